Source: an optimization exercise on an open RTL-to-GDS flow (aim: small area, a short achievable clock period and few clock cycles). Production flows keep margins and buffers that such runs may drop. Where RTL was checked, it was by simulation tests only, not by an equivalence proof against the original. Order is by start time. A run may have started before the one above it ended, and the first run may already hold edits. Some runs may be left out. An edit can pass the tests and still lose a function that they never use. For runs 5 to 17, 20 to 25 and 27 to 30, only the layout was checked, not whether the RTL still works. Power figures rest on the tool's default switching activity, not on a simulated workload.

==> design/flow/design.v <==
module Sbox5 (
    input [5 : 0] in,
    output reg [3 : 0] out
);
reg [1 : 0] row;
reg [3 : 0] column;
    always @(*) begin
        row = {in[5], in[0]};
        column = in[4 : 1];
        case (column)
            4'b0000 : case (row)
                        2'b00 :  out = 4'b0010; 
                        2'b01 :  out = 4'b1110;
                        2'b10 :  out = 4'b0100;
                        2'b11 :  out = 4'b1011;
                    endcase
            4'b0001 : case (row)
                        2'b00 :  out = 4'b1100; 
                        2'b01 :  out = 4'b1011;
                        2'b10 :  out = 4'b0010;
                        2'b11 :  out = 4'b1000;
                    endcase
            4'b0010 : case (row)
                        2'b00 :  out = 4'b0100; 
                        2'b01 :  out = 4'b0010;
                        2'b10 :  out = 4'b0001;
                        2'b11 :  out = 4'b1100;
                    endcase
            4'b0011 : case (row)
                        2'b00 :  out = 4'b0001; 
                        2'b01 :  out = 4'b1100;
                        2'b10 :  out = 4'b1011;
                        2'b11 :  out = 4'b0111;
                    endcase
            4'b0100 : case (row)
                        2'b00 :  out = 4'b0111;
                        2'b01 :  out = 4'b0100;
                        2'b10 :  out = 4'b1100;
                        2'b11 :  out = 4'b0001;
                    endcase
            4'b0101 : case (row)
                        2'b00 :  out = 4'b1010; 
                        2'b01 :  out = 4'b0111;
                        2'b10 :  out = 4'b1101;
                        2'b11 :  out = 4'b1110;
                    endcase
            4'b0110 : case (row)
                        2'b00 :  out = 4'b1011;
                        2'b01 :  out = 4'b1101;
                        2'b10 :  out = 4'b0111;
                        2'b11 :  out = 4'b0010;
                    endcase
            4'b0111 : case (row)
                        2'b00 :  out = 4'b0110;
                        2'b01 :  out = 4'b0001;
                        2'b10 :  out = 4'b1000;
                        2'b11 :  out = 4'b1101;
                    endcase
            4'b1000 : case (row)
                        2'b00 :  out = 4'b1000; 
                        2'b01 :  out = 4'b0101;
                        2'b10 :  out = 4'b1111;
                        2'b11 :  out = 4'b0110;
                    endcase
            4'b1001 : case (row)
                        2'b00 :  out = 4'b0101;
                        2'b01 :  out = 4'b0000;
                        2'b10 :  out = 4'b1001;
                        2'b11 :  out = 4'b1111;
                    endcase
            4'b1010 : case (row)
                        2'b00 :  out = 4'b0011;
                        2'b01 :  out = 4'b1111;
                        2'b10 :  out = 4'b1100;
                        2'b11 :  out = 4'b0000;
                    endcase
            4'b1011 : case (row)
                        2'b00 :  out = 4'b1111; 
                        2'b01 :  out = 4'b1100;
                        2'b10 :  out = 4'b0101;
                        2'b11 :  out = 4'b1001;
                    endcase
            4'b1100 :  case (row)
                        2'b00 :  out = 4'b1101;
                        2'b01 :  out = 4'b0011;
                        2'b10 :  out = 4'b0110;
                        2'b11 :  out = 4'b1100;
                    endcase
            4'b1101 :  case (row)
                        2'b00 :  out = 4'b0000; 
                        2'b01 :  out = 4'b1001;
                        2'b10 :  out = 4'b0011;
                        2'b11 :  out = 4'b0100;
                    endcase
            4'b1110 : case (row)
                        2'b00 :  out = 4'b1110; 
                        2'b01 :  out = 4'b1000;
                        2'b10 :  out = 4'b0000;
                        2'b11 :  out = 4'b0101;
                    endcase
            4'b1111 : case (row)
                        2'b00 :  out = 4'b1001;
                        2'b01 :  out = 4'b0110;
                        2'b10 :  out = 4'b1110;
                        2'b11 :  out = 4'b0011;
                    endcase 
        endcase
    end
endmodule
module Round (
    input [3 : 0] s_box_out, 
    input [7 : 0] [3 : 0] h_in, 
    output reg [7 : 0] [3 : 0]  h_out 
);
reg [3 : 0] temp; 
    always @(*) begin
        temp = h_in[2] ^ s_box_out;
        h_out[0] = temp;
        temp = h_in[3] ^ s_box_out;
        h_out[1] = temp;
        temp = h_in[4] ^ s_box_out;
        h_out[2] = (temp << 1) | (temp >> 3);
        temp = h_in[5] ^ s_box_out;
        h_out[3] = (temp << 1) | (temp >> 3);
        temp = h_in[6] ^ s_box_out;
        h_out[4] = (temp << 2) | (temp >> 2);
        temp = h_in[7] ^ s_box_out;
        h_out[5] = (temp << 2) | (temp >> 2);
        temp = h_in[0] ^ s_box_out;
        h_out[6] = (temp << 3) | (temp >> 1);
        temp = h_in[1] ^ s_box_out;
        h_out[7] = (temp << 3) | (temp >> 1);
    end
endmodule
module HashIteration (
    input [7 : 0] M,
    input [7 : 0] [3 : 0] h,
    output [7 : 0] [3 : 0] h_out
);
reg [3 : 0] s_box_out;
wire [5 : 0] M6;
assign M6 = {M[5], M[7]^M[2], M[3], M[0], M[4]^M[1], M[6]};
Sbox5 sbox(
    .in (M6),
    .out (s_box_out)
);
wire [7 : 0] [3 : 0] h1_out;
wire [7 : 0] [3 : 0] h2_out;
wire [7 : 0] [3 : 0] h3_out;
Round round1 (
    .s_box_out(s_box_out),
    .h_in(h),
    .h_out(h1_out)
);
Round round2 (
    .s_box_out(s_box_out),
    .h_in(h1_out),
    .h_out(h2_out)
);
Round round3 (
    .s_box_out(s_box_out),
    .h_in(h2_out),
    .h_out(h3_out)
);
Round round4 (
    .s_box_out(s_box_out),
    .h_in(h3_out),
    .h_out(h_out)
);
endmodule
 module lightHashDES(
        input clk, 
        input M_valid,
        input rst_n,
        input [7 : 0] M,
        input [63 : 0] input_lenght,
        output reg hash_ready, 
        output reg [31 : 0] digest
    );
localparam Iv_h0 = 4'hF;
localparam Iv_h1 = 4'h3;
localparam Iv_h2 = 4'hC;
localparam Iv_h3 = 4'h2;
localparam Iv_h4 = 4'h9;
localparam Iv_h5 = 4'hD;
localparam Iv_h6 = 4'h4;
localparam Iv_h7 = 4'hB;    
reg busy;
reg [63:0] counter;
reg [7 : 0] M_t;
reg M_valid_t;
reg [7 : 0] [3 : 0]  H;
wire [7 : 0] [3 : 0] H_fb;
wire init_state;
wire compute_state;
wire final_state;
assign init_state = busy == 0 && M_valid; 
assign compute_state = busy == 1 && counter > 0;
assign final_state = busy == 1 && counter == 0;  
HashIteration main(
    .M(M_t), 
    .h(H),
    .h_out(H_fb)
);
always @(posedge clk or negedge rst_n) begin
        if (!rst_n) begin 
            hash_ready <= 0;
            busy <= 0;
        end else if(init_state) begin 
            counter <= input_lenght;
            busy <= 1;
            hash_ready <= 0;
            M_t <= M;
            M_valid_t <= M_valid;
            H[0] <= Iv_h0;
            H[1] <= Iv_h1;
            H[2] <= Iv_h2;
            H[3] <= Iv_h3;
            H[4] <= Iv_h4;
            H[5] <= Iv_h5;
            H[6] <= Iv_h6;
            H[7] <= Iv_h7;
        end else if(compute_state) begin 
            if(M_valid_t == 1)begin 
                counter <= (counter - 1);
                H <= H_fb;
            end
                M_t <= M;
                M_valid_t <= M_valid;
        end else if(final_state) begin 
            hash_ready <= 1; 
            busy <= 0;
            digest <= H;
        end else begin 
        end
    end
 endmodule
==> design/flow/run.sh <==
#!/bin/bash
# synth_recipe.tcl (not shown) runs the flow's synth.tcl, then flattens the netlist and writes it again
# the make line also repeats each setting of config.mk as NAME=value (left out here)
make -C /OpenROAD-flow-scripts/flow DESIGN_CONFIG=/design/flow/config.mk WORK_HOME=/design/flow/orfs CLKGATE_MAP_FILE= SYNTH_SCRIPT=/design/flow/synth_recipe.tcl finish
==> design/flow/config.mk <==
export PLATFORM = sky130hd
export DESIGN_NAME = lightHashDES
export DESIGN_NICKNAME = lightHashDES
export VERILOG_FILES = /design/flow/design.v
export SDC_FILE = /design/flow/constraint.sdc
export NUM_CORES = 4
export LEC_CHECK = 0
export CAP_MARGIN = 20
export CORE_MARGIN = 2
export CORE_UTILIZATION = 40
export PLACE_DENSITY = 0.6
export SLEW_MARGIN = 20
==> design/flow/constraint.sdc <==
create_clock -name core_clock -period 4.5 [get_ports {clk}]
set_input_delay 0.9000 -clock core_clock [delete_from_list [all_inputs] [get_ports {clk}]]
set_output_delay 0.9000 -clock core_clock [all_outputs]
set_load 0.01 [all_outputs]
==> results.txt, run 1 <==
The run finished with no timing, DRC or antenna violations. The met2 routing resource usage after global routing is 0.243. The count of buffers from port buffering is 107. The synthesized design contains 139 register bits. The CTS clock-pin slew for the worst setup and hold paths is 0.07 ns.

The number of instances in the synthesized netlist is 659. After synthesis the cells add up to between 0.007 and 0.008 mm^2. The count of buffers added by post-CTS timing repair for setup is 0. The final period demand of the worst path came out at 3.41 ns.

The number of hold buffers added after CTS came out at 0. The number of remaining DRC errors came out at 0. The initial core utilization came out at 0.408.

The die is about 140 um wide. After the first detailed-routing iteration, the DRC count stood at 303. The remaining global-route overflow came out at 0. TritonCTS built the clock tree.

The register cell area after layout came out at 0.00416 mm^2. The power density over the cells came out at 376 mW/mm^2. The count of nets left with antenna violations once routing finished came out at 0.

The net count of the finished layout is 840. The count of yosys warnings during synthesis is 3. The maximum number of pins on one net before global-route repair is 124. The first global-routing pass estimated 25.1 mm of wire. The detailed placement HPWL came out at 10.3 mm. The total core area came out at 0.0180 mm^2.

In this run the deepest clock path goes through 2 buffers. For the worst setup path, the data required time is around 4.8 ns. The share of async-settable or async-resettable flops after synthesis is 0.0144. For the pin with the worst max-slew slack, the measured transition is ~1.1 ns.

After floorplanning, the core was divided into 49 placement rows. The setup TNS is 0 ns. The later pin in the worst-skew pair is clocked with a latency of around 0.42 ns. The global-route total usage across every layer came out at 0.160. The die area came out at 0.0194 mm^2. The count of final setup violators came out at 0. The critical path arrival came out at around 3.7 ns. The number of filler cells placed in the layout came out at 1582. The number of antenna violations at the first check in global routing is 0.

The number of detailed-routing iterations run before antenna repair is 4. The peak clock frequency supported by timing is 293 MHz. The routability-driven placement congestion ratio is approximately 0.83.

Setup repair after global routing left no endpoint under its margin. During I/O placement, the number of pins put on the boundary was 108. The tool flagged a number of max-cap violations equal to 0. The worst setup skew after layout is 0.0108 ns. The worst setup path is captured at a flip-flop. The most common cell after layout, fill and taps aside is sky130_fd_sc_hd__edfxtp_1. The max-slew headroom at the worst pin is 0.281. The library cell used as clock root buffer is sky130_fd_sc_hd__clkbuf_16. The synthesized design contains 137 enable-type register cells. The analysis attributes to cell leakage a power of 2.93 nW. The final standard cell utilization of the core is 0.511.

From bottom edge to top edge, the die measures around 140 um. The fraction of final layout cells with drive strength greater than 1 is 0.0703. After routing the design area is 0.00918 mm^2.

The number of buffers created by CTS came out at 17. The worst setup path is launched from a flip-flop. The worst vdd rail ir drop is about 0.29 mV. After clock tree synthesis, the repair step resized 0 gates. The register-to-register path setup slack came out at between 1 and 1.5 ns. The number of global-route vias before repair came out at 4960.

The routed via count divided by cell count came out at between 5 and 6. The top cell types in the final layout, fill and taps aside, are sky130_fd_sc_hd__edfxtp_1 (137), sky130_fd_sc_hd__clkdlybuf4s50_1 (107), sky130_fd_sc_hd__nand2_1 (86). The number of pins with negative max-slew slack in the final report came out at 0.

The startpoint-to-endpoint class of the critical path is reg -> reg. Along the worst path, the maximum fanout reaches 24. The routing usage on met1 is 0.226.

The post-detailed-route wirelength per cell is 15.4 um. The final worst-path cycle share came out at 0.759. In the global route stage, met3 resource usage came out at 0.0365. The repair_antennas step left the layout with diodes totalling 0.

The tree built by TritonCTS fans out to 139 sinks. The routed via count came out at 5199. The multi-input combinational cell area is 0.00302 mm^2. The path class of the lowest-slack min-delay path is reg -> reg.

For this block, the routed nets add up to 15.3 mm of wire. The portion of the post-synthesis area used by sequential elements came out at 0.568. Compared with the post-synthesis result, the final layout area differs by 25.1%. The leading register cell type out of synthesis is sky130_fd_sc_hd__edfxtp_1. The H-tree depth came out at 4. The number of distinct library cells after synthesis is 63. The synthesized area per cell is 11.1 um^2.

The count of endpoints failing hold in the final timing report is 0. The standard cell area after detailed placement came out at 0.00861 mm^2. The highest-utilization routing layer at the global route stage is met2.
[report_power, final]
part / total (mW) / switching [mW] / internal, mW / leakage, nW
Combinational: 0.503 / 0.247 / 0.256 / 1.36
Clock: 1.34 / 0.569 / 0.769 / 0.271
Sequential: 1.61 / 0.0644 / 1.55 / 1.30
Total: 3.45 / 0.880 / 2.57 / 2.93
[cells by family after synthesis]
logic type / synth area share
buf+inv: 0.0258
mux: 0.0164
compound gates: 0.0960
xor+xnor: 0.109
simple gates: 0.170
fa+ha+maj: 0.0154
flops: 0.568
[layer usage]
layer	up-vias	wire length, um
met5	-	0
met4	0	252
met3	25	727
met2	150	7080
met1	2450	7250
li1	2574	-
[Yosys cell counts (all sizes together), types with 2 or more instances]
cell type	n	share of area
a2111oi	2	0.0024
a211oi	5	0.0051
a21oi	12	0.0082
a31oi	4	0.0034
a32oi	2	0.0024
and2	12	0.010
and3	2	0.0017
buf	11	0.0094
clkbuf	23	0.012
dfrtp	2	0.0068
edfxtp	137	0.56
ha	9	0.015
inv	9	0.0046
mux2i	12	0.016
nand2	86	0.044
nand2b	11	0.0094
nand3	8	0.0055
nand3b	2	0.0020
nand4	5	0.0043
nor2	65	0.034
nor2b	4	0.0034
nor3	25	0.017
nor3b	3	0.0031
nor4	16	0.017
o21ai	70	0.048
o2bb2ai	2	0.0024
o311ai	3	0.0060
o41ai	2	0.0024
or2	2	0.0017
or3	11	0.0094
or4	3	0.0031
xnor2	56	0.069
xor2	27	0.039
[final timing paths]
check | start | end | depth (start not counted)
worst max register to register | M_t[2]$_DFFE_PP_ | H[1]$_SDFFCE_PP1P_ | 7
worst min register to register | H[19]$_SDFFCE_PP1P_ | digest[19]$_DFFE_PP_ | 0
min in group asynchronous | rst_n | hash_ready$_DFFE_PN0P_ | 1
max in group asynchronous | rst_n | busy$_DFFE_PN0P_ | 1
worst min-delay path | H[19]$_SDFFCE_PP1P_ | digest[19]$_DFFE_PP_ | 0
worst max-delay path | M_t[2]$_DFFE_PP_ | H[1]$_SDFFCE_PP1P_ | 7
[critical path, cell delays in order, from the launching register on]
cell                        delay (ns)
sky130_fd_sc_hd__edfxtp_1         0.44
sky130_fd_sc_hd__xor2_2           0.80
sky130_fd_sc_hd__o21ai_1          0.19
sky130_fd_sc_hd__a2111oi_0        0.66
sky130_fd_sc_hd__o21ai_2          0.20
sky130_fd_sc_hd__xor2_4           0.46
sky130_fd_sc_hd__xnor2_4          0.26
sky130_fd_sc_hd__mux2i_1          0.26
[metrics by stage]
stage / std cells / hold slack [ns] / worst slack, ns / total power [mW]
after floorplan: 659 / 0.417 / -0.0331 / 1.99
after detailed placement: 966 / 0.431 / 1.18 / 2.14
final: 997 / 0.449 / 1.09 / 3.45
after global placement: 966 / 0.430 / 1.32 / 2.11
after CTS: 997 / 0.450 / 1.09 / 3.48
after global routing: 997 / 0.461 / 0.848 / 3.60
[flip-flops by register name (all words and copies together), names as in the netlist]
register	cells
M_t	8
digest	32
busy	1
M_valid_t	1
counter	64
H	32
hash_ready	1
[area by class of cell]
type	count	area share
flip-flops and latches	139	0.454
multi-input cells	477	0.329
repair buffers	112	0.121
clock buffers	17	0.0463
well taps	229	0.0312
clock inverters	14	0.0147
inverters	9	0.00368
Testbench counts, summed over its fixed seeds: cycles 31,577.
==> run 2: changes to the inputs <==
--- a/design/flow/design.v
+++ b/design/flow/design.v
@@ -110,33 +110,28 @@
 module Round (
-    input [3 : 0] s_box_out, 
-    input [7 : 0] [3 : 0] h_in, 
-    output reg [7 : 0] [3 : 0]  h_out 
-);
-reg [3 : 0] temp; 
-    always @(*) begin
-        temp = h_in[2] ^ s_box_out;
-        h_out[0] = temp;
-        temp = h_in[3] ^ s_box_out;
-        h_out[1] = temp;
-        temp = h_in[4] ^ s_box_out;
-        h_out[2] = (temp << 1) | (temp >> 3);
-        temp = h_in[5] ^ s_box_out;
-        h_out[3] = (temp << 1) | (temp >> 3);
-        temp = h_in[6] ^ s_box_out;
-        h_out[4] = (temp << 2) | (temp >> 2);
-        temp = h_in[7] ^ s_box_out;
-        h_out[5] = (temp << 2) | (temp >> 2);
-        temp = h_in[0] ^ s_box_out;
-        h_out[6] = (temp << 3) | (temp >> 1);
-        temp = h_in[1] ^ s_box_out;
-        h_out[7] = (temp << 3) | (temp >> 1);
-    end
+    input              odd,     
+    input              A,
+    input              B,
+    output [7 : 0] [3 : 0] h_out
+);
+localparam [31:0] IV = 32'hB4D92C3F;
+genvar i;
+generate
+    for (i = 0; i < 8; i = i + 1) begin : nib
+        wire [3:0] iv  = IV[i*4 +: 4];
+        wire [3:0] ivr = {iv[1:0], iv[3:2]};
+        wire [3:0] g   = (i < 2) ? {4{A ^ B}} :
+                         (i < 4) ? {B, A, B, A} :
+                         (i < 6) ? 4'b0000 :
+                                   {A, B, A, B};
+        assign h_out[i] = (odd ? ivr : iv) ^ g;
+    end
+endgenerate
 endmodule
 module HashIteration (
-    input [7 : 0] M,
-    input [7 : 0] [3 : 0] h,
-    output [7 : 0] [3 : 0] h_out
-);
-reg [3 : 0] s_box_out;
+    input  [7 : 0] M,
+    output         a,
+    output         b
+);
 wire [5 : 0] M6;
+wire [3 : 0] s_box_out;
 assign M6 = {M[5], M[7]^M[2], M[3], M[0], M[4]^M[1], M[6]};
@@ -146,28 +141,7 @@
 );
-wire [7 : 0] [3 : 0] h1_out;
-wire [7 : 0] [3 : 0] h2_out;
-wire [7 : 0] [3 : 0] h3_out;
-Round round1 (
-    .s_box_out(s_box_out),
-    .h_in(h),
-    .h_out(h1_out)
-);
-Round round2 (
-    .s_box_out(s_box_out),
-    .h_in(h1_out),
-    .h_out(h2_out)
-);
-Round round3 (
-    .s_box_out(s_box_out),
-    .h_in(h2_out),
-    .h_out(h3_out)
-);
-Round round4 (
-    .s_box_out(s_box_out),
-    .h_in(h3_out),
-    .h_out(h_out)
-);
-endmodule
- module lightHashDES(
-        input clk, 
+assign a = s_box_out[1] ^ s_box_out[3];
+assign b = s_box_out[0] ^ s_box_out[2];
+endmodule
+module lightHashDES(
+        input clk,
         input M_valid,
@@ -176,62 +150,53 @@
         input [63 : 0] input_lenght,
-        output reg hash_ready, 
-        output reg [31 : 0] digest
+        output reg hash_ready,
+        output [31 : 0] digest
     );
-localparam Iv_h0 = 4'hF;
-localparam Iv_h1 = 4'h3;
-localparam Iv_h2 = 4'hC;
-localparam Iv_h3 = 4'h2;
-localparam Iv_h4 = 4'h9;
-localparam Iv_h5 = 4'hD;
-localparam Iv_h6 = 4'h4;
-localparam Iv_h7 = 4'hB;    
 reg busy;
 reg [63:0] counter;
-reg [7 : 0] M_t;
-reg M_valid_t;
-reg [7 : 0] [3 : 0]  H;
-wire [7 : 0] [3 : 0] H_fb;
-wire init_state;
-wire compute_state;
-wire final_state;
-assign init_state = busy == 0 && M_valid; 
-assign compute_state = busy == 1 && counter > 0;
-assign final_state = busy == 1 && counter == 0;  
+reg odd, A, B;
+wire a, b;
 HashIteration main(
-    .M(M_t), 
-    .h(H),
-    .h_out(H_fb)
-);
+    .M(M),
+    .a(a),
+    .b(b)
+);
+Round expand(
+    .odd(odd),
+    .A(A),
+    .B(B),
+    .h_out(digest)
+);
+wire start    = !busy && M_valid;
+wire len_le1  = input_lenght[63:1] == 63'd0;
+wire len_zero = len_le1 && !input_lenght[0];
+wire last     = busy && M_valid && counter == 64'd2;
 always @(posedge clk or negedge rst_n) begin
-        if (!rst_n) begin 
-            hash_ready <= 0;
-            busy <= 0;
-        end else if(init_state) begin 
-            counter <= input_lenght;
-            busy <= 1;
-            hash_ready <= 0;
-            M_t <= M;
-            M_valid_t <= M_valid;
-            H[0] <= Iv_h0;
-            H[1] <= Iv_h1;
-            H[2] <= Iv_h2;
-            H[3] <= Iv_h3;
-            H[4] <= Iv_h4;
-            H[5] <= Iv_h5;
-            H[6] <= Iv_h6;
-            H[7] <= Iv_h7;
-        end else if(compute_state) begin 
-            if(M_valid_t == 1)begin 
-                counter <= (counter - 1);
-                H <= H_fb;
-            end
-                M_t <= M;
-                M_valid_t <= M_valid;
-        end else if(final_state) begin 
-            hash_ready <= 1; 
-            busy <= 0;
-            digest <= H;
-        end else begin 
-        end
-    end
- endmodule
+    if (!rst_n) begin
+        hash_ready <= 1'b0;
+        busy <= 1'b0;
+    end else if (start) begin
+        hash_ready <= len_le1;
+        busy <= !len_le1;
+    end else if (last) begin
+        hash_ready <= 1'b1;
+        busy <= 1'b0;
+    end
+end
+always @(posedge clk) begin
+    if (!busy)
+        counter <= input_lenght;
+    else if (M_valid)
+        counter <= counter - 64'd1;
+end
+always @(posedge clk) begin
+    if (start) begin
+        odd <= !len_zero;
+        A <= a && !len_zero;
+        B <= b && !len_zero;
+    end else if (busy && M_valid) begin
+        odd <= !odd;
+        A <= A ^ a;
+        B <= B ^ b;
+    end
+end
+endmodule
==> results.txt, run 2 <==
Setup violations remaining at the end of the flow were counted as 0. The number of antenna violations at the first check in global routing is 0. The most numerous cell type found on the critical path is sky130_fd_sc_hd__mux2i_1. The total core area is 0.0127 mm^2.

The final period demand of the worst path came out at 3.74 ns. The power density over the cells is 364 mW/mm^2. The top cell type's share of synthesized area is 0.386. Counting every instance in the synthesized netlist gives 584. The number of pins with negative max-slew slack in the final report was 0. The number of global-route vias before repair is approximately 4500.

Entering global routing, the biggest net connects 74 pins. The peak clock frequency supported by timing is 268 MHz. The required time at the endpoint of the critical path is 4.58 ns. The post-synthesis sequential element count came out at 69. The total number of clock tree sinks came out at just under 70. The number of antenna diodes in the final layout is 0. The global-route total usage across every layer is 0.202. The clock latency of the later-clocked register in the worst-skew pair came out at roughly 0.34 ns. The setup TNS is 0 ns. The critical path goes through clkdlybuf4s50_1 -> inv_1 -> ha_1 -> nor2_1 -> nor3_1 -> a311o_1 -> a2111oi_0 -> buf_4 -> a21oi_1 -> mux2i_1 -> mux2i_1 -> nand3_1.

The flip-flop count of the largest register, all copies and words added came out at 64. Setup repair after global routing left no endpoint under its margin. The delay of the slowest cell on the worst path came out at about 0.56 ns. The number of hold buffers added after CTS came out at 0.

From synthesis to final layout, the design area changed by 26.7%. In the synthesized netlist the dominant register cell turns out to be sky130_fd_sc_hd__edfxtp_1. The number of detailed-routing iterations run before antenna repair is 4. In the final design database the tool counted 747 nets. The netlist uses between 60 and 70 different library cells. The synthesized design spends more area on one cell type than any other, namely sky130_fd_sc_hd__edfxtp_1. The final antenna-violating net count is 0. The measured slew at the worst slew-check pin came out at 0.666 ns. The number of buffers created by CTS came out at 9.

The number of filler cells placed in the layout came out at between 1000 and 1500. The largest fanout on the critical path is 6. The number of cells on the worst hold path came out at 2. The setup check on the worst reg-to-reg path leaves a slack of 1.61 ns. The count of cells in the finished layout, fillers not included, comes to 840. The path class of the lowest-slack min-delay path is reg -> reg. The clock tree synthesis step divided the H-tree into 3 levels. STA classifies the critical path endpoint as a flip-flop. The critical-path cell with the highest stage delay is sky130_fd_sc_hd__clkdlybuf4s50_1. Together, buffers and inverters on the worst path number 3. The worst setup skew after layout came out at 0.0121 ns.

In this run the most critical hold path is launched from hash_ready$_DFFE_PN0P_. The synthesized design contains 67 enable-type register cells. Leaving out fill and tap cells, the most frequent cells in the layout are sky130_fd_sc_hd__clkdlybuf4s50_1 (105), sky130_fd_sc_hd__nor2_1 (103), sky130_fd_sc_hd__edfxtp_1 (67). The worst setup path is launched from an input pin. The fraction of final layout cells with drive strength greater than 1 is 0.0778. In the final routed layout, each cell accounts on average for ~16 um. The setup path with the least slack is of type in -> reg.

The final worst-path cycle share came out at 0.831. The wire-length estimate of the detail-placed layout is between 10 and 15 mm. The library cell used as clock root buffer is sky130_fd_sc_hd__clkbuf_16.

By instance count, the leading cell after synthesis is sky130_fd_sc_hd__nor2_1. The synthesized netlist occupies a cell area of 0.00521 mm^2. The routed via count came out at 4552.

The final wirelength is 13.6 mm. The flow ran to the end and the layout has no timing, DRC or antenna violations. The max-cap violation count is 0.

The die covers 0.0140 mm^2. The wire length of the first global-routing pass came out at between 20 and 25 mm. Yosys printed 2 warnings. Input and output buffers added on the ports amount to about 110.

The count of buffers added by post-CTS timing repair for setup came out at 0. The worst hold path terminates at hash_ready$_DFFE_PN0P_. For this design the static power due to leakage is about 2.2 nW.

By area the synthesized netlist is led by sky130_fd_sc_hd__edfxtp_1 (39%), sky130_fd_sc_hd__nor2_1 (7.4%), sky130_fd_sc_hd__xnor2_1 (6.9%). The number of remaining DRC errors came out at 0. The height of the chip is 118 um. The worst vdd rail ir drop is 0.214 mV. The CTS clock-pin slew for the worst setup and hold paths is 0.07 ns.

Routability-driven placement finished with a final weighted congestion of 0.803. The length in cells of the worst reg-to-reg path is 7. The count of standard-cell rows is 41. More flip-flops sit in one register than any other, and that register is counter.

In this run the tightest slew margin relative to its limit is 0.556. The synthesized area per cell came out at around 8.9 um^2. The routed via count divided by cell count came out at 5.42.

The most common cell after layout, fill and taps aside is sky130_fd_sc_hd__clkdlybuf4s50_1. In this run the critical register-to-register path is launched from counter[5]$_DFFE_PP_. The post-cts resize count came out at 0. The category of cells accounting for the largest share of critical-path delay is compound AO/OA/AOI/OAI gates.

Counting flops with an async set or reset pin after synthesis yields a share of 0.0290. The worst register-to-register path ends at counter[44]$_DFFE_PP_. The maximum root-to-sink buffer count is 2. The count of endpoints failing hold in the final timing report is 0. In this run the horizontal extent of the chip is 118 um.

The number of placed I/O pins came out at roughly 110. The commonest cells after synthesis are sky130_fd_sc_hd__nor2_1 (103), sky130_fd_sc_hd__edfxtp_1 (67), sky130_fd_sc_hd__a21oi_1 (65), sky130_fd_sc_hd__xnor2_1 (41), sky130_fd_sc_hd__nand2_1 (33). Summed over all layers, the global routing overflow is 0. The violation count after the first detailed-routing iteration is 198. The initial core utilization is 0.411. The portion of the post-synthesis area used by sequential elements is 0.396. The total instance count after detailed placement is ~820. The critical path arrival is 3.82 ns.

TritonCTS built the clock tree.
run 2: cell families (layout without fill, tap and decap cells):
group                    after synthesis  after routing  share of synthesized area
other                                  1              2                   0.000720
AO/OA/AOI/OAI                        118            118                      0.137
adder cells (fa/ha/maj)                9              9                     0.0216
XOR/XNOR                              65             65                      0.109
AND/OR/NAND/NOR                      249            249                      0.253
multiplexers                           8              8                     0.0180
flip-flops                            69             69                      0.396
buffers and inverters                 65            148                     0.0641
run 2: cell type report:
cell class | count | area [um^2] | share of cell area
clock inverters | 5 | 58.8 | 0.00890
clock buffers | 11 | 243 | 0.0367
well taps | 172 | 215 | 0.0326
inverters | 14 | 52.6 | 0.00796
multi-input cells | 451 | 2820 | 0.427
flip-flops and latches | 69 | 2070 | 0.313
repair buffers | 118 | 1150 | 0.174
run 2: worst max path at each step:
stage	startpoint	to	slack (ns)	cells after the start
after floorplan	M[6]	A$_DFFE_PP_	1.38	10
after global placement	M[6]	A$_DFFE_PP_	0.56	12
after global routing	M[6]	A$_DFFE_PP_	0.46	12
after detailed placement	M[6]	A$_DFFE_PP_	0.42	12
after CTS	M[6]	A$_DFFE_PP_	0.78	12
final	M[6]	A$_DFFE_PP_	0.76	12
run 2: metal layers:
layer	track usage	vias to the layer above	share of wire
li1	-	2277	-
met1	0.271	2154	0.47
met2	0.327	109	0.48
met3	0.0357	12	0.045
met4	0.0715	0	0.013
met5	0	-	0
run 2: worst reg2reg max path, stage by stage (launching register included):
cell,delay [ns]
sky130_fd_sc_hd__edfxtp_1,0.41
sky130_fd_sc_hd__nor4_1,0.51
sky130_fd_sc_hd__nand2_1,0.31
sky130_fd_sc_hd__or3_1,0.50
sky130_fd_sc_hd__nor3_1,0.49
sky130_fd_sc_hd__nand3b_1,0.16
sky130_fd_sc_hd__xor2_1,0.15
sky130_fd_sc_hd__a21oi_1,0.08
run 2: metrics by stage:
stage | total power, mW | setup slack (ns) | hold WS [ns] | util | instance area [um^2]
global placement | 1.68 | 0.563 | 0.521 | 0.497 | 6300
global route | 2.53 | 0.457 | 0.613 | 0.521 | 6610
floorplan | 1.42 | 1.38 | 0.571 | - | 5220
CTS | 2.42 | 0.784 | 0.549 | 0.521 | 6610
detailed placement | 1.69 | 0.423 | 0.535 | 0.497 | 6300
finish | 2.40 | 0.762 | 0.549 | 0.521 | 6610
run 2: power by group:
group          total, mW  leakage [nW]  switching, mW  internal, mW
registers          0.974         0.674          0.116         0.858
logic              0.699          1.33          0.319         0.380
clock network      0.731         0.142          0.285         0.446
Testbench counts for the RTL of run 2, summed over its fixed seeds: cycles 29,177.
==> run 3: changes to the inputs <==
--- a/design/flow/design.v
+++ b/design/flow/design.v
@@ -185,6 +185,3 @@
 always @(posedge clk) begin
-    if (!busy)
-        counter <= input_lenght;
-    else if (M_valid)
-        counter <= counter - 64'd1;
+    counter <= busy ? counter - {63'd0, M_valid} : input_lenght;
 end
==> results.txt, run 3 <==
The number of instances in the synthesized netlist is 587. The area added between synthesis and finish came out at 28.1%. The largest individual stage delay along the critical path comes from the cell sky130_fd_sc_hd__clkdlybuf4s50_1. The critical path goes through clkdlybuf4s50_1 -> ha_1 -> nor4b_1 -> nand3_1 -> nor3_1 -> nand4bb_1 -> nor3b_1 -> xnor2_1 -> a21oi_1. The number of buffer and inverter instances along the worst setup path is 1. The number of flops mapped to enable cells by yosys came out at 3. The count of endpoints failing hold in the final timing report came to 0. The measured slew at the worst slew-check pin is 0.843 ns.

The tightest min-delay check is of the reg -> reg type. The peak clock frequency supported by timing is 271 MHz. The routed via count divided by cell count came out at roughly 5.3. Setup violations remaining at the end of the flow were counted as 0. Setup repair after global routing left no endpoint under its margin.

The run finished with no timing, DRC or antenna violations. The number of remaining DRC errors came out at 0. The number of buffers created by CTS came out at 9. The register with the most flip-flops in the layout has between 60 and 70 of them. The total number of clock tree sinks is 69. The worst setup skew after layout came out at 0.00711 ns. Subtracting the final worst setup slack from the clock period gives 3.69 ns. The number of global-route vias before repair came out at about 4000. The largest single stage delay on the critical path is 0.64 ns.

Along the worst path, the maximum fanout reaches 7. The count of buffers from port buffering came out at 105. Dividing the detail-routed wire length by the instance count gives 14.6 um.

The routed layout has ~4300 vias. The first global-routing pass estimated between 15 and 20 mm of wire. Across the run, the number of max-cap violations was 0. The total core area came out at ~0.011 mm^2. The portion of the post-synthesis area used by sequential elements is 0.315. The worst setup path is launched from an input pin.

The die covers 0.0121 mm^2. The floorplan step set the die width to 110 um. The initial utilization of the core area, before any placement, comes to 0.412.

Summed over all cells, the static leakage comes to just under 2 nW. The filler cells instantiated in the layout total 1070. The max-slew headroom at the worst pin came out at 0.438.

The top cell types in the final layout, fill and taps aside, are sky130_fd_sc_hd__clkdlybuf4s50_1 (105), sky130_fd_sc_hd__nor2_1 (93), sky130_fd_sc_hd__a21oi_1 (67). The maximum number of pins on one net before global-route repair is 129. After clock tree synthesis, the flow added hold-fix buffers numbering 0. The synthesized cell area came out at 0.00451 mm^2. sky130_fd_sc_hd__nor2_1 is the most common cell in the netlist. Before antenna repair, the detailed router went through 5 iterations. The synthesized design spends more area on one cell type than any other, namely sky130_fd_sc_hd__dfxtp_1.

Of the post-synthesis cell area, the dominant cell type holds 0.284. The maximum root-to-sink buffer count is 2. In this run the count of I/O pins placed on the die edge is 108.

By startpoint and endpoint, the worst setup path is classified as in -> reg. The final wirelength came out at 11.7 mm. In the final layout, the share of cells above drive strength 1 is 0.0499. IR analysis of the VDD net gives a maximum drop of 0.257 mV. The synthesized netlist contains 58 unique library cells. The count of buffers added by post-CTS timing repair for setup is 0. The leading register cell type out of synthesis is sky130_fd_sc_hd__dfxtp_1. The critical path arrival came out at roughly 3.9 ns. The share of async-settable or async-resettable flops after synthesis is 0.0290. At the end of routability-driven placement, the weighted congestion stood at 0.852. The commonest cells after synthesis are sky130_fd_sc_hd__nor2_1 (93), sky130_fd_sc_hd__a21oi_1 (67), sky130_fd_sc_hd__dfxtp_1 (64), sky130_fd_sc_hd__xnor2_1 (46), sky130_fd_sc_hd__nor4_1 (32). The H-tree depth is 3. The register name with the most flops is counter. The clock latency of the later-clocked register in the worst-skew pair is 0.32 ns. The number of pins with negative max-slew slack in the final report came to 0. In this run, synthesis produced a sequential element count of 69.

The count of standard-cell rows is 38. The final antenna-violating net count came out at 0. In this run, the number of DRC markers left after iteration 0 of detailed routing was 253. The setup TNS came out at 0 ns. Clock-pin slew was measured on the worst setup and hold paths at roughly 0.060 ns.

The final standard cell utilization of the core is 0.528. The count of yosys warnings during synthesis came out at 2. The height of the chip came out at 110 um.

The remaining global-route overflow came out at 0. STA classifies the critical path endpoint as a flip-flop. Dividing total power by cell area gives a power density of 439 mW/mm^2. The CTS tree is built. Across every metal layer, demand over resource in global routing totals 0.197. The detailed placement HPWL is 8.75 mm. Leaving out fill and tap cells, the most frequent cell in the layout is sky130_fd_sc_hd__clkdlybuf4s50_1. A synthesized cell averages 7.68 um^2. The final worst-path cycle share is 0.819. The number of antenna violations at the first check in global routing is 0. The number of nets in the finished design is 740.

The post-cts resize count is 0. The library cell used as clock root buffer is sky130_fd_sc_hd__clkbuf_16. Data on the critical path is required at its endpoint by 4.67 ns. The number of antenna diodes in the final layout is 0. Grouping stages by cell kind, the critical path spends the most delay in simple AND/OR/NAND/NOR gates. In the post-synthesis netlist, the biggest area contributors are sky130_fd_sc_hd__dfxtp_1 (28%), sky130_fd_sc_hd__xnor2_1 (8.9%), sky130_fd_sc_hd__nor2_1 (7.7%).
[run 3: changes by cell type after synthesis, moves of 5 or more]
cell                       delta
sky130_fd_sc_hd__dfxtp_1     +64
sky130_fd_sc_hd__nand2_1     -14
sky130_fd_sc_hd__edfxtp_1    -64
sky130_fd_sc_hd__nor4_1       +6
sky130_fd_sc_hd__nor2b_1      +6
sky130_fd_sc_hd__o21ai_0      +9
sky130_fd_sc_hd__nor2_1      -10
sky130_fd_sc_hd__xnor2_1      +5
sky130_fd_sc_hd__or3_1        +7
sky130_fd_sc_hd__nor3_1       +7
[run 3: path summary, 6_finish.rpt]
| kind | from | to | slack, ns | cells past startpoint |
|---|---|---|---|---|
| max reg2reg | counter[37]$_DFF_P_ | counter[60]$_DFF_P_ | 1.42 | 7 |
| max | M_valid | counter[63]$_DFF_P_ | 0.81 | 9 |
| min | counter[7]$_DFF_P_ | counter[7]$_DFF_P_ | 0.49 | 2 |
| min in group asynchronous | rst_n | busy$_DFFE_PN0P_ | 0.74 | 1 |
| max in group asynchronous | rst_n | busy$_DFFE_PN0P_ | 3.62 | 1 |
| min reg2reg | counter[7]$_DFF_P_ | counter[7]$_DFF_P_ | 0.49 | 2 |
[run 3: layer usage]
metal | track usage | wire length, um
met5 | 0 | 0
met4 | 0.0402 | 97
met3 | 0.0447 | 565
met2 | 0.326 | 5620
met1 | 0.263 | 5410
[run 3: report_power, final]
group | internal (mW) | switching (mW)
sequential | 0.845 | 0.199
combinational | 0.474 | 0.359
clock | 0.402 | 0.255
total | 1.72 | 0.814
[run 3: area by class of cell]
cell class	instances	area [um^2]	share of cell area
clock inverters	5	33.8	0.00585
multi-input cells	451	2740	0.474
repair buffers	111	1100	0.190
well taps	140	175	0.0303
clock buffers	11	253	0.0437
flip-flops and latches	69	1430	0.247
inverters	14	52.6	0.00909
[run 3: logic make-up after synthesis]
family	share of synthesized area
fa+ha+maj	0.0250
flops	0.315
mux	0.00916
other cells	0.000832
simple gates	0.282
compound gates	0.153
buf+inv	0.0777
xor+xnor	0.137
[run 3: metrics by stage]
stage / setup WS, ns / cell area, um^2 / hold WS [ns] / instances / total power, mW
final: 0.814 / 5780 / 0.487 / 801 / 2.53
after global routing: 0.401 / 5780 / 0.524 / 801 / 2.70
after CTS: 0.869 / 5770 / 0.492 / 801 / 2.56
after detailed placement: 0.545 / 5490 / 0.484 / 785 / 1.88
after global placement: 0.580 / 5480 / 0.479 / 784 / 1.86
after floorplan: 1.56 / 4510 / 0.457 / 588 / 1.60
[run 3: worst register-to-register path, cell delays in order (launching register included)]
cell and delay [ns]:
sky130_fd_sc_hd__dfxtp_1 0.34, sky130_fd_sc_hd__or3_1 0.46, sky130_fd_sc_hd__nor4_1 0.44, sky130_fd_sc_hd__or4b_2 0.71, sky130_fd_sc_hd__nor3_2 0.54, sky130_fd_sc_hd__nand3b_1 0.16, sky130_fd_sc_hd__xor2_1 0.19, sky130_fd_sc_hd__a21oi_1 0.08
Testbench counts for the RTL of run 3, summed over its fixed seeds: cycles 29,177.
==> run 4: changes to the inputs <==
==> design/flow/flow/run.sh (new file) <==
#!/bin/bash
set -euo pipefail
bash standard.sh "BUFFER_PORTS_ARGS=-buffer_cell sky130_fd_sc_hd__buf_1" finish > flow.log 2>&1
==> design/flow/standard.sh (new file) <==
#!/bin/bash
# synth_recipe.tcl (not shown) runs the flow's synth.tcl, then flattens the netlist and writes it again
# the make line also repeats each setting of config.mk as NAME=value (left out here)
make -C /OpenROAD-flow-scripts/flow DESIGN_CONFIG=/design/flow/config.mk WORK_HOME=/design/flow/orfs CLKGATE_MAP_FILE= SYNTH_SCRIPT=/design/flow/synth_recipe.tcl "${@:-finish}"
removed: design/flow/run.sh
==> results.txt, run 4 <==
The number of antenna violations at the first check in global routing is 0. The share of the Yosys chip area taken by registers is 0.315. The Yosys step of the flow raised 2 warnings.

The maximum root-to-sink buffer count came out at 2. The setup TNS is 0 ns. The measured slew at the worst slew-check pin came out at 1.05 ns. In the layout the commonest cells are sky130_fd_sc_hd__buf_1 (105), sky130_fd_sc_hd__nor2_1 (93), sky130_fd_sc_hd__a21oi_1 (67). The path class of the lowest-slack min-delay path is in -> async.

The number of setup buffers added after CTS is 0. The count of standard-cell rows is 38. Counting tap cells, the placed design contains a total of 784 instances.

Averaged over all synthesized cells, the footprint is around 7.7 um^2. The worst-case IR drop observed on VDD is 0.215 mV. The power density over the cells came out at ~470 mW/mm^2. The number of remaining DRC errors came out at 0. Setup violations remaining at the end of the flow were counted as 0. In this run the cell area measured after placement is 0.00483 mm^2. The final wirelength came out at about 11 mm.

The area added between synthesis and finish came out at 12.9%. At the worst endpoint, the required time is 4.69 ns. The tightest hold path in the finished design has a slack of 0.364 ns.

Setup repair after global routing left no endpoint under its margin. The die area came out at 0.0121 mm^2. By instance count, the leading cell after synthesis is sky130_fd_sc_hd__nor2_1.

The number of buffers created by CTS came out at 9. Of the post-synthesis cell area, the part taken by muxes is 0.00916. The number of gates resized after CTS was 0. The routability-driven placement congestion ratio came out at 0.853. Summing all non-filler instances in the final layout gives an area of 0.00509 mm^2. The first global-routing pass estimated 17.5 mm of wire.

The number of inserted diodes came out at 0. The max-cap violation count came out at 0. The share of synthesized cell area in and, or, nand and nor gates is 0.282. Across the whole layout, storage elements account for 0.00143 mm^2. The final standard cell count with taps included and fillers excluded is 798.

After synthesis, the share of flip-flops with an asynchronous set or reset is 0.0290. The worst setup path is captured at a flip-flop. In this run, synthesis produced a sequential element count of 69.

The top cell type's share of synthesized area came out at 0.284. The number of placed I/O pins is 108. The length in cells of the worst reg-to-reg path came out at 7. In the synthesized netlist the dominant register cell turns out to be sky130_fd_sc_hd__dfxtp_1. The worst register-to-register path begins at counter[37]$_DFF_P_. The number of detailed-routing iterations run before antenna repair is 4. The peak clock frequency supported by timing came out at 311 MHz. The endpoint identified for the worst register-to-register timing path is counter[58]$_DFF_P_. The final worst-path cycle share came out at 0.715. The number of hold buffers added after CTS came out at 0. In this run, the number of DRC markers left after iteration 0 of detailed routing was 240. The routed via count divided by cell count is roughly 5.3.

Counting distinct cell types in the post-synthesis netlist gives 58. Of the cells placed in the final design, the portion with a size suffix greater than 1 is 0.0441. The library cell used as clock root buffer is sky130_fd_sc_hd__clkbuf_16. The flow ran to the end and the layout has no timing, DRC or antenna violations.

The worst register-to-register path has a setup slack of 1.44 ns. The tree built by TritonCTS fans out to 69 sinks. The worst setup skew after layout came out at about 0.0060 ns. In this run the tightest slew margin relative to its limit is 0.303. The final antenna-violating net count came out at 0. The count of endpoints failing hold in the final timing report was 0. The die is 110 um tall. The clock latency of the later-clocked register in the worst-skew pair is 0.33 ns. The detailed router placed 4205 vias in this run. The maximum number of pins on one net before global-route repair is 70. The post-detailed-route wirelength per cell is 14.2 um. Leaving out fill and tap cells, the most frequent cell in the layout is sky130_fd_sc_hd__buf_1. The number of global-route vias before repair came out at 3764.

The number of nets in the finished design is around 740. Setup slack on the critical path of the routed design comes to 1.28 ns. The register name with the most flops is counter. The region available for standard cell placement spans 0.0109 mm^2. The number of instances in the synthesized netlist is a little under 600. The worst setup slack before clock tree synthesis is 0.945 ns. The global-route total usage across every layer came out at 0.184. The critical path arrival came out at 3.40 ns. The fraction of the mapped netlist area in adder cells is 0.0250.

The largest fanout on the critical path is 8. After synthesis, the most frequently instantiated cells are sky130_fd_sc_hd__nor2_1 (93), sky130_fd_sc_hd__a21oi_1 (67), sky130_fd_sc_hd__dfxtp_1 (64), sky130_fd_sc_hd__xnor2_1 (46), sky130_fd_sc_hd__nor4_1 (32). TritonCTS built the clock tree. The H-tree depth came out at 3. The detailed placement HPWL came out at 8.47 mm. The floorplan step set the die width to between 100 and 150 um. The number of pins with negative max-slew slack in the final report is 0. The element type at the critical path start is an input pin. The startpoint-to-endpoint class of the critical path is in -> reg. The final period demand of the worst path came out at 3.22 ns. The share of the synthesized area in compound gates (AO/OA/AOI/OAI) is 0.153.

The largest family of logic cells by synthesized area is simple AND/OR/NAND/NOR gates. The count of buffers from port buffering is 105. The layout has 1128 filler cells.

The CTS clock-pin slew for the worst setup and hold paths is 0.05 ns. The remaining global-route overflow is 0. Ranked by total cell area, the synthesized netlist is headed by sky130_fd_sc_hd__dfxtp_1 (28%), sky130_fd_sc_hd__xnor2_1 (8.9%), sky130_fd_sc_hd__nor2_1 (7.7%). After synthesis the cells add up to 0.00451 mm^2. The initial utilization of the core area, before any placement, comes to 0.412. The number of flops mapped to enable cells by yosys came out at 3.

The flip-flop count of the largest register, all copies and words added came out at 64. In the final layout, the multi-input gates occupy roughly 0.0027 mm^2. sky130_fd_sc_hd__dfxtp_1 takes more of the synthesized area than any other cell. Of the total synthesized cell area, the portion taken by XOR and XNOR cells is 0.137.

In this run the static leakage power is 1.68 nW.
-- run 4: cells by family (layout without fill, tap and decap cells) --
group                    after synthesis  in the layout
multiplexers                           4              4
other                                  1              2
XOR/XNOR                              69             69
adder cells (fa/ha/maj)                9              9
buffers and inverters                 68            138
flip-flops                            69             69
AND/OR/NAND/NOR                      248            248
AO/OA/AOI/OAI                        119            119
-- run 4: cell type report --
type                            count  share of cell area
Clock buffer                       12              0.0504
Inverter                           14              0.0103
Sequential cell                    69               0.280
Clock inverter                      2             0.00197
Tap cell                          140              0.0344
Timing Repair Buffer              110              0.0848
Multi-Input combinational cell    451               0.538
-- run 4: stage by stage --
stage,util,total power [mW]
floorplan,-,1.60
global placement,0.441,1.71
detailed placement,0.441,1.74
CTS,0.466,2.38
global route,0.466,2.52
finish,0.466,2.37
-- run 4: worst max-delay path, cell delays in order --
cell                      delay [ns]
sky130_fd_sc_hd__buf_1          0.27
sky130_fd_sc_hd__ha_1           0.28
sky130_fd_sc_hd__ha_1           0.24
sky130_fd_sc_hd__nand4_1        0.13
sky130_fd_sc_hd__or3_1          0.57
sky130_fd_sc_hd__or2_4          0.34
sky130_fd_sc_hd__or4_4          0.42
sky130_fd_sc_hd__xor2_1         0.17
sky130_fd_sc_hd__a21oi_1        0.08
-- run 4: metal layers --
metal  part of all wire  vias up  GRT usage
met1               0.47     1904      0.251
met5                  0        -          0
met3              0.061       12     0.0353
li1                   -     2184          -
met4              0.018        0     0.0589
met2               0.45      105      0.294
-- run 4: how the worst max path moves through the flow --
stage / start / end / slack [ns] / depth (start not counted)
after floorplan: M[5] / A$_DFFE_PP_ / 1.56 / 10
final: M_valid / counter[42]$_DFF_P_ / 1.28 / 9
after global placement: M_valid / counter[42]$_DFF_P_ / 1.02 / 9
after global routing: M_valid / counter[62]$_DFF_P_ / 1.04 / 9
after CTS: M_valid / counter[42]$_DFF_P_ / 1.28 / 9
after detailed placement: M_valid / counter[42]$_DFF_P_ / 0.94 / 9
-- run 4: where the power goes --
part	internal [mW]	switching [mW]	total, mW
combinational	0.324	0.345	0.669
clock	0.395	0.247	0.642
sequential	0.845	0.216	1.06
total	1.56	0.808	2.37
==> run 5: changes to the inputs <==
--- a/design/flow/design.v
+++ b/design/flow/design.v
@@ -154,2 +154,3 @@
 reg busy;
+reg pend;
 reg [63:0] counter;
@@ -171,3 +172,5 @@
 wire len_zero = len_le1 && !input_lenght[0];
-wire last     = busy && M_valid && counter == 64'd2;
+wire at_two   = pend ? counter == 64'd3 : counter == 64'd2;
+wire last     = busy && M_valid && at_two;
+wire take     = M_valid && (busy || !len_zero);
 always @(posedge clk or negedge rst_n) begin
@@ -185,14 +188,9 @@
 always @(posedge clk) begin
-    counter <= busy ? counter - {63'd0, M_valid} : input_lenght;
+    pend <= busy && M_valid;
+    counter <= busy ? counter - {63'd0, pend} : input_lenght;
 end
 always @(posedge clk) begin
-    if (start) begin
-        odd <= !len_zero;
-        A <= a && !len_zero;
-        B <= b && !len_zero;
-    end else if (busy && M_valid) begin
-        odd <= !odd;
-        A <= A ^ a;
-        B <= B ^ b;
-    end
+    odd <= (odd && !start) ^ take;
+    A   <= (A   && !start) ^ (a && take);
+    B   <= (B   && !start) ^ (b && take);
 end
==> results.txt, run 5 <==
The setup path with the least slack is of type in -> reg. sky130_fd_sc_hd__nor2_1 is the most common cell in the netlist. The met2 routed wirelength is ~5.4 mm.

After synthesis, the cell types taking the most area are sky130_fd_sc_hd__dfxtp_1 (30%), sky130_fd_sc_hd__xnor2_1 (8.8%), sky130_fd_sc_hd__nor2_1 (7.8%). The flip-flop count of the largest register, all copies and words added came out at 64. The number of antenna violations at the first check in global routing is 0.

The leakage power of the design came out at 1.78 nW. The area added between synthesis and finish came out at 14.1%. The maximum root-to-sink buffer count came out at 2. Synthesis inferred 70 register bits. The clock latency of the later-clocked register in the worst-skew pair is 0.34 ns.

The die covers 0.0123 mm^2. In the layout the commonest cells are sky130_fd_sc_hd__buf_1 (105), sky130_fd_sc_hd__nor2_1 (95), sky130_fd_sc_hd__dfxtp_1 (68), sky130_fd_sc_hd__a21oi_1 (68), sky130_fd_sc_hd__xnor2_1 (46). Buffers added to address setup during post-CTS repair amount to 0. The maximum number of pins on one net before global-route repair is 108. 0 antenna diodes ended up in the layout. The design area is between 0.005 and 0.006 mm^2. The number of hold buffers added after CTS came out at 0. For the final routed database, the setup TNS stands at 0 ns. After detailed routing, the number of vias per cell comes to 5.41.

The die outline width is 111 um. The number of distinct library cells after synthesis is 62. In this run the critical register-to-register path is captured at counter[59]$_DFF_P_. Setup violations remaining at the end of the flow were counted as 0. The peak clock frequency supported by timing came out at around 310 MHz. The clock drives 70 sinks. The wire length of the first global-routing pass is 19.5 mm. The share of async-settable or async-resettable flops after synthesis came out at 0.0286. The routability-driven placement congestion ratio came out at 0.824. The critical path arrival came out at 3.44 ns. The final antenna-violating net count is 0. Summing all multi-input logic gate instances after layout gives 0.00285 mm^2.

At the pin with the least slew margin, the transition time is 1.00 ns. The final worst-path cycle share is 0.718. The launching element of the worst setup path is M[5]. By count the netlist is led by sky130_fd_sc_hd__nor2_1 (95), sky130_fd_sc_hd__a21oi_1 (68), sky130_fd_sc_hd__dfxtp_1 (68), sky130_fd_sc_hd__xnor2_1 (46). The register cell area after layout is 0.00142 mm^2. The count of endpoints failing hold in the final timing report was 0. The count of standard-cell rows is 39. The worst setup path is launched from an input pin. The number of global-route vias before repair came out at 4076. After detailed routing, the wire length on met1 is 5.42 mm.

The power density over the cells came out at 410 mW/mm^2. The number of nets in the finished design came out at 747. Setup repair after global routing left no endpoint under its margin. The length in cells of the worst reg-to-reg path came out at 8. The worst setup skew after layout is 0.0114 ns. At the worst endpoint, the required time is 4.71 ns. During synthesis, Yosys emitted a total of 2 warnings.

The met3 routed wirelength is about 640 um. The routed via count is 4386. The number of detailed-routing iterations run before antenna repair is 5. The number of pins with negative max-slew slack in the final report is 0.

Following the worst setup path forward leads to its endpoint at A$_DFF_P_. The synthesized cell area is 0.00458 mm^2. The post-cts resize count came out at 0.

The H-tree depth is 3. Setup slack on the critical path of the routed design comes to approximately 1.3 ns. The worst setup path is captured at a flip-flop. The global-route total usage across every layer is 0.191. The standard cell area after detailed placement came out at slightly below 0.005 mm^2. In this run, synthesis inferred 0 flip-flops with an integrated enable. The number of filler cells placed in the layout came out at 1177. The synthesized area per cell came out at 7.77 um^2.

The count of buffers from port buffering came out at 105. The number of placed I/O pins is 108. The max-cap violation count is 0. The run finished with no timing, DRC or antenna violations. For this run, the register share of the synthesized area comes to 0.308.

The worst pin sits at a relative slew slack of 0.331. In this run the register-to-register setup slack is around 1.6 ns. The CTS clock-pin slew for the worst setup and hold paths is 0.06 ns.

Once detailed placement completed, the half-perimeter wirelength came to around 8.4 mm. TritonCTS built the clock tree. The height of the chip is about 110 um. Total power for the finished layout comes to 2.14 mW. The number of remaining DRC errors is 0.

Measured on the finished design, the core utilization comes to 0.462. The tree is rooted in a sky130_fd_sc_hd__clkbuf_16. The initial utilization of the core area, before any placement, comes to 0.405.

The final wirelength is between 10 and 15 mm. Buffers inserted during clock tree synthesis total 9. Summed over all instances, the cell type with the most area after synthesis is sky130_fd_sc_hd__dfxtp_1. In this run the worst hold path is classified as in -> async. OpenSTA, run right after detailed placement, puts the worst setup slack at 0.968 ns. The library cell used most frequently in the layout, excluding fill and tap cells, is sky130_fd_sc_hd__buf_1.

The worst vdd rail ir drop came out at 0.341 mV. The fraction of final layout cells with drive strength greater than 1 is 0.0599. More flip-flops sit in one register than any other, and that register is counter. The most used flip-flop cell after synthesis is sky130_fd_sc_hd__dfxtp_1. For this block, the initial DRC count from the detailed router was 224.

In this run the top signal layer used is met4. The post-detailed-route wirelength per cell is 14.3 um. The reg-to-reg critical path startpoint is counter[21]$_DFF_P_. The largest fanout on the critical path is 14. The number of instances in the synthesized netlist is a little under 600. The final period demand of the worst path came out at 3.23 ns. The share of synthesized area in the top cell type comes to 0.297.

The total core area came out at 0.0113 mm^2. The remaining global-route overflow came out at 0.
==> run 5: power by group <==
| part | internal (mW) | total, mW | switching [mW] |
|---|---|---|---|
| Combinational | 0.256 | 0.615 | 0.359 |
| Clock | 0.430 | 0.712 | 0.283 |
| Sequential | 0.709 | 0.817 | 0.108 |
| Total | 1.39 | 2.14 | 0.749 |
==> run 5: layout make-up <==
type,count,share of cell area
flip-flops and latches,70,0.271
clock buffers,9,0.0431
inverters,14,0.0100
well taps,143,0.0342
clock inverters,7,0.0139
multi-input cells,457,0.544
repair buffers,111,0.0840
==> run 5: per-layer routing <==
layer,GRT usage,vias to the layer above
li1,-,2213
met1,0.258,2034
met2,0.307,126
met3,0.0344,13
met4,0.0724,0
met5,0,-
==> run 5: cells by family after synthesis <==
family | synth area share
xor+xnor | 0.137
compound gates | 0.153
mux | 0.0134
simple gates | 0.291
other cells | 0.000818
buf+inv | 0.0715
flops | 0.308
fa+ha+maj | 0.0246
==> run 5: how the worst min path moves through the flow <==
stage / start / to / slack, ns / depth (start not counted)
final: rst_n / busy$_DFFE_PN0P_ / 0.34 / 1
after global routing: rst_n / busy$_DFFE_PN0P_ / 0.34 / 1
after CTS: rst_n / hash_ready$_DFFE_PN0P_ / 0.33 / 1
after detailed placement: counter[5]$_DFF_P_ / counter[5]$_DFF_P_ / 0.51 / 2
after global placement: counter[5]$_DFF_P_ / counter[5]$_DFF_P_ / 0.50 / 2
after floorplan: counter[5]$_DFF_P_ / counter[5]$_DFF_P_ / 0.48 / 2
==> run 5: critical path, stage by stage <==
cell and delay (ns):
sky130_fd_sc_hd__buf_1 0.13, sky130_fd_sc_hd__inv_1 0.13, sky130_fd_sc_hd__ha_1 0.48, sky130_fd_sc_hd__o21ba_2 0.24, sky130_fd_sc_hd__nand3_1 0.08, sky130_fd_sc_hd__o311ai_0 0.13, sky130_fd_sc_hd__and3_1 0.20, sky130_fd_sc_hd__or4_1 0.52
sky130_fd_sc_hd__and3_1 0.20, sky130_fd_sc_hd__o311ai_1 0.29, sky130_fd_sc_hd__o211ai_1 0.13
==> run 5: stage by stage <==
step / hold WS [ns] / cells
after global placement: 0.503 / 795
after detailed placement: 0.508 / 795
final: 0.342 / 811
after CTS: 0.334 / 811
after floorplan: 0.480 / 591
after global routing: 0.342 / 811
==> run 6: changes to the inputs <==
--- a/design/flow/config.mk
+++ b/design/flow/config.mk
@@ -7,2 +7,3 @@
 export LEC_CHECK = 0
+export ABC_AREA = 1
 export CAP_MARGIN = 20
@@ -11,2 +12,3 @@
 export PLACE_DENSITY = 0.6
+export SETUP_SLACK_MARGIN = 2.7
 export SLEW_MARGIN = 20
==> results.txt, run 6 <==
The flow ran to the end and the layout has no timing, DRC or antenna violations. Of the total power, the share spent switching nets is 0.362. At the worst endpoint, the required time is 3.60 ns. The worst setup slack before clock tree synthesis is 1.79 ns. The H-tree depth is 3. The clock latency of the later-clocked register in the worst-skew pair came out at 0.34 ns. The critical path arrival is 1.29 ns.

The peak clock frequency supported by timing came out at approximately 460 MHz. Across the VDD grid, the largest voltage drop is about 0.43 mV. The post-synthesis sequential element count came out at 70. The die covers 0.0149 mm^2. The number of hold buffers added after CTS came out at 0. The top cell type's share of synthesized area is 0.245. Final hold analysis gives a worst-case slack of roughly 0.35 ns. The net load switching power came out at 858 uW.

The number of remaining DRC errors is 0. The first routing iteration left between 300 and 400 violations. In this run, synthesis inferred 0 flip-flops with an integrated enable. Setup repair after global routing could not meet its margin everywhere. Yosys printed 2 warnings. In this run the standard cell core region covers 0.0137 mm^2. Of the total power, registers draw 0.323. The maximum number of pins on one net before global-route repair is 83. The element type at the critical path start is a flip-flop. For the pin with the worst max-slew slack, the measured transition is 0.560 ns. The wire length of the first global-routing pass came out at around 27 mm.

Headroom to the max-slew limit came out at 0.627. The tool flagged a number of max-cap violations equal to 0. The CTS clock-pin slew for the worst setup and hold paths came out at 0.05 ns. The die outline width came out at 122 um. The top cell types in the final layout, fill and taps aside, are sky130_fd_sc_hd__nand2_1 (252), sky130_fd_sc_hd__inv_1 (99), sky130_fd_sc_hd__nor2_1 (99). The number of distinct library cells after synthesis came out at 39. The final wirelength is roughly 18 mm. Leaving out fill and tap cells, the most frequent cell in the layout is sky130_fd_sc_hd__nand2_1.

After layout, the minimum clock period comes to 2.19 ns. By area the synthesized netlist is led by sky130_fd_sc_hd__dfxtp_1 (24%), sky130_fd_sc_hd__nand2_1 (19%), sky130_fd_sc_hd__nor2_1 (11%). In the final layout, the share of cells above drive strength 1 is 0.280. The kind of end point of the critical path is an output pin. The routed via count is roughly 6200. For this configuration, the core starts out at a cell density of 0.405. TritonCTS built the clock tree. The number of buffers created by CTS came out at 9. The area added between synthesis and finish came out at 40.1%.

The global-route total usage across every layer came out at 0.231. Each instance of the synthesized netlist takes up on average 5.95 um^2. The setup path with the least slack is of type reg -> out. Counting flops per register, the top entry is counter.

108 I/O pins were placed. For this design the static power due to leakage is 3.47 nW. The portion of the post-synthesis area used by sequential elements came out at 0.254. The count of standard-cell rows is 43. Dividing total power by cell area gives a power density of 304 mW/mm^2.

The number of detailed-routing iterations run before antenna repair came out at 5. After routing, the total negative slack on setup checks comes to 0 ns. The power share of the combinational group came out at 0.408. After synthesis, the share of flip-flops with an asynchronous set or reset is 0.0286. Of the total power, the clock network draws 0.269. The routed via count divided by cell count came out at 4.96. The count of buffers from port buffering is between 100 and 150.

The remaining global-route overflow came out at 0. The path class of the lowest-slack min-delay path is in -> async. The leading register cell type out of synthesis is sky130_fd_sc_hd__dfxtp_1. The flip-flop count of the largest register, all copies and words added is 64. CTS placed an instance of sky130_fd_sc_hd__clkbuf_16 at the clock tree root. The count of final setup violators came out at 0.

The final antenna-violating net count came out at 0. The synthesized netlist occupies a cell area of 0.00556 mm^2. The post-detailed-route wirelength per cell is 14.3 um. In the post-synthesis netlist, the cell with the most instances is sky130_fd_sc_hd__nand2_1.

For the final database, setup skew stands at between 0.006 and 0.007 ns. The number of pins with negative max-slew slack in the final report is 0. The wire-length estimate of the detail-placed layout is 12.9 mm. The dominant cell type by area after synthesis is sky130_fd_sc_hd__dfxtp_1. The worst setup slack after layout came out at 2.31 ns.

The number of filler cells placed in the layout is 1345. The final worst-path cycle share came out at 0.486. The maximum root-to-sink buffer count came out at 2. The register-to-register path setup slack is 2.56 ns. Synthesis produced ~940 cells. The total number of clock tree sinks came out at 70. The internal cell power came out at 1.51 mW. After synthesis, the most frequently instantiated cells are sky130_fd_sc_hd__nand2_1 (287), sky130_fd_sc_hd__nor2_1 (168), sky130_fd_sc_hd__inv_1 (119), sky130_fd_sc_hd__dfxtp_1 (68), sky130_fd_sc_hd__nand3_1 (40).

The number of inserted diodes is 0. The power consumption came out at around 2.4 mW. The count of endpoints failing hold in the final timing report came to 0. The number of antenna violations at the first check in global routing is 0.

Along the worst path, the maximum fanout reaches 3. The routability-driven placement congestion ratio came out at between 0.9 and 1. The net count of the finished layout is 1152. The number of global-route vias before repair came out at about 5600.

The height of the chip came out at 122 um.
## run 6: changes by cell type after synthesis, sizes merged, moves of 7 or more
cell    previous run  this run
inv               14       123
o21ai             12        51
or4                7         0
clkbuf            25        11
nand2             23       294
nor2              96       178
nand4              8        23
a21oi             68         5
nor3              29        11
nand3             15        40
xnor2             47        36
or3               11         0
nor4              30        18
## run 6: what timing repair did
action | in CTS | in global routing
pin swaps | 57 | 70
gates resized for setup | 153 | 153
setup buffers | 29 | 23
setup endpoints to repair | 66 | 75
## run 6: cell families (layout without fill, tap and decap cells)
logic type,Yosys count,after routing,synth area share
and+or+nand+nor,573,573,0.451
xor gates and xnor gates,59,59,0.0929
buffers and inverters,162,298,0.125
DFF,70,70,0.254
other,1,2,0.000674
AOI/OAI and AO/OA,61,61,0.0567
adders and majority gates,9,9,0.0202
## run 6: area by class of cell
type / count / area, um^2 / area share
clock inverters: 2 / 10.0 / 0.00128
clock buffers: 13 / 250 / 0.0321
inverters: 124 / 505 / 0.0649
multi-input cells: 704 / 4360 / 0.560
well taps: 180 / 225 / 0.0289
flip-flops and latches: 70 / 1430 / 0.184
repair buffers: 159 / 1000 / 0.129
## run 6: worst paths after layout
check,start,to,cells after the start
worst max register to register,counter[4]$_DFF_P_,counter[60]$_DFF_P_,13
worst max-delay path,B$_DFF_P_,digest[4],4
min in group core_clock,counter[63]$_DFF_P_,counter[63]$_DFF_P_,2
worst min-delay path,rst_n,hash_ready$_DFFE_PN0P_,1
worst min register to register,counter[63]$_DFF_P_,counter[63]$_DFF_P_,2
max in group asynchronous,rst_n,busy$_DFFE_PN0P_,1
## run 6: worst max-delay path, cell delays in order (launching register included)
cell and delay, ns:
sky130_fd_sc_hd__dfxtp_4 0.37, sky130_fd_sc_hd__xnor2_4 0.21, sky130_fd_sc_hd__xor2_2 0.20, sky130_fd_sc_hd__inv_2 0.05, sky130_fd_sc_hd__buf_1 0.13
## run 6: layer usage
metal,vias up,GRT usage,share of wire
li1,3145,-,-
met1,2825,0.292,0.43
met2,204,0.397,0.48
met3,40,0.0506,0.062
met4,0,0.0618,0.024
met5,-,0,0
## run 6: power groups by stage
| stage | Combinational [mW] | Sequential [mW] | Clock [mW] |
|---|---|---|---|
| after global routing | 1.05 | 0.772 | 0.684 |
| final | 0.966 | 0.765 | 0.637 |
| after floorplan | 0.669 | 0.746 | 0 |
| after detailed placement | 0.696 | 0.757 | 0 |
| after global placement | 0.701 | 0.758 | 0 |
| after CTS | 0.835 | 0.762 | 0.652 |
## run 6: stage by stage
step	utilization	instance area (um^2)	std cells
2_1_floorplan	-	5710	936
3_3_place_gp	0.445	6110	1185
3_5_place_dp	0.445	6110	1185
4_1_cts	0.518	7110	1229
5_1_grt	0.568	7790	1252
6_report	0.568	7790	1252
==> run 7: changes to the inputs <==
--- a/design/flow/config.mk
+++ b/design/flow/config.mk
@@ -7,3 +7,2 @@
 export LEC_CHECK = 0
-export ABC_AREA = 1
 export CAP_MARGIN = 20
==> results.txt, run 7 <==
After legalization and detailed placement, the total HPWL measured around 8.5 mm. The critical path is of the in -> reg type. In the layout the commonest cells are sky130_fd_sc_hd__nor2_1 (84), sky130_fd_sc_hd__buf_1 (67), sky130_fd_sc_hd__a21oi_1 (66).

The synthesized netlist contains a little over 60 unique library cells. TritonCTS built the clock tree. The leakage power of the design is 2.74 nW. The flip-flop count of the largest register, all copies and words added is 64. The later pin in the worst-skew pair is clocked with a latency of approximately 0.34 ns. The share of async-settable or async-resettable flops after synthesis is 0.0286.

The die area is 0.0123 mm^2. The total number of clock tree sinks is 70. The standard cell area after detailed placement came out at ~0.0053 mm^2. Setup repair after global routing could not meet its margin everywhere. For this run, global-route usage on met3 was measured as 0.0443. VDD sags by at most 0.304 mV.

The delay of the slowest cell on the worst path came out at approximately 0.52 ns. The layer flagged by global routing as most heavily used is met2. The count of nets left with antenna violations once routing finished came out at 0. The largest fanout on the critical path is 8.

The number of instances in the synthesized netlist came out at 590. Entering global routing, the biggest net connects roughly 130 pins. The run finished with no timing, DRC or antenna violations. The library cell used as clock root buffer is sky130_fd_sc_hd__clkbuf_16. The number of nets in the finished design is 829.

The maximum root-to-sink buffer count is 2. The number of placed I/O pins came out at about 110. The count of yosys warnings during synthesis is 2. The height of the chip is 111 um. For this design the ratio of total power to cell area is 367 mW/mm^2. The most numerous cell type found on the critical path is sky130_fd_sc_hd__o311ai_4. The number of pins with negative max-slew slack in the final report is 0. The kind of end point of the critical path is a flip-flop. The count of final setup violators is 0. In the post-synthesis netlist, the biggest area contributors are sky130_fd_sc_hd__dfxtp_1 (30%), sky130_fd_sc_hd__xnor2_1 (8.8%), sky130_fd_sc_hd__nor2_1 (7.8%).

Clock-pin slew was measured on the worst setup and hold paths at 0.06 ns. The setup TNS came out at 0 ns. The peak clock frequency supported by timing is 372 MHz. The number of global-route vias before repair came out at 4514. The number of inserted diodes came out at 0. The count of endpoints failing hold in the final timing report was 0. The count of standard-cell rows is 39. The minimum hold slack came out at between 0.3 and 0.4 ns. In this run the worst hold path is classified as in -> async. In the synthesized netlist, the cells that appear most often are sky130_fd_sc_hd__nor2_1 (95), sky130_fd_sc_hd__a21oi_1 (68), sky130_fd_sc_hd__dfxtp_1 (68), sky130_fd_sc_hd__xnor2_1 (46). The finished cells cover 0.00724 mm^2.

Across every metal layer, demand over resource in global routing totals 0.210. Leaving out fill and tap cells, the most frequent cell in the layout is sky130_fd_sc_hd__nor2_1. The area added between synthesis and finish is 57.9%.

The H-tree depth is 3. The final period demand of the worst path came out at 2.69 ns. The post-detailed-route wirelength per cell came out at 15.8 um. The synthesized area per cell came out at 7.77 um^2. The met2 routing resource usage after global routing came out at 0.348. The wire length of the first global-routing pass is 21.3 mm. The most used flip-flop cell after synthesis is sky130_fd_sc_hd__dfxtp_1. The count of buffers from port buffering came out at 105.

The total core area came out at 0.0113 mm^2. The fraction of final layout cells with drive strength greater than 1 is 0.368. The number of antenna violations at the first check in global routing is 0.

The element type at the critical path start is an input pin. The number of hold buffers added after CTS came out at 0. The share of synthesized area in the top cell type comes to 0.297. For this run, the register share of the synthesized area comes to 0.308. The measured slew at the worst slew-check pin is 0.845 ns. The first detailed-routing pass took 5 iterations.

The required time at the endpoint of the critical path is 4.72 ns. The post-synthesis sequential element count came out at 70. The initial core utilization is 0.405. The routed via count is 4855.

Among all cell types in the netlist, the one instantiated most often is sky130_fd_sc_hd__nor2_1. Measured along the x axis, the die boundary spans 111 um. The routability-driven placement congestion ratio came out at 0.836. The routing usage on met1 is 0.271. The dominant cell type by area after synthesis is sky130_fd_sc_hd__dfxtp_1.

Summed over all layers, the routed wires come to 14.1 mm. In the routed design, unresolved DRC markers number 0. The critical path arrival is 2.91 ns. The max-cap violation count is 0. The register with the most flip-flops in the final layout is counter. The remaining global-route overflow came out at 0. The routed via count divided by cell count is 5.44.

The number of flops mapped to enable cells by yosys came out at 0. The critical-path cell with the highest stage delay is sky130_fd_sc_hd__or4_4. The synthesized cell area came out at 0.00458 mm^2. The number of buffer and inverter instances along the worst setup path came out at 2. The signal on the critical path passes through buf_6 -> inv_6 -> ha_4 -> o21ba_4 -> nand3_2 -> o311ai_4 -> and3_1 -> or4_4 -> and3_4 -> o311ai_4 -> o211ai_1.

The number of clock buffers added by TritonCTS is 9. The worst setup skew after layout is just under 0.009 ns. The kind of cell with the highest combined delay along the critical path is simple AND/OR/NAND/NOR gates. Measured against its own limit, the worst slew margin works out to 0.437. The final worst-path cycle share is 0.598. After the first detailed-routing iteration, the DRC count stood at about 230.
## run 7: cell count changes in the layout (fill, tap and decap cells not counted), sizes merged, moves of 25 or more
cell	delta
inv	-109
a21oi	+63
nor2	-82
o21ai	-39
nand2	-271
nand3	-25
buf	+30
## run 7: worst paths after layout
kind	startpoint	end	slack (ns)	cells after the start
max	M[5]	A$_DFF_P_	1.81	11
min	rst_n	busy$_DFFE_PN0P_	0.34	1
min reg2reg	counter[17]$_DFF_P_	counter[17]$_DFF_P_	0.55	2
max reg2reg	counter[10]$_DFF_P_	counter[61]$_DFF_P_	1.89	9
max in group asynchronous	rst_n	busy$_DFFE_PN0P_	4.01	1
min in group core_clock	counter[17]$_DFF_P_	counter[17]$_DFF_P_	0.55	2
## run 7: layer usage
metal	routed length, um	up-vias
met4	252	0
met5	0	-
li1	-	2381
met1	5990	2301
met2	7060	149
met3	818	24
## run 7: metrics by stage
step	power, mW	setup WS (ns)	cells	util
2_1_floorplan	1.44	1.70	591	-
3_3_place_gp	1.48	1.14	791	0.464
3_5_place_dp	1.49	1.05	791	0.464
4_1_cts	2.41	1.72	845	0.557
5_1_grt	2.78	1.73	892	0.639
6_report	2.66	1.81	892	0.639
## run 7: worst reg2reg max path: stages (launching register included)
cell and delay, ns:
sky130_fd_sc_hd__dfxtp_2 0.32, sky130_fd_sc_hd__or4_4 0.57, sky130_fd_sc_hd__nor4_4 0.24, sky130_fd_sc_hd__nand4_4 0.14, sky130_fd_sc_hd__or4_4 0.46, sky130_fd_sc_hd__nor3_4 0.21, sky130_fd_sc_hd__buf_6 0.14, sky130_fd_sc_hd__nand3b_1 0.10
sky130_fd_sc_hd__xor2_1 0.19, sky130_fd_sc_hd__a21oi_1 0.09
## run 7: logic make-up after synthesis
kind of cell             after synthesis  share of synthesized area
XOR/XNOR                              71                      0.137
AND/OR/NAND/NOR                      251                      0.291
multiplexers                           6                     0.0134
adder cells (fa/ha/maj)                9                     0.0246
AO/OA/AOI/OAI                        118                      0.153
buffers and inverters                 64                     0.0715
other                                  1                   0.000818
flip-flops                            70                      0.308
## run 7: power breakdown
part	switching, mW	internal [mW]
Sequential	0.141	0.722
Combinational	0.499	0.616
Clock	0.263	0.415
Total	0.903	1.75
## run 7: cell type report
cell class | count | area (um^2)
Inverter | 14 | 70.1
Clock buffer | 14 | 274
Clock inverter | 1 | 5.00
Multi-Input combinational cell | 459 | 3860
Timing Repair Buffer | 191 | 1420
Tap cell | 143 | 179
Sequential cell | 70 | 1430
Fill cell | 948 | 4090
## run 7: what timing repair did
item / 4_1_cts / 5_1_grt
pin swaps: 44 / 79
cloned: 0 / 2
endpoints found under the setup margin: 90 / 92
resized for setup: 120 / 128
buffers inserted: 39 / 45
==> run 8: changes to the inputs <==
--- a/design/flow/design.v
+++ b/design/flow/design.v
@@ -110,20 +110,13 @@
 module Round (
-    input              odd,     
-    input              A,
-    input              B,
-    output [7 : 0] [3 : 0] h_out
-);
-localparam [31:0] IV = 32'hB4D92C3F;
-genvar i;
-generate
-    for (i = 0; i < 8; i = i + 1) begin : nib
-        wire [3:0] iv  = IV[i*4 +: 4];
-        wire [3:0] ivr = {iv[1:0], iv[3:2]};
-        wire [3:0] g   = (i < 2) ? {4{A ^ B}} :
-                         (i < 4) ? {B, A, B, A} :
-                         (i < 6) ? 4'b0000 :
-                                   {A, B, A, B};
-        assign h_out[i] = (odd ? ivr : iv) ^ g;
-    end
-endgenerate
+    input o, no, A, nA, nAB, oA, noA, oB, noB, oAB, noAB,
+    output [31 : 0] h_out
+);
+assign h_out[ 3: 0] = {nAB,  nAB,  nAB,  nAB };
+assign h_out[ 7: 4] = {oAB,  oAB,  noAB, noAB};
+assign h_out[11: 8] = {noB,  noA,  oB,   oA  };
+assign h_out[15:12] = {oB,   A,    noB,  A   };
+assign h_out[19:16] = {no,   o,    o,    no  };
+assign h_out[23:20] = {no,   1'b1, o,    1'b1};
+assign h_out[27:24] = {A,    noB,  A,    oB  };
+assign h_out[31:28] = {nA,   oB,   nA,   noB };
 endmodule
@@ -156,3 +149,3 @@
 reg [63:0] counter;
-reg odd, A, B;
+reg o, no, A, nA, nAB, oA, noA, oB, noB, oAB, noAB;
 wire a, b;
@@ -164,13 +157,35 @@
 Round expand(
-    .odd(odd),
-    .A(A),
-    .B(B),
+    .o(o), .no(no), .A(A), .nA(nA), .nAB(nAB), .oA(oA), .noA(noA),
+    .oB(oB), .noB(noB), .oAB(oAB), .noAB(noAB),
     .h_out(digest)
 );
+wire [7:0]  blk_zero;
+wire [7:0]  blk_pre;
+wire [63:0] low_zero;
+genvar i;
+generate
+    for (i = 0; i < 8; i = i + 1) begin : blk
+        assign blk_zero[i] = ~|counter[8*i +: 8];
+        if (i == 0) begin : first
+            assign blk_pre[i] = 1'b1;
+        end else begin : rest
+            assign blk_pre[i] = &blk_zero[i-1:0];
+        end
+    end
+    for (i = 0; i < 64; i = i + 1) begin : bit_
+        if (i % 8 == 0) begin : first
+            assign low_zero[i] = blk_pre[i/8];
+        end else begin : rest
+            assign low_zero[i] = blk_pre[i/8] & ~|counter[i-1 : 8*(i/8)];
+        end
+    end
+endgenerate
 wire start    = !busy && M_valid;
-wire len_le1  = input_lenght[63:1] == 63'd0;
+wire len_le1  = ~|input_lenght[63:1];
 wire len_zero = len_le1 && !input_lenght[0];
-wire at_two   = pend ? counter == 64'd3 : counter == 64'd2;
+wire at_two   = ~|counter[63:2] && counter[1] && (counter[0] == pend);
 wire last     = busy && M_valid && at_two;
 wire take     = M_valid && (busy || !len_zero);
+wire ta       = take && a;
+wire tb       = take && b;
 always @(posedge clk or negedge rst_n) begin
@@ -189,8 +204,16 @@
     pend <= busy && M_valid;
-    counter <= busy ? counter - {63'd0, pend} : input_lenght;
+    counter <= busy ? counter ^ ({64{pend}} & low_zero) : input_lenght;
 end
 always @(posedge clk) begin
-    odd <= (odd && !start) ^ take;
-    A   <= (A   && !start) ^ (a && take);
-    B   <= (B   && !start) ^ (b && take);
+    o    <= (start ? 1'b0 : o   ) ^ take;
+    no   <= (start ? 1'b1 : no  ) ^ take;
+    A    <= (start ? 1'b0 : A   ) ^ ta;
+    nA   <= (start ? 1'b1 : nA  ) ^ ta;
+    nAB  <= (start ? 1'b1 : nAB ) ^ ta ^ tb;
+    oA   <= (start ? 1'b0 : oA  ) ^ take ^ ta;
+    noA  <= (start ? 1'b1 : noA ) ^ take ^ ta;
+    oB   <= (start ? 1'b0 : oB  ) ^ take ^ tb;
+    noB  <= (start ? 1'b1 : noB ) ^ take ^ tb;
+    oAB  <= (start ? 1'b0 : oAB ) ^ take ^ ta ^ tb;
+    noAB <= (start ? 1'b1 : noAB) ^ take ^ ta ^ tb;
 end
--- a/design/flow/config.mk
+++ b/design/flow/config.mk
@@ -11,3 +11,2 @@
 export PLACE_DENSITY = 0.6
-export SETUP_SLACK_MARGIN = 2.7
 export SLEW_MARGIN = 20
==> results.txt, run 8 <==
The wire length of the first global-routing pass came out at 19.2 mm. The count of buffers from port buffering came out at approximately 110. Walking the worst path, the cells encountered are buf_1 -> inv_1 -> ha_1 -> mux2_2 -> nand3_1 -> o311ai_0 -> a221oi_1 -> nand4_1 -> o21ai_1 -> xnor2_1 -> o211a_1. The violation count after the first detailed-routing iteration is approximately 290. The register with the most flip-flops in the layout has 64 of them. At the worst endpoint, the arrival time is 3.65 ns.

For this configuration, the core starts out at a cell density of 0.409. The fraction of final layout cells with drive strength greater than 1 is 0.0701. The startpoint-to-endpoint class of the critical path is in -> reg. The required time at the endpoint of the critical path is 4.72 ns. The number of global-route vias before repair came out at 4111. In the layout the commonest cells are sky130_fd_sc_hd__buf_1 (105), sky130_fd_sc_hd__nor2_1 (102), sky130_fd_sc_hd__dfxtp_1 (76). The die outline width is 115 um. The synthesized-area fraction occupied by xor and xnor cells is 0.132.

The H-tree generated during clock tree synthesis spans 3 levels. Summed over all layers, the routed wires come to 11.7 mm. In the final layout, the multi-input gates occupy 0.00291 mm^2. Setup repair after global routing left no endpoint under its margin. The number of hold buffers added after CTS is 0. The multiplexer area fraction after synthesis is 0.0107. The remaining global-route overflow came out at 0. The count of final setup violators is 0.

The routability-driven placement congestion ratio came out at 0.845. The peak clock frequency supported by timing came out at 292 MHz. By area the synthesized netlist is led by sky130_fd_sc_hd__dfxtp_1 (31%), sky130_fd_sc_hd__xnor2_1 (8.0%), sky130_fd_sc_hd__nor2_1 (7.8%).

The number of instances in the synthesized netlist is 621. The post-detailed-route wirelength per cell is 14.0 um. TritonCTS built the clock tree.

Across the routed clock network, the largest skew measured is 0.00526 ns. The cell sitting at the root of the clock tree is a sky130_fd_sc_hd__clkbuf_16. The number of nets in the finished design came out at approximately 760. The share of the synthesized area in compound gates (AO/OA/AOI/OAI) is 0.162.

The length in cells of the worst reg-to-reg path is 8. The final route contains 4454 vias. The die covers 0.0131 mm^2. The critical-path cell with the highest stage delay is sky130_fd_sc_hd__a221oi_1. The share of async-settable or async-resettable flops after synthesis is 0.0256. Setup slack on the worst reg-to-reg path comes out at 1.72 ns. The number of inserted diodes came out at 0.

The maximum root-to-sink buffer count is 2. The detailed placement HPWL is 8.80 mm. The max-cap violation count is 0. The clock latency of the later-clocked register in the worst-skew pair came out at roughly 0.33 ns. The analysis attributes to cell leakage a power of between 1.5 and 2 nW. The CTS clock-pin slew for the worst setup and hold paths came out at 0.06 ns.

The measured slew at the worst slew-check pin came out at approximately 0.7 ns. The setup TNS is 0 ns. The filler cells instantiated in the layout total around 1200. The cell area that synthesis handed to floorplanning was roughly 0.0049 mm^2. The count of buffers added by post-CTS timing repair for setup came out at 0. The dominant cell type by area after synthesis is sky130_fd_sc_hd__dfxtp_1. The library cell used most frequently in the layout, excluding fill and tap cells, is sky130_fd_sc_hd__buf_1.

The worst pin sits at a relative slew slack of 0.533. The kind of end point of the critical path is a flip-flop. The global-route total usage across every layer is 0.182. The top cell type's share of synthesized area came out at 0.311. The number of pins with negative max-slew slack in the final report came out at 0.

The synthesized area per cell came out at 7.89 um^2. STA classifies the critical path startpoint as an input pin. The number of cells on the critical path came out at 11.

The fraction of the mapped netlist area in adder cells came out at 0.0230. Power spread over the standard cell area amounts to 522 mW/mm^2. The synthesized netlist contains 70 unique library cells. The maximum number of pins on one net before global-route repair came out at 70. The area added between synthesis and finish came out at 12.0%.

The routed via count divided by cell count came out at 5.35. The number of remaining DRC errors is 0. The category of cells accounting for the largest share of critical-path delay is compound AO/OA/AOI/OAI gates. The count of yosys warnings during synthesis came out at 2. For the finished layout, the period the worst path requires is between 3 and 4 ns. Before antenna repair, the detailed router went through 4 iterations. The worst vdd rail ir drop came out at 0.188 mV. Ranked by instance count, the synthesized netlist is headed by sky130_fd_sc_hd__nor2_1 (102), sky130_fd_sc_hd__dfxtp_1 (76), sky130_fd_sc_hd__a21oi_1 (68), sky130_fd_sc_hd__xnor2_1 (45), sky130_fd_sc_hd__buf_4 (32). The number of placed I/O pins came out at 108.

The number of gates resized after CTS was 0. The post-synthesis sequential element count is 78. The leading register cell type out of synthesis is sky130_fd_sc_hd__dfxtp_1.

At the end of the flow the core is filled with cells to 0.459. In the final layout, flip-flops and latches occupy 0.00158 mm^2. The final worst-path cycle share came out at 0.762. The total core area is roughly 0.012 mm^2. For this run, the register share of the synthesized area comes to 0.321. The flow ran to the end and the layout has no timing, DRC or antenna violations. The delay of the slowest cell on the worst path came out at about 0.49 ns.

The count of endpoints failing hold in the final timing report is 0. The share of synthesized cell area in and, or, nand and nor gates came out at 0.265. After synthesis, the largest family of logic cells by area is simple AND/OR/NAND/NOR gates. The largest fanout on the critical path came out at 9. The count of standard-cell rows came out at 40.

The total number of clock tree sinks came out at 78. The register with the most flip-flops in the final layout is counter. The tightest min-delay check is of the in -> async type. The number of buffers created by CTS came out at 9.

The cell with the most instances after synthesis is sky130_fd_sc_hd__nor2_1. The number of antenna violations at the first check in global routing came out at 0. The number of flops mapped to enable cells by yosys came out at 0.

The final antenna-violating net count came out at 0. The height of the chip came out at between 100 and 150 um. The number of buffer and inverter instances along the worst setup path came out at 2.
## run 8: final timing paths
check | endpoint | start
setup / recovery | noAB$_DFF_P_ | M[5]
hold / removal | busy$_DFFE_PN0P_ | rst_n
setup reg to reg | counter[53]$_DFF_P_ | counter[2]$_DFF_P_
hold reg to reg | oA$_DFF_P_ | oA$_DFF_P_
max in group asynchronous | busy$_DFFE_PN0P_ | rst_n
min in group core_clock | oA$_DFF_P_ | oA$_DFF_P_
## run 8: area by class of cell
type | count | share of cell area
repair buffers | 113 | 0.0828
well taps | 147 | 0.0335
clock inverters | 6 | 0.0171
flip-flops and latches | 78 | 0.287
clock buffers | 10 | 0.0417
multi-input cells | 468 | 0.531
inverters | 10 | 0.00684
## run 8: stage by stage
step	instances	instance area [um^2]	total power, mW	setup WS [ns]	hold WS, ns
2_1_floorplan	622	4900	2.01	1.33	0.452
3_3_place_gp	816	5160	2.06	0.867	0.471
3_5_place_dp	816	5160	2.10	0.740	0.476
4_1_cts	832	5490	2.89	1.07	0.334
5_1_grt	832	5490	3.06	0.771	0.334
6_report	832	5490	2.86	1.07	0.342
## run 8: metal layers
layer  wire (um)  share of wire  GRT usage
met3         673          0.058     0.0355
met5           0              0          0
met1        5440           0.47      0.247
met4         200          0.017     0.0683
met2        5350           0.46      0.286
## run 8: power breakdown
group	internal, mW	total (mW)	switching [mW]
clock network	0.490	0.779	0.289
logic	0.403	0.852	0.449
registers	0.966	1.23	0.267
## run 8: cells by family after synthesis
group	Yosys count
AO/OA/AOI/OAI	128
XOR/XNOR	74
adder cells (fa/ha/maj)	9
buffers and inverters	76
flip-flops	78
multiplexers	5
other	1
AND/OR/NAND/NOR	250
==> run 9: changes to the inputs <==
--- a/design/flow/config.mk
+++ b/design/flow/config.mk
@@ -7,2 +7,3 @@
 export LEC_CHECK = 0
+export ABC_AREA = 1
 export CAP_MARGIN = 20
==> results.txt, run 9 <==
The commonest cells after synthesis are sky130_fd_sc_hd__nand2_1 (201), sky130_fd_sc_hd__nor2_1 (150), sky130_fd_sc_hd__dfxtp_1 (76), sky130_fd_sc_hd__inv_1 (72), sky130_fd_sc_hd__nand3_1 (41). The number of nets in the finished design came out at 962. The first global-routing pass estimated 21.4 mm of wire. The share of synthesized area in the top cell type comes to 0.296. Counting flops with a built-in enable in the synthesized netlist gives 0.

The area added between synthesis and finish is 12.3%. The global-route total usage across every layer came out at 0.188. The worst vdd rail ir drop is 0.339 mV. The post-detailed-route wirelength per cell is 11.9 um. The path class of the lowest-slack min-delay path is in -> async. The library cell used as clock root buffer is sky130_fd_sc_hd__clkbuf_16. The maximum number of pins on one net before global-route repair came out at 69. The max-slew headroom at the worst pin came out at 0.576. At the end of the flow the core is filled with cells to 0.460.

The fraction of final layout cells with drive strength greater than 1 came out at 0.0725. Dividing total power by cell area gives a power density of slightly below 400 mW/mm^2. The final wirelength came out at 12.6 mm. The critical path arrival came out at 2.87 ns. The repair_antennas step left the layout with diodes totalling 0. The peak clock frequency supported by timing is 379 MHz. The count of standard-cell rows is 41.

The H-tree depth is 3. The setup path with the least slack is of type in -> reg. Adding up every negative setup slack in the final design gives 0 ns. The number of placed I/O pins came out at about 110. The number of buffer and inverter instances along the worst setup path came out at 2. The die area came out at 0.0138 mm^2.

The post-synthesis sequential element count is 78. For this run, asynchronously set or reset flops after synthesis account for 0.0256. The max-cap violation count came out at 0.

The worst setup path is launched from an input pin. TritonCTS built the clock tree. The leakage power of the design is approximately 2.5 nW. Yosys attributes the largest share of cell area to sky130_fd_sc_hd__dfxtp_1 (30%), sky130_fd_sc_hd__nand2_1 (15%), sky130_fd_sc_hd__nor2_1 (11%). In this run the standard cell core region covers 0.0126 mm^2. The flip-flop count of the largest register, all copies and words added came out at 64. The length in cells of the worst reg-to-reg path came out at 11. The count of yosys warnings during synthesis is 2. The remaining global-route overflow is 0. The final period demand of the worst path came out at ~2.6 ns. The final antenna-violating net count came out at 0. For this configuration, the core starts out at a cell density of 0.410. The required time at the endpoint of the critical path is between 4 and 5 ns. After filler insertion, the fill cell instance count of the layout stands at 1383.

The critical-path cell with the highest stage delay is sky130_fd_sc_hd__or2_2. The count of endpoints failing hold in the final timing report came out at 0. Synthesis produced around 810 cells. The number of pins with negative max-slew slack in the final report is 0. Clock latency on the worst-skew pair, taken at its later pin, is 0.33 ns. The critical path runs through a total of 16 cells. The delay of the slowest cell on the worst path came out at ~0.35 ns. A synthesized cell averages 6.39 um^2. The total number of clock tree sinks is 78.

The final worst-path cycle share came out at 0.586. In the routed design, unresolved DRC markers number 0. The routability-driven placement congestion ratio came out at around 0.91. The post-cts resize count is 0. For this run, the leading register cell type out of synthesis is sky130_fd_sc_hd__dfxtp_1. The category of cells accounting for the largest share of critical-path delay is simple AND/OR/NAND/NOR gates. The number of global-route vias before repair is about 4700. Across all layers, the routed design uses 5039 vias.

The routed via count divided by cell count came out at ~4.8. No sink is reached through more buffers than the 2 on the longest clock path. The detailed placement HPWL is 9.77 mm. The number of different library cells used by synthesis comes to 38. The run finished with no timing, DRC or antenna violations. The measured slew at the worst slew-check pin came out at 0.635 ns. The largest fanout on the critical path is 6. The cell area that synthesis handed to floorplanning was 0.00515 mm^2. After the first detailed-routing iteration, the DRC count stood at 295.

The number of hold buffers added after CTS came out at 0. The most numerous cell type found on the critical path is sky130_fd_sc_hd__nand2_1. The count of final setup violators is 0. The CTS clock-pin slew for the worst setup and hold paths came out at 0.06 ns. The most common cell after layout, fill and taps aside is sky130_fd_sc_hd__nand2_1. Measured along the x axis, the die boundary spans between 100 and 150 um.

The number of buffers created by CTS came out at 9. The library cells used most frequently in the layout, excluding fill and tap cells, are sky130_fd_sc_hd__nand2_1 (201), sky130_fd_sc_hd__nor2_1 (150), sky130_fd_sc_hd__buf_1 (105). The critical path goes through buf_1 -> inv_1 -> ha_1 -> or2_2 -> nand2_1 -> nand2_1 -> nor2_1 -> nand2_1 -> nor2_1 -> nand2_1 -> nand2_1 -> nand3_2 -> nand2_1 -> nand2_1 -> nand2_1 -> nand2_1. The count of buffers added by post-CTS timing repair for setup is 0. The worst setup path is captured at a flip-flop. The dominant cell type by area after synthesis is sky130_fd_sc_hd__dfxtp_1. The worst setup skew after layout is 0.00473 ns.

Setup repair after global routing left no endpoint under its margin. The count of buffers from port buffering is 105. The number of antenna violations at the first check in global routing is 0.

The height of the chip is 117 um. The register with the most flip-flops in the final layout is counter. The portion of the post-synthesis area used by sequential elements came out at 0.305. The first TritonRoute pass finished after 5 iterations. Among all cell types in the netlist, the one instantiated most often is sky130_fd_sc_hd__nand2_1.
## run 9: cell count changes after synthesis, moves of 10 or more
cell and change:
sky130_fd_sc_hd__a21oi_1 -56, sky130_fd_sc_hd__a31oi_1 +31, sky130_fd_sc_hd__clkbuf_1 -11, sky130_fd_sc_hd__inv_1 +63, sky130_fd_sc_hd__nand2_1 +171, sky130_fd_sc_hd__nand3_1 +31, sky130_fd_sc_hd__nor2_1 +48, sky130_fd_sc_hd__nor4_1 -17
sky130_fd_sc_hd__o21ai_1 +13, sky130_fd_sc_hd__or2_1 +10, sky130_fd_sc_hd__xnor2_1 -41
## run 9: final cells by class
class                      count  area [um^2]  area share
multi-input combinational    603         2980       0.516
sequential                    78         1570       0.272
timing repair buffer         107          409      0.0708
inverter                      79          298      0.0515
clock buffer                  12          256      0.0444
tap                          172          215      0.0372
clock inverter                 4         45.0     0.00779
## run 9: per-layer routing
layer	routed length [um]	vias to the layer above	GRT usage
met2	5920	118	0.322
met4	44	0	0.0361
li1	-	2683	-
met5	0	-	0
met3	669	2	0.0486
met1	5950	2236	0.241
## run 9: cell families after synthesis
kind of cell	count (synthesis)	synth area share
AND/OR/NAND/NOR	479	0.414
buffers and inverters	126	0.116
AO/OA/AOI/OAI	85	0.0950
flip-flops	78	0.305
XOR/XNOR	28	0.0476
adder cells (fa/ha/maj)	9	0.0219
other	1	0.000729
## run 9: path summary, 6_finish.rpt
path                                      from                      to  slack, ns
max                                       M[5]             nAB$_DFF_P_       1.86
min                                      rst_n  hash_ready$_DFFE_PN0P_       0.36
max reg2reg                       pend$_DFF_P_     counter[51]$_DFF_P_       2.33
min reg2reg                counter[10]$_DFF_P_     counter[10]$_DFF_P_       0.47
max in group asynchronous                rst_n        busy$_DFFE_PN0P_       3.98
min in group core_clock    counter[10]$_DFF_P_     counter[10]$_DFF_P_       0.47
## run 9: worst register-to-register path: cells and delay by family, from the launching register on
family / cells / cell delay, ns
compound gates: 2 / 0.22
simple gates: 9 / 1.17
flops: 1 / 0.64
## run 9: through the flow
stage | hold slack (ns) | cell area, um^2 | total power, mW | cells | setup WS (ns)
3_3_place_gp | 0.462 | 5480 | 1.50 | 1039 | 1.58
3_5_place_dp | 0.464 | 5480 | 1.50 | 1039 | 1.53
5_1_grt | 0.353 | 5780 | 2.36 | 1055 | 1.67
2_1_floorplan | 0.443 | 5150 | 1.49 | 807 | 1.99
6_report | 0.360 | 5780 | 2.22 | 1055 | 1.86
4_1_cts | 0.345 | 5780 | 2.25 | 1055 | 1.87
## run 9: power breakdown
group	leakage, nW	internal, mW	switching (mW)
registers	0.656	0.811	0.0984
clock network	0.152	0.457	0.277
logic	1.71	0.219	0.360
total	2.51	1.49	0.735
==> run 10: changes to the inputs <==
==> design/flow/flow/run.sh (replaced) <==
#!/bin/bash
set -euo pipefail
bash standard.sh "ADDER_MAP_FILE=" "BUFFER_PORTS_ARGS=-buffer_cell sky130_fd_sc_hd__buf_1" finish > flow.log 2>&1
--- a/design/flow/config.mk
+++ b/design/flow/config.mk
@@ -7,3 +7,2 @@
 export LEC_CHECK = 0
-export ABC_AREA = 1
 export CAP_MARGIN = 20
==> results.txt, run 10 <==
The die outline width came out at around 110 um. The number of nets in the finished design came out at ~670. The max-cap violation count came out at 0. The setup TNS came out at 0 ns.

The number of flops mapped to enable cells by yosys is 0. The critical-path cell with the highest stage delay is sky130_fd_sc_hd__a2111oi_0. The worst setup slack before clock tree synthesis is 1.27 ns. At the pin with the least slew margin, the transition time is 0.893 ns. The clock latency of the later-clocked register in the worst-skew pair came out at between 0.3 and 0.4 ns.

By count the netlist is led by sky130_fd_sc_hd__nor2_1 (98), sky130_fd_sc_hd__dfxtp_1 (76), sky130_fd_sc_hd__a21oi_1 (61), sky130_fd_sc_hd__xnor2_1 (42), sky130_fd_sc_hd__buf_4 (32). After detailed placement, the design holds a cell count of ~700. The number of detailed-routing iterations run before antenna repair is 4. Counting the buffers created by CTS gives 9.

The tightest min-delay check is of the in -> async type. After clock tree synthesis, the clock-pin slew on the worst setup and hold paths is roughly 0.07 ns. The H-tree depth is 3. The number of global-route vias before repair came out at 3399.

The most used flip-flop cell after synthesis is sky130_fd_sc_hd__dfxtp_1. The number of gates resized after CTS was 0. The delay of the slowest cell on the worst path is ~0.69 ns. In this run, the number of DRC markers left after iteration 0 of detailed routing was 195. The total number of clock tree sinks came out at 78. The routed via count came out at 3793. The routed design has between 9 and 10 mm of wire. The post-detailed-route wirelength per cell is 13.2 um. The library cell used most frequently in the layout, excluding fill and tap cells, is sky130_fd_sc_hd__buf_1. For this run, asynchronously set or reset flops after synthesis account for 0.0256. The synthesized cell area came out at 0.00428 mm^2. Along the worst path, the maximum fanout reaches 8.

The required time at the endpoint of the critical path came out at 4.72 ns. Detailed placement ended at an HPWL of 7.25 mm. The number of hold buffers added after CTS is 0. The fraction of final layout cells with drive strength greater than 1 is 0.0599.

The final period demand of the worst path came out at around 2.9 ns. The flow ran to the end and the layout has no timing, DRC or antenna violations. The region available for standard cell placement spans roughly 0.010 mm^2. The number of inserted diodes is 0. In this run the remaining antenna-violating nets after routing total 0. The number of antenna violations at the first check in global routing is 0.

TritonCTS built the clock tree. The design area came out at 0.00476 mm^2. The power consumption is 2.00 mW. Using the TritonRoute via totals, the vias-per-cell ratio works out to a little over 5. The worst setup path is launched from an input pin. During synthesis, Yosys emitted a total of 2 warnings. The leakage power of the design is around 1.6 nW.

The register with the most flip-flops in the layout has 64 of them. The number of pins with negative max-slew slack in the final report came out at 0. The remaining global-route overflow is 0. The number of buffers and inverters on the critical path is 1. The global-route total usage across every layer is 0.171. The top cell type's share of synthesized area is 0.355. The biggest area contributor in the post-synthesis netlist is sky130_fd_sc_hd__dfxtp_1. The peak clock frequency supported by timing came out at 349 MHz. The wire length of the first global-routing pass came out at 15.9 mm. Counting flops and latches in the post-synthesis netlist gives 78.

The maximum root-to-sink buffer count is 2. The count of buffers added by post-CTS timing repair for setup came out at 0. The cell with the most instances after synthesis is sky130_fd_sc_hd__nor2_1. Traced cell by cell, the critical path runs through buf_1 -> xnor2_1 -> or4_1 -> a31oi_1 -> a2111oi_0 -> a21boi_0 -> o21ai_0 -> xor2_1.

The die covers 0.0115 mm^2. The count of endpoints failing hold in the final timing report is 0. In this run the count of I/O pins placed on the die edge is ~110.

The synthesized area per cell came out at 8.06 um^2. The library cell used as clock root buffer is sky130_fd_sc_hd__clkbuf_8. Synthesis produced approximately 530 cells. The power density over the cells came out at 420 mW/mm^2.

The critical path arrival came out at 3.08 ns. Clock skew on the completed layout was measured at 0.0157 ns. The final worst-path cycle share came out at 0.637.

The area added between synthesis and finish came out at 11.2%. The startpoint-to-endpoint class of the critical path is in -> reg. Setup repair after global routing left no endpoint under its margin.

Setup violations remaining at the end of the flow were counted as 0. The max-slew headroom at the worst pin came out at 0.404. From bottom edge to top edge, the die measures 107 um. After detailed routing, the number of remaining DRC violations is 0. The cell family contributing the most delay on the critical path is compound AO/OA/AOI/OAI gates. In the post-synthesis netlist, the biggest area contributors are sky130_fd_sc_hd__dfxtp_1 (36%), sky130_fd_sc_hd__nor2_1 (8.6%), sky130_fd_sc_hd__xnor2_1 (8.6%). The count of standard-cell rows came out at 37. The standard cell area after detailed placement came out at approximately 0.0045 mm^2. The worst setup slack after layout came out at 1.63 ns.

Excluding fillers, the count of instances in the completed layout stands at 737. The number of filler cells placed in the layout is ~1100. The maximum number of pins on one net before global-route repair is 97. The worst vdd rail ir drop came out at roughly 0.29 mV.

In the layout the commonest cells are sky130_fd_sc_hd__buf_1 (105), sky130_fd_sc_hd__nor2_1 (98), sky130_fd_sc_hd__dfxtp_1 (76). The kind of end point of the critical path is a flip-flop. The register name with the most flops is counter. The portion of the post-synthesis area used by sequential elements came out at 0.367. The routability-driven placement congestion ratio is 0.767. The initial core utilization is 0.413. Input and output buffers added on the ports amount to 105. The number of different library cells used by synthesis comes to 53.
[run 10: cell count changes after synthesis, sizes merged, moves of 6 or more]
cell   previous run  this run
xnor2             4        42
a21oi            12        61
o21ai            35        10
nor2            158        99
nand2           208        19
nor4              6        28
ha                9         0
or4               0         8
or2              22         1
a31oi            37         9
inv              78         4
nand3            46        10
nor3             27        21
or3               0        16
[run 10: cells by family after synthesis]
family,after synthesis,share of synthesized area
compound gates,94,0.121
xor+xnor,70,0.143
buf+inv,57,0.0804
flops,78,0.367
other cells,1,0.000876
simple gates,231,0.287
[run 10: path summary, 6_finish.rpt]
check	cells after the start	slack, ns	from	end
min in group core_clock	2	0.49	counter[5]$_DFF_P_	counter[5]$_DFF_P_
setup / recovery	8	1.63	M[1]	noAB$_DFF_P_
max in group asynchronous	1	4.02	rst_n	busy$_DFFE_PN0P_
hold / removal	1	0.33	rst_n	hash_ready$_DFFE_PN0P_
hold reg to reg	2	0.49	counter[5]$_DFF_P_	counter[5]$_DFF_P_
setup reg to reg	7	1.84	counter[16]$_DFF_P_	counter[46]$_DFF_P_
[run 10: per-stage QoR]
stage	util	hold slack (ns)
after floorplan	-	0.452
after global placement	0.437	0.467
after detailed placement	0.437	0.475
after CTS	0.459	0.328
after global routing	0.459	0.322
final	0.459	0.334
[run 10: worst reg2reg max path: stages, from the launching register on]
cell	delay [ns]
sky130_fd_sc_hd__dfxtp_1	0.36
sky130_fd_sc_hd__or4_4	0.55
sky130_fd_sc_hd__nor4_4	0.41
sky130_fd_sc_hd__nand3_1	0.30
sky130_fd_sc_hd__or3_1	0.51
sky130_fd_sc_hd__nor3_4	0.17
sky130_fd_sc_hd__xnor2_1	0.13
sky130_fd_sc_hd__a21oi_1	0.08
[run 10: per-layer routing]
layer	track usage	up-vias	wire, um
li1	-	1951	-
met1	0.234	1739	4700
met4	0.0385	0	67
met5	0	-	0
met3	0.0412	10	515
met2	0.272	93	4440
[run 10: report_power, final]
part / internal [mW] / switching [mW] / total, mW / leakage [nW]
Sequential: 0.820 / 0.117 / 0.938 / 0.662
Clock: 0.332 / 0.275 / 0.607 / 0.117
Combinational: 0.201 / 0.252 / 0.453 / 0.780
[run 10: final cells by class]
type                            instances  area, um^2  share of cell area
Clock buffer                           10         138              0.0289
Clock inverter                          6        91.3              0.0192
Inverter                                4        15.0             0.00315
Multi-Input combinational cell        397        2370               0.498
Sequential cell                        78        1580               0.331
Tap cell                              136         170              0.0357
Timing Repair Buffer                  106         402              0.0844
==> run 11: changes to the inputs <==
--- a/design/flow/config.mk
+++ b/design/flow/config.mk
@@ -9,4 +9,5 @@
 export CORE_MARGIN = 2
-export CORE_UTILIZATION = 40
-export PLACE_DENSITY = 0.6
+export CORE_UTILIZATION = 60
+export CTS_BUF_LIST = sky130_fd_sc_hd__clkbuf_4 sky130_fd_sc_hd__clkbuf_8
+export PLACE_DENSITY = 0.7
 export SLEW_MARGIN = 20
==> results.txt, run 11 <==
The number of global-route vias before repair came to 3343. counter holds more flip-flops than any other register. The number of flops mapped to enable cells by yosys is 0. Headroom to the max-slew limit came out at 0.374.

Summed over all instances, the cell type with the most area after synthesis is sky130_fd_sc_hd__dfxtp_1. The initial core utilization is 0.627. The max-cap violation count is 0. The share of synthesized area in the top cell type comes to 0.355.

By area the synthesized netlist is led by sky130_fd_sc_hd__dfxtp_1 (36%), sky130_fd_sc_hd__nor2_1 (8.6%), sky130_fd_sc_hd__xnor2_1 (8.6%). The height of the chip is 88.5 um. Counting tap cells, the placed design contains a total of 681 instances.

The number of cells on the worst reg-to-reg path is 7. The power consumption came out at 2.10 mW. The critical-path cell with the highest stage delay is sky130_fd_sc_hd__a2111oi_0.

Along the worst path, the maximum fanout reaches 13. Leaving out fill and tap cells, the most frequent cells in the layout are sky130_fd_sc_hd__buf_1 (105), sky130_fd_sc_hd__nor2_1 (98), sky130_fd_sc_hd__dfxtp_1 (76). The required time at the endpoint of the critical path came out at 4.74 ns.

The end point of the critical path is oAB$_DFF_P_. The CTS tree is built. The count of endpoints failing hold in the final timing report is 0.

The count of buffers added by post-CTS timing repair for setup is 0. Summed over all layers, the global routing overflow is 0. The most critical setup path has its startpoint at M[0]. The first global-routing pass estimated 14.8 mm of wire. In this run the count of I/O pins placed on the die edge is between 100 and 150.

In this run the cell area measured after placement is 0.00448 mm^2. The critical path arrival came out at 3.24 ns. The synthesized design contains 78 register bits. The global-route total usage across every layer is 0.242.

Dividing the detail-routed wire length by the instance count gives 13.2 um. In this run, the number of DRC markers left after iteration 0 of detailed routing was 106. The final wirelength is roughly 9.2 mm.

The count of buffers from port buffering is 105. In this run, post-CTS repair resized a total of 0 instances. The total number of clock tree sinks came out at between 70 and 80. The met2 routed wirelength is about 4.4 mm.

After synthesis the cells add up to 0.00428 mm^2. The number of remaining DRC errors is 0. For this run, asynchronously set or reset flops after synthesis account for 0.0256. The clock latency of the later-clocked register in the worst-skew pair came out at 0.35 ns. The number of hold buffers added after CTS is 0. The register with the most flip-flops in the layout has between 60 and 70 of them. The run finished with no timing, DRC or antenna violations.

The delay of the slowest cell on the worst path came out at 0.79 ns. The tree is rooted in a sky130_fd_sc_hd__clkbuf_8. The synthesized area per cell is 8.06 um^2. The reg-to-reg critical path startpoint is counter[17]$_DFF_P_. The number of pins with negative max-slew slack in the final report is 0.

Yosys mapped the design onto 53 distinct sky130hd cell types. The number of nets in the finished design is 671. The worst setup skew after layout came out at 0.00992 ns. The met3 routed wirelength came out at 372 um. The number of filler cells placed in the layout came out at about 630. The minimum hold slack is around 0.33 ns. Adding up every negative setup slack in the final design gives 0 ns. Setup violations remaining at the end of the flow were counted as 0.

The register-to-register path setup slack came out at 1.79 ns. Walking the worst path, the cells encountered are buf_1 -> inv_1 -> o2111ai_1 -> a31oi_1 -> a2111oi_0 -> a21boi_0 -> o21ai_0 -> xor2_1. In this run the horizontal extent of the chip is around 90 um. The final antenna-violating net count came out at 0.

The most common cell after layout, fill and taps aside is sky130_fd_sc_hd__buf_1. For this block, wires on met1 add up to ~4.2 mm. For this run, the leading register cell type out of synthesis is sky130_fd_sc_hd__dfxtp_1. Setup repair after global routing left no endpoint under its margin.

IR analysis of the VDD net gives a maximum drop of 0.222 mV. The design area is 0.00475 mm^2. In the finished design, the share of the clock period the worst path needs comes to 0.666.

The final period demand of the worst path is 3.00 ns. The kind of end point of the critical path is a flip-flop. The congestion estimate from routability-driven global placement came to 0.843. Counting the buffers created by CTS gives 9. The measured slew at the worst slew-check pin came out at 0.938 ns. The routed via count is ~3800.

The die area is 0.00783 mm^2. The HPWL after detailed placement is 6.94 mm. In the final layout, the share of cells above drive strength 1 is 0.0599. In this run the static leakage power is 1.57 nW. Ranked by instance count, the synthesized netlist is headed by sky130_fd_sc_hd__nor2_1 (98), sky130_fd_sc_hd__dfxtp_1 (76), sky130_fd_sc_hd__a21oi_1 (61), sky130_fd_sc_hd__xnor2_1 (42), sky130_fd_sc_hd__buf_4 (32). Based on the critical path, the design can be clocked at up to 333 MHz.

The final standard cell count with taps included and fillers excluded is 697. The H-tree was split into 3 levels. The CTS clock-pin slew for the worst setup and hold paths came out at 0.09 ns. The highest metal layer carrying signal wires in the routed design is met4.

The portion of the post-synthesis area used by sequential elements is 0.367. The element type at the critical path start is an input pin. The number of detailed-routing iterations run before antenna repair came out at 4. The worst flop-to-flop path endpoint is counter[62]$_DFF_P_. The number of antenna violations at the first check in global routing came out at 0. 0 antenna diodes ended up in the layout. The count of yosys warnings during synthesis is 2. In the routed layout, each cell is associated on average with a via count of 5.44.

In the synthesized netlist, the number of instances is 531. The path class of the lowest-slack min-delay path is in -> async. The area added between synthesis and finish came out at 11.0%. The total core area is 0.00683 mm^2. The maximum number of pins on one net before global-route repair is 104. The critical path in this run is classified as in -> reg.

The count of standard-cell rows is 30. The clock passes through at most 2 buffers. The power density over the cells is about 440 mW/mm^2.

By instance count, the leading cell after synthesis is sky130_fd_sc_hd__nor2_1.
[run 11: cell counts after synthesis]
Identical to the previous run, type by type.
[run 11: kinds of logic after synthesis]
group / synth area share
AND/OR/NAND/NOR: 0.287
AO/OA/AOI/OAI: 0.121
flip-flops: 0.367
XOR/XNOR: 0.143
buffers and inverters: 0.0804
other: 0.000876
[run 11: how the worst min path moves through the flow]
stage / depth (start not counted) / from / slack [ns] / end
after global placement: 2 / oA$_DFF_P_ / 0.46 / oA$_DFF_P_
final: 1 / rst_n / 0.33 / busy$_DFFE_PN0P_
after floorplan: 2 / oA$_DFF_P_ / 0.45 / oA$_DFF_P_
after detailed placement: 2 / oA$_DFF_P_ / 0.47 / oA$_DFF_P_
after global routing: 1 / rst_n / 0.33 / busy$_DFFE_PN0P_
after CTS: 1 / rst_n / 0.32 / busy$_DFFE_PN0P_
[run 11: stage by stage]
step / util / setup WS, ns
4_1_cts: 0.695 / 1.53
3_5_place_dp: 0.656 / 1.14
3_3_place_gp: 0.656 / 1.29
5_1_grt: 0.695 / 1.23
6_report: 0.695 / 1.50
2_1_floorplan: - / 1.72
[run 11: worst max-delay path: cells and delay by family]
family | cells | cell delay (ns)
compound gates | 5 | 1.60
xor+xnor | 1 | 0.22
buf+inv | 2 | 0.51
[run 11: layer usage]
metal,vias up,global-route usage
met2,94,0.407
met3,17,0.0429
li1,1973,-
met5,-,0
met1,1707,0.310
met4,0,0.0950
[run 11: power breakdown]
part / leakage [nW] / total (mW) / internal [mW] / switching, mW
logic: 0.780 / 0.460 / 0.201 / 0.259
clock network: 0.130 / 0.698 / 0.427 / 0.271
registers: 0.662 / 0.939 / 0.820 / 0.119
[run 11: area by class of cell]
type | instances | area [um^2] | share of cell area
repair buffers | 106 | 402 | 0.0845
inverters | 4 | 15.0 | 0.00316
clock buffers | 9 | 124 | 0.0261
multi-input cells | 397 | 2370 | 0.499
well taps | 96 | 120 | 0.0253
flip-flops and latches | 78 | 1580 | 0.332
clock inverters | 7 | 145 | 0.0306
==> run 12: changes to the inputs <==
--- a/design/flow/config.mk
+++ b/design/flow/config.mk
@@ -9,5 +9,5 @@
 export CORE_MARGIN = 2
-export CORE_UTILIZATION = 60
-export CTS_BUF_LIST = sky130_fd_sc_hd__clkbuf_4 sky130_fd_sc_hd__clkbuf_8
-export PLACE_DENSITY = 0.7
+export CORE_UTILIZATION = 40
+export PLACE_DENSITY = 0.6
+export SETUP_SLACK_MARGIN = 2.6
 export SLEW_MARGIN = 20
==> results.txt, run 12 <==
The flow ran to the end and the layout has no timing, DRC or antenna violations. Of the synthesized area, sequential elements account for 0.367. The power consumption came out at 2.11 mW. Counting I/O delays and the setup requirement, the final critical path takes 2.38 ns.

The final wirelength came out at 11.3 mm. The worst setup slack after layout came out at 2.12 ns. In this run the static leakage power is 2.13 nW. Across all layers, the routed design uses between 4000 and 5000 vias. In the final layout, the share of cells above drive strength 1 is 0.292.

The register name with the most flops is counter. The number of remaining DRC errors is 0. The maximum number of pins on one net before global-route repair is 97. The required time at the endpoint of the critical path is roughly 4.7 ns. The detail route stage leaves a number of antenna-violating nets equal to 0.

The length in cells of the worst reg-to-reg path is 7. In the final design database the tool counted approximately 700 nets. Setup total negative slack on the finished layout was measured at 0 ns. The worst vdd rail ir drop is approximately 0.18 mV.

Of all nets on the critical path, the largest fanout is 3. At the worst endpoint, the arrival time is 2.61 ns. After detailed routing, the number of vias per cell comes to 5.13. Before CTS, the worst setup slack after placement is 1.59 ns. The share of synthesized area in the top cell type comes to 0.355. The post-synthesis sequential element count is 78. At the pin with the least slew margin, the transition time is 0.871 ns. The synthesized cell area is roughly 0.0043 mm^2.

The number of placed I/O pins is 108. The initial utilization of the core area, before any placement, comes to 0.413. The number of distinct library cells after synthesis is 53. The library cells used most frequently in the layout, excluding fill and tap cells, are sky130_fd_sc_hd__buf_1 (91), sky130_fd_sc_hd__nor2_1 (88), sky130_fd_sc_hd__dfxtp_1 (66). Clock tree synthesis inserted a total of 9 buffers.

The share of async-settable or async-resettable flops after synthesis came out at 0.0256. The max-cap violation count is 0. The register cell area after layout came out at 0.00160 mm^2. The later pin in the worst-skew pair is clocked with a latency of 0.37 ns. The total overflow left after global routing is 0. The clock net in this run drives a total of 78 sinks.

The die is 107 um tall. The worst pin sits at a relative slew slack of 0.419. The violation count after the first detailed-routing iteration is 181. The count of final setup violators is 0.

The routability-driven placement congestion ratio is 0.762. Sorting the synthesized cells by how often they occur yields sky130_fd_sc_hd__nor2_1 (98), sky130_fd_sc_hd__dfxtp_1 (76), sky130_fd_sc_hd__a21oi_1 (61), sky130_fd_sc_hd__xnor2_1 (42), sky130_fd_sc_hd__buf_4 (32). The global-route total usage across every layer came out at 0.194.

The CTS tree is built. The most common cell after layout, fill and taps aside is sky130_fd_sc_hd__buf_1. The post-detailed-route wirelength per cell came out at 14.3 um.

The leading register cell type out of synthesis is sky130_fd_sc_hd__dfxtp_1. Counting every instance in the synthesized netlist gives 531. The power density over the cells came out at approximately 350 mW/mm^2. The total core area came out at 0.0104 mm^2. The number of detailed-routing iterations run before antenna repair came out at 4. The number of antenna violations at the first check in global routing is 0. The signal on the critical path passes through or4_4 -> and4bb_4 -> nand3_4 -> or4b_4 -> nor2_4 -> xnor2_1 -> a21oi_1. The critical path is of the reg -> reg type. The number of filler cells placed in the layout is roughly 910.

The count of yosys warnings during synthesis is 2. The register-to-register path setup slack is 2.12 ns. STA classifies the critical path endpoint as a flip-flop. sky130_fd_sc_hd__dfxtp_1 takes more of the synthesized area than any other cell. The synthesized area per cell is 8.06 um^2. The number of global-route vias before repair is 3848.

The maximum root-to-sink buffer count came out at 2. The number of pins with negative max-slew slack in the final report is 0. The worst setup path is launched from a flip-flop.

Setup repair after global routing could not meet its margin everywhere. The number of inserted diodes came out at 0. The path class of the tightest hold or removal check is in -> async. The die area came out at roughly 0.012 mm^2. The most critical setup path has its startpoint at counter[11]$_DFF_P_. The most critical setup path has its endpoint at counter[31]$_DFF_P_.

In the post-synthesis netlist, the cell with the most instances is sky130_fd_sc_hd__nor2_1. The count of endpoints failing hold in the final timing report came to 0. After legalization and detailed placement, the total HPWL measured 7.50 mm. The first global-routing pass estimated 17.6 mm of wire. The count of buffers from port buffering came out at ~110. The number of flops mapped to enable cells by yosys is 0. The multi-input combinational cell area came out at ~0.0031 mm^2. The count of standard-cell rows came out at 37. The library cell used as clock root buffer is sky130_fd_sc_hd__clkbuf_8. The worst flop-to-flop path endpoint is counter[31]$_DFF_P_. In this run the critical register-to-register path is launched from counter[11]$_DFF_P_. The slowest stage of the critical path belongs to the cell sky130_fd_sc_hd__or4b_4. The H-tree depth is 3. Derived from the worst setup path, the maximum achievable clock frequency is around 420 MHz. Yosys attributes the largest share of cell area to sky130_fd_sc_hd__dfxtp_1 (36%), sky130_fd_sc_hd__nor2_1 (8.6%), sky130_fd_sc_hd__xnor2_1 (8.6%). The worst setup skew after layout is 0.0139 ns. The final worst-path cycle share came out at 0.528. The CTS clock-pin slew for the worst setup and hold paths came out at roughly 0.090 ns.

The flip-flop count of the largest register, all copies and words added is 64. The die outline width came out at 107 um. The area added between synthesis and finish came out at 41.6%. The delay of the slowest cell on the worst path is 0.59 ns.
==> run 12: cell counts after synthesis <==
Identical to the previous run, type by type.
==> run 12: worst min path at each step <==
stage / from / end / slack (ns)
floorplan: oA$_DFF_P_ / oA$_DFF_P_ / 0.45
global placement: oA$_DFF_P_ / oA$_DFF_P_ / 0.46
detailed placement: oA$_DFF_P_ / oA$_DFF_P_ / 0.48
CTS: rst_n / busy$_DFFE_PN0P_ / 0.29
global route: rst_n / busy$_DFFE_PN0P_ / 0.30
finish: rst_n / busy$_DFFE_PN0P_ / 0.30
==> run 12: metal layers <==
layer | wire length (um) | global-route usage | share of wire
met4 | 208 | 0.0806 | 0.018
met5 | 0 | 0 | 0
met3 | 442 | 0.0406 | 0.039
met1 | 4870 | 0.233 | 0.43
met2 | 5730 | 0.335 | 0.51
==> run 12: power by group <==
group / internal (mW) / total [mW] / switching (mW)
logic: 0.260 / 0.558 / 0.298
registers: 0.821 / 0.954 / 0.133
clock network: 0.314 / 0.595 / 0.281
==> run 12: timing repair <==
action                                  in CTS  in global routing
endpoints found under the setup margin      61                 63
setup buffers                               32                 18
pin swaps                                   44                 47
cloned                                       0                  0
resized for setup                           78                 65
hold buffers                                 0                  0
==> run 12: worst max-delay path, delay by kind of cell (launching register included) <==
family	cells	cell delay, ns
AOI/OAI and AO/OA	1	0.07
xor gates and xnor gates	1	0.11
DFF	1	0.33
and+or+nand+nor	5	1.72
==> run 12: logic make-up after synthesis <==
group	count (synthesis)	share of synthesized area
compound gates	94	0.121
xor+xnor	70	0.143
buf+inv	57	0.0804
flops	78	0.367
other cells	1	0.000876
simple gates	231	0.287
==> run 12: final cells by class <==
type                    count  share of cell area
clock inverters             7              0.0157
multi-input cells         397               0.513
repair buffers            156               0.157
inverters                   4             0.00248
well taps                 136              0.0281
clock buffers               9              0.0204
flip-flops and latches     78               0.263
==> run 12: metrics by stage <==
stage                     utilization  instances  hold slack (ns)  instance area (um^2)
after CTS                       0.542        769            0.289                  5620
after floorplan                     -        532            0.452                  4590
after detailed placement        0.466        721            0.476                  4830
after global routing            0.584        787            0.296                  6060
final                           0.584        787            0.300                  6060
after global placement          0.466        721            0.465                  4830
==> run 13: changes to the inputs <==
--- a/design/flow/design.v
+++ b/design/flow/design.v
@@ -161,21 +161,23 @@
 );
+reg  [7:1]  blk_borrow;
+wire [7:0]  borrow_in = {blk_borrow, pend};
 wire [7:0]  blk_zero;
-wire [7:0]  blk_pre;
-wire [63:0] low_zero;
+wire [63:0] low_zero;      
 genvar i;
 generate
+    for (i = 0; i < 64; i = i + 1) begin : bit_
+        if (i % 8 == 0) begin : first
+            assign low_zero[i] = 1'b1;
+        end else begin : rest
+            assign low_zero[i] = ~|counter[i-1 : 8*(i/8)];
+        end
+    end
     for (i = 0; i < 8; i = i + 1) begin : blk
         assign blk_zero[i] = ~|counter[8*i +: 8];
-        if (i == 0) begin : first
-            assign blk_pre[i] = 1'b1;
-        end else begin : rest
-            assign blk_pre[i] = &blk_zero[i-1:0];
-        end
-    end
-    for (i = 0; i < 64; i = i + 1) begin : bit_
-        if (i % 8 == 0) begin : first
-            assign low_zero[i] = blk_pre[i/8];
-        end else begin : rest
-            assign low_zero[i] = blk_pre[i/8] & ~|counter[i-1 : 8*(i/8)];
-        end
+    end
+endgenerate
+wire [63:0] toggle;
+generate
+    for (i = 0; i < 64; i = i + 1) begin : tog
+        assign toggle[i] = borrow_in[i/8] & low_zero[i];
     end
@@ -204,3 +206,4 @@
     pend <= busy && M_valid;
-    counter <= busy ? counter ^ ({64{pend}} & low_zero) : input_lenght;
+    blk_borrow <= {7{busy}} & borrow_in[6:0] & blk_zero[6:0];
+    counter <= busy ? counter ^ toggle : input_lenght;
 end
==> design/flow/flow/run.sh (replaced) <==
#!/bin/bash
set -euo pipefail
bash standard.sh "ADDER_MAP_FILE=" "BUFFER_PORTS_ARGS=-buffer_cell sky130_fd_sc_hd__buf_1" \
  "CTS_ARGS=-sink_clustering_enable -repair_clock_nets -dont_use_dummy_load" finish > flow.log 2>&1
--- a/design/flow/config.mk
+++ b/design/flow/config.mk
@@ -11,3 +11,3 @@
 export PLACE_DENSITY = 0.6
-export SETUP_SLACK_MARGIN = 2.6
+export SETUP_SLACK_MARGIN = 2.65
 export SLEW_MARGIN = 20
==> results.txt, run 13 <==
The number of global-route vias before repair is 3528. The most common cell after layout, fill and taps aside is sky130_fd_sc_hd__nor2_1. The worst setup slack after layout is 2.27 ns. The area added between synthesis and finish came out at 20.9%.

The detailed placement HPWL came out at 7.26 mm. In this run the remaining antenna-violating nets after routing total 0. The largest fanout on the critical path came out at 7. In this run the core area contains 37 standard-cell rows. CTS saw 85 sinks. The H-tree depth is 3. The later pin in the worst-skew pair is clocked with a latency of ~0.35 ns. The number of flops mapped to enable cells by yosys is 0. The worst flop-to-flop path endpoint is busy$_DFFE_PN0P_. The worst-case IR drop observed on VDD is 0.187 mV. The maximum number of pins on one net before global-route repair is 77. The number of inserted diodes is 0. Ranked by instance count, the synthesized netlist is headed by sky130_fd_sc_hd__nor2_1 (100), sky130_fd_sc_hd__dfxtp_1 (83), sky130_fd_sc_hd__a21oi_1 (52), sky130_fd_sc_hd__xnor2_1 (36), sky130_fd_sc_hd__buf_4 (33). The height of the chip is approximately 110 um.

The length in cells of the worst reg-to-reg path is 5. Summed over all instances, the cell type with the most area after synthesis is sky130_fd_sc_hd__dfxtp_1. Headroom to the max-slew limit came out at 0.544. The total instance count after detailed placement is 712.

In the final layout, the registers with the most flip-flops are counter (64), blk_borrow (7). The max-cap violation count is 0. The number of antenna violations at the first check in global routing was 0.

After global routing the overflow that remains totals 0. The count of final setup violators came out at 0. The worst path in the final design needs a cycle of about 2.2 ns, including I/O delays and setup. Buffers placed on the I/O ports in this run total 105. In this run the clock root is driven by a sky130_fd_sc_hd__clkbuf_8. The CTS tree is built. The top cell types in the final layout, fill and taps aside, are sky130_fd_sc_hd__nor2_1 (99), sky130_fd_sc_hd__buf_1 (89), sky130_fd_sc_hd__dfxtp_1 (82). The critical path arrival is 2.46 ns. The global-route total usage across every layer came out at 0.182. The register name with the most flops is counter.

For this run, the register share of the synthesized area comes to 0.408. The first routing iteration left between 200 and 250 violations. The worst register-to-register path begins at busy$_DFFE_PN0P_. The synthesized cell area came out at 0.00420 mm^2. The top cell type's share of synthesized area came out at 0.396. Dividing the detail-routed via count by the number of cells gives ~5.1. The leakage power of the design came out at 1.74 nW. The number of placed I/O pins is 108. For flop-to-flop paths, the worst setup slack is between 2 and 3 ns. The share of async-settable or async-resettable flops after synthesis is 0.0235.

The number of instances in the synthesized netlist came out at 520. The post-synthesis sequential element count is 85. The run finished with no timing, DRC or antenna violations. The critical path is of the in -> reg type. Clock tree synthesis inserted a total of 9 buffers. At the worst endpoint, the required time is between 4 and 5 ns. For the final routed database, the setup TNS stands at 0 ns. The launching element of the worst setup path is M[1]. Of the cells placed in the final design, the portion with a size suffix greater than 1 is 0.123. The number of pins with negative max-slew slack in the final report was 0.

In the final design database the tool counted between 600 and 700 nets. The die area is 0.0113 mm^2. The CTS clock-pin slew for the worst setup and hold paths is 0.06 ns. The power consumption is 2.44 mW.

By area the synthesized netlist is led by sky130_fd_sc_hd__dfxtp_1 (40%), sky130_fd_sc_hd__nor2_1 (8.9%), sky130_fd_sc_hd__xnor2_1 (7.5%). The final standard cell count with taps included and fillers excluded is 736. The initial utilization of the core area, before any placement, comes to 0.408. The die outline width came out at 106 um. The number of filler cells placed in the layout is between 1000 and 1500. The routability-driven placement congestion ratio came out at 0.849. The element type at the critical path start is an input pin. After detailed routing, the average wire length per cell comes to 13.8 um. The kind of end point of the critical path is a flip-flop. After floorplanning, the core was sized to cover 0.0103 mm^2.

The number of detailed-routing iterations run before antenna repair came out at 4. Setup repair after global routing could not meet its margin everywhere. The worst setup slack before clock tree synthesis came out at about 1.4 ns. The count of endpoints failing hold in the final timing report came out at 0. The wire length of the first global-routing pass came out at about 16 mm. The routed layout has 3777 vias. In this run the worst hold path is classified as in -> async.

During synthesis, Yosys emitted a total of 2 warnings. The synthesized area per cell came out at 8.07 um^2. The cell with the most instances after synthesis is sky130_fd_sc_hd__nor2_1. Among all flip-flop cells after synthesis, the most frequent one is sky130_fd_sc_hd__dfxtp_1. The power density over the cells is 481 mW/mm^2. The register with the most flip-flops in the layout has 64 of them. For the pin with the worst max-slew slack, the measured transition is 0.678 ns. The worst setup skew after layout is 0.0239 ns. The final worst-path cycle share is 0.496. The number of distinct library cells after synthesis is 41.

In this run the deepest clock path goes through 2 buffers. The final wirelength is between 10 and 15 mm. The number of remaining DRC errors is 0.

The peak clock frequency supported by timing came out at 448 MHz.
==> run 13: changes by cell type after synthesis, sizes merged, moves of 5 or more <==
cell,previous run,this run
or3,16,1
xnor2,42,37
or4,8,1
xor2,28,22
inv,4,10
nand3b,5,0
dfxtp,76,83
a21oi,61,52
a31oi,9,20
==> run 13: cell families after synthesis <==
family,synth area share
flip-flops,0.408
AO/OA/AOI/OAI,0.145
other,0.000893
buffers and inverters,0.0846
XOR/XNOR,0.127
AND/OR/NAND/NOR,0.235
==> run 13: critical path: stages <==
cell and delay [ns]:
sky130_fd_sc_hd__buf_4 0.15, sky130_fd_sc_hd__xnor2_4 0.28, sky130_fd_sc_hd__buf_4 0.17, sky130_fd_sc_hd__nor3_1 0.04, sky130_fd_sc_hd__o21ai_0 0.20, sky130_fd_sc_hd__o2111ai_2 0.16
sky130_fd_sc_hd__a21o_1 0.20, sky130_fd_sc_hd__a21bo_1 0.22, sky130_fd_sc_hd__xor2_1 0.14
==> run 13: worst max-delay path by stage <==
stage | endpoint | slack (ns) | depth (start not counted)
6_report | oAB$_DFF_P_ | 2.27 | 9
2_1_floorplan | noAB$_DFF_P_ | 2.24 | 8
4_1_cts | noAB$_DFF_P_ | 2.32 | 8
5_1_grt | noAB$_DFF_P_ | 2.20 | 8
3_3_place_gp | noAB$_DFF_P_ | 1.40 | 7
3_5_place_dp | oAB$_DFF_P_ | 1.42 | 7
==> run 13: through the flow <==
| step | area [um^2] | utilization | hold slack, ns |
|---|---|---|---|
| after floorplan | 4310 | - | 0.446 |
| after global placement | 4560 | 0.444 | 0.466 |
| after detailed placement | 4560 | 0.444 | 0.474 |
| after CTS | 4990 | 0.486 | 0.340 |
| after global routing | 5070 | 0.494 | 0.360 |
| final | 5070 | 0.494 | 0.354 |
==> run 13: power breakdown <==
part           switching [mW]  total, mW  leakage [nW]  internal, mW
clock network           0.241      0.421        0.0647         0.179
registers               0.241       1.27         0.717          1.03
logic                   0.388      0.752         0.955         0.364
total                   0.871       2.44          1.74          1.57
==> run 13: what timing repair did <==
item | in CTS | in global routing
pin swaps | 20 | 9
gates resized for setup | 45 | 19
setup buffers | 14 | 1
setup endpoints to repair | 15 | 18
hold buffers | 0 | 0
==> run 13: per-layer routing <==
metal / track usage / part of all wire / up-vias
met4: 0.0696 / 0.018 / 0
met3: 0.0288 / 0.055 / 17
met1: 0.251 / 0.47 / 1716
li1: - / - / 1945
met5: 0 / 0 / -
met2: 0.284 / 0.46 / 99
==> run 13: cell type report <==
cell class                      count  area [um^2]  share of cell area
Multi-Input combinational cell    375         2410               0.476
Timing Repair Buffer              121          613               0.121
Inverter                           10         37.5             0.00740
Clock buffer                        9          124              0.0244
Sequential cell                    85         1720               0.338
Tap cell                          136          170              0.0335
==> run 14: changes to the inputs <==
==> design/flow/flow/run.sh (replaced) <==
#!/bin/bash
set -euo pipefail
bash standard.sh "ADDER_MAP_FILE=" "BUFFER_PORTS_ARGS=-buffer_cell sky130_fd_sc_hd__buf_1" finish > flow.log 2>&1
==> results.txt, run 14 <==
From bottom edge to top edge, the die measures 106 um. The die outline width is 106 um. Of the total power, the share spent switching nets is 0.352. The sequential share of power came out at 0.492. The worst setup skew after layout came out at about 0.010 ns. In the final layout, the registers with the most flip-flops are counter (64), blk_borrow (7).

sky130_fd_sc_hd__nor2_1 is the most common cell in the netlist. The maximum root-to-sink buffer count is 2. The final layout contains routed wiring with a total length of ~10 mm. Counting instances in the post-synthesis netlist gives the leading cell types as sky130_fd_sc_hd__nor2_1 (100), sky130_fd_sc_hd__dfxtp_1 (83), sky130_fd_sc_hd__a21oi_1 (52), sky130_fd_sc_hd__xnor2_1 (36), sky130_fd_sc_hd__buf_4 (33). For this configuration, the core starts out at a cell density of 0.408. The category of cells accounting for the largest share of critical-path delay is simple AND/OR/NAND/NOR gates. The routed via count divided by cell count came out at 5.07. Of the cells placed in the final design, the portion with a size suffix greater than 1 is 0.138.

The total number of clock tree sinks came out at 85. The synthesized cell area came out at ~0.0042 mm^2. Clock tree synthesis inserted a total of 9 buffers. The delay of the slowest cell on the worst path came out at 0.30 ns. After clock tree synthesis, the clock-pin slew on the worst setup and hold paths is 0.08 ns. At the later pin of the worst-skew pair, clock insertion delay measures ~0.35 ns. The library cell used as clock root buffer is sky130_fd_sc_hd__clkbuf_8. The final standard cell utilization of the core came out at 0.501. The count of endpoints failing hold in the final timing report is 0.

The number of global-route vias before repair came out at 3527. Of all cell types, the one taking the most synthesized area is sky130_fd_sc_hd__dfxtp_1. The routed via count came out at 3765. The critical-path cell with the highest stage delay is sky130_fd_sc_hd__nor4_4. The measured slew at the worst slew-check pin came out at roughly 0.68 ns. The detailed router finished its first iteration with 234 violations. The internal cell power is 1.68 mW. Across the VDD grid, the largest voltage drop is 0.192 mV.

The leakage power of the design came out at 1.77 nW. The most critical setup path has its startpoint at input_lenght[35]. The number of detailed-routing iterations run before antenna repair came out at 4. The count of yosys warnings during synthesis is 2.

The remaining global-route overflow is 0. The number of pins with negative max-slew slack in the final report came out at 0. The area added between synthesis and finish came out at 22.7%. The share of async-settable or async-resettable flops after synthesis came out at 0.0235.

The critical path arrival is approximately 2.5 ns. Measured in cells, the most critical reg-to-reg path has a length of 5. The detailed placement HPWL came out at ~7.3 mm. The final period demand of the worst path came out at 2.21 ns. Synthesis handed over a netlist of 520 instances. The element type at the critical path start is an input pin. The final worst-path cycle share came out at 0.490. The path class of the lowest-slack min-delay path is in -> async.

The portion of the post-synthesis area used by sequential elements is 0.408. The cell repeated most along the worst path is sky130_fd_sc_hd__nor4_4. The max-cap violation count is 0. The post-detailed-route wirelength per cell is 13.7 um. The net load switching power is 912 uW.

For this run, design rule violations remaining after detail routing come to 0. Of the total power, the clock network draws 0.220. The critical path runs through a total of 8 cells. Together, buffers and inverters on the worst path number 2. Yosys attributes the largest share of cell area to sky130_fd_sc_hd__dfxtp_1 (40%), sky130_fd_sc_hd__nor2_1 (8.9%), sky130_fd_sc_hd__xnor2_1 (7.5%).

The final antenna-violating net count is 0. The number of antenna violations at the first check in global routing was 0. The share of total power dissipated in combinational logic is 0.288.

The max-slew headroom at the worst pin is 0.545. At the end of routability-driven placement, the weighted congestion stood at 0.849. The kind of end point of the critical path is a flip-flop.

The top cell type's share of synthesized area came out at 0.396. Among all flip-flop cells after synthesis, the most frequent one is sky130_fd_sc_hd__dfxtp_1. The critical path in this run is classified as in -> reg. The register with the most flip-flops in the layout has 64 of them.

Leaving out fill and tap cells, the most frequent cells in the layout are sky130_fd_sc_hd__nor2_1 (99), sky130_fd_sc_hd__buf_1 (89), sky130_fd_sc_hd__dfxtp_1 (79). Setup violations remaining at the end of the flow were counted as 0. The total core area is 0.0103 mm^2. The count of buffers from port buffering came out at 105. Setup repair after global routing could not meet its margin everywhere. The first global-routing pass estimated about 16 mm of wire. Across every metal layer, demand over resource in global routing totals 0.181. The worst register-to-register path begins at busy$_DFFE_PN0P_. Total power for the finished layout comes to 2.60 mW. Timing would allow up to ~450 MHz.

The number of nets in the finished design is approximately 680. The register name with the most flops is counter. The count of standard-cell rows came out at 37. The number of flops mapped to enable cells by yosys came out at 0. The number of hold buffers added after CTS is 0. Synthesis instantiated 41 different standard cells from the library. The H-tree depth came out at 3. The power density over the cells came out at 504 mW/mm^2.

The largest fanout on the critical path came out at 7. The setup TNS came out at 0 ns. TritonCTS built the clock tree. The die area is 0.0113 mm^2. The library cell used most frequently in the layout, excluding fill and tap cells, is sky130_fd_sc_hd__nor2_1. The synthesized area per cell came out at 8.07 um^2.

Walking the worst path, the cells encountered are clkbuf_2 -> nor4_4 -> nand4_1 -> nor4_4 -> buf_4 -> a21boi_4 -> a21bo_1 -> xor2_1. The number of antenna diodes in the final layout is 0. At the worst endpoint, the required time is 4.78 ns. The number of placed I/O pins is 108.

The run finished with no timing, DRC or antenna violations. Entering global routing, the biggest net connects 77 pins. Counting flops and latches in the post-synthesis netlist gives 85.
## run 14: final timing paths
path / end / slack (ns)
setup / recovery: oAB$_DFF_P_ / 2.29
hold / removal: busy$_DFFE_PN0P_ / 0.33
setup reg to reg: busy$_DFFE_PN0P_ / 2.65
hold reg to reg: oA$_DFF_P_ / 0.49
max in group asynchronous: busy$_DFFE_PN0P_ / 4.01
min in group core_clock: oA$_DFF_P_ / 0.49
## run 14: timing repair
action                                  4_1_cts  5_1_grt
pin swaps                                    19       10
resized for setup                            44       22
endpoints found under the setup margin       23       26
buffers inserted                             13        2
## run 14: final cells by class
type | count | area (um^2)
multi-input cells | 375 | 2400
repair buffers | 121 | 613
flip-flops and latches | 85 | 1720
clock inverters | 4 | 55.1
inverters | 10 | 37.5
clock buffers | 12 | 155
well taps | 136 | 170
fillers | 1052 | 5130
## run 14: power by group through the flow
| stage | sequential [mW] | clock, mW | combinational [mW] |
|---|---|---|---|
| floorplan | 1.22 | 0 | 0.706 |
| global placement | 1.27 | 0 | 0.683 |
| detailed placement | 1.29 | 0 | 0.699 |
| CTS | 1.27 | 0.588 | 0.747 |
| global route | 1.32 | 0.617 | 0.835 |
| finish | 1.28 | 0.571 | 0.748 |
## run 14: kinds of logic after synthesis
| family | after synthesis | synth area share |
|---|---|---|
| flops | 85 | 0.408 |
| buf+inv | 61 | 0.0846 |
| simple gates | 210 | 0.235 |
| compound gates | 104 | 0.145 |
| xor+xnor | 59 | 0.127 |
| other cells | 1 | 0.000893 |
## run 14: stage by stage
| stage | hold slack, ns | area, um^2 | instances | setup slack, ns |
|---|---|---|---|---|
| floorplan | 0.446 | 4310 | 521 | 2.24 |
| global placement | 0.466 | 4560 | 712 | 1.40 |
| detailed placement | 0.474 | 4560 | 712 | 1.42 |
| CTS | 0.315 | 5050 | 741 | 2.34 |
| global route | 0.337 | 5150 | 743 | 2.22 |
| finish | 0.334 | 5150 | 743 | 2.29 |
## run 14: routing by layer
metal	up-vias	wire, um	GRT usage	share of wire
li1	1949	-	-	-
met1	1731	4920	0.253	0.48
met2	75	4700	0.282	0.46
met3	10	416	0.0288	0.041
met4	0	118	0.0659	0.012
met5	-	0	0	0
==> run 15: changes to the inputs <==
==> design/flow/design.v (replaced) <==
module Sbox5 (
    input  [7 : 0] M,
    output a,
    output b,
    output p
);
localparam [15:0] A00 = 16'hd899, A01 = 16'hdb69, A10 = 16'h36b5, A11 = 16'h99e8;
localparam [15:0] B00 = 16'h3f66, B01 = 16'h24cf, B10 = 16'h3664, B11 = 16'hf9e8;
localparam [15:0] P00 = 16'he7ff, P01 = 16'hffa6, P10 = 16'h00d1, P11 = 16'h6000;
wire [3:0] e = {M[5], M[3], M[0], M[6]};
wire x = M[7] ^ M[2];
wire y = M[4] ^ M[1];
wire [3:0] av = {A11[e], A10[e], A01[e], A00[e]};
wire [3:0] bv = {B11[e], B10[e], B01[e], B00[e]};
wire [3:0] pv = {P11[e], P10[e], P01[e], P00[e]};
assign a = av[{x, y}];
assign b = bv[{x, y}];
assign p = pv[{x, y}];
endmodule
module Round (
    input o, no, A, nA, nAB, oA, noA, oB, noB, oAB, noAB,
    output [31 : 0] h_out
);
assign h_out[ 3: 0] = {nAB,  nAB,  nAB,  nAB };
assign h_out[ 7: 4] = {oAB,  oAB,  noAB, noAB};
assign h_out[11: 8] = {noB,  noA,  oB,   oA  };
assign h_out[15:12] = {oB,   A,    noB,  A   };
assign h_out[19:16] = {no,   o,    o,    no  };
assign h_out[23:20] = {no,   1'b1, o,    1'b1};
assign h_out[27:24] = {A,    noB,  A,    oB  };
assign h_out[31:28] = {nA,   oB,   nA,   noB };
endmodule
module HashIteration (
    input  [7 : 0] M,
    output         a,
    output         b,
    output         p
);
Sbox5 sbox(
    .M (M),
    .a (a),
    .b (b),
    .p (p)
);
endmodule
module lightHashDES(
        input clk,
        input M_valid,
        input rst_n,
        input [7 : 0] M,
        input [63 : 0] input_lenght,
        output reg hash_ready,
        output [31 : 0] digest
    );
reg busy;
reg pend;
reg [63:0] counter;
reg o, no, A, nA, nAB, oA, noA, oB, noB, oAB, noAB;
wire a, b, p;
HashIteration main(
    .M(M),
    .a(a),
    .b(b),
    .p(p)
);
Round expand(
    .o(o), .no(no), .A(A), .nA(nA), .nAB(nAB), .oA(oA), .noA(noA),
    .oB(oB), .noB(noB), .oAB(oAB), .noAB(noAB),
    .h_out(digest)
);
reg  [7:1]  blk_borrow;
wire [7:0]  borrow_in = {blk_borrow, pend};
wire [7:0]  blk_zero;
wire [63:0] low_zero;      
genvar i;
generate
    for (i = 0; i < 64; i = i + 1) begin : bit_
        if (i % 8 == 0) begin : first
            assign low_zero[i] = 1'b1;
        end else begin : rest
            assign low_zero[i] = ~|counter[i-1 : 8*(i/8)];
        end
    end
    for (i = 0; i < 8; i = i + 1) begin : blk
        assign blk_zero[i] = ~|counter[8*i +: 8];
    end
endgenerate
wire [63:0] toggle;
generate
    for (i = 0; i < 64; i = i + 1) begin : tog
        assign toggle[i] = borrow_in[i/8] & low_zero[i];
    end
endgenerate
wire start    = !busy && M_valid;
wire len_le1  = ~|input_lenght[63:1];
wire len_zero = len_le1 && !input_lenght[0];
wire at_two   = ~|counter[63:2] && counter[1] && (counter[0] == pend);
wire last     = busy && M_valid && at_two;
wire take     = M_valid && (busy || !len_zero);
always @(posedge clk or negedge rst_n) begin
    if (!rst_n) begin
        hash_ready <= 1'b0;
        busy <= 1'b0;
    end else if (start) begin
        hash_ready <= len_le1;
        busy <= !len_le1;
    end else if (last) begin
        hash_ready <= 1'b1;
        busy <= 1'b0;
    end
end
always @(posedge clk) begin
    pend <= busy && M_valid;
    blk_borrow <= {7{busy}} & borrow_in[6:0] & blk_zero[6:0];
    counter <= busy ? counter ^ toggle : input_lenght;
end
wire [10:0] k = start ? 11'b10101011010 : {noAB, oAB, noB, oB, noA, oA, nAB, nA, A, no, o};
wire [10:0] kt = k ^ {11{take}};
always @(posedge clk) begin
    o    <= kt[0];
    no   <= kt[1];
    A    <= a ? kt[2]  : k[2];
    nA   <= a ? kt[3]  : k[3];
    nAB  <= p ? kt[4]  : k[4];
    oA   <= a ? k[5]   : kt[5];
    noA  <= a ? k[6]   : kt[6];
    oB   <= b ? k[7]   : kt[7];
    noB  <= b ? k[8]   : kt[8];
    oAB  <= p ? k[9]   : kt[9];
    noAB <= p ? k[10]  : kt[10];
end
endmodule
==> design/flow/flow/run.sh (replaced) <==
#!/bin/bash
set -euo pipefail
bash standard.sh "ADDER_MAP_FILE=" "BUFFER_PORTS_ARGS=-buffer_cell sky130_fd_sc_hd__buf_1" \
  "SYNTH_KEEP_MODULES=Sbox5" "CTS_ARGS=-sink_clustering_enable -repair_clock_nets -dont_use_dummy_load" finish > flow.log 2>&1
==> results.txt, run 15 <==
The violation count after the first detailed-routing iteration is ~180. The count of standard-cell rows came out at 38. The leakage power of the design came out at approximately 1.8 nW. The fraction of final layout cells with drive strength greater than 1 came out at 0.138. Entering global routing, the biggest net connects 102 pins. The final antenna-violating net count came out at 0. The routed layout has 4019 vias. The critical path goes through buf_1 -> nor4_2 -> nand4_1 -> nor4_4 -> nand2_2 -> a32o_1. The number of remaining DRC errors came out at 0. In the synthesized netlist, the number of instances is 544. The critical path arrival is approximately 2.4 ns. The register-to-register path setup slack came out at approximately 2.5 ns. The clock latency of the later-clocked register in the worst-skew pair came out at roughly 0.35 ns. Of all nets on the critical path, the largest fanout is 6. In this run the power density over the cells is 460 mW/mm^2. The net load switching power is 869 uW. The leading register cell type out of synthesis is sky130_fd_sc_hd__dfxtp_1.

Static timing analysis puts the maximum clock frequency at 455 MHz. The post-detailed-route wirelength per cell is 14.9 um. The switching power as a share of total power is 0.362. The number of detailed-routing iterations run before antenna repair came out at 4. The final standard cell utilization of the core is 0.485.

The total number of clock tree sinks came out at between 80 and 90. The flow ran to the end and the layout has no timing, DRC or antenna violations. IR analysis of the VDD net gives a maximum drop of around 0.16 mV. Setup repair after global routing could not meet its margin everywhere. Counting cells, the worst reg-to-reg path comes to 5. The share of synthesized area in the top cell type comes to 0.381. The die covers between 0.01 and 0.015 mm^2. The number of antenna violations at the first check in global routing came out at 0.

The final standard cell count with taps included and fillers excluded is 757. Counting instances in the post-synthesis netlist gives the leading cell types as sky130_fd_sc_hd__nor2_1 (90), sky130_fd_sc_hd__dfxtp_1 (83), sky130_fd_sc_hd__a21oi_1 (56), sky130_fd_sc_hd__buf_4 (32), sky130_fd_sc_hd__nand2_1 (30). The cell with the most instances after synthesis is sky130_fd_sc_hd__nor2_1. In the layout the commonest cells are sky130_fd_sc_hd__nor2_1 (89), sky130_fd_sc_hd__buf_1 (88), sky130_fd_sc_hd__dfxtp_1 (76). After synthesis the cells add up to 0.00436 mm^2. TritonCTS built the clock tree. The register name with the most flops is counter.

The share of total power dissipated in the clock network is 0.175. The delay of the slowest cell on the worst path is 0.41 ns. STA classifies the critical path endpoint as a flip-flop. The internal cell power is 1.53 mW. The number of flops mapped to enable cells by yosys came out at 0. The remaining global-route overflow came out at 0. The number of global-route vias before repair came to approximately 3700. The most common cell after layout, fill and taps aside is sky130_fd_sc_hd__nor2_1. The final period demand of the worst path is 2.20 ns. The sequential share of power is 0.536.

Routability-driven placement finished with a final weighted congestion of 0.862. The portion of the post-synthesis area used by sequential elements came out at 0.393. The final wirelength is around 11 mm. The biggest area contributor in the post-synthesis netlist is sky130_fd_sc_hd__dfxtp_1.

The die outline width came out at 108 um. On the critical path, the stage with the largest delay is an instance of sky130_fd_sc_hd__nor4_4. The number of placed I/O pins came out at approximately 110.

A synthesized cell averages ~8.0 um^2. The global-route total usage across every layer is 0.189. The final worst-path cycle share is 0.488. The worst setup skew after layout is 0.0235 ns. The tool flagged a number of max-cap violations equal to 0.

The height of the chip came out at 108 um. The share of async-settable or async-resettable flops after synthesis came out at 0.0235. The maximum root-to-sink buffer count is 2. The count of endpoints failing hold in the final timing report is 0. The reg-to-reg critical path startpoint is counter[7]$_DFF_P_. The worst flop-to-flop path endpoint is busy$_DFFE_PN0P_. The number of distinct library cells after synthesis came out at just under 60. CTS placed an instance of sky130_fd_sc_hd__clkbuf_8 at the clock tree root. At the end of the flow, the number of nets in the layout was 694. The measured slew at the worst slew-check pin is 0.670 ns. The worst setup path is launched from an input pin. By area the synthesized netlist is led by sky130_fd_sc_hd__dfxtp_1 (38%), sky130_fd_sc_hd__nor2_1 (7.8%), sky130_fd_sc_hd__a21oi_1 (6.4%).

The number of inserted diodes is 0. The area added between synthesis and finish is 19.7%. The startpoint-to-endpoint class of the critical path is in -> reg. The number of buffers created by CTS came out at 9. The count of final setup violators came out at 0.

The count of buffers from port buffering is 105. The power share of the combinational group is 0.289. The flip-flop count of the largest register, all copies and words added came out at 64. The number of pins with negative max-slew slack in the final report is 0.

The H-tree depth came out at 3. The CTS clock-pin slew for the worst setup and hold paths is around 0.060 ns. In this run the tightest slew margin relative to its limit is 0.553. The detailed placement HPWL came out at around 8 mm. On the final layout, the worst hold slack is 0.339 ns. The total core area is 0.0107 mm^2. The routed via count divided by cell count came out at 5.31. The count of yosys warnings during synthesis came out at 1. The setup TNS is 0 ns.

The wire length of the first global-routing pass came out at roughly 17 mm. The post-synthesis sequential element count came out at 85. The largest registers in the layout are counter (64), blk_borrow (7).

The tightest min-delay check is of the in -> async type. Data on the critical path is required at its endpoint by 4.73 ns. The initial core utilization came out at 0.405.

The total instance count after detailed placement came out at 736. The number of filler cells placed in the layout came out at ~1100.
-- run 15: changes by cell type after synthesis, sizes merged, moves of 7 or more --
cell and change:
buf +12, clkbuf -7, nand2 +8, nor2 -9, nor3 -7, o21ai +12
xnor2 -8
-- run 15: power groups by stage --
stage / Combinational (mW) / Sequential (mW) / Clock [mW]
after CTS: 0.688 / 1.27 / 0.430
final: 0.694 / 1.29 / 0.420
after detailed placement: 0.650 / 1.28 / 0
after global routing: 0.775 / 1.32 / 0.457
after floorplan: 0.612 / 1.21 / 0
after global placement: 0.633 / 1.26 / 0
-- run 15: layout make-up --
| type | instances | area [um^2] | share of cell area |
|---|---|---|---|
| Inverter | 13 | 48.8 | 0.00936 |
| Multi-Input combinational cell | 392 | 2570 | 0.492 |
| Clock buffer | 9 | 124 | 0.0238 |
| Tap cell | 140 | 175 | 0.0336 |
| Sequential cell | 85 | 1730 | 0.331 |
| Timing Repair Buffer | 118 | 572 | 0.110 |
-- run 15: layer usage --
| layer | part of all wire | up-vias | track usage |
|---|---|---|---|
| met2 | 0.50 | 78 | 0.329 |
| li1 | - | 2033 | - |
| met1 | 0.44 | 1896 | 0.230 |
| met4 | 0.013 | 0 | 0.0549 |
| met3 | 0.043 | 12 | 0.0482 |
| met5 | 0 | - | 0 |
-- run 15: what timing repair did --
item                                    4_1_cts  5_1_grt
cloned                                        2        0
hold buffers                                  0        0
buffers inserted                              8        2
endpoints found under the setup margin       49       38
pin swaps                                    17       14
resized for setup                            46       25
-- run 15: worst max-delay path, delay by kind of cell --
family,cells,cell delay (ns)
and+or+nand+nor,4,1.16
AOI/OAI and AO/OA,1,0.27
buffers and inverters,1,0.09
-- run 15: Yosys stat by module, one instance, submodules excluded --
module / area, um^2 / flops+latches / copies in the design / cells inside
lightHashDES: 3990 / 85 / 1 / 490
Sbox5: 367 / 0 / 1 / 54
-- run 15: kinds of logic after synthesis --
logic type / count (synthesis) / synth area share
xor gates and xnor gates: 47 / 0.0997
AOI/OAI and AO/OA: 129 / 0.179
and+or+nand+nor: 211 / 0.235
muxes: 2 / 0.00460
other: 1 / 0.000861
DFF: 85 / 0.393
buffers and inverters: 69 / 0.0879
-- run 15: how the worst max path moves through the flow --
stage / start / to / cells after the start
after floorplan: input_lenght[18] / o$_DFF_P_ / 6
final: input_lenght[44] / oB$_DFF_P_ / 6
after detailed placement: input_lenght[5] / oAB$_DFF_P_ / 6
after CTS: input_lenght[62] / oB$_DFF_P_ / 6
after global placement: input_lenght[5] / o$_DFF_P_ / 6
after global routing: input_lenght[15] / oB$_DFF_P_ / 6
-- run 15: stage by stage --
stage          instance area (um^2)  setup WS (ns)  total power [mW]
3_3_place_gp                   4730           1.76              1.90
3_5_place_dp                   4730           1.67              1.93
4_1_cts                        5120           2.34              2.39
5_1_grt                        5210           2.27              2.55
6_report                       5210           2.30              2.40
2_1_floorplan                  4510           2.34              1.82
==> run 16: changes to the inputs <==
==> design/flow/flow/run.sh (replaced) <==
#!/bin/bash
set -euo pipefail
bash standard.sh "ADDER_MAP_FILE=" "BUFFER_PORTS_ARGS=-buffer_cell sky130_fd_sc_hd__buf_1" \
  "CTS_ARGS=-sink_clustering_enable -repair_clock_nets -dont_use_dummy_load" finish > flow.log 2>&1
==> results.txt, run 16 <==
The number of buffers created by CTS came out at 9. The minimum hold slack came out at between 0.3 and 0.4 ns. The violation count after the first detailed-routing iteration is 181. The total instance count after detailed placement came out at approximately 700. The maximum number of pins on one net before global-route repair is 77.

The worst register-to-register path ends at oB$_DFF_P_. The number of inserted diodes is 0. The synthesized cell area is 0.00429 mm^2. The clock latency of the later-clocked register in the worst-skew pair came out at around 0.35 ns. The element type at the critical path start is an input pin. The count of yosys warnings during synthesis came out at 1. The H-tree was split into 3 levels. The final wirelength came out at 10.3 mm. The setup TNS came out at 0 ns.

By area the synthesized netlist is led by sky130_fd_sc_hd__dfxtp_1 (39%), sky130_fd_sc_hd__nor2_1 (8.0%), sky130_fd_sc_hd__xnor2_1 (7.6%). The detailed router placed 3780 vias in this run. The number of cells on the worst reg-to-reg path is 4. The maximum root-to-sink buffer count is 2. The total core area came out at 0.0104 mm^2. The number of remaining DRC errors is 0. The CTS clock-pin slew for the worst setup and hold paths is roughly 0.07 ns. In this run the cell area measured after placement is 0.00463 mm^2.

In the layout the commonest cells are sky130_fd_sc_hd__buf_1 (94), sky130_fd_sc_hd__nor2_1 (91), sky130_fd_sc_hd__dfxtp_1 (83). The critical path arrival came out at approximately 2.5 ns. Ranked by flip-flop count, first place goes to counter. The share of async-settable or async-resettable flops after synthesis came out at 0.0235. The die is 108 um wide. The synthesized area per cell is 8.10 um^2. Of the available clock period, the critical path in the final layout requires 0.507.

sky130_fd_sc_hd__nor2_1 is the most common cell in the netlist. The number of detailed-routing iterations run before antenna repair is 5. The min-delay analysis places its worst path in the category in -> async. The number of nets in the finished design came out at between 600 and 700.

The worst setup slack after layout came out at 2.22 ns. The count of endpoints failing hold in the final timing report came to 0. Setup violations remaining at the end of the flow were counted as 0. The number of placed I/O pins came out at roughly 110.

The tool flagged a number of max-cap violations equal to 0. The internal cell power came out at 1.56 mW. The max-slew headroom at the worst pin is 0.562. The die is 108 um tall. Synthesis produced a netlist whose cell count is 530. The share of the Yosys chip area taken by registers is 0.399. The first global-routing pass estimated about 17 mm of wire.

Setup repair after global routing could not meet its margin everywhere. The sequential share of power came out at 0.521. The number of antenna violations at the first check in global routing is 0. The total number of clock tree sinks is 85. The count of standard-cell rows is 37.

Leaving out fill and tap cells, the most frequent cell in the layout is sky130_fd_sc_hd__buf_1. The count of nets left with antenna violations once routing finished came out at 0. The number of pins with negative max-slew slack in the final report is 0. The most used flip-flop cell after synthesis is sky130_fd_sc_hd__dfxtp_1. In the final layout, the share of cells above drive strength 1 is 0.0956. After detailed routing, the average wire length per cell comes to between 10 and 15 um.

The largest registers in the layout are counter (64), blk_borrow (7). The die area is 0.0116 mm^2. The power share of the combinational group is 0.307.

Global routing finished with a remaining overflow of 0. The count of buffers from port buffering is 105. The routed via count divided by cell count is roughly 5.2. In this run, synthesis inferred 0 flip-flops with an integrated enable. The routability-driven placement congestion ratio came out at 0.795. For the finished layout, the period the worst path requires is approximately 2.3 ns.

The power density over the cells is 485 mW/mm^2. TritonCTS built the clock tree. The final standard cell utilization of the core came out at 0.482. The area added between synthesis and finish is 16.4%. After layout, the design draws a total of 2.43 mW.

The initial core utilization is 0.414. The largest fanout on the critical path came out at 6. The startpoint-to-endpoint class of the critical path is in -> reg. The number of global-route vias before repair came out at ~3500. The design area is 0.00500 mm^2.

The run finished with no timing, DRC or antenna violations. The worst setup skew after layout came out at 0.0249 ns. Timing analysis after detailed placement gives a worst setup slack of 1.43 ns. The worst vdd rail ir drop is 0.170 mV.

The net load switching power is 864 uW. For this run, the top clock speed supported by timing is 438 MHz. The global-route total usage across every layer came out at 0.186. The flip-flop count of the largest register, all copies and words added is 64. The final standard cell count with taps included and fillers excluded came out at between 700 and 800. The switching power as a share of total power came out at 0.356.

Counting instances in the post-synthesis netlist gives the leading cell types as sky130_fd_sc_hd__nor2_1 (92), sky130_fd_sc_hd__dfxtp_1 (83), sky130_fd_sc_hd__a21oi_1 (50), sky130_fd_sc_hd__xnor2_1 (37), sky130_fd_sc_hd__buf_4 (33). The share of total power dissipated in the clock network is 0.172. The post-synthesis sequential element count came out at 85. The required time at the endpoint of the critical path came out at 4.71 ns. STA classifies the critical path endpoint as a flip-flop.

The measured slew at the worst slew-check pin is approximately 0.65 ns. The HPWL after detailed placement is ~7.7 mm. The library cell used as clock root buffer is sky130_fd_sc_hd__clkbuf_8. In this run the register-to-register setup slack is 2.53 ns. The top cell type's share of synthesized area came out at 0.387.

The number of distinct library cells after synthesis is 45. The dominant cell type by area after synthesis is sky130_fd_sc_hd__dfxtp_1. The startpoint identified for the worst register-to-register timing path is busy$_DFFE_PN0P_.

In this run the static leakage power is roughly 1.7 nW.
run 16: how the worst max path moves through the flow:
| stage | startpoint | cells after the start | end |
|---|---|---|---|
| final | input_lenght[4] | 7 | A$_DFF_P_ |
| after global routing | input_lenght[1] | 7 | A$_DFF_P_ |
| after CTS | input_lenght[1] | 7 | A$_DFF_P_ |
| after detailed placement | input_lenght[13] | 7 | nA$_DFF_P_ |
| after global placement | input_lenght[13] | 7 | nA$_DFF_P_ |
| after floorplan | M[1] | 7 | noA$_DFF_P_ |
run 16: cells by family after synthesis:
| group | after synthesis | share of synthesized area |
|---|---|---|
| other cells | 1 | 0.000874 |
| compound gates | 110 | 0.152 |
| buf+inv | 65 | 0.0875 |
| simple gates | 209 | 0.238 |
| xor+xnor | 60 | 0.122 |
| flops | 85 | 0.399 |
run 16: cell type report:
type | count | area [um^2]
Inverter | 9 | 33.8
Tap cell | 136 | 170
Timing Repair Buffer | 112 | 500
Fill cell | 1053 | 5370
Sequential cell | 85 | 1720
Multi-Input combinational cell | 381 | 2450
Clock buffer | 9 | 124
run 16: routing by layer:
layer / vias to the layer above / global-route usage / part of all wire
met3: 13 / 0.0393 / 0.053
met5: - / 0 / 0
met4: 0 / 0.0632 / 0.017
met1: 1734 / 0.273 / 0.48
met2: 86 / 0.270 / 0.45
li1: 1947 / - / -
run 16: what timing repair did:
item	in CTS	in global routing
pin swaps	8	3
buffers inserted	3	3
setup endpoints to repair	21	19
gates resized for setup	25	12
hold buffers	0	0
run 16: power by group through the flow:
stage | clock network [mW] | registers [mW] | logic, mW
5_1_grt | 0.463 | 1.31 | 0.843
4_1_cts | 0.428 | 1.26 | 0.741
2_1_floorplan | 0 | 1.22 | 0.713
6_report | 0.417 | 1.26 | 0.744
3_3_place_gp | 0 | 1.26 | 0.699
3_5_place_dp | 0 | 1.28 | 0.713
run 16: worst max-delay path, cell delays in order:
cell and delay [ns]:
sky130_fd_sc_hd__buf_1 0.13, sky130_fd_sc_hd__nor4_4 0.36, sky130_fd_sc_hd__nand4_1 0.20, sky130_fd_sc_hd__nor4_4 0.44, sky130_fd_sc_hd__a21boi_4 0.15, sky130_fd_sc_hd__nor4b_4 0.16, sky130_fd_sc_hd__xnor2_1 0.15
==> run 17: changes to the inputs <==
--- a/design/flow/design.v
+++ b/design/flow/design.v
@@ -56,3 +56,7 @@
 reg pend;
-reg [63:0] counter;
+reg [7:0] low;
+reg [55:0] up;
+reg [5:0]  phase;
+reg        req;    
+reg        bor;    
 reg o, no, A, nA, nAB, oA, noA, oB, noB, oAB, noAB;
@@ -70,25 +74,15 @@
 );
-reg  [7:1]  blk_borrow;
-wire [7:0]  borrow_in = {blk_borrow, pend};
-wire [7:0]  blk_zero;
-wire [63:0] low_zero;      
+wire [7:0] low_zero;       
 genvar i;
 generate
-    for (i = 0; i < 64; i = i + 1) begin : bit_
-        if (i % 8 == 0) begin : first
+    for (i = 0; i < 8; i = i + 1) begin : bit_
+        if (i == 0) begin : first
             assign low_zero[i] = 1'b1;
         end else begin : rest
-            assign low_zero[i] = ~|counter[i-1 : 8*(i/8)];
+            assign low_zero[i] = ~|low[i-1 : 0];
         end
     end
-    for (i = 0; i < 8; i = i + 1) begin : blk
-        assign blk_zero[i] = ~|counter[8*i +: 8];
-    end
 endgenerate
-wire [63:0] toggle;
-generate
-    for (i = 0; i < 64; i = i + 1) begin : tog
-        assign toggle[i] = borrow_in[i/8] & low_zero[i];
-    end
-endgenerate
+wire phase0  = phase == 6'd0;
+wire bor_eff = phase0 ? req : bor;
 wire start    = !busy && M_valid;
@@ -96,3 +90,3 @@
 wire len_zero = len_le1 && !input_lenght[0];
-wire at_two   = ~|counter[63:2] && counter[1] && (counter[0] == pend);
+wire at_two   = ~|up && ~|low[7:2] && low[1] && (low[0] == pend);
 wire last     = busy && M_valid && at_two;
@@ -113,4 +107,7 @@
     pend <= busy && M_valid;
-    blk_borrow <= {7{busy}} & borrow_in[6:0] & blk_zero[6:0];
-    counter <= busy ? counter ^ toggle : input_lenght;
+    low <= busy ? low ^ ({8{pend}} & low_zero) : input_lenght[7:0];
+    up <= busy ? {up[0] ^ bor_eff, up[55:1]} : input_lenght[63:8];
+    phase <= (busy && phase != 6'd55) ? phase + 6'd1 : 6'd0;
+    req <= busy && ((pend && low == 8'd0) || (req && !phase0));
+    bor <= busy && bor_eff && !up[0];
 end
==> results.txt, run 17 <==
Of the post-synthesis cell area, the dominant cell type holds 0.437. After synthesis, the share of cell area in mux cells is 0.169. Walking the worst path, the cells encountered are buf_4 -> xor2_4 -> buf_6 -> maj3_1 -> nor4_2 -> a31oi_2 -> a21boi_4 -> xnor2_1. Yosys attributes the largest share of cell area to sky130_fd_sc_hd__dfxtp_1 (44%), sky130_fd_sc_hd__mux2_2 (16%), sky130_fd_sc_hd__buf_4 (6.2%). Clock tree synthesis selected as its root buffer the cell sky130_fd_sc_hd__clkbuf_8.

Leaving out fill and tap cells, the most frequent cell in the layout is sky130_fd_sc_hd__dfxtp_1. The register-to-register path setup slack came out at 2.79 ns. Leaving out fill and tap cells, the most frequent cells in the layout are sky130_fd_sc_hd__dfxtp_1 (80), sky130_fd_sc_hd__buf_1 (78), sky130_fd_sc_hd__mux2_2 (56).

The total instance count after detailed placement is 566. The max-cap violation count came out at 0. In the post-route analysis, the smallest setup slack over all paths is roughly 2.4 ns. The relative contribution of the clock network to total power came out at 0.166. The routability-driven placement congestion ratio is 0.763. Of all flip-flops after synthesis, the portion carrying an async set or reset was 0.0233.

The largest fanout on the critical path is 3. The largest registers in the layout are up (56), low (8), phase (6). The number of inserted diodes came out at 0. The violation count after the first detailed-routing iteration came out at 100.

The number of buffers created by CTS is 9. The power consumption came out at 2.46 mW. The register name with the most flops is up. The delay of the slowest cell on the worst path came out at 0.37 ns. The post-synthesis sequential element count came out at between 80 and 90. The most used flip-flop cell after synthesis is sky130_fd_sc_hd__dfxtp_1. The floorplan step defined a die boundary enclosing 0.0104 mm^2.

Based on the critical path, the design can be clocked at up to 474 MHz. The initial core utilization came out at 0.414. The number of detailed-routing iterations run before antenna repair is 4. The internal cell power came out at 1.67 mW.

The critical path arrival is 2.39 ns. For this run, the number of standard cells in the final layout without fillers is 588. The maximum number of pins on one net before global-route repair is between 40 and 50. The startpoint-to-endpoint class of the critical path is in -> reg. The synthesized area per cell came out at 10.2 um^2. The total number of clock tree sinks came out at 86. The flow ran to the end and the layout has no timing, DRC or antenna violations. The leakage power of the design came out at 1.74 nW. TritonCTS built the clock tree. The number of buffer and inverter instances along the worst setup path came out at 2. The number of flops mapped to enable cells by yosys came out at 0. On the critical path, the stage with the largest delay is an instance of sky130_fd_sc_hd__maj3_1. The clock latency of the later-clocked register in the worst-skew pair came out at 0.35 ns. The reg-to-reg critical path startpoint is up[14]$_DFF_P_. Among all cell types in the netlist, the one instantiated most often is sky130_fd_sc_hd__dfxtp_1.

The setup TNS came out at 0 ns. The final wirelength is roughly 8.7 mm. The number of hold buffers added after CTS came out at 0. The flip-flop count of the largest register, all copies and words added came out at 56. The share of synthesized cell area in and, or, nand and nor gates came out at 0.168. The H-tree depth is 3. The fraction of final layout cells with drive strength greater than 1 came out at 0.314. The number of nets in the finished design is 536. The switching power as a share of total power is 0.321.

The number of global-route vias before repair came to roughly 2800. The number of pins with negative max-slew slack in the final report is 0. The worst register-to-register path ends at busy$_DFFE_PN0P_.

Clock skew on the completed layout was measured at 0.0176 ns. The area added between synthesis and finish came out at 24.2%. The worst register-to-register path has a depth of 5. The number of placed I/O pins is 108. The count of buffers from port buffering is 105. IR analysis of the VDD net gives a maximum drop of approximately 0.27 mV.

Setup repair after global routing could not meet its margin everywhere. The share of total power dissipated in combinational logic is 0.308. The biggest area contributor in the post-synthesis netlist is sky130_fd_sc_hd__dfxtp_1.

The final antenna-violating net count is 0. STA classifies the critical path endpoint as a flip-flop. The worst setup path is launched from an input pin. The post-detailed-route wirelength per cell is 14.8 um.

The synthesized cell area is ~0.0038 mm^2. The count of yosys warnings during synthesis came out at 1. Setup violations remaining at the end of the flow were counted as 0.

Clock-pin slew was measured on the worst setup and hold paths at 0.08 ns. On the critical path the largest part of the delay comes from adder cells. The number of distinct library cells after synthesis came out at 47. The count of endpoints failing hold in the final timing report is 0.

The die outline width is 102 um. The detailed placement HPWL is 6.39 mm. The portion of the post-synthesis area used by sequential elements is 0.450. By area, the combinational part of the netlist is dominated by multiplexers.

The required time at the endpoint of the critical path is 4.78 ns. The final period demand of the worst path is 2.11 ns. The worst setup slack before clock tree synthesis is ~1.6 ns. The count of standard-cell rows came out at 35. After technology mapping, the gate count stands at 378. The minimum hold slack came out at 0.338 ns. The core region is a little over 0.009 mm^2. The sequential share of power is 0.526. The final worst-path cycle share is 0.468. For this run, the total global-route usage over all layers was measured as 0.170. The synthesized-area fraction occupied by xor and xnor cells is 0.0635. The final standard cell utilization of the core is 0.514. The net load switching power is 790 uW. The die is 102 um tall. After routing the design area is roughly 0.0048 mm^2. The standard cell area after detailed placement came out at 0.00422 mm^2. The number of remaining DRC errors came out at 0. The share of the synthesized area in compound gates (AO/OA/AOI/OAI) came out at 0.0635.

Dividing total power by cell area gives a power density of 516 mW/mm^2. Across all layers, the routed design uses 3036 vias. The wire length of the first global-routing pass is roughly 14 mm. In this run the worst hold path is classified as in -> async. After synthesis, the most frequently instantiated cells are sky130_fd_sc_hd__dfxtp_1 (84), sky130_fd_sc_hd__mux2_2 (56), sky130_fd_sc_hd__buf_4 (32), sky130_fd_sc_hd__nor4_1 (32), sky130_fd_sc_hd__nor2_1 (21). The fraction of the mapped netlist area in adder cells is 0.00260. Counting along the longest clock path gives a buffer depth of 2. The routed via count divided by cell count is roughly 5.2. The remaining global-route overflow came out at 0. The number of antenna violations at the first check in global routing was 0.
-- run 17: cell types whose count changed after synthesis, moves of 13 or more --
cell,previous run,this run
sky130_fd_sc_hd__xnor2_1,37,18
sky130_fd_sc_hd__a21oi_1,50,8
sky130_fd_sc_hd__mux2_2,0,56
sky130_fd_sc_hd__nor3_1,18,5
sky130_fd_sc_hd__nor2_1,92,21
sky130_fd_sc_hd__xor2_1,23,8
-- run 17: cells by family (layout without fill, tap and decap cells) --
logic type               count (synthesis)  after routing
XOR/XNOR                                27             27
flip-flops                              86             86
adder cells (fa/ha/maj)                  1              1
multiplexers                            58             58
other                                    1              2
AND/OR/NAND/NOR                        117            117
AO/OA/AOI/OAI                           37             37
buffers and inverters                   51            131
-- run 17: worst register-to-register path, cell delays in order (launching register included) --
cell and delay (ns):
sky130_fd_sc_hd__dfxtp_1 0.32, sky130_fd_sc_hd__nor4_1 0.35, sky130_fd_sc_hd__nand4_1 0.18, sky130_fd_sc_hd__nor4_2 0.35
sky130_fd_sc_hd__nand4_1 0.16, sky130_fd_sc_hd__a21o_1 0.21
-- run 17: timing repair --
action / CTS / global route
pin swaps: 15 / 23
setup endpoints to repair: 42 / 62
resized for setup: 44 / 47
endpoints found under the hold margin: 0 / 0
buffers inserted: 8 / 5
-- run 17: final cells by class --
| class | count | area [um^2] |
|---|---|---|
| repair buffers | 119 | 623 |
| multi-input cells | 242 | 2120 |
| clock buffers | 9 | 124 |
| flip-flops and latches | 86 | 1740 |
| inverters | 3 | 11.3 |
| well taps | 129 | 161 |
| fillers | 899 | 4510 |
-- run 17: worst max-delay path by stage --
stage	start	endpoint	slack (ns)	depth (start not counted)
global placement	M[6]	A$_DFF_P_	1.66	7
CTS	input_lenght[2]	oB$_DFF_P_	2.39	7
detailed placement	M[6]	A$_DFF_P_	1.62	7
global route	M[2]	oB$_DFF_P_	2.32	8
finish	M[2]	oB$_DFF_P_	2.39	8
floorplan	M[1]	A$_DFF_P_	2.29	6
-- run 17: routing by layer --
metal	wire length (um)	GRT usage	vias to the layer above	part of all wire
met2	4230	0.276	94	0.48
met1	3800	0.217	1444	0.44
li1	-	-	1487	-
met4	112	0.0421	0	0.013
met3	580	0.0622	11	0.067
met5	0	0	-	0
-- run 17: power by group through the flow --
stage	combinational, mW	sequential (mW)	clock (mW)
global placement	0.686	1.30	0
finish	0.759	1.30	0.408
floorplan	0.708	1.24	0
global route	0.847	1.34	0.459
CTS	0.730	1.30	0.422
detailed placement	0.698	1.31	0
==> run 18: changes to the inputs <==
--- a/design/flow/design.v
+++ b/design/flow/design.v
@@ -31,2 +31,20 @@
 assign h_out[31:28] = {nA,   oB,   nA,   noB };
+endmodule
+module LenCheck (
+    input  [63 : 0] len,
+    output          le1,
+    output          zero
+);
+wire [31:0] n1 = ~(len[63:32] | len[31:0]);
+wire [15:0] n2 = n1[31:16] & n1[15:0];
+wire [7:0]  n3 = n2[15:8] & n2[7:0];
+wire [3:0]  n4 = n3[7:4] & n3[3:0];
+wire [1:0]  n5 = n4[3:2] & n4[1:0];
+wire [31:0] m1 = {n1[31:1], ~len[32]};
+wire [15:0] m2 = m1[31:16] & m1[15:0];
+wire [7:0]  m3 = m2[15:8] & m2[7:0];
+wire [3:0]  m4 = m3[7:4] & m3[3:0];
+wire [1:0]  m5 = m4[3:2] & m4[1:0];
+assign zero = n5[1] & n5[0];
+assign le1  = m5[1] & m5[0];
 endmodule
@@ -88,7 +106,10 @@
 wire start    = !busy && M_valid;
-wire len_le1  = ~|input_lenght[63:1];
-wire len_zero = len_le1 && !input_lenght[0];
+wire len_le1, len_zero;
+LenCheck len_check(
+    .len(input_lenght),
+    .le1(len_le1),
+    .zero(len_zero)
+);
 wire at_two   = ~|up && ~|low[7:2] && low[1] && (low[0] == pend);
 wire last     = busy && M_valid && at_two;
-wire take     = M_valid && (busy || !len_zero);
 always @(posedge clk or negedge rst_n) begin
@@ -113,16 +134,20 @@
 end
-wire [10:0] k = start ? 11'b10101011010 : {noAB, oAB, noB, oB, noA, oA, nAB, nA, A, no, o};
-wire [10:0] kt = k ^ {11{take}};
+wire [10:0] c  = 11'b10101011010;
+wire [10:0] k  = start ? c : {noAB, oAB, noB, oB, noA, oA, nAB, nA, A, no, o};
+wire [10:0] kt = k ^ {11{M_valid}};
+wire        zs = start && len_zero;
+wire [10:0] nx;
+assign nx[0]  = kt[0];
+assign nx[1]  = kt[1];
+assign nx[2]  = a ? kt[2]  : k[2];
+assign nx[3]  = a ? kt[3]  : k[3];
+assign nx[4]  = p ? kt[4]  : k[4];
+assign nx[5]  = a ? k[5]   : kt[5];
+assign nx[6]  = a ? k[6]   : kt[6];
+assign nx[7]  = b ? k[7]   : kt[7];
+assign nx[8]  = b ? k[8]   : kt[8];
+assign nx[9]  = p ? k[9]   : kt[9];
+assign nx[10] = p ? k[10]  : kt[10];
 always @(posedge clk) begin
-    o    <= kt[0];
-    no   <= kt[1];
-    A    <= a ? kt[2]  : k[2];
-    nA   <= a ? kt[3]  : k[3];
-    nAB  <= p ? kt[4]  : k[4];
-    oA   <= a ? k[5]   : kt[5];
-    noA  <= a ? k[6]   : kt[6];
-    oB   <= b ? k[7]   : kt[7];
-    noB  <= b ? k[8]   : kt[8];
-    oAB  <= p ? k[9]   : kt[9];
-    noAB <= p ? k[10]  : kt[10];
+    {noAB, oAB, noB, oB, noA, oA, nAB, nA, A, no, o} <= zs ? c : nx;
 end
==> design/flow/flow/run.sh (replaced) <==
#!/bin/bash
set -euo pipefail
bash standard.sh "ADDER_MAP_FILE=" "BUFFER_PORTS_ARGS=-buffer_cell sky130_fd_sc_hd__buf_1" \
  "SYNTH_KEEP_MODULES=Sbox5 LenCheck" "CTS_ARGS=-sink_clustering_enable -repair_clock_nets -dont_use_dummy_load" finish > flow.log 2>&1
==> results.txt, run 18 <==
The flow ran to the end and the layout has no timing, DRC or antenna violations. Of all nets on the critical path, the largest fanout is 6. The total number of clock tree sinks is 86.

The area added between synthesis and finish came out at 19.5%. The count of buffers from port buffering came out at 105. In this run the remaining antenna-violating nets after routing total 0. The met1 routed wirelength after detailed routing is 4.64 mm.

The worst setup slack after layout is around 2.1 ns. In the global route stage, overall resource usage came out at 0.182. The number of antenna violations at the first check in global routing was 0.

The count of cells in the finished layout, fillers not included, comes to roughly 600. The number of pins with negative max-slew slack in the final report came out at 0. After clock tree synthesis, the clock-pin slew on the worst setup and hold paths is 0.09 ns. Between clock sinks in the finished design, the worst skew comes to 0.0253 ns.

The setup TNS is 0 ns. Counting distinct cell types in the post-synthesis netlist gives 55. The register with the most flip-flops in the layout has 56 of them. The total core area is 0.00968 mm^2. The top cell type's share of synthesized area is 0.423. The first routing iteration left 117 violations. The number of global-route vias before repair is 3057. Setup repair after global routing could not meet its margin everywhere. The routed via count divided by cell count came out at 5.27. In this run the vertical extent of the chip is 104 um. The share of async-settable or async-resettable flops after synthesis came out at 0.0233. Summing all multi-input logic gate instances after layout gives 0.00213 mm^2. The worst setup slack before clock tree synthesis came out at around 1.6 ns.

Ranked by instance count, the synthesized netlist is headed by sky130_fd_sc_hd__dfxtp_1 (84), sky130_fd_sc_hd__mux2_2 (56), sky130_fd_sc_hd__buf_4 (32), sky130_fd_sc_hd__nor4_1 (26), sky130_fd_sc_hd__nor2_1 (24). After detailed routing, the met2 layer carries 4.67 mm of wire. The portion of the post-synthesis area used by sequential elements is 0.436. The count of standard-cell rows is 36. The synthesized design contains 86 register bits.

Of the cells placed in the final design, the portion with a size suffix greater than 1 is 0.277. The repair_antennas step left the layout with diodes totalling 0. The path class of the tightest hold or removal check is in -> async. The number of instances in the synthesized netlist came out at roughly 400. The cell with the most instances after synthesis is sky130_fd_sc_hd__dfxtp_1. Summed over all instances, the cell type with the most area after synthesis is sky130_fd_sc_hd__dfxtp_1.

The count of final setup violators came out at 0. For this run, the share of the core covered by cells in the final layout is 0.490. The measured slew at the worst slew-check pin came out at 0.514 ns. Entering global routing, the biggest net connects 43 pins. The library cell used most frequently in the layout, excluding fill and tap cells, is sky130_fd_sc_hd__buf_1. The met3 routed wirelength is ~460 um.

The library cell used as clock root buffer is sky130_fd_sc_hd__clkbuf_8. The H-tree generated during clock tree synthesis spans 3 levels. The worst vdd rail ir drop is roughly 0.17 mV. The detailed placement HPWL is ~7.3 mm.

The signal on the critical path passes through buf_1 -> nor4_2 -> nand4_1 -> nor4_4 -> nor2b_4 -> nor2_4 -> o21bai_1 -> a32o_1. The final period demand of the worst path came out at approximately 2.4 ns. The final wirelength is 9.89 mm. The number of buffers created by CTS came out at 9. In this run the power density over the cells is 393 mW/mm^2. The number of placed I/O pins came out at 108. The CTS tree is built. STA classifies the critical path endpoint as a flip-flop. The number of filler cells placed in the layout came out at 930.

The total instance count after detailed placement came out at roughly 600. The max-cap violation count came out at 0. The slowest stage of the critical path belongs to the cell sky130_fd_sc_hd__nor4_4. On the worst path, the slowest cell contributes a delay of approximately 0.37 ns. In the layout the commonest cells are sky130_fd_sc_hd__buf_1 (87), sky130_fd_sc_hd__dfxtp_1 (78), sky130_fd_sc_hd__mux2_2 (55).

The peak clock frequency supported by timing is 420 MHz. The clock latency of the later-clocked register in the worst-skew pair is 0.35 ns. The number of remaining DRC errors came out at 0. Counting flops with a built-in enable in the synthesized netlist gives 0. The post-detailed-route wirelength per cell is 16.4 um.

The most used flip-flop cell after synthesis is sky130_fd_sc_hd__dfxtp_1. The leakage power of the design is 1.76 nW. By startpoint and endpoint, the worst setup path is classified as in -> reg. By area the synthesized netlist is led by sky130_fd_sc_hd__dfxtp_1 (42%), sky130_fd_sc_hd__mux2_2 (16%), sky130_fd_sc_hd__buf_4 (6.0%). The first global-routing pass estimated 15.5 mm of wire. The critical path arrival came out at 2.64 ns. The register cell area after layout came out at 0.00174 mm^2.

The die area is 0.0107 mm^2. The synthesized area per cell came out at 10.0 um^2. The max-slew headroom at the worst pin is 0.654. The count of endpoints failing hold in the final timing report is 0.

The clock passes through at most 2 buffers. The die outline width is 104 um. Hold timing on the final database bottoms out at a slack of 0.320 ns.

More flip-flops sit in one register than any other, and that register is up. The initial core utilization is 0.410. The number of nets in the finished design is 547.

The synthesized cell area is ~0.0040 mm^2. The routed via count is 3176. In the final layout, the registers with the most flip-flops are up (56), low (8), phase (6). The number of detailed-routing iterations run before antenna repair is 4. The required time at the endpoint of the critical path came out at 4.76 ns.

The worst setup path is launched from an input pin. Of the available clock period, the critical path in the final layout requires 0.529. For this run, the number of Yosys warnings is 1. The routability-driven placement congestion ratio is 0.869. The top layer used by detailed routing is met4. The remaining global-route overflow came out at 0.
run 18: logic make-up (layout without fill, tap and decap cells):
group,Yosys count,count (layout),synth area share
other,1,2,0.000944
muxes,59,59,0.166
xor gates and xnor gates,13,13,0.0343
buffers and inverters,59,130,0.0888
AOI/OAI and AO/OA,68,68,0.117
DFF,86,86,0.436
and+or+nand+nor,111,112,0.157
run 18: layout make-up:
class | count | share of cell area
clock buffer | 9 | 0.0261
timing repair buffer | 114 | 0.118
multi-input combinational | 254 | 0.448
sequential | 86 | 0.367
inverter | 7 | 0.00554
tap | 133 | 0.0351
run 18: where the power goes:
part / internal, mW / switching (mW) / total [mW]
logic: 0.222 / 0.247 / 0.469
registers: 0.881 / 0.0996 / 0.980
clock network: 0.179 / 0.236 / 0.415
total: 1.28 / 0.582 / 1.86
run 18: through the flow:
step / power [mW] / area [um^2]
after floorplan: 1.40 / 4040
after global placement: 1.41 / 4280
after detailed placement: 1.43 / 4280
after CTS: 1.85 / 4580
after global routing: 1.97 / 4750
final: 1.86 / 4750
run 18: final timing paths:
check	from	to	slack [ns]	cells past startpoint
setup / recovery	input_lenght[10]	oAB$_SDFF_PP0_	2.12	8
setup reg to reg	busy$_DFFE_PN0P_	busy$_DFFE_PN0P_	2.49	4
hold / removal	rst_n	busy$_DFFE_PN0P_	0.32	1
min in group core_clock	o$_SDFF_PP0_	o$_SDFF_PP0_	0.48	2
hold reg to reg	o$_SDFF_PP0_	o$_SDFF_PP0_	0.48	2
max in group asynchronous	rst_n	busy$_DFFE_PN0P_	4.02	1
run 18: per-layer routing:
layer | vias to the layer above | track usage
met2 | 97 | 0.296
li1 | 1558 | -
met4 | 0 | 0.0463
met3 | 13 | 0.0422
met5 | - | 0
met1 | 1508 | 0.245
run 18: repair_timing:
item                       CTS  global route
hold buffers                 0             0
gates cloned                 1             0
setup endpoints to repair   56            27
resized for setup           30            48
setup buffers                5             2
pin swaps                    7            18
run 18: modules after synthesis (local to each module, per instance):
module	cell area (um^2)	copies in the design
LenCheck	149	1
lightHashDES	3460	1
Sbox5	367	1
run 18: critical path, delay by kind of cell:
family                 cells  cell delay, ns
AND/OR/NAND/NOR            5            1.19
buffers and inverters      1            0.11
AO/OA/AOI/OAI              2            0.44
Testbench counts for the RTL of run 18, summed over its fixed seeds: cycles 29,177.
==> run 19: changes to the inputs <==
==> design/flow/flow/run.sh (replaced) <==
#!/bin/bash
set -euo pipefail
bash standard.sh "ADDER_MAP_FILE=" "BUFFER_PORTS_ARGS=-buffer_cell sky130_fd_sc_hd__buf_1" \
  "CTS_ARGS=-sink_clustering_enable -repair_clock_nets -dont_use_dummy_load" finish > flow.log 2>&1
==> results.txt, run 19 <==
The flow ran to the end and the layout has no timing, DRC or antenna violations. The number of placed I/O pins came out at 108. The number of instances in the synthesized netlist came out at 402.

The number of antenna violations at the first check in global routing came out at 0. The element type at the critical path start is an input pin. Static timing analysis puts the maximum clock frequency at 474 MHz. The repair_antennas step left the layout with diodes totalling 0. The clock drives 86 sinks. The count of yosys warnings during synthesis came out at 1.

The tree is rooted in a sky130_fd_sc_hd__clkbuf_8. The max-cap violation count came out at 0. The routed via count divided by cell count is 5.10. The number of distinct library cells after synthesis is 49. The count of endpoints failing hold in the final timing report came out at 0. The worst register-to-register path begins at busy$_DFFE_PN0P_. The final worst-path cycle share came out at 0.469.

The number of detailed-routing iterations run before antenna repair is 4. Compared with the post-synthesis result, the final layout area differs by 20.3%. The violation count after the first detailed-routing iteration came out at 110.

Counting flops per register, the top entry is up. In the post-synthesis netlist, the biggest area contributors are sky130_fd_sc_hd__dfxtp_1 (43%), sky130_fd_sc_hd__mux2_2 (16%), sky130_fd_sc_hd__buf_4 (6.1%). The number of remaining DRC errors is 0.

The design area came out at 0.00472 mm^2. The die outline width is 103 um. The path class of the lowest-slack min-delay path is in -> async.

For this configuration, the core starts out at a cell density of 0.407. The number of filler cells placed in the layout is roughly 950. The required time at the endpoint of the critical path came out at ~4.8 ns. The category of cells accounting for the largest share of critical-path delay is simple AND/OR/NAND/NOR gates.

The final antenna-violating net count came out at 0. TritonCTS built the clock tree. Dividing the detail-routed wire length by the instance count gives roughly 14 um. The worst setup skew after layout is 0.0166 ns. The biggest area contributor in the post-synthesis netlist is sky130_fd_sc_hd__dfxtp_1.

Yosys instantiated no cell more often than sky130_fd_sc_hd__dfxtp_1. Of the post-synthesis cell area, the dominant cell type holds 0.428. Summed over all layers, the global routing overflow is 0.

The clock latency of the later-clocked register in the worst-skew pair came out at approximately 0.36 ns. After synthesis, the most frequently instantiated cells are sky130_fd_sc_hd__dfxtp_1 (84), sky130_fd_sc_hd__mux2_2 (56), sky130_fd_sc_hd__nor2_1 (33), sky130_fd_sc_hd__buf_4 (32), sky130_fd_sc_hd__nor4_1 (27). The power density over the cells is between 500 and 600 mW/mm^2. The routed via count came out at 3114. The H-tree depth came out at 3. The number of global-route vias before repair came out at 2939.

The measured slew at the worst slew-check pin is 0.850 ns. STA classifies the critical path endpoint as a flip-flop. The post-synthesis sequential element count is 86. Once detailed placement completed, the half-perimeter wirelength came to 6.52 mm. The placed instances occupy a cell area of 0.00426 mm^2. Measured against its own limit, the worst slew margin works out to 0.433. The core region is 0.00964 mm^2. The maximum number of pins on one net before global-route repair is 74. The setup TNS is 0 ns. The global-route total usage across every layer is 0.170. The startpoint-to-endpoint class of the critical path is in -> reg.

Among the stages of the critical path, the cell type that occurs most often is sky130_fd_sc_hd__nor4_4. The portion of the post-synthesis area used by sequential elements is 0.441. In this run the tool buffered the top-level ports with 105 buffer cells. The CTS clock-pin slew for the worst setup and hold paths came out at 0.08 ns. In the synthesized netlist the async set-or-reset flop fraction comes to 0.0233.

Leaving out fill and tap cells, the most frequent cell in the layout is sky130_fd_sc_hd__buf_1. The die covers 0.0106 mm^2. The number of buffer and inverter instances along the worst setup path is 2.

The leading register cell type out of synthesis is sky130_fd_sc_hd__dfxtp_1. In the final layout, the registers with the most flip-flops are up (56), low (8), phase (6). The count of standard-cell rows came out at 36. Setup repair after global routing could not meet its margin everywhere. The flip-flop count of the largest register, all copies and words added is 56. The synthesized netlist occupies a cell area of 0.00393 mm^2.

The average instance in the mapped netlist occupies 9.77 um^2. The wire length of the first global-routing pass is 13.9 mm. The delay of the slowest cell on the worst path came out at 0.36 ns.

The count of final setup violators is 0. The slowest stage of the critical path belongs to the cell sky130_fd_sc_hd__nor4_4. After the last flow step, the layout net total stands at 555. The worst register-to-register path ends at noB$_SDFF_PP1_.

The critical path arrival came out at around 2.4 ns. The routability-driven placement congestion ratio is 0.779. Summed over all layers, the routed wires come to roughly 8.8 mm.

For flop-to-flop paths, the worst setup slack is ~2.7 ns. The length in cells of the worst reg-to-reg path is 7. The worst-case IR drop observed on VDD is roughly 0.25 mV. Counting I/O delays and the setup requirement, the final critical path takes 2.11 ns. The number of buffers created by CTS came out at 9. Traced cell by cell, the critical path runs through buf_8 -> nor4_4 -> nand4_1 -> nor4_4 -> and2_4 -> buf_12 -> nor2_1 -> mux2i_1. The synthesized design contains 0 enable-type register cells. The number of pins with negative max-slew slack in the final report came out at 0. The fraction of final layout cells with drive strength greater than 1 came out at 0.291. The largest fanout on the critical path is 5. Measured along the y axis, the die boundary spans between 100 and 150 um. The maximum root-to-sink buffer count came out at 2. The analysis attributes to cell leakage a power of 1.75 nW.

The library cells used most frequently in the layout, excluding fill and tap cells, are sky130_fd_sc_hd__buf_1 (84), sky130_fd_sc_hd__dfxtp_1 (78), sky130_fd_sc_hd__mux2_2 (56).
==> run 19: cell count changes in the layout (fill, tap and decap cells not counted), sizes merged, moves of 3 or more <==
cell    change
a21o        -3
nor2b       +4
a211oi      +4
o21bai      -4
nand2       +7
nor2        +8
inv         -5
a32o        -4
a21oi       -3
mux2i       +6
nor3        +5
==> run 19: what timing repair did <==
action | CTS | global route
resized for setup | 51 | 22
buffers inserted | 7 | 1
cloned | 1 | 0
hold buffers | 0 | 0
endpoints found under the setup margin | 17 | 35
pin swaps | 20 | 10
==> run 19: logic make-up after synthesis <==
group / count (synthesis) / synth area share
XOR/XNOR: 14 / 0.0312
AO/OA/AOI/OAI: 49 / 0.0787
flip-flops: 86 / 0.441
other: 1 / 0.000955
buffers and inverters: 52 / 0.0838
AND/OR/NAND/NOR: 135 / 0.181
multiplexers: 65 / 0.183
==> run 19: power by group <==
| group | internal (mW) | switching [mW] | leakage, nW |
|---|---|---|---|
| Combinational | 0.376 | 0.346 | 0.960 |
| Clock | 0.179 | 0.240 | 0.0647 |
| Sequential | 1.07 | 0.203 | 0.728 |
| Total | 1.63 | 0.788 | 1.75 |
==> run 19: final cells by class <==
class | count | area, um^2 | area share
multi-input combinational | 266 | 2140 | 0.453
inverter | 3 | 11.3 | 0.00238
timing repair buffer | 114 | 542 | 0.115
clock buffer | 9 | 124 | 0.0262
sequential | 86 | 1740 | 0.368
tap | 133 | 166 | 0.0352
==> run 19: metal layers <==
metal / up-vias / global-route usage / wire length [um]
met5: - / 0 / 0
met4: 0 / 0.0577 / 108
met3: 9 / 0.0427 / 501
met2: 90 / 0.297 / 4380
met1: 1455 / 0.205 / 3820
li1: 1560 / - / -
==> run 19: how the worst max path moves through the flow <==
stage | end | cells past startpoint | slack, ns | start
global placement | nAB$_SDFF_PP1_ | 7 | 1.71 | input_lenght[23]
CTS | nAB$_SDFF_PP1_ | 7 | 2.38 | input_lenght[9]
global route | nA$_SDFF_PP1_ | 8 | 2.30 | input_lenght[25]
detailed placement | nAB$_SDFF_PP1_ | 7 | 1.67 | input_lenght[23]
floorplan | nAB$_SDFF_PP1_ | 7 | 2.34 | input_lenght[55]
finish | noB$_SDFF_PP1_ | 8 | 2.39 | input_lenght[25]
==> run 19: stage by stage <==
step	power, mW	util	hold WS (ns)	std cells	setup WS (ns)
2_1_floorplan	1.89	-	0.441	403	2.34
3_3_place_gp	1.94	0.442	0.459	593	1.71
3_5_place_dp	1.97	0.442	0.471	593	1.67
4_1_cts	2.42	0.485	0.304	610	2.38
5_1_grt	2.59	0.490	0.301	611	2.30
6_report	2.41	0.490	0.318	611	2.39
==> run 20: changes to the inputs <==
--- a/design/flow/design.v
+++ b/design/flow/design.v
@@ -1,6 +1,6 @@
 module Sbox5 (
-    input  [7 : 0] M,
-    output a,
-    output b,
-    output p
+    input  [3 : 0]  e,
+    output [3 : 0]  a,     
+    output [3 : 0]  b,
+    output [3 : 0]  p
 );
@@ -9,11 +9,5 @@
 localparam [15:0] P00 = 16'he7ff, P01 = 16'hffa6, P10 = 16'h00d1, P11 = 16'h6000;
-wire [3:0] e = {M[5], M[3], M[0], M[6]};
-wire x = M[7] ^ M[2];
-wire y = M[4] ^ M[1];
-wire [3:0] av = {A11[e], A10[e], A01[e], A00[e]};
-wire [3:0] bv = {B11[e], B10[e], B01[e], B00[e]};
-wire [3:0] pv = {P11[e], P10[e], P01[e], P00[e]};
-assign a = av[{x, y}];
-assign b = bv[{x, y}];
-assign p = pv[{x, y}];
+assign a = {A11[e], A10[e], A01[e], A00[e]};
+assign b = {B11[e], B10[e], B01[e], B00[e]};
+assign p = {P11[e], P10[e], P01[e], P00[e]};
 endmodule
@@ -34,17 +28,36 @@
     input  [63 : 0] len,
-    output          le1,
-    output          zero
-);
-wire [31:0] n1 = ~(len[63:32] | len[31:0]);
-wire [15:0] n2 = n1[31:16] & n1[15:0];
-wire [7:0]  n3 = n2[15:8] & n2[7:0];
-wire [3:0]  n4 = n3[7:4] & n3[3:0];
-wire [1:0]  n5 = n4[3:2] & n4[1:0];
-wire [31:0] m1 = {n1[31:1], ~len[32]};
-wire [15:0] m2 = m1[31:16] & m1[15:0];
-wire [7:0]  m3 = m2[15:8] & m2[7:0];
-wire [3:0]  m4 = m3[7:4] & m3[3:0];
-wire [1:0]  m5 = m4[3:2] & m4[1:0];
-assign zero = n5[1] & n5[0];
-assign le1  = m5[1] & m5[0];
+    output          nz,
+    output          nle1
+);
+wire [31:0] z1;    
+wire [15:0] n2;    
+wire [7:0]  z3;    
+wire [3:0]  n4;    
+wire [1:0]  z5;    
+wire z1x, n2x, z3x, n4x, z5x;    
+genvar i;
+generate
+    for (i = 0; i < 32; i = i + 1) begin : l1
+        ZNor2 g(.i0(len[2*i]), .i1(len[2*i+1]), .o(z1[i]));
+    end
+    for (i = 0; i < 16; i = i + 1) begin : l2
+        ZNand2 g(.i0(z1[2*i]), .i1(z1[2*i+1]), .o(n2[i]));
+    end
+    for (i = 0; i < 8; i = i + 1) begin : l3
+        ZNor2 g(.i0(n2[2*i]), .i1(n2[2*i+1]), .o(z3[i]));
+    end
+    for (i = 0; i < 4; i = i + 1) begin : l4
+        ZNand2 g(.i0(z3[2*i]), .i1(z3[2*i+1]), .o(n4[i]));
+    end
+    for (i = 0; i < 2; i = i + 1) begin : l5
+        ZNor2 g(.i0(n4[2*i]), .i1(n4[2*i+1]), .o(z5[i]));
+    end
+endgenerate
+ZNand2 l6(.i0(z5[0]), .i1(z5[1]), .o(nz));
+ZInv   x1(.i0(len[1]), .o(z1x));
+ZNand2 x2(.i0(z1x), .i1(z1[1]), .o(n2x));
+ZNor2  x3(.i0(n2x), .i1(n2[1]), .o(z3x));
+ZNand2 x4(.i0(z3x), .i1(z3[1]), .o(n4x));
+ZNor2  x5(.i0(n4x), .i1(n4[1]), .o(z5x));
+ZNand2 x6(.i0(z5x), .i1(z5[1]), .o(nle1));
 endmodule
@@ -56,8 +69,45 @@
 );
+wire [3:0] av, bv, pv;
 Sbox5 sbox(
-    .M (M),
-    .a (a),
-    .b (b),
-    .p (p)
-);
+    .e ({M[5], M[3], M[0], M[6]}),
+    .a (av),
+    .b (bv),
+    .p (pv)
+);
+wire x = M[7] ^ M[2];
+wire y = M[4] ^ M[1];
+wire [1:0] an, bn, pn;
+ZMux2i a0(.s(y), .i0(av[0]), .i1(av[1]), .o(an[0]));
+ZMux2i a1(.s(y), .i0(av[2]), .i1(av[3]), .o(an[1]));
+ZMux2i a2(.s(x), .i0(an[0]), .i1(an[1]), .o(a));
+ZMux2i b0(.s(y), .i0(bv[0]), .i1(bv[1]), .o(bn[0]));
+ZMux2i b1(.s(y), .i0(bv[2]), .i1(bv[3]), .o(bn[1]));
+ZMux2i b2(.s(x), .i0(bn[0]), .i1(bn[1]), .o(b));
+ZMux2i p0(.s(y), .i0(pv[0]), .i1(pv[1]), .o(pn[0]));
+ZMux2i p1(.s(y), .i0(pv[2]), .i1(pv[3]), .o(pn[1]));
+ZMux2i p2(.s(x), .i0(pn[0]), .i1(pn[1]), .o(p));
+endmodule
+module ZNor2 (input i0, input i1, output o);
+assign o = ~(i0 | i1);
+endmodule
+module ZNand2 (input i0, input i1, output o);
+assign o = ~(i0 & i1);
+endmodule
+module ZInv (input i0, output o);
+assign o = ~i0;
+endmodule
+module FlagZ0 (input nx, input nz, input q, output o);
+assign o = nx & (nz | q);
+endmodule
+module FlagZ1 (input nx, input nz, input q, output o);
+assign o = nx | ~(nz | q);
+endmodule
+module ZMux2i (input s, input i0, input i1, output o);
+assign o = ~(s ? i1 : i0);
+endmodule
+module FlagZ0n (input nx, input nz, input q, output o);
+assign o = ~(nx & (nz | q));
+endmodule
+module FlagZ1n (input nx, input nz, input q, output o);
+assign o = ~(nx | ~(nz | q));
 endmodule
@@ -106,7 +156,7 @@
 wire start    = !busy && M_valid;
-wire len_le1, len_zero;
+wire len_nz, len_gt1;
 LenCheck len_check(
     .len(input_lenght),
-    .le1(len_le1),
-    .zero(len_zero)
+    .nz(len_nz),
+    .nle1(len_gt1)
 );
@@ -119,4 +169,4 @@
     end else if (start) begin
-        hash_ready <= len_le1;
-        busy <= !len_le1;
+        hash_ready <= !len_gt1;
+        busy <= len_gt1;
     end else if (last) begin
@@ -134,20 +184,36 @@
 end
-wire [10:0] c  = 11'b10101011010;
+localparam [10:0] c = 11'b10101011010;
 wire [10:0] k  = start ? c : {noAB, oAB, noB, oB, noA, oA, nAB, nA, A, no, o};
 wire [10:0] kt = k ^ {11{M_valid}};
-wire        zs = start && len_zero;
-wire [10:0] nx;
-assign nx[0]  = kt[0];
-assign nx[1]  = kt[1];
-assign nx[2]  = a ? kt[2]  : k[2];
-assign nx[3]  = a ? kt[3]  : k[3];
-assign nx[4]  = p ? kt[4]  : k[4];
-assign nx[5]  = a ? k[5]   : kt[5];
-assign nx[6]  = a ? k[6]   : kt[6];
-assign nx[7]  = b ? k[7]   : kt[7];
-assign nx[8]  = b ? k[8]   : kt[8];
-assign nx[9]  = p ? k[9]   : kt[9];
-assign nx[10] = p ? k[10]  : kt[10];
+wire        q  = busy || !M_valid;    
+wire [10:0] f    = {p, p, b, b, a, a, p, a, a, 1'b1, 1'b1};
+localparam [10:0] flip = 11'b11111100000;
+wire [10:0] kn, ktn, d;
+genvar j;
+generate
+    for (j = 0; j < 11; j = j + 1) begin : flag
+        if (j < 2) begin : plain
+            if (c[j]) begin : one
+                FlagZ1 z(.nx(kt[j]), .nz(len_nz), .q(q), .o(d[j]));
+            end else begin : zero
+                FlagZ0 z(.nx(kt[j]), .nz(len_nz), .q(q), .o(d[j]));
+            end
+        end else begin : pick
+            if (c[j]) begin : one
+                FlagZ1n z0(.nx(k[j]),  .nz(len_nz), .q(q), .o(kn[j]));
+                FlagZ1n z1(.nx(kt[j]), .nz(len_nz), .q(q), .o(ktn[j]));
+            end else begin : zero
+                FlagZ0n z0(.nx(k[j]),  .nz(len_nz), .q(q), .o(kn[j]));
+                FlagZ0n z1(.nx(kt[j]), .nz(len_nz), .q(q), .o(ktn[j]));
+            end
+            if (flip[j]) begin : inv
+                ZMux2i m(.s(f[j]), .i0(ktn[j]), .i1(kn[j]), .o(d[j]));
+            end else begin : pos
+                ZMux2i m(.s(f[j]), .i0(kn[j]), .i1(ktn[j]), .o(d[j]));
+            end
+        end
+    end
+endgenerate
 always @(posedge clk) begin
-    {noAB, oAB, noB, oB, noA, oA, nAB, nA, A, no, o} <= zs ? c : nx;
+    {noAB, oAB, noB, oB, noA, oA, nAB, nA, A, no, o} <= d;
 end
==> design/flow/flow/run.sh (replaced) <==
#!/bin/bash
set -euo pipefail
bash standard.sh "ADDER_MAP_FILE=" "BUFFER_PORTS_ARGS=-buffer_cell sky130_fd_sc_hd__buf_1" \
  "SYNTH_KEEP_MODULES=Sbox5 ZNor2 ZNand2 ZInv ZMux2i FlagZ0 FlagZ1 FlagZ0n FlagZ1n" \
  "CTS_ARGS=-sink_clustering_enable -repair_clock_nets -dont_use_dummy_load" finish > flow.log 2>&1
==> results.txt, run 20 <==
The flow ran to the end and the layout has no timing, DRC or antenna violations. The total number of clock tree sinks came out at 86. The height of the chip came out at approximately 110 um. The H-tree depth is 3. The number of remaining DRC errors is 0. The peak clock frequency supported by timing is 530 MHz. Counting flops with a built-in enable in the synthesized netlist gives 0. Of all flip-flops after synthesis, the portion carrying an async set or reset was 0.0233.

The top cell type's share of synthesized area came out at 0.391. Among all cell types in the netlist, the one instantiated most often is sky130_fd_sc_hd__dfxtp_1. The final period demand of the worst path came out at 1.89 ns. The maximum number of pins on one net before global-route repair is 47. The setup path with the least slack is of type in -> reg. After floorplanning, the core was divided into 37 placement rows. The number of placed I/O pins is roughly 110. TritonCTS built the clock tree. The violation count after the first detailed-routing iteration came out at 97. Of all nets on the critical path, the largest fanout is 5. Once detailed placement completed, the half-perimeter wirelength came to 6.58 mm. The tree is rooted in a sky130_fd_sc_hd__clkbuf_8. The number of global-route vias before repair is 3227. After global routing the overflow that remains totals 0. Summed over all cells, the static leakage comes to 2.11 nW. The critical path arrival is 2.12 ns. The floorplan step defined a die boundary enclosing 0.0116 mm^2.

The count of final setup violators is 0. The final wirelength is 9.90 mm. The number of antenna violations at the first check in global routing is 0. Setup repair after global routing could not meet its margin everywhere. STA classifies the critical path endpoint as a flip-flop. The area added between synthesis and finish came out at 21.9%. The flip-flop count of the largest register, all copies and words added is between 50 and 60. Ranked by instance count, the synthesized netlist is headed by sky130_fd_sc_hd__dfxtp_1 (84), sky130_fd_sc_hd__nor2_1 (60), sky130_fd_sc_hd__mux2_2 (55), sky130_fd_sc_hd__nand2_1 (36), sky130_fd_sc_hd__buf_4 (34). The clock passes through at most 2 buffers. Across all hold checks on the routed design, the worst slack comes to 0.340 ns. The count of yosys warnings during synthesis came out at 1. The number of detailed-routing iterations run before antenna repair is 4. The worst setup slack after layout came out at roughly 2.6 ns.

For this design, the CTS-stage hold fixing added 0 buffers. A synthesized cell averages 9.24 um^2. In the final layout, the share of cells above drive strength 1 is 0.299. The setup TNS came out at 0 ns.

The initial core utilization came out at 0.414. The count of endpoints failing hold in the final timing report is 0. The routability-driven placement congestion ratio came out at 0.761.

Leaving out fill and tap cells, the most frequent cell in the layout is sky130_fd_sc_hd__buf_1. In the synthesized netlist the dominant register cell turns out to be sky130_fd_sc_hd__dfxtp_1. The mapped netlist covers 0.00430 mm^2.

The worst setup slack before clock tree synthesis came out at approximately 1.7 ns. The repair_antennas step left the layout with diodes totalling 0. Of all cell types, the one taking the most synthesized area is sky130_fd_sc_hd__dfxtp_1.

The total core area is 0.0104 mm^2. The number of pins with negative max-slew slack in the final report came out at 0. The routed via count came out at 3460. The die outline width came out at 108 um. The cell count after synthesis came out at 465. Synthesis inferred 86 register bits.

Leaving out fill and tap cells, the most frequent cells in the layout are sky130_fd_sc_hd__buf_1 (78), sky130_fd_sc_hd__dfxtp_1 (77), sky130_fd_sc_hd__mux2_2 (55). The portion of the post-synthesis area used by sequential elements is 0.403. The post-detailed-route wirelength per cell is roughly 14 um. The number of nets in the finished design is 628. The number of distinct library cells after synthesis came out at 53. Ranked by total cell area, the synthesized netlist is headed by sky130_fd_sc_hd__dfxtp_1 (39%), sky130_fd_sc_hd__mux2_2 (14%), sky130_fd_sc_hd__buf_4 (5.9%). The power density over the cells came out at 423 mW/mm^2. The routed via count divided by cell count is between 5 and 6.

The final antenna-violating net count is 0. The tool flagged a number of max-cap violations equal to 0. In the final layout, the registers with the most flip-flops are up (56), low (8), phase (6). The register name with the most flops is up.

Data on the critical path is required at its endpoint by 4.74 ns. The number of placed instances, taps included, is 658. The number of buffers created by CTS is 9.

STA classifies the critical path startpoint as an input pin. The count of buffers added on input and output ports is 105. The first global-routing pass estimated 15.1 mm of wire. The worst setup skew after layout is around 0.022 ns. The clock latency of the later-clocked register in the worst-skew pair is 0.35 ns. In the global route stage, overall resource usage came out at 0.168. The CTS clock-pin slew for the worst setup and hold paths came out at 0.08 ns. The final worst-path cycle share came out at 0.419. The final standard cell count with taps included and fillers excluded came out at 687. The tightest min-delay check is of the in -> async type. The worst vdd rail ir drop is 0.233 mV.
## run 20: cell types whose count changed in the layout (fill, tap and decap cells not counted), moves of 8 or more
cell,delta
sky130_fd_sc_hd__clkbuf_2,+8
sky130_fd_sc_hd__inv_1,+10
sky130_fd_sc_hd__mux2i_1,+9
sky130_fd_sc_hd__nand2_1,+10
sky130_fd_sc_hd__nor2_1,+15
sky130_fd_sc_hd__nor4_4,-8
sky130_fd_sc_hd__o21ai_1,+8
sky130_fd_sc_hd__o21ba_1,+11
## run 20: Yosys stat by module (local to each module, per instance), a selection
module	area, um^2	flip-flops and latches
FlagZ0	7.51	0
FlagZ0n	5.00	0
FlagZ1	7.51	0
FlagZ1n	10.0	0
Sbox5	290	0
ZInv	3.75	0
ZMux2i	10.0	0
ZNand2	3.75	0
lightHashDES	3410	86
## run 20: area by class of cell
| cell class | instances | area, um^2 |
|---|---|---|
| Inverter | 13 | 53.8 |
| Tap cell | 136 | 170 |
| Timing Repair Buffer | 123 | 743 |
| Sequential cell | 86 | 1740 |
| Multi-Input combinational cell | 320 | 2400 |
| Clock buffer | 9 | 124 |
| Fill cell | 995 | 5130 |
## run 20: cells by family after synthesis
group,Yosys count,synth area share
simple gates,161,0.183
buf+inv,62,0.0865
compound gates,65,0.102
flops,86,0.403
xor+xnor,12,0.0262
other cells,1,0.000873
mux,78,0.199
## run 20: per-layer routing
metal	track usage	wire, um	up-vias
li1	-	-	1749
met5	0	0	-
met2	0.290	4940	85
met1	0.202	4420	1617
met3	0.0496	441	9
met4	0.0476	99	0
## run 20: power breakdown
group	internal (mW)	switching, mW	leakage [nW]
Sequential	0.954	0.154	0.729
Clock	0.179	0.240	0.0647
Combinational	0.369	0.318	1.31
## run 20: worst max-delay path, stage by stage
cell and delay [ns]:
sky130_fd_sc_hd__buf_12 0.11, sky130_fd_sc_hd__nor3_4 0.25, sky130_fd_sc_hd__a21oi_2 0.05, sky130_fd_sc_hd__mux2_4 0.26, sky130_fd_sc_hd__mux2i_1 0.17, sky130_fd_sc_hd__mux2i_2 0.09, sky130_fd_sc_hd__buf_4 0.17, sky130_fd_sc_hd__mux2i_1 0.11
## run 20: stage by stage
stage                      util  total power [mW]  instance area (um^2)
after detailed placement  0.440              1.74                  4570
after global routing      0.505              2.37                  5240
final                     0.505              2.22                  5240
after CTS                 0.473              2.19                  4900
after floorplan               -              1.70                  4330
after global placement    0.440              1.72                  4570
## run 20: path summary, 6_finish.rpt
check                              endpoint             start  cells after the start  slack [ns]
setup / recovery                 oA$_DFF_P_              M[6]                      8        2.61
max in group asynchronous  busy$_DFFE_PN0P_             rst_n                      1        4.02
setup reg to reg           busy$_DFFE_PN0P_  busy$_DFFE_PN0P_                      4        2.70
hold / removal             busy$_DFFE_PN0P_             rst_n                      1        0.34
hold reg to reg               up[2]$_DFF_P_     up[3]$_DFF_P_                      1        0.48
min in group core_clock       up[2]$_DFF_P_     up[3]$_DFF_P_                      1        0.48
## run 20: repair_timing
| action | in CTS | in global routing |
|---|---|---|
| pin swaps | 1 | 29 |
| resized for setup | 34 | 78 |
| cloned | 1 | 3 |
| endpoints found under the setup margin | 25 | 32 |
| setup buffers | 6 | 10 |
==> run 21: changes to the inputs <==
--- a/design/flow/config.mk
+++ b/design/flow/config.mk
@@ -11,3 +11,3 @@
 export PLACE_DENSITY = 0.6
-export SETUP_SLACK_MARGIN = 2.65
+export SETUP_SLACK_MARGIN = 2.5
 export SLEW_MARGIN = 20
==> results.txt, run 21 <==
The flow ran to the end and the layout has no timing, DRC or antenna violations. The power consumption is 2.16 mW. The number of buffers created by CTS came out at 9. Setup repair after global routing could not meet its margin everywhere. In the post-route analysis, the smallest setup slack over all paths is 2.52 ns. The final worst-path cycle share came out at 0.439. The final standard cell count with taps included and fillers excluded came out at approximately 670. The net load switching power is 693 uW. In this run the cell area of the synthesized design comes to between 0.004 and 0.005 mm^2. Summing over every cut layer, the via total after detailed routing is 3338.

The count of endpoints failing hold in the final timing report is 0. The max-slew headroom at the worst pin is 0.624. A synthesized cell averages 9.24 um^2. The largest fanout on the critical path is 3. STA classifies the critical path startpoint as an input pin. The total instance count after detailed placement is 659. The maximum number of pins on one net before global-route repair came out at 47.

The final antenna-violating net count came out at 0. More flip-flops sit in one register than any other, and that register is up. The measured slew at the worst slew-check pin came out at 0.562 ns. Dividing total power by cell area gives a power density of between 400 and 500 mW/mm^2. The maximum root-to-sink buffer count came out at 2. The sequential share of power is 0.512. For the final routed database, the setup TNS stands at 0 ns. In this run, synthesis produced a sequential element count of between 80 and 90. The kind of end point of the critical path is a flip-flop. The number of nets in the finished design is 615. For the worst setup path, the data arrival time is 2.21 ns.

The number of flops mapped to enable cells by yosys came out at 0. The CTS clock-pin slew for the worst setup and hold paths came out at around 0.080 ns. The number of detailed-routing iterations run before antenna repair is 4.

The final wirelength came out at 9.42 mm. The portion of the post-synthesis area used by sequential elements is 0.403. IR analysis of the VDD net gives a maximum drop of 0.208 mV.

The startpoint-to-endpoint class of the critical path is in -> reg. The global-route total usage across every layer came out at 0.168. The count of final setup violators is 0. The max-cap violation count is 0. The leakage power of the design came out at about 1.9 nW. In the final layout, the share of cells above drive strength 1 is 0.182. From synthesis to final layout, the design area changed by 13.3%. In the synthesized netlist, the number of instances is 465. The number of placed I/O pins came out at 108. The largest total area in the synthesized netlist belongs to sky130_fd_sc_hd__dfxtp_1. The required time at the endpoint of the critical path is 4.73 ns. The routability-driven placement congestion ratio came out at between 0.8 and 0.9.

The wire length of the first global-routing pass came out at 15.3 mm. The H-tree depth came out at 3. The share of async-settable or async-resettable flops after synthesis is 0.0233. The total number of clock tree sinks came out at 86.

The violation count after the first detailed-routing iteration is 101. The final period demand of the worst path is 1.98 ns. The clock latency of the later-clocked register in the worst-skew pair is around 0.34 ns. Among all flip-flop cells after synthesis, the most frequent one is sky130_fd_sc_hd__dfxtp_1. In the final routed layout, each cell accounts on average for 14.0 um. The number of pins with negative max-slew slack in the final report came out at 0. In the routed layout, each cell is associated on average with a via count of approximately 5.0. Clock tree synthesis selected as its root buffer the cell sky130_fd_sc_hd__clkbuf_8.

The detailed placement HPWL came out at between 6 and 7 mm. Buffers placed on the I/O ports in this run total 105. The largest registers in the layout are up (56), low (8), phase (6). The peak clock frequency supported by timing is 506 MHz. The register with the most flip-flops in the layout has between 50 and 60 of them. For this run the aggregate overflow at the end of global routing stands at 0.

The floorplan step defined a die boundary enclosing 0.0116 mm^2. The minimum hold slack came out at 0.320 ns. In the layout the commonest cells are sky130_fd_sc_hd__buf_1 (100), sky130_fd_sc_hd__dfxtp_1 (84), sky130_fd_sc_hd__nor2_1 (58).

Prior to clock tree synthesis, the placed netlist has a worst setup slack of 1.80 ns. The number of antenna violations at the first check in global routing is 0. For this run, design rule violations remaining after detail routing come to 0.

The cell with the most instances after synthesis is sky130_fd_sc_hd__dfxtp_1. The number of global-route vias before repair was 3273. The power share of the combinational group is 0.296. TritonCTS built the clock tree. The commonest cells after synthesis are sky130_fd_sc_hd__dfxtp_1 (84), sky130_fd_sc_hd__nor2_1 (60), sky130_fd_sc_hd__mux2_2 (55), sky130_fd_sc_hd__nand2_1 (36), sky130_fd_sc_hd__buf_4 (34). By area the synthesized netlist is led by sky130_fd_sc_hd__dfxtp_1 (39%), sky130_fd_sc_hd__mux2_2 (14%), sky130_fd_sc_hd__buf_4 (5.9%).

The top cell type's share of synthesized area came out at 0.391. The count of standard-cell rows is 37. The count of yosys warnings during synthesis is 1. The switching power as a share of total power is 0.321. The number of distinct library cells after synthesis came out at 53. The height of the chip is roughly 110 um.

The internal cell power is 1.46 mW. The most common cell after layout, fill and taps aside is sky130_fd_sc_hd__buf_1. In this run the horizontal extent of the chip is 108 um. The relative contribution of the clock network to total power is 0.192. The tightest min-delay check is of the in -> async type. The initial core utilization is 0.414. 0 antenna diodes ended up in the layout. Across the routed clock network, the largest skew measured is 0.0150 ns. The total core area is 0.0104 mm^2.
-- run 21: cell counts after synthesis --
Identical to the previous run, type by type.
-- run 21: worst paths after layout --
kind	from	endpoint	slack, ns	cells after the start
worst min-delay path	rst_n	hash_ready$_DFFE_PN0P_	0.32	1
worst max-delay path	M_valid	busy$_DFFE_PN0P_	2.52	6
max in group asynchronous	rst_n	busy$_DFFE_PN0P_	4.04	1
worst max register to register	busy$_DFFE_PN0P_	busy$_DFFE_PN0P_	2.69	4
worst min register to register	up[15]$_DFF_P_	up[14]$_DFF_P_	0.48	1
min in group core_clock	up[15]$_DFF_P_	up[14]$_DFF_P_	0.48	1
-- run 21: modules after synthesis, one instance, submodules excluded --
module,area [um^2],flops+latches,times used,cells inside
FlagZ0,7.51,0,1,1
FlagZ0n,5.00,0,8,1
FlagZ1,7.51,0,1,1
FlagZ1n,10.0,0,10,1
Sbox5,290,0,1,42
ZInv,3.75,0,1,1
ZMux2i,10.0,0,18,1
ZNand2,3.75,0,24,1
ZNor2,3.75,0,44,1
lightHashDES,3410,86,1,316
-- run 21: logic make-up (layout without fill, tap and decap cells) --
family                    Yosys count  after routing  share of synthesized area
buffers and inverters              62            134                     0.0865
DFF                                86             86                      0.403
xor gates and xnor gates           12             12                     0.0262
muxes                              78             78                      0.199
and+or+nand+nor                   161            161                      0.183
AOI/OAI and AO/OA                  65             65                      0.102
other                               1              2                   0.000873
-- run 21: layout make-up --
| type | instances | area [um^2] |
|---|---|---|
| tap | 136 | 170 |
| fill | 1024 | 5500 |
| sequential | 86 | 1740 |
| timing repair buffer | 112 | 513 |
| inverter | 13 | 53.8 |
| multi-input combinational | 318 | 2270 |
| clock buffer | 9 | 124 |
-- run 21: per-layer routing --
metal  wire (um)  global-route usage  part of all wire  up-vias
li1            -                   -                 -     1719
met1        4190               0.204              0.45     1526
met2        4600               0.288              0.49       82
met3         484              0.0412             0.051       11
met4         135              0.0595             0.014        0
met5           0                   0                 0        -
-- run 21: repair_timing --
item | CTS | global route
gates cloned | 1 | 0
resized for setup | 12 | 18
hold buffers | 0 | 0
buffers inserted | 4 | 1
setup endpoints to repair | 12 | 11
pin swaps | 1 | 2
-- run 21: power groups by stage --
stage	combinational, mW	clock [mW]	sequential, mW
after floorplan	0.625	0	1.08
after global placement	0.609	0	1.11
after detailed placement	0.624	0	1.12
after CTS	0.634	0.435	1.10
after global routing	0.716	0.462	1.13
final	0.638	0.415	1.10
-- run 21: worst max-delay path, stage by stage --
cell                       delay (ns)
sky130_fd_sc_hd__buf_2           0.15
sky130_fd_sc_hd__buf_8           0.12
sky130_fd_sc_hd__nor4bb_4        0.26
sky130_fd_sc_hd__nand4_1         0.15
sky130_fd_sc_hd__or4_4           0.44
sky130_fd_sc_hd__o21ba_1         0.18
-- run 21: per-stage QoR --
| step | util | cell area [um^2] |
|---|---|---|
| global placement | 0.441 | 4570 |
| global route | 0.470 | 4870 |
| CTS | 0.463 | 4800 |
| floorplan | - | 4330 |
| detailed placement | 0.441 | 4570 |
| finish | 0.470 | 4870 |
==> run 22: changes to the inputs <==
--- a/design/flow/config.mk
+++ b/design/flow/config.mk
@@ -11,3 +11,3 @@
 export PLACE_DENSITY = 0.6
-export SETUP_SLACK_MARGIN = 2.5
+export SETUP_SLACK_MARGIN = 2.3
 export SLEW_MARGIN = 20
==> results.txt, run 22 <==
Yosys mapped the design onto between 50 and 60 distinct sky130hd cell types. Of the total power, the clock network draws 0.194. The number of placed I/O pins is 108. The count of final setup violators came out at 0. Among all cell types in the netlist, the one instantiated most often is sky130_fd_sc_hd__dfxtp_1.

The final standard cell count with taps included and fillers excluded is around 670. The clock arrives with 0.0360 ns of skew. The number of antenna violations at the first check in global routing came to 0.

The final antenna-violating net count came out at 0. The number of buffers created by CTS came out at 9. The startpoint-to-endpoint class of the critical path is in -> reg. The number of inserted diodes came out at 0. The final layout contains routed wiring with a total length of 9.05 mm. The signal on the critical path passes through buf_1 -> buf_6 -> nor4bb_2 -> nand4_1 -> or4_1 -> o21ba_1.

The number of remaining DRC errors is 0. In the final layout, the registers with the most flip-flops are up (56), low (8), phase (6). The largest individual stage delay along the critical path comes from the cell sky130_fd_sc_hd__or4_1. The library cell used as clock root buffer is sky130_fd_sc_hd__clkbuf_8. The number of hold buffers added after CTS is 0.

In this run, the number of DRC markers left after iteration 0 of detailed routing was around 110. The delay of the slowest cell on the worst path is 0.56 ns. The share of async-settable or async-resettable flops after synthesis came out at 0.0233. The sequential share of power is 0.515. The min-delay analysis places its worst path in the category in -> async. CTS saw 86 sinks. The die outline width is 108 um. The count of buffers from port buffering came out at 105. TritonCTS built the clock tree. A synthesized cell averages 9.24 um^2.

The number of flops mapped to enable cells by yosys came out at 0. The final worst-path cycle share is 0.464. The critical path arrival is 2.32 ns.

The element type at the critical path start is an input pin. The synthesized netlist occupies a cell area of 0.00430 mm^2. After routing, the total negative slack on setup checks comes to 0 ns. Across all hold checks on the routed design, the worst slack comes to 0.322 ns. In the synthesized netlist the dominant register cell turns out to be sky130_fd_sc_hd__dfxtp_1.

The count of yosys warnings during synthesis came out at 1. The routed via count divided by cell count came out at 4.96. The global-route total usage across every layer is 0.162.

The H-tree depth came out at 3. The dominant cell type by area after synthesis is sky130_fd_sc_hd__dfxtp_1. The routability-driven placement congestion ratio came out at 0.740. The die area is 0.0116 mm^2. The number of buffer and inverter instances along the worst setup path is 2.

The critical path runs through a total of 6 cells. The internal cell power came out at 1.45 mW. The register with the most flip-flops in the layout has 56 of them. The cell family contributing the most delay on the critical path is simple AND/OR/NAND/NOR gates.

Summed over all nets, the switching power comes to 688 uW. The flow ran to the end and the layout has no timing, DRC or antenna violations. Subtracting the final worst setup slack from the clock period gives approximately 2.1 ns. The total core area came out at 0.0104 mm^2. The fraction of final layout cells with drive strength greater than 1 is 0.159. The number of pins with negative max-slew slack in the final report came out at 0. The wire length of the first global-routing pass is 14.8 mm. The maximum number of pins on one net before global-route repair is 48. Measured along the y axis, the die boundary spans 108 um. The power density over the cells is 449 mW/mm^2.

Detailed placement ended at an HPWL of 6.57 mm. The measured slew at the worst slew-check pin came out at 0.543 ns. The initial utilization of the core area, before any placement, comes to 0.414. The remaining global-route overflow came out at 0. In the layout the commonest cells are sky130_fd_sc_hd__buf_1 (101), sky130_fd_sc_hd__dfxtp_1 (84), sky130_fd_sc_hd__nor2_1 (60).

The standard cell area after detailed placement came out at 0.00455 mm^2. Of all nets on the critical path, the largest fanout is 3. The worst vdd rail ir drop is 0.192 mV. For this design the static power due to leakage is 1.86 nW. The portion of the post-synthesis area used by sequential elements came out at 0.403. The power consumption is 2.14 mW. The number of nets in the finished design is 613. The switching power as a share of total power is 0.321. The clock latency of the later-clocked register in the worst-skew pair came out at between 0.3 and 0.4 ns. Max-cap violations in this run came to 0.

The count of endpoints failing hold in the final timing report is 0. The number of global-route vias before repair was between 3000 and 4000. By count the netlist is led by sky130_fd_sc_hd__dfxtp_1 (84), sky130_fd_sc_hd__nor2_1 (60), sky130_fd_sc_hd__mux2_2 (55), sky130_fd_sc_hd__nand2_1 (36), sky130_fd_sc_hd__buf_4 (34). The design area came out at roughly 0.0048 mm^2.

Setup repair after global routing left no endpoint under its margin. The post-synthesis sequential element count came out at 86. Leaving out fill and tap cells, the most frequent cell in the layout is sky130_fd_sc_hd__buf_1. The max-slew headroom at the worst pin is 0.637. The maximum root-to-sink buffer count is 2. The routed via count is 3334. The register name with the most flops is up. Including well taps, the total number of placed cells is about 660. In the final routed layout, each cell accounts on average for 13.5 um. The required time at the endpoint of the critical path is 4.74 ns. The length in cells of the worst reg-to-reg path came out at 4. The first TritonRoute pass finished after 4 iterations. The power share of the combinational group is 0.292. The share of synthesized area in the top cell type comes to 0.391. Based on the critical path, the design can be clocked at up to about 480 MHz. The number of instances in the synthesized netlist is 465. The CTS clock-pin slew for the worst setup and hold paths came out at 0.08 ns. By area the synthesized netlist is led by sky130_fd_sc_hd__dfxtp_1 (39%), sky130_fd_sc_hd__mux2_2 (14%), sky130_fd_sc_hd__buf_4 (5.9%).

The area added between synthesis and finish came out at 11.0%. In this run the core area contains 37 standard-cell rows. The worst setup path is captured at a flip-flop.
-- run 22: cell counts after synthesis --
No cell type changed its count.
-- run 22: area by class of cell --
| class | count | area [um^2] |
|---|---|---|
| fill | 1049 | 5600 |
| multi-input combinational | 318 | 2230 |
| sequential | 86 | 1740 |
| timing repair buffer | 110 | 463 |
| tap | 136 | 170 |
| clock buffer | 9 | 124 |
| inverter | 13 | 50.0 |
-- run 22: logic make-up after synthesis --
group | synth area share
and+or+nand+nor | 0.183
xor gates and xnor gates | 0.0262
AOI/OAI and AO/OA | 0.102
buffers and inverters | 0.0865
muxes | 0.199
DFF | 0.403
other | 0.000873
-- run 22: modules after synthesis (local to each module, per instance) --
module        cell area (um^2)  copies in the design
FlagZ0                    7.51                     1
ZInv                      3.75                     1
lightHashDES              3410                     1
ZMux2i                    10.0                    18
FlagZ0n                   5.00                     8
FlagZ1n                   10.0                    10
ZNor2                     3.75                    44
FlagZ1                    7.51                     1
Sbox5                      290                     1
ZNand2                    3.75                    24
-- run 22: power by group through the flow --
stage	clock, mW	sequential, mW	combinational (mW)
global placement	0	1.11	0.608
finish	0.415	1.10	0.625
global route	0.464	1.13	0.707
floorplan	0	1.08	0.622
CTS	0.430	1.10	0.628
detailed placement	0	1.12	0.620
-- run 22: stage by stage --
step	utilization	setup slack, ns
after floorplan	-	2.30
after global placement	0.439	1.79
after detailed placement	0.439	1.69
after CTS	0.454	2.31
after global routing	0.460	2.34
final	0.460	2.41
-- run 22: final timing paths --
kind | end | slack, ns | startpoint
setup / recovery | busy$_DFFE_PN0P_ | 2.41 | M_valid
hold / removal | busy$_DFFE_PN0P_ | 0.32 | rst_n
setup reg to reg | busy$_DFFE_PN0P_ | 2.57 | busy$_DFFE_PN0P_
hold reg to reg | up[50]$_DFF_P_ | 0.46 | up[51]$_DFF_P_
max in group asynchronous | busy$_DFFE_PN0P_ | 4.04 | rst_n
min in group core_clock | up[50]$_DFF_P_ | 0.46 | up[51]$_DFF_P_
-- run 22: per-layer routing --
metal,track usage,part of all wire
met2,0.280,0.49
met5,0,0
met3,0.0430,0.055
met4,0.0723,0.025
met1,0.188,0.43
-- run 22: repair_timing --
item                                    4_1_cts  5_1_grt
gates resized for setup                       5        6
endpoints found under the setup margin       12       12
setup buffers                                 1        2
cloned                                        0        1
==> run 23: changes to the inputs <==
--- a/design/flow/design.v
+++ b/design/flow/design.v
@@ -163,3 +163,9 @@
 wire at_two   = ~|up && ~|low[7:2] && low[1] && (low[0] == pend);
-wire last     = busy && M_valid && at_two;
+wire len_le1;
+ZInv le1_inv(.i0(len_gt1), .o(len_le1));
+wire busy_xn, hr_yn, busy_d, hr_d;
+ZMux2i busy_x(.s(busy), .i0(len_gt1), .i1(!at_two), .o(busy_xn));
+ZMux2i hr_y  (.s(busy), .i0(len_le1), .i1(at_two),  .o(hr_yn));
+ZMux2i busy_m(.s(M_valid), .i0(!busy),       .i1(busy_xn), .o(busy_d));
+ZMux2i hr_m  (.s(M_valid), .i0(!hash_ready), .i1(hr_yn),   .o(hr_d));
 always @(posedge clk or negedge rst_n) begin
@@ -168,8 +174,5 @@
         busy <= 1'b0;
-    end else if (start) begin
-        hash_ready <= !len_gt1;
-        busy <= len_gt1;
-    end else if (last) begin
-        hash_ready <= 1'b1;
-        busy <= 1'b0;
+    end else begin
+        hash_ready <= hr_d;
+        busy <= busy_d;
     end
--- a/design/flow/config.mk
+++ b/design/flow/config.mk
@@ -11,3 +11,3 @@
 export PLACE_DENSITY = 0.6
-export SETUP_SLACK_MARGIN = 2.3
+export SETUP_SLACK_MARGIN = 2.5
 export SLEW_MARGIN = 20
==> results.txt, run 23 <==
For this run, the number of Yosys warnings is 1. The slowest stage of the critical path belongs to the cell sky130_fd_sc_hd__mux2_4. The number of inserted diodes came out at 0.

The largest registers in the layout are up (56), low (8), phase (6). The detailed placement HPWL came out at roughly 6.5 mm. The number of pins with negative max-slew slack in the final report came out at 0. The layout has 1078 filler cells.

IR analysis of the VDD net gives a maximum drop of ~0.25 mV. The violation count after the first detailed-routing iteration is 116. The number of remaining DRC errors is 0.

The required time at the endpoint of the critical path came out at 4.70 ns. The die covers 0.0117 mm^2. Entering global routing, the biggest net connects 83 pins. The initial core utilization is 0.405.

The remaining global-route overflow came out at 0. The critical path starts at M[6]. The largest fanout on the critical path came out at 15. At the pin with the least slew margin, the transition time is 0.693 ns. The number of nets in the finished design came out at 614. The total number of clock tree sinks is 86. The number of buffers created by CTS is 9. The worst setup skew after layout is 0.0211 ns. TritonCTS built the clock tree. The share of async-settable or async-resettable flops after synthesis came out at 0.0233. STA classifies the critical path startpoint as an input pin.

The number of instances in the synthesized netlist came out at 468. Leaving out fill and tap cells, the most frequent cell in the layout is sky130_fd_sc_hd__buf_1. By count the netlist is led by sky130_fd_sc_hd__dfxtp_1 (84), sky130_fd_sc_hd__nor2_1 (64), sky130_fd_sc_hd__mux2_2 (55), sky130_fd_sc_hd__nand2_1 (39), sky130_fd_sc_hd__buf_4 (34). The CTS clock-pin slew for the worst setup and hold paths is 0.07 ns. The signal on the critical path passes through clkbuf_4 -> nand2b_4 -> a21boi_1 -> mux2_4 -> mux2i_2 -> mux2i_4 -> mux2i_1. Summed over all cells, the static leakage comes to 1.92 nW.

The number of cells on the critical path came out at 7. The register with the most flip-flops in the layout has between 50 and 60 of them. The power consumption came out at 1.93 mW. The routed layout has 3341 vias.

The maximum root-to-sink buffer count is 2. On the critical path the largest part of the delay comes from multiplexers. The routability-driven placement congestion ratio came out at ~0.74. The number of distinct library cells after synthesis came out at 52. By startpoint and endpoint, the worst setup path is classified as in -> reg. A synthesized cell averages 9.26 um^2. The root buffer cell chosen for the clock tree is sky130_fd_sc_hd__clkbuf_8. For this block, the routed nets add up to 8.88 mm of wire. The final antenna-violating net count came out at 0. The kind of end point of the critical path is a flip-flop. Before CTS, the worst setup slack after placement is ~1.8 ns. The number of flops mapped to enable cells by yosys came out at 0.

The register-to-register path setup slack came out at 2.72 ns. The H-tree depth is 3. The number of global-route vias before repair came to 3196. At the later pin of the worst-skew pair, clock insertion delay measures 0.35 ns. The worst path in the final design needs a cycle of a little under 2 ns, including I/O delays and setup.

The number of placed I/O pins came out at 108. The leading register cell type out of synthesis is sky130_fd_sc_hd__dfxtp_1. By area the synthesized netlist is led by sky130_fd_sc_hd__dfxtp_1 (39%), sky130_fd_sc_hd__mux2_2 (14%), sky130_fd_sc_hd__mux2i_1 (6.0%). Setup repair after global routing could not meet its margin everywhere. The setup TNS is 0 ns. The share of synthesized area in the top cell type comes to 0.388. The count of endpoints failing hold in the final timing report is 0. The wire length of the first global-routing pass is between 10 and 15 mm. The endpoint identified for the worst register-to-register timing path is hash_ready$_DFF_PN0_. The count of final setup violators came out at 0. The dominant cell type by area after synthesis is sky130_fd_sc_hd__dfxtp_1. The area growth from synthesis to layout is 11.3%. The max-cap violation count is 0. The number of buffer and inverter instances along the worst setup path came out at 1. The worst register-to-register path begins at up[25]$_DFF_P_. Setup slack on the critical path of the routed design comes to 2.52 ns.

In this run the power density over the cells is ~400 mW/mm^2. For the worst flop-to-flop path, the logic depth is 6. The height of the chip is about 110 um.

The run finished with no timing, DRC or antenna violations. The register name with the most flops is up. In the final layout, the share of cells above drive strength 1 is 0.173.

The total core area came out at 0.0107 mm^2. Headroom to the max-slew limit came out at 0.538. The floorplan has 38 rows. The global-route total usage across every layer came out at 0.157.

sky130_fd_sc_hd__dfxtp_1 is the most common cell in the netlist. The post-synthesis sequential element count is 86. The number of antenna violations at the first check in global routing is 0. The die outline width came out at 108 um.

The first detailed-routing pass ran for 6 iterations. The final worst-path cycle share came out at 0.440. Dividing the detail-routed wire length by the instance count gives 13.1 um. The peak clock frequency supported by timing is 505 MHz.

The synthesized cell area came out at 0.00433 mm^2. The portion of the post-synthesis area used by sequential elements is 0.400. The critical path arrival came out at 2.18 ns.

The delay of the slowest cell on the worst path is 0.27 ns. During placement, the flow inserted port buffers numbering 105. The end point of the critical path is oA$_DFF_P_. The tightest min-delay check is of the in -> async type.

In the layout the commonest cells are sky130_fd_sc_hd__buf_1 (101), sky130_fd_sc_hd__dfxtp_1 (84), sky130_fd_sc_hd__nor2_1 (62). The routed via count divided by cell count came out at 4.94.
-- run 23: changes by cell type after synthesis, moves of 3 or more --
cell,before,now
sky130_fd_sc_hd__nor2b_1,6,2
sky130_fd_sc_hd__nor2_1,60,64
sky130_fd_sc_hd__nand2_1,36,39
sky130_fd_sc_hd__mux2i_1,22,26
-- run 23: layout make-up --
type / instances / area, um^2 / area share
Clock buffer: 9 / 124 / 0.0257
Inverter: 13 / 48.8 / 0.0101
Multi-Input combinational cell: 321 / 2310 / 0.478
Sequential cell: 86 / 1730 / 0.359
Tap cell: 140 / 175 / 0.0363
Timing Repair Buffer: 108 / 437 / 0.0905
-- run 23: stage by stage --
stage | utilization | cells | hold WS (ns) | instance area, um^2
4_1_cts | 0.445 | 675 | 0.353 | 4760
2_1_floorplan | - | 469 | 0.444 | 4360
5_1_grt | 0.451 | 677 | 0.355 | 4820
3_5_place_dp | 0.430 | 666 | 0.470 | 4600
6_report | 0.451 | 677 | 0.356 | 4820
3_3_place_gp | 0.430 | 666 | 0.458 | 4600
-- run 23: cell families (layout without fill, tap and decap cells) --
family,Yosys count,in the layout,share of synthesized area
DFF,86,86,0.400
and+or+nand+nor,164,165,0.186
other,1,2,0.000865
xor gates and xnor gates,11,11,0.0240
AOI/OAI and AO/OA,61,61,0.0947
muxes,82,82,0.206
buffers and inverters,63,130,0.0886
-- run 23: metal layers --
metal	up-vias	share of wire	track usage
li1	1716	-	-
met2	79	0.46	0.254
met1	1536	0.47	0.203
met4	0	0.017	0.0440
met5	-	0	0
met3	10	0.052	0.0458
-- run 23: modules after synthesis (local to each module, per instance), excerpt --
| module | flops+latches | copies in the design |
|---|---|---|
| FlagZ0n | 0 | 8 |
| FlagZ1 | 0 | 1 |
| ZInv | 0 | 2 |
| ZMux2i | 0 | 22 |
| ZNand2 | 0 | 24 |
| ZNor2 | 0 | 44 |
| lightHashDES | 86 | 1 |
-- run 23: where the power goes --
part	switching [mW]	leakage, nW	internal [mW]	total [mW]
clock	0.231	0.0647	0.179	0.410
combinational	0.266	1.13	0.264	0.530
sequential	0.109	0.731	0.880	0.988
total	0.605	1.92	1.32	1.93
-- run 23: worst min path at each step --
stage | start | endpoint | slack [ns] | cells after the start
finish | rst_n | hash_ready$_DFF_PN0_ | 0.36 | 1
global route | rst_n | hash_ready$_DFF_PN0_ | 0.35 | 1
CTS | rst_n | hash_ready$_DFF_PN0_ | 0.35 | 1
detailed placement | up[2]$_DFF_P_ | up[1]$_DFF_P_ | 0.47 | 1
global placement | phase[0]$_SDFF_PN0_ | phase[0]$_SDFF_PN0_ | 0.46 | 1
floorplan | phase[0]$_SDFF_PN0_ | phase[0]$_SDFF_PN0_ | 0.44 | 1
-- run 23: what timing repair did --
item | in CTS | in global routing
setup endpoints to repair | 9 | 11
resized for setup | 10 | 14
setup buffers | 0 | 1
hold buffers | 0 | 0
pin swaps | 0 | 1
gates cloned | 0 | 1
==> run 24: changes to the inputs <==
--- a/design/flow/design.v
+++ b/design/flow/design.v
@@ -14,5 +14,11 @@
 module Round (
-    input o, no, A, nA, nAB, oA, noA, oB, noB, oAB, noAB,
+    input o, A, nAB, oA, oB, oAB,
     output [31 : 0] h_out
 );
+wire no, nA, noA, noB, noAB;
+ZInv i_no  (.i0(o),   .o(no));
+ZInv i_nA  (.i0(A),   .o(nA));
+ZInv i_noA (.i0(oA),  .o(noA));
+ZInv i_noB (.i0(oB),  .o(noB));
+ZInv i_noAB(.i0(oAB), .o(noAB));
 assign h_out[ 3: 0] = {nAB,  nAB,  nAB,  nAB };
@@ -129,3 +135,3 @@
 reg        bor;    
-reg o, no, A, nA, nAB, oA, noA, oB, noB, oAB, noAB;
+reg o, A, nAB, oA, oB, oAB;
 wire a, b, p;
@@ -138,4 +144,3 @@
 Round expand(
-    .o(o), .no(no), .A(A), .nA(nA), .nAB(nAB), .oA(oA), .noA(noA),
-    .oB(oB), .noB(noB), .oAB(oAB), .noAB(noAB),
+    .o(o), .A(A), .nAB(nAB), .oA(oA), .oB(oB), .oAB(oAB),
     .h_out(digest)
@@ -187,13 +192,13 @@
 end
-localparam [10:0] c = 11'b10101011010;
-wire [10:0] k  = start ? c : {noAB, oAB, noB, oB, noA, oA, nAB, nA, A, no, o};
-wire [10:0] kt = k ^ {11{M_valid}};
-wire        q  = busy || !M_valid;    
-wire [10:0] f    = {p, p, b, b, a, a, p, a, a, 1'b1, 1'b1};
-localparam [10:0] flip = 11'b11111100000;
-wire [10:0] kn, ktn, d;
+localparam [5:0] c = 6'b000100;
+wire [5:0] k  = start ? c : {oAB, oB, oA, nAB, A, o};
+wire [5:0] kt = k ^ {6{M_valid}};
+wire       q  = busy || !M_valid;    
+wire [5:0] f    = {p, b, a, p, a, 1'b1};
+localparam [5:0] flip = 6'b111000;
+wire [5:0] kn, ktn, d;
 genvar j;
 generate
-    for (j = 0; j < 11; j = j + 1) begin : flag
-        if (j < 2) begin : plain
+    for (j = 0; j < 6; j = j + 1) begin : flag
+        if (j < 1) begin : plain
             if (c[j]) begin : one
@@ -220,3 +225,3 @@
 always @(posedge clk) begin
-    {noAB, oAB, noB, oB, noA, oA, nAB, nA, A, no, o} <= d;
+    {oAB, oB, oA, nAB, A, o} <= d;
 end
==> results.txt, run 24 <==
The run stopped with a tool error. The flow stopped in 1_2_yosys. The tool reported: "ERROR: No such module: FlagZ1". The count of yosys warnings during synthesis came out at 1.
==> run 25: changes to the inputs <==
--- a/design/flow/config.mk
+++ b/design/flow/config.mk
@@ -11,3 +11,3 @@
 export PLACE_DENSITY = 0.6
-export SETUP_SLACK_MARGIN = 2.5
+export SETUP_SLACK_MARGIN = 2.6
 export SLEW_MARGIN = 20
==> results.txt, run 25 <==
The tool reported: "ERROR: No such module: FlagZ1". The flow stopped in 1_2_yosys. The count of yosys warnings during synthesis came out at 1.

The run stopped with a tool error.
==> run 26: changes to the inputs <==
--- a/design/flow/design.v
+++ b/design/flow/design.v
@@ -106,5 +106,2 @@
 assign o = nx & (nz | q);
-endmodule
-module FlagZ1 (input nx, input nz, input q, output o);
-assign o = nx | ~(nz | q);
 endmodule
@@ -170,7 +167,5 @@
 ZInv le1_inv(.i0(len_gt1), .o(len_le1));
-wire busy_xn, hr_yn, busy_d, hr_d;
-ZMux2i busy_x(.s(busy), .i0(len_gt1), .i1(!at_two), .o(busy_xn));
-ZMux2i hr_y  (.s(busy), .i0(len_le1), .i1(at_two),  .o(hr_yn));
-ZMux2i busy_m(.s(M_valid), .i0(!busy),       .i1(busy_xn), .o(busy_d));
-ZMux2i hr_m  (.s(M_valid), .i0(!hash_ready), .i1(hr_yn),   .o(hr_d));
+wire busy_x, hr_y;
+ZMux2i busy_m(.s(busy), .i0(len_le1), .i1(at_two),  .o(busy_x));
+ZMux2i hr_m  (.s(busy), .i0(len_gt1), .i1(!at_two), .o(hr_y));
 always @(posedge clk or negedge rst_n) begin
@@ -179,5 +174,5 @@
         busy <= 1'b0;
-    end else begin
-        hash_ready <= hr_d;
-        busy <= busy_d;
+    end else if (M_valid) begin
+        hash_ready <= hr_y;
+        busy <= busy_x;
     end
==> design/flow/flow/run.sh (replaced) <==
#!/bin/bash
set -euo pipefail
bash standard.sh "ADDER_MAP_FILE=" "BUFFER_PORTS_ARGS=-buffer_cell sky130_fd_sc_hd__buf_1" \
  "SYNTH_KEEP_MODULES=Sbox5 ZNor2 ZNand2 ZInv ZMux2i FlagZ0 FlagZ0n FlagZ1n" \
  "CTS_ARGS=-sink_clustering_enable -repair_clock_nets -dont_use_dummy_load" finish > flow.log 2>&1
==> results.txt, run 26 <==
The flow ran to the end and the layout has no timing, DRC or antenna violations. The routability-driven placement congestion ratio is 0.764. The register name with the most flops is up.

The number of inserted diodes is 0. The peak clock frequency supported by timing is 531 MHz. The signal on the critical path passes through clkbuf_4 -> and2b_2 -> nor3_2 -> a211o_1 -> mux2i_1 -> mux2i_1 -> mux2i_1. The clock latency of the later-clocked register in the worst-skew pair came out at roughly 0.34 ns. The number of global-route vias before repair came out at 2846. The synthesized design contains 0 enable-type register cells. The count of standard-cell rows is 36. The required time at the endpoint of the critical path is 4.74 ns. The number of antenna violations at the first check in global routing came out at 0. Of all flip-flops after synthesis, the portion carrying an async set or reset was 0.0247. The fraction of final layout cells with drive strength greater than 1 came out at 0.208. The number of placed I/O pins is 108. The worst setup path is launched from an input pin. Using the TritonRoute via totals, the vias-per-cell ratio works out to between 4 and 5.

The height of the chip is 104 um. The largest single stage delay on the critical path is about 0.26 ns. Setup repair after global routing could not meet its margin everywhere. The first detailed-routing pass ran for 4 iterations. For this run, design rule violations remaining after detail routing come to 0.

The number of clock buffers added by TritonCTS is 9. The count of final setup violators is 0. The worst vdd rail ir drop came out at 0.185 mV. The cell with the most instances after synthesis is sky130_fd_sc_hd__dfxtp_1. The number of pins with negative max-slew slack in the final report is 0. The worst flop-to-flop path endpoint is busy$_DFFE_PN0P_.

Measured along the x axis, the die boundary spans 104 um. The power consumption is 1.84 mW. Among the stages of the critical path, the cell type that occurs most often is sky130_fd_sc_hd__mux2i_1.

The final wirelength came out at 8.16 mm. The maximum root-to-sink buffer count came out at 2. The count of endpoints failing hold in the final timing report is 0.

The end point of the critical path is A$_DFF_P_. Summed over all instances, the cell type with the most area after synthesis is sky130_fd_sc_hd__dfxtp_1. On the critical path, the stage with the largest delay is an instance of sky130_fd_sc_hd__mux2i_1. The max-slew headroom at the worst pin is 0.561. Input and output buffers added on the ports amount to between 100 and 150. The die area is 0.0109 mm^2. The critical path starts at M[5]. The setup TNS is 0 ns. The leading register cell type out of synthesis is sky130_fd_sc_hd__dfxtp_1. The length in cells of the worst reg-to-reg path came out at 7. Across every metal layer, demand over resource in global routing totals 0.149.

In this run, the number of DRC markers left after iteration 0 of detailed routing was 73. The post-synthesis sequential element count came out at 81. The power density over the cells came out at 402 mW/mm^2. By startpoint and endpoint, the worst setup path is classified as in -> reg.

The CTS tree is built. The remaining global-route overflow came out at 0. The register with the most flip-flops in the layout has 56 of them. The final route contains 3120 vias. The number of buffer and inverter instances along the worst setup path came out at 1. Data on the critical path arrives at its endpoint at between 2 and 2.5 ns. The H-tree depth is 3. For flop-to-flop paths, the worst setup slack is roughly 2.8 ns. The total core area came out at 0.00977 mm^2. The worst setup skew after layout came out at 0.0212 ns. The largest fanout on the critical path is 13. From synthesis to final layout, the design area changed by 13.7%. The leakage power of the design came out at roughly 1.8 nW. In the final layout, the registers with the most flip-flops are up (56), low (8), phase (6). By area the synthesized netlist is led by sky130_fd_sc_hd__dfxtp_1 (39%), sky130_fd_sc_hd__mux2_2 (16%), sky130_fd_sc_hd__buf_4 (6.3%). The post-detailed-route wirelength per cell is 12.7 um.

The detailed placement HPWL came out at 6.07 mm. The minimum hold slack is around 0.35 ns. The top cell type's share of synthesized area is 0.393. Counting I/O delays and the setup requirement, the final critical path takes 1.88 ns. The count of yosys warnings during synthesis is 1. The final worst-path cycle share is 0.418.

The synthesized cell area came out at 0.00402 mm^2. The kind of end point of the critical path is a flip-flop. On the critical path the largest part of the delay comes from multiplexers. The wire length of the first global-routing pass came out at 13.0 mm. The total number of clock tree sinks came out at 81.

The portion of the post-synthesis area used by sequential elements came out at 0.405. The max-cap violation count is 0. The synthesized area per cell is 9.21 um^2. Counting buffers and inverters, the worst setup path is 7 cells deep. Leaving out fill and tap cells, the most frequent cell in the layout is sky130_fd_sc_hd__buf_1.

The number of distinct library cells after synthesis came out at 52. The final antenna-violating net count came out at 0. The reg-to-reg critical path startpoint is up[22]$_DFF_P_.

The CTS clock-pin slew for the worst setup and hold paths came out at 0.06 ns. By count the netlist is led by sky130_fd_sc_hd__dfxtp_1 (79), sky130_fd_sc_hd__nor2_1 (66), sky130_fd_sc_hd__mux2_2 (56), sky130_fd_sc_hd__nand2_1 (37), sky130_fd_sc_hd__buf_4 (34). In the layout the commonest cells are sky130_fd_sc_hd__buf_1 (100), sky130_fd_sc_hd__dfxtp_1 (74), sky130_fd_sc_hd__nor2_1 (64). For this run, the post-layout net count is 586. The number of instances in the synthesized netlist came out at between 400 and 500.

The measured slew at the worst slew-check pin is 0.658 ns. The tightest min-delay check is of the in -> async type. The library cell used as clock root buffer is sky130_fd_sc_hd__clkbuf_8. The initial core utilization is 0.412. The maximum number of pins on one net before global-route repair is ~80.
==> run 26: final cells by class <==
type / instances / area (um^2)
clock buffer: 9 / 124
fill: 988 / 5200
inverter: 13 / 48.8
multi-input combinational: 297 / 2150
sequential: 81 / 1640
tap: 133 / 166
timing repair buffer: 109 / 449
==> run 26: kinds of logic (layout without fill, tap and decap cells) <==
family / after synthesis / in the layout / share of synthesized area
AOI/OAI and AO/OA: 50 / 50 / 0.0765
xor gates and xnor gates: 11 / 11 / 0.0258
buffers and inverters: 61 / 131 / 0.0936
DFF: 81 / 81 / 0.405
muxes: 75 / 75 / 0.205
other: 1 / 2 / 0.000932
and+or+nand+nor: 158 / 159 / 0.192
==> run 26: modules after synthesis (local to each module, per instance) <==
module	cells inside	area, um^2	copies in the design
FlagZ0	1	7.51	1
FlagZ0n	1	5.00	8
FlagZ1n	1	10.0	2
Sbox5	42	290	1
ZInv	1	3.75	7
ZMux2i	1	10.0	16
ZNand2	1	3.75	24
ZNor2	1	3.75	44
lightHashDES	293	3220	1
==> run 26: how the worst min path moves through the flow <==
stage	slack (ns)	end	from	cells after the start
floorplan	0.44	phase[0]$_SDFF_PN0_	phase[0]$_SDFF_PN0_	1
global placement	0.46	phase[0]$_SDFF_PN0_	phase[0]$_SDFF_PN0_	1
detailed placement	0.47	up[33]$_DFF_P_	up[34]$_DFF_P_	1
CTS	0.33	hash_ready$_DFFE_PN0P_	rst_n	1
global route	0.34	hash_ready$_DFFE_PN0P_	rst_n	1
finish	0.35	hash_ready$_DFFE_PN0P_	rst_n	1
==> run 26: per-stage QoR <==
| stage | cell area [um^2] | std cells | worst slack, ns | utilization |
|---|---|---|---|---|
| after global routing | 4570 | 642 | 2.54 | 0.468 |
| final | 4570 | 642 | 2.62 | 0.468 |
| after CTS | 4430 | 638 | 2.60 | 0.453 |
| after detailed placement | 4280 | 629 | 1.89 | 0.438 |
| after floorplan | 4050 | 438 | 2.50 | - |
| after global placement | 4280 | 629 | 1.98 | 0.438 |
==> run 26: what timing repair did <==
item / in CTS / in global routing
cloned: 0 / 1
pin swaps: 0 / 6
hold buffers: 0 / 0
setup endpoints to repair: 13 / 11
resized for setup: 11 / 28
buffers inserted: 0 / 3
==> run 26: per-layer routing <==
metal	wire length (um)	global-route usage	vias to the layer above
met5	0	0	-
met4	119	0.0579	0
met3	375	0.0376	9
met2	3960	0.250	82
met1	3710	0.181	1425
li1	-	-	1604
==> run 26: power breakdown <==
| part | switching (mW) | total [mW] | internal (mW) |
|---|---|---|---|
| sequential | 0.105 | 0.956 | 0.850 |
| combinational | 0.250 | 0.483 | 0.233 |
| clock | 0.220 | 0.398 | 0.179 |
Testbench counts for the RTL of run 26, summed over its fixed seeds: cycles 29,177.
==> run 27: changes to the inputs <==
--- a/design/flow/design.v
+++ b/design/flow/design.v
@@ -126,3 +126,2 @@
 reg busy;
-reg pend;
 reg [7:0] low;
@@ -164,3 +163,3 @@
 );
-wire at_two   = ~|up && ~|low[7:2] && low[1] && (low[0] == pend);
+wire at_two   = ~|up && low == 8'd2;
 wire len_le1;
@@ -180,7 +179,6 @@
 always @(posedge clk) begin
-    pend <= busy && M_valid;
-    low <= busy ? low ^ ({8{pend}} & low_zero) : input_lenght[7:0];
+    low <= busy ? low ^ ({8{M_valid}} & low_zero) : input_lenght[7:0];
     up <= busy ? {up[0] ^ bor_eff, up[55:1]} : input_lenght[63:8];
     phase <= (busy && phase != 6'd55) ? phase + 6'd1 : 6'd0;
-    req <= busy && ((pend && low == 8'd0) || (req && !phase0));
+    req <= busy && ((M_valid && low == 8'd0) || (req && !phase0));
     bor <= busy && bor_eff && !up[0];
==> results.txt, run 27 <==
The worst setup path is of the reg -> reg kind. In this run the cell area of the synthesized design comes to 0.00402 mm^2. After synthesis, the share of cell area in mux cells is 0.206.

The required time at the endpoint of the critical path is 4.77 ns. The largest registers in the layout are up (56), low (8), phase (6). In this run the core area contains 36 standard-cell rows. The analysis attributes to cell leakage a power of around 1.8 nW. After detailed routing, the number of vias per cell comes to 4.91. In this run the critical register-to-register path is launched from low[5]$_DFF_P_. The synthesized-area fraction occupied by xor and xnor cells came out at 0.0193. The path class of the lowest-slack min-delay path is in -> async. The final standard cell utilization of the core came out at 0.472. STA classifies the critical path startpoint as a flip-flop. The share of async-settable or async-resettable flops after synthesis came out at 0.0250. The die area is between 0.01 and 0.015 mm^2.

Once detailed placement completed, the half-perimeter wirelength came to 6.48 mm. The number of global-route vias before repair came out at 3101. The count of endpoints failing hold in the final timing report is 0.

The clock latency of the later-clocked register in the worst-skew pair came out at 0.35 ns. At the worst endpoint, the arrival time is ~2.2 ns. Relative to the synthesized area, the layout overhead comes to 14.7%. The H-tree depth came out at 3. The largest fanout on the critical path came out at 2.

The power density over the cells came out at between 400 and 500 mW/mm^2. The top cell types in the final layout, fill and taps aside, are sky130_fd_sc_hd__buf_1 (96), sky130_fd_sc_hd__dfxtp_1 (71), sky130_fd_sc_hd__nor2_1 (61). The measured slew at the worst slew-check pin is 0.909 ns.

The minimum hold slack is roughly 0.35 ns. Detailed routing inserted a total of 3170 vias. The biggest area contributor in the post-synthesis netlist is sky130_fd_sc_hd__dfxtp_1. The net load switching power came out at 589 uW. The wire length of the first global-routing pass came out at 14.2 mm. The share of the synthesized area in compound gates (AO/OA/AOI/OAI) is 0.0855. Synthesis produced 434 cells. The register-to-register path setup slack is 2.57 ns.

The worst setup slack before clock tree synthesis is 1.89 ns. By area the synthesized netlist is led by sky130_fd_sc_hd__dfxtp_1 (39%), sky130_fd_sc_hd__mux2_2 (11%), sky130_fd_sc_hd__buf_4 (6.3%). The first routing iteration left 80 violations.

The switching power as a share of total power is 0.317. The worst setup path is captured at a flip-flop. The final period demand of the worst path came out at around 1.9 ns.

The remaining global-route overflow is 0. The post-detailed-route wirelength per cell is 13.5 um. The maximum root-to-sink buffer count came out at 2. The largest family of logic cells by synthesized area is multiplexers.

The post-synthesis sequential element count is 80. The relative contribution of the clock network to total power is 0.215. In the synthesized netlist the dominant register cell turns out to be sky130_fd_sc_hd__dfxtp_1.

The flip-flop count of the largest register, all copies and words added is 56. The number of inserted diodes is 0. The number of placed I/O pins is 108. The CTS tree is built. The global-route total usage across every layer is 0.160. The worst-case IR drop observed on VDD is 0.189 mV. The launching element of the worst setup path is low[5]$_DFF_P_.

The share of the Yosys chip area taken by registers is 0.400. The flow ran to the end and the layout has no timing, DRC or antenna violations. sky130_fd_sc_hd__dfxtp_1 is the most common cell in the netlist. The fraction of final layout cells with drive strength greater than 1 came out at 0.199.

The die outline width came out at 104 um. The total area inside the core boundary comes to 0.00977 mm^2. Port buffering added 105 buffers.

The number of buffers created by CTS is 9. The count of final setup violators is 0. The maximum number of pins on one net before global-route repair is 78.

The number of flops mapped to enable cells by yosys is 0. The count of yosys warnings during synthesis is 1. The number of hold buffers added after CTS is 0. The tool flagged a number of max-cap violations equal to 0.

Summed over all failing endpoints, the final setup total negative slack is 0 ns. The final layout contains routed wiring with a total length of between 8 and 9 mm. The count of nets left with antenna violations once routing finished came out at 0.

The power share of the combinational group came out at 0.267. The number of antenna violations at the first check in global routing came out at 1. The top cell type's share of synthesized area is 0.388.

The library cell used as clock root buffer is sky130_fd_sc_hd__clkbuf_8. The number of pins with negative max-slew slack in the final report is 0. Clock-pin slew was measured on the worst setup and hold paths at 0.07 ns.

The max-slew headroom at the worst pin came out at 0.394. Internal power comes to 1.27 mW. The synthesized area per cell came out at roughly 9.3 um^2.

The final worst-path cycle share came out at 0.429. The most common cell after layout, fill and taps aside is sky130_fd_sc_hd__buf_1. Counting distinct cell types in the post-synthesis netlist gives 54. Setup repair after global routing could not meet its margin everywhere. The register name with the most flops is up.

The initial core utilization came out at 0.412. The height of the chip is around 100 um. In the synthesized netlist, the cells that appear most often are sky130_fd_sc_hd__dfxtp_1 (78), sky130_fd_sc_hd__nor2_1 (64), sky130_fd_sc_hd__mux2_2 (40), sky130_fd_sc_hd__buf_4 (34), sky130_fd_sc_hd__nand2_1 (33). The net count of the finished layout is 589. The routability-driven placement congestion ratio is between 0.8 and 0.9.

The worst setup slack after layout is 2.57 ns. The fraction of the mapped netlist area in adder cells came out at 0. The total number of clock tree sinks is 80. After detailed routing, the number of remaining DRC violations is 0. The peak clock frequency supported by timing came out at 518 MHz. Across the routed clock network, the largest skew measured is 0.0186 ns.

The number of detailed-routing iterations run before antenna repair is 4. The share of total power dissipated in sequential elements is 0.518. Of the total synthesized cell area, the portion taken by AND, OR, NAND and NOR gates is 0.198.
-- run 27: cell types whose count changed in the layout (fill, tap and decap cells not counted), moves of 4 or more --
cell | previous run | this run
sky130_fd_sc_hd__o21a_1 | 6 | 1
sky130_fd_sc_hd__mux2_1 | 0 | 16
sky130_fd_sc_hd__buf_1 | 100 | 96
sky130_fd_sc_hd__buf_4 | 3 | 9
sky130_fd_sc_hd__o21ai_1 | 9 | 13
sky130_fd_sc_hd__a31oi_1 | 1 | 6
sky130_fd_sc_hd__mux2_2 | 56 | 40
-- run 27: worst max-delay path, stage by stage, from the launching register on --
cell                       delay [ns]
sky130_fd_sc_hd__dfxtp_2         0.33
sky130_fd_sc_hd__or4_4           0.57
sky130_fd_sc_hd__nand4b_4        0.19
sky130_fd_sc_hd__or4_4           0.43
sky130_fd_sc_hd__mux2i_2         0.18
sky130_fd_sc_hd__mux2_4          0.17
-- run 27: metrics by stage --
step | instances | area [um^2] | power, mW
floorplan | 435 | 4060 | 1.43
CTS | 639 | 4490 | 1.86
global route | 645 | 4620 | 1.98
detailed placement | 627 | 4300 | 1.45
finish | 645 | 4620 | 1.86
global placement | 627 | 4300 | 1.43
-- run 27: worst paths after layout --
path,cells past startpoint,endpoint
hold / removal,1,hash_ready$_DFFE_PN0P_
setup / recovery,5,hash_ready$_DFFE_PN0P_
setup reg to reg,5,hash_ready$_DFFE_PN0P_
hold reg to reg,1,up[54]$_DFF_P_
min in group core_clock,1,up[54]$_DFF_P_
max in group asynchronous,1,busy$_DFFE_PN0P_
-- run 27: modules after synthesis, one instance, submodules excluded, a selection --
| module | cells inside | area (um^2) | flip-flops and latches | times used |
|---|---|---|---|---|
| FlagZ0 | 1 | 7.51 | 0 | 1 |
| FlagZ0n | 1 | 5.00 | 0 | 8 |
| FlagZ1n | 1 | 10.0 | 0 | 2 |
| Sbox5 | 42 | 290 | 0 | 1 |
| ZInv | 1 | 3.75 | 0 | 7 |
| ZMux2i | 1 | 10.0 | 0 | 16 |
| ZNor2 | 1 | 3.75 | 0 | 44 |
| lightHashDES | 290 | 3220 | 80 | 1 |
-- run 27: cells by family after synthesis --
group | count (synthesis)
multiplexers | 75
XOR/XNOR | 8
buffers and inverters | 59
AO/OA/AOI/OAI | 57
AND/OR/NAND/NOR | 154
other | 1
flip-flops | 80
-- run 27: timing repair --
| item | in CTS | in global routing |
|---|---|---|
| gates cloned | 0 | 1 |
| resized for setup | 18 | 26 |
| endpoints found under the setup margin | 22 | 18 |
| pin swaps | 3 | 3 |
| buffers inserted | 3 | 5 |
-- run 27: layout make-up --
type,count,area (um^2)
fill,986,5160
multi-input combinational,297,2150
sequential,80,1620
timing repair buffer,114,510
tap,133,166
clock buffer,9,124
inverter,12,45.0
-- run 27: power groups by stage --
stage,clock network [mW],registers (mW),logic (mW)
2_1_floorplan,0,0.938,0.488
3_3_place_gp,0,0.967,0.467
3_5_place_dp,0,0.972,0.476
4_1_cts,0.415,0.960,0.488
5_1_grt,0.443,0.984,0.549
6_report,0.400,0.964,0.497
-- run 27: metal layers --
layer	part of all wire	GRT usage	wire [um]
met2	0.49	0.276	4290
met1	0.45	0.197	3930
met3	0.050	0.0508	436
met5	0	0	0
met4	0.0067	0.0290	58
==> run 28: changes to the inputs <==
--- a/design/flow/design.v
+++ b/design/flow/design.v
@@ -35,10 +35,9 @@
     output          nz,
-    output          nle1
+    output          nle1,
+    output          up_zero
 );
 wire [31:0] z1;    
-wire [15:0] n2;    
-wire [7:0]  z3;    
-wire [3:0]  n4;    
-wire [1:0]  z5;    
-wire z1x, n2x, z3x, n4x, z5x;    
+wire [7:0]  n2;    
+wire [3:0]  z3;    
+wire z1x, n2x, z3x;    
 genvar i;
@@ -48,22 +47,15 @@
     end
-    for (i = 0; i < 16; i = i + 1) begin : l2
-        ZNand2 g(.i0(z1[2*i]), .i1(z1[2*i+1]), .o(n2[i]));
-    end
-    for (i = 0; i < 8; i = i + 1) begin : l3
+    for (i = 0; i < 8; i = i + 1) begin : l2
+        ZNand4 g(.i0(z1[4*i]), .i1(z1[4*i+1]), .i2(z1[4*i+2]), .i3(z1[4*i+3]), .o(n2[i]));
+    end
+    for (i = 0; i < 4; i = i + 1) begin : l3
         ZNor2 g(.i0(n2[2*i]), .i1(n2[2*i+1]), .o(z3[i]));
     end
-    for (i = 0; i < 4; i = i + 1) begin : l4
-        ZNand2 g(.i0(z3[2*i]), .i1(z3[2*i+1]), .o(n4[i]));
-    end
-    for (i = 0; i < 2; i = i + 1) begin : l5
-        ZNor2 g(.i0(n4[2*i]), .i1(n4[2*i+1]), .o(z5[i]));
-    end
 endgenerate
-ZNand2 l6(.i0(z5[0]), .i1(z5[1]), .o(nz));
+ZNand4 l4(.i0(z3[0]), .i1(z3[1]), .i2(z3[2]), .i3(z3[3]), .o(nz));
 ZInv   x1(.i0(len[1]), .o(z1x));
-ZNand2 x2(.i0(z1x), .i1(z1[1]), .o(n2x));
+ZNand4 x2(.i0(z1x), .i1(z1[1]), .i2(z1[2]), .i3(z1[3]), .o(n2x));
 ZNor2  x3(.i0(n2x), .i1(n2[1]), .o(z3x));
-ZNand2 x4(.i0(z3x), .i1(z3[1]), .o(n4x));
-ZNor2  x5(.i0(n4x), .i1(n4[1]), .o(z5x));
-ZNand2 x6(.i0(z5x), .i1(z5[1]), .o(nle1));
+ZNand4 x4(.i0(z3x), .i1(z3[1]), .i2(z3[2]), .i3(z3[3]), .o(nle1));
+assign up_zero = !n2[1] && z3[1] && z3[2] && z3[3];
 endmodule
@@ -98,4 +90,4 @@
 endmodule
-module ZNand2 (input i0, input i1, output o);
-assign o = ~(i0 & i1);
+module ZNand4 (input i0, input i1, input i2, input i3, output o);
+assign o = ~(i0 & i1 & i2 & i3);
 endmodule
@@ -126,2 +118,3 @@
 reg busy;
+reg pend;
 reg [7:0] low;
@@ -131,2 +124,4 @@
 reg        bor;    
+reg        up_zero;
+reg        up_acc;
 reg o, A, nAB, oA, oB, oAB;
@@ -155,5 +150,7 @@
 wire phase0  = phase == 6'd0;
+wire phase55 = phase == 6'd55;
 wire bor_eff = phase0 ? req : bor;
+wire up_in   = up[0] ^ bor_eff;    
 wire start    = !busy && M_valid;
-wire len_nz, len_gt1;
+wire len_nz, len_gt1, len_up_zero;
 LenCheck len_check(
@@ -161,5 +158,6 @@
     .nz(len_nz),
-    .nle1(len_gt1)
-);
-wire at_two   = ~|up && low == 8'd2;
+    .nle1(len_gt1),
+    .up_zero(len_up_zero)
+);
+wire at_two   = up_zero && ~|low[7:2] && low[1] && (low[0] == pend);
 wire len_le1;
@@ -179,6 +177,9 @@
 always @(posedge clk) begin
-    low <= busy ? low ^ ({8{M_valid}} & low_zero) : input_lenght[7:0];
-    up <= busy ? {up[0] ^ bor_eff, up[55:1]} : input_lenght[63:8];
-    phase <= (busy && phase != 6'd55) ? phase + 6'd1 : 6'd0;
-    req <= busy && ((M_valid && low == 8'd0) || (req && !phase0));
+    pend <= busy && M_valid;
+    low <= busy ? low ^ ({8{pend}} & low_zero) : input_lenght[7:0];
+    up <= busy ? {up_in, up[55:1]} : input_lenght[63:8];
+    phase <= (busy && !phase55) ? phase + 6'd1 : 6'd0;
+    up_acc <= busy && !phase55 && (up_in || (up_acc && !phase0));
+    up_zero <= busy ? (phase55 ? !(up_in || up_acc) : up_zero) : len_up_zero;
+    req <= busy && ((pend && low == 8'd0) || (req && !phase0));
     bor <= busy && bor_eff && !up[0];
==> design/flow/flow/run.sh (replaced) <==
#!/bin/bash
set -euo pipefail
bash standard.sh "ADDER_MAP_FILE=" "BUFFER_PORTS_ARGS=-buffer_cell sky130_fd_sc_hd__buf_1" \
  "SYNTH_KEEP_MODULES=Sbox5 ZNor2 ZNand4 ZInv ZMux2i FlagZ0 FlagZ0n FlagZ1n" \
  "CTS_ARGS=-sink_clustering_enable -repair_clock_nets -dont_use_dummy_load" finish > flow.log 2>&1
==> results.txt, run 28 <==
The total instance count after detailed placement came out at 608. In this run the power density over the cells is 478 mW/mm^2. The region available for standard cell placement spans 0.00977 mm^2. Leaving out fill and tap cells, the most frequent cells in the layout are sky130_fd_sc_hd__buf_1 (98), sky130_fd_sc_hd__dfxtp_1 (74), sky130_fd_sc_hd__mux2_1 (56). The finished layout holds 621 standard cells, fillers aside. The minimum hold slack came out at ~0.32 ns. The synthesized area per cell came out at 9.68 um^2. The CTS clock-pin slew for the worst setup and hold paths is 0.09 ns. The worst setup slack before clock tree synthesis is 1.91 ns. The multi-input combinational cell area came out at 0.00204 mm^2. The remaining global-route overflow is 0. The routability-driven placement congestion ratio came out at 0.833. The count of buffers from port buffering came out at 105. The total number of clock tree sinks is between 80 and 90. The leading register cell type out of synthesis is sky130_fd_sc_hd__dfxtp_1. The violation count after the first detailed-routing iteration came out at 103.

The required time at the endpoint of the critical path came out at 4.71 ns. The worst register-to-register path has a depth of 4. The met2 routed wirelength is roughly 3.7 mm. The met3 routed wirelength is 387 um.

The number of buffers created by CTS came out at 9. The worst setup skew after layout came out at 0.0354 ns. Across every metal layer, demand over resource in global routing totals 0.145. The number of instances in the synthesized netlist is 416. The design area is ~0.0045 mm^2. The final period demand of the worst path came out at 1.85 ns.

The detailed placement HPWL came out at between 5 and 6 mm. The count of endpoints failing hold in the final timing report is 0. The number of buffer and inverter instances along the worst setup path came out at 2.

Summing all placed instances gives a cell area of roughly 0.0043 mm^2. The power consumption came out at 2.17 mW. Dividing the detail-routed via count by the number of cells gives 4.81.

Setup repair after global routing could not meet its margin everywhere. The leakage power of the design came out at 1.77 nW. Summing all flip-flop and latch instances after layout gives 0.00170 mm^2. The worst-case IR drop observed on VDD is 0.198 mV.

Traced cell by cell, the critical path runs through buf_6 -> nand2b_1 -> a21boi_0 -> a211o_1 -> mux2i_1 -> mux2i_1 -> buf_4 -> mux2i_1. The number of detailed-routing iterations run before antenna repair came out at 4. By instance count, the cell type seen most on the critical path is sky130_fd_sc_hd__mux2i_1. The H-tree depth is 3. The fraction of final layout cells with drive strength greater than 1 is 0.100.

No sink is reached through more buffers than the 2 on the longest clock path. In this run the count of I/O pins placed on the die edge is between 100 and 150. The number of antenna violations at the first check in global routing is 0. The number of pins with negative max-slew slack in the final report was 0. The count of final setup violators is 0. The worst setup path is captured at a flip-flop. The largest single stage delay on the critical path is approximately 0.27 ns. The synthesized cell area came out at 0.00403 mm^2. The worst setup path is launched from an input pin.

More flip-flops sit in one register than any other, and that register is up. Measured against its own limit, the worst slew margin works out to 0.597. For this run, the number of Yosys warnings is 1. The number of cells on the critical path is 8. The repair_antennas step left the layout with diodes totalling 0.

The number of global-route vias before repair was about 2900. The worst setup slack after layout is 2.65 ns. TritonCTS built the clock tree. STA puts the critical path data arrival time at 2.06 ns. The peak clock frequency supported by timing came out at 540 MHz.

The initial utilization of the core area, before any placement, comes to 0.412. Among all cell types in the netlist, the one instantiated most often is sky130_fd_sc_hd__dfxtp_1. The synthesized netlist contains 58 unique library cells. The measured slew at the worst slew-check pin came out at 0.604 ns. The flow ran to the end and the layout has no timing, DRC or antenna violations. The setup TNS is 0 ns. The routed via count came out at 2987. The number of filler cells placed in the layout came out at between 900 and 1000. The wire length of the first global-routing pass is around 13 mm.

The number of flops mapped to enable cells by yosys is 1. The tree is rooted in a sky130_fd_sc_hd__clkbuf_8. In the post-synthesis netlist, the biggest area contributors are sky130_fd_sc_hd__dfxtp_1 (40%), sky130_fd_sc_hd__mux2_1 (16%), sky130_fd_sc_hd__buf_4 (6.3%). The path class of the tightest hold or removal check is in -> async. Entering global routing, the biggest net connects 46 pins. The largest registers in the layout are up (56), low (8), phase (6). The dominant cell type by area after synthesis is sky130_fd_sc_hd__dfxtp_1.

In the final routing, the length of wire on met1 measures between 3 and 4 mm. Of the post-synthesis cell area, the dominant cell type holds 0.398. The flip-flop count of the largest register, all copies and words added came out at 56.

The clock latency of the later-clocked register in the worst-skew pair came out at 0.35 ns. The floorplan step set the die width to 104 um. The area added between synthesis and finish came out at 12.8%. The max-cap violation count came out at 0. The die is 104 um tall. The largest fanout on the critical path is 13. The number of remaining DRC errors came out at 0. In this run the remaining antenna-violating nets after routing total 0. In the synthesized netlist the async set-or-reset flop fraction comes to 0.0241.

The die area is between 0.01 and 0.015 mm^2. Counting instances in the post-synthesis netlist gives the leading cell types as sky130_fd_sc_hd__dfxtp_1 (80), sky130_fd_sc_hd__nor2_1 (58), sky130_fd_sc_hd__mux2_1 (56), sky130_fd_sc_hd__buf_4 (34), sky130_fd_sc_hd__a21oi_1 (21). In this run the top signal layer used is met4. Leaving out fill and tap cells, the most frequent cell in the layout is sky130_fd_sc_hd__buf_1. The number of nets in the finished design is 565. The number of hold buffers added after CTS is 0. Once layout is complete, the utilization of the core stands at 0.465. After detailed routing, the average wire length per cell comes to 12.4 um.

The count of standard-cell rows is 36. The final worst-path cycle share is 0.411. For this design, the slowest cell found on the critical path is sky130_fd_sc_hd__a211o_1. The category of cells accounting for the largest share of critical-path delay is compound AO/OA/AOI/OAI gates. The final wirelength came out at 7.69 mm. The worst setup path is of the in -> reg kind. The portion of the post-synthesis area used by sequential elements came out at 0.418. The post-synthesis sequential element count came out at 83.
## run 28: cell types whose count changed after synthesis, moves of 4 or more
| cell | delta |
|---|---|
| sky130_fd_sc_hd__mux2_1 | +39 |
| sky130_fd_sc_hd__mux2_2 | -39 |
| sky130_fd_sc_hd__nand2_1 | -16 |
| sky130_fd_sc_hd__nand3b_1 | -4 |
| sky130_fd_sc_hd__nand4_1 | +9 |
| sky130_fd_sc_hd__nor2_1 | -6 |
| sky130_fd_sc_hd__nor4_1 | -14 |
| sky130_fd_sc_hd__o21ai_1 | -5 |
| sky130_fd_sc_hd__or4_1 | -4 |
## run 28: cell families (layout without fill, tap and decap cells)
family | count (synthesis) | count (layout) | share of synthesized area
muxes | 77 | 77 | 0.210
xor gates and xnor gates | 12 | 12 | 0.0280
and+or+nand+nor | 132 | 132 | 0.171
AOI/OAI and AO/OA | 52 | 52 | 0.0802
buffers and inverters | 59 | 130 | 0.0920
other | 1 | 2 | 0.000931
DFF | 83 | 83 | 0.418
## run 28: where the power goes
group	switching (mW)	total [mW]	internal (mW)	leakage, nW
sequential	0.173	1.17	0.995	0.706
combinational	0.296	0.604	0.308	0.996
clock	0.221	0.400	0.179	0.0647
## run 28: path summary, 6_finish.rpt
| check | start | to | slack (ns) |
|---|---|---|---|
| max in group asynchronous | rst_n | busy$_DFFE_PN0P_ | 4.03 |
| hold reg to reg | up[35]$_DFF_P_ | up[34]$_DFF_P_ | 0.42 |
| setup / recovery | M[5] | oA$_DFF_P_ | 2.65 |
| hold / removal | rst_n | busy$_DFFE_PN0P_ | 0.32 |
| min in group core_clock | up[35]$_DFF_P_ | up[34]$_DFF_P_ | 0.42 |
| setup reg to reg | busy$_DFFE_PN0P_ | nAB$_DFF_P_ | 2.78 |
## run 28: Yosys stat by module (local to each module, per instance), a selection
module | flip-flops and latches | area (um^2) | cells inside
FlagZ0n | 0 | 5.00 | 1
ZInv | 0 | 3.75 | 1
Sbox5 | 0 | 290 | 42
lightHashDES | 83 | 3270 | 292
FlagZ1n | 0 | 10.0 | 1
FlagZ0 | 0 | 7.51 | 1
ZMux2i | 0 | 10.0 | 1
ZNand4 | 0 | 6.26 | 1
## run 28: metal layers
layer,global-route usage,vias up
li1,-,1542
met1,0.171,1369
met2,0.246,68
met3,0.0489,8
met4,0.0463,0
met5,0,-
## run 28: repair_timing
action	in CTS	in global routing
pin swaps	2	3
resized for setup	12	16
buffers inserted	3	1
endpoints found under the hold margin	0	0
setup endpoints to repair	20	17
## run 28: cell type report
type,count,share of cell area
Multi-Input combinational cell,275,0.450
Sequential cell,83,0.373
Clock buffer,9,0.0273
Tap cell,133,0.0366
Inverter,12,0.00991
Timing Repair Buffer,109,0.103
==> run 29: changes to the inputs <==
--- a/design/flow/config.mk
+++ b/design/flow/config.mk
@@ -9,4 +9,4 @@
 export CORE_MARGIN = 2
-export CORE_UTILIZATION = 40
-export PLACE_DENSITY = 0.6
+export CORE_UTILIZATION = 60
+export PLACE_DENSITY = 0.75
 export SETUP_SLACK_MARGIN = 2.6
==> results.txt, run 29 <==
The total core area is 0.00642 mm^2. The worst setup path is launched from an input pin. Setup repair after global routing could not meet its margin everywhere. Headroom to the max-slew limit came out at 0.666. The commonest cells after synthesis are sky130_fd_sc_hd__dfxtp_1 (80), sky130_fd_sc_hd__nor2_1 (58), sky130_fd_sc_hd__mux2_1 (56), sky130_fd_sc_hd__buf_4 (34), sky130_fd_sc_hd__a21oi_1 (21).

The slowest stage of the critical path is the sky130_fd_sc_hd__mux2i_2 cell. The post-synthesis sequential element count came out at 83. The routed via count came out at 3072.

The global-route total usage across every layer came out at 0.218. Setup violations remaining at the end of the flow were counted as 0. After detailed routing, the average wire length per cell comes to around 13 um.

In the layout the commonest cells are sky130_fd_sc_hd__buf_1 (100), sky130_fd_sc_hd__dfxtp_1 (76), sky130_fd_sc_hd__mux2_1 (56). The final standard cell utilization of the core is 0.694. The number of flops mapped to enable cells by yosys came out at 1. The portion of the post-synthesis area used by sequential elements is 0.418.

The most common cell after layout, fill and taps aside is sky130_fd_sc_hd__buf_1. The measured slew at the worst slew-check pin is 0.500 ns. The wire length of the first global-routing pass is between 10 and 15 mm.

In this run the vertical extent of the chip is approximately 86 um. The routability-driven placement congestion ratio came out at 0.799. The worst register-to-register path begins at busy$_DFFE_PN0P_. The peak clock frequency supported by timing is 538 MHz.

The average instance in the mapped netlist occupies 9.68 um^2. Dividing the detail-routed via count by the number of cells gives 5.45. The delay of the slowest cell on the worst path came out at between 0.2 and 0.25 ns.

The worst setup path is of the in -> reg kind. Traced cell by cell, the critical path runs through buf_4 -> nand2b_4 -> a21boi_1 -> mux2_4 -> mux2i_2 -> mux2i_2 -> mux2i_1. The tightest min-delay check is of the in -> async type. The final wirelength came out at around 7.6 mm. The number of placed I/O pins is between 100 and 150. For this run, the number of Yosys warnings is 1. In the final layout, the registers with the most flip-flops are up (56), low (8), phase (6). The setup TNS is 0 ns. Counting along the longest clock path gives a buffer depth of 2.

STA classifies the critical path endpoint as a flip-flop. The number of global-route vias before repair is 2987. The cell with the most instances after synthesis is sky130_fd_sc_hd__dfxtp_1.

The wire-length estimate of the detail-placed layout is 5.52 mm. The worst setup slack before clock tree synthesis came out at around 1.9 ns. The required time at the endpoint of the critical path is 4.75 ns. Yosys mapped the design onto 58 distinct sky130hd cell types.

up holds more flip-flops than any other register. The critical path arrival came out at 2.11 ns. The final antenna-violating net count came out at 0. The synthesized cell area is 0.00403 mm^2. The number of pins with negative max-slew slack in the final report is 0. The flow ran to the end and the layout has no timing, DRC or antenna violations. In the final layout, the share of cells above drive strength 1 is 0.0945. The final worst-path cycle share is 0.413. The largest fanout on the critical path is 15. The worst path in the final design needs a cycle of 1.86 ns, including I/O delays and setup. After global routing the overflow that remains totals 0. The flip-flop count of the largest register, all copies and words added came out at 56. The cell that appears most often on the critical path is sky130_fd_sc_hd__mux2i_2. The worst register-to-register path has a depth of 5.

0 antenna diodes ended up in the layout. In this run the worst setup path terminates at A$_DFF_P_. The number of antenna violations at the first check in global routing is 0.

The H-tree depth came out at 3. The die outline width came out at 85.9 um. The number of buffers created by CTS came out at 9. Clock latency on the worst-skew pair, taken at its later pin, is 0.34 ns. The violation count after the first detailed-routing iteration is roughly 80. In this run the critical register-to-register path is captured at up_zero$_DFFE_PN_. The top cell type's share of synthesized area came out at 0.398.

Entering global routing, the biggest net connects 36 pins. The register-to-register path setup slack is 2.85 ns. In this run the core area contains 29 standard-cell rows. The worst-case IR drop observed on VDD is 0.276 mV.

For this design the static power due to leakage is ~1.7 nW. CTS placed an instance of sky130_fd_sc_hd__clkbuf_8 at the clock tree root. The area added between synthesis and finish is 10.6%.

Among all flip-flop cells after synthesis, the most frequent one is sky130_fd_sc_hd__dfxtp_1. The count of buffers from port buffering came out at 105. In this run the worst setup path begins at M[6]. The worst setup slack after layout is 2.64 ns. The number of nets in the finished design is 564. Before antenna repair, the detailed router went through 4 iterations. TritonCTS built the clock tree.

The max-cap violation count is 0. The CTS clock-pin slew for the worst setup and hold paths came out at 0.07 ns. Of all flip-flops after synthesis, the portion carrying an async set or reset was 0.0241. Sorting the synthesized cells by area gives the leading types as sky130_fd_sc_hd__dfxtp_1 (40%), sky130_fd_sc_hd__mux2_1 (16%), sky130_fd_sc_hd__buf_4 (6.3%). The number of remaining DRC errors came out at 0. The initial utilization of the core area, before any placement, comes to 0.627.

In the synthesized netlist, the number of instances is around 420. The synthesized design spends more area on one cell type than any other, namely sky130_fd_sc_hd__dfxtp_1. The worst setup skew after layout came out at 0.0201 ns. The total number of clock tree sinks came out at 83. Dividing total power by cell area gives a power density of between 400 and 500 mW/mm^2. The count of endpoints failing hold in the final timing report was 0.

The die area is approximately 0.0074 mm^2.
-- run 29: area by class of cell --
cell class	instances	area, um^2
tap	77	96.3
multi-input combinational	275	2050
sequential	83	1690
inverter	12	45.0
timing repair buffer	108	445
clock buffer	9	124
fill	523	1970
-- run 29: repair_timing --
item / in CTS / in global routing
setup endpoints to repair: 45 / 14
hold buffers: 0 / 0
buffers inserted: 2 / 0
pin swaps: 1 / 1
gates resized for setup: 11 / 15
-- run 29: how the worst min path moves through the flow --
stage / to / slack, ns / cells past startpoint
after floorplan: up[10]$_DFF_P_ / 0.42 / 1
after global placement: up[19]$_DFF_P_ / 0.42 / 1
after detailed placement: up[19]$_DFF_P_ / 0.42 / 1
after CTS: busy$_DFFE_PN0P_ / 0.34 / 1
after global routing: busy$_DFFE_PN0P_ / 0.35 / 1
final: busy$_DFFE_PN0P_ / 0.35 / 1
-- run 29: metrics by stage --
step                      hold slack (ns)  power (mW)  cell area [um^2]  std cells
after floorplan                     0.417        1.73              4070        417
after global placement              0.419        1.74              4240        553
after detailed placement            0.425        1.78              4240        553
after CTS                           0.338        2.19              4400        564
after global routing                0.348        2.34              4450        564
final                               0.354        2.18              4450        564
-- run 29: layer usage --
layer | GRT usage | share of wire
met2 | 0.376 | 0.48
met4 | 0.0765 | 0.017
met1 | 0.263 | 0.44
met5 | 0 | 0
met3 | 0.0520 | 0.061
-- run 29: kinds of logic (layout without fill, tap and decap cells) --
family / after synthesis / in the layout / share of synthesized area
buf+inv: 59 / 129 / 0.0920
mux: 77 / 77 / 0.210
compound gates: 52 / 52 / 0.0802
xor+xnor: 12 / 12 / 0.0280
simple gates: 132 / 132 / 0.171
flops: 83 / 83 / 0.418
other cells: 1 / 2 / 0.000931
-- run 29: report_power, final --
| part | switching [mW] | internal (mW) |
|---|---|---|
| clock network | 0.222 | 0.179 |
| registers | 0.173 | 0.993 |
| logic | 0.306 | 0.305 |
| total | 0.700 | 1.48 |
-- run 29: Yosys stat by module (local to each module, per instance) --
module,area [um^2],flops+latches,copies in the design
lightHashDES,3270,83,1
FlagZ0n,5.00,0,8
FlagZ0,7.51,0,1
Sbox5,290,0,1
ZInv,3.75,0,7
ZMux2i,10.0,0,16
ZNand4,6.26,0,11
FlagZ1n,10.0,0,2
ZNor2,3.75,0,37
-- run 29: worst max-delay path: cells and delay by family --
family	cells	cell delay [ns]
buffers and inverters	1	0.18
AO/OA/AOI/OAI	1	0.19
multiplexers	4	0.68
AND/OR/NAND/NOR	1	0.17
==> run 30: changes to the inputs <==
--- a/design/flow/config.mk
+++ b/design/flow/config.mk
@@ -9,5 +9,5 @@
 export CORE_MARGIN = 2
-export CORE_UTILIZATION = 60
-export PLACE_DENSITY = 0.75
-export SETUP_SLACK_MARGIN = 2.6
+export CORE_UTILIZATION = 40
+export PLACE_DENSITY = 0.6
+export SETUP_SLACK_MARGIN = 2.67
 export SLEW_MARGIN = 20
==> results.txt, run 30 <==
The largest fanout on the critical path is 15. The synthesized-area fraction occupied by xor and xnor cells is 0.0280. Data on the critical path is required at its endpoint by approximately 4.7 ns. The cell with the most instances after synthesis is sky130_fd_sc_hd__dfxtp_1. The routed via count divided by cell count came out at 4.85.

The highest layer touched by signal routing is met4. The top cell type's share of synthesized area is 0.398. The final antenna-violating net count is 0.

The initial core utilization came out at 0.412. The final standard cell utilization of the core is 0.476. The detailed placement HPWL came out at around 5.6 mm. The number of placed I/O pins came out at about 110. The register-to-register path setup slack came out at about 2.9 ns. The number of flops mapped to enable cells by yosys is 1.

The die area is around 0.011 mm^2. The design area is 0.00465 mm^2. The fraction of final layout cells with drive strength greater than 1 is 0.151. The routability-driven placement congestion ratio came out at 0.831. The share of synthesized cell area in and, or, nand and nor gates came out at 0.171. The clock passes through at most 2 buffers. The met1 routed wirelength after detailed routing came out at ~3.5 mm. The number of inserted diodes is 0. The worst setup slack after layout came out at 2.71 ns. At the placement stage, the worst setup path has a slack of 1.93 ns. The multiplexer area fraction after synthesis came out at 0.210. The clock latency of the later-clocked register in the worst-skew pair is 0.35 ns. The number of buffers created by CTS came out at 9.

The peak clock frequency supported by timing is between 500 and 600 MHz. The number of distinct library cells after synthesis is 58. The leading register cell type out of synthesis is sky130_fd_sc_hd__dfxtp_1. Dividing the detail-routed wire length by the instance count gives 12.6 um. The run finished with no timing, DRC or antenna violations.

Of all cell types, the one taking the most synthesized area is sky130_fd_sc_hd__dfxtp_1. The violation count after the first detailed-routing iteration is 94. CTS saw 83 sinks. The global-route total usage across every layer came out at 0.145.

After synthesis the netlist holds a flip-flop and latch count of 83. The share of the synthesized area in compound gates (AO/OA/AOI/OAI) is 0.0802. The power density over the cells came out at 476 mW/mm^2. The portion of the post-synthesis area used by sequential elements is 0.418. The number of pins with negative max-slew slack in the final report is 0. The layout has 921 filler cells.

The remaining global-route overflow came out at 0. The critical path arrival came out at 2.00 ns. The die outline width is 104 um. The number of nets in the finished design is 567. For this run, the number of Yosys warnings is 1. Counting I/O delays and the setup requirement, the final critical path takes between 1.5 and 2 ns. TritonCTS built the clock tree. For this block, the routed nets add up to 7.85 mm of wire. The setup TNS came out at 0 ns. The max-slew headroom at the worst pin is 0.665. Leaving out fill and tap cells, the most frequent cell in the layout is sky130_fd_sc_hd__buf_1.

The routed design uses 415 um of met3 wire. The flip-flop count of the largest register, all copies and words added came out at 56. In the final layout, the registers with the most flip-flops are up (56), low (8), phase (6). The final worst-path cycle share is 0.399. Leaving out fill and tap cells, the most frequent cells in the layout are sky130_fd_sc_hd__buf_1 (84), sky130_fd_sc_hd__dfxtp_1 (74), sky130_fd_sc_hd__mux2_1 (56). The share of async-settable or async-resettable flops after synthesis came out at 0.0241. The count of standard-cell rows came out at 36. The worst setup path is of the in -> reg kind. The number of global-route vias before repair came to 2878.

Of the total synthesized cell area, the portion taken by full adders, half adders and majority gates is 0. The CTS clock-pin slew for the worst setup and hold paths came out at 0.09 ns. The max-cap violation count came out at 0.

The met2 routed wirelength came out at 3.78 mm. The count of final setup violators is 0. Summing every instance area after synthesis gives 0.00403 mm^2.

For this block, the via count after detailed routing is 3019. The H-tree depth came out at 3. The worst flop-to-flop path endpoint is low[7]$_DFF_P_. The height of the chip is 104 um. The element type at the critical path start is an input pin. After synthesis, the mean cell area works out to 9.68 um^2. The worst setup path is captured at a flip-flop. Clock tree synthesis selected as its root buffer the cell sky130_fd_sc_hd__clkbuf_8. The number of antenna violations at the first check in global routing was 0. The number of instances in the synthesized netlist came out at about 420. The worst register-to-register path begins at low[1]$_DFF_P_. The commonest cells after synthesis are sky130_fd_sc_hd__dfxtp_1 (80), sky130_fd_sc_hd__nor2_1 (58), sky130_fd_sc_hd__mux2_1 (56), sky130_fd_sc_hd__buf_4 (34), sky130_fd_sc_hd__a21oi_1 (21). The leakage power of the design is 1.84 nW.

The standard cell area after detailed placement came out at 0.00430 mm^2. The path class of the lowest-slack min-delay path is in -> async. The wire length of the first global-routing pass came out at approximately 13 mm. Entering global routing, the biggest net connects 46 pins. The worst vdd rail ir drop is roughly 0.2 mV. Setup repair after global routing could not meet its margin everywhere. After synthesis, the largest family of logic cells by area is multiplexers. In the post-synthesis netlist, the biggest area contributors are sky130_fd_sc_hd__dfxtp_1 (40%), sky130_fd_sc_hd__mux2_1 (16%), sky130_fd_sc_hd__buf_4 (6.3%).

The register with the most flip-flops in the final layout is up. After detailed routing, the number of remaining DRC violations is 0. The count of endpoints failing hold in the final timing report is 0.

The measured slew at the worst slew-check pin came out at ~0.50 ns. The minimum hold slack is about 0.32 ns. The count of buffers from port buffering is 105. In this run, post-CTS hold repair placed 0 buffers. The number of detailed-routing iterations run before antenna repair is 4. The worst setup skew after layout came out at 0.0272 ns. In this run the standard cell core region covers slightly below 0.01 mm^2. The area added between synthesis and finish is 15.4%. The worst register-to-register path has a depth of 4.
[run 30: cell counts after synthesis]
Identical to the previous run, type by type.
[run 30: worst max path at each step]
stage,startpoint,endpoint,slack (ns),cells after the start
after detailed placement,M[6],oA$_DFF_P_,1.93,7
after global routing,oB$_DFF_P_,digest[11],2.65,2
final,M[6],oA$_DFF_P_,2.71,7
after global placement,M[6],A$_DFF_P_,1.99,7
after CTS,M[6],oAB$_DFF_P_,2.67,7
after floorplan,M[0],A$_DFF_P_,2.50,7
[run 30: cell families (layout without fill, tap and decap cells)]
kind of cell | count (synthesis) | in the layout
flip-flops | 83 | 83
multiplexers | 77 | 77
buffers and inverters | 59 | 132
AO/OA/AOI/OAI | 52 | 52
XOR/XNOR | 12 | 12
AND/OR/NAND/NOR | 132 | 132
other | 1 | 2
[run 30: cell type report]
type | instances | area (um^2) | area share
clock buffer | 9 | 124 | 0.0266
inverter | 12 | 45.0 | 0.00969
multi-input combinational | 275 | 2070 | 0.445
sequential | 83 | 1700 | 0.366
tap | 133 | 166 | 0.0358
timing repair buffer | 111 | 542 | 0.117
[run 30: timing repair]
action | 4_1_cts | 5_1_grt
setup endpoints to repair | 37 | 25
gates resized for setup | 25 | 38
pin swaps | 2 | 6
buffers inserted | 3 | 3
[run 30: per-layer routing]
layer / vias up / GRT usage
li1: 1541 / -
met5: - / 0
met3: 9 / 0.0426
met4: 0 / 0.0579
met1: 1393 / 0.176
met2: 76 / 0.240
[run 30: critical path: stages]
cell and delay, ns:
sky130_fd_sc_hd__buf_8 0.13, sky130_fd_sc_hd__nand2b_4 0.15, sky130_fd_sc_hd__a21boi_1 0.12, sky130_fd_sc_hd__mux2_4 0.26, sky130_fd_sc_hd__mux2i_1 0.16, sky130_fd_sc_hd__mux2i_2 0.12, sky130_fd_sc_hd__mux2i_1 0.14
[run 30: Yosys stat by module, one instance, submodules excluded]
module / area [um^2] / cells inside / flip-flops and latches / times used
FlagZ0: 7.51 / 1 / 0 / 1
ZNand4: 6.26 / 1 / 0 / 11
lightHashDES: 3270 / 292 / 83 / 1
Sbox5: 290 / 42 / 0 / 1
ZNor2: 3.75 / 1 / 0 / 37
FlagZ0n: 5.00 / 1 / 0 / 8
FlagZ1n: 10.0 / 1 / 0 / 2
ZInv: 3.75 / 1 / 0 / 7
ZMux2i: 10.0 / 1 / 0 / 16
[run 30: stage by stage]
step           instances  power [mW]
3_3_place_gp         608        1.75
4_1_cts              620        2.20
2_1_floorplan        417        1.73
5_1_grt              623        2.37
3_5_place_dp         608        1.77
6_report             623        2.21
[run 30: power breakdown]
group          internal [mW]  switching [mW]  total (mW)
logic                  0.338           0.304       0.642
registers              0.999           0.170        1.17
clock network          0.179           0.224       0.403
total                   1.52           0.698        2.21
==> run 31: changes to the inputs <==
--- a/design/flow/design.v
+++ b/design/flow/design.v
@@ -203,7 +203,6 @@
         end else begin : pick
+            assign kn[j] = ~k[j];
             if (c[j]) begin : one
-                FlagZ1n z0(.nx(k[j]),  .nz(len_nz), .q(q), .o(kn[j]));
                 FlagZ1n z1(.nx(kt[j]), .nz(len_nz), .q(q), .o(ktn[j]));
             end else begin : zero
-                FlagZ0n z0(.nx(k[j]),  .nz(len_nz), .q(q), .o(kn[j]));
                 FlagZ0n z1(.nx(kt[j]), .nz(len_nz), .q(q), .o(ktn[j]));
--- a/design/flow/config.mk
+++ b/design/flow/config.mk
@@ -9,5 +9,5 @@
 export CORE_MARGIN = 2
-export CORE_UTILIZATION = 40
-export PLACE_DENSITY = 0.6
-export SETUP_SLACK_MARGIN = 2.67
+export CORE_UTILIZATION = 60
+export PLACE_DENSITY = 0.75
+export SETUP_SLACK_MARGIN = 2.65
 export SLEW_MARGIN = 20
==> results.txt, run 31 <==
Traced cell by cell, the critical path runs through buf_1 -> nor2_1 -> nand4_1 -> nor2_4 -> nand4_1 -> inv_1 -> mux2i_1 -> mux2_4. The number of flops mapped to enable cells by yosys is 1. The register-to-register path setup slack is approximately 2.9 ns. The most common cell after layout, fill and taps aside is sky130_fd_sc_hd__buf_1.

The detail route stage leaves a number of antenna-violating nets equal to 0. Final hold analysis gives a worst-case slack of 0.342 ns. The height of the chip came out at 85.7 um. The critical-path cell with the highest stage delay is sky130_fd_sc_hd__mux2_4. The final standard cell count with taps included and fillers excluded is 559. The routed via count divided by cell count is 5.43.

The dominant cell type by area after synthesis is sky130_fd_sc_hd__dfxtp_1. The number of global-route vias before repair came out at 2892. The fraction of final layout cells with drive strength greater than 1 is 0.295. The remaining global-route overflow is 0. The delay of the slowest cell on the worst path is 0.27 ns. STA classifies the critical path endpoint as a flip-flop. The number of instances in the synthesized netlist is 411. Before antenna repair, the detailed router went through 4 iterations. The cell repeated most along the worst path is sky130_fd_sc_hd__nand4_1. The count of yosys warnings during synthesis is 1.

The routed via count is slightly above 3000. The mapped netlist covers 0.00401 mm^2. The top cell type's share of synthesized area came out at 0.400. The number of placed I/O pins is 108.

The number of nets in the finished design is 559. In this run the deepest clock path goes through 2 buffers. The path class of the lowest-slack min-delay path is in -> async. The peak clock frequency supported by timing is roughly 550 MHz. Dividing the detail-routed wire length by the instance count gives 13.7 um.

Sorting the synthesized cells by how often they occur yields sky130_fd_sc_hd__dfxtp_1 (80), sky130_fd_sc_hd__nor2_1 (58), sky130_fd_sc_hd__mux2_2 (57), sky130_fd_sc_hd__buf_4 (34). The final period demand of the worst path is 1.81 ns. The post-synthesis sequential element count is 83. The share of synthesized cell area in and, or, nand and nor gates came out at 0.169.

The portion of the post-synthesis area used by sequential elements is 0.420. CTS saw 83 sinks. After routing, the total negative slack on setup checks comes to 0 ns. The detailed placement HPWL came out at 5.33 mm. The multiplexer area fraction after synthesis is 0.211.

The worst setup path is of the in -> reg kind. The critical path starts at input_lenght[17]. The number of cells on the critical path came out at 8. Dividing total power by cell area gives a power density of 487 mW/mm^2.

The category of cells accounting for the largest share of critical-path delay is simple AND/OR/NAND/NOR gates. In this run, placement finished with an instance count of 548. The critical path arrival is 2.02 ns. On the final layout, the worst clock skew is 0.0207 ns.

TritonCTS built the clock tree. The count of standard-cell rows is 29. The flip-flop count of the largest register, all copies and words added came out at 56. STA classifies the critical path startpoint as an input pin. The design area is 0.00456 mm^2. Among all cell types in the netlist, the one instantiated most often is sky130_fd_sc_hd__dfxtp_1.

The count of endpoints failing hold in the final timing report came out at 0. The clock latency of the later-clocked register in the worst-skew pair is 0.35 ns. After synthesis, the largest family of logic cells by area is multiplexers. Across the VDD grid, the largest voltage drop is about 0.31 mV. The routability-driven placement congestion ratio is 0.809.

The final worst-path cycle share is 0.402. The number of antenna violations at the first check in global routing came out at 0. In the post-route analysis, the smallest setup slack over all paths is 2.69 ns. The maximum number of pins on one net before global-route repair came out at 59. Once placement finished, the instance area stood at 0.00418 mm^2. Setup repair after global routing could not meet its margin everywhere. The leakage power of the design is ~1.9 nW. Of all flip-flops after synthesis, the portion carrying an async set or reset was 0.0241.

The number of inserted diodes came out at 0. The critical path ends at busy$_DFFE_PN0P_. The CTS clock-pin slew for the worst setup and hold paths is 0.06 ns. From synthesis to final layout, the design area changed by 13.8%.

Setup violations remaining at the end of the flow were counted as 0. The H-tree generated during clock tree synthesis spans 3 levels. The total core area came out at approximately 0.0064 mm^2. The leading register cell type out of synthesis is sky130_fd_sc_hd__dfxtp_1. From left edge to right edge, the die measures 85.7 um. Ranked by total cell area, the synthesized netlist is headed by sky130_fd_sc_hd__dfxtp_1 (40%), sky130_fd_sc_hd__mux2_2 (16%), sky130_fd_sc_hd__buf_4 (6.4%). The number of distinct library cells after synthesis came out at 56. The power consumption is between 2 and 2.5 mW. The worst register-to-register path begins at low[1]$_DFF_P_. In this run the tool buffered the top-level ports with around 110 buffer cells. The final wirelength is around 7.7 mm. Together, buffers and inverters on the worst path number 2. Prior to clock tree synthesis, the placed netlist has a worst setup slack of 1.91 ns. In this run, post-CTS hold repair placed 0 buffers. The number of pins with negative max-slew slack in the final report was 0.

In this run the mean area of a mapped cell was 9.75 um^2. The required time at the endpoint of the critical path came out at ~4.7 ns. The number of remaining DRC errors came out at 0. The max-cap violation count is 0.

The first routing iteration left 93 violations. For this run, the share of the core covered by cells in the final layout is 0.714. Of the total synthesized cell area, the portion taken by full adders, half adders and majority gates is 0.

The synthesized-area fraction occupied by xor and xnor cells came out at 0.0281. The initial core utilization is 0.627. The die covers 0.00735 mm^2. The length in cells of the worst reg-to-reg path came out at 4. The register name with the most flops is up. CTS placed an instance of sky130_fd_sc_hd__clkbuf_8 at the clock tree root. The endpoint identified for the worst register-to-register timing path is low[6]$_DFF_P_. The largest fanout on the critical path is 3. TritonCTS created 9 clock buffers. For this run, the total global-route usage over all layers was measured as 0.213. The run finished with no timing, DRC or antenna violations. The share of the synthesized area in compound gates (AO/OA/AOI/OAI) came out at 0.0731.

In the final layout, the registers with the most flip-flops are up (56), low (8), phase (6). The wire length of the first global-routing pass is 12.5 mm. In the layout the commonest cells are sky130_fd_sc_hd__buf_1 (76), sky130_fd_sc_hd__dfxtp_1 (74), sky130_fd_sc_hd__mux2_2 (56).
## run 31: report_power, final
part           internal, mW  switching, mW  leakage (nW)
clock                 0.179          0.224        0.0647
sequential            0.997          0.176         0.707
combinational         0.345          0.302          1.09
## run 31: modules after synthesis, one instance, submodules excluded
module,area (um^2),flip-flops and latches,cells,times used
Sbox5,290,0,42,1
FlagZ0n,5.00,0,1,4
ZNand4,6.26,0,1,11
FlagZ1n,10.0,0,1,1
ZNor2,3.75,0,1,37
ZInv,3.75,0,1,7
ZMux2i,10.0,0,1,16
lightHashDES,3280,83,292,1
FlagZ0,7.51,0,1,1
## run 31: final cells by class
| type | count | area (um^2) |
|---|---|---|
| Fill cell | 506 | 1830 |
| Sequential cell | 83 | 1700 |
| Multi-Input combinational cell | 270 | 2060 |
| Timing Repair Buffer | 108 | 534 |
| Inverter | 12 | 47.5 |
| Clock buffer | 9 | 124 |
| Tap cell | 77 | 96.3 |
## run 31: logic make-up after synthesis
kind of cell	after synthesis
AO/OA/AOI/OAI	47
XOR/XNOR	12
buffers and inverters	59
flip-flops	83
multiplexers	77
other	1
AND/OR/NAND/NOR	132
## run 31: worst min path at each step
stage,end,slack [ns],cells past startpoint
after floorplan,up[0]$_DFF_P_,0.43,1
after global placement,up[18]$_DFF_P_,0.43,1
after detailed placement,up[50]$_DFF_P_,0.44,1
after CTS,hash_ready$_DFFE_PN0P_,0.33,1
after global routing,hash_ready$_DFFE_PN0P_,0.33,1
final,hash_ready$_DFFE_PN0P_,0.34,1
## run 31: timing repair
item,4_1_cts,5_1_grt
setup buffers,1,1
gates resized for setup,22,68
endpoints found under the setup margin,60,45
pin swaps,1,32
## run 31: metal layers
layer	part of all wire	GRT usage	up-vias
met5	0	0	-
met4	0.014	0.0808	0
met3	0.053	0.0597	10
met2	0.49	0.369	90
met1	0.44	0.250	1407
li1	-	-	1526
Testbench counts for the RTL of run 31, summed over its fixed seeds: cycles 29,177.
==> run 32: changes to the inputs <==
--- a/design/flow/config.mk
+++ b/design/flow/config.mk
@@ -9,4 +9,4 @@
 export CORE_MARGIN = 2
-export CORE_UTILIZATION = 60
-export PLACE_DENSITY = 0.75
+export CORE_UTILIZATION = 40
+export PLACE_DENSITY = 0.6
 export SETUP_SLACK_MARGIN = 2.65
==> results.txt, run 32 <==
For this design the static power due to leakage is 1.83 nW. The number of placed I/O pins is 108. Ranked by total cell area, the synthesized netlist is headed by sky130_fd_sc_hd__dfxtp_1 (40%), sky130_fd_sc_hd__mux2_2 (16%), sky130_fd_sc_hd__buf_4 (6.4%).

sky130_fd_sc_hd__dfxtp_1 is the most common cell in the netlist. The setup TNS is 0 ns. The largest fanout on the critical path came out at 8. By count the netlist is led by sky130_fd_sc_hd__dfxtp_1 (80), sky130_fd_sc_hd__nor2_1 (58), sky130_fd_sc_hd__mux2_2 (57), sky130_fd_sc_hd__buf_4 (34).

The path class of the tightest hold or removal check is in -> async. For met2 alone, demand over resource in global routing was 0.237. The routing usage on met1 came out at 0.173. The count of endpoints failing hold in the final timing report came out at 0.

The maximum root-to-sink buffer count is 2. IR analysis of the VDD net gives a maximum drop of 0.195 mV. The run finished with no timing, DRC or antenna violations. Summed over all instances, the cell type with the most area after synthesis is sky130_fd_sc_hd__dfxtp_1.

The detailed placement HPWL came out at 5.58 mm. The delay of the slowest cell on the worst path is 0.39 ns. For this run, global-route usage on met3 was measured as 0.0602. Max-cap violations in this run came to 0.

The CTS tree is built. The final antenna-violating net count is 0. The number of nets in the finished design is 565. The number of filler cells placed in the layout came out at 989. Synthesis handed over a netlist of 411 instances. The number of antenna violations at the first check in global routing is 0. Compared with the post-synthesis result, the final layout area differs by 14.5%. The number of flops mapped to enable cells by yosys is 1. In the routed layout, each cell is associated on average with a via count of 4.78.

The register name with the most flops is up. Leaving out fill and tap cells, the most frequent cell in the layout is sky130_fd_sc_hd__buf_1. Traced cell by cell, the critical path runs through inv_4 -> buf_2. The remaining global-route overflow is 0. The congestion estimate from routability-driven global placement came to 0.763. The final standard cell count with taps included and fillers excluded came out at 621.

The final wirelength came out at 7.79 mm. Of the post-synthesis cell area, the part taken by muxes is 0.211. The total core area came out at around 0.01 mm^2.

The global routing stage identified its most utilized layer as met2. The leading register cell type out of synthesis is sky130_fd_sc_hd__dfxtp_1. The worst setup path is launched from a flip-flop. The fraction of the mapped netlist area in adder cells came out at 0. The required time at the endpoint of the critical path came out at 3.60 ns. Of the total synthesized cell area, the portion taken by AND, OR, NAND and NOR gates is 0.169. The count of standard-cell rows is 36. The initial core utilization came out at 0.412.

The clock tree synthesis step divided the H-tree into 3 levels. STA classifies the critical path endpoint as an output pin. The flip-flop count of the largest register, all copies and words added came out at 56.

The number of clock buffers added by TritonCTS is 9. The number of detailed-routing iterations run before antenna repair is 4. The synthesized cell area came out at 0.00401 mm^2. The synthesized area per cell came out at 9.75 um^2. The maximum number of pins on one net before global-route repair is slightly above 60. The number of inserted diodes is 0.

The global-route total usage across every layer is 0.145. The portion of the post-synthesis area used by sequential elements is 0.420. The total instance count after detailed placement is 604.

The tree built by TritonCTS fans out to 83 sinks. The clock latency of the later-clocked register in the worst-skew pair came out at 0.36 ns. The count of buffers from port buffering came out at 105. The startpoint-to-endpoint class of the critical path is reg -> out. The library cell used as clock root buffer is sky130_fd_sc_hd__clkbuf_8. The critical path arrival is 0.92 ns. In the layout the commonest cells are sky130_fd_sc_hd__buf_1 (92), sky130_fd_sc_hd__dfxtp_1 (74), sky130_fd_sc_hd__mux2_2 (57). The number of global-route vias before repair is 2864.

The die area came out at 0.0108 mm^2. The largest family of logic cells by synthesized area is multiplexers. After synthesis, the share of flip-flops with an asynchronous set or reset is 0.0241.

The synthesized-area fraction occupied by xor and xnor cells is 0.0281. The register-to-register path setup slack came out at 2.86 ns. The share of the synthesized area in compound gates (AO/OA/AOI/OAI) is 0.0731.

The die outline width came out at 104 um. For this run, design rule violations remaining after detail routing come to 0. The minimum hold slack is 0.342 ns. In the final layout, the registers with the most flip-flops are up (56), low (8), phase (6). The fraction of final layout cells with drive strength greater than 1 is 0.236. The wire length of the first global-routing pass is 12.8 mm. The final standard cell utilization of the core came out at 0.472. Synthesis inferred a little over 80 register bits. The worst setup skew after layout came out at 0.0282 ns. The top cell type's share of synthesized area came out at 0.400. The count of final setup violators came out at 0.

Together, buffers and inverters on the worst path number 2. The largest individual stage delay along the critical path comes from the cell sky130_fd_sc_hd__dfxtp_4. The count of yosys warnings during synthesis is 1. Setup repair after global routing could not meet its margin everywhere. The CTS clock-pin slew for the worst setup and hold paths is 0.07 ns. Dividing the final minimum period by the clock period gives 0.404. Power spread over the standard cell area amounts to between 400 and 500 mW/mm^2. The post-detailed-route wirelength per cell came out at 12.5 um.

The routed via count came out at just under 3000. The peak clock frequency supported by timing came out at roughly 550 MHz. The violation count after the first detailed-routing iteration came out at 76. The final period demand of the worst path came out at 1.82 ns. The kind of cell with the highest combined delay along the critical path is flip-flops. The number of distinct library cells after synthesis is 56.

The height of the chip is 104 um. The number of pins with negative max-slew slack in the final report was 0.
[run 32: cell count changes in the layout (fill, tap and decap cells not counted), moves of 2 or more]
cell,change
sky130_fd_sc_hd__buf_1,+16
sky130_fd_sc_hd__nor2_1,+15
sky130_fd_sc_hd__clkbuf_2,-14
sky130_fd_sc_hd__nor2_2,-13
sky130_fd_sc_hd__buf_4,+5
sky130_fd_sc_hd__buf_6,-3
sky130_fd_sc_hd__nor2_4,-2
[run 32: layout make-up]
type | count | area (um^2) | share of cell area
clock buffer | 9 | 124 | 0.0270
inverter | 12 | 47.5 | 0.0104
multi-input combinational | 270 | 2000 | 0.435
sequential | 83 | 1700 | 0.371
tap | 133 | 166 | 0.0363
timing repair buffer | 114 | 551 | 0.120
[run 32: stage by stage]
step                power [mW]  area (um^2)  setup slack, ns
floorplan                 1.74         4030             2.50
detailed placement        1.78         4250             1.90
CTS                       2.22         4410             2.65
global placement          1.76         4250             1.96
global route              2.40         4590             2.62
finish                    2.23         4590             2.68
[run 32: final timing paths]
kind / start / to / cells past startpoint
max in group asynchronous: rst_n / busy$_DFFE_PN0P_ / 1
min: rst_n / busy$_DFFE_PN0P_ / 1
max reg2reg: low[1]$_DFF_P_ / low[6]$_DFF_P_ / 4
max: oB$_DFF_P_ / digest[13] / 2
min reg2reg: up[54]$_DFF_P_ / up[53]$_DFF_P_ / 1
min in group core_clock: up[54]$_DFF_P_ / up[53]$_DFF_P_ / 1
[run 32: cell families (layout without fill, tap and decap cells)]
logic type | count (synthesis) | count (layout)
simple gates | 132 | 132
flops | 83 | 83
mux | 77 | 77
buf+inv | 59 | 135
compound gates | 47 | 47
xor+xnor | 12 | 12
other cells | 1 | 2
[run 32: modules after synthesis (local to each module, per instance), excerpt]
module	times used	flops+latches
ZNor2	37	0
Sbox5	1	0
FlagZ0n	4	0
lightHashDES	1	83
FlagZ0	1	0
FlagZ1n	1	0
ZInv	7	0
[run 32: where the power goes]
group / total [mW] / switching, mW / leakage (nW) / internal, mW
Sequential: 1.17 / 0.173 / 0.707 / 0.999
Combinational: 0.649 / 0.300 / 1.06 / 0.350
Clock: 0.409 / 0.230 / 0.0647 / 0.179
Total: 2.23 / 0.703 / 1.83 / 1.53
[run 32: timing repair]
item                       4_1_cts  5_1_grt
buffers inserted                 1        6
setup endpoints to repair       62       48
resized for setup               19       32
hold buffers                     0        0
gates cloned                     0        1
pin swaps                        1        4
[run 32: layer usage]
metal  vias to the layer above  routed length (um)
li1                       1537                   -
met1                      1352                3500
met2                        78                3630
met3                         4                 609
met4                         0                  53
met5                         -                   0
==> run 33: changes to the inputs <==
==> design/flow/flow/run.sh (replaced) <==
#!/bin/bash
set -euo pipefail
bash standard.sh "ADDER_MAP_FILE=" "BUFFER_PORTS_ARGS=-buffer_cell sky130_fd_sc_hd__buf_1" \
  "SYNTH_KEEP_MODULES=Sbox5 ZNor2 ZNand4 ZInv ZMux2i FlagZ0 FlagZ0n FlagZ1n" \
  "CTS_ARGS=-sink_clustering_enable -sink_clustering_size 30 -repair_clock_nets -dont_use_dummy_load" finish > flow.log 2>&1
==> results.txt, run 33 <==
Compared with the post-synthesis result, the final layout area differs by 14.5%. The worst setup path is of the reg -> out kind. The final worst-path cycle share came out at 0.404. The leakage power of the design came out at 1.83 nW. The share of synthesized cell area in and, or, nand and nor gates is 0.169. The routing usage on met1 came out at 0.173. The routed via count came out at 2971. After layout, the minimum clock period comes to 1.82 ns.

The congestion estimate from routability-driven global placement came to 0.763. The cell sitting at the root of the clock tree is a sky130_fd_sc_hd__clkbuf_8. The synthesized area per cell came out at 9.75 um^2. For this run, the number of Yosys warnings is 1.

Clock tree synthesis inserted a total of 9 buffers. The share of the synthesized area in compound gates (AO/OA/AOI/OAI) came out at 0.0731. In the final layout, the registers with the most flip-flops are up (56), low (8), phase (6). The share of async-settable or async-resettable flops after synthesis is 0.0241. The standard cell area after detailed placement is 0.00425 mm^2.

Port buffering added 105 buffers. The minimum hold slack is 0.342 ns. The portion of the post-synthesis area used by sequential elements came out at 0.420. In the layout the commonest cells are sky130_fd_sc_hd__buf_1 (92), sky130_fd_sc_hd__dfxtp_1 (74), sky130_fd_sc_hd__mux2_2 (57). The netlist uses 56 different library cells. The fraction of the mapped netlist area in adder cells is 0. By instance count, the leading cell after synthesis is sky130_fd_sc_hd__dfxtp_1. The power density over the cells came out at roughly 490 mW/mm^2. The post-detailed-route wirelength per cell is around 13 um. The CTS tree is built. The setup TNS came out at 0 ns.

The longest clock path from root to sink contains 2 buffers. The initial utilization of the core area, before any placement, comes to 0.412. The largest family of logic cells by synthesized area is multiplexers. The peak clock frequency supported by timing is between 500 and 600 MHz. Setup repair after global routing could not meet its margin everywhere. For this run, the leading register cell type out of synthesis is sky130_fd_sc_hd__dfxtp_1. The detailed placement HPWL came out at between 5 and 6 mm. For this run, global-route usage on met3 was measured as 0.0602. The number of nets in the finished design came out at around 570. Leaving out fill and tap cells, the most frequent cell in the layout is sky130_fd_sc_hd__buf_1.

STA classifies the critical path startpoint as a flip-flop. The largest total area in the synthesized netlist belongs to sky130_fd_sc_hd__dfxtp_1. The CTS clock-pin slew for the worst setup and hold paths is 0.07 ns. The total number of clock tree sinks came out at 83. The critical path arrival is 0.92 ns.

In the routed layout, each cell is associated on average with a via count of 4.78. Of the total synthesized cell area, the portion taken by XOR and XNOR cells is 0.0281. The number of remaining DRC errors came out at 0.

The path class of the tightest hold or removal check is in -> async. Traced cell by cell, the critical path runs through inv_4 -> buf_2. 108 I/O pins were placed. The die outline width is 104 um. The required time at the endpoint of the critical path is 3.60 ns. For this run, the slowest stage of the critical path takes 0.39 ns. The number of antenna violations at the first check in global routing is 0.

Clock latency on the worst-skew pair, taken at its later pin, is 0.36 ns. The number of flops mapped to enable cells by yosys is 1. The count of standard-cell rows is 36. The worst vdd rail ir drop came out at approximately 0.20 mV. Measured along the y axis, the die boundary spans 104 um. The top cell type's share of synthesized area came out at 0.400.

In the final layout, the share of cells above drive strength 1 is 0.236. The violation count after the first detailed-routing iteration is 76. In this design, the largest share of critical-path delay is due to flip-flops. The clock tree synthesis step divided the H-tree into 3 levels. 0 antenna diodes ended up in the layout.

The run finished with no timing, DRC or antenna violations. The number of buffer and inverter instances along the worst setup path is 2. The number of hold buffers added after CTS came out at 0. The max-cap violation count is 0.

The maximum number of pins on one net before global-route repair is between 60 and 70. The global routing stage identified its most utilized layer as met2. The critical-path cell with the highest stage delay is sky130_fd_sc_hd__dfxtp_4. The final antenna-violating net count came out at 0.

The count of endpoints failing hold in the final timing report came out at 0. After synthesis, the most frequently instantiated cells are sky130_fd_sc_hd__dfxtp_1 (80), sky130_fd_sc_hd__nor2_1 (58), sky130_fd_sc_hd__mux2_2 (57), sky130_fd_sc_hd__buf_4 (34). Across the routed clock network, the largest skew measured is 0.0282 ns. The global-route total usage across every layer came out at 0.145.

Synthesis inferred 83 register bits. After synthesis, the share of cell area in mux cells is 0.211. The number of detailed-routing iterations run before antenna repair came out at 4. The wire length of the first global-routing pass came out at 12.8 mm. Of all nets on the critical path, the largest fanout is 8.

By area the synthesized netlist is led by sky130_fd_sc_hd__dfxtp_1 (40%), sky130_fd_sc_hd__mux2_2 (16%), sky130_fd_sc_hd__buf_4 (6.4%). The final standard cell utilization of the core came out at 0.472. The flip-flop count of the largest register, all copies and words added is 56.

The kind of end point of the critical path is an output pin. The remaining global-route overflow is 0. The number of global-route vias before repair was 2864. The number of pins with negative max-slew slack in the final report was 0.

After detailed routing, the total wire length is 7.79 mm. The number of instances in the synthesized netlist came out at roughly 410. The count of final setup violators came out at 0.

More flip-flops sit in one register than any other, and that register is up. The design area is 0.00459 mm^2. The synthesized cell area is 0.00401 mm^2. The total core area is approximately 0.01 mm^2. For this run, global-route usage on met2 was measured as 0.237. The die area is 0.0108 mm^2.
run 33: cell counts in the layout (fill, tap and decap cells not counted):
No cell type changed its count.
run 33: modules after synthesis, one instance, submodules excluded:
module	cells inside	flops+latches	copies in the design	area, um^2
FlagZ0n	1	0	4	5.00
ZNand4	1	0	11	6.26
ZMux2i	1	0	16	10.0
FlagZ0	1	0	1	7.51
Sbox5	42	0	1	290
lightHashDES	292	83	1	3280
ZNor2	1	0	37	3.75
ZInv	1	0	7	3.75
FlagZ1n	1	0	1	10.0
run 33: cell families (layout without fill, tap and decap cells):
| logic type | after synthesis | count (layout) |
|---|---|---|
| flip-flops | 83 | 83 |
| AND/OR/NAND/NOR | 132 | 132 |
| other | 1 | 2 |
| buffers and inverters | 59 | 135 |
| multiplexers | 77 | 77 |
| AO/OA/AOI/OAI | 47 | 47 |
| XOR/XNOR | 12 | 12 |
run 33: worst register-to-register path: stages, from the launching register on:
cell                      delay [ns]
sky130_fd_sc_hd__dfxtp_1        0.33
sky130_fd_sc_hd__or4b_1         0.71
sky130_fd_sc_hd__nor4_4         0.24
sky130_fd_sc_hd__xnor2_1        0.15
sky130_fd_sc_hd__a21oi_1        0.08
run 33: final cells by class:
cell class	count	area [um^2]
Clock buffer	9	124
Sequential cell	83	1700
Tap cell	133	166
Timing Repair Buffer	114	551
Multi-Input combinational cell	270	2000
Inverter	12	47.5
Fill cell	989	5140
run 33: path summary, 6_finish.rpt:
path | from | end | cells after the start | slack (ns)
min in group core_clock | up[54]$_DFF_P_ | up[53]$_DFF_P_ | 1 | 0.44
setup reg to reg | low[1]$_DFF_P_ | low[6]$_DFF_P_ | 4 | 2.86
setup / recovery | oB$_DFF_P_ | digest[13] | 2 | 2.68
max in group asynchronous | rst_n | busy$_DFFE_PN0P_ | 1 | 4.01
hold / removal | rst_n | busy$_DFFE_PN0P_ | 1 | 0.34
hold reg to reg | up[54]$_DFF_P_ | up[53]$_DFF_P_ | 1 | 0.44
run 33: through the flow:
stage | std cells | worst slack, ns | power, mW
2_1_floorplan | 412 | 2.50 | 1.74
3_3_place_gp | 604 | 1.96 | 1.76
3_5_place_dp | 604 | 1.90 | 1.78
4_1_cts | 614 | 2.65 | 2.22
5_1_grt | 621 | 2.62 | 2.40
6_report | 621 | 2.68 | 2.23
run 33: timing repair:
action	4_1_cts	5_1_grt
setup endpoints to repair	62	48
pin swaps	1	4
resized for setup	19	32
endpoints found under the hold margin	0	0
cloned	0	1
setup buffers	1	6
run 33: routing by layer:
layer	vias to the layer above	part of all wire
met2	78	0.47
met3	4	0.078
met5	-	0
met4	0	0.0068
li1	1537	-
met1	1352	0.45
run 33: power breakdown:
part,total (mW),internal [mW],switching [mW]
clock,0.409,0.179,0.230
combinational,0.649,0.350,0.300
sequential,1.17,0.999,0.173
total,2.23,1.53,0.703
==> run 34: changes to the inputs <==
--- a/design/flow/design.v
+++ b/design/flow/design.v
@@ -120,3 +120,3 @@
 reg [7:0] low;
-reg [55:0] up;
+reg [55:0] upn;
 reg [5:0]  phase;
@@ -152,3 +152,3 @@
 wire bor_eff = phase0 ? req : bor;
-wire up_in   = up[0] ^ bor_eff;    
+wire upn_in  = upn[0] ^ bor_eff;   
 wire start    = !busy && M_valid;
@@ -179,8 +179,8 @@
     low <= busy ? low ^ ({8{pend}} & low_zero) : input_lenght[7:0];
-    up <= busy ? {up_in, up[55:1]} : input_lenght[63:8];
+    upn <= busy ? {upn_in, upn[55:1]} : ~input_lenght[63:8];
     phase <= (busy && !phase55) ? phase + 6'd1 : 6'd0;
-    up_acc <= busy && !phase55 && (up_in || (up_acc && !phase0));
-    up_zero <= busy ? (phase55 ? !(up_in || up_acc) : up_zero) : len_up_zero;
+    up_acc <= busy && !phase55 && (!upn_in || (up_acc && !phase0));
+    up_zero <= busy ? (phase55 ? !(!upn_in || up_acc) : up_zero) : len_up_zero;
     req <= busy && ((pend && low == 8'd0) || (req && !phase0));
-    bor <= busy && bor_eff && !up[0];
+    bor <= busy && bor_eff && upn[0];
 end
==> design/flow/flow/run.sh (replaced) <==
#!/bin/bash
set -euo pipefail
bash standard.sh "ADDER_MAP_FILE=" "BUFFER_PORTS_ARGS=-buffer_cell sky130_fd_sc_hd__buf_1" \
  "SYNTH_KEEP_MODULES=Sbox5 ZNor2 ZNand4 ZInv ZMux2i FlagZ0 FlagZ0n FlagZ1n" \
  "CTS_ARGS=-sink_clustering_enable -repair_clock_nets -dont_use_dummy_load" finish > flow.log 2>&1
==> results.txt, run 34 <==
The required time at the endpoint of the critical path came out at around 3.6 ns. The number of instances in the synthesized netlist came out at 471. The kind of end point of the critical path is an output pin. The number of remaining DRC errors is 0. For this configuration, the core starts out at a cell density of 0.416. The number of antenna violations at the first check in global routing came out at 0. After layout, the design draws a total of 1.84 mW. The area added between synthesis and finish is 14.6%. Among all flip-flop cells after synthesis, the most frequent one is sky130_fd_sc_hd__dfxtp_1.

The number of flops mapped to enable cells by yosys came out at 1. The commonest cells after synthesis are sky130_fd_sc_hd__dfxtp_1 (80), sky130_fd_sc_hd__nand2_1 (77), sky130_fd_sc_hd__nor2_1 (66), sky130_fd_sc_hd__o21ai_0 (59), sky130_fd_sc_hd__buf_4 (34). In this run the worst hold path is classified as in -> async. The critical path in this run is classified as reg -> out.

Synthesis inferred 83 register bits. For this design the ratio of total power to cell area is 414 mW/mm^2. For this design the static power due to leakage is roughly 1.8 nW. The height of the chip came out at 102 um. The later pin in the worst-skew pair is clocked with a latency of about 0.36 ns. The maximum number of pins on one net before global-route repair came out at 68.

Dividing the detail-routed via count by the number of cells gives between 4 and 5. Synthesis instantiated 54 different standard cells from the library. The synthesized design spends more area on one cell type than any other, namely sky130_fd_sc_hd__dfxtp_1.

In the layout the commonest cells are sky130_fd_sc_hd__buf_1 (84), sky130_fd_sc_hd__nand2_1 (77), sky130_fd_sc_hd__dfxtp_1 (74). In this run the horizontal extent of the chip is 102 um. The detailed placement HPWL is 5.41 mm.

The largest fanout on the critical path came out at 8. The count of final setup violators came out at 0. The routability-driven placement congestion ratio is slightly below 0.8.

The portion of the post-synthesis area used by sequential elements came out at 0.434. Of the post-synthesis cell area, the dominant cell type holds 0.413. The critical path arrival came out at 0.92 ns. The die area is about 0.010 mm^2. Setup repair after global routing could not meet its margin everywhere.

Clock tree synthesis found a total of 83 sinks. The max-cap violation count is 0. At the end of the flow, the number of nets in the layout was 621. The synthesized cell area came out at 0.00388 mm^2. In this run, CTS created clock tree buffers numbering 9. The number of hold buffers added after CTS was 0. The tree is rooted in a sky130_fd_sc_hd__clkbuf_8. Yosys instantiated no cell more often than sky130_fd_sc_hd__dfxtp_1. After filler insertion, the fill cell instance count of the layout stands at 962. Buffers placed on the I/O ports in this run total 105. The peak clock frequency supported by timing came out at approximately 550 MHz. The library cell used most frequently in the layout, excluding fill and tap cells, is sky130_fd_sc_hd__buf_1.

Of the available clock period, the critical path in the final layout requires 0.404. The final period demand of the worst path is 1.82 ns. The count of yosys warnings during synthesis is 1. The number of global-route vias before repair came out at 2886. TritonCTS built the clock tree. Before antenna repair, the detailed router went through 5 iterations. By area the synthesized netlist is led by sky130_fd_sc_hd__dfxtp_1 (41%), sky130_fd_sc_hd__o21ai_0 (7.6%), sky130_fd_sc_hd__nand2_1 (7.5%). The fraction of final layout cells with drive strength greater than 1 came out at 0.123. The maximum root-to-sink buffer count is 2.

The CTS clock-pin slew for the worst setup and hold paths is around 0.060 ns. STA classifies the critical path startpoint as a flip-flop. The number of antenna diodes in the final layout is 0. The worst setup skew after layout is 0.0262 ns. For this block, the via count after detailed routing is 3283.

After routing, the total negative slack on setup checks comes to 0 ns. The share of async-settable or async-resettable flops after synthesis came out at 0.0241. The synthesized area per cell came out at 8.23 um^2. The flow ran to the end and the layout has no timing, DRC or antenna violations.

The first global-routing pass estimated 12.8 mm of wire. IR analysis of the VDD net gives a maximum drop of 0.160 mV. The largest registers in the layout are upn (56), low (8), phase (6). The violation count after the first detailed-routing iteration came out at 126. The detail route stage leaves a number of antenna-violating nets equal to 0. The region available for standard cell placement spans 0.00933 mm^2. The final wirelength came out at 8.26 mm. Pin placement for this block handled 108 I/O pins. The H-tree was split into 3 levels.

The global-route total usage across every layer came out at 0.156. More flip-flops sit in one register than any other, and that register is upn. After detailed routing, the average wire length per cell comes to 12.3 um. The count of standard-cell rows came out at 35.

The flip-flop count of the largest register, all copies and words added came out at 56. The count of endpoints failing hold in the final timing report came out at 0. The remaining global-route overflow came out at 0. The number of pins with negative max-slew slack in the final report came out at 0.
run 34: changes by cell type in the layout (fill, tap and decap cells not counted), sizes merged, moves of 7 or more:
cell / previous run / this run
buf: 107 / 100
clkbuf: 16 / 25
mux2: 58 / 2
nand2: 21 / 77
nor2: 59 / 66
o21ai: 6 / 63
run 34: routing by layer:
metal  global-route usage  vias up  part of all wire
met5                    0        -                 0
met4               0.0462        0            0.0099
met3               0.0499        6             0.051
met2                0.256       75              0.48
met1                0.196     1512              0.46
li1                     -     1690                 -
run 34: cell families after synthesis:
| kind of cell | synth area share |
|---|---|
| AND/OR/NAND/NOR | 0.219 |
| flip-flops | 0.434 |
| XOR/XNOR | 0.0290 |
| other | 0.000967 |
| AO/OA/AOI/OAI | 0.150 |
| multiplexers | 0.0558 |
| buffers and inverters | 0.112 |
run 34: worst max-delay path, cell delays in order, from the launching register on:
cell                      delay (ns)
sky130_fd_sc_hd__dfxtp_2        0.39
sky130_fd_sc_hd__inv_1          0.06
sky130_fd_sc_hd__buf_1          0.12
run 34: cell type report:
cell class | instances | area, um^2 | area share
inverters | 11 | 41.3 | 0.00930
well taps | 129 | 161 | 0.0363
flip-flops and latches | 83 | 1700 | 0.382
clock buffers | 9 | 124 | 0.0279
multi-input cells | 325 | 1810 | 0.407
repair buffers | 116 | 613 | 0.138
run 34: power by group:
part           internal [mW]  leakage, nW  switching (mW)
Clock                  0.179       0.0647           0.228
Combinational          0.210         1.06           0.259
Sequential             0.866        0.705          0.0957
run 34: timing repair:
action                                  4_1_cts  5_1_grt
gates resized for setup                      20       28
endpoints found under the hold margin         0        0
endpoints found under the setup margin       37       28
cloned                                        0        2
pin swaps                                     1        3
buffers inserted                              3        6
run 34: final timing paths:
kind                                     start                     end  slack (ns)  cells past startpoint
min                                      rst_n  hash_ready$_DFFE_PN0P_        0.34                      1
max reg2reg                phase[1]$_SDFF_PN0_         upn[55]$_DFF_P_        2.84                      4
max                                  A$_DFF_P_              digest[31]        2.68                      2
min reg2reg                    upn[44]$_DFF_P_         upn[43]$_DFF_P_        0.42                      2
min in group core_clock        upn[44]$_DFF_P_         upn[43]$_DFF_P_        0.42                      2
max in group asynchronous                rst_n        busy$_DFFE_PN0P_        4.00                      1
run 34: metrics by stage:
stage | hold slack [ns] | cell area [um^2] | worst slack, ns | instances | utilization
after floorplan | 0.406 | 3900 | 2.50 | 472 | -
after global placement | 0.408 | 4060 | 1.98 | 653 | 0.436
after detailed placement | 0.415 | 4060 | 1.91 | 653 | 0.436
after CTS | 0.336 | 4280 | 2.65 | 665 | 0.459
after global routing | 0.332 | 4440 | 2.61 | 673 | 0.476
final | 0.344 | 4440 | 2.68 | 673 | 0.476
run 34: per-module statistics from Yosys (local to each module, per instance):
module,cells,copies in the design,area [um^2]
ZMux2i,1,16,10.0
ZInv,1,7,3.75
ZNor2,1,37,3.75
FlagZ0n,1,4,5.00
ZNand4,1,11,6.26
FlagZ1n,1,1,10.0
lightHashDES,352,1,3160
FlagZ0,1,1,7.51
Sbox5,42,1,290
Testbench counts for the RTL of run 34, summed over its fixed seeds: cycles 29,177.
==> run 35: changes to the inputs <==
--- a/design/flow/design.v
+++ b/design/flow/design.v
@@ -118,4 +118,3 @@
 reg busy;
-reg pend;
-reg [7:0] low;
+reg [7:0] lown;
 reg [55:0] upn;
@@ -145,3 +144,3 @@
         end else begin : rest
-            assign low_zero[i] = ~|low[i-1 : 0];
+            assign low_zero[i] = &lown[i-1 : 0];
         end
@@ -161,3 +160,3 @@
 );
-wire at_two   = up_zero && ~|low[7:2] && low[1] && (low[0] == pend);
+wire at_two   = up_zero && lown == 8'hfd;
 wire len_le1;
@@ -177,4 +176,3 @@
 always @(posedge clk) begin
-    pend <= busy && M_valid;
-    low <= busy ? low ^ ({8{pend}} & low_zero) : input_lenght[7:0];
+    lown <= busy ? lown ^ ({8{M_valid}} & low_zero) : ~input_lenght[7:0];
     upn <= busy ? {upn_in, upn[55:1]} : ~input_lenght[63:8];
@@ -183,3 +181,3 @@
     up_zero <= busy ? (phase55 ? !(!upn_in || up_acc) : up_zero) : len_up_zero;
-    req <= busy && ((pend && low == 8'd0) || (req && !phase0));
+    req <= busy && ((M_valid && lown == 8'hff) || (req && !phase0));
     bor <= busy && bor_eff && upn[0];
==> results.txt, run 35 <==
The initial utilization of the core area, before any placement, comes to 0.412. The wire length of the first global-routing pass is 13.0 mm. For this run, the total global-route usage over all layers was measured as 0.159. In this run, CTS created clock tree buffers numbering 9. The number of detailed-routing iterations run before antenna repair came out at 4. Pin placement for this block handled between 100 and 150 I/O pins. The number of global-route vias before repair came out at 2895.

upn holds more flip-flops than any other register. The worst setup path is launched from an input pin. Along the worst path, the maximum fanout reaches 15. After synthesis, the mean cell area works out to 8.19 um^2. The die outline width is a little over 100 um. The number of buffer and inverter instances along the worst setup path came out at 1. Traced cell by cell, the critical path runs through buf_6 -> nand2b_4 -> a21boi_1 -> mux2_4 -> mux2i_1 -> mux2i_2 -> mux2i_1. The detail route stage leaves a number of antenna-violating nets equal to 0.

The number of flops mapped to enable cells by yosys is 1. The total number of clock tree sinks is 82. The detailed placement HPWL came out at 5.61 mm.

The count of yosys warnings during synthesis is 1. The critical-path cell with the highest stage delay is sky130_fd_sc_hd__mux2_4. Hold repair after CTS inserted 0 buffers. For this design the ratio of total power to cell area is around 420 mW/mm^2. The largest registers in the layout are upn (56), lown (8), phase (6).

The final period demand of the worst path came out at about 1.8 ns. The max-cap violation count is 0. Headroom to the max-slew limit came out at 0.632. For this design the static power due to leakage is 1.81 nW.

The final wirelength came out at ~8.0 mm. Clock-pin slew was measured on the worst setup and hold paths at about 0.06 ns. By area the synthesized netlist is led by sky130_fd_sc_hd__dfxtp_1 (42%), sky130_fd_sc_hd__nand2_1 (7.9%), sky130_fd_sc_hd__o21ai_0 (7.8%). The flip-flop count of the largest register, all copies and words added is 56. For this run, the leading register cell type out of synthesis is sky130_fd_sc_hd__dfxtp_1.

The measured slew at the worst slew-check pin came out at 0.547 ns. The fraction of final layout cells with drive strength greater than 1 came out at 0.115. The synthesized cell area came out at 0.00381 mm^2. The top cell type's share of synthesized area is 0.415. The multi-input combinational cell area came out at 0.00184 mm^2. The die covers 0.0103 mm^2. The total overflow left after global routing is 0. The area added between synthesis and finish came out at 15.3%. The post-detailed-route wirelength per cell is 12.1 um. The flow ran to the end and the layout has no timing, DRC or antenna violations. The count of standard-cell rows is 35. Clock tree synthesis selected as its root buffer the cell sky130_fd_sc_hd__clkbuf_8. The number of distinct library cells after synthesis is 53. The critical path in this run is classified as in -> reg. The H-tree depth is 3. The required time at the endpoint of the critical path came out at 4.71 ns. The height of the chip is 102 um. The worst setup skew after layout came out at ~0.015 ns. The cell count after synthesis came out at about 470.

The highest layer touched by signal routing is met4. The kind of end point of the critical path is a flip-flop. In this run, synthesis produced a sequential element count of between 80 and 90.

The biggest area contributor in the post-synthesis netlist is sky130_fd_sc_hd__dfxtp_1. By count the netlist is led by sky130_fd_sc_hd__nand2_1 (80), sky130_fd_sc_hd__dfxtp_1 (79), sky130_fd_sc_hd__o21ai_0 (59), sky130_fd_sc_hd__nor2_1 (55), sky130_fd_sc_hd__buf_4 (34). On the critical path the largest part of the delay comes from multiplexers.

Leaving out fill and tap cells, the most frequent cell in the layout is sky130_fd_sc_hd__buf_1. Of the available clock period, the critical path in the final layout requires 0.402. The met2 routed wirelength came out at around 3.6 mm.

The cell repeated most along the worst path is sky130_fd_sc_hd__mux2i_1. The violation count after the first detailed-routing iteration is 89. The filler cells instantiated in the layout total around 940. The maximum root-to-sink buffer count is 2. The top cell types in the final layout, fill and taps aside, are sky130_fd_sc_hd__buf_1 (91), sky130_fd_sc_hd__nand2_1 (80), sky130_fd_sc_hd__dfxtp_1 (74). The portion of the post-synthesis area used by sequential elements is 0.436. The routed via count came out at 3195. Summing internal, switching and leakage power gives between 1.5 and 2 mW.

Setup repair after global routing could not meet its margin everywhere. The routed via count divided by cell count came out at 4.83. The path class of the tightest hold or removal check is in -> async. The most common cell in the synthesized netlist is sky130_fd_sc_hd__nand2_1. The total area inside the core boundary comes to 0.00924 mm^2. The register cell area after layout is 0.00168 mm^2. The number of nets in the finished design came out at 609. The count of endpoints failing hold in the final timing report is 0. The number of antenna violations at the first check in global routing came out at 0. The number of remaining DRC errors is 0.

TritonCTS built the clock tree. The met3 routed wirelength came out at 408 um. The largest single stage delay on the critical path is roughly 0.26 ns. The critical path arrival came out at 2.02 ns. The number of inserted diodes came out at 0.

Static timing analysis puts the maximum clock frequency at 553 MHz. The routability-driven placement congestion ratio is 0.839. The clock latency of the later-clocked register in the worst-skew pair came out at 0.34 ns.

The share of async-settable or async-resettable flops after synthesis is 0.0244. The setup TNS came out at 0 ns. The count of buffers from port buffering came out at 105. The detailed router put a total of 3.84 mm of wire on met1.

Setup violations remaining at the end of the flow were counted as 0. VDD sags by at most 0.165 mV. The number of pins with negative max-slew slack in the final report came out at 0. Entering global routing, the biggest net connects 67 pins.
## run 35: cell count changes after synthesis, sizes merged, moves of 3 or more
| cell | delta |
|---|---|
| nor2 | -11 |
| mux2i | +7 |
| buf | +3 |
| nand2 | +3 |
## run 35: cell type report
type	instances	share of cell area
inverters	10	0.00940
repair buffers	112	0.125
well taps	129	0.0368
multi-input cells	319	0.418
flip-flops and latches	82	0.382
clock buffers	9	0.0282
## run 35: Yosys stat by module (local to each module, per instance), a selection
module	cell area, um^2	cells
lightHashDES	3090	346
Sbox5	290	42
ZMux2i	10.0	1
FlagZ0	7.51	1
ZNand4	6.26	1
FlagZ0n	5.00	1
ZNor2	3.75	1
## run 35: final timing paths
kind / end / slack [ns] / cells past startpoint / start
max: oA$_DFF_P_ / 2.69 / 7 / M[6]
min: busy$_DFFE_PN0P_ / 0.35 / 1 / rst_n
max reg2reg: nAB$_DFF_P_ / 2.82 / 4 / busy$_DFFE_PN0P_
min reg2reg: upn[54]$_DFF_P_ / 0.42 / 2 / upn[55]$_DFF_P_
max in group asynchronous: busy$_DFFE_PN0P_ / 4.00 / 1 / rst_n
min in group core_clock: upn[54]$_DFF_P_ / 0.42 / 2 / upn[55]$_DFF_P_
## run 35: report_power, final
group          internal (mW)  switching, mW  leakage [nW]
Sequential             0.867          0.106         0.698
Clock                  0.179          0.219        0.0647
Combinational          0.213          0.263          1.04
## run 35: timing repair
item,CTS,global route
setup endpoints to repair,45,19
resized for setup,21,31
cloned,0,1
pin swaps,2,6
buffers inserted,2,3
## run 35: kinds of logic (layout without fill, tap and decap cells)
logic type,Yosys count,after routing,synth area share
buf+inv,65,131,0.101
other cells,1,2,0.000985
compound gates,101,101,0.148
flops,82,82,0.436
mux,28,28,0.0753
simple gates,176,176,0.209
xor+xnor,12,12,0.0296
## run 35: stage by stage
| step | setup WS, ns | instances | utilization | hold slack (ns) | area, um^2 |
|---|---|---|---|---|---|
| finish | 2.69 | 661 | 0.475 | 0.351 | 4390 |
| global route | 2.61 | 661 | 0.475 | 0.354 | 4390 |
| CTS | 2.65 | 657 | 0.461 | 0.334 | 4260 |
| detailed placement | 1.89 | 646 | 0.438 | 0.418 | 4050 |
| global placement | 1.97 | 646 | 0.438 | 0.410 | 4050 |
| floorplan | 2.50 | 466 | - | 0.406 | 3830 |
## run 35: per-layer routing
| metal | GRT usage | up-vias |
|---|---|---|
| met3 | 0.0352 | 10 |
| met5 | 0 | - |
| met2 | 0.251 | 80 |
| met4 | 0.0686 | 0 |
| met1 | 0.211 | 1440 |
| li1 | - | 1665 |
Testbench counts for the RTL of run 35, summed over its fixed seeds: cycles 29,177.
==> run 36: changes to the inputs <==
--- a/design/flow/config.mk
+++ b/design/flow/config.mk
@@ -11,3 +11,3 @@
 export PLACE_DENSITY = 0.6
-export SETUP_SLACK_MARGIN = 2.65
+export SETUP_SLACK_MARGIN = 2.6
 export SLEW_MARGIN = 20
==> results.txt, run 36 <==
The met2 routing resource usage after global routing is 0.247. For this block, the routed nets add up to 7.88 mm of wire. The top cell type's share of synthesized area came out at 0.415. Counting every sink on the clock net gives 82.

The peak clock frequency supported by timing came out at 537 MHz. The routed via count divided by cell count is 4.78. The count of endpoints failing hold in the final timing report came out at 0. Synthesis handed over a netlist of 465 instances. No sink is reached through more buffers than the 2 on the longest clock path. The final antenna-violating net count is 0. Summed over all layers, the global routing overflow is 0. The final route contains 3142 vias. TritonCTS built the clock tree. The routing usage on met1 is 0.201.

The mapped netlist covers between 0.003 and 0.004 mm^2. The library cell used most frequently in the layout, excluding fill and tap cells, is sky130_fd_sc_hd__buf_1. The worst vdd rail ir drop is 0.168 mV. The analysis attributes to cell leakage a power of 1.76 nW. The number of pins with negative max-slew slack in the final report came out at 0. The final period demand of the worst path came out at 1.86 ns. The delay of the slowest cell on the worst path came out at 0.28 ns. Routability-driven placement finished with a final weighted congestion of roughly 0.79.

The worst setup skew after layout came out at 0.0216 ns. The die area came out at 0.0103 mm^2. Of all flip-flops after synthesis, the portion carrying an async set or reset was 0.0244. In the synthesized netlist, the cells that appear most often are sky130_fd_sc_hd__nand2_1 (80), sky130_fd_sc_hd__dfxtp_1 (79), sky130_fd_sc_hd__o21ai_0 (59), sky130_fd_sc_hd__nor2_1 (55), sky130_fd_sc_hd__buf_4 (34). The critical path arrival is 2.07 ns. The library cell used as clock root buffer is sky130_fd_sc_hd__clkbuf_8. For the pin with the worst max-slew slack, the measured transition is 0.663 ns. The synthesized design contains 82 register bits. The flip-flop count of the largest register, all copies and words added came out at 56. The global-route total usage across every layer is 0.155. The number of antenna diodes in the final layout is 0. For this design, the slowest cell found on the critical path is sky130_fd_sc_hd__mux2_4. The initial core utilization came out at 0.412. The die outline width is 102 um. Broken down by cell family, the worst path's largest delay share belongs to multiplexers. The H-tree depth came out at 3. The number of distinct library cells after synthesis is 53. The number of remaining DRC errors is 0. After global routing, the most crowded layer is met2. The area added between synthesis and finish came out at 12.4%. The largest fanout on the critical path is 15.

The detailed placement HPWL is 5.63 mm. More flip-flops sit in one register than any other, and that register is upn. The number of buffers created by CTS is 9. The power density over the cells came out at ~430 mW/mm^2. The clock latency of the later-clocked register in the worst-skew pair came out at 0.34 ns. STA classifies the critical path endpoint as a flip-flop. The leading register cell type out of synthesis is sky130_fd_sc_hd__dfxtp_1. The largest registers in the layout are upn (56), lown (8), phase (6). The number of global-route vias before repair is 2819. The maximum number of pins on one net before global-route repair is 127.

The final worst-path cycle share is 0.413. From bottom edge to top edge, the die measures 102 um. The critical path is of the in -> reg type. The portion of the post-synthesis area used by sequential elements is 0.436. For this run, the number of Yosys warnings is 1. The max-cap violation count is 0. The total area inside the core boundary comes to 0.00924 mm^2. The violation count after the first detailed-routing iteration came out at 125. The critical path goes through buf_4 -> nand2b_4 -> a21boi_1 -> mux2_4 -> mux2i_2 -> mux2i_2 -> mux2i_1. The CTS clock-pin slew for the worst setup and hold paths is 0.07 ns. Setup repair after global routing could not meet its margin everywhere. The number of buffer and inverter instances along the worst setup path is 1. The run finished with no timing, DRC or antenna violations. The number of nets in the finished design came out at 605. The fraction of final layout cells with drive strength greater than 1 came out at 0.0985. The count of final setup violators came out at 0.

The final standard cell utilization of the core is 0.463. The synthesized area per cell is 8.19 um^2. Buffers placed on the I/O ports in this run total 105. Among all cell types in the netlist, the one instantiated most often is sky130_fd_sc_hd__nand2_1. STA classifies the critical path startpoint as an input pin.

Counting flops with a built-in enable in the synthesized netlist gives 1. Yosys attributes the largest share of cell area to sky130_fd_sc_hd__dfxtp_1 (42%), sky130_fd_sc_hd__nand2_1 (7.9%), sky130_fd_sc_hd__o21ai_0 (7.8%). The initialized floorplan defines 35 standard-cell rows. The path class of the lowest-slack min-delay path is in -> async. The number of placed I/O pins is 108. The max-slew headroom at the worst pin came out at 0.558. The number of detailed-routing iterations run before antenna repair came out at 4. By instance count, the cell type seen most on the critical path is sky130_fd_sc_hd__mux2i_2.

The wire length of the first global-routing pass came out at 12.6 mm. The setup TNS came out at 0 ns. The biggest area contributor in the post-synthesis netlist is sky130_fd_sc_hd__dfxtp_1.

After detailed routing, the average wire length per cell comes to 12.0 um. For this run, global-route usage on met3 was measured as 0.0469. In the layout the commonest cells are sky130_fd_sc_hd__buf_1 (93), sky130_fd_sc_hd__nand2_1 (80), sky130_fd_sc_hd__dfxtp_1 (74). The number of antenna violations at the first check in global routing came out at 0. The required time at the endpoint of the critical path came out at 4.71 ns.
-- run 36: cells by family (layout without fill, tap and decap cells) --
group | Yosys count | in the layout | share of synthesized area
muxes | 28 | 28 | 0.0753
DFF | 82 | 82 | 0.436
xor gates and xnor gates | 12 | 12 | 0.0296
buffers and inverters | 65 | 127 | 0.101
other | 1 | 2 | 0.000985
AOI/OAI and AO/OA | 101 | 101 | 0.148
and+or+nand+nor | 176 | 176 | 0.209
-- run 36: final cells by class --
class,instances,area [um^2]
fillers,933,4960
multi-input cells,319,1830
flip-flops and latches,82,1670
repair buffers,108,450
well taps,129,161
clock buffers,9,124
inverters,10,37.5
-- run 36: per-module statistics from Yosys, one instance, submodules excluded --
module        cell area [um^2]  flip-flops and latches  cells
FlagZ0                    7.51                       0      1
FlagZ0n                   5.00                       0      1
FlagZ1n                   10.0                       0      1
Sbox5                      290                       0     42
ZInv                      3.75                       0      1
ZMux2i                    10.0                       0      1
ZNand4                    6.26                       0      1
ZNor2                     3.75                       0      1
lightHashDES              3090                      82    346
-- run 36: worst paths after layout --
path | start | end | slack (ns) | cells past startpoint
min in group core_clock | upn[55]$_DFF_P_ | upn[54]$_DFF_P_ | 0.41 | 2
setup reg to reg | busy$_DFFE_PN0P_ | up_zero$_DFFE_PN_ | 2.81 | 5
hold reg to reg | upn[55]$_DFF_P_ | upn[54]$_DFF_P_ | 0.41 | 2
setup / recovery | M[6] | A$_DFF_P_ | 2.64 | 7
max in group asynchronous | rst_n | busy$_DFFE_PN0P_ | 3.99 | 1
hold / removal | rst_n | busy$_DFFE_PN0P_ | 0.35 | 1
-- run 36: stage by stage --
step / area [um^2] / setup slack, ns / power (mW) / hold slack [ns] / instances
after floorplan: 3830 / 2.50 / 1.42 / 0.406 / 466
after global placement: 4050 / 2.00 / 1.42 / 0.411 / 646
after detailed placement: 4050 / 1.94 / 1.43 / 0.418 / 646
after CTS: 4200 / 2.60 / 1.85 / 0.340 / 656
after global routing: 4280 / 2.57 / 1.99 / 0.334 / 657
final: 4280 / 2.64 / 1.84 / 0.349 / 657
-- run 36: metal layers --
metal / wire, um / vias to the layer above
met3: 406 / 9
met5: 0 / -
met4: 98 / 0
met1: 3690 / 1393
met2: 3690 / 87
li1: - / 1653
-- run 36: what timing repair did --
action	in CTS	in global routing
resized for setup	11	28
buffers inserted	1	1
pin swaps	1	1
hold buffers	0	0
setup endpoints to repair	24	21
-- run 36: power by group --
group	internal (mW)	switching [mW]
Clock	0.179	0.226
Sequential	0.865	0.101
Combinational	0.201	0.268
==> run 37: changes to the inputs <==
--- a/design/flow/config.mk
+++ b/design/flow/config.mk
@@ -11,3 +11,3 @@
 export PLACE_DENSITY = 0.6
-export SETUP_SLACK_MARGIN = 2.6
+export SETUP_SLACK_MARGIN = 2.72
 export SLEW_MARGIN = 20
==> results.txt, run 37 <==
The required time at the endpoint of the critical path came out at 4.72 ns. The post-detailed-route wirelength per cell came out at 12.9 um. The synthesized area per cell came out at 8.19 um^2.

The worst vdd rail ir drop is 0.182 mV. The die area is 0.0103 mm^2. The area added between synthesis and finish is 24.2%. The synthesized-area fraction occupied by xor and xnor cells is 0.0296. The final standard cell count with taps included and fillers excluded came out at 672. In this run the worst hold path is classified as in -> async. The multiplexer area fraction after synthesis is 0.0753.

The number of clock buffers added by TritonCTS is 9. The flip-flop count of the largest register, all copies and words added is between 50 and 60. In this run, placement finished with an instance count of 646. Counting every instance in the synthesized netlist gives 465.

The dominant cell type by area after synthesis is sky130_fd_sc_hd__dfxtp_1. Hold repair after CTS inserted 0 buffers. The fraction of final layout cells with drive strength greater than 1 came out at 0.188. The measured slew at the worst slew-check pin is 0.539 ns. In the layout the commonest cells are sky130_fd_sc_hd__nand2_1 (79), sky130_fd_sc_hd__dfxtp_1 (73), sky130_fd_sc_hd__buf_1 (68). The CTS tree is built. The count of final setup violators came out at 0.

The count of yosys warnings during synthesis is 1. The number of flops mapped to enable cells by yosys came out at 1. The fraction of the mapped netlist area in adder cells came out at 0. The initial core utilization is 0.412. Summing internal, switching and leakage power gives 2.05 mW. The share of async-settable or async-resettable flops after synthesis is 0.0244. CTS built an H-tree with a depth of 3. The top cell type's share of synthesized area is 0.415. The startpoint-to-endpoint class of the critical path is in -> reg. The number of global-route vias before repair is roughly 3000.

The routability-driven placement congestion ratio is between 0.8 and 0.9. The maximum number of pins on one net before global-route repair is 67. The synthesized cell area is 0.00381 mm^2. After synthesis, the largest family of logic cells by area is simple AND/OR/NAND/NOR gates.

The final antenna-violating net count came out at 0. The number of detailed-routing iterations run before antenna repair came out at 4. For this run, the register share of the synthesized area comes to 0.436. The share of the synthesized area in compound gates (AO/OA/AOI/OAI) is 0.148.

For this block, the via count after detailed routing is roughly 3300. Dividing total power by cell area gives a power density of 433 mW/mm^2. The worst setup path is captured at a flip-flop. The detailed placement HPWL is 5.67 mm. By area the synthesized netlist is led by sky130_fd_sc_hd__dfxtp_1 (42%), sky130_fd_sc_hd__nand2_1 (7.9%), sky130_fd_sc_hd__o21ai_0 (7.8%). The largest fanout on the critical path is 7. Timing would allow up to 547 MHz. At the worst endpoint, the arrival time is 2.05 ns. In this run the tightest slew margin relative to its limit is 0.637. STA classifies the critical path startpoint as an input pin. In the synthesized netlist the dominant register cell turns out to be sky130_fd_sc_hd__dfxtp_1.

The height of the chip came out at 102 um. The root buffer cell chosen for the clock tree is sky130_fd_sc_hd__clkbuf_8. The number of pins with negative max-slew slack in the final report was 0.

Pin placement for this block handled about 110 I/O pins. The global-route total usage across every layer came out at 0.168. After detailed routing, the number of vias per cell comes to 4.85. The most common cell after layout, fill and taps aside is sky130_fd_sc_hd__nand2_1. The initialized floorplan defines 35 standard-cell rows. The register cell area after layout is roughly 0.0017 mm^2. The multi-input combinational cell area came out at ~0.0019 mm^2. The number of remaining DRC errors came out at 0.

Counting flops per register, the top entry is upn. The later pin in the worst-skew pair is clocked with a latency of 0.34 ns. Setup repair after global routing could not meet its margin everywhere. The run finished with no timing, DRC or antenna violations. The repair_antennas step left the layout with diodes totalling 0. Buffers placed on the I/O ports in this run total 105. The worst setup skew after layout came out at roughly 0.028 ns.

In this run the static leakage power is 1.99 nW. The number of nets in the finished design came out at 620. The total core area is 0.00924 mm^2. By instance count, the leading cell after synthesis is sky130_fd_sc_hd__nand2_1. Measured along the x axis, the die boundary spans between 100 and 150 um. The setup TNS is 0 ns.

The violation count after the first detailed-routing iteration is 129. By count the netlist is led by sky130_fd_sc_hd__nand2_1 (80), sky130_fd_sc_hd__dfxtp_1 (79), sky130_fd_sc_hd__o21ai_0 (59), sky130_fd_sc_hd__nor2_1 (55), sky130_fd_sc_hd__buf_4 (34). Fill cells in the final layout number 885. The post-synthesis sequential element count came out at 82. The largest registers in the layout are upn (56), lown (8), phase (6). The number of antenna violations at the first check in global routing is 0. The wire length of the first global-routing pass is ~14 mm. The number of distinct library cells after synthesis came out at 53.

Of the total synthesized cell area, the portion taken by AND, OR, NAND and NOR gates is 0.209. Once routing completed, OpenROAD measured the worst setup slack at about 2.7 ns. The final period demand of the worst path is 1.83 ns. The remaining global-route overflow is 0. Max-cap violations in this run came to 0. Before CTS, the worst setup slack after placement is 1.90 ns.

The final worst-path cycle share is 0.407. The maximum root-to-sink buffer count is 2. The count of endpoints failing hold in the final timing report was 0. The CTS clock-pin slew for the worst setup and hold paths came out at around 0.060 ns.

Counting every sink on the clock net gives 82. The final wirelength is 8.64 mm.
-- run 37: cell counts after synthesis --
No cell type changed its count.
-- run 37: per-module statistics from Yosys (local to each module, per instance) --
module | times used | area, um^2
FlagZ0 | 1 | 7.51
FlagZ0n | 4 | 5.00
FlagZ1n | 1 | 10.0
Sbox5 | 1 | 290
ZInv | 7 | 3.75
ZMux2i | 16 | 10.0
ZNand4 | 11 | 6.26
ZNor2 | 37 | 3.75
lightHashDES | 1 | 3090
-- run 37: cell type report --
type	instances	area share
multi-input cells	319	0.395
flip-flops and latches	82	0.357
repair buffers	123	0.177
well taps	129	0.0341
clock buffers	9	0.0262
inverters	10	0.0109
-- run 37: cells by family (layout without fill, tap and decap cells) --
kind of cell              count (synthesis)  count (layout)
and+or+nand+nor                         176             176
AOI/OAI and AO/OA                       101             101
DFF                                      82              82
buffers and inverters                    65             142
muxes                                    28              28
xor gates and xnor gates                 12              12
other                                     1               2
-- run 37: final timing paths --
| check | from | endpoint | slack [ns] | depth (start not counted) |
|---|---|---|---|---|
| min in group core_clock | upn[55]$_DFF_P_ | upn[54]$_DFF_P_ | 0.40 | 2 |
| worst min-delay path | rst_n | hash_ready$_DFFE_PN0P_ | 0.35 | 1 |
| worst max register to register | phase[0]$_SDFF_PN0_ | upn[55]$_DFF_P_ | 2.84 | 4 |
| worst min register to register | upn[55]$_DFF_P_ | upn[54]$_DFF_P_ | 0.40 | 2 |
| worst max-delay path | M[0] | oA$_DFF_P_ | 2.67 | 8 |
| max in group asynchronous | rst_n | busy$_DFFE_PN0P_ | 3.98 | 1 |
-- run 37: critical path, stage by stage --
cell and delay (ns):
sky130_fd_sc_hd__buf_12 0.12, sky130_fd_sc_hd__and2b_2 0.25, sky130_fd_sc_hd__nor3_2 0.04, sky130_fd_sc_hd__a211o_1 0.23, sky130_fd_sc_hd__mux2i_1 0.13, sky130_fd_sc_hd__mux2i_1 0.09, sky130_fd_sc_hd__buf_4 0.16, sky130_fd_sc_hd__mux2i_1 0.11
-- run 37: what timing repair did --
action,4_1_cts,5_1_grt
gates resized for setup,78,49
endpoints found under the hold margin,0,0
endpoints found under the setup margin,50,38
setup buffers,13,3
gates cloned,0,1
pin swaps,3,8
-- run 37: where the power goes --
group          internal, mW  switching [mW]
clock                 0.179           0.223
sequential            0.873           0.113
combinational         0.361           0.299
total                  1.41           0.635
-- run 37: per-stage QoR --
step	hold slack (ns)	utilization	instance area [um^2]
final	0.354	0.512	4730
after global routing	0.341	0.512	4730
after CTS	0.340	0.486	4490
after detailed placement	0.414	0.438	4050
after global placement	0.410	0.438	4050
after floorplan	0.406	-	3840
-- run 37: metal layers --
layer  GRT usage  share of wire  vias to the layer above
met5           0              0                        -
met2       0.268           0.48                       83
met3      0.0366          0.043                       14
li1            -              -                     1687
met1       0.219           0.46                     1474
met4      0.0728          0.016                        0
==> run 38: changes to the inputs <==
==> design/flow/flow/run.sh (replaced) <==
#!/bin/bash
set -euo pipefail
bash standard.sh "ADDER_MAP_FILE=" "BUFFER_PORTS_ARGS=-buffer_cell sky130_fd_sc_hd__buf_1" \
  "SYNTH_KEEP_MODULES=Sbox5 ZNor2 ZNand4 ZInv ZMux2i FlagZ0 FlagZ0n FlagZ1n" \
  "CTS_ARGS=-repair_clock_nets -dont_use_dummy_load" finish > flow.log 2>&1
--- a/design/flow/config.mk
+++ b/design/flow/config.mk
@@ -11,3 +11,3 @@
 export PLACE_DENSITY = 0.6
-export SETUP_SLACK_MARGIN = 2.72
+export SETUP_SLACK_MARGIN = 2.6
 export SLEW_MARGIN = 20
==> results.txt, run 38 <==
For this design, the slowest cell found on the critical path is sky130_fd_sc_hd__mux2_4. After detailed routing, the average wire length per cell comes to 12.0 um. Input and output buffers added on the ports amount to 105. The sequential share of power came out at 0.525. The count of endpoints failing hold in the final timing report came out at 0. The top cell type's share of synthesized area is 0.415. The detailed placement HPWL came out at 5.63 mm. The H-tree depth came out at 3. The number of antenna violations at the first check in global routing came out at 0. In this run the standard cell core region covers 0.00924 mm^2. Setup repair after global routing could not meet its margin everywhere. The startpoint-to-endpoint class of the critical path is in -> reg.

The path class of the lowest-slack min-delay path is in -> async. The run finished with no timing, DRC or antenna violations. After routing, the total negative slack on setup checks comes to 0 ns.

The worst setup skew after layout came out at ~0.022 ns. The number of detailed-routing iterations run before antenna repair is 4. At the end of routability-driven placement, the weighted congestion stood at 0.787. The max-slew headroom at the worst pin is 0.558. TritonCTS built the clock tree.

The worst vdd rail ir drop came out at 0.168 mV. The required time at the endpoint of the critical path came out at between 4 and 5 ns. The synthesized netlist contains between 50 and 60 unique library cells. The share of total power dissipated in combinational logic is 0.255. The library cell used as clock root buffer is sky130_fd_sc_hd__clkbuf_8.

The most common cell after layout, fill and taps aside is sky130_fd_sc_hd__buf_1. In this run the cell area of the synthesized design comes to 0.00381 mm^2. By area the synthesized netlist is led by sky130_fd_sc_hd__dfxtp_1 (42%), sky130_fd_sc_hd__nand2_1 (7.9%), sky130_fd_sc_hd__o21ai_0 (7.8%). The number of nets in the finished design is 605.

The portion of the post-synthesis area used by sequential elements came out at 0.436. The cell repeated most along the worst path is sky130_fd_sc_hd__mux2i_2. The count of yosys warnings during synthesis came out at 1. The post-synthesis sequential element count came out at 82. The area added between synthesis and finish is 12.4%. Of the total synthesized cell area, the portion taken by AND, OR, NAND and NOR gates is 0.209. The maximum number of pins on one net before global-route repair is 127.

In this run, the number of DRC markers left after iteration 0 of detailed routing was 125. The number of filler cells placed in the layout is around 930. At the pin with the least slew margin, the transition time is about 0.66 ns.

During I/O placement, the number of pins put on the boundary was 108. The net load switching power is just under 600 uW. The max-cap violation count is 0. The leakage power of the design is 1.76 nW. The number of global-route vias before repair came out at 2819.

Ranked by flip-flop count, first place goes to upn. The commonest cells after synthesis are sky130_fd_sc_hd__nand2_1 (80), sky130_fd_sc_hd__dfxtp_1 (79), sky130_fd_sc_hd__o21ai_0 (59), sky130_fd_sc_hd__nor2_1 (55), sky130_fd_sc_hd__buf_4 (34). The total instance count after detailed placement came out at 646. The number of remaining DRC errors is 0. The minimum hold slack came out at about 0.35 ns. For this configuration, the core starts out at a cell density of 0.412. Clock tree synthesis inserted a total of 9 buffers. The register with the most flip-flops in the layout has 56 of them. The total number of clock tree sinks came out at between 80 and 90. Among all flip-flop cells after synthesis, the most frequent one is sky130_fd_sc_hd__dfxtp_1. Setup violations remaining at the end of the flow were counted as 0. In the final layout, the registers with the most flip-flops are upn (56), lown (8), phase (6). Data arrives at the worst endpoint at 2.07 ns. The dominant cell type by area after synthesis is sky130_fd_sc_hd__dfxtp_1. The most common cell in the synthesized netlist is sky130_fd_sc_hd__nand2_1. The final standard cell utilization of the core came out at 0.463. The synthesized-area fraction occupied by xor and xnor cells came out at 0.0296. The fraction of the mapped netlist area in adder cells came out at 0. For this run, the slowest stage of the critical path takes 0.28 ns.

Buffers inserted to repair hold after CTS numbered 0. Measured against the total synthesized area, the mux share comes to 0.0753. The wire length of the first global-routing pass came out at 12.6 mm.

The maximum root-to-sink buffer count came out at 2. The height of the chip is 102 um. The final wirelength came out at 7.88 mm. The relative contribution of the clock network to total power came out at 0.220.

The CTS clock-pin slew for the worst setup and hold paths came out at 0.07 ns. The routed via count divided by cell count came out at 4.78. Across every metal layer, demand over resource in global routing totals 0.155. The number of flops mapped to enable cells by yosys came out at 1. The number of inserted diodes is 0.

For the worst-skew pair, the clock arrives at the later sink with an insertion delay of 0.34 ns. The die is 102 um wide. The worst setup path is launched from an input pin. Leaving out fill and tap cells, the most frequent cells in the layout are sky130_fd_sc_hd__buf_1 (93), sky130_fd_sc_hd__nand2_1 (80), sky130_fd_sc_hd__dfxtp_1 (74). Traced cell by cell, the critical path runs through buf_4 -> nand2b_4 -> a21boi_1 -> mux2_4 -> mux2i_2 -> mux2i_2 -> mux2i_1. The synthesized area per cell came out at 8.19 um^2. The power density over the cells is 430 mW/mm^2. The remaining global-route overflow came out at 0. The smallest clock period supported by the final layout is computed as 1.86 ns. The count of standard-cell rows is 35. After synthesis, the largest family of logic cells by area is simple AND/OR/NAND/NOR gates. The number of pins with negative max-slew slack in the final report came out at 0.

The share of the synthesized area in compound gates (AO/OA/AOI/OAI) came to 0.148. The share of async-settable or async-resettable flops after synthesis is 0.0244. The number of instances in the synthesized netlist came out at 465. The peak clock frequency supported by timing is 537 MHz. The internal cell power came out at 1.25 mW. The fraction of final layout cells with drive strength greater than 1 is 0.0985. After the flow finishes, the layout carries non-filler instances totaling 657. The largest fanout on the critical path came out at 15. The floorplan step defined a die boundary enclosing about 0.010 mm^2. The final antenna-violating net count came out at 0. The final worst-path cycle share is 0.413.

The final route contains 3142 vias. The switching power as a share of total power is 0.323. STA classifies the critical path endpoint as a flip-flop.
==> run 38: cell families (layout without fill, tap and decap cells) <==
kind of cell,after synthesis,in the layout
flops,82,82
buf+inv,65,127
compound gates,101,101
mux,28,28
xor+xnor,12,12
simple gates,176,176
other cells,1,2
==> run 38: final timing paths <==
kind / startpoint / end / slack [ns] / cells after the start
max: M[6] / A$_DFF_P_ / 2.64 / 7
min reg2reg: upn[55]$_DFF_P_ / upn[54]$_DFF_P_ / 0.41 / 2
min in group core_clock: upn[55]$_DFF_P_ / upn[54]$_DFF_P_ / 0.41 / 2
max in group asynchronous: rst_n / busy$_DFFE_PN0P_ / 3.99 / 1
max reg2reg: busy$_DFFE_PN0P_ / up_zero$_DFFE_PN_ / 2.81 / 5
min: rst_n / busy$_DFFE_PN0P_ / 0.35 / 1
==> run 38: layer usage <==
layer / part of all wire / track usage / vias up
met5: 0 / 0 / -
met4: 0.012 / 0.0468 / 0
met3: 0.052 / 0.0469 / 9
met2: 0.47 / 0.247 / 87
met1: 0.47 / 0.201 / 1393
li1: - / - / 1653
==> run 38: cell type report <==
| type | instances | area [um^2] | area share |
|---|---|---|---|
| inverters | 10 | 37.5 | 0.00877 |
| repair buffers | 108 | 450 | 0.105 |
| multi-input cells | 319 | 1830 | 0.428 |
| well taps | 129 | 161 | 0.0377 |
| clock buffers | 9 | 124 | 0.0289 |
| flip-flops and latches | 82 | 1670 | 0.391 |
==> run 38: per-module statistics from Yosys, one instance, submodules excluded <==
module        flops+latches  copies in the design  cell area [um^2]
lightHashDES             82                     1              3090
FlagZ1n                   0                     1              10.0
ZNor2                     0                    37              3.75
FlagZ0n                   0                     4              5.00
ZNand4                    0                    11              6.26
ZMux2i                    0                    16              10.0
ZInv                      0                     7              3.75
FlagZ0                    0                     1              7.51
Sbox5                     0                     1               290
==> run 38: worst max-delay path, delay by kind of cell <==
| kind | cells | cell delay (ns) |
|---|---|---|
| buffers and inverters | 1 | 0.18 |
| AO/OA/AOI/OAI | 1 | 0.12 |
| AND/OR/NAND/NOR | 1 | 0.17 |
| multiplexers | 4 | 0.70 |
==> run 38: timing repair <==
action	in CTS	in global routing
cloned	0	0
gates resized for setup	11	28
setup endpoints to repair	24	21
pin swaps	1	1
hold endpoints to repair	0	0
setup buffers	1	1
==> run 38: power groups by stage <==
stage | registers (mW) | clock network, mW | logic, mW
after global routing | 0.989 | 0.457 | 0.539
after global placement | 0.972 | 0 | 0.448
after CTS | 0.963 | 0.425 | 0.460
after detailed placement | 0.976 | 0 | 0.457
after floorplan | 0.944 | 0 | 0.478
final | 0.966 | 0.405 | 0.469
==> run 38: metrics by stage <==
step	total power, mW	instance area, um^2	setup WS, ns
after CTS	1.85	4200	2.60
final	1.84	4280	2.64
after floorplan	1.42	3830	2.50
after global placement	1.42	4050	2.00
after global routing	1.99	4280	2.57
after detailed placement	1.43	4050	1.94
==> run 39: changes to the inputs <==
--- a/design/flow/design.v
+++ b/design/flow/design.v
@@ -195,7 +195,3 @@
         if (j < 1) begin : plain
-            if (c[j]) begin : one
-                FlagZ1 z(.nx(kt[j]), .nz(len_nz), .q(q), .o(d[j]));
-            end else begin : zero
-                FlagZ0 z(.nx(kt[j]), .nz(len_nz), .q(q), .o(d[j]));
-            end
+            FlagZ0 z(.nx(kt[j]), .nz(len_nz), .q(q), .o(d[j]));
         end else begin : pick
==> design/flow/flow/run.sh (replaced) <==
#!/bin/bash
set -euo pipefail
bash standard.sh "ADDER_MAP_FILE=" "BUFFER_PORTS_ARGS=-buffer_cell sky130_fd_sc_hd__buf_1" \
  "SYNTH_KEEP_MODULES=Sbox5 ZNor2 ZNand4 ZInv ZMux2i FlagZ0 FlagZ0n FlagZ1n" \
  "CTS_ARGS=-sink_clustering_enable -repair_clock_nets -dont_use_dummy_load" finish > flow.log 2>&1
--- a/design/flow/config.mk
+++ b/design/flow/config.mk
@@ -11,3 +11,3 @@
 export PLACE_DENSITY = 0.6
-export SETUP_SLACK_MARGIN = 2.6
+export SETUP_SLACK_MARGIN = 2.65
 export SLEW_MARGIN = 20
==> results.txt, run 39 <==
The routability-driven placement congestion ratio came out at 0.839. Dividing the detail-routed wire length by the instance count gives 12.1 um. The number of detailed-routing iterations run before antenna repair came out at 4. The clock latency of the later-clocked register in the worst-skew pair is 0.34 ns.

The measured slew at the worst slew-check pin came out at approximately 0.55 ns. The delay of the slowest cell on the worst path came out at 0.26 ns. The number of pins with negative max-slew slack in the final report came out at 0.

Leaving out fill and tap cells, the most frequent cell in the layout is sky130_fd_sc_hd__buf_1. The minimum hold slack is ~0.35 ns. Clock tree synthesis selected as its root buffer the cell sky130_fd_sc_hd__clkbuf_8.

The count of endpoints failing hold in the final timing report came out at 0. The count of buffers added on input and output ports is 105. The setup TNS came out at 0 ns.

The worst vdd rail ir drop is around 0.17 mV. The kind of end point of the critical path is a flip-flop. Counting flops with a built-in enable in the synthesized netlist gives 1. The final antenna-violating net count is 0. For this block, the routed nets add up to 8.00 mm of wire. The die covers between 0.01 and 0.015 mm^2.

After floorplanning, the core was divided into 35 placement rows. The top cell type's share of synthesized area came out at 0.415. The register-to-register path setup slack is 2.82 ns.

The power consumption came out at 1.85 mW. Detailed placement finished with a half-perimeter wire length of 5.61 mm. In the post-synthesis netlist, the cell with the most instances is sky130_fd_sc_hd__nand2_1.

The peak clock frequency supported by timing came out at roughly 550 MHz. The count of final setup violators is 0. By count the netlist is led by sky130_fd_sc_hd__nand2_1 (80), sky130_fd_sc_hd__dfxtp_1 (79), sky130_fd_sc_hd__o21ai_0 (59), sky130_fd_sc_hd__nor2_1 (55), sky130_fd_sc_hd__buf_4 (34). The final standard cell count with taps included and fillers excluded came out at 661. The routed via count is 3195. The total number of clock tree sinks is 82. The smallest clock period supported by the final layout is computed as 1.81 ns. In the layout the commonest cells are sky130_fd_sc_hd__buf_1 (91), sky130_fd_sc_hd__nand2_1 (80), sky130_fd_sc_hd__dfxtp_1 (74). In the final layout, the share of cells above drive strength 1 is 0.115. The count of yosys warnings during synthesis came out at 1. At the worst endpoint, the required time is 4.71 ns. The height of the chip came out at between 100 and 150 um.

Of the synthesized area, sequential elements account for 0.436. The power density over the cells is 420 mW/mm^2. Setup repair after global routing could not meet its margin everywhere. The remaining global-route overflow came out at 0. The number of antenna violations at the first check in global routing is 0. The synthesized netlist occupies a cell area of ~0.0038 mm^2. The largest fanout on the critical path came out at 15. For this run, design rule violations remaining after detail routing come to 0. For this design the top-level I/O count stands at 108. The largest total area in the synthesized netlist belongs to sky130_fd_sc_hd__dfxtp_1. The flow ran to the end and the layout has no timing, DRC or antenna violations. The total instance count after detailed placement came out at 646.

The number of nets in the finished design came out at 609. Dividing the detail-routed via count by the number of cells gives 4.83. The worst setup skew after layout is around 0.015 ns. The global-route total usage across every layer came out at 0.159. The maximum root-to-sink buffer count is 2. The share of async-settable or async-resettable flops after synthesis is 0.0244.

The CTS clock-pin slew for the worst setup and hold paths came out at approximately 0.060 ns. The number of buffers created by CTS came out at 9. The wire length of the first global-routing pass is approximately 13 mm. The H-tree depth came out at 3. The max-cap violation count is 0. Among cell families on the critical path, the largest total delay comes from multiplexers. For this configuration, the core starts out at a cell density of 0.412. Summed over all cells, the static leakage comes to 1.81 nW.

In the synthesized netlist the dominant register cell turns out to be sky130_fd_sc_hd__dfxtp_1. After floorplanning, the core was sized to cover 0.00924 mm^2. The number of instances in the synthesized netlist came out at 465.

The area added between synthesis and finish is 15.3%. The number of buffers and inverters on the critical path is 1. The synthesized area per cell came out at 8.19 um^2. On the critical path, the stage with the largest delay is an instance of sky130_fd_sc_hd__mux2_4.

The number of inserted diodes is 0. The critical path arrival is approximately 2.0 ns. The critical path is of the in -> reg type. The most numerous cell type found on the critical path is sky130_fd_sc_hd__mux2i_1. The post-synthesis sequential element count came out at 82. The number of global-route vias before repair came to roughly 2900. Traced cell by cell, the critical path runs through buf_6 -> nand2b_4 -> a21boi_1 -> mux2_4 -> mux2i_1 -> mux2i_2 -> mux2i_1.

Measured against its own limit, the worst slew margin works out to 0.632. The flip-flop count of the largest register, all copies and words added came out at 56. By area the synthesized netlist is led by sky130_fd_sc_hd__dfxtp_1 (42%), sky130_fd_sc_hd__nand2_1 (7.9%), sky130_fd_sc_hd__o21ai_0 (7.8%). In the final layout, the registers with the most flip-flops are upn (56), lown (8), phase (6). The number of hold buffers added after CTS is 0.

The number of distinct library cells after synthesis is 53. The die outline width is 102 um. Entering global routing, the biggest net connects 67 pins.

TritonCTS built the clock tree. The min-delay analysis places its worst path in the category in -> async. The register with the most flip-flops in the final layout is upn.

The violation count after the first detailed-routing iteration is 89. The worst setup path is launched from an input pin. In the finished design, the share of the clock period the worst path needs comes to 0.402.
## run 39: cell count changes in the layout (fill, tap and decap cells not counted), moves of 2 or more
cell	previous run	this run
sky130_fd_sc_hd__buf_12	0	3
sky130_fd_sc_hd__buf_2	2	5
sky130_fd_sc_hd__buf_1	93	91
sky130_fd_sc_hd__dfxtp_2	4	2
sky130_fd_sc_hd__dfxtp_4	1	3
sky130_fd_sc_hd__inv_1	9	7
## run 39: path summary, 6_finish.rpt
kind | endpoint | from | depth (start not counted)
max | oA$_DFF_P_ | M[6] | 7
min | busy$_DFFE_PN0P_ | rst_n | 1
max reg2reg | nAB$_DFF_P_ | busy$_DFFE_PN0P_ | 4
min reg2reg | upn[54]$_DFF_P_ | upn[55]$_DFF_P_ | 2
max in group asynchronous | busy$_DFFE_PN0P_ | rst_n | 1
min in group core_clock | upn[54]$_DFF_P_ | upn[55]$_DFF_P_ | 2
## run 39: logic make-up after synthesis
family | after synthesis | synth area share
AOI/OAI and AO/OA | 101 | 0.148
xor gates and xnor gates | 12 | 0.0296
buffers and inverters | 65 | 0.101
DFF | 82 | 0.436
muxes | 28 | 0.0753
other | 1 | 0.000985
and+or+nand+nor | 176 | 0.209
## run 39: layer usage
layer,up-vias,track usage,share of wire
met5,-,0,0
met2,80,0.251,0.46
met1,1440,0.211,0.48
met3,10,0.0352,0.051
li1,1665,-,-
met4,0,0.0686,0.014
## run 39: report_power, final
| group | internal, mW | switching [mW] |
|---|---|---|
| Combinational | 0.213 | 0.263 |
| Clock | 0.179 | 0.219 |
| Sequential | 0.867 | 0.106 |
| Total | 1.26 | 0.588 |
## run 39: metrics by stage
step / util / setup WS (ns) / instance area [um^2]
6_report: 0.475 / 2.69 / 4390
5_1_grt: 0.475 / 2.61 / 4390
4_1_cts: 0.461 / 2.65 / 4260
3_5_place_dp: 0.438 / 1.89 / 4050
3_3_place_gp: 0.438 / 1.97 / 4050
2_1_floorplan: - / 2.50 / 3830
## run 39: area by class of cell
type	instances	area, um^2
clock buffer	9	124
fill	938	4850
inverter	10	41.3
multi-input combinational	319	1840
sequential	82	1680
tap	129	161
timing repair buffer	112	551
## run 39: Yosys stat by module, one instance, submodules excluded
module        flip-flops and latches  cells inside
ZInv                               0             1
lightHashDES                      82           346
FlagZ0                             0             1
FlagZ0n                            0             1
FlagZ1n                            0             1
ZMux2i                             0             1
ZNor2                              0             1
ZNand4                             0             1
Sbox5                              0            42
## run 39: timing repair
action,4_1_cts,5_1_grt
gates resized for setup,21,31
setup buffers,2,3
setup endpoints to repair,45,19
pin swaps,2,6
gates cloned,0,1
Testbench counts for the RTL of run 39, summed over its fixed seeds: cycles 29,177.

==> what the ideal ports hide <==
Ports are ideal in the flow. The routed layouts listed here were re-timed in OpenROAD.
Step 1 sets driving cells, clkbuf_16 on the clock port and buf_2 on the other inputs (assumed; they add their load-dependent delay and slew).
Step 2 adds t to the input delays and takes it off the output delays; t is the mean of the earliest and latest rising clock arrival at the registers after step 1. Input paths then give back, and output paths get back, about the clock's delay inside the block.
Slacks: ideal / step 1 / step 2; pairs: ideal / step 1.
run	t, ns	setup slack, ns	worst setup path after step 2
run 1	0.459	1.085 / 1.085 / 1.085	register to register
run 2	0.380	0.762 / 0.783 / 0.403	input to register
run 3	0.358	0.814 / 0.822 / 0.463	input to register
run 4	0.365	1.283 / 1.302 / 0.937	input to register
run 5	0.372	1.271 / 1.289 / 0.916	input to register
run 6	0.376	2.311 / 2.270 / 2.130	input to register
run 7	0.379	1.810 / 1.803 / 1.424	input to register
run 8	0.367	1.070 / 1.087 / 0.720	input to register
run 9	0.371	1.861 / 1.880 / 1.509	input to register
run 10	0.374	1.634 / 1.640 / 1.266	input to register
run 11	0.378	1.501 / 1.506 / 1.129	input to register
run 12	0.403	2.125 / 2.125 / 1.828	input to register
run 13	0.374	2.268 / 2.277 / 1.903	input to register
run 14	0.382	2.294 / 2.303 / 1.922	input to register
run 15	0.373	2.302 / 2.307 / 1.933	input to register
run 16	0.372	2.217 / 2.221 / 1.848	input to register
run 17	0.371	2.392 / 2.392 / 2.021	input to register
run 18	0.374	2.118 / 2.127 / 1.752	input to register
run 19	0.377	2.389 / 2.380 / 2.003	input to register
run 20	0.376	2.614 / 2.526 / 2.151	input to register
run 21	0.373	2.525 / 2.538 / 2.165	input to register
run 22	0.373	2.413 / 2.424 / 2.051	input to register
run 23	0.365	2.521 / 2.532 / 2.166	input to register
run 26	0.363	2.617 / 2.628 / 2.264	input to register
run 27	0.368	2.569 / 2.569 / 2.260	input to register
run 28	0.363	2.649 / 2.629 / 2.266	input to register
run 29	0.356	2.641 / 2.631 / 2.274	input to register
run 30	0.370	2.706 / 2.675 / 2.305	input to register
run 31	0.369	2.693 / 2.660 / 2.290	input to register
run 32	0.371	2.680 / 2.650 / 2.306	input to register
run 33	0.371	2.680 / 2.650 / 2.306	input to register
run 34	0.378	2.683 / 2.644 / 2.267	input to register
run 35	0.358	2.692 / 2.620 / 2.262	input to register
run 36	0.358	2.639 / 2.646 / 2.287	input to register
run 37	0.362	2.671 / 2.616 / 2.254	input to register
run 38	0.358	2.639 / 2.646 / 2.287	input to register
run 39	0.358	2.692 / 2.620 / 2.262	input to register
After both steps setup and hold are still met in every run listed. The setup slack of run 20, which loses most, moves by -0.088 ns with the drivers and by -0.463 ns with both steps.
